This design comes from an exercise in tuning for small area, a short achievable clock period and few clock cycles per item on the open sky130 flow, not from production work.
RTL that was checked went through simulation tests only; none was proved equivalent to the original.
Runs are listed by start time; runs that overlapped did not see each other's results, and the first one shown may already differ from the original design.
The series may have gaps, and a smaller design here may also do less where the tests do not look.
For runs 2 to 12, 14, 17 to 19, 22, 23, 25, 27, 31, 33, 36 and 37, only the layout was checked, not whether the RTL still works.
Power is estimated from default activity; no workload was simulated.

**design.v**
```verilog
`timescale 1ns / 1ps
module CLA_4bit(
    input  signed [3:0] A,
    input  signed [3:0] B,
    input        Cin,
    output signed [3:0] Sum,
    output       Cout
);
    wire [3:0] G, P;  
    wire [4:1] C;     
    assign G = A & B;
    assign P = A ^ B;
    assign C[1] = G[0] | (P[0] & Cin);
    assign C[2] = G[1] | (P[1] & G[0]) | (P[1] & P[0] & Cin);
    assign C[3] = G[2] | (P[2] & G[1]) | (P[2] & P[1] & G[0]) | (P[2] & P[1] & P[0] & Cin);
    assign Cout = G[3] | (P[3] & G[2]) | (P[3] & P[2] & G[1]) | (P[3] & P[2] & P[1] & G[0]) | (P[3] & P[2] & P[1] & P[0] & Cin);
    assign Sum = P ^ {C[3:1], Cin};
endmodule
module CLA_16bit(
    input  signed [15:0] A,
    input  signed [15:0] B,
    input         Cin,
    output  signed [15:0] Sum,
    output        Cout
);
    wire [3:0] C_block; 
    CLA_4bit CLA0 (.A(A[3:0]),   .B(B[3:0]),   .Cin(Cin),      .Sum(Sum[3:0]),   .Cout(C_block[0]));
    CLA_4bit CLA1 (.A(A[7:4]),   .B(B[7:4]),   .Cin(C_block[0]),.Sum(Sum[7:4]),   .Cout(C_block[1]));
    CLA_4bit CLA2 (.A(A[11:8]),  .B(B[11:8]),  .Cin(C_block[1]),.Sum(Sum[11:8]),  .Cout(C_block[2]));
    CLA_4bit CLA3 (.A(A[15:12]), .B(B[15:12]), .Cin(C_block[2]),.Sum(Sum[15:12]), .Cout(C_block[3]));
    assign Cout = C_block[3];
endmodule
`timescale 1ns / 1ps
module Adder_16bit (
    input  signed [15:0] A,
    input  signed [15:0] B,
    input         Cin,   
    output signed [15:0] Sum,
    output        Cout    
);
    CLA_16bit cla_add (
        .A(A),
        .B(B),
        .Cin(Cin),
        .Sum(Sum),
        .Cout(Cout)
    );
endmodule
`timescale 1ns / 1ps
module Subtractor_16bit (
    input  signed [15:0] A,
    input  signed [15:0] B,
    input         Bin,   
    output signed [15:0] Diff,
    output        Bout    
);
    wire signed [15:0] B_inverted;
    wire        Cout;     
    wire        Cin;  
    assign B_inverted = ~B;
    assign Cin = ~Bin;
    CLA_16bit cla_sub (
        .A   (A),
        .B   (B_inverted),
        .Cin (Cin),
        .Sum (Diff),
        .Cout(Cout)
    );
    assign Bout = ~Cout;
endmodule
module Comparator_16bit (
    input  signed [15:0] A,
    input  signed [15:0] B,
    output wire signed [1:0] comp_out   
);
    wire signed [15:0] Diff;
    wire        Bout;
    Subtractor_16bit sub (
        .A   (A),
        .B   (B),
        .Bin (1'b0),
        .Diff(Diff),
        .Bout(Bout)
    );
    wire sign     = Diff[15];
    wire zero     = (Diff == 16'sd0);
    wire overflow = (A[15] ^ B[15]) & (A[15] ^ Diff[15]);
    wire lt = (sign ^ overflow);
    wire gt = ~zero & ~lt;
    assign comp_out = (lt  == 1'b1) ? -2'sd1 :
							 (gt  == 1'b1) ?  2'sd1 : 2'sd0;
endmodule
`timescale 1ns / 1ps
module Shifter16_Left (
    input  wire [15:0] in,      
    input  wire [3:0]  ctrl,   
    output reg  [15:0] out     
);
    always @(*) begin
        case (ctrl)
            4'd0:  out = in;
            4'd1:  out = in << 1;
            4'd2:  out = in << 2;
            4'd3:  out = in << 3;
            4'd4:  out = in << 4;
            4'd5:  out = in << 5;
            4'd6:  out = in << 6;
            4'd7:  out = in << 7;
            4'd8:  out = in << 8;
            4'd9:  out = in << 9;
            4'd10: out = in << 10;
            4'd11: out = in << 11;
            4'd12: out = in << 12;
            4'd13: out = in << 13;
            4'd14: out = in << 14;
            4'd15: out = in << 15;
            default: out = {16{1'bx}};
        endcase
    end
endmodule
module Shifter16_Right (
    input  wire [15:0] in,     
    input  wire [3:0]  ctrl,   
    output reg  [15:0] out      
);
    always @(*) begin
        case (ctrl)
            4'd0:  out = in;
            4'd1:  out = in >> 1;
            4'd2:  out = in >> 2;
            4'd3:  out = in >> 3;
            4'd4:  out = in >> 4;
            4'd5:  out = in >> 5;
            4'd6:  out = in >> 6;
            4'd7:  out = in >> 7;
            4'd8:  out = in >> 8;
            4'd9:  out = in >> 9;
            4'd10: out = in >> 10;
            4'd11: out = in >> 11;
            4'd12: out = in >> 12;
            4'd13: out = in >> 13;
            4'd14: out = in >> 14;
            4'd15: out = in >> 15;
            default: out = {16{1'bx}};
        endcase
    end
endmodule
module Rotate16_Left (
    input  wire [15:0] in,
    input  wire [3:0]  ctrl,
    output reg  [15:0] out
);
    always @(*) begin
        case (ctrl)
            4'd0:  out = in;
            4'd1:  out = {in[14:0], in[15]};
            4'd2:  out = {in[13:0], in[15:14]};
            4'd3:  out = {in[12:0], in[15:13]};
            4'd4:  out = {in[11:0], in[15:12]};
            4'd5:  out = {in[10:0], in[15:11]};
            4'd6:  out = {in[9:0],  in[15:10]};
            4'd7:  out = {in[8:0],  in[15:9]};
            4'd8:  out = {in[7:0],  in[15:8]};
            4'd9:  out = {in[6:0],  in[15:7]};
            4'd10: out = {in[5:0],  in[15:6]};
            4'd11: out = {in[4:0],  in[15:5]};
            4'd12: out = {in[3:0],  in[15:4]};
            4'd13: out = {in[2:0],  in[15:3]};
            4'd14: out = {in[1:0],  in[15:2]};
            4'd15: out = {in[0],    in[15:1]};
            default: out = {16{1'bx}};
        endcase
    end
endmodule
module Rotate16_Right (
    input  wire [15:0] in,
    input  wire [3:0]  ctrl,
    output reg  [15:0] out
);
    always @(*) begin
        case (ctrl)
            4'd0:  out = in;
            4'd1:  out = {in[0],    in[15:1]};
            4'd2:  out = {in[1:0],  in[15:2]};
            4'd3:  out = {in[2:0],  in[15:3]};
            4'd4:  out = {in[3:0],  in[15:4]};
            4'd5:  out = {in[4:0],  in[15:5]};
            4'd6:  out = {in[5:0],  in[15:6]};
            4'd7:  out = {in[6:0],  in[15:7]};
            4'd8:  out = {in[7:0],  in[15:8]};
            4'd9:  out = {in[8:0],  in[15:9]};
            4'd10: out = {in[9:0],  in[15:10]};
            4'd11: out = {in[10:0], in[15:11]};
            4'd12: out = {in[11:0], in[15:12]};
            4'd13: out = {in[12:0], in[15:13]};
            4'd14: out = {in[13:0], in[15:14]};
            4'd15: out = {in[14:0], in[15]};
            default: out = {16{1'bx}};
        endcase
    end
endmodule
`timescale 1ns / 1ps
module Multiplier_16bit(
    input             clk,
    input             rst,
    input             start,
    input  signed [15:0] X,     
    input  signed [15:0] Y,     
    output reg signed [31:0] Z,  
    output reg        valid
);
    reg pres_state, next_state;
    reg [3:0] count, next_count;
    reg signed [34:0] P, next_P;    
    reg signed [34:0] P_temp;
    reg signed [31:0] next_Z;
    reg               next_valid;
    wire signed [34:0] M_ext = {{2{Y[15]}}, Y, 17'b0};
    wire [2:0] triple = {P[2], P[1], P[0]};
    parameter IDLE  = 1'b0,
              START = 1'b1;
    always @(posedge clk or negedge rst) begin
        if (!rst) begin
            P          <= 35'd0;
            count      <= 4'd0;
            pres_state <= IDLE;
            Z          <= 32'd0;
            valid      <= 1'b0;
        end else begin
            P          <= next_P;
            count      <= next_count;
            pres_state <= next_state;
            Z          <= next_Z;
            valid      <= next_valid;
        end
    end
    always @(*) begin
        next_state = pres_state;
        next_P     = P;
        next_count = count;
        next_Z     = Z;
        next_valid = 1'b0;
        case (pres_state)
            IDLE: begin
                if (start) begin
                    next_state = START;
                    next_P     = {19'd0, X, 1'b0};   
                    next_count = 4'd0;
                end else begin
                    next_Z = 32'd0;
                end
            end
            START: begin
                case (triple)
                    3'b001, 3'b010: P_temp = P + M_ext;          
                    3'b011:         P_temp = P + (M_ext <<< 1);  
                    3'b100:         P_temp = P - (M_ext <<< 1);  
                    3'b101, 3'b110: P_temp = P - M_ext;          
                    default:        P_temp = P;                  
                endcase
                next_P     = P_temp >>> 2;
                next_count = count + 4'd1;
                if (count == 4'd7) begin
                    next_state = IDLE;
                    next_Z     = next_P[32:1];
                    next_valid = 1'b1;
                end
            end
        endcase
    end
endmodule
`timescale 1ns / 1ps
module Divider_16bit (
    input  wire        clk,   
    input  wire        rst,   
    input  wire        start, 
    input  wire signed [15:0] A,       
    input  wire signed [15:0] B,       
    output wire signed [15:0] quot,    
    output wire signed [15:0] rem,     
    output reg               valid   
);
    reg [31:0] Z, next_Z;
    reg [31:0] Z_temp, Z_temp1;
    reg        pres_state, next_state;
    reg [3:0]  count, next_count;
    reg signed [15:0] quot_reg, rem_reg;
    assign quot = quot_reg;
    assign rem  = rem_reg;
    reg sign_A, sign_B, sign_q, sign_r;
    reg [15:0] A_abs, B_abs;
    localparam IDLE  = 1'b0;
    localparam START = 1'b1;
    always @(posedge clk or negedge rst) begin
        if (!rst) begin
            Z          <= 32'd0;
            pres_state <= IDLE;
            count      <= 4'd0;
            valid      <= 1'b0;
            quot_reg   <= 16'd0;
            rem_reg    <= 16'd0;
            sign_A     <= 1'b0;
            sign_B     <= 1'b0;
            sign_q     <= 1'b0;
            sign_r     <= 1'b0;
            A_abs      <= 16'd0;
            B_abs      <= 16'd0;
        end else begin
            if (pres_state == IDLE && start) begin
                sign_A <= A[15];
                sign_B <= B[15];
                sign_q <= A[15] ^ B[15];
                sign_r <= A[15];
                A_abs  <= A[15] ? -A : A;
                B_abs  <= B[15] ? -B : B;
            end
            Z          <= next_Z;
            pres_state <= next_state;
            count      <= next_count;
            valid      <= (pres_state == START) ? (&count) : 1'b0;
            if ((pres_state == START) && (&count)) begin
                if (sign_q)
                    quot_reg <= -$signed(next_Z[15:0]);
                else
                    quot_reg <=  $signed(next_Z[15:0]);
                if (sign_r)
                    rem_reg <= -$signed(next_Z[31:16]);
                else
                    rem_reg <=  $signed(next_Z[31:16]);
            end
        end
    end
    always @(*) begin
        next_Z     = Z;
        next_state = pres_state;
        next_count = count;
        case (pres_state)
            IDLE: begin
                if (start) begin
                    next_state = START;
                    next_count = 4'd0;
                    next_Z     = {16'd0, (A[15] ? -A : A)};   
                end
            end
            START: begin
                next_count = count + 1'b1;
                Z_temp  = Z << 1;
                Z_temp1 = {Z_temp[31:16] - B_abs, Z_temp[15:0]};
                if (Z_temp1[31]) begin
                    next_Z = { Z_temp[31:16], Z_temp[15:1], 1'b0 };
                end else begin
                    next_Z = { Z_temp1[31:16], Z_temp[15:1], 1'b1 };
                end
                if (&count)
                    next_state = IDLE;
            end
            default: next_state = IDLE;
        endcase
    end
endmodule
`timescale 1ns / 1ps
module ALU_16bit (
    input              clk,
    input              rst,
    input              start,
    input       [3:0]  op,         
    input  signed [15:0] A,
    input  signed [15:0] B,
    output reg signed [15:0] Z_low,
    output reg signed [15:0] Z_high,
    output reg         valid
);
    wire start_mul = (op == 4'b0010) && start;
    wire start_div = (op == 4'b0011) && start && (B != 16'sd0);   
    wire signed [15:0] sum;
    wire               cout;
    Adder_16bit adder (
        .A   (A),
        .B   (B),
        .Cin (1'b0),
        .Sum (sum),
        .Cout(cout)
    );
    wire signed [15:0] diff;
    wire               bout;
    Subtractor_16bit subtractor (
        .A   (A),
        .B   (B),
        .Bin (1'b0),
        .Diff(diff),
        .Bout(bout)
    );
    wire signed [31:0] mul_z;
    wire               mul_valid;
    Multiplier_16bit multiplier (
        .clk   (clk),
        .rst   (rst),
        .start (start_mul),
        .X     (A),
        .Y     (B),
        .Z     (mul_z),
        .valid (mul_valid)
    );
    wire signed [15:0] quot;
    wire signed [15:0] rem;
    wire               div_valid;
    Divider_16bit divider (
        .clk   (clk),
        .rst   (rst),
        .start (start_div),
        .A     (A),
        .B     (B),
        .quot  (quot),
        .rem   (rem),
        .valid (div_valid)
    );
    wire signed [1:0] comp_result;
    Comparator_16bit comparator (
        .A(A),
        .B(B),
        .comp_out(comp_result)
    );
    wire [15:0] shl_out;
    wire [15:0] shr_out;
    Shifter16_Left  shl (
        .in   (A),            
        .ctrl (B[3:0]),
        .out  (shl_out)
    );
    Shifter16_Right shr (
        .in   (A),            
        .ctrl (B[3:0]),
        .out  (shr_out)
    );
    wire [15:0] rol_out;
    wire [15:0] ror_out;
    Rotate16_Left  rol (
        .in   (A),           
        .ctrl (B[3:0]),
        .out  (rol_out)
    );
    Rotate16_Right ror (
        .in   (A),           
        .ctrl (B[3:0]),
        .out  (ror_out)
    );
    always @(posedge clk or negedge rst) begin
        if (!rst) begin
            Z_low  <= 16'sd0;
            Z_high <= 16'sd0;
            valid  <= 1'b0;
        end else begin
            case (op)
                4'b0000: begin  
                    Z_low  <= sum;
                    Z_high <= {{16{sum[15]}}};
                    valid  <= start;
                end
                4'b0001: begin  
                    Z_low  <= diff;
                    Z_high <= {{16{diff[15]}}};
                    valid  <= start;
                end
                4'b0010: begin  
                    if (mul_valid) begin
                        Z_low  <= mul_z[15:0];
                        Z_high <= mul_z[31:16];
                        valid  <= 1'b1;
                    end else begin
                        valid <= 1'b0;
                    end
                end
                4'b0011: begin  
                    if (start && B == 16'sd0) begin
                        Z_low  <= -16'sd1;
                        Z_high <= A;
                        valid  <= 1'b1;
                    end else if (div_valid) begin
                        Z_low  <= quot;
                        Z_high <= rem;
                        valid  <= 1'b1;
                    end else begin
                        valid <= 1'b0;
                    end
                end
                4'b0100: begin  
                    Z_low  <= {{14{comp_result[1]}}, comp_result};
                    Z_high <= 16'sd0;
                    valid  <= start;
                end
                4'b0101: begin  
                    Z_low  <= ~(A & B);
                    Z_high <= 16'sd0;
                    valid  <= start;
                end
                4'b0110: begin  
                    Z_low  <= A & B;
                    Z_high <= 16'sd0;
                    valid  <= start;
                end
                4'b0111: begin  
                    Z_low  <= ~(A | B);
                    Z_high <= 16'sd0;
                    valid  <= start;
                end
                4'b1000: begin  
                    Z_low  <= A | B;
                    Z_high <= 16'sd0;
                    valid  <= start;
                end
                4'b1001: begin  
                    Z_low  <= A ^ B;
                    Z_high <= 16'sd0;
                    valid  <= start;
                end
                4'b1010: begin  
                    Z_low  <= shl_out;
                    Z_high <= 16'sd0;
                    valid  <= start;
                end
                4'b1011: begin  
                    Z_low  <= shr_out;
                    Z_high <= 16'sd0;
                    valid  <= start;
                end
                4'b1100: begin  
                    Z_low  <= rol_out;
                    Z_high <= 16'sd0;
                    valid  <= start;
                end
                4'b1101: begin  
                    Z_low  <= ror_out;
                    Z_high <= 16'sd0;
                    valid  <= start;
                end
                default: begin
                    Z_low  <= 16'sd0;
                    Z_high <= 16'sd0;
                    valid  <= 1'b0;
                end
            endcase
        end
    end
endmodule
```
**run.sh**
```bash
#!/bin/bash
# synth_recipe.tcl (not shown) runs the flow's synth.tcl, then flattens the netlist and writes it again
# the make line also repeats each setting of config.mk as NAME=value (left out here)
make -C /OpenROAD-flow-scripts/flow DESIGN_CONFIG=/design/flow/config.mk WORK_HOME=/design/flow/orfs CLKGATE_MAP_FILE= SYNTH_SCRIPT=/design/flow/synth_recipe.tcl finish
```
**config.mk**
```make
export PLATFORM = sky130hd
export DESIGN_NAME = ALU_16bit
export DESIGN_NICKNAME = ALU_16bit
export VERILOG_FILES = /design/flow/design.v
export SDC_FILE = /design/flow/constraint.sdc
export NUM_CORES = 4
export LEC_CHECK = 0
export CAP_MARGIN = 20
export CORE_MARGIN = 2
export CORE_UTILIZATION = 40
export SLEW_MARGIN = 20
```
**constraint.sdc**
```tcl
create_clock -name core_clock -period 6.0 [get_ports {clk}]
set_input_delay 1.2000 -clock core_clock [delete_from_list [all_inputs] [get_ports {clk}]]
set_output_delay 1.2000 -clock core_clock [all_outputs]
set_load 0.01 [all_outputs]
```
==> results of run 1 <==
==> final timing paths <==
check / end / startpoint
min reg2reg: divider.quot_reg[1] / divider.quot_reg[1]
min: divider.quot_reg[1] / divider.quot_reg[1]
max: Z_low[7] / A[0]
min in group asynchronous: divider.Z[28] / rst
max in group asynchronous: multiplier.P[25] / rst
max reg2reg: divider.rem_reg[15] / divider.B_abs[6]
==> synthesized netlist by cell type (all sizes together), types with 29 or more instances <==
cell	n
a21oi	120
a22oi	51
a31oi	40
buf	29
clkbuf	155
dfrtp	192
ha	110
inv	97
mux2i	52
nand2	463
nand3	64
nand4	70
nor2	153
nor3	52
o21ai	216
xnor2	93
==> metal layers <==
| layer | track usage, % | wire length, um | vias up |
|---|---|---|---|
| li1 | - | - | 8636 |
| met5 | 0 | 0 | - |
| met3 | 5.60 | 6900 | 303 |
| met4 | 19.0 | 5030 | 0 |
| met2 | 52.9 | 35500 | 1213 |
| met1 | 42.2 | 31000 | 9336 |
==> worst register-to-register path, stage by stage (launching register included) <==
cell and delay, ps:
dfrtp_1 360, inv_1 130, ha_1 310, a2111oi_0 410, nor3_1 110, o21ai_1 150, o21a_1 440, mux2i_1 280
buf_4 260, a221oi_1 670, and3_1 360, nand4b_1 260, or3_1 440, nand3_1 70
==> final cells by class <==
type | instances | area share (%)
Multi-Input combinational cell | 1928 | 60.5
Clock buffer | 17 | 2.13
Tap cell | 592 | 3.70
Timing Repair Buffer | 157 | 6.91
Sequential cell | 192 | 24.0
Antenna cell | 2 | 0.0250
Inverter | 98 | 1.84
Clock inverter | 15 | 0.925
==> cells by family (layout without fill, tap and decap cells) <==
group           Yosys count  in the layout  synth area share [%]
compound gates          672            672                  24.4
xor+xnor                121            121                  5.90
fa+ha+maj               121            121                  8.89
buf+inv                 282            287                  6.07
flops                   192            192                  26.7
mux                      62             62                  3.52
other cells               0              2                     0
simple gates            952            952                  24.5
==> where the power goes <==
group | switching, mW | internal (mW)
combinational | 3.36 | 2.16
clock | 0.633 | 0.568
sequential | 0.461 | 1.81
total | 4.45 | 4.54
==> results.toml, run 1 <==
[global_routing]
grt_pass1_wl_um = 117000
antenna_found_initial = 1
grt-ovfl-total = 0
grt_usage_pct = 33.1
grt_pass1_vias = 18700
grt_max_degree = 153

[sta]
grt_setup_unrepaired = "no"
layout_min_cycle_time_ps = 5710
fin_ws_ps = 290
tns_ps = 0
slew_headroom_pct = 22.5
setup-violations-final = 0
hold_ws_ps = 483
min_period_over_period_pct = 95.2
fmax_mhz = 175
finClkSkew_ps = 17.5
hold_viol_final = 0
worst_pin_slew_ps = 1130
maxSlewViolCount = 0

[clocking]
htreeDepth = 4
clock_path_buffers = 2
post_cts_resize_count = 0
numCtsBuffers = 17
path_clk_slew_ps = 90
clock-root-buffer = "clkbuf_16"
ctsHoldBuffers = 0
tritoncts = "built"
post_cts_buffers = 0
clock_latency_ps = 470
numClockSinks = 192

[logic_synthesis]
yosysUniqueCellTypes = 77
synth.avg_cell_area_sq_um = 7.48
synth_edf_count = 0
async_flop_share_pct = 100
syn_area_sq_um = 18000
synth_seq_cells = 192
yosysWarnings = 7
seq_area_frac_synth_pct = 26.7
synth_top_area_share_pct = 26.7
synthCells = 2402
yosysTopAreaCell = "dfrtp_1"
ys.flop_type = "dfrtp_1"
syn_nets = 2562
synth_area_leaders = "dfrtp_1, nand2_1, ha_1"

[final_layout]
mostFrequentLayoutCells = "nand2_1, o21ai_0, dfrtp_1, nor2_1, a21oi_1"
top_regs = "multiplier.P x33, divider.Z x32, multiplier.Z x32"
postLayoutCoreUtil_pct = 45.2
regArea_sq_um = 4810
instances_no_fill = 3001
multi_input_area_sq_um = 12100
final_cell_area_sq_um = 20000
drive_gt1_share_pct = 6.65
n_fill_cell = 4530
nets = 2554
regMostFlops = "multiplier.P"
syn_to_final_growth_pct = 11.4
largest_reg_flops = 33
layout_commonest_cell = "nand2_1"

[route]
routed_wl_um = 78500
vias_per_cell = 6.49
drt_iter0_drc = 2773
routedWlPerCell_um = 26.2
first_pass_iters = 6
via_count = 19500
ant_nets = 0
drcViolationCount = 0

[critical_path]
crit_type = "in2reg"
r2r_slack_ps = 1680
max_stage_delay_ps = 980
arrival_ps = 6070
crit_path_end_kind = "flop"
crit_fanout = 8
crit_buf_inv = 3
required_ps = 6360
path_delay_family = "compound AO/OA/AOI/OAI gates"
startpoint_type = "primary input"
path_cells = "clkdlybuf4s50_1, inv_1, ha_1, nor2b_1, o21ai_0, a311oi_1, o31a_1, o21bai_1, a211o_1, a31oi_1, fa_1, nand2_1, nor3_1, buf_4, a2111oi_0, nand4_1, a22o_1"
reg2reg_depth = 13
path_depth = 17
cpMaxStageDelayCell = "a2111oi_0"

[die]
die_y_um = 216
initial_core_util_pct = 40.5
rows = 77
ios = 72
core_sq_um = 44300
die_w_um = 216
die_area_sq_um = 46600

[placed_design]
place.gp.congestion = 1.01
dpl.hpwl_um = 55900
dpl-instance-area_sq_um = 19400
dpl_worst_slack_ps = 52.6
numPlacedInstances = 2965
port_buffers = 71

[outcome]
status = "finished clean"

[power]
p_leak_nw = 8.86
power_density_nw_per_um2 = 449
irDropWorstVdd_uv = 344
power.total_mw = 8.99

[job]
max-cap-violations = 0

[hold_path]
hold_class = "reg2reg"
min_path_cells = 2
Testbench counts, summed over its fixed seeds: cycles 68,425, items 24,000.
==> inputs of run 2 (changes only) <==
==> design.v (replaced) <==
`timescale 1ns / 1ps
module ALU_16bit (
    input              clk,
    input              rst,
    input              start,
    input       [3:0]  op,
    input  signed [15:0] A,
    input  signed [15:0] B,
    output reg signed [15:0] Z_low,
    output reg signed [15:0] Z_high,
    output reg         valid
);
    reg        s_mul;      
    reg        s_norm;     
    reg        s_iter;     
    reg        s_fixq;     
    reg        s_fixr;     
    reg  [3:0] cnt;
    wire idle   = ~(s_mul | s_norm | s_iter | s_fixq | s_fixr);
    wire go     = start & idle;
    wire op_mul = (op == 4'b0010);
    wire op_div = (op == 4'b0011);
    wire sign_a = A[15];
    wire sign_b = B[15];
    wire sign_q = A[15] ^ B[15];
    function [4:0] clz16;
        input [15:0] x;
        integer i;
        reg found;
        begin
            clz16 = 5'd16;
            found = 1'b0;
            for (i = 15; i >= 0; i = i - 1)
                if (!found && x[i]) begin
                    clz16 = 15 - i;
                    found = 1'b1;
                end
        end
    endfunction
    wire [4:0] ca = clz16(A ^ {16{sign_a}});
    wire [4:0] cb = clz16(B ^ {16{sign_b}});
    wire signed [6:0] k_est = 7'sd15 - $signed({2'b00, cb}) + $signed({2'b00, ca}) - $signed({6'b0, sign_a});
    wire div_zero    = (B == 16'd0);
    wire div_trivial = (k_est > 7'sd15);           
    wire [3:0] k_ld  = k_est[6] ? 4'd0 : k_est[3:0];
    wire [16:0] a_ext = {A, 1'b0};
    wire [2:0]  trip  = s_mul ? a_ext[{cnt[2:0], 1'b0} +: 3] : {A[1:0], 1'b0};
    wire b_one  = (trip == 3'b001) | (trip == 3'b010) | (trip == 3'b101) | (trip == 3'b110);
    wire b_two  = (trip == 3'b011) | (trip == 3'b100);
    wire b_neg  = trip[2] & ~(trip == 3'b111);
    wire [17:0] b_ext  = {{2{B[15]}}, B};
    wire [17:0] b_ext2 = {B[15], B, 1'b0};
    reg  [17:0] ax;        
    reg  [17:0] by;        
    reg         inv_y;
    reg         cin;
    wire [15:0] r_sh = {Z_high[14:0], Z_low[15]};    
    always @(*) begin
        ax    = {{2{A[15]}}, A};
        by    = b_ext;
        inv_y = 1'b0;
        cin   = 1'b0;
        if (s_mul | (idle & op_mul)) begin
            ax    = s_mul ? {{2{Z_high[15]}}, Z_high} : 18'd0;
            by    = b_two ? b_ext2 : (b_one ? b_ext : 18'd0);
            inv_y = b_neg;
            cin   = b_neg;
        end else if (s_iter) begin
            ax    = {2'b00, r_sh};
            by    = b_ext;
            inv_y = ~sign_b;            
            cin   = ~sign_b;
        end else if (s_fixq) begin
            ax    = {2'b11, ~Z_low};
            by    = 18'd0;
            cin   = 1'b1;
        end else if (s_fixr) begin
            ax    = {2'b11, ~Z_high};
            by    = 18'd0;
            cin   = 1'b1;
        end else if (op_div) begin
            ax    = {{2{A[15]}}, A} ^ {18{sign_a}};    
            by    = 18'd0;
            cin   = sign_a;
        end else begin
            inv_y = op[0] | op[2];
            cin   = op[0] | op[2];
        end
    end
    wire [17:0] sum = ax + (by ^ {18{inv_y}}) + {17'd0, cin};
    wire [3:0]  s_amt  = B[3:0];
    wire        right  = op[0];            
    wire [3:0]  r_amt  = s_norm ? cnt : (right ? (4'd0 - s_amt) : s_amt);
    wire [15:0] r_in   = s_norm ? Z_low : A;
    wire [31:0] r_dbl  = {r_in, r_in} << r_amt;
    wire [15:0] rot    = r_dbl[31:16];
    wire [15:0] hmask  = 16'hFFFF << r_amt;           
    wire [15:0] shr_m  = 16'hFFFF >> s_amt;
    wire        lt  = sum[17];
    wire        eq  = (A == B);
    reg  [15:0] res;
    always @(*) begin
        case (op)
            4'b0000, 4'b0001: res = sum[15:0];
            4'b0100: res = lt ? 16'hFFFF : {15'd0, ~eq};
            4'b0101: res = ~(A & B);
            4'b0110: res = A & B;
            4'b0111: res = ~(A | B);
            4'b1000: res = A | B;
            4'b1001: res = A ^ B;
            4'b1010: res = rot & hmask;
            4'b1011: res = rot & shr_m;
            default: res = rot;           
        endcase
    end
    wire        take = ~sum[17];                           
    always @(posedge clk or negedge rst) begin
        if (!rst) begin
            valid  <= 1'b0;
            s_mul  <= 1'b0;
            s_norm <= 1'b0;
            s_iter <= 1'b0;
            s_fixq <= 1'b0;
            s_fixr <= 1'b0;
            cnt    <= 4'd0;
        end else begin
            valid  <= 1'b0;
            if (go) begin
                if (op_mul) begin
                    s_mul <= 1'b1;
                    cnt   <= 4'd1;
                end else if (op_div) begin
                    if (div_zero | div_trivial) begin
                        valid <= 1'b1;
                    end else begin
                        s_norm <= 1'b1;
                        cnt    <= k_ld;
                    end
                end else begin
                    valid <= 1'b1;
                end
            end
            if (s_mul) begin
                cnt <= cnt + 4'd1;
                if (cnt == 4'd7) begin
                    s_mul <= 1'b0;
                    valid <= 1'b1;
                end
            end
            if (s_norm) begin
                s_norm <= 1'b0;
                s_iter <= 1'b1;
                cnt    <= ~cnt;
            end
            if (s_iter) begin
                cnt <= cnt - 4'd1;
                if (cnt == 4'd0) begin
                    s_iter <= 1'b0;
                    if (sign_q)
                        s_fixq <= 1'b1;
                    else if (sign_a)
                        s_fixr <= 1'b1;
                    else
                        valid <= 1'b1;
                end
            end
            if (s_fixq) begin
                s_fixq <= 1'b0;
                if (sign_a)
                    s_fixr <= 1'b1;
                else
                    valid <= 1'b1;
            end
            if (s_fixr) begin
                s_fixr <= 1'b0;
                valid  <= 1'b1;
            end
        end
    end
    always @(posedge clk) begin
        if (s_mul | (go & op_mul)) begin
            Z_high <= sum[17:2];
            Z_low  <= {sum[1:0], Z_low[15:2]};
        end else if (s_norm) begin
            Z_high <= rot & ~hmask;
            Z_low  <= rot & hmask;
        end else if (s_iter) begin
            Z_high <= take ? sum[15:0] : r_sh;
            Z_low  <= {Z_low[14:0], take};
        end else if (s_fixq) begin
            Z_low  <= sum[15:0];
        end else if (s_fixr) begin
            Z_high <= sum[15:0];
        end else if (op_div) begin
            Z_high <= A;
            Z_low  <= div_zero ? 16'hFFFF : (div_trivial ? 16'd0 : sum[15:0]);
        end else begin
            Z_high <= (op[3:1] == 3'b000) ? {16{sum[15]}} : 16'd0;
            Z_low  <= res;
        end
    end
endmodule
==> run 2 against run 1 <==
Sequential share of layout area down 14 points. First-iteration DRC count down 36%. Maximum frequency down 3.2%. Critical path type unchanged. Highest routed layer unchanged.
==> results.toml, run 2 <==
[route]
routed_wl_um = 55200
drcViolationCount = 0
drt_iter0_drc = 1782
via_count = 12600
first_pass_iters = 6
ant_nets = 0
routedWlPerCell_um = 29.0
vias_per_cell = 6.62

[critical_path]
path_delay_family = "compound AO/OA/AOI/OAI gates"
crit_fanout = 10
path_depth = 23
max_stage_delay_ps = 470
path_cells = "clkdlybuf4s50_1, inv_1, mux4_2, nand2_2, a32oi_4, ha_4, mux2_4, and2_4, buf_12, a22oi_1, xor2_1, ha_2, o21a_1, o21a_1, o2111ai_2, buf_4, buf_4, nand3_1, xnor2_1, buf_4, a211o_1, o211ai_1, a31oi_1"
startpoint_type = "primary input"
arrival_ps = 5960
reg2reg_depth = 23
cpMostUsedCell = "buf_4"
crit_type = "in2reg"
crit_buf_inv = 6
cpMaxStageDelayCell = "clkdlybuf4s50_1"
crit_path_end_kind = "flop"
required_ps = 6060

[clocking]
clock_path_buffers = 2
numCtsBuffers = 5
clock-root-buffer = "clkbuf_16"
numClockSinks = 42
path_clk_slew_ps = 80
clock_latency_ps = 320
tritoncts = "built"
htreeDepth = 2

[logic_synthesis]
syn_area_sq_um = 9810
synthCells = 1371
synth.avg_cell_area_sq_um = 7.16
syn_nets = 1485
synth_top_cells_by_count = "nand2_1, a21oi_1, o21ai_0"
seq_area_frac_synth_pct = 12.3
yosysTopAreaCell = "edfxtp_1"
synth_seq_cells = 42
synth_top_area_share_pct = 9.79
synth_area_leaders = "edfxtp_1, ha_1, mux2i_1"
yosysUniqueCellTypes = 90
ys.flop_type = "edfxtp_1"
yosysWarnings = 1
yosysMostFrequentCell = "nand2_1"
synth_edf_count = 32
async_flop_share_pct = 23.8

[final_layout]
regArea_sq_um = 1210
top_regs = "Z_high x16, Z_low x16, cnt x4"
nets = 1694
postLayoutCoreUtil_pct = 52.7
multi_input_area_sq_um = 8040
drive_gt1_share_pct = 20.5
syn_to_final_growth_pct = 29.8
layout_commonest_cell = "buf_4"
n_fill_cell = 2395
mostFrequentLayoutCells = "buf_4, nand2_1, a21oi_1, nor2_1, o21ai_0"

[global_routing]
grt_pass1_vias = 11600
antenna_found_initial = 1
grt_pass1_wl_um = 78700
grt_max_degree = 59
grt-ovfl-total = 0
grt_usage_pct = 41.5

[sta]
setup-violations-final = 0
hold_viol_final = 0
fmax_mhz = 170
maxSlewViolCount = 0
tns_ps = 0
layout_min_cycle_time_ps = 5900
hold_ws_ps = 742
min_period_over_period_pct = 98.3
worst_pin_slew_ps = 1130
slew_headroom_pct = 23.9
finClkSkew_ps = 14.9

[die]
die_area_sq_um = 25800
initial_core_util_pct = 40.6
die_y_um = 161
core_sq_um = 24200
rows = 57
die_w_um = 161
ios = 72

[placed_design]
place.gp.congestion = 1.05
dpl.hpwl_um = 43300
port_buffers = 71

[outcome]
status = "finished clean"

[hold_path]
min_path_cells = 2
hold_class = "reg2reg"

[job]
max-cap-violations = 0
run 2: cell count changes after synthesis, sizes merged, moves of 32 or more:
cell	delta
nand2	-314
dfrtp	-182
o21ai	-100
clkbuf	-79
xnor2	-68
nand4	-64
nor2	-46
ha	-39
inv	-34
edfxtp	+32
run 2: kinds of logic (layout without fill, tap and decap cells):
kind of cell	Yosys count	count (layout)	synth area share (%)
AO/OA/AOI/OAI	503	503	34.2
AND/OR/NAND/NOR	429	429	20.6
buffers and inverters	174	384	7.56
multiplexers	99	99	11.1
adder cells (fa/ha/maj)	75	75	9.87
XOR/XNOR	49	49	4.37
flip-flops	42	42	12.3
other	0	1	0
run 2: final cells by class:
| cell class | instances | share of cell area (%) |
|---|---|---|
| diodes | 1 | 0.0196 |
| clock buffers | 5 | 0.982 |
| clock inverters | 3 | 0.383 |
| inverters | 65 | 1.92 |
| multi-input cells | 1155 | 63.1 |
| flip-flops and latches | 42 | 9.54 |
| well taps | 324 | 3.18 |
| repair buffers | 311 | 20.8 |
run 2: final timing paths:
check	from	end	slack (ps)
min in group asynchronous	rst	valid	1210
setup reg to reg	cnt[0]	Z_low[13]	550
max in group asynchronous	rst	s_fixr	4450
hold / removal	Z_low[4]	Z_low[2]	740
hold reg to reg	Z_low[4]	Z_low[2]	740
setup / recovery	A[8]	Z_low[13]	100
run 2: repair_timing:
item | in CTS | in global routing
gates resized for setup | 12 | 42
buffers inserted | 1 | 5
hold buffers | 0 | 0
pin swaps | 6 | 27
endpoints found under the setup margin | 26 | 33
cloned | 0 | 2
run 2: metal layers:
metal | vias up | share of wire, % | track usage, %
met3 | 203 | 11 | 9.01
li1 | 5578 | - | -
met4 | 0 | 6.7 | 22.7
met5 | - | 0 | 0
met2 | 905 | 43 | 64.1
met1 | 5929 | 39 | 54.0
run 2: worst reg2reg max path: stages, from the launching register on:
cell and delay (ps):
dfrtp_1 630, inv_1 270, mux4_2 290, nand2_2 80, a32oi_4 340, inv_1 90, ha_2 200, mux2_4 300
and2_4 180, buf_12 130, a22oi_1 160, xor2_1 240, ha_2 330, o21a_1 210, o21a_1 230, o2111ai_2 80
buf_4 160, buf_4 100, nand3_1 130, xnor2_1 150, buf_4 170, a211o_1 310, o211ai_1 290, a31oi_1 130
run 2: per-stage QoR:
stage                     std cells  setup WS, ps  area, sq um
after floorplan                1371          21.8         9830
after global placement         1889          -496        12300
after detailed placement       1889          -536        12300
after CTS                      1898          11.8        12500
after global routing           1905         -48.1        12700
final                          1906           104        12700
Power of run 2 is not shown: the default activity estimate is doubtful for this run.
==> inputs of run 3 (changes only) <==
==> design.v (replaced) <==
`timescale 1ns / 1ps
module ALU_16bit (
    input              clk,
    input              rst,
    input              start,
    input       [3:0]  op,
    input  signed [15:0] A,
    input  signed [15:0] B,
    output reg signed [15:0] Z_low,
    output reg signed [15:0] Z_high,
    output reg         valid
);
    reg        s_mul;      
    reg        s_norm;     
    reg        s_iter;     
    reg        s_fix;      
    reg  [3:0] cnt;
    reg        d_one, d_two, d_neg;    
    wire idle   = ~(s_mul | s_norm | s_iter | s_fix);
    wire go     = start & idle;
    wire op_mul = (op == 4'b0010);
    wire op_div = (op == 4'b0011);
    wire sign_a = A[15];
    wire sign_b = B[15];
    wire sign_q = A[15] ^ B[15];
    function [4:0] clz16;
        input [15:0] x;
        integer i;
        reg found;
        begin
            clz16 = 5'd16;
            found = 1'b0;
            for (i = 15; i >= 0; i = i - 1)
                if (!found && x[i]) begin
                    clz16 = 15 - i;
                    found = 1'b1;
                end
        end
    endfunction
    wire [4:0] ca = clz16(A ^ {16{sign_a}});
    wire [4:0] cb = clz16(B ^ {16{sign_b}});
    wire signed [6:0] k_est = 7'sd15 - $signed({2'b00, cb}) + $signed({2'b00, ca}) - $signed({6'b0, sign_a});
    wire div_zero    = (B == 16'd0);
    wire div_trivial = (k_est > 7'sd15);           
    wire [3:0] k_ld  = k_est[6] ? 4'd0 : k_est[3:0];
    wire [16:0] a_ext  = {A, 1'b0};
    wire [2:0]  nxt_i  = go ? 3'd1 : (cnt[2:0] + 3'd1);
    wire [2:0]  trip_n = a_ext[{nxt_i, 1'b0} +: 3];
    wire n_one = trip_n[1] ^ trip_n[0];
    wire n_two = (trip_n == 3'b011) | (trip_n == 3'b100);
    wire n_neg = trip_n[2] & ~(trip_n[1] & trip_n[0]);
    wire b_one = s_mul ? d_one : A[0];
    wire b_two = s_mul ? d_two : (A[1] & ~A[0]);
    wire b_neg = s_mul ? d_neg : A[1];
    wire [15:0] r_sh = {Z_high[14:0], Z_low[15]};        
    wire        fix_neg = s_fix & sign_a;
    wire [17:0] it_x = s_iter ? {2'b00, r_sh}
                     : s_mul  ? {{2{Z_high[15]}}, Z_high}
                     : s_fix  ? ({2'b00, Z_high} ^ {18{fix_neg}})
                     : 18'd0;
    wire        dv   = s_iter;
    wire [17:0] it_y0 = ({18{dv | b_one}} & {{2{B[15]}}, B})
                      | ({18{~dv & b_two}} & {B[15], B, 1'b0});
    wire        it_inv = dv ? ~sign_b : b_neg;
    wire        it_use = dv | s_mul | ~s_fix;
    wire [17:0] it_y = (it_y0 & {18{it_use}}) ^ {18{it_inv & it_use}};
    wire        it_c = (it_inv & it_use) | fix_neg;
    wire [18:0] it_s = {it_x, 1'b1} + {it_y, it_c};
    wire [17:0] it_sum = it_s[18:1];
    wire [15:0] negq = ~Z_low + 16'd1;
    wire        sub  = op[0] | op[2];              
    wire [17:0] ad_s = {A[15], A, 1'b1} + ({B[15], B, sub} ^ {{17{sub}}, 1'b0});
    wire [16:0] add  = ad_s[17:1];
    wire        right  = op[0];                    
    wire [15:0] abs_lo = sign_a ? negq : Z_low;
    wire [15:0] r_in   = s_norm ? abs_lo : (right ? {A[14:0], A[15]} : A);
    wire [3:0]  r_amt  = s_norm ? cnt : (B[3:0] ^ {4{right}});
    wire [31:0] r_dbl  = {r_in, r_in} << r_amt;
    wire [15:0] rot    = r_dbl[31:16];
    wire [15:0] hmask  = 16'hFFFF << r_amt;        
    wire [15:0] shr_m  = 16'hFFFF >> B[3:0];
    wire        lt  = add[16];
    wire        eq  = (A == B);
    reg  [15:0] res;
    always @(*) begin
        case (op)
            4'b0000, 4'b0001: res = add[15:0];
            4'b0100: res = lt ? 16'hFFFF : {15'd0, ~eq};
            4'b0101: res = ~(A & B);
            4'b0110: res = A & B;
            4'b0111: res = ~(A | B);
            4'b1000: res = A | B;
            4'b1001: res = A ^ B;
            4'b1010: res = rot & hmask;
            4'b1011: res = rot & shr_m;
            default: res = rot;           
        endcase
    end
    wire take = ~it_sum[17];              
    always @(posedge clk or negedge rst) begin
        if (!rst) begin
            valid  <= 1'b0;
            s_mul  <= 1'b0;
            s_norm <= 1'b0;
            s_iter <= 1'b0;
            s_fix  <= 1'b0;
            cnt    <= 4'd0;
            d_one  <= 1'b0;
            d_two  <= 1'b0;
            d_neg  <= 1'b0;
        end else begin
            valid <= 1'b0;
            d_one <= n_one;
            d_two <= n_two;
            d_neg <= n_neg;
            if (go) begin
                if (op_mul) begin
                    s_mul <= 1'b1;
                    cnt   <= 4'd1;
                end else if (op_div) begin
                    if (div_zero | div_trivial) begin
                        valid <= 1'b1;
                    end else begin
                        s_norm <= 1'b1;
                        cnt    <= k_ld;
                    end
                end else begin
                    valid <= 1'b1;
                end
            end
            if (s_mul) begin
                cnt <= cnt + 4'd1;
                if (cnt[2:0] == 3'd7) begin
                    s_mul <= 1'b0;
                    valid <= 1'b1;
                end
            end
            if (s_norm) begin
                s_norm <= 1'b0;
                s_iter <= 1'b1;
                cnt    <= ~cnt;
            end
            if (s_iter) begin
                cnt <= cnt - 4'd1;
                if (cnt == 4'd0) begin
                    s_iter <= 1'b0;
                    if (sign_q | sign_a)
                        s_fix <= 1'b1;
                    else
                        valid <= 1'b1;
                end
            end
            if (s_fix) begin
                s_fix <= 1'b0;
                valid <= 1'b1;
            end
        end
    end
    always @(posedge clk) begin
        if (s_mul | (idle & op_mul)) begin
            Z_high <= it_sum[17:2];
            Z_low  <= {it_sum[1:0], Z_low[15:2]};
        end else if (s_norm) begin
            Z_high <= rot & ~hmask;
            Z_low  <= rot & hmask;
        end else if (s_iter) begin
            Z_high <= take ? it_sum[15:0] : r_sh;
            Z_low  <= {Z_low[14:0], take};
        end else if (s_fix) begin
            Z_high <= it_sum[15:0];
            Z_low  <= sign_q ? negq : Z_low;
        end else if (op_div) begin
            Z_high <= A;
            Z_low  <= div_zero ? 16'hFFFF : (div_trivial ? 16'd0 : A);
        end else begin
            Z_high <= (op[3:1] == 3'b000) ? {16{add[15]}} : 16'd0;
            Z_low  <= res;
        end
    end
endmodule
--- a/config.mk
+++ b/config.mk
@@ -5,6 +5,7 @@
 export SDC_FILE = /design/flow/constraint.sdc
 export NUM_CORES = 4
 export LEC_CHECK = 0
+export ABC_AREA = 1
 export CAP_MARGIN = 20
 export CORE_MARGIN = 2
 export CORE_UTILIZATION = 40
==> run 3 against run 2 <==
Setup slack better by 330 ps. Count of clock-buffer cells in the layout is 1 higher. Critical path type unchanged. Sequential cell count is 2 higher. Die area is 11% higher.
==> results.toml, run 3 <==
[outcome]
status = "finished clean"

[clocking]
tritoncts = "built"
post_cts_buffers = 0
post_cts_resize_count = 0
ctsHoldBuffers = 0
clock-root-buffer = "clkbuf_16"
numClockSinks = 44
clock_path_buffers = 2
path_clk_slew_ps = 80
htreeDepth = 2
clock_latency_ps = 300
numCtsBuffers = 5

[global_routing]
antenna_found_initial = 0
grt_usage_pct = 33.5
grt_pass1_wl_um = 73100
grt-ovfl-total = 0
grt_max_degree = 38
grt_pass1_vias = 12300

[logic_synthesis]
synth_top_area_share_pct = 15.0
synth.avg_cell_area_sq_um = 5.98
synth_mux_area_share_pct = 0.103
synth_top_cells_by_count = "nand2_1, inv_1, nand3_1"
ys.flop_type = "edfxtp_1"
synth_area_leaders = "nand2_1, ha_1, nand3_1"
synth_edf_count = 16
synth-compound-area-share_pct = 23.8
synthSimpleGateAreaFrac_pct = 36.5
synthCells = 1822
synth_top_family_by_area = "simple AND/OR/NAND/NOR gates"
seq_area_frac_synth_pct = 10.1
syn_nets = 1950
synth_seq_cells = 44
synthAdderAreaFrac_pct = 10.4
async_flop_share_pct = 27.3
yosysUniqueCellTypes = 69
yosysMostFrequentCell = "nand2_1"
yosysTopAreaCell = "nand2_1"
syn_area_sq_um = 10900
synth_xor_area_share_pct = 6.89
yosysWarnings = 1

[final_layout]
multi_input_area_sq_um = 8490
nets = 1998
postLayoutCoreUtil_pct = 45.3
layout_commonest_cell = "nand2_1"
drive_gt1_share_pct = 9.19
diodes = 0
mostFrequentLayoutCells = "nand2_1, inv_1, nand3_1, nor2_1, a21oi_1"
top_regs = "Z_high x16, Z_low x16, cnt x4"
regArea_sq_um = 1100
final_cell_area_sq_um = 12200
syn_to_final_growth_pct = 11.7
n_fill_cell = 2903

[sta]
tns_ps = 0
finClkSkew_ps = 9.05
hold_ws_ps = 598
slew_headroom_pct = 46.4
setup-violations-final = 0
layout_min_cycle_time_ps = 5560
maxSlewViolCount = 0
min_period_over_period_pct = 92.7
hold_viol_final = 0
worst_pin_slew_ps = 803
grt_setup_unrepaired = "no"
fmax_mhz = 180

[die]
rows = 60
initial_core_util_pct = 40.5
die_area_sq_um = 28600
die_w_um = 169
die_y_um = 169
core_sq_um = 26900
ios = 72

[critical_path]
required_ps = 6050
crit_type = "in2reg"
crit_path_end_kind = "flop"
startpoint_type = "primary input"
crit_fanout = 15
cpMaxStageDelayCell = "clkdlybuf4s50_1"
max_stage_delay_ps = 460
arrival_ps = 5620
cpMostUsedCell = "nand2_1"

[route]
first_pass_iters = 5
drt_iter0_drc = 1869
routed_wl_um = 48900
via_count = 13400
drcViolationCount = 0
routedWlPerCell_um = 22.1
ant_nets = 0
vias_per_cell = 6.04

[power]
power_density_nw_per_um2 = 479
irDropWorstVdd_uv = 214
p_leak_nw = 5.98

[placed_design]
dpl-instance-area_sq_um = 12000
place.gp.congestion = 1.04
port_buffers = 71
dpl.hpwl_um = 38400

[job]
max-cap-violations = 0

[hold_path]
hold_class = "reg2reg"
[run 3: power breakdown]
| group | switching, mW | internal [mW] | leakage, nW |
|---|---|---|---|
| combinational | 3.16 | 1.63 | 5.44 |
| sequential | 0.207 | 0.501 | 0.462 |
| clock | 0.153 | 0.182 | 0.0786 |
[run 3: layout make-up]
type                       instances  share of cell area (%)
clock inverter                     2                   0.134
inverter                         232                    7.20
timing repair buffer             125                    9.13
multi-input combinational       1462                    69.8
sequential                        44                    9.05
clock buffer                       6                    1.23
tap                              341                    3.51
[run 3: worst paths after layout]
path / start / endpoint / slack, ps / cells past startpoint
max: A[14] / Z_low[4] / 440 / 30
min: cnt[1] / cnt[1] / 600 / 2
max reg2reg: s_mul / Z_high[12] / 1500 / 23
min reg2reg: cnt[1] / cnt[1] / 600 / 2
max in group asynchronous: rst / valid / 4400 / 1
min in group asynchronous: rst / s_iter / 1240 / 1
[run 3: per-stage QoR]
stage	worst slack (ps)	std cells	total power, mW
floorplan	741	1822	3.90
global placement	276	2203	5.36
detailed placement	112	2203	5.35
CTS	422	2211	5.70
global route	4.30	2212	6.33
finish	439	2212	5.83
[run 3: routing by layer]
metal / routed length, um / GRT usage, % / vias to the layer above
li1: - / - / 6308
met1: 20300 / 45.6 / 6077
met2: 20400 / 51.3 / 821
met3: 5320 / 5.40 / 152
met4: 2830 / 16.6 / 0
met5: 0 / 0 / -
[run 3: kinds of logic (layout without fill, tap and decap cells)]
logic type | count (synthesis) | count (layout)
xor+xnor | 84 | 84
simple gates | 875 | 875
flops | 44 | 44
buf+inv | 316 | 365
compound gates | 413 | 413
fa+ha+maj | 89 | 89
mux | 1 | 1
[run 3: critical path, delay by kind of cell]
kind	cells	cell delay (ps)
buf+inv	5	850
xor+xnor	1	210
compound gates	4	690
fa+ha+maj	3	870
simple gates	17	1790
==> inputs of run 4 (changes only) <==
==> design.v (replaced) <==
`timescale 1ns / 1ps
module Lzc16 (
    input  [15:0] x,
    output [3:0]  n
);
    wire       z3 = ~|x[15:8];
    wire [7:0] y8 = z3 ? x[7:0] : x[15:8];
    wire       z2 = ~|y8[7:4];
    wire [3:0] y4 = z2 ? y8[3:0] : y8[7:4];
    wire       z1 = ~|y4[3:2];
    wire [1:0] y2 = z1 ? y4[1:0] : y4[3:2];
    wire       z0 = ~y2[1];
    assign n = {z3, z2, z1, z0};
endmodule
`timescale 1ns / 1ps
module ALU_16bit (
    input              clk,
    input              rst,
    input              start,
    input       [3:0]  op,
    input  signed [15:0] A,
    input  signed [15:0] B,
    output reg signed [15:0] Z_low,
    output reg signed [15:0] Z_high,
    output reg         valid
);
    reg        s_mul;      
    reg        s_norm;     
    reg        s_iter;     
    reg        s_fix;      
    reg  [4:0] cnt;
    reg        d_one, d_two, d_neg;    
    reg        triv;       
    wire idle   = ~(s_mul | s_norm | s_iter | s_fix);
    wire go     = start & idle;
    wire op_mul = (op == 4'b0010);
    wire op_div = (op == 4'b0011);
    wire sign_a = A[15];
    wire sign_b = B[15];
    wire sign_q = A[15] ^ B[15];
    wire dz     = ~|B;
    wire [15:0] xa = {A[14:0] ^ {15{sign_a}}, 1'b1};
    wire [15:0] xb = {B[14:0] ^ {15{sign_b}}, 1'b1};
    wire [3:0]  ca1, cb1;
    Lzc16 lza (.x(xa), .n(ca1));
    Lzc16 lzb (.x(xb), .n(cb1));
    wire [4:0]  t_k   = {1'b0, ca1} + {1'b0, ~cb1} + {4'd0, ~sign_a};
    wire        trivial = t_k[4] & (|t_k[3:0]);        
    wire        t_zero = A[15] & ~A[14] & (&B);
    wire [4:0]  t_ld  = {t_k[4:1], t_k[0] | t_zero};
    wire [16:0] a_ext  = {A, 1'b0};
    wire [2:0]  nxt_i  = s_mul ? (cnt[2:0] + 3'd1) : 3'd1;
    wire [2:0]  trip_n = a_ext[{nxt_i, 1'b0} +: 3];
    wire n_one = trip_n[1] ^ trip_n[0];
    wire n_two = (trip_n == 3'b011) | (trip_n == 3'b100);
    wire n_neg = trip_n[2] & ~(trip_n[1] & trip_n[0]);
    wire        sub    = op[0] | op[2];           
    wire [15:0] r_sh   = {Z_high[14:0], Z_low[15]};
    wire        fix_neg = s_fix & sign_a;
    reg  [17:0] ax;
    reg         e1, e2, inv;
    always @(*) begin
        if (s_mul) begin
            ax = {{2{Z_high[15]}}, Z_high};
            e1 = d_one;  e2 = d_two;  inv = d_neg;
        end else if (s_iter) begin
            ax = {2'b00, r_sh};
            e1 = 1'b1;   e2 = 1'b0;   inv = ~sign_b;
        end else if (s_fix) begin
            ax = {2'b00, Z_high} ^ {18{fix_neg}};
            e1 = 1'b0;   e2 = 1'b0;   inv = 1'b0;
        end else if (op_mul) begin
            ax = 18'd0;
            e1 = A[0];   e2 = A[1] & ~A[0];   inv = A[1];
        end else begin
            ax = {{2{A[15]}}, A};
            e1 = ~op_div; e2 = 1'b0;  inv = sub & ~op_div;
        end
    end
    wire [17:0] by  = (({18{e1}} & {{2{B[15]}}, B}) | ({18{e2}} & {B[15], B, 1'b0})) ^ {18{inv}};
    wire [18:0] s19 = {ax, 1'b1} + {by, inv | fix_neg};
    wire [17:0] sum = s19[18:1];
    wire [15:0] negq = ~Z_low + 16'd1;
    wire        right  = op[0];                    
    wire [15:0] abs_lo = sign_a ? negq : Z_low;
    wire [15:0] r_in   = s_norm ? {abs_lo[0], abs_lo[15:1]} : (right ? {A[14:0], A[15]} : A);
    wire [3:0]  r_amt  = s_norm ? cnt[3:0] : (B[3:0] ^ {4{right}});
    wire [31:0] r_dbl  = {r_in, r_in} << r_amt;
    wire [15:0] rot    = r_dbl[31:16];
    wire [15:0] hmask  = 16'hFFFF << r_amt;        
    wire [15:0] nmask  = {1'b1, cnt[4] ? 15'd0 : hmask[15:1]};    
    wire [15:0] shr_m  = 16'hFFFF >> B[3:0];
    wire        lt  = sum[17];
    wire        eq  = (A == B);
    wire        op_cmp = (op == 4'b0100);
    wire        op_log = (op[3:2] == 2'b01 & op[1:0] != 2'b00) | (op[3:1] == 3'b100);   
    wire        op_shl = (op == 4'b1010);
    wire        op_shr = (op == 4'b1011);
    wire        op_rot = (op[3:1] == 3'b110);
    wire        op_sum = (op[3:2] == 2'b00);                                           
    wire        g_t11 = (op == 4'b0110) | (op == 4'b1000);                      
    wire        g_t01 = (op == 4'b0101) | (op == 4'b1000) | (op == 4'b1001);   
    wire        g_t00 = (op == 4'b0101) | (op == 4'b0111);                      
    wire [15:0] l_and = A & B;
    wire [15:0] l_or  = A | B;
    wire [15:0] logic_r = (l_and & {16{g_t11}}) | (l_or & ~l_and & {16{g_t01}}) | (~l_or & {16{g_t00}});
    wire [15:0] sh_m  = ({16{op_shl}} & hmask) | ({16{op_shr}} & shr_m) | {16{op_rot}};
    wire [15:0] res   = ({16{op_sum}} & sum[15:0])
                      | ({16{op_log}} & logic_r)
                      | (sh_m & rot)
                      | {{15{op_cmp & lt}}, op_cmp & (lt | ~eq)};
    wire take = ~sum[17];                 
    always @(posedge clk or negedge rst) begin
        if (!rst) begin
            valid  <= 1'b0;
            s_mul  <= 1'b0;
            s_norm <= 1'b0;
            s_iter <= 1'b0;
            s_fix  <= 1'b0;
            cnt    <= 5'd0;
        end else begin
            valid <= 1'b0;
            if (go) begin
                if (op_mul) begin
                    s_mul <= 1'b1;
                    cnt   <= 5'd1;
                end else if (op_div) begin
                    s_norm <= 1'b1;
                    cnt    <= t_ld;
                end else begin
                    valid <= 1'b1;
                end
            end
            if (s_mul) begin
                cnt <= cnt + 5'd1;
                if (cnt[2:0] == 3'd7) begin
                    s_mul <= 1'b0;
                    valid <= 1'b1;
                end
            end
            if (s_norm) begin
                s_norm <= 1'b0;
                cnt    <= 5'd16 - cnt;
                if (triv)
                    valid  <= 1'b1;
                else
                    s_iter <= 1'b1;
            end
            if (s_iter) begin
                cnt <= cnt - 5'd1;
                if (cnt[3:0] == 4'd0) begin
                    s_iter <= 1'b0;
                    if (sign_q | sign_a)
                        s_fix <= 1'b1;
                    else
                        valid <= 1'b1;
                end
            end
            if (s_fix) begin
                s_fix <= 1'b0;
                valid <= 1'b1;
            end
        end
    end
    always @(posedge clk) begin
        d_one <= n_one;
        d_two <= n_two;
        d_neg <= n_neg;
        triv  <= trivial | dz;
        if (s_mul | (idle & op_mul)) begin
            Z_high <= sum[17:2];
            Z_low  <= {sum[1:0], Z_low[15:2]};
        end else if (s_norm) begin
            Z_high <= triv ? A : (rot & ~nmask);
            Z_low  <= triv ? {16{dz}} : (rot & nmask);
        end else if (s_iter) begin
            Z_high <= take ? sum[15:0] : r_sh;
            Z_low  <= {Z_low[14:0], take};
        end else if (s_fix) begin
            Z_high <= sum[15:0];
            Z_low  <= sign_q ? negq : Z_low;
        end else begin
            Z_high <= op_div ? A : ((op[3:1] == 3'b000) ? {16{sum[15]}} : 16'd0);
            Z_low  <= res;
        end
    end
endmodule
==> run 4 against run 3 <==
Still clean. Sequential share of layout area is 1.4 points higher. Via count is 7.1% lower. Final cell count shrank 9.9%. Worst hold slack improved by 120 ps. Count of clock-buffer cells in the layout fell by 1. Design area down 11%. Register-to-register slack got worse by 40 ps. Clock power increased by 6.3%. First-iteration DRC count fell by 6.8%. Synthesized cell count shrank 11%. Largest cell class unchanged. Largest power group unchanged.
==> results.toml, run 4 <==
[sta]
hold_ws_ps = 713
tns_ps = 0
worst_pin_slew_ps = 1020
grt_setup_unrepaired = "no"
hold_viol_final = 0
slew_headroom_pct = 31.8
min_period_over_period_pct = 86.2
fmax_mhz = 193
finClkSkew_ps = 8.71
setup-violations-final = 0
layout_min_cycle_time_ps = 5170
maxSlewViolCount = 0

[logic_synthesis]
ys.flop_type = "dfxtp_1"
synth_edf_count = 16
yosysWarnings = 1
synth_top_area_share_pct = 12.3
yosysTopAreaCell = "nand2_1"
synth.avg_cell_area_sq_um = 5.86
yosysUniqueCellTypes = 58
yosysMostFrequentCell = "nand2_1"
async_flop_share_pct = 21.7
seq_area_frac_synth_pct = 11.9
synth_area_leaders = "nand2_1, nand3_1, ha_1"
syn_area_sq_um = 9520
synth_seq_cells = 46
syn_nets = 1727
synthCells = 1623
synth_top_cells_by_count = "nand2_1, nand3_1, inv_1"

[die]
die_area_sq_um = 25000
ios = 72
rows = 56
die_w_um = 158
die_y_um = 158
initial_core_util_pct = 40.7
core_sq_um = 23400

[clocking]
clock-root-buffer = "clkbuf_16"
htreeDepth = 2
path_clk_slew_ps = 80
ctsHoldBuffers = 0
numClockSinks = 46
clock_latency_ps = 310
tritoncts = "built"
numCtsBuffers = 5
clock_path_buffers = 2
post_cts_buffers = 0
post_cts_resize_count = 0

[global_routing]
grt_pass1_vias = 11200
grt_usage_pct = 40.1
grt-ovfl-total = 0
grt_max_degree = 43
grt_pass1_wl_um = 72900
antenna_found_initial = 0

[placed_design]
port_buffers = 71
numPlacedInstances = 1983
dpl.hpwl_um = 40700
place.gp.congestion = 1.08

[final_layout]
instances_no_fill = 1992
postLayoutCoreUtil_pct = 46.2
top_regs = "Z_high x16, Z_low x16, cnt x5"
diodes = 0
drive_gt1_share_pct = 6.28
syn_to_final_growth_pct = 13.7
mostFrequentLayoutCells = "nand2_1, nand3_1, inv_1, o21ai_0, nor2_1"
layout_commonest_cell = "nand2_1"
nets = 1776

[power]
p_switching_mw = 3.20
switching_share_pct = 61.6
seqPwrFrac_pct = 14.2
irDropWorstVdd_uv = 601
power_density_nw_per_um2 = 480
power.total_mw = 5.19
pwr-share-comb_pct = 79.0
p_leak_nw = 5.07
p_clk_share_pct = 6.9
internal_power_mw = 1.99

[outcome]
status = "finished clean"

[route]
first_pass_iters = 8
drt_iter0_drc = 1741
vias_per_cell = 6.23
routed_wl_um = 50800
ant_nets = 0
via_count = 12400
drcViolationCount = 0
routedWlPerCell_um = 25.5

[critical_path]
crit_fanout = 16
reg2reg_depth = 23
crit_path_end_kind = "flop"
arrival_ps = 5250
startpoint_type = "primary input"
crit_type = "in2reg"
required_ps = 6070

[hold_path]
hold_class = "reg2reg"
min_path_cells = 2

[job]
max-cap-violations = 0
==> run 4: layout make-up <==
type / count / area [sq um]
sequential: 46 / 1130
timing repair buffer: 121 / 1090
inverter: 212 / 796
multi-input combinational: 1286 / 7230
clock inverter: 3 / 48.8
clock buffer: 5 / 125
tap: 319 / 399
fill: 2629 / 12600
==> run 4: logic make-up (layout without fill, tap and decap cells) <==
logic type | Yosys count | after routing | synth area share [%]
xor+xnor | 73 | 73 | 6.80
buf+inv | 291 | 341 | 12.3
simple gates | 766 | 766 | 36.3
flops | 46 | 46 | 11.9
mux | 3 | 3 | 0.329
fa+ha+maj | 65 | 65 | 8.78
compound gates | 379 | 379 | 23.6
==> run 4: final timing paths <==
check / start / end / slack [ps]
hold reg to reg: cnt[1] / cnt[1] / 710
max in group asynchronous: rst / s_fix / 4470
setup reg to reg: s_fix / Z_low[13] / 1460
setup / recovery: op[0] / Z_low[13] / 830
hold / removal: cnt[1] / cnt[1] / 710
min in group asynchronous: rst / s_norm / 1210
==> run 4: power by group through the flow <==
stage	Combinational [mW]	Clock, mW	Sequential, mW
floorplan	2.56	0	0.659
global placement	3.95	0	0.726
CTS	3.97	0.355	0.718
finish	4.10	0.356	0.735
global route	4.44	0.364	0.738
detailed placement	3.96	0	0.724
==> run 4: critical path, stage by stage <==
cell	delay, ps
clkdlybuf4s50_1	570
nor2_4	70
nand3_1	160
nor4_1	90
a21oi_2	540
o22ai_1	170
xnor2_1	210
ha_1	390
nand2_1	120
o21ai_0	260
a31oi_1	150
nand2_1	80
nand2_1	120
nand2_1	110
nand2_2	110
nand2_2	100
inv_2	70
nor2_4	260
o211ai_1	180
nand2_1	110
nand3_1	60
o21ai_1	80
inv_1	60
==> run 4: metal layers <==
| metal | GRT usage, % | up-vias | wire length, um |
|---|---|---|---|
| li1 | - | 5663 | - |
| met1 | 51.6 | 5841 | 20200 |
| met2 | 63.8 | 747 | 22500 |
| met3 | 4.52 | 158 | 4340 |
| met4 | 25.6 | 0 | 3740 |
| met5 | 0 | - | 0 |
==> run 4: per-stage QoR <==
| step | worst slack (ps) | cell area (sq um) |
|---|---|---|
| global route | 391 | 10800 |
| finish | 827 | 10800 |
| detailed placement | 254 | 10600 |
| global placement | 229 | 10600 |
| CTS | 574 | 10800 |
| floorplan | 1460 | 9520 |
==> inputs of run 5 (changes only) <==
--- a/config.mk
+++ b/config.mk
@@ -9,4 +9,5 @@
 export CAP_MARGIN = 20
 export CORE_MARGIN = 2
 export CORE_UTILIZATION = 40
+export SETUP_SLACK_MARGIN = 2.0
 export SLEW_MARGIN = 20
==> run 5 against run 4 <==
Sequential power up 1%. Synthesized area unchanged. Synthesized cell count unchanged. Final cell count up 4.7%. Worst hold slack worse by 13 ps. Maximum frequency up 16%. Sequential share of layout area down 1.5 points. Critical path depth down 2. Clock skew up 5.0 ps.
==> results.toml, run 5 <==
[outcome]
status = "finished clean"

[global_routing]
grt_pass1_wl_um = 74900
grt_pass1_vias = 11800
antenna_found_initial = 0
grt-ovfl-total = 0
grt_usage_pct = 40.9
grt_max_degree = 44

[logic_synthesis]
synthCells = 1623
syn_nets = 1727
yosysMostFrequentCell = "nand2_1"
async_flop_share_pct = 21.7
synth_seq_cells = 46
yosysUniqueCellTypes = 58
syn_area_sq_um = 9520
ys.flop_type = "dfxtp_1"
yosysWarnings = 1
synth_top_area_share_pct = 12.3
seq_area_frac_synth_pct = 11.9
synth_top_cells_by_count = "nand2_1, nand3_1, inv_1"
synth.avg_cell_area_sq_um = 5.86
yosysTopAreaCell = "nand2_1"
synth_area_leaders = "nand2_1, nand3_1, ha_1"
synth_edf_count = 16

[final_layout]
drive_gt1_share_pct = 20.3
top_regs = "Z_high x16, Z_low x16, cnt x5"
layout_commonest_cell = "nand2_1"
syn_to_final_growth_pct = 32.7
instances_no_fill = 2085
mostFrequentLayoutCells = "nand2_1, nand3_1, inv_1, buf_4, nor2_1"
diodes = 0
nets = 1869
n_fill_cell = 2427
postLayoutCoreUtil_pct = 54.0

[power]
p_clk_share_pct = 6.1
power_density_nw_per_um2 = 483
p_switching_mw = 3.59
irDropWorstVdd_uv = 674
pwr-share-comb_pct = 81.7
p_leak_nw = 5.80
power.total_mw = 6.10
seqPwrFrac_pct = 12.2
internal_power_mw = 2.51
switching_share_pct = 58.8

[clocking]
path_clk_slew_ps = 90
ctsHoldBuffers = 0
clock_latency_ps = 320
clock-root-buffer = "clkbuf_16"
numCtsBuffers = 5
numClockSinks = 46
htreeDepth = 2
tritoncts = "built"
clock_path_buffers = 2

[die]
ios = 72
die_y_um = 158
rows = 56
core_sq_um = 23400
die_area_sq_um = 25000
die_w_um = 158
initial_core_util_pct = 40.7

[sta]
maxSlewViolCount = 0
worst_pin_slew_ps = 1040
min_period_over_period_pct = 74.4
finClkSkew_ps = 13.7
hold_viol_final = 0
fin_ws_ps = 1540
layout_min_cycle_time_ps = 4460
setup-violations-final = 0
fmax_mhz = 224
tns_ps = 0
grt_setup_unrepaired = "yes"
slew_headroom_pct = 30.1

[critical_path]
arrival_ps = 4710
crit_fanout = 18
startpoint_type = "flop"
crit_path_end_kind = "flop"
crit_type = "reg2reg"
required_ps = 6250

[placed_design]
numPlacedInstances = 1982
place.gp.congestion = 1.10
dpl_worst_slack_ps = 435
dpl.hpwl_um = 39500
port_buffers = 71

[route]
routed_wl_um = 52500
ant_nets = 0
first_pass_iters = 7
drt_iter0_drc = 1883
vias_per_cell = 6.24
via_count = 13000
drcViolationCount = 0
routedWlPerCell_um = 25.2

[job]
max-cap-violations = 0

[hold_path]
hold_class = "reg2reg"
==> run 5: cell counts after synthesis <==
Identical to the previous run, type by type.
==> run 5: final timing paths <==
kind	start	to	slack, ps	cells past startpoint
setup / recovery	s_iter	Z_high[15]	1540	21
hold / removal	cnt[1]	cnt[1]	700	2
setup reg to reg	s_iter	Z_high[15]	1540	21
hold reg to reg	cnt[1]	cnt[1]	700	2
max in group asynchronous	rst	s_mul	4460	1
min in group asynchronous	rst	cnt[1]	1220	1
==> run 5: kinds of logic (layout without fill, tap and decap cells) <==
logic type | after synthesis | after routing | share of synthesized area (%)
xor+xnor | 73 | 73 | 6.80
mux | 3 | 3 | 0.329
buf+inv | 291 | 431 | 12.3
simple gates | 766 | 766 | 36.3
compound gates | 379 | 382 | 23.6
fa+ha+maj | 65 | 65 | 8.78
flops | 46 | 46 | 11.9
==> run 5: per-stage QoR <==
| stage | hold WS, ps | cell area (sq um) |
|---|---|---|
| final | 700 | 12600 |
| after global routing | 749 | 12600 |
| after CTS | 695 | 11900 |
| after detailed placement | 685 | 10800 |
| after global placement | 666 | 10800 |
| after floorplan | 564 | 9780 |
==> run 5: cell type report <==
cell class	count	area [sq um]	share of cell area [%]
multi-input cells	1289	8120	64.3
clock buffers	5	125	0.991
flip-flops and latches	46	1130	8.96
clock inverters	3	48.8	0.386
well taps	319	399	3.16
inverters	212	843	6.68
repair buffers	210	1950	15.5
repair inverters	1	5.00	0.0396
==> run 5: layer usage <==
metal	share of wire, %	vias up	wire length (um)	GRT usage, %
met4	9.0	0	4710	29.5
met1	38	6009	19900	51.8
met5	0	-	0	0
met2	42	893	22300	62.0
li1	-	5862	-	-
met3	11	251	5630	7.72
==> run 5: power by group through the flow <==
stage                     Clock, mW  Sequential (mW)  Combinational (mW)
after detailed placement          0            0.725                4.02
after global routing          0.376            0.748                5.30
after floorplan                   0            0.662                2.66
final                         0.372            0.743                4.98
after CTS                     0.364            0.726                4.53
after global placement            0            0.728                4.02
==> run 5: critical path, stage by stage, from the launching register on <==
cell	delay [ps]
dfrtp_1	390
buf_4	190
nor2_1	810
nand2_1	180
nand2_2	160
nand2_8	150
xnor2_1	350
ha_4	230
inv_2	70
nor3_4	200
nand2_2	80
nand2_2	70
nand4_1	100
buf_4	150
nand3b_1	150
nand4_1	230
buf_4	230
o211ai_1	170
o211ai_1	170
nand2_1	90
nand2_1	70
a22oi_2	150
==> run 5: what timing repair did <==
item	CTS	global route
endpoints found under the setup margin	38	37
buffers inserted	54	31
pin swaps	61	60
gates cloned	6	4
gates resized for setup	181	103
==> inputs of run 6 (changes only) <==
==> flow/run.sh (new file) <==
#!/bin/bash
# The standard layout, except that the ports are buffered with buf_2 cells
# instead of the default delay-type buffer.  Each tool's output is in
# standard.log (make) and orfs/logs/.
export BUFFER_PORTS_ARGS="-buffer_cell sky130_fd_sc_hd__buf_2"
bash standard.sh > standard.log 2>&1
==> standard.sh (new file) <==
#!/bin/bash
# synth_recipe.tcl (not shown) runs the flow's synth.tcl, then flattens the netlist and writes it again
# the make line also repeats each setting of config.mk as NAME=value (left out here)
make -C /OpenROAD-flow-scripts/flow DESIGN_CONFIG=/design/flow/config.mk WORK_HOME=/design/flow/orfs CLKGATE_MAP_FILE= SYNTH_SCRIPT=/design/flow/synth_recipe.tcl "${@:-finish}"
--- a/config.mk
+++ b/config.mk
@@ -9,5 +9,4 @@
 export CAP_MARGIN = 20
 export CORE_MARGIN = 2
 export CORE_UTILIZATION = 40
-export SETUP_SLACK_MARGIN = 2.0
 export SLEW_MARGIN = 20
removed: run.sh
==> run 6 against run 5 <==
Sequential power fell by 1%. Die area did not move. Clock skew fell by 4.7 ps. Critical path depth rose by 1. Critical path type is now in2reg. Critical endpoint is now Z_high[11].
==> results.toml, run 6 <==
[logic_synthesis]
synth_area_leaders = "nand2_1, nand3_1, ha_1"
yosysTopAreaCell = "nand2_1"
syn_nets = 1727
synthCells = 1623
synth_edf_count = 16
yosysWarnings = 1
ys.flop_type = "dfxtp_1"
synth_top_area_share_pct = 12.3
synth.avg_cell_area_sq_um = 5.86
async_flop_share_pct = 21.7
synth_seq_cells = 46
seq_area_frac_synth_pct = 11.9
syn_area_sq_um = 9520
yosysUniqueCellTypes = 58
synth_top_cells_by_count = "nand2_1, nand3_1, inv_1"
yosysMostFrequentCell = "nand2_1"

[route]
first_pass_iters = 6
ant_nets = 0
vias_per_cell = 6.25
routedWlPerCell_um = 24.2
drcViolationCount = 0
drt_iter0_drc = 2117
via_count = 12300
routed_wl_um = 47700

[sta]
finClkSkew_ps = 8.95
slew_headroom_pct = 29.2
layout_min_cycle_time_ps = 5380
grt_setup_unrepaired = "no"
tns_ps = 0
hold_viol_final = 0
hold_ws_ps = 680
fmax_mhz = 186
fin_ws_ps = 618
setup-violations-final = 0
min_period_over_period_pct = 89.7
maxSlewViolCount = 0
worst_pin_slew_ps = 1060

[final_layout]
mostFrequentLayoutCells = "nand2_1, nand3_1, inv_1, o21ai_0, nor2_1"
syn_to_final_growth_pct = 7.81
drive_gt1_share_pct = 9.15
top_regs = "Z_high x16, Z_low x16, cnt x5"
n_fill_cell = 2677
diodes = 0
layout_commonest_cell = "nand2_1"
nets = 1753

[power]
p_leak_nw = 4.97
power_density_nw_per_um2 = 487
power.total_mw = 5.00
irDropWorstVdd_uv = 494

[global_routing]
grt_util_met2_pct = 58.3
grt_pass1_vias = 11100
busiest_layer = "met2"
grt_pass1_wl_um = 69500
antenna_found_initial = 1
grt_max_degree = 53
grt_usage_pct = 37.8
gr-usage-met1_pct = 50.2
grt-ovfl-total = 0
use_met3_pct = 4.79

[die]
die_y_um = 158
initial_core_util_pct = 40.7
core_sq_um = 23400
die_w_um = 158
ios = 72
rows = 56
die_area_sq_um = 25000

[critical_path]
arrival_ps = 5630
crit_path_end_kind = "flop"
required_ps = 6250
crit_type = "in2reg"
crit_fanout = 16
startpoint_type = "primary input"

[clocking]
numCtsBuffers = 5
htreeDepth = 2
tritoncts = "built"
clock_path_buffers = 2
ctsHoldBuffers = 0
post_cts_resize_count = 0
path_clk_slew_ps = 80
clock_latency_ps = 310
clock-root-buffer = "clkbuf_16"
numClockSinks = 46
post_cts_buffers = 0

[hold_path]
hold_class = "reg2reg"

[placed_design]
dpl.hpwl_um = 37400
dpl_worst_slack_ps = 464
port_buffers = 71
place.gp.congestion = 1.12

[job]
max-cap-violations = 0

[outcome]
status = "finished clean"
==> run 6: cell counts after synthesis <==
No cell type changed its count.
==> run 6: kinds of logic (layout without fill, tap and decap cells) <==
kind of cell | Yosys count | count (layout) | synth area share (%)
AOI/OAI and AO/OA | 379 | 379 | 23.6
xor gates and xnor gates | 73 | 73 | 6.80
adders and majority gates | 65 | 65 | 8.78
buffers and inverters | 291 | 318 | 12.3
DFF | 46 | 46 | 11.9
muxes | 3 | 3 | 0.329
and+or+nand+nor | 766 | 766 | 36.3
==> run 6: critical path, cell delays in order <==
cell	delay, ps
buf_2	130
nor2_4	380
nand2_2	90
a21oi_1	120
o21ai_0	130
o21ai_1	520
buf_4	280
o22ai_1	130
xnor2_1	190
ha_1	360
a21oi_1	200
o21ai_0	150
a31oi_1	210
nand2_1	80
nand2_1	170
nand4_1	380
buf_4	330
a31oi_1	130
o21ai_0	90
nand3_1	140
o21ai_0	130
inv_1	70
==> run 6: cell type report <==
class,count,area [sq um],share of cell area (%)
well taps,319,399,3.89
multi-input cells,1286,7230,70.5
flip-flops and latches,46,1130,11.0
clock inverters,2,13.8,0.134
clock buffers,6,129,1.26
repair buffers,98,558,5.44
inverters,212,796,7.76
==> run 6: power breakdown <==
part / switching [mW] / internal (mW)
Clock: 0.149 / 0.155
Combinational: 2.76 / 1.19
Sequential: 0.247 / 0.486
Total: 3.16 / 1.84
==> run 6: per-layer routing <==
layer	vias to the layer above	routed length, um	part of all wire [%]
met2	862	20400	43
met4	0	3200	6.7
li1	5613	-	-
met5	-	0	0
met3	175	5050	11
met1	5647	19000	40
==> run 6: final timing paths <==
path | to | cells after the start | start | slack (ps)
max in group asynchronous | s_norm | 1 | rst | 5070
min in group asynchronous | cnt[0] | 1 | rst | 730
worst min register to register | cnt[1] | 2 | cnt[1] | 680
worst max-delay path | Z_high[11] | 22 | op[2] | 620
worst max register to register | Z_high[11] | 19 | s_mul | 1260
worst min-delay path | cnt[1] | 2 | cnt[1] | 680
==> run 6: through the flow <==
stage / instance area, sq um / instances / util (%)
global placement: 10100 / 1961 / 43.2
floorplan: 9520 / 1623 / -
detailed placement: 10100 / 1961 / 43.2
finish: 10300 / 1969 / 43.8
global route: 10300 / 1969 / 43.8
CTS: 10300 / 1969 / 43.8
==> inputs of run 7 (changes only) <==
--- a/design.v
+++ b/design.v
@@ -11,6 +11,15 @@
     wire [1:0] y2 = z1 ? y4[1:0] : y4[3:2];
     wire       z0 = ~y2[1];
     assign n = {z3, z2, z1, z0};
+endmodule
+module PrefixOr16 (
+    input  [15:0] x,
+    output [15:0] y
+);
+    wire [15:0] l1 = x  | {x[14:0], 1'b0};
+    wire [15:0] l2 = l1 | {l1[13:0], 2'b0};
+    wire [15:0] l3 = l2 | {l2[11:0], 4'b0};
+    assign y       = l3 | {l3[7:0], 8'b0};
 endmodule
 `timescale 1ns / 1ps
 module ALU_16bit (
@@ -30,6 +39,7 @@
     reg        s_fix;      
     reg  [4:0] cnt;
     reg        d_one, d_two, d_neg;    
+    reg        f_one, f_two, f_neg;    
     reg        triv;       
     wire idle   = ~(s_mul | s_norm | s_iter | s_fix);
     wire go     = start & idle;
@@ -49,55 +59,71 @@
     wire        t_zero = A[15] & ~A[14] & (&B);
     wire [4:0]  t_ld  = {t_k[4:1], t_k[0] | t_zero};
     wire [16:0] a_ext  = {A, 1'b0};
-    wire [2:0]  nxt_i  = s_mul ? (cnt[2:0] + 3'd1) : 3'd1;
-    wire [2:0]  trip_n = a_ext[{nxt_i, 1'b0} +: 3];
-    wire n_one = trip_n[1] ^ trip_n[0];
-    wire n_two = (trip_n == 3'b011) | (trip_n == 3'b100);
-    wire n_neg = trip_n[2] & ~(trip_n[1] & trip_n[0]);
-    wire        sub    = op[0] | op[2];           
+    wire [1:0]  nxt_j  = s_mul ? (cnt[1:0] + 2'd1) : 2'd1;
+    wire [2:0]  trp_lo = a_ext[{nxt_j, 2'b00} +: 3];
+    wire [2:0]  trp_hi = a_ext[{nxt_j, 2'b10} +: 3];
+    wire n_one = trp_lo[1] ^ trp_lo[0];
+    wire n_two = (trp_lo == 3'b011) | (trp_lo == 3'b100);
+    wire n_neg = trp_lo[2] & ~(trp_lo[1] & trp_lo[0]);
+    wire m_one = trp_hi[1] ^ trp_hi[0];
+    wire m_two = (trp_hi == 3'b011) | (trp_hi == 3'b100);
+    wire m_neg = trp_hi[2] & ~(trp_hi[1] & trp_hi[0]);
     wire [15:0] r_sh   = {Z_high[14:0], Z_low[15]};
     wire        fix_neg = s_fix & sign_a;
-    reg  [17:0] ax;
+    reg  [19:0] ax;
     reg         e1, e2, inv;
+    reg         h1, h2, hinv;
     always @(*) begin
+        h1 = 1'b0;   h2 = 1'b0;   hinv = 1'b0;
         if (s_mul) begin
-            ax = {{2{Z_high[15]}}, Z_high};
+            ax = {{4{Z_high[15]}}, Z_high};
             e1 = d_one;  e2 = d_two;  inv = d_neg;
+            h1 = f_one;  h2 = f_two;  hinv = f_neg;
         end else if (s_iter) begin
-            ax = {2'b00, r_sh};
+            ax = {4'b0000, r_sh};
             e1 = 1'b1;   e2 = 1'b0;   inv = ~sign_b;
         end else if (s_fix) begin
-            ax = {2'b00, Z_high} ^ {18{fix_neg}};
+            ax = {4'b0000, Z_high} ^ {20{fix_neg}};
             e1 = 1'b0;   e2 = 1'b0;   inv = 1'b0;
-        end else if (op_mul) begin
-            ax = 18'd0;
-            e1 = A[0];   e2 = A[1] & ~A[0];   inv = A[1];
         end else begin
-            ax = {{2{A[15]}}, A};
-            e1 = ~op_div; e2 = 1'b0;  inv = sub & ~op_div;
+            ax = {20{A[1]}} & {{3{B[15]}}, B, 1'b0};
+            e1 = A[0];   e2 = 1'b0;   inv = 1'b0;
+            h1 = A[2];   h2 = A[3] & ~A[2];   hinv = A[3];
         end
     end
-    wire [17:0] by  = (({18{e1}} & {{2{B[15]}}, B}) | ({18{e2}} & {B[15], B, 1'b0})) ^ {18{inv}};
-    wire [18:0] s19 = {ax, 1'b1} + {by, inv | fix_neg};
-    wire [17:0] sum = s19[18:1];
-    wire [15:0] negq = ~Z_low + 16'd1;
+    wire        mul_any = s_mul | idle;
+    wire [17:0] by18 = (({18{e1}} & {{2{B[15]}}, B}) | ({18{e2}} & {B[15], B, 1'b0})) ^ {18{inv}};
+    wire [19:0] by  = {{2{by18[17]}}, by18};
+    wire [17:0] hy  = ((({18{h1}} & {{2{B[15]}}, B}) | ({18{h2}} & {B[15], B, 1'b0})) ^ {18{hinv}});
+    wire [19:0] ty  = mul_any ? {hy, hinv, inv} : 20'd0;
+    wire [19:0] cs_s = ax ^ by ^ ty;
+    wire [19:0] cs_c = {(ax[18:0] & by[18:0]) | (ax[18:0] & ty[18:0]) | (by[18:0] & ty[18:0]), mul_any & hinv};
+    wire        a_ci = mul_any ? hinv : (inv | fix_neg);
+    wire [20:0] s21 = {cs_s, 1'b1} + {cs_c, a_ci};
+    wire [19:0] sum = s21[20:1];
+    wire        sub  = op[0] | op[2];              
+    wire [17:0] ad_s = {A[15], A, 1'b1} + ({B[15], B, sub} ^ {{17{sub}}, 1'b0});
+    wire [16:0] add  = ad_s[17:1];
+    wire        cn_on = s_norm ? sign_a : sign_q;    
+    wire [15:0] zl_or;                                
+    PrefixOr16 zpo (.x(Z_low), .y(zl_or));
+    wire [15:0] zl_cn = Z_low ^ ({zl_or[14:0], 1'b0} & {16{cn_on}});
     wire        right  = op[0];                    
-    wire [15:0] abs_lo = sign_a ? negq : Z_low;
-    wire [15:0] r_in   = s_norm ? {abs_lo[0], abs_lo[15:1]} : (right ? {A[14:0], A[15]} : A);
+    wire [15:0] r_in   = s_norm ? {zl_cn[0], zl_cn[15:1]} : (right ? {A[14:0], A[15]} : A);
     wire [3:0]  r_amt  = s_norm ? cnt[3:0] : (B[3:0] ^ {4{right}});
     wire [31:0] r_dbl  = {r_in, r_in} << r_amt;
     wire [15:0] rot    = r_dbl[31:16];
     wire [15:0] hmask  = 16'hFFFF << r_amt;        
     wire [15:0] nmask  = {1'b1, cnt[4] ? 15'd0 : hmask[15:1]};    
     wire [15:0] shr_m  = 16'hFFFF >> B[3:0];
-    wire        lt  = sum[17];
+    wire        lt  = add[16];
     wire        eq  = (A == B);
     wire        op_cmp = (op == 4'b0100);
     wire        op_log = (op[3:2] == 2'b01 & op[1:0] != 2'b00) | (op[3:1] == 3'b100);   
     wire        op_shl = (op == 4'b1010);
     wire        op_shr = (op == 4'b1011);
     wire        op_rot = (op[3:1] == 3'b110);
-    wire        op_sum = (op[3:2] == 2'b00);                                           
+    wire        op_sum = (op[3:1] == 3'b000);                                          
     wire        g_t11 = (op == 4'b0110) | (op == 4'b1000);                      
     wire        g_t01 = (op == 4'b0101) | (op == 4'b1000) | (op == 4'b1001);   
     wire        g_t00 = (op == 4'b0101) | (op == 4'b0111);                      
@@ -105,11 +131,12 @@
     wire [15:0] l_or  = A | B;
     wire [15:0] logic_r = (l_and & {16{g_t11}}) | (l_or & ~l_and & {16{g_t01}}) | (~l_or & {16{g_t00}});
     wire [15:0] sh_m  = ({16{op_shl}} & hmask) | ({16{op_shr}} & shr_m) | {16{op_rot}};
-    wire [15:0] res   = ({16{op_sum}} & sum[15:0])
+    wire [15:0] res   = ({16{op_sum}} & add[15:0])
+                      | ({16{op_div}} & A)
                       | ({16{op_log}} & logic_r)
                       | (sh_m & rot)
                       | {{15{op_cmp & lt}}, op_cmp & (lt | ~eq)};
-    wire take = ~sum[17];                 
+    wire take = ~sum[19];                 
     always @(posedge clk or negedge rst) begin
         if (!rst) begin
             valid  <= 1'b0;
@@ -133,7 +160,7 @@
             end
             if (s_mul) begin
                 cnt <= cnt + 5'd1;
-                if (cnt[2:0] == 3'd7) begin
+                if (cnt[1:0] == 2'd3) begin
                     s_mul <= 1'b0;
                     valid <= 1'b1;
                 end
@@ -166,10 +193,13 @@
         d_one <= n_one;
         d_two <= n_two;
         d_neg <= n_neg;
+        f_one <= m_one;
+        f_two <= m_two;
+        f_neg <= m_neg;
         triv  <= trivial | dz;
         if (s_mul | (idle & op_mul)) begin
-            Z_high <= sum[17:2];
-            Z_low  <= {sum[1:0], Z_low[15:2]};
+            Z_high <= sum[19:4];
+            Z_low  <= {sum[3:0], Z_low[15:4]};
         end else if (s_norm) begin
             Z_high <= triv ? A : (rot & ~nmask);
             Z_low  <= triv ? {16{dz}} : (rot & nmask);
@@ -178,9 +208,9 @@
             Z_low  <= {Z_low[14:0], take};
         end else if (s_fix) begin
             Z_high <= sum[15:0];
-            Z_low  <= sign_q ? negq : Z_low;
+            Z_low  <= zl_cn;
         end else begin
-            Z_high <= op_div ? A : ((op[3:1] == 3'b000) ? {16{sum[15]}} : 16'd0);
+            Z_high <= op_div ? A : (op_sum ? {16{add[15]}} : 16'd0);
             Z_low  <= res;
         end
     end
==> run.sh (new file) <==
#!/bin/bash
# synth_recipe.tcl (not shown) runs the flow's synth.tcl, then flattens the netlist and writes it again
# the make line also repeats each setting of config.mk as NAME=value (left out here)
make -C /OpenROAD-flow-scripts/flow DESIGN_CONFIG=/design/flow/config.mk WORK_HOME=/design/flow/orfs CLKGATE_MAP_FILE= SYNTH_SCRIPT=/design/flow/synth_recipe.tcl finish
removed: flow/run.sh
removed: standard.sh
==> run 7 against run 6 <==
Still clean. Core utilization up 1.4 points. Routed wire length up 18%. Worst hold slack worse by 150 ps. Power up 29%. Synthesized cell count up 22%. Sequential power down 6.8%. First-iteration DRC count down 7.7%. Via count up 19%. Register-to-register slack worse by 400 ps. Critical path type unchanged. Largest power group unchanged.
==> results.toml, run 7 <==
[placed_design]
dpl.hpwl_um = 45500
port_buffers = 71
numPlacedInstances = 2420
place.gp.congestion = 1.04

[critical_path]
crit_type = "in2reg"
required_ps = 6200
r2r-end = "Z_high[0]"
r2r_slack_ps = 860
reg2reg_depth = 25
path_cells = "clkdlybuf4s50_1, inv_1, o21ai_0, o21ai_1, buf_4, o22ai_1, xor2_1, fa_1, inv_1, ha_1, a21oi_1, o21ai_0, a21oi_1, nand3_1, nand2_1, nand2_1, nand2_1, nand2_1, nand2_1, nand2_1, nand2_1, nand3_1, nand2_1, nand2_1"
cpMaxStageDelayCell = "clkdlybuf4s50_1"
startpoint_type = "primary input"
cpMostUsedCell = "nand2_1"
reg2reg_from = "s_mul"
max_stage_delay_ps = 540
crit_fanout = 15
crit_path_end_kind = "flop"
arrival_ps = 5850

[global_routing]
grt_max_degree = 45
use_met3_pct = 4.67
busiest_layer = "met2"
antenna_found_initial = 0
grt_usage_pct = 36.3
grt-ovfl-total = 0
grt_util_met2_pct = 58.5
gr-usage-met1_pct = 47.2
grt_pass1_wl_um = 83400
grt_pass1_vias = 13500

[logic_synthesis]
syn_area_sq_um = 11500
synth_seq_cells = 49
synth-compound-area-share_pct = 21.8
synth_mux_area_share_pct = 0.0981
yosysTopAreaCell = "nand2_1"
synth_top_area_share_pct = 15.3
synth.avg_cell_area_sq_um = 5.78
synth_edf_count = 1
synthCells = 1987
async_flop_share_pct = 20.4
seq_area_frac_synth_pct = 9.07
ys.flop_type = "dfxtp_1"
synth_top_cells_by_count = "nand2_1, nand3_1, inv_1"
synth_top_family_by_area = "simple AND/OR/NAND/NOR gates"
synth_area_leaders = "nand2_1, nand3_1, ha_1"
syn_nets = 2128
yosysMostFrequentCell = "nand2_1"
synthAdderAreaFrac_pct = 12.6
synth_xor_area_share_pct = 6.33
synthSimpleGateAreaFrac_pct = 38.1
yosysUniqueCellTypes = 58
yosysWarnings = 1

[final_layout]
syn_to_final_growth_pct = 12.3
regArea_sq_um = 1040
layout_commonest_cell = "nand2_1"
nets = 2184
drive_gt1_share_pct = 6.12
multi_input_area_sq_um = 9060
instances_no_fill = 2428
mostFrequentLayoutCells = "nand2_1, nand3_1, inv_1, nor2_1, a21oi_1"
diodes = 0
n_fill_cell = 3201
top_regs = "Z_high x16, Z_low x16, cnt x5"

[die]
ios = 72
core_sq_um = 28500
rows = 62
die_y_um = 173
die_w_um = 173
initial_core_util_pct = 40.3
die_area_sq_um = 30100

[clocking]
numCtsBuffers = 5
tritoncts = "built"
ctsHoldBuffers = 0
clock_path_buffers = 2
numClockSinks = 49
htreeDepth = 2
post_cts_buffers = 0
clock-root-buffer = "clkbuf_16"
clock_latency_ps = 310
path_clk_slew_ps = 70
post_cts_resize_count = 0

[sta]
tns_ps = 0
finClkSkew_ps = 8.16
hold_ws_ps = 534
min_period_over_period_pct = 94.3
hold_viol_final = 0
maxSlewViolCount = 0
grt_setup_unrepaired = "no"
fmax_mhz = 177
slew_headroom_pct = 29.6
setup-violations-final = 0
layout_min_cycle_time_ps = 5660
worst_pin_slew_ps = 1050

[hold_path]
min_path_cells = 2
hold_class = "reg2reg"
hold_path.startpoint = "Z_low[10]"
holdPathEnd = "Z_low[6]"

[power]
switching_share_pct = 61.3
power_density_nw_per_um2 = 500
p_clk_share_pct = 5.2
p_leak_nw = 6.27
pwr-share-comb_pct = 84.2
p_switching_mw = 3.95
seqPwrFrac_pct = 10.6
internal_power_mw = 2.50
irDropWorstVdd_uv = 377

[route]
via_count = 14600
ant_nets = 0
first_pass_iters = 6
routedWlPerCell_um = 23.1
vias_per_cell = 6.01
routed_wl_um = 56000
drt_iter0_drc = 1953
drcViolationCount = 0

[outcome]
status = "finished clean"

[job]
max-cap-violations = 0
==> run 7: power by group through the flow <==
stage | combinational [mW] | sequential (mW) | clock (mW)
6_report | 5.43 | 0.683 | 0.334
5_1_grt | 6.01 | 0.690 | 0.345
4_1_cts | 5.35 | 0.670 | 0.332
3_5_place_dp | 5.32 | 0.677 | 0
3_3_place_gp | 5.30 | 0.679 | 0
2_1_floorplan | 3.63 | 0.628 | 0
==> run 7: cell families after synthesis <==
kind of cell,count (synthesis)
buffers and inverters,341
AND/OR/NAND/NOR,992
AO/OA/AOI/OAI,419
XOR/XNOR,83
adder cells (fa/ha/maj),102
flip-flops,49
multiplexers,1
==> run 7: cell type report <==
| class | instances | area share [%] |
|---|---|---|
| Inverter | 258 | 7.53 |
| Timing Repair Buffer | 132 | 9.06 |
| Clock buffer | 8 | 1.30 |
| Tap cell | 384 | 3.73 |
| Sequential cell | 49 | 8.07 |
| Multi-Input combinational cell | 1597 | 70.3 |
==> run 7: metal layers <==
metal	up-vias	wire, um
li1	6797	-
met1	6806	22900
met5	-	0
met2	808	24600
met4	0	3810
met3	190	4750
==> run 7: worst max path at each step <==
stage	from	cells past startpoint	slack [ps]	to
4_1_cts	A[2]	24	440	Z_high[0]
2_1_floorplan	A[2]	26	1200	Z_high[4]
3_3_place_gp	A[3]	24	260	Z_high[0]
3_5_place_dp	A[3]	23	150	Z_high[0]
6_report	A[0]	24	340	Z_high[0]
5_1_grt	A[0]	24	10	Z_high[8]
==> run 7: worst max-delay path, delay by kind of cell <==
family | cells | cell delay [ps]
compound gates | 6 | 1420
simple gates | 11 | 1240
buf+inv | 4 | 950
fa+ha+maj | 2 | 890
xor+xnor | 1 | 130
==> run 7: metrics by stage <==
stage          total power, mW  cell area (sq um)  setup WS, ps  util, %
2_1_floorplan             4.26              11500          1200        -
3_3_place_gp              5.98              12700           260     44.7
3_5_place_dp              5.99              12700           145     44.7
4_1_cts                   6.35              12900           439     45.3
5_1_grt                   7.05              12900          12.1     45.3
6_report                  6.44              12900           342     45.3
==> inputs of run 8 (changes only) <==
==> flow/run.sh (new file) <==
#!/bin/bash
# The standard layout, except that the ports are buffered with buf_2 cells
# instead of the default delay-type buffer.  Each tool's output is in
# standard.log (make) and orfs/logs/.
export BUFFER_PORTS_ARGS="-buffer_cell sky130_fd_sc_hd__buf_2"
bash standard.sh > standard.log 2>&1
==> standard.sh (new file) <==
#!/bin/bash
# synth_recipe.tcl (not shown) runs the flow's synth.tcl, then flattens the netlist and writes it again
# the make line also repeats each setting of config.mk as NAME=value (left out here)
make -C /OpenROAD-flow-scripts/flow DESIGN_CONFIG=/design/flow/config.mk WORK_HOME=/design/flow/orfs CLKGATE_MAP_FILE= SYNTH_SCRIPT=/design/flow/synth_recipe.tcl "${@:-finish}"
--- a/config.mk
+++ b/config.mk
@@ -9,4 +9,5 @@
 export CAP_MARGIN = 20
 export CORE_MARGIN = 2
 export CORE_UTILIZATION = 40
+export SETUP_SLACK_MARGIN = 1.0
 export SLEW_MARGIN = 20
removed: run.sh
==> run 8 against run 7 <==
Synthesized cell count did not move. Core utilization fell by 0.61 points. Design area fell by 1.3%. Via count fell by 0.18%. Sequential cell count did not move. Clock skew fell by 3.1 ps. Power rose by 2.4%. Non-clock buffer count fell by 11. Largest cell class unchanged. Largest power group unchanged.
==> results.toml, run 8 <==
[critical_path]
crit_type = "in2reg"
startpoint_type = "primary input"
crit_fanout = 17
reg2reg_depth = 27
r2r_slack_ps = 1200
crit_path_end_kind = "flop"
r2r-end = "Z_high[8]"
arrival_ps = 5060
required_ps = 6200
reg2reg_from = "s_fix"

[route]
routed.top_layer = "met5"
first_pass_iters = 6
drcViolationCount = 0
vias_per_cell = 6.02
ant_nets = 0
drt_iter0_drc = 1985
via_count = 14600
routed_wl_um = 56000
wl_met3_um = 5780
dr_wl_met2_um = 24500
routedWlPerCell_um = 23.1
wl_met1_um = 22300

[hold_path]
holdPathEnd = "Z_low[8]"
min_path_cells = 2
hold_path.startpoint = "Z_low[12]"
hold_class = "reg2reg"

[logic_synthesis]
synth_seq_cells = 49
yosysUniqueCellTypes = 58
syn_nets = 2128
synthSimpleGateAreaFrac_pct = 38.1
yosysTopAreaCell = "nand2_1"
synth.avg_cell_area_sq_um = 5.78
synth_area_leaders = "nand2_1, nand3_1, ha_1"
synth_top_family_by_area = "simple AND/OR/NAND/NOR gates"
yosysMostFrequentCell = "nand2_1"
syn_area_sq_um = 11500
seq_area_frac_synth_pct = 9.07
synth-compound-area-share_pct = 21.8
synthCells = 1987
synth_edf_count = 1
synth_xor_area_share_pct = 6.33
synth_mux_area_share_pct = 0.0981
synthAdderAreaFrac_pct = 12.6
synth_top_cells_by_count = "nand2_1, nand3_1, inv_1"
synth_top_area_share_pct = 15.3
async_flop_share_pct = 20.4
ys.flop_type = "dfxtp_1"
yosysWarnings = 1

[sta]
grt_setup_unrepaired = "no"
setup-violations-final = 0
hold_viol_final = 0
tns_ps = 0
fin_ws_ps = 1140
worst_pin_slew_ps = 1100
fmax_mhz = 206
min_period_over_period_pct = 81.0
finClkSkew_ps = 5.05
layout_min_cycle_time_ps = 4860
slew_headroom_pct = 26.3
maxSlewViolCount = 0

[global_routing]
grt_max_degree = 45
grt-ovfl-total = 0
antenna_found_initial = 3
grt_pass1_wl_um = 82500
grt_pass1_vias = 13400
grt_usage_pct = 35.9

[die]
core_sq_um = 28500
die_area_sq_um = 30100
die_w_um = 173
initial_core_util_pct = 40.3
die_y_um = 173
rows = 62
ios = 72

[power]
p_leak_nw = 6.28
irDropWorstVdd_uv = 429
power_density_nw_per_um2 = 519

[placed_design]
port_buffers = 71
dpl.hpwl_um = 44300
dpl_worst_slack_ps = 256
place.gp.congestion = 1.05

[clocking]
htreeDepth = 2
tritoncts = "built"
numCtsBuffers = 5
clock-root-buffer = "clkbuf_16"
clock_path_buffers = 2
ctsHoldBuffers = 0
numClockSinks = 49
clock_latency_ps = 300
path_clk_slew_ps = 70

[final_layout]
mostFrequentLayoutCells = "nand2_1, nand3_1, inv_1, nor2_1, a21oi_1"
drive_gt1_share_pct = 11.3
top_regs = "Z_high x16, Z_low x16, cnt x5"
syn_to_final_growth_pct = 10.8
layout_commonest_cell = "nand2_1"
nets = 2175

[job]
max-cap-violations = 0

[outcome]
status = "finished clean"
## run 8: cell counts after synthesis
Identical to the previous run, type by type.
## run 8: logic make-up after synthesis
family,count (synthesis)
AOI/OAI and AO/OA,419
xor gates and xnor gates,83
adders and majority gates,102
buffers and inverters,341
DFF,49
muxes,1
and+or+nand+nor,992
## run 8: metal layers
metal	GRT usage (%)	up-vias
met3	7.11	186
met4	18.3	4
li1	-	6781
met5	0	-
met1	46.4	6780
met2	56.9	824
## run 8: cell type report
cell class	instances	area (sq um)
timing repair buffer	121	756
sequential	49	1040
inverter	258	1000
clock buffer	8	168
timing repair inverter	1	7.51
multi-input combinational	1598	9260
tap	384	480
fill	3188	15800
antenna	1	2.50
## run 8: metrics by stage
stage / hold slack (ps) / power [mW] / utilization (%) / instance area [sq um] / cells
after floorplan: 513 / 4.26 / - / 11500 / 1987
after global placement: 517 / 5.77 / 42.8 / 12200 / 2396
after detailed placement: 521 / 5.80 / 42.8 / 12200 / 2396
after CTS: 533 / 6.20 / 43.6 / 12400 / 2405
after global routing: 551 / 7.21 / 44.7 / 12700 / 2419
final: 533 / 6.60 / 44.7 / 12700 / 2420
## run 8: worst max-delay path by stage
| stage | end | startpoint |
|---|---|---|
| after floorplan | Z_high[4] | A[2] |
| after global placement | Z_high[12] | A[2] |
| after detailed placement | Z_high[13] | A[2] |
| after CTS | Z_high[13] | A[3] |
| after global routing | Z_high[8] | A[0] |
| final | Z_high[8] | A[0] |
## run 8: critical path: stages
cell	delay [ps]
buf_2	120
inv_1	180
o21ai_1	120
o21ai_1	130
buf_6	220
a21oi_1	100
xor2_1	180
buf_4	150
fa_1	490
inv_1	40
ha_1	340
a21o_1	220
nand3_1	90
nand2_1	80
a21oi_2	220
nand3_1	140
nand2_1	90
nand2_2	100
nand2_4	130
clkinvlp_4	210
a21oi_2	180
nand2_1	60
nand2_1	50
nand3_1	80
o21ai_1	80
inv_1	50
## run 8: repair_timing
action,4_1_cts,5_1_grt
gates cloned,1,1
pin swaps,1,8
resized for setup,14,51
setup endpoints to repair,17,19
buffers inserted,0,13
## run 8: where the power goes
part,leakage (nW),internal [mW],switching (mW)
sequential,0.452,0.464,0.201
combinational,5.74,1.86,3.74
clock,0.0823,0.192,0.143
total,6.28,2.52,4.09
==> inputs of run 9 (changes only) <==
--- a/config.mk
+++ b/config.mk
@@ -9,5 +9,5 @@
 export CAP_MARGIN = 20
 export CORE_MARGIN = 2
 export CORE_UTILIZATION = 40
-export SETUP_SLACK_MARGIN = 1.0
+export SETUP_SLACK_MARGIN = 2.0
 export SLEW_MARGIN = 20
==> run 9 against run 8 <==
Register-to-register slack improved by 430 ps. Combinational power increased by 39%. Sequential power increased by 2%. Sequential share of layout area decreased by 1.0 points. Power increased by 33%. Synthesized cell count unchanged. Core utilization increased by 6.5 points. Worst hold slack got worse by 4.2 ps. Global-route usage increased by 1.6 points.
==> results.toml, run 9 <==
[critical_path]
path_delay_family = "simple AND/OR/NAND/NOR gates"
cpMaxStageDelayCell = "fa_1"
crit_path_end_kind = "flop"
startpoint_type = "primary input"
path_depth = 23
arrival_ps = 4660
reg2reg_depth = 25
cpMostUsedCell = "nand2_1"
crit_type = "in2reg"
required_ps = 6200
crit_buf_inv = 6
crit_fanout = 11
path_cells = "buf_2, inv_2, o22ai_2, or2_2, nand3_2, fa_1, inv_1, ha_4, nand2_2, nor2_4, and2_4, buf_6, nand3_4, nand4_1, nand2_4, nand2_8, inv_12, a22oi_2, nand2_1, nand2_1, nand3_1, nand2_1, inv_1"
max_stage_delay_ps = 560

[logic_synthesis]
synth_edf_count = 1
synth_top_area_share_pct = 15.3
yosysWarnings = 1
seq_area_frac_synth_pct = 9.07
synth_seq_cells = 49
ys.flop_type = "dfxtp_1"
syn_area_sq_um = 11500
syn_nets = 2128
yosysUniqueCellTypes = 58
synth_top_cells_by_count = "nand2_1, nand3_1, inv_1"
synth_area_leaders = "nand2_1, nand3_1, ha_1"
synth.avg_cell_area_sq_um = 5.78
synthCells = 1987
yosysTopAreaCell = "nand2_1"
async_flop_share_pct = 20.4
yosysMostFrequentCell = "nand2_1"

[final_layout]
top_regs = "Z_high x16, Z_low x16, cnt x5"
syn_to_final_growth_pct = 26.9
nets = 2230
n_fill_cell = 2987
diodes = 0
drive_gt1_share_pct = 21.9
mostFrequentLayoutCells = "nand2_1, nand3_1, inv_1, nor2_1, a21oi_1"
layout_commonest_cell = "nand2_1"
regArea_sq_um = 1040
postLayoutCoreUtil_pct = 51.2
multi_input_area_sq_um = 10400

[sta]
min_period_over_period_pct = 74.3
hold_viol_final = 0
maxSlewViolCount = 0
worst_pin_slew_ps = 924
layout_min_cycle_time_ps = 4460
fmax_mhz = 224
slew_headroom_pct = 38.2
tns_ps = 0
fin_ws_ps = 1540
finClkSkew_ps = 5.42
grt_setup_unrepaired = "yes"
setup-violations-final = 0

[die]
die_y_um = 173
core_sq_um = 28500
die_area_sq_um = 30100
rows = 62
die_w_um = 173
initial_core_util_pct = 40.3
ios = 72

[global_routing]
grt_pass1_wl_um = 85700
busiest_layer = "met2"
gr-usage-met1_pct = 48.5
grt-ovfl-total = 0
use_met3_pct = 6.16
antenna_found_initial = 0
grt_max_degree = 45
grt_util_met2_pct = 60.7
grt_usage_pct = 37.5
grt_pass1_vias = 13700

[route]
vias_per_cell = 6.11
routed_wl_um = 59000
ant_nets = 0
drt_iter0_drc = 2180
routedWlPerCell_um = 23.9
via_count = 15100
first_pass_iters = 6
drcViolationCount = 0

[power]
p_leak_nw = 6.87
power_density_nw_per_um2 = 603
irDropWorstVdd_uv = 529
power.total_mw = 8.79

[hold_path]
min_path_cells = 2
hold_class = "reg2reg"

[placed_design]
dpl.hpwl_um = 44400
port_buffers = 71
place.gp.congestion = 1.05
dpl_worst_slack_ps = 550

[clocking]
clock-root-buffer = "clkbuf_16"
clock_path_buffers = 2
tritoncts = "built"
numClockSinks = 49
numCtsBuffers = 5
ctsHoldBuffers = 0
clock_latency_ps = 310
path_clk_slew_ps = 70
htreeDepth = 2

[job]
max-cap-violations = 0

[outcome]
status = "finished clean"
## run 9: layer usage
| metal | share of wire (%) | wire (um) |
|---|---|---|
| met2 | 45 | 26500 |
| met4 | 6.5 | 3860 |
| met3 | 9.3 | 5500 |
| met1 | 39 | 23200 |
| met5 | 0 | 0 |
## run 9: worst paths after layout
check                          start        end  slack [ps]
max                             B[0]  Z_high[4]        1540
max in group asynchronous        rst     s_iter        5040
min                        Z_low[10]   Z_low[6]         530
min reg2reg                Z_low[10]   Z_low[6]         530
min in group asynchronous        rst     s_norm         750
max reg2reg                   s_iter  Z_high[4]        1630
## run 9: through the flow
step,hold slack (ps),area [sq um],cells
2_1_floorplan,513,11900,1987
3_3_place_gp,517,12400,2386
3_5_place_dp,525,12400,2386
4_1_cts,537,13900,2440
5_1_grt,555,14600,2474
6_report,529,14600,2474
## run 9: power breakdown
group / internal (mW) / switching [mW] / total (mW)
Clock: 0.192 / 0.143 / 0.336
Sequential: 0.464 / 0.211 / 0.676
Combinational: 2.98 / 4.80 / 7.77
## run 9: logic make-up after synthesis
| group | after synthesis | synth area share (%) |
|---|---|---|
| AOI/OAI and AO/OA | 419 | 21.8 |
| and+or+nand+nor | 992 | 38.1 |
| xor gates and xnor gates | 83 | 6.33 |
| buffers and inverters | 341 | 12.1 |
| adders and majority gates | 102 | 12.6 |
| DFF | 49 | 9.07 |
| muxes | 1 | 0.0981 |
## run 9: what timing repair did
item / 4_1_cts / 5_1_grt
setup buffers: 38 / 34
resized for setup: 196 / 101
gates cloned: 8 / 0
setup endpoints to repair: 38 / 34
pin swaps: 69 / 56
## run 9: cell type report
class,count,share of cell area (%)
repair buffers,170,9.18
clock buffers,8,1.15
inverters,258,7.34
well taps,384,3.30
multi-input cells,1602,71.6
flip-flops and latches,49,7.16
repair inverters,3,0.232
## run 9: worst min-delay path, delay by kind of cell, from the launching register on
family,cells,cell delay (ps)
AND/OR/NAND/NOR,2,130
flip-flops,1,360
==> inputs of run 10 (changes only) <==
--- a/config.mk
+++ b/config.mk
@@ -9,5 +9,5 @@
 export CAP_MARGIN = 20
 export CORE_MARGIN = 2
 export CORE_UTILIZATION = 40
-export SETUP_SLACK_MARGIN = 2.0
+export SETUP_SLACK_MARGIN = 1.5
 export SLEW_MARGIN = 20
==> run 10 against run 9 <==
Die area did not move. First-iteration DRC count fell by 13%. Clock skew fell by 3.0 ps. Synthesized cell count did not move. Setup slack got worse by 220 ps. Highest routed layer unchanged. Largest power group unchanged. Critical endpoint is now Z_high[2].
==> results.toml, run 10 <==
[clocking]
tritoncts = "built"
clock_latency_ps = 300
clock_path_buffers = 2
clock-root-buffer = "clkbuf_16"
htreeDepth = 2
ctsHoldBuffers = 0
numCtsBuffers = 5
path_clk_slew_ps = 70
numClockSinks = 49

[route]
drcViolationCount = 0
routedWlPerCell_um = 23.4
first_pass_iters = 6
via_count = 15000
vias_per_cell = 6.04
routed_wl_um = 57900
ant_nets = 0
drt_iter0_drc = 1894

[logic_synthesis]
seq_area_frac_synth_pct = 9.07
yosysUniqueCellTypes = 58
synth_seq_cells = 49
yosysTopAreaCell = "nand2_1"
yosysMostFrequentCell = "nand2_1"
yosysWarnings = 1
ys.flop_type = "dfxtp_1"
syn_area_sq_um = 11500
synth_top_cells_by_count = "nand2_1, nand3_1, inv_1"
synth.avg_cell_area_sq_um = 5.78
synth_edf_count = 1
synthCells = 1987
synth_top_area_share_pct = 15.3
async_flop_share_pct = 20.4
synth_area_leaders = "nand2_1, nand3_1, ha_1"
syn_nets = 2128

[critical_path]
cpMaxStageDelayCell = "fa_1"
r2r-end = "Z_high[2]"
crit_fanout = 7
crit_type = "in2reg"
arrival_ps = 4930
reg2reg_depth = 28
crit_buf_inv = 7
startpoint_type = "primary input"
path_delay_family = "compound AO/OA/AOI/OAI gates"
cp-startpoint = "A[0]"
max_stage_delay_ps = 510
cp-endpoint = "Z_high[2]"
cpMostUsedCell = "nand2_1"
crit_path_end_kind = "flop"
r2r_slack_ps = 1360
path_depth = 26
required_ps = 6250
reg2reg_from = "s_mul"

[sta]
layout_min_cycle_time_ps = 4680
tns_ps = 0
hold_viol_final = 0
maxSlewViolCount = 0
min_period_over_period_pct = 78.0
grt_setup_unrepaired = "yes"
finClkSkew_ps = 2.41
hold_ws_ps = 533
slew_headroom_pct = 27.5
worst_pin_slew_ps = 1080
fmax_mhz = 214
setup-violations-final = 0

[global_routing]
grt-ovfl-total = 0
grt_pass1_wl_um = 84500
antenna_found_initial = 2
grt_max_degree = 45
grt_usage_pct = 36.8
grt_pass1_vias = 13800

[die]
ios = 72
die_area_sq_um = 30100
die_w_um = 173
core_sq_um = 28500
die_y_um = 173
initial_core_util_pct = 40.3
rows = 62

[final_layout]
layout_commonest_cell = "nand2_1"
final_cell_area_sq_um = 14000
postLayoutCoreUtil_pct = 49.2
nets = 2231
syn_to_final_growth_pct = 22.1
mostFrequentLayoutCells = "nand2_1, nand3_1, inv_1, nor2_1, a21oi_1"
top_regs = "Z_high x16, Z_low x16, cnt x5"
drive_gt1_share_pct = 18.7

[placed_design]
dpl-instance-area_sq_um = 12200
dpl.hpwl_um = 44400
place.gp.congestion = 1.04
port_buffers = 71

[power]
power_density_nw_per_um2 = 603
power.total_mw = 8.46
p_leak_nw = 6.75
irDropWorstVdd_uv = 521

[job]
max-cap-violations = 0

[hold_path]
min_path_cells = 2
hold_class = "reg2reg"

[outcome]
status = "finished clean"
-- run 10: cell counts after synthesis --
Identical to the previous run, type by type.
-- run 10: kinds of logic after synthesis --
kind of cell / Yosys count / share of synthesized area, %
AND/OR/NAND/NOR: 992 / 38.1
AO/OA/AOI/OAI: 419 / 21.8
buffers and inverters: 341 / 12.1
adder cells (fa/ha/maj): 102 / 12.6
XOR/XNOR: 83 / 6.33
flip-flops: 49 / 9.07
multiplexers: 1 / 0.0981
-- run 10: tightest hold or removal path, cell delays in order, from the launching register on --
cell and delay [ps]:
dfxtp_1 360, nand2_1 80, nand2_1 50
-- run 10: worst min path at each step --
stage	end	from	slack [ps]
floorplan	Z_low[8]	Z_low[12]	510
global placement	Z_low[8]	Z_low[12]	510
detailed placement	Z_low[8]	Z_low[12]	520
CTS	Z_low[8]	Z_low[12]	530
global route	Z_low[10]	Z_low[14]	570
finish	Z_low[6]	Z_low[10]	530
-- run 10: cell type report --
class	count	area, sq um
Fill cell	3036	14500
Sequential cell	49	1040
Clock buffer	8	168
Tap cell	384	480
Timing Repair inverter	2	13.8
Antenna cell	1	2.50
Multi-Input combinational cell	1600	9990
Inverter	258	1030
Timing Repair Buffer	174	1300
-- run 10: stage by stage --
| stage | setup WS, ps | std cells |
|---|---|---|
| floorplan | 1510 | 1987 |
| global placement | 539 | 2393 |
| detailed placement | 479 | 2393 |
| CTS | 1420 | 2442 |
| global route | 1210 | 2475 |
| finish | 1320 | 2476 |
-- run 10: layer usage --
metal | track usage (%) | wire [um]
met2 | 59.9 | 25800
met4 | 16.9 | 3500
met3 | 6.84 | 5730
met5 | 0 | 0
met1 | 47.3 | 22900
-- run 10: repair_timing --
action                                  4_1_cts  5_1_grt
pin swaps                                    59       40
gates cloned                                  7        0
setup buffers                                34       33
gates resized for setup                     135       90
endpoints found under the setup margin       22       33
hold endpoints to repair                      0        0
-- run 10: power breakdown --
group          switching (mW)  internal (mW)  leakage, nW
registers               0.212          0.464        0.452
clock network           0.137          0.192       0.0823
logic                    4.59           2.86         6.21
==> inputs of run 11 (changes only) <==
--- a/design.v
+++ b/design.v
@@ -1,3 +1,31 @@
+`timescale 1ns / 1ps
+module BkCarry #(parameter WIDTH = 17) (
+    input  [WIDTH-1:0] p,
+    input  [WIDTH-1:0] g,
+    input              ci,
+    output [WIDTH-1:0] co
+);
+    integer i, j;
+    reg [WIDTH-1:0] pp, gg;
+    always @* begin
+        pp = p;
+        gg = g;
+        gg[0] = g[0] | (p[0] & ci);
+        for (i = 1; i <= $clog2(WIDTH); i = i + 1) begin
+            for (j = 2**i - 1; j < WIDTH; j = j + 2**i) begin
+                gg[j] = gg[j] | (pp[j] & gg[j - 2**(i-1)]);
+                pp[j] = pp[j] & pp[j - 2**(i-1)];
+            end
+        end
+        for (i = $clog2(WIDTH); i > 0; i = i - 1) begin
+            for (j = 2**i + 2**(i-1) - 1; j < WIDTH; j = j + 2**i) begin
+                gg[j] = gg[j] | (pp[j] & gg[j - 2**(i-1)]);
+                pp[j] = pp[j] & pp[j - 2**(i-1)];
+            end
+        end
+    end
+    assign co = gg;
+endmodule
 `timescale 1ns / 1ps
 module Lzc16 (
     input  [15:0] x,
@@ -101,9 +129,14 @@
     wire        a_ci = mul_any ? hinv : (inv | fix_neg);
     wire [20:0] s21 = {cs_s, 1'b1} + {cs_c, a_ci};
     wire [19:0] sum = s21[20:1];
-    wire        sub  = op[0] | op[2];              
-    wire [17:0] ad_s = {A[15], A, 1'b1} + ({B[15], B, sub} ^ {{17{sub}}, 1'b0});
-    wire [16:0] add  = ad_s[17:1];
+    wire        sub  = (op == 4'b0001) | (op == 4'b0100);    
+    wire [16:0] ae   = {A[15], A};
+    wire [16:0] be   = {B[15], B} ^ {17{sub}};
+    wire [16:0] ap   = ae ^ be;
+    wire [16:0] ag   = ae & be;
+    wire [16:0] aco;
+    BkCarry #(.WIDTH(17)) acy (.p(ap), .g(ag), .ci(sub), .co(aco));
+    wire [16:0] add  = ap ^ {aco[15:0], sub};
     wire        cn_on = s_norm ? sign_a : sign_q;    
     wire [15:0] zl_or;                                
     PrefixOr16 zpo (.x(Z_low), .y(zl_or));
@@ -117,7 +150,7 @@
     wire [15:0] nmask  = {1'b1, cnt[4] ? 15'd0 : hmask[15:1]};    
     wire [15:0] shr_m  = 16'hFFFF >> B[3:0];
     wire        lt  = add[16];
-    wire        eq  = (A == B);
+    wire        eq  = &ap[15:0];
     wire        op_cmp = (op == 4'b0100);
     wire        op_log = (op[3:2] == 2'b01 & op[1:0] != 2'b00) | (op[3:1] == 3'b100);   
     wire        op_shl = (op == 4'b1010);
@@ -127,9 +160,7 @@
     wire        g_t11 = (op == 4'b0110) | (op == 4'b1000);                      
     wire        g_t01 = (op == 4'b0101) | (op == 4'b1000) | (op == 4'b1001);   
     wire        g_t00 = (op == 4'b0101) | (op == 4'b0111);                      
-    wire [15:0] l_and = A & B;
-    wire [15:0] l_or  = A | B;
-    wire [15:0] logic_r = (l_and & {16{g_t11}}) | (l_or & ~l_and & {16{g_t01}}) | (~l_or & {16{g_t00}});
+    wire [15:0] logic_r = (ag[15:0] & {16{g_t11}}) | (ap[15:0] & {16{g_t01}}) | (~(ap[15:0] | ag[15:0]) & {16{g_t00}});
     wire [15:0] sh_m  = ({16{op_shl}} & hmask) | ({16{op_shr}} & shr_m) | {16{op_rot}};
     wire [15:0] res   = ({16{op_sum}} & add[15:0])
                       | ({16{op_div}} & A)
--- a/config.mk
+++ b/config.mk
@@ -9,5 +9,5 @@
 export CAP_MARGIN = 20
 export CORE_MARGIN = 2
 export CORE_UTILIZATION = 40
-export SETUP_SLACK_MARGIN = 1.5
+export SETUP_SLACK_MARGIN = 1.0
 export SLEW_MARGIN = 20
==> run 11 against run 10 <==
Still clean on timing, DRC and antenna. Non-clock buffer count shrank 57. First-iteration DRC count shrank 14%. Die area shrank 4.8%. Sequential cell count is the same. Sequential share of layout area grew 0.94 points. Critical path type unchanged. Highest routed layer unchanged.
==> results.toml, run 11 <==
[logic_synthesis]
async_flop_share_pct = 20.4
synth_edf_count = 1
synthCells = 1850
syn_area_sq_um = 10900
syn_nets = 1983
seq_area_frac_synth_pct = 9.54
yosysTopAreaCell = "nand2_1"
synth_top_cells_by_count = "nand2_1, nand3_1, inv_1"
yosysUniqueCellTypes = 59
yosysMostFrequentCell = "nand2_1"
synth_top_area_share_pct = 12.8
yosysWarnings = 2
synth_seq_cells = 49
ys.flop_type = "dfxtp_1"
synth_area_leaders = "nand2_1, nand3_1, inv_1"
synth.avg_cell_area_sq_um = 5.90

[placed_design]
dpl-instance-area_sq_um = 11600
dpl.hpwl_um = 42300
dpl_worst_slack_ps = 124
place.gp.congestion = 1.08
port_buffers = 71

[critical_path]
crit_fanout = 7
startpoint_type = "primary input"
cpMaxStageDelayCell = "fa_1"
crit_path_end_kind = "flop"
r2r-end = "Z_high[2]"
cp-startpoint = "A[2]"
reg2reg_from = "s_iter"
crit_type = "in2reg"
path_cells = "buf_4, clkinvlp_4, o31ai_4, buf_6, buf_4, nand2_1, o21ai_0, o21ai_0, a21oi_2, fa_1, ha_4, nand4_1, nor3_2, nand3_2, nand4_1, nand2_1, nor2_1, nand2_1, nand4_1, nand2_1, nand3_1, o21ai_1, inv_1"
arrival_ps = 5130
required_ps = 6260
reg2reg_depth = 24
path_delay_family = "simple AND/OR/NAND/NOR gates"
r2r_slack_ps = 1210
crit_buf_inv = 5
max_stage_delay_ps = 500
cpMostUsedCell = "nand2_1"

[sta]
fin_ws_ps = 1120
hold_viol_final = 0
tns_ps = 0
finClkSkew_ps = 9.04
min_period_over_period_pct = 81.3
slew_headroom_pct = 35.4
fmax_mhz = 205
layout_min_cycle_time_ps = 4880
worst_pin_slew_ps = 965
maxSlewViolCount = 0
setup-violations-final = 0
grt_setup_unrepaired = "yes"
hold_ws_ps = 589

[global_routing]
grt-ovfl-total = 0
antenna_found_initial = 0
grt_pass1_vias = 12700
grt_max_degree = 46
grt_pass1_wl_um = 79400
grt_usage_pct = 36.7

[route]
ant_nets = 0
routed_wl_um = 54000
routedWlPerCell_um = 24.2
vias_per_cell = 6.19
first_pass_iters = 7
drcViolationCount = 0
drt_iter0_drc = 1624
via_count = 13800

[hold_path]
min_path_cells = 2
hold_path.startpoint = "Z_low[14]"
hold_class = "reg2reg"
holdPathEnd = "Z_low[10]"

[die]
initial_core_util_pct = 40.6
rows = 60
ios = 72
core_sq_um = 26900
die_w_um = 169
die_y_um = 169
die_area_sq_um = 28600

[outcome]
status = "finished clean"

[final_layout]
n_fill_cell = 2891
top_regs = "Z_high x16, Z_low x16, cnt x5"
syn_to_final_growth_pct = 14.1
mostFrequentLayoutCells = "nand2_1, nand3_1, inv_1, nor2_1, o21ai_0"
nets = 2025
drive_gt1_share_pct = 13.9
final_cell_area_sq_um = 12500
diodes = 0
layout_commonest_cell = "nand2_1"

[clocking]
tritoncts = "built"
clock_latency_ps = 310
numClockSinks = 49
clock_path_buffers = 2
path_clk_slew_ps = 80
htreeDepth = 2
ctsHoldBuffers = 0
numCtsBuffers = 5
clock-root-buffer = "clkbuf_16"

[job]
max-cap-violations = 0
run 11: cell count changes after synthesis, moves of 6 or more:
cell / change
a22oi_1: -11
ha_1: -16
a211oi_1: +8
clkbuf_1: -6
nand2_1: -96
nand3_1: -22
fa_1: +8
clkinv_1: -8
o21ai_0: +9
nor2_1: +9
xnor2_1: +10
a21oi_1: -18
run 11: repair_timing:
item | CTS | global route
gates resized for setup | 12 | 95
setup endpoints to repair | 18 | 21
setup buffers | 3 | 11
cloned | 0 | 4
pin swaps | 1 | 28
run 11: how the worst max path moves through the flow:
stage,to,cells past startpoint
after global placement,Z_high[8],24
after floorplan,Z_high[0],27
after CTS,Z_high[8],22
after detailed placement,Z_high[8],23
final,Z_high[2],23
after global routing,Z_high[5],24
run 11: cell type report:
class | count | area (sq um) | share of cell area (%)
Timing Repair inverter | 2 | 13.8 | 0.111
Multi-Input combinational cell | 1463 | 9040 | 72.6
Clock buffer | 5 | 125 | 1.00
Tap cell | 341 | 427 | 3.43
Clock inverter | 3 | 68.8 | 0.553
Timing Repair Buffer | 117 | 752 | 6.04
Sequential cell | 49 | 1040 | 8.38
Inverter | 254 | 978 | 7.86
run 11: logic make-up after synthesis:
group	count (synthesis)	share of synthesized area, %
flip-flops	49	9.54
buffers and inverters	339	12.6
multiplexers	1	0.103
adder cells (fa/ha/maj)	94	12.8
AO/OA/AOI/OAI	406	22.5
AND/OR/NAND/NOR	868	34.9
XOR/XNOR	93	7.53
run 11: worst min-delay path: cells and delay by family, from the launching register on:
kind | cells | cell delay [ps]
flops | 1 | 380
simple gates | 2 | 170
run 11: stage by stage:
step	util, %	cells
3_5_place_dp	43.0	2208
5_1_grt	46.3	2234
3_3_place_gp	43.0	2208
4_1_cts	44.1	2219
2_1_floorplan	-	1850
6_report	46.3	2234
run 11: per-layer routing:
metal  GRT usage, %  wire length [um]  vias to the layer above
met5              0                 0                        -
met4           18.7              3440                        0
met3           4.69              5020                      191
met2           57.9             23700                      824
met1           49.2             21800                     6498
li1               -                 -                     6310
Power of run 11 is not shown: the default activity estimate is doubtful for this run.
==> inputs of run 12 (changes only) <==
==> design.v: back to that of run 7 <==
--- a/config.mk
+++ b/config.mk
@@ -9,5 +9,4 @@
 export CAP_MARGIN = 20
 export CORE_MARGIN = 2
 export CORE_UTILIZATION = 40
-export SETUP_SLACK_MARGIN = 1.0
 export SLEW_MARGIN = 20
==> run 12 against run 11 <==
Register-to-register slack lost 640 ps. Design area shrank 0.73%. Core utilization shrank 2.9 points. First-iteration DRC count grew 34%. Via count grew 5.1%. Synthesized area grew 5.2%. Count of clock-buffer cells in the layout grew 3. Setup slack lost 790 ps. Still clean. Sequential cell count is the same. Critical path depth grew 2.
==> results.toml, run 12 <==
[sta]
maxSlewViolCount = 0
finClkSkew_ps = 5.98
setup-violations-final = 0
hold_viol_final = 0
min_period_over_period_pct = 94.4
slew_headroom_pct = 27.8
grt_setup_unrepaired = "no"
hold_ws_ps = 538
layout_min_cycle_time_ps = 5670
fmax_mhz = 176
worst_pin_slew_ps = 1080
tns_ps = 0

[die]
ios = 72
initial_core_util_pct = 40.3
die_w_um = 173
die_y_um = 173
die_area_sq_um = 30100
rows = 62
core_sq_um = 28500

[clocking]
clock-root-buffer = "clkbuf_16"
post_cts_resize_count = 0
htreeDepth = 2
path_clk_slew_ps = 70
clock_latency_ps = 300
clock_path_buffers = 2
tritoncts = "built"
post_cts_buffers = 0
numClockSinks = 49
ctsHoldBuffers = 0
numCtsBuffers = 5

[final_layout]
top_regs = "Z_high x16, Z_low x16, cnt x5"
postLayoutCoreUtil_pct = 43.4
instances_no_fill = 2406
nets = 2160
n_fill_cell = 3222
layout_commonest_cell = "nand2_1"
mostFrequentLayoutCells = "nand2_1, nand3_1, inv_1, nor2_1, a21oi_1"
syn_to_final_growth_pct = 7.67
drive_gt1_share_pct = 8.51

[power]
p_leak_nw = 6.19
seqPwrFrac_pct = 10.5
switching_share_pct = 62.7
pwr-share-comb_pct = 84.2
internal_power_mw = 2.34
power_density_nw_per_um2 = 507
power.total_mw = 6.27
irDropWorstVdd_uv = 407
p_switching_mw = 3.93
p_clk_share_pct = 5.3

[hold_path]
min_path_cells = 2
holdPathEnd = "Z_low[8]"
hold_path.startpoint = "Z_low[12]"
hold_class = "reg2reg"

[placed_design]
numPlacedInstances = 2396
port_buffers = 71
place.gp.congestion = 1.05
dpl.hpwl_um = 44300

[critical_path]
crit_type = "in2reg"
reg2reg_depth = 25
r2r_slack_ps = 570
crit_path_end_kind = "flop"
arrival_ps = 5910
required_ps = 6250
crit_fanout = 17
r2r-end = "Z_high[12]"
reg2reg_from = "s_iter"
startpoint_type = "primary input"

[global_routing]
busiest_layer = "met2"
grt_max_degree = 45
gr-usage-met1_pct = 46.9
use_met3_pct = 6.71
grt-ovfl-total = 0
grt_pass1_vias = 13400
antenna_found_initial = 2
grt_pass1_wl_um = 82500
grt_util_met2_pct = 56.9
grt_usage_pct = 35.9

[outcome]
status = "finished clean"

[route]
first_pass_iters = 6
vias_per_cell = 6.04
routed_wl_um = 55400
drcViolationCount = 0
ant_nets = 0
routedWlPerCell_um = 23.0
drt_iter0_drc = 2171
via_count = 14500

[logic_synthesis]
synthCells = 1987
synth_area_leaders = "nand2_1, nand3_1, ha_1"
seq_area_frac_synth_pct = 9.07
synth_top_cells_by_count = "nand2_1, nand3_1, inv_1"
yosysMostFrequentCell = "nand2_1"
synth_top_area_share_pct = 15.3
syn_area_sq_um = 11500
ys.flop_type = "dfxtp_1"
yosysTopAreaCell = "nand2_1"
yosysUniqueCellTypes = 58
yosysWarnings = 1
synth_edf_count = 1
synth.avg_cell_area_sq_um = 5.78
syn_nets = 2128
synth_seq_cells = 49
async_flop_share_pct = 20.4

[job]
max-cap-violations = 0
run 12: routing by layer:
layer	vias up	share of wire, %
li1	6752	-
met1	6746	40
met2	857	44
met3	172	10
met4	2	5.6
met5	-	0.023
run 12: cell type report:
type | count | area, sq um | area share, %
diodes | 2 | 5.00 | 0.0405
flip-flops and latches | 49 | 1040 | 8.42
well taps | 384 | 480 | 3.89
repair buffers | 108 | 633 | 5.12
multi-input cells | 1597 | 9060 | 73.3
clock buffers | 8 | 168 | 1.36
inverters | 258 | 971 | 7.85
run 12: metrics by stage:
step / instance area, sq um / setup slack (ps)
final: 12400 / 334
after global routing: 12400 / 95.6
after CTS: 12400 / 550
after detailed placement: 12200 / 256
after global placement: 12200 / 424
after floorplan: 11500 / 1200
run 12: critical path, stage by stage:
cell and delay [ps]:
buf_2 220, inv_1 170, o31ai_1 490, clkinv_1 130, buf_4 220, o22ai_1 210
or2_2 160, nand3_1 90, fa_1 550, inv_1 40, ha_1 380, nand2_1 130
nor3_1 390, nand3_1 190, nand3_1 150, nand2_1 60, nand2_1 140, nand2_1 140
inv_1 360, nand2_1 90, nand3_1 100, nand2_1 60, nand3_1 110, nand2_1 60
nand2_1 60
run 12: worst max-delay path by stage:
stage,from,endpoint,slack [ps]
2_1_floorplan,A[2],Z_high[4],1200
3_3_place_gp,A[2],Z_high[12],420
3_5_place_dp,A[2],Z_high[13],260
4_1_cts,A[2],Z_high[13],550
5_1_grt,A[2],Z_high[13],100
6_report,A[2],Z_high[12],330
run 12: logic make-up (layout without fill, tap and decap cells):
| group | count (synthesis) | count (layout) | share of synthesized area, % |
|---|---|---|---|
| muxes | 1 | 1 | 0.0981 |
| DFF | 49 | 49 | 9.07 |
| adders and majority gates | 102 | 102 | 12.6 |
| and+or+nand+nor | 992 | 992 | 38.1 |
| AOI/OAI and AO/OA | 419 | 419 | 21.8 |
| buffers and inverters | 341 | 374 | 12.1 |
| other | 0 | 2 | 0 |
| xor gates and xnor gates | 83 | 83 | 6.33 |
run 12: power by group through the flow:
| stage | Combinational, mW | Clock [mW] | Sequential, mW |
|---|---|---|---|
| 5_1_grt | 5.86 | 0.347 | 0.669 |
| 6_report | 5.28 | 0.335 | 0.657 |
| 2_1_floorplan | 3.63 | 0 | 0.628 |
| 3_5_place_dp | 5.14 | 0 | 0.654 |
| 3_3_place_gp | 5.12 | 0 | 0.652 |
| 4_1_cts | 5.17 | 0.333 | 0.648 |
==> inputs of run 13 (changes only) <==
--- a/design.v
+++ b/design.v
@@ -1,3 +1,31 @@
+`timescale 1ns / 1ps
+module BkCarry #(parameter WIDTH = 17, parameter LOGW = 5) (
+    input  [WIDTH-1:0] p,
+    input  [WIDTH-1:0] g,
+    input              ci,
+    output [WIDTH-1:0] co
+);
+    integer i, j;
+    reg [WIDTH-1:0] pp, gg;
+    always @* begin
+        pp = p;
+        gg = g;
+        gg[0] = g[0] | (p[0] & ci);
+        for (i = 1; i <= LOGW; i = i + 1) begin
+            for (j = 2**i - 1; j < WIDTH; j = j + 2**i) begin
+                gg[j] = gg[j] | (pp[j] & gg[j - 2**(i-1)]);
+                pp[j] = pp[j] & pp[j - 2**(i-1)];
+            end
+        end
+        for (i = LOGW; i > 0; i = i - 1) begin
+            for (j = 2**i + 2**(i-1) - 1; j < WIDTH; j = j + 2**i) begin
+                gg[j] = gg[j] | (pp[j] & gg[j - 2**(i-1)]);
+                pp[j] = pp[j] & pp[j - 2**(i-1)];
+            end
+        end
+    end
+    assign co = gg;
+endmodule
 `timescale 1ns / 1ps
 module Lzc16 (
     input  [15:0] x,
@@ -101,9 +129,14 @@
     wire        a_ci = mul_any ? hinv : (inv | fix_neg);
     wire [20:0] s21 = {cs_s, 1'b1} + {cs_c, a_ci};
     wire [19:0] sum = s21[20:1];
-    wire        sub  = op[0] | op[2];              
-    wire [17:0] ad_s = {A[15], A, 1'b1} + ({B[15], B, sub} ^ {{17{sub}}, 1'b0});
-    wire [16:0] add  = ad_s[17:1];
+    wire        sub  = (op == 4'b0001) | (op == 4'b0100);    
+    wire [16:0] ae   = {A[15], A};
+    wire [16:0] be   = {B[15], B} ^ {17{sub}};
+    wire [16:0] ap   = ae ^ be;
+    wire [16:0] ag   = ae & be;
+    wire [16:0] aco;
+    BkCarry #(.WIDTH(17), .LOGW(5)) acy (.p(ap), .g(ag), .ci(sub), .co(aco));
+    wire [16:0] add  = ap ^ {aco[15:0], sub};
     wire        cn_on = s_norm ? sign_a : sign_q;    
     wire [15:0] zl_or;                                
     PrefixOr16 zpo (.x(Z_low), .y(zl_or));
@@ -117,7 +150,7 @@
     wire [15:0] nmask  = {1'b1, cnt[4] ? 15'd0 : hmask[15:1]};    
     wire [15:0] shr_m  = 16'hFFFF >> B[3:0];
     wire        lt  = add[16];
-    wire        eq  = (A == B);
+    wire        eq  = &ap[15:0];
     wire        op_cmp = (op == 4'b0100);
     wire        op_log = (op[3:2] == 2'b01 & op[1:0] != 2'b00) | (op[3:1] == 3'b100);   
     wire        op_shl = (op == 4'b1010);
@@ -127,9 +160,7 @@
     wire        g_t11 = (op == 4'b0110) | (op == 4'b1000);                      
     wire        g_t01 = (op == 4'b0101) | (op == 4'b1000) | (op == 4'b1001);   
     wire        g_t00 = (op == 4'b0101) | (op == 4'b0111);                      
-    wire [15:0] l_and = A & B;
-    wire [15:0] l_or  = A | B;
-    wire [15:0] logic_r = (l_and & {16{g_t11}}) | (l_or & ~l_and & {16{g_t01}}) | (~l_or & {16{g_t00}});
+    wire [15:0] logic_r = (ag[15:0] & {16{g_t11}}) | (ap[15:0] & {16{g_t01}}) | (~(ap[15:0] | ag[15:0]) & {16{g_t00}});
     wire [15:0] sh_m  = ({16{op_shl}} & hmask) | ({16{op_shr}} & shr_m) | {16{op_rot}};
     wire [15:0] res   = ({16{op_sum}} & add[15:0])
                       | ({16{op_div}} & A)
--- a/config.mk
+++ b/config.mk
@@ -9,4 +9,5 @@
 export CAP_MARGIN = 20
 export CORE_MARGIN = 2
 export CORE_UTILIZATION = 40
+export SETUP_SLACK_MARGIN = 1.0
 export SLEW_MARGIN = 20
==> run 13 against run 12 <==
Still clean. Sequential share of layout area is essentially flat. Via count shrank 4.9%. Worst hold slack gained 51 ps. First-iteration DRC count shrank 25%. Critical path depth shrank 2. Final cell count shrank 7.1%. Core utilization grew 2.9 points.
==> results.toml, run 13 <==
[job]
max-cap-violations = 0

[route]
routedWlPerCell_um = 24.2
drt_iter0_drc = 1624
routed_wl_um = 54000
first_pass_iters = 7
via_count = 13800
drcViolationCount = 0
ant_nets = 0
vias_per_cell = 6.19

[sta]
tns_ps = 0
fmax_mhz = 205
finClkSkew_ps = 9.04
slew_headroom_pct = 35.4
hold_viol_final = 0
worst_pin_slew_ps = 965
grt_setup_unrepaired = "yes"
setup-violations-final = 0
layout_min_cycle_time_ps = 4880
maxSlewViolCount = 0
min_period_over_period_pct = 81.3

[placed_design]
port_buffers = 71
dpl.hpwl_um = 42300
place.gp.congestion = 1.08

[global_routing]
grt_pass1_vias = 12700
grt_usage_pct = 36.7
antenna_found_initial = 0
grt_pass1_wl_um = 79400
grt-ovfl-total = 0
grt_max_degree = 46

[logic_synthesis]
yosysUniqueCellTypes = 59
syn_nets = 1983
synth_seq_cells = 49
synth_top_cells_by_count = "nand2_1, nand3_1, inv_1"
synth.avg_cell_area_sq_um = 5.90
synth_edf_count = 1
synth_area_leaders = "nand2_1, nand3_1, inv_1"
syn_area_sq_um = 10900
synthCells = 1850
yosysMostFrequentCell = "nand2_1"
async_flop_share_pct = 20.4
ys.flop_type = "dfxtp_1"
yosysTopAreaCell = "nand2_1"
yosysWarnings = 2
seq_area_frac_synth_pct = 9.54
synth_top_area_share_pct = 12.8

[final_layout]
syn_to_final_growth_pct = 14.1
nets = 2025
mostFrequentLayoutCells = "nand2_1, nand3_1, inv_1, nor2_1, o21ai_0"
n_fill_cell = 2891
layout_commonest_cell = "nand2_1"
drive_gt1_share_pct = 13.9
top_regs = "Z_high x16, Z_low x16, cnt x5"
diodes = 0

[clocking]
htreeDepth = 2
clock_path_buffers = 2
numCtsBuffers = 5
clock_latency_ps = 310
ctsHoldBuffers = 0
numClockSinks = 49
tritoncts = "built"
path_clk_slew_ps = 80
clock-root-buffer = "clkbuf_16"

[critical_path]
crit_path_end_kind = "flop"
cpMostUsedCell = "nand2_1"
arrival_ps = 5130
path_delay_family = "simple AND/OR/NAND/NOR gates"
crit_buf_inv = 5
cpMaxStageDelayCell = "fa_1"
max_stage_delay_ps = 500
crit_fanout = 7
path_cells = "buf_4, clkinvlp_4, o31ai_4, buf_6, buf_4, nand2_1, o21ai_0, o21ai_0, a21oi_2, fa_1, ha_4, nand4_1, nor3_2, nand3_2, nand4_1, nand2_1, nor2_1, nand2_1, nand4_1, nand2_1, nand3_1, o21ai_1, inv_1"
crit_type = "in2reg"
startpoint_type = "primary input"
required_ps = 6260

[die]
initial_core_util_pct = 40.6
ios = 72
rows = 60
core_sq_um = 26900
die_w_um = 169
die_y_um = 169
die_area_sq_um = 28600

[hold_path]
hold_class = "reg2reg"

[outcome]
status = "finished clean"
[run 13: changes by cell type after synthesis, moves of 8 or more]
| cell | previous run | this run |
|---|---|---|
| nand3_1 | 269 | 247 |
| nand2_1 | 467 | 371 |
| fa_1 | 22 | 30 |
| xnor2_1 | 22 | 32 |
| a22oi_1 | 27 | 16 |
| clkinv_1 | 17 | 9 |
| a21oi_1 | 132 | 114 |
| ha_1 | 80 | 64 |
| nor2_1 | 152 | 161 |
| a211oi_1 | 6 | 14 |
| o21ai_0 | 107 | 116 |
[run 13: stage by stage]
step           instances  utilization (%)  hold WS, ps  area (sq um)  worst slack, ps
2_1_floorplan       1850                -          494         11000             1010
3_3_place_gp        2208             43.0          568         11600              249
3_5_place_dp        2208             43.0          565         11600              124
4_1_cts             2219             44.1          580         11800              935
5_1_grt             2234             46.3          601         12500              888
6_report            2234             46.3          589         12500             1120
[run 13: layout make-up]
cell class,count,area (sq um),share of cell area [%]
multi-input combinational,1463,9040,72.6
sequential,49,1040,8.38
inverter,254,978,7.86
timing repair buffer,117,752,6.04
tap,341,427,3.43
clock buffer,5,125,1.00
clock inverter,3,68.8,0.553
timing repair inverter,2,13.8,0.111
[run 13: kinds of logic (layout without fill, tap and decap cells)]
family | after synthesis | after routing | share of synthesized area (%)
and+or+nand+nor | 868 | 869 | 34.9
DFF | 49 | 49 | 9.54
AOI/OAI and AO/OA | 406 | 406 | 22.5
adders and majority gates | 94 | 94 | 12.8
xor gates and xnor gates | 93 | 93 | 7.53
muxes | 1 | 1 | 0.103
buffers and inverters | 339 | 381 | 12.6
[run 13: worst paths after layout]
| check | startpoint | to | slack (ps) | cells after the start |
|---|---|---|---|---|
| setup / recovery | A[2] | Z_high[2] | 1120 | 23 |
| hold / removal | Z_low[14] | Z_low[10] | 590 | 2 |
| setup reg to reg | s_iter | Z_high[2] | 1210 | 24 |
| hold reg to reg | Z_low[14] | Z_low[10] | 590 | 2 |
| max in group asynchronous | rst | s_fix | 5020 | 1 |
| min in group asynchronous | rst | s_mul | 750 | 1 |
[run 13: repair_timing]
action	4_1_cts	5_1_grt
pin swaps	1	28
setup endpoints to repair	18	21
gates resized for setup	12	95
cloned	0	4
buffers inserted	3	11
[run 13: routing by layer]
layer / track usage [%] / wire [um]
met5: 0 / 0
met4: 18.7 / 3440
met3: 4.69 / 5020
met2: 57.9 / 23700
met1: 49.2 / 21800
[run 13: worst register-to-register path: stages (launching register included)]
cell and delay (ps):
dfrtp_2 490, buf_4 240, inv_1 110, nand2_2 220
inv_1 210, o21ai_0 100, o21ai_1 80, buf_4 260
a21oi_2 110, xor2_2 190, buf_4 160, fa_1 550
ha_4 320, nand4_1 160, nor3_2 300, nand3_2 130
nand4_1 120, nand2_1 160, nor2_1 320, nand2_1 90
nand4_1 110, nand2_1 60, nand3_1 100, o21ai_1 70
inv_1 80
Testbench counts for the RTL of run 13, summed over its fixed seeds: cycles 37,038, items 24,000.
Power of run 13 is not shown: the default activity estimate is doubtful for this run.
==> inputs of run 14 (changes only) <==
--- a/design.v
+++ b/design.v
@@ -1,31 +1,3 @@
-`timescale 1ns / 1ps
-module BkCarry #(parameter WIDTH = 17, parameter LOGW = 5) (
-    input  [WIDTH-1:0] p,
-    input  [WIDTH-1:0] g,
-    input              ci,
-    output [WIDTH-1:0] co
-);
-    integer i, j;
-    reg [WIDTH-1:0] pp, gg;
-    always @* begin
-        pp = p;
-        gg = g;
-        gg[0] = g[0] | (p[0] & ci);
-        for (i = 1; i <= LOGW; i = i + 1) begin
-            for (j = 2**i - 1; j < WIDTH; j = j + 2**i) begin
-                gg[j] = gg[j] | (pp[j] & gg[j - 2**(i-1)]);
-                pp[j] = pp[j] & pp[j - 2**(i-1)];
-            end
-        end
-        for (i = LOGW; i > 0; i = i - 1) begin
-            for (j = 2**i + 2**(i-1) - 1; j < WIDTH; j = j + 2**i) begin
-                gg[j] = gg[j] | (pp[j] & gg[j - 2**(i-1)]);
-                pp[j] = pp[j] & pp[j - 2**(i-1)];
-            end
-        end
-    end
-    assign co = gg;
-endmodule
 `timescale 1ns / 1ps
 module Lzc16 (
     input  [15:0] x,
@@ -96,8 +68,10 @@
     wire m_one = trp_hi[1] ^ trp_hi[0];
     wire m_two = (trp_hi == 3'b011) | (trp_hi == 3'b100);
     wire m_neg = trp_hi[2] & ~(trp_hi[1] & trp_hi[0]);
+    wire        sub    = op[0] | op[2];           
     wire [15:0] r_sh   = {Z_high[14:0], Z_low[15]};
     wire        fix_neg = s_fix & sign_a;
+    wire        mul_any = s_mul | (idle & op_mul);
     reg  [19:0] ax;
     reg         e1, e2, inv;
     reg         h1, h2, hinv;
@@ -113,13 +87,17 @@
         end else if (s_fix) begin
             ax = {4'b0000, Z_high} ^ {20{fix_neg}};
             e1 = 1'b0;   e2 = 1'b0;   inv = 1'b0;
+        end else if (op_mul) begin
+            ax = 20'd0;
+            e1 = A[0];   e2 = A[1] & ~A[0];   inv = A[1];
+            h1 = A[2] ^ A[1];
+            h2 = (A[3:1] == 3'b011) | (A[3:1] == 3'b100);
+            hinv = A[3] & ~(A[2] & A[1]);
         end else begin
-            ax = {20{A[1]}} & {{3{B[15]}}, B, 1'b0};
-            e1 = A[0];   e2 = 1'b0;   inv = 1'b0;
-            h1 = A[2];   h2 = A[3] & ~A[2];   hinv = A[3];
+            ax = {{4{A[15]}}, A};
+            e1 = ~op_div; e2 = 1'b0;  inv = sub & ~op_div;
         end
     end
-    wire        mul_any = s_mul | idle;
     wire [17:0] by18 = (({18{e1}} & {{2{B[15]}}, B}) | ({18{e2}} & {B[15], B, 1'b0})) ^ {18{inv}};
     wire [19:0] by  = {{2{by18[17]}}, by18};
     wire [17:0] hy  = ((({18{h1}} & {{2{B[15]}}, B}) | ({18{h2}} & {B[15], B, 1'b0})) ^ {18{hinv}});
@@ -129,14 +107,6 @@
     wire        a_ci = mul_any ? hinv : (inv | fix_neg);
     wire [20:0] s21 = {cs_s, 1'b1} + {cs_c, a_ci};
     wire [19:0] sum = s21[20:1];
-    wire        sub  = (op == 4'b0001) | (op == 4'b0100);    
-    wire [16:0] ae   = {A[15], A};
-    wire [16:0] be   = {B[15], B} ^ {17{sub}};
-    wire [16:0] ap   = ae ^ be;
-    wire [16:0] ag   = ae & be;
-    wire [16:0] aco;
-    BkCarry #(.WIDTH(17), .LOGW(5)) acy (.p(ap), .g(ag), .ci(sub), .co(aco));
-    wire [16:0] add  = ap ^ {aco[15:0], sub};
     wire        cn_on = s_norm ? sign_a : sign_q;    
     wire [15:0] zl_or;                                
     PrefixOr16 zpo (.x(Z_low), .y(zl_or));
@@ -149,21 +119,22 @@
     wire [15:0] hmask  = 16'hFFFF << r_amt;        
     wire [15:0] nmask  = {1'b1, cnt[4] ? 15'd0 : hmask[15:1]};    
     wire [15:0] shr_m  = 16'hFFFF >> B[3:0];
-    wire        lt  = add[16];
-    wire        eq  = &ap[15:0];
+    wire        lt  = sum[19];
+    wire        eq  = (A == B);
     wire        op_cmp = (op == 4'b0100);
     wire        op_log = (op[3:2] == 2'b01 & op[1:0] != 2'b00) | (op[3:1] == 3'b100);   
     wire        op_shl = (op == 4'b1010);
     wire        op_shr = (op == 4'b1011);
     wire        op_rot = (op[3:1] == 3'b110);
-    wire        op_sum = (op[3:1] == 3'b000);                                          
+    wire        op_sum = (op[3:2] == 2'b00);                                           
     wire        g_t11 = (op == 4'b0110) | (op == 4'b1000);                      
     wire        g_t01 = (op == 4'b0101) | (op == 4'b1000) | (op == 4'b1001);   
     wire        g_t00 = (op == 4'b0101) | (op == 4'b0111);                      
-    wire [15:0] logic_r = (ag[15:0] & {16{g_t11}}) | (ap[15:0] & {16{g_t01}}) | (~(ap[15:0] | ag[15:0]) & {16{g_t00}});
+    wire [15:0] l_and = A & B;
+    wire [15:0] l_or  = A | B;
+    wire [15:0] logic_r = (l_and & {16{g_t11}}) | (l_or & ~l_and & {16{g_t01}}) | (~l_or & {16{g_t00}});
     wire [15:0] sh_m  = ({16{op_shl}} & hmask) | ({16{op_shr}} & shr_m) | {16{op_rot}};
-    wire [15:0] res   = ({16{op_sum}} & add[15:0])
-                      | ({16{op_div}} & A)
+    wire [15:0] res   = ({16{op_sum}} & sum[15:0])
                       | ({16{op_log}} & logic_r)
                       | (sh_m & rot)
                       | {{15{op_cmp & lt}}, op_cmp & (lt | ~eq)};
@@ -228,7 +199,7 @@
         f_two <= m_two;
         f_neg <= m_neg;
         triv  <= trivial | dz;
-        if (s_mul | (idle & op_mul)) begin
+        if (mul_any) begin
             Z_high <= sum[19:4];
             Z_low  <= {sum[3:0], Z_low[15:4]};
         end else if (s_norm) begin
@@ -241,7 +212,7 @@
             Z_high <= sum[15:0];
             Z_low  <= zl_cn;
         end else begin
-            Z_high <= op_div ? A : (op_sum ? {16{add[15]}} : 16'd0);
+            Z_high <= op_div ? A : ((op[3:1] == 3'b000) ? {16{sum[15]}} : 16'd0);
             Z_low  <= res;
         end
     end
==> run 14 against run 13 <==
Still clean on timing, DRC and antenna. Global-route usage increased by 2.9 points. Design area down 0.82%. Routed wire length decreased by 0.38%. Core utilization up 2.9 points. Count of clock-buffer cells in the layout did not move. Die area down 6.1%. Critical path depth is 3 higher. Largest cell class unchanged.
==> results.toml, run 14 <==
[sta]
maxSlewViolCount = 0
finClkSkew_ps = 8.07
min_period_over_period_pct = 85.8
fmax_mhz = 194
hold_viol_final = 0
fin_ws_ps = 850
grt_setup_unrepaired = "yes"
setup-violations-final = 0
worst_pin_slew_ps = 1070
layout_min_cycle_time_ps = 5150
slew_headroom_pct = 28.4
tns_ps = 0
hold_ws_ps = 585

[critical_path]
crit_buf_inv = 7
startpoint_type = "primary input"
crit_path_end_kind = "flop"
reg2reg_from = "s_mul"
arrival_ps = 5370
cp-endpoint = "Z_low[3]"
cpMostUsedCell = "inv_1"
required_ps = 6220
path_delay_family = "compound AO/OA/AOI/OAI gates"
reg2reg_depth = 26
r2r_slack_ps = 890
path_depth = 26
cpMaxStageDelayCell = "fa_1"
max_stage_delay_ps = 570
crit_fanout = 8
r2r-end = "Z_low[3]"
cp-startpoint = "A[3]"
crit_type = "in2reg"

[clocking]
tritoncts = "built"
htreeDepth = 2
numClockSinks = 49
numCtsBuffers = 5
path_clk_slew_ps = 80
clock-root-buffer = "clkbuf_16"
clock_path_buffers = 2
clock_latency_ps = 320

[final_layout]
syn_to_final_growth_pct = 20.7
nets = 1925
regArea_sq_um = 1040
multi_input_area_sq_um = 8670
layout_commonest_cell = "nand2_1"
top_regs = "Z_high x16, Z_low x16, cnt x5"
mostFrequentLayoutCells = "nand2_1, nand3_1, inv_1, a21oi_1, o21ai_0"
drive_gt1_share_pct = 18.7
n_fill_cell = 2694

[logic_synthesis]
syn_nets = 1836
synth_seq_cells = 49
yosysWarnings = 1
synth.avg_cell_area_sq_um = 5.99
yosysTopAreaCell = "nand3_1"
synth_top_area_share_pct = 11.9
ys.flop_type = "dfxtp_1"
syn_area_sq_um = 10200
yosysMostFrequentCell = "nand2_1"
synth_area_leaders = "nand3_1, nand2_1, ha_1"
async_flop_share_pct = 20.4
synth_edf_count = 1
synth_top_cells_by_count = "nand2_1, nand3_1, inv_1"
seq_area_frac_synth_pct = 10.2
yosysUniqueCellTypes = 60
synthCells = 1709

[global_routing]
grt_pass1_wl_um = 78400
grt_pass1_vias = 12400
grt_max_degree = 42
antenna_found_initial = 1
grt-ovfl-total = 0
grt_usage_pct = 39.6

[route]
first_pass_iters = 6
routed_wl_um = 53800
ant_nets = 0
routedWlPerCell_um = 25.2
vias_per_cell = 6.34
via_count = 13500
drcViolationCount = 0
drt_iter0_drc = 1935

[placed_design]
dpl_worst_slack_ps = 3.64
dpl.hpwl_um = 41200
port_buffers = 71
place.gp.congestion = 1.05

[die]
rows = 58
die_w_um = 164
die_y_um = 164
core_sq_um = 25100
ios = 72
die_area_sq_um = 26900
initial_core_util_pct = 40.7

[job]
max-cap-violations = 0

[outcome]
status = "finished clean"

[hold_path]
hold_class = "reg2reg"
[run 14: changes by cell type in the layout (fill, tap and decap cells not counted), moves of 16 or more]
cell | previous run | this run
buf_4 | 43 | 73
nand2_1 | 365 | 310
inv_1 | 232 | 192
o21ai_1 | 17 | 42
nor2_1 | 157 | 97
xor2_1 | 50 | 34
[run 14: timing repair]
item,in CTS,in global routing
endpoints found under the hold margin,0,0
pin swaps,21,48
setup buffers,26,16
endpoints found under the setup margin,32,36
cloned,2,1
hold buffers,0,0
resized for setup,107,107
[run 14: tightest hold or removal path: stages, from the launching register on]
cell and delay, ps:
dfxtp_1 380, nor2_1 120, a31oi_1 40
[run 14: how the worst min path moves through the flow]
stage / depth (start not counted) / start / end
final: 2 / Z_low[14] / Z_low[10]
after global routing: 2 / Z_low[14] / Z_low[10]
after CTS: 2 / Z_low[14] / Z_low[10]
after detailed placement: 2 / Z_low[14] / Z_low[10]
after global placement: 2 / Z_low[14] / Z_low[10]
after floorplan: 1 / triv / s_iter
[run 14: logic make-up (layout without fill, tap and decap cells)]
logic type | count (synthesis) | after routing | share of synthesized area (%)
fa+ha+maj | 88 | 88 | 12.4
flops | 49 | 49 | 10.2
buf+inv | 299 | 388 | 12.2
other cells | 0 | 1 | 0
simple gates | 752 | 752 | 33.1
mux | 2 | 2 | 0.208
compound gates | 452 | 453 | 26.0
xor+xnor | 67 | 67 | 5.88
[run 14: layout make-up]
class                           instances  area share (%)
Multi-Input combinational cell       1362            70.2
Timing Repair Buffer                  164            10.0
Sequential cell                        49            8.44
Inverter                              216            6.72
Tap cell                              330            3.34
Clock buffer                            5            1.01
Clock inverter                          3           0.203
Antenna cell                            1          0.0203
[run 14: layer usage]
layer	up-vias	track usage (%)	part of all wire [%]
met5	-	1.52	0.071
met4	2	25.3	8.2
met3	230	5.25	9.9
met2	918	63.1	44
met1	6301	50.2	38
li1	6054	-	-
[run 14: per-stage QoR]
stage | cell area (sq um) | instances | util, %
2_1_floorplan | 10200 | 1709 | -
3_3_place_gp | 10900 | 2076 | 43.6
3_5_place_dp | 10900 | 2076 | 43.6
4_1_cts | 11800 | 2112 | 47.1
5_1_grt | 12300 | 2129 | 49.2
6_report | 12400 | 2130 | 49.2
Power of run 14 is not shown: the default activity estimate is doubtful for this run.
==> inputs of run 15 (changes only) <==
==> design.v: back to that of run 13 <==
--- a/config.mk
+++ b/config.mk
@@ -9,5 +9,5 @@
 export CAP_MARGIN = 20
 export CORE_MARGIN = 2
 export CORE_UTILIZATION = 40
-export SETUP_SLACK_MARGIN = 1.0
+export SETUP_SLACK_MARGIN = 0.7
 export SLEW_MARGIN = 20
==> run 15 against run 14 <==
Still clean. Highest routed layer is now met4. Die area up 6.5%. Sequential share of layout area up 0.35 points. Critical endpoint is now Z_high[4]. Global-route usage down 3.8 points.
==> results.toml, run 15 <==
[outcome]
status = "finished clean"

[sta]
worst_pin_slew_ps = 957
min_period_over_period_pct = 84.0
maxSlewViolCount = 0
finClkSkew_ps = 6.52
slew_headroom_pct = 35.7
fmax_mhz = 198
hold_viol_final = 0
tns_ps = 0
setup-violations-final = 0
hold_ws_ps = 580
grt_setup_unrepaired = "no"
layout_min_cycle_time_ps = 5040

[die]
die_area_sq_um = 28600
die_y_um = 169
ios = 72
initial_core_util_pct = 40.6
core_sq_um = 26900
die_w_um = 169
rows = 60

[critical_path]
max_stage_delay_ps = 500
path_cells = "inv_1, nor2_1, inv_1, nor2_1, a31oi_1, a21oi_1, fa_1, ha_1, a21o_1, nand3_1, nand2_1, a21oi_1, nand3_1, nand2_1, nand2_1, nand2_2, nand2_4, nand2_1, o211ai_1, nand2_1, nand3_1, nand2_1, inv_1"
crit_fanout = 13
cpMaxStageDelayCell = "fa_1"
arrival_ps = 5250
cpMostUsedCell = "nand2_1"
crit_path_end_kind = "flop"
crit_type = "reg2reg"
startpoint_type = "flop"
required_ps = 6210

[final_layout]
drive_gt1_share_pct = 10.2
layout_commonest_cell = "nand2_1"
mostFrequentLayoutCells = "nand2_1, nand3_1, inv_1, nor2_1, o21ai_0"
instances_no_fill = 2224
syn_to_final_growth_pct = 8.60
top_regs = "Z_high x16, Z_low x16, cnt x5"
diodes = 0
nets = 2015

[logic_synthesis]
seq_area_frac_synth_pct = 9.54
yosysWarnings = 2
synth.avg_cell_area_sq_um = 5.90
yosysUniqueCellTypes = 59
synthCells = 1850
synth_top_cells_by_count = "nand2_1, nand3_1, inv_1"
yosysTopAreaCell = "nand2_1"
async_flop_share_pct = 20.4
synth_top_area_share_pct = 12.8
ys.flop_type = "dfxtp_1"
synth_edf_count = 1
synth_seq_cells = 49
syn_nets = 1983
synth_area_leaders = "nand2_1, nand3_1, inv_1"
yosysMostFrequentCell = "nand2_1"
syn_area_sq_um = 10900

[route]
routed_wl_um = 51800
ant_nets = 0
first_pass_iters = 6
drcViolationCount = 0
drt_iter0_drc = 1685
vias_per_cell = 6.13
routedWlPerCell_um = 23.3
via_count = 13600

[placed_design]
dpl.hpwl_um = 41400
numPlacedInstances = 2214
place.gp.congestion = 1.08
port_buffers = 71

[global_routing]
grt_pass1_vias = 12700
grt_usage_pct = 35.8
grt_pass1_wl_um = 77600
antenna_found_initial = 0
grt_max_degree = 46
grt-ovfl-total = 0

[clocking]
tritoncts = "built"
clock_latency_ps = 310
clock_path_buffers = 2
numCtsBuffers = 5
ctsHoldBuffers = 0
clock-root-buffer = "clkbuf_16"
htreeDepth = 2
path_clk_slew_ps = 80
numClockSinks = 49

[hold_path]
hold_class = "reg2reg"

[job]
max-cap-violations = 0
run 15: changes by cell type in the layout (fill, tap and decap cells not counted), moves of 15 or more:
| cell | change |
|---|---|
| nor2_1 | +63 |
| nand2_1 | +58 |
| inv_1 | +43 |
| buf_4 | -37 |
| o21ai_1 | -27 |
| xor2_1 | +24 |
| nand3_1 | +17 |
| ha_4 | -15 |
run 15: area by class of cell:
class	count	area, sq um
fillers	2999	15000
well taps	341	427
clock buffers	5	125
multi-input cells	1462	8590
clock inverters	3	23.8
flip-flops and latches	49	1040
inverters	254	971
repair buffers	110	671
run 15: worst paths after layout:
check	depth (start not counted)	end	start	slack (ps)
worst min register to register	2	Z_low[10]	Z_low[14]	580
worst max register to register	23	Z_high[4]	s_fix	960
min in group asynchronous	1	valid	rst	740
worst max-delay path	23	Z_high[4]	s_fix	960
worst min-delay path	2	Z_low[10]	Z_low[14]	580
max in group asynchronous	1	s_iter	rst	5030
run 15: cell families after synthesis:
family / after synthesis / share of synthesized area [%]
and+or+nand+nor: 868 / 34.9
DFF: 49 / 9.54
muxes: 1 / 0.103
xor gates and xnor gates: 93 / 7.53
adders and majority gates: 94 / 12.8
AOI/OAI and AO/OA: 406 / 22.5
buffers and inverters: 339 / 12.6
run 15: metal layers:
layer | part of all wire (%) | up-vias | global-route usage, % | wire length (um)
met3 | 10 | 166 | 7.00 | 5310
met2 | 44 | 777 | 56.8 | 22700
li1 | - | 6281 | - | -
met1 | 40 | 6415 | 46.4 | 20600
met4 | 6.1 | 0 | 18.1 | 3190
met5 | 0 | - | 0 | 0
run 15: timing repair:
action,CTS,global route
hold endpoints to repair,0,0
gates resized for setup,2,27
pin swaps,0,1
setup endpoints to repair,3,18
buffers inserted,0,2
run 15: critical path, delay by kind of cell (launching register included):
family          cells  cell delay (ps)
compound gates      5             1050
simple gates       13             1940
fa+ha+maj           2              860
flops               1              470
buf+inv             3              620
run 15: through the flow:
| stage | instance area [sq um] | utilization (%) | setup slack, ps |
|---|---|---|---|
| detailed placement | 11600 | 43.1 | 387 |
| global route | 11900 | 44.1 | 714 |
| floorplan | 10900 | - | 724 |
| CTS | 11700 | 43.7 | 712 |
| finish | 11900 | 44.1 | 961 |
| global placement | 11600 | 43.1 | 449 |
Testbench counts for the RTL of run 15, summed over its fixed seeds: cycles 37,038, items 24,000.
Power of run 15 is not shown: the default activity estimate is doubtful for this run.
==> inputs of run 16 (changes only) <==
--- a/config.mk
+++ b/config.mk
@@ -8,6 +8,7 @@
 export ABC_AREA = 1
 export CAP_MARGIN = 20
 export CORE_MARGIN = 2
-export CORE_UTILIZATION = 40
-export SETUP_SLACK_MARGIN = 0.7
+export CORE_UTILIZATION = 55
+export PLACE_DENSITY = 0.7
+export SETUP_SLACK_MARGIN = 1.0
 export SLEW_MARGIN = 20
==> run 16 against run 15 <==
Sequential cell count unchanged. Via count is 2.6% higher. Die area shrank 27%. Synthesized area unchanged. Worst hold slack got worse by 3.9 ps. Final cell count down 3.4%. Synthesized cell count unchanged. Global-route usage is 12 points higher. Sequential share of layout area decreased by 0.16 points. Count of clock-buffer cells in the layout is 1 higher. Maximum frequency rose by 1.8%. Critical endpoint is now Z_high[11].
==> results.toml, run 16 <==
[clocking]
htreeDepth = 2
numCtsBuffers = 5
tritoncts = "built"
numClockSinks = 49
clock_path_buffers = 2
clock-root-buffer = "clkbuf_16"
path_clk_slew_ps = 90
ctsHoldBuffers = 0
clock_latency_ps = 320

[die]
die_area_sq_um = 21000
core_sq_um = 19500
rows = 51
die_w_um = 145
ios = 72
initial_core_util_pct = 56.1
die_y_um = 145

[route]
routedWlPerCell_um = 23.6
ant_nets = 0
routed_wl_um = 50700
drcViolationCount = 0
drt_iter0_drc = 2062
first_pass_iters = 8
vias_per_cell = 6.51
via_count = 14000

[sta]
setup-violations-final = 0
fmax_mhz = 202
fin_ws_ps = 1050
finClkSkew_ps = 13.9
layout_min_cycle_time_ps = 4950
maxSlewViolCount = 0
hold_viol_final = 0
slew_headroom_pct = 30.0
min_period_over_period_pct = 82.5
tns_ps = 0
worst_pin_slew_ps = 1050
grt_setup_unrepaired = "yes"

[critical_path]
crit_fanout = 8
reg2reg_from = "s_fix"
crit_type = "in2reg"
cpMaxStageDelayCell = "fa_1"
cp-startpoint = "A[0]"
required_ps = 6260
crit_path_end_kind = "flop"
cp-endpoint = "Z_high[11]"
arrival_ps = 5210
path_cells = "buf_2, inv_1, o21ai_0, o21ai_2, a21oi_1, xor2_4, fa_1, ha_1, nand4_1, nor3_2, nand3_1, nand3_1, nand2_1, nand2_4, nand2_2, nand2_4, inv_2, nor2_1, o21ai_1, nand3_1, nand2_1, inv_1"
reg2reg_depth = 26
startpoint_type = "primary input"
max_stage_delay_ps = 490
r2r_slack_ps = 1090
cpMostUsedCell = "nand3_1"
r2r-end = "Z_high[11]"

[logic_synthesis]
synth_top_area_share_pct = 12.8
synth_top_cells_by_count = "nand2_1, nand3_1, inv_1"
synth_area_leaders = "nand2_1, nand3_1, inv_1"
ys.flop_type = "dfxtp_1"
synth.avg_cell_area_sq_um = 5.90
synth_edf_count = 1
synthCells = 1850
yosysTopAreaCell = "nand2_1"
synth_seq_cells = 49
syn_area_sq_um = 10900
yosysMostFrequentCell = "nand2_1"
seq_area_frac_synth_pct = 9.54
yosysWarnings = 2
syn_nets = 1983
async_flop_share_pct = 20.4
yosysUniqueCellTypes = 59

[final_layout]
drive_gt1_share_pct = 12.7
postLayoutCoreUtil_pct = 62.0
final_cell_area_sq_um = 12100
mostFrequentLayoutCells = "nand2_1, nand3_1, inv_1, nor2_1, o21ai_0"
layout_commonest_cell = "nand2_1"
nets = 2015
syn_to_final_growth_pct = 10.6
diodes = 0
top_regs = "Z_high x16, Z_low x16, cnt x5"

[placed_design]
dpl.hpwl_um = 39100
port_buffers = 71
dpl-instance-area_sq_um = 11400
dpl_worst_slack_ps = 312
place.gp.congestion = 1.09

[global_routing]
grt_max_degree = 46
grt_pass1_wl_um = 73900
grt-ovfl-total = 0
grt_pass1_vias = 12500
grt_usage_pct = 47.4
antenna_found_initial = 0

[job]
max-cap-violations = 0

[hold_path]
hold_class = "reg2reg"

[outcome]
status = "finished clean"
[run 16: cell counts after synthesis]
No cell type changed its count.
[run 16: cells by family (layout without fill, tap and decap cells)]
group,count (synthesis),after routing,synth area share (%)
flops,49,49,9.54
xor+xnor,93,93,7.53
mux,1,1,0.103
simple gates,868,869,34.9
fa+ha+maj,94,94,12.8
buf+inv,339,371,12.6
compound gates,406,406,22.5
[run 16: layer usage]
metal	vias to the layer above	track usage, %	wire length, um
met2	1126	72.3	21400
met3	297	13.2	7100
met5	-	1.25	0
met4	0	33.4	4680
li1	6290	-	-
met1	6279	57.3	17600
[run 16: worst min-delay path by stage]
stage / cells past startpoint / slack (ps) / endpoint / from
floorplan: 1 / 490 / s_iter / triv
global placement: 2 / 540 / Z_low[10] / Z_low[14]
detailed placement: 2 / 560 / Z_low[10] / Z_low[14]
CTS: 2 / 570 / Z_low[10] / Z_low[14]
global route: 2 / 610 / Z_low[10] / Z_low[14]
finish: 2 / 580 / Z_low[10] / Z_low[14]
[run 16: per-stage QoR]
| stage | instances | hold slack, ps |
|---|---|---|
| 6_report | 2148 | 576 |
| 5_1_grt | 2148 | 613 |
| 4_1_cts | 2138 | 571 |
| 3_5_place_dp | 2127 | 556 |
| 3_3_place_gp | 2127 | 540 |
| 2_1_floorplan | 1850 | 494 |
[run 16: critical path: cells and delay by family]
kind / cells / cell delay, ps
adders and majority gates: 2 / 880
AOI/OAI and AO/OA: 4 / 960
buffers and inverters: 4 / 400
and+or+nand+nor: 11 / 1500
xor gates and xnor gates: 1 / 260
[run 16: area by class of cell]
cell class | instances | area [sq um]
Clock inverter | 2 | 13.8
Timing Repair Buffer | 108 | 673
Fill cell | 1964 | 7390
Sequential cell | 49 | 1040
Clock buffer | 6 | 150
Tap cell | 265 | 332
Inverter | 254 | 980
Multi-Input combinational cell | 1463 | 8880
Timing Repair inverter | 1 | 7.51
[run 16: repair_timing]
item,in CTS,in global routing
gates cloned,0,2
pin swaps,0,7
endpoints found under the setup margin,18,21
buffers inserted,3,8
resized for setup,16,76
Power of run 16 is not shown: the default activity estimate is doubtful for this run.
==> inputs of run 17 (changes only) <==
--- a/design.v
+++ b/design.v
@@ -98,27 +98,16 @@
     wire m_neg = trp_hi[2] & ~(trp_hi[1] & trp_hi[0]);
     wire [15:0] r_sh   = {Z_high[14:0], Z_low[15]};
     wire        fix_neg = s_fix & sign_a;
-    reg  [19:0] ax;
-    reg         e1, e2, inv;
-    reg         h1, h2, hinv;
-    always @(*) begin
-        h1 = 1'b0;   h2 = 1'b0;   hinv = 1'b0;
-        if (s_mul) begin
-            ax = {{4{Z_high[15]}}, Z_high};
-            e1 = d_one;  e2 = d_two;  inv = d_neg;
-            h1 = f_one;  h2 = f_two;  hinv = f_neg;
-        end else if (s_iter) begin
-            ax = {4'b0000, r_sh};
-            e1 = 1'b1;   e2 = 1'b0;   inv = ~sign_b;
-        end else if (s_fix) begin
-            ax = {4'b0000, Z_high} ^ {20{fix_neg}};
-            e1 = 1'b0;   e2 = 1'b0;   inv = 1'b0;
-        end else begin
-            ax = {20{A[1]}} & {{3{B[15]}}, B, 1'b0};
-            e1 = A[0];   e2 = 1'b0;   inv = 1'b0;
-            h1 = A[2];   h2 = A[3] & ~A[2];   hinv = A[3];
-        end
-    end
+    wire [19:0] ax = ({20{s_mul}}  & {{4{Z_high[15]}}, Z_high})
+                   | ({20{s_iter}} & {4'b0000, r_sh})
+                   | ({20{s_fix}}  & ({4'b0000, Z_high} ^ {20{fix_neg}}))
+                   | ({20{idle & A[1]}} & {{3{B[15]}}, B, 1'b0});
+    wire e1   = (s_mul & d_one) | s_iter | (idle & A[0]);
+    wire e2   = s_mul & d_two;
+    wire inv  = (s_mul & d_neg) | (s_iter & ~sign_b);
+    wire h1   = (s_mul & f_one) | (idle & A[2]);
+    wire h2   = (s_mul & f_two) | (idle & A[3] & ~A[2]);
+    wire hinv = (s_mul & f_neg) | (idle & A[3]);
     wire        mul_any = s_mul | idle;
     wire [17:0] by18 = (({18{e1}} & {{2{B[15]}}, B}) | ({18{e2}} & {B[15], B, 1'b0})) ^ {18{inv}};
     wire [19:0] by  = {{2{by18[17]}}, by18};
@@ -129,7 +118,7 @@
     wire        a_ci = mul_any ? hinv : (inv | fix_neg);
     wire [20:0] s21 = {cs_s, 1'b1} + {cs_c, a_ci};
     wire [19:0] sum = s21[20:1];
-    wire        sub  = (op == 4'b0001) | (op == 4'b0100);    
+    wire        sub  = (op[0] ^ op[2]) & ~op[1] & ~op[3];     
     wire [16:0] ae   = {A[15], A};
     wire [16:0] be   = {B[15], B} ^ {17{sub}};
     wire [16:0] ap   = ae ^ be;
@@ -168,6 +157,11 @@
                       | (sh_m & rot)
                       | {{15{op_cmp & lt}}, op_cmp & (lt | ~eq)};
     wire take = ~sum[19];                 
+    wire sel_mul  = s_mul | (idle & op_mul);
+    wire sel_norm = s_norm;
+    wire sel_iter = s_iter;
+    wire sel_fix  = s_fix;
+    wire sel_idle = idle & ~op_mul;
     always @(posedge clk or negedge rst) begin
         if (!rst) begin
             valid  <= 1'b0;
@@ -228,21 +222,15 @@
         f_two <= m_two;
         f_neg <= m_neg;
         triv  <= trivial | dz;
-        if (s_mul | (idle & op_mul)) begin
-            Z_high <= sum[19:4];
-            Z_low  <= {sum[3:0], Z_low[15:4]};
-        end else if (s_norm) begin
-            Z_high <= triv ? A : (rot & ~nmask);
-            Z_low  <= triv ? {16{dz}} : (rot & nmask);
-        end else if (s_iter) begin
-            Z_high <= take ? sum[15:0] : r_sh;
-            Z_low  <= {Z_low[14:0], take};
-        end else if (s_fix) begin
-            Z_high <= sum[15:0];
-            Z_low  <= zl_cn;
-        end else begin
-            Z_high <= op_div ? A : (op_sum ? {16{add[15]}} : 16'd0);
-            Z_low  <= res;
-        end
+        Z_high <= ({16{sel_mul}}  & sum[19:4])
+                | ({16{sel_norm}} & (triv ? A : (rot & ~nmask)))
+                | ({16{sel_iter}} & ((take ? sum[15:0] : r_sh)))
+                | ({16{sel_fix}}  & sum[15:0])
+                | ({16{sel_idle}} & (op_div ? A : (op_sum ? {16{add[15]}} : 16'd0)));
+        Z_low  <= ({16{sel_mul}}  & {sum[3:0], Z_low[15:4]})
+                | ({16{sel_norm}} & (triv ? {16{dz}} : (rot & nmask)))
+                | ({16{sel_iter}} & {Z_low[14:0], take})
+                | ({16{sel_fix}}  & zl_cn)
+                | ({16{sel_idle}} & res);
     end
 endmodule
--- a/config.mk
+++ b/config.mk
@@ -8,7 +8,6 @@
 export ABC_AREA = 1
 export CAP_MARGIN = 20
 export CORE_MARGIN = 2
-export CORE_UTILIZATION = 55
-export PLACE_DENSITY = 0.7
+export CORE_UTILIZATION = 40
 export SETUP_SLACK_MARGIN = 1.0
 export SLEW_MARGIN = 20
==> run 17 against run 16 <==
Sequential share of layout area is 0.083 points higher. Maximum frequency is 2.5% higher. Setup slack gained 120 ps. Critical path depth down 2. Count of clock-buffer cells in the layout grew 1. Clock skew shrank 4.4 ps. Synthesized area shrank 4.4%. Final cell count shrank 1.7%. Worst hold slack improved by 41 ps. Core utilization is 16 points lower. First-iteration DRC count fell by 5.9%. Register-to-register slack better by 180 ps.
==> results.toml, run 17 <==
[outcome]
status = "finished clean"

[die]
die_w_um = 165
ios = 72
rows = 59
core_sq_um = 25800
die_y_um = 165
die_area_sq_um = 27400
initial_core_util_pct = 40.4

[critical_path]
path_delay_family = "simple AND/OR/NAND/NOR gates"
max_stage_delay_ps = 510
startpoint_type = "primary input"
r2r_slack_ps = 1270
arrival_ps = 5010
crit_fanout = 7
cp-endpoint = "Z_high[15]"
cp-startpoint = "A[1]"
reg2reg_from = "s_iter"
crit_path_end_kind = "flop"
cpMaxStageDelayCell = "fa_1"
cpMostUsedCell = "nand2_1"
reg2reg_depth = 16
r2r-end = "Z_high[15]"
required_ps = 6180
crit_buf_inv = 4
crit_type = "in2reg"
path_depth = 20
path_cells = "buf_2, inv_1, nor2_1, inv_1, nor2_1, a221oi_1, fa_1, inv_1, ha_1, a21oi_2, nand2_1, a21oi_1, o21ai_0, nand2_1, nand2_1, or2_2, nand2_1, nor2_1, a211oi_2, nand2_1"

[clocking]
tritoncts = "built"
htreeDepth = 2
clock-root-buffer = "clkbuf_16"
numCtsBuffers = 5
clock_path_buffers = 2
clock_latency_ps = 300
numClockSinks = 49
path_clk_slew_ps = 70

[final_layout]
postLayoutCoreUtil_pct = 45.8
mostFrequentLayoutCells = "nand2_1, nand3_1, inv_1, nor2_1, buf_2"
instances_no_fill = 2111
nets = 1908
top_regs = "Z_high x16, Z_low x16, cnt x5"
diodes = 0
layout_commonest_cell = "nand2_1"
regArea_sq_um = 1030
n_fill_cell = 2788
drive_gt1_share_pct = 14.2
final_cell_area_sq_um = 11800
syn_to_final_growth_pct = 13.4
multi_input_area_sq_um = 8550

[logic_synthesis]
async_flop_share_pct = 20.4
yosysTopAreaCell = "nand2_1"
yosysWarnings = 2
synth_seq_cells = 49
syn_nets = 1839
synthCells = 1706
seq_area_frac_synth_pct = 9.88
ys.flop_type = "dfxtp_1"
yosysUniqueCellTypes = 59
synth.avg_cell_area_sq_um = 6.11
syn_area_sq_um = 10400
yosysMostFrequentCell = "nand2_1"
synth_area_leaders = "nand2_1, nand3_1, inv_1"
synth_top_area_share_pct = 12.6
synth_edf_count = 0
synth_top_cells_by_count = "nand2_1, nand3_1, inv_1"

[route]
drt_iter0_drc = 1940
vias_per_cell = 6.16
drcViolationCount = 0
routedWlPerCell_um = 22.7
via_count = 13000
first_pass_iters = 6
ant_nets = 0
routed_wl_um = 48000

[power]
p_switching_mw = 3.60
power_density_nw_per_um2 = 496
switching_share_pct = 61.4
pwr-share-comb_pct = 83.1
power.total_mw = 5.87
seqPwrFrac_pct = 11.0
p_leak_nw = 5.71
p_clk_share_pct = 5.9
internal_power_mw = 2.26
irDropWorstVdd_uv = 372

[sta]
fmax_mhz = 207
worst_pin_slew_ps = 1050
setup-violations-final = 0
hold_viol_final = 0
layout_min_cycle_time_ps = 4830
min_period_over_period_pct = 80.5
slew_headroom_pct = 30.2
finClkSkew_ps = 9.47
hold_ws_ps = 617
tns_ps = 0
maxSlewViolCount = 0
fin_ws_ps = 1170
grt_setup_unrepaired = "no"

[placed_design]
dpl.hpwl_um = 38300
dpl-instance-area_sq_um = 11100
place.gp.congestion = 1.05
numPlacedInstances = 2080
port_buffers = 71
dpl_worst_slack_ps = 343

[global_routing]
grt_max_degree = 38
gr-usage-met1_pct = 49.1
grt-ovfl-total = 0
grt_pass1_vias = 11500
use_met3_pct = 7.72
antenna_found_initial = 0
grt_util_met2_pct = 51.3
grt_pass1_wl_um = 70800
grt_usage_pct = 34.6
busiest_layer = "met2"

[hold_path]
hold_class = "reg2reg"

[job]
max-cap-violations = 0
-- run 17: cell count changes after synthesis, moves of 15 or more --
cell,change
nor2_1,-38
nand2_1,-20
inv_1,-21
o22ai_1,+17
o21ai_0,-41
o221ai_1,+15
a21oi_1,-45
-- run 17: final cells by class --
cell class	count	area share, %
multi-input combinational	1361	72.3
sequential	49	8.71
inverter	237	7.68
timing repair buffer	120	6.26
tap	335	3.54
clock buffer	7	1.21
clock inverter	1	0.254
timing repair inverter	1	0.0423
-- run 17: metal layers --
metal | wire [um] | share of wire, %
met1 | 20200 | 42
met2 | 20000 | 42
met3 | 5890 | 12
met4 | 1950 | 4.1
met5 | 0 | 0
-- run 17: how the worst min path moves through the flow --
stage                    from   endpoint  slack [ps]  cells after the start
finish              Z_high[5]  Z_high[6]         620                      2
floorplan           Z_high[5]  Z_high[6]         570                      2
global placement    Z_high[5]  Z_high[6]         620                      2
detailed placement  Z_high[5]  Z_high[6]         600                      2
CTS                 Z_high[5]  Z_high[6]         610                      2
global route        Z_high[5]  Z_high[6]         640                      2
-- run 17: repair_timing --
action	in CTS	in global routing
gates cloned	0	2
resized for setup	13	77
pin swaps	4	15
setup buffers	10	11
hold buffers	0	0
setup endpoints to repair	17	20
hold endpoints to repair	0	0
-- run 17: power groups by stage --
stage | combinational, mW | sequential, mW | clock [mW]
floorplan | 3.19 | 0.604 | 0
global placement | 4.48 | 0.646 | 0
detailed placement | 4.51 | 0.645 | 0
CTS | 4.55 | 0.639 | 0.342
global route | 5.35 | 0.658 | 0.357
finish | 4.88 | 0.647 | 0.344
-- run 17: cells by family after synthesis --
| kind of cell | Yosys count | share of synthesized area [%] |
|---|---|---|
| AND/OR/NAND/NOR | 824 | 35.3 |
| AO/OA/AOI/OAI | 339 | 21.0 |
| buffers and inverters | 297 | 11.7 |
| XOR/XNOR | 102 | 8.57 |
| adder cells (fa/ha/maj) | 94 | 13.4 |
| flip-flops | 49 | 9.88 |
| multiplexers | 1 | 0.108 |
-- run 17: worst min-delay path, cell delays in order (launching register included) --
cell and delay, ps:
dfxtp_1 360, nand3_1 110, nand4_1 90
==> inputs of run 18 (changes only) <==
--- a/design.v
+++ b/design.v
@@ -58,9 +58,12 @@
     input  signed [15:0] A,
     input  signed [15:0] B,
     output reg signed [15:0] Z_low,
-    output reg signed [15:0] Z_high,
+    output     signed [15:0] Z_high,
     output reg         valid
 );
+    reg  [15:0] zh_r;
+    reg         zh_ext;
+    assign Z_high = zh_r | {16{zh_ext & Z_low[15]}};
     reg        s_mul;      
     reg        s_norm;     
     reg        s_iter;     
@@ -96,11 +99,11 @@
     wire m_one = trp_hi[1] ^ trp_hi[0];
     wire m_two = (trp_hi == 3'b011) | (trp_hi == 3'b100);
     wire m_neg = trp_hi[2] & ~(trp_hi[1] & trp_hi[0]);
-    wire [15:0] r_sh   = {Z_high[14:0], Z_low[15]};
+    wire [15:0] r_sh   = {zh_r[14:0], Z_low[15]};
     wire        fix_neg = s_fix & sign_a;
-    wire [19:0] ax = ({20{s_mul}}  & {{4{Z_high[15]}}, Z_high})
+    wire [19:0] ax = ({20{s_mul}}  & {{4{zh_r[15]}}, zh_r})
                    | ({20{s_iter}} & {4'b0000, r_sh})
-                   | ({20{s_fix}}  & ({4'b0000, Z_high} ^ {20{fix_neg}}))
+                   | ({20{s_fix}}  & ({4'b0000, zh_r} ^ {20{fix_neg}}))
                    | ({20{idle & A[1]}} & {{3{B[15]}}, B, 1'b0});
     wire e1   = (s_mul & d_one) | s_iter | (idle & A[0]);
     wire e2   = s_mul & d_two;
@@ -222,11 +225,12 @@
         f_two <= m_two;
         f_neg <= m_neg;
         triv  <= trivial | dz;
-        Z_high <= ({16{sel_mul}}  & sum[19:4])
+        zh_r   <= ({16{sel_mul}}  & sum[19:4])
                 | ({16{sel_norm}} & (triv ? A : (rot & ~nmask)))
                 | ({16{sel_iter}} & ((take ? sum[15:0] : r_sh)))
                 | ({16{sel_fix}}  & sum[15:0])
-                | ({16{sel_idle}} & (op_div ? A : (op_sum ? {16{add[15]}} : 16'd0)));
+                | ({16{sel_idle & op_div}} & A);
+        zh_ext <= sel_idle & op_sum;
         Z_low  <= ({16{sel_mul}}  & {sum[3:0], Z_low[15:4]})
                 | ({16{sel_norm}} & (triv ? {16{dz}} : (rot & nmask)))
                 | ({16{sel_iter}} & {Z_low[14:0], take})
==> run 18 against run 17 <==
Still clean. Clock power grew 4%. Global-route usage is 1.6 points lower. Register-to-register slack got worse by 30 ps. Final cell count is 0.33% higher. Sequential power down 2%. Count of clock-buffer cells in the layout shrank 2. Synthesized cell count is 1.9% higher. Sequential cell count rose by 1. Die area is 1.2% higher. Via count decreased by 1.9%. Combinational power down 4%. Non-clock buffer count fell by 17. Critical path type unchanged.
==> results.toml, run 18 <==
[sta]
slew_headroom_pct = 40.8
grt_setup_unrepaired = "no"
min_period_over_period_pct = 80.7
hold_viol_final = 0
fmax_mhz = 207
tns_ps = 0
maxSlewViolCount = 0
layout_min_cycle_time_ps = 4840
worst_pin_slew_ps = 887
hold_ws_ps = 672
finClkSkew_ps = 13.9
setup-violations-final = 0

[logic_synthesis]
synth_top_cells_by_count = "nand2_1, nand3_1, inv_1"
synth_area_leaders = "nand2_1, nand3_1, inv_1"
synth_seq_cells = 50
yosysMostFrequentCell = "nand2_1"
yosysTopAreaCell = "nand2_1"
synth_top_area_share_pct = 14.0
yosysWarnings = 2
ys.flop_type = "dfxtp_1"
synthCells = 1738
seq_area_frac_synth_pct = 9.95
syn_nets = 1871
synth_edf_count = 0
syn_area_sq_um = 10600
yosysUniqueCellTypes = 62
async_flop_share_pct = 20.0
synth.avg_cell_area_sq_um = 6.08

[route]
ant_nets = 0
drcViolationCount = 0
routedWlPerCell_um = 22.3
vias_per_cell = 6.02
via_count = 12800
first_pass_iters = 6
drt_iter0_drc = 1970
routed_wl_um = 47200

[clocking]
numCtsBuffers = 5
clock_latency_ps = 320
htreeDepth = 2
ctsHoldBuffers = 0
path_clk_slew_ps = 90
tritoncts = "built"
numClockSinks = 50
clock-root-buffer = "clkbuf_16"
clock_path_buffers = 2

[global_routing]
grt-ovfl-total = 0
antenna_found_initial = 0
grt_usage_pct = 33.0
grt_pass1_vias = 11600
grt_pass1_wl_um = 70900
grt_max_degree = 38

[final_layout]
diodes = 0
syn_to_final_growth_pct = 8.59
regArea_sq_um = 1050
multi_input_area_sq_um = 8260
nets = 1915
instances_no_fill = 2118
postLayoutCoreUtil_pct = 44.1
top_regs = "Z_low x16, zh_r x16, cnt x5"
layout_commonest_cell = "nand2_1"
drive_gt1_share_pct = 9.93
n_fill_cell = 2845
mostFrequentLayoutCells = "nand2_1, nand3_1, inv_1, nor2_1, xor2_1"

[critical_path]
crit_type = "in2reg"
crit_path_end_kind = "flop"
reg2reg_from = "s_mul"
crit_fanout = 12
cp-startpoint = "A[0]"
arrival_ps = 5040
startpoint_type = "primary input"
required_ps = 6200

[die]
die_area_sq_um = 27700
ios = 72
rows = 59
initial_core_util_pct = 40.6
die_y_um = 166
die_w_um = 166
core_sq_um = 26000

[hold_path]
hold_class = "reg2reg"
hold_path.startpoint = "zh_r[10]"

[placed_design]
numPlacedInstances = 2101
place.gp.congestion = 1.03
port_buffers = 71
dpl.hpwl_um = 38000

[outcome]
status = "finished clean"

[power]
power.total_mw = 5.68
irDropWorstVdd_uv = 321
power_density_nw_per_um2 = 495
p_leak_nw = 5.77

[job]
max-cap-violations = 0
-- run 18: cell types whose count changed in the layout (fill, tap and decap cells not counted), moves of 5 or more --
cell	delta
nand2_1	+47
xor2_1	+14
ha_1	+6
or2_2	-9
nand2_2	-7
nand3b_1	+5
xor2_4	-6
buf_4	-16
inv_2	-7
a21oi_1	+8
o21ai_1	-9
inv_1	+26
inv_4	-5
-- run 18: per-stage QoR --
step	instance area, sq um	setup WS [ps]
2_1_floorplan	10600	1270
3_3_place_gp	11100	519
3_5_place_dp	11100	555
4_1_cts	11300	1030
5_1_grt	11500	980
6_report	11500	1160
-- run 18: kinds of logic (layout without fill, tap and decap cells) --
group,count (synthesis),after routing,synth area share (%)
muxes,1,1,0.107
and+or+nand+nor,850,850,35.6
DFF,50,50,9.95
adders and majority gates,94,94,13.3
xor gates and xnor gates,103,103,8.61
buffers and inverters,318,363,12.6
AOI/OAI and AO/OA,322,322,19.9
-- run 18: what timing repair did --
action	CTS	global route
setup buffers	0	9
setup endpoints to repair	11	24
cloned	0	0
pin swaps	0	1
gates resized for setup	2	16
-- run 18: critical path: stages --
cell,delay [ps]
buf_2,180
clkinvlp_4,190
o221ai_2,230
inv_2,150
buf_4,170
o22ai_1,140
xor2_1,270
fa_1,500
ha_1,400
o21ai_1,320
o21ai_0,210
nand3_1,110
nand2_1,100
a21oi_1,240
xor2_2,280
o21ai_0,120
a21oi_1,130
o21ai_0,90
-- run 18: where the power goes --
part	switching [mW]	total, mW	leakage (nW)	internal [mW]
logic	3.16	4.69	5.22	1.53
clock network	0.158	0.357	0.0842	0.199
registers	0.182	0.632	0.460	0.450
total	3.50	5.68	5.77	2.18
-- run 18: final timing paths --
kind	end	slack (ps)	depth (start not counted)
worst max-delay path	zh_r[15]	1160	18
worst min-delay path	zh_r[11]	670	2
worst max register to register	zh_r[15]	1240	17
worst min register to register	zh_r[11]	670	2
max in group asynchronous	cnt[2]	4990	1
min in group asynchronous	valid	770	1
-- run 18: layout make-up --
class / count / area share, %
Tap cell: 335 / 3.66
Sequential cell: 50 / 9.17
Clock inverter: 3 / 0.382
Timing Repair Buffer: 103 / 5.30
Inverter: 252 / 8.41
Multi-Input combinational cell: 1370 / 72.0
Clock buffer: 5 / 1.09
-- run 18: layer usage --
layer	part of all wire, %	GRT usage [%]	vias up
li1	-	-	5933
met3	11	7.20	94
met4	3.7	10.8	0
met1	43	46.6	5985
met2	42	49.8	748
met5	0	0	-
==> inputs of run 19 (changes only) <==
--- a/config.mk
+++ b/config.mk
@@ -9,5 +9,5 @@
 export CAP_MARGIN = 20
 export CORE_MARGIN = 2
 export CORE_UTILIZATION = 40
-export SETUP_SLACK_MARGIN = 1.0
+export SETUP_SLACK_MARGIN = 1.5
 export SLEW_MARGIN = 20
==> run 19 against run 18 <==
Still clean. Maximum frequency is 9.2% higher. Sequential share of layout area is 0.58 points lower. Routed wire length is 2.1% higher. Global-route usage is 0.37 points lower.
==> results.toml, run 19 <==
[final_layout]
mostFrequentLayoutCells = "nand2_1, nand3_1, inv_1, nor2_1, xor2_1"
top_regs = "Z_low x16, zh_r x16, cnt x5"
drive_gt1_share_pct = 17.2
nets = 1957
n_fill_cell = 2807
syn_to_final_growth_pct = 17.1
layout_commonest_cell = "nand2_1"

[route]
vias_per_cell = 6.04
ant_nets = 0
first_pass_iters = 6
via_count = 13000
drt_iter0_drc = 1727
routedWlPerCell_um = 22.3
drcViolationCount = 0
routed_wl_um = 48100

[critical_path]
arrival_ps = 4630
crit_path_end_kind = "flop"
startpoint_type = "primary input"
crit_type = "in2reg"
required_ps = 6200
crit_fanout = 6

[die]
rows = 59
die_area_sq_um = 27700
core_sq_um = 26000
ios = 72
die_y_um = 166
initial_core_util_pct = 40.6
die_w_um = 166

[sta]
slew_headroom_pct = 32.2
fin_ws_ps = 1570
grt_setup_unrepaired = "yes"
fmax_mhz = 226
min_period_over_period_pct = 73.9
maxSlewViolCount = 0
tns_ps = 0
finClkSkew_ps = 6.70
layout_min_cycle_time_ps = 4430
worst_pin_slew_ps = 1020
setup-violations-final = 0
hold_viol_final = 0

[clocking]
numClockSinks = 50
clock_latency_ps = 310
clock_path_buffers = 2
numCtsBuffers = 5
clock-root-buffer = "clkbuf_16"
path_clk_slew_ps = 80
tritoncts = "built"
htreeDepth = 2

[global_routing]
antenna_found_initial = 1
grt_pass1_wl_um = 70400
grt-ovfl-total = 0
grt_max_degree = 38
grt_pass1_vias = 11600
grt_usage_pct = 32.6

[logic_synthesis]
synthAdderAreaFrac_pct = 13.3
async_flop_share_pct = 20.0
synth_seq_cells = 50
synth-compound-area-share_pct = 19.9
seq_area_frac_synth_pct = 9.95
synth_edf_count = 0
yosysTopAreaCell = "nand2_1"
synthSimpleGateAreaFrac_pct = 35.6
synth_area_leaders = "nand2_1, nand3_1, inv_1"
syn_nets = 1871
ys.flop_type = "dfxtp_1"
synth.avg_cell_area_sq_um = 6.08
synth_xor_area_share_pct = 8.61
yosysMostFrequentCell = "nand2_1"
synth_top_area_share_pct = 14.0
yosysUniqueCellTypes = 62
synth_top_cells_by_count = "nand2_1, nand3_1, inv_1"
synth_mux_area_share_pct = 0.107
syn_area_sq_um = 10600
synth_top_family_by_area = "simple AND/OR/NAND/NOR gates"
synthCells = 1738
yosysWarnings = 2

[outcome]
status = "finished clean"

[placed_design]
dpl_worst_slack_ps = 401
dpl.hpwl_um = 37300
place.gp.congestion = 1.03
port_buffers = 71

[power]
irDropWorstVdd_uv = 312
power_density_nw_per_um2 = 512
p_leak_nw = 6.02
power.total_mw = 6.32

[job]
max-cap-violations = 0

[hold_path]
hold_class = "reg2reg"
-- run 19: cell count changes in the layout (fill, tap and decap cells not counted), sizes merged --
cell | previous run | this run
clkbuf | 5 | 8
clkinv | 5 | 6
clkinvlp | 1 | 6
buf | 103 | 139
diode | 0 | 1
bufinv | 1 | 0
inv | 248 | 245
nor2 | 128 | 129
-- run 19: metrics by stage --
step	cell area, sq um	hold WS (ps)	utilization [%]	std cells
after floorplan	10600	530	-	1738
after global placement	11100	635	42.8	2097
after detailed placement	11100	636	42.8	2097
after CTS	11500	644	44.3	2120
after global routing	12400	564	47.6	2160
final	12400	547	47.6	2161
-- run 19: metal layers --
layer	share of wire, %	GRT usage [%]	wire length, um	vias up
met5	0	0	0	-
met1	41	46.3	19500	5976
met2	42	47.9	20000	922
met4	4.7	13.2	2270	0
li1	-	-	-	6028
met3	13	6.92	6360	121
-- run 19: worst max-delay path: stages --
cell,delay [ps]
buf_6,120
clkinvlp_4,140
o221ai_4,230
inv_2,130
nand2_1,80
nand2_1,120
xor2_2,180
inv_1,110
fa_1,520
ha_4,310
nand2_2,70
inv_1,80
nand3_1,110
nor3_2,230
nand4_1,150
nand3_2,100
or2_1,110
nand2_2,70
nand2_1,160
o221ai_1,230
inv_1,110
nand3_1,70
-- run 19: path summary, 6_finish.rpt --
kind,startpoint,end,slack [ps],cells after the start
max in group asynchronous,rst,s_mul,4970,1
worst min-delay path,s_fix,s_fix,550,1
worst max-delay path,A[0],Z_low[0],1570,22
worst min register to register,s_fix,s_fix,550,1
worst max register to register,s_norm,Z_low[0],1640,25
min in group asynchronous,rst,valid,770,1
-- run 19: power breakdown --
part	switching (mW)	internal [mW]	total [mW]
clock	0.147	0.166	0.313
combinational	3.46	1.91	5.37
sequential	0.189	0.452	0.640
total	3.79	2.53	6.32
-- run 19: layout make-up --
cell class | instances | area, sq um | area share [%]
diodes | 1 | 2.50 | 0.0202
clock buffers | 6 | 139 | 1.12
clock inverters | 2 | 11.3 | 0.0911
inverters | 252 | 1000 | 8.10
multi-input cells | 1371 | 8760 | 70.8
flip-flops and latches | 50 | 1060 | 8.58
well taps | 335 | 419 | 3.39
repair buffers | 141 | 951 | 7.69
repair inverters | 3 | 21.3 | 0.172
-- run 19: repair_timing --
| item | CTS | global route |
|---|---|---|
| endpoints found under the setup margin | 30 | 30 |
| buffers inserted | 15 | 34 |
| resized for setup | 32 | 144 |
| hold buffers | 0 | 0 |
| hold endpoints to repair | 0 | 0 |
| pin swaps | 5 | 37 |
| cloned | 0 | 6 |
-- run 19: cells by family (layout without fill, tap and decap cells) --
family          count (synthesis)  count (layout)
simple gates                  850             851
compound gates                322             322
buf+inv                       318             404
xor+xnor                      103             103
fa+ha+maj                      94              94
flops                          50              50
mux                             1               1
other cells                     0               1
==> inputs of run 20 (changes only) <==
--- a/design.v
+++ b/design.v
@@ -68,7 +68,7 @@
     reg        s_norm;     
     reg        s_iter;     
     reg        s_fix;      
-    reg  [4:0] cnt;
+    reg  [3:0] cnt;
     reg        d_one, d_two, d_neg;    
     reg        f_one, f_two, f_neg;    
     reg        triv;       
@@ -85,12 +85,12 @@
     wire [3:0]  ca1, cb1;
     Lzc16 lza (.x(xa), .n(ca1));
     Lzc16 lzb (.x(xb), .n(cb1));
-    wire [4:0]  t_k   = {1'b0, ca1} + {1'b0, ~cb1} + {4'd0, ~sign_a};
-    wire        trivial = t_k[4] & (|t_k[3:0]);        
+    wire [5:0]  u_k   = {2'b00, cb1} - {2'b00, ca1} + {5'd0, sign_a};    
+    wire        trivial = u_k[5];                      
     wire        t_zero = A[15] & ~A[14] & (&B);
-    wire [4:0]  t_ld  = {t_k[4:1], t_k[0] | t_zero};
+    wire [3:0]  u_ld  = u_k[3:0] | {4{t_zero}};        
     wire [16:0] a_ext  = {A, 1'b0};
-    wire [1:0]  nxt_j  = s_mul ? (cnt[1:0] + 2'd1) : 2'd1;
+    wire [1:0]  nxt_j  = s_mul ? {1'b1, ~cnt[1]} : 2'd1;
     wire [2:0]  trp_lo = a_ext[{nxt_j, 2'b00} +: 3];
     wire [2:0]  trp_hi = a_ext[{nxt_j, 2'b10} +: 3];
     wire n_one = trp_lo[1] ^ trp_lo[0];
@@ -134,12 +134,11 @@
     PrefixOr16 zpo (.x(Z_low), .y(zl_or));
     wire [15:0] zl_cn = Z_low ^ ({zl_or[14:0], 1'b0} & {16{cn_on}});
     wire        right  = op[0];                    
-    wire [15:0] r_in   = s_norm ? {zl_cn[0], zl_cn[15:1]} : (right ? {A[14:0], A[15]} : A);
-    wire [3:0]  r_amt  = s_norm ? cnt[3:0] : (B[3:0] ^ {4{right}});
+    wire [15:0] r_in   = s_norm ? zl_cn : (right ? {A[14:0], A[15]} : A);
+    wire [3:0]  r_amt  = (B[3:0] ^ {4{right}}) & {4{~s_norm}} | (~cnt & {4{s_norm}});
     wire [31:0] r_dbl  = {r_in, r_in} << r_amt;
     wire [15:0] rot    = r_dbl[31:16];
     wire [15:0] hmask  = 16'hFFFF << r_amt;        
-    wire [15:0] nmask  = {1'b1, cnt[4] ? 15'd0 : hmask[15:1]};    
     wire [15:0] shr_m  = 16'hFFFF >> B[3:0];
     wire        lt  = add[16];
     wire        eq  = &ap[15:0];
@@ -172,37 +171,36 @@
             s_norm <= 1'b0;
             s_iter <= 1'b0;
             s_fix  <= 1'b0;
-            cnt    <= 5'd0;
+            cnt    <= 4'd0;
         end else begin
             valid <= 1'b0;
             if (go) begin
                 if (op_mul) begin
                     s_mul <= 1'b1;
-                    cnt   <= 5'd1;
+                    cnt   <= 4'd2;
                 end else if (op_div) begin
                     s_norm <= 1'b1;
-                    cnt    <= t_ld;
+                    cnt    <= u_ld;
                 end else begin
                     valid <= 1'b1;
                 end
             end
             if (s_mul) begin
-                cnt <= cnt + 5'd1;
-                if (cnt[1:0] == 2'd3) begin
+                cnt <= cnt - 4'd1;
+                if (cnt[1:0] == 2'd0) begin
                     s_mul <= 1'b0;
                     valid <= 1'b1;
                 end
             end
             if (s_norm) begin
                 s_norm <= 1'b0;
-                cnt    <= 5'd16 - cnt;
                 if (triv)
                     valid  <= 1'b1;
                 else
                     s_iter <= 1'b1;
             end
             if (s_iter) begin
-                cnt <= cnt - 5'd1;
+                cnt <= cnt - 4'd1;
                 if (cnt[3:0] == 4'd0) begin
                     s_iter <= 1'b0;
                     if (sign_q | sign_a)
@@ -226,13 +224,13 @@
         f_neg <= m_neg;
         triv  <= trivial | dz;
         zh_r   <= ({16{sel_mul}}  & sum[19:4])
-                | ({16{sel_norm}} & (triv ? A : (rot & ~nmask)))
+                | ({16{sel_norm}} & (triv ? A : (rot & ~hmask)))
                 | ({16{sel_iter}} & ((take ? sum[15:0] : r_sh)))
                 | ({16{sel_fix}}  & sum[15:0])
                 | ({16{sel_idle & op_div}} & A);
         zh_ext <= sel_idle & op_sum;
         Z_low  <= ({16{sel_mul}}  & {sum[3:0], Z_low[15:4]})
-                | ({16{sel_norm}} & (triv ? {16{dz}} : (rot & nmask)))
+                | ({16{sel_norm}} & (triv ? {16{dz}} : (rot & hmask)))
                 | ({16{sel_iter}} & {Z_low[14:0], take})
                 | ({16{sel_fix}}  & zl_cn)
                 | ({16{sel_idle}} & res);
--- a/config.mk
+++ b/config.mk
@@ -9,5 +9,5 @@
 export CAP_MARGIN = 20
 export CORE_MARGIN = 2
 export CORE_UTILIZATION = 40
-export SETUP_SLACK_MARGIN = 1.5
+export SETUP_SLACK_MARGIN = 1.0
 export SLEW_MARGIN = 20
==> run 20 against run 19 <==
Final cell count decreased by 3.3%. Worst hold slack improved by 17 ps. Count of clock-buffer cells in the layout increased by 2. Design area decreased by 8.9%. Core utilization decreased by 2.8 points. Maximum frequency decreased by 7.4%. Critical path type unchanged.
==> results.toml, run 20 <==
[outcome]
status = "finished clean"

[global_routing]
grt-ovfl-total = 0
antenna_found_initial = 0
grt_pass1_vias = 11400
grt_usage_pct = 35.4
grt_max_degree = 37
grt_pass1_wl_um = 71300

[sta]
min_period_over_period_pct = 79.7
maxSlewViolCount = 0
fmax_mhz = 209
grt_setup_unrepaired = "no"
finClkSkew_ps = 4.36
worst_pin_slew_ps = 757
slew_headroom_pct = 49.5
tns_ps = 0
hold_viol_final = 0
layout_min_cycle_time_ps = 4780
setup-violations-final = 0

[final_layout]
multi_input_area_sq_um = 8040
top_regs = "Z_low x16, zh_r x16, cnt x4"
drive_gt1_share_pct = 9.72
syn_to_final_growth_pct = 10.0
diodes = 0
regArea_sq_um = 1030
postLayoutCoreUtil_pct = 44.7
final_cell_area_sq_um = 11300
mostFrequentLayoutCells = "nand2_1, inv_1, nand3_1, nor2_1, a21oi_1"
instances_no_fill = 2089
nets = 1892
n_fill_cell = 2757
layout_commonest_cell = "nand2_1"

[critical_path]
r2r-end = "zh_r[14]"
path_delay_family = "compound AO/OA/AOI/OAI gates"
reg2reg_depth = 23
crit_path_end_kind = "flop"
cpMaxStageDelayCell = "fa_1"
crit_type = "in2reg"
startpoint_type = "primary input"
cp-endpoint = "zh_r[13]"
required_ps = 6150
cp-startpoint = "A[0]"
path_depth = 18
max_stage_delay_ps = 510
arrival_ps = 4940
r2r_slack_ps = 1370
crit_buf_inv = 4
reg2reg_from = "s_fix"
path_cells = "buf_2, clkinvlp_4, o221ai_4, inv_2, buf_4, o22ai_1, xor2_1, fa_1, ha_1, a21oi_1, nand2_1, a21oi_1, o21ai_1, nand3_1, nand2_1, xnor2_1, o21bai_1, nand4_1"
crit_fanout = 10

[placed_design]
dpl.hpwl_um = 38500
port_buffers = 71
place.gp.congestion = 1.03
dpl-instance-area_sq_um = 10900
numPlacedInstances = 2071

[die]
initial_core_util_pct = 40.7
die_w_um = 164
die_y_um = 164
ios = 72
die_area_sq_um = 26900
rows = 58
core_sq_um = 25200

[logic_synthesis]
seq_area_frac_synth_pct = 10.0
yosysWarnings = 2
syn_nets = 1841
async_flop_share_pct = 18.4
yosysMostFrequentCell = "nand2_1"
synth_top_cells_by_count = "nand2_1, inv_1, nand3_1"
yosysTopAreaCell = "nand2_1"
synth_edf_count = 0
synth_area_leaders = "nand2_1, nand3_1, inv_1"
synth_top_area_share_pct = 14.5
ys.flop_type = "dfxtp_1"
synth.avg_cell_area_sq_um = 6.00
synth_seq_cells = 49
synthCells = 1707
yosysUniqueCellTypes = 57
syn_area_sq_um = 10200

[clocking]
clock_latency_ps = 300
htreeDepth = 2
tritoncts = "built"
ctsHoldBuffers = 0
clock-root-buffer = "clkbuf_16"
clock_path_buffers = 2
numClockSinks = 49
numCtsBuffers = 5
path_clk_slew_ps = 70

[route]
routedWlPerCell_um = 23.0
first_pass_iters = 6
ant_nets = 0
routed_wl_um = 48100
via_count = 12700
drcViolationCount = 0
vias_per_cell = 6.07
drt_iter0_drc = 2076

[hold_path]
hold_class = "reg2reg"
hold_path.startpoint = "zh_r[3]"

[job]
max-cap-violations = 0
==> run 20: cell types whose count changed in the layout (fill, tap and decap cells not counted), sizes merged, moves of 6 or more <==
cell	delta
o221ai	+6
nor2	-15
nand3	-29
xnor2	-6
nand4	+8
inv	+7
a21oi	+11
a221oi	-7
buf	-31
o21ai	+7
==> run 20: cell families after synthesis <==
kind of cell,Yosys count,synth area share [%]
and+or+nand+nor,808,34.5
AOI/OAI and AO/OA,334,20.6
buffers and inverters,321,12.5
xor gates and xnor gates,99,8.54
adders and majority gates,95,13.7
DFF,49,10.0
muxes,1,0.110
==> run 20: area by class of cell <==
class,count,area share (%)
timing repair buffer,108,5.88
inverter,257,8.64
multi-input combinational,1337,71.4
tap,330,3.67
clock buffer,8,1.30
sequential,49,9.16
==> run 20: how the worst min path moves through the flow <==
stage	slack, ps	depth (start not counted)	to
floorplan	480	2	zh_r[4]
global placement	530	2	zh_r[4]
detailed placement	530	2	zh_r[4]
CTS	560	2	zh_r[4]
global route	590	2	zh_r[4]
finish	560	2	zh_r[4]
==> run 20: through the flow <==
| stage | setup slack (ps) | hold WS, ps |
|---|---|---|
| CTS | 1040 | 555 |
| floorplan | 1120 | 482 |
| detailed placement | 331 | 529 |
| finish | 1220 | 564 |
| global placement | 509 | 534 |
| global route | 972 | 587 |
==> run 20: what timing repair did <==
| item | 4_1_cts | 5_1_grt |
|---|---|---|
| pin swaps | 0 | 2 |
| resized for setup | 6 | 24 |
| buffers inserted | 3 | 7 |
| endpoints found under the setup margin | 24 | 19 |
==> run 20: layer usage <==
layer  GRT usage (%)  part of all wire [%]
met5               0                     0
met4            13.7                   4.7
met3            4.90                    11
met2            52.6                    42
met1            51.4                    42
==> run 20: tightest hold or removal path: stages (launching register included) <==
cell and delay (ps):
dfxtp_1 370, a31oi_1 100, nand3_1 70
Testbench counts for the RTL of run 20, summed over its fixed seeds: cycles 37,038, items 24,000.
Power of run 20 is not shown: default switching activity piles up to over one toggle a cycle in this logic, so the estimate is an artifact.
==> inputs of run 21 (changes only) <==
--- a/config.mk
+++ b/config.mk
@@ -8,6 +8,7 @@
 export ABC_AREA = 1
 export CAP_MARGIN = 20
 export CORE_MARGIN = 2
-export CORE_UTILIZATION = 40
+export CORE_UTILIZATION = 65
+export PLACE_DENSITY = 0.75
 export SETUP_SLACK_MARGIN = 1.0
 export SLEW_MARGIN = 20
==> run 21 against run 20 <==
Still clean on timing, DRC and antenna. Maximum frequency about the same. Count of clock-buffer cells in the layout down 2. Via count is 4.7% higher. Critical endpoint is now Z_low[12].
==> results.toml, run 21 <==
[route]
drt_iter0_drc = 2536
first_pass_iters = 12
vias_per_cell = 6.74
ant_nets = 0
drcViolationCount = 0
routed_wl_um = 44300
via_count = 13300
routedWlPerCell_um = 22.5

[sta]
layout_min_cycle_time_ps = 4780
fin_ws_ps = 1220
worst_pin_slew_ps = 838
tns_ps = 0
setup-violations-final = 0
grt_setup_unrepaired = "no"
fmax_mhz = 209
min_period_over_period_pct = 79.7
maxSlewViolCount = 0
finClkSkew_ps = 12.6
hold_viol_final = 0
slew_headroom_pct = 43.7

[critical_path]
max_stage_delay_ps = 510
crit_path_end_kind = "flop"
r2r-end = "zh_r[11]"
cpMaxStageDelayCell = "fa_1"
arrival_ps = 5000
crit_type = "in2reg"
required_ps = 6210
cpMostUsedCell = "nand3_1"
startpoint_type = "primary input"
cp-startpoint = "op[0]"
reg2reg_from = "s_iter"
path_cells = "buf_2, buf_4, a21oi_2, buf_6, xor2_1, ha_1, nand3_1, nand3_1, inv_1, or2_1, o2111ai_1, inv_1, nor2_1, nor2_1, fa_1, o22ai_1, a211oi_1, nand3_1, nand2_1, nand2_1"
r2r_slack_ps = 1240
crit_fanout = 38
cp-endpoint = "Z_low[12]"
reg2reg_depth = 23

[job]
max-cap-violations = 0

[die]
core_sq_um = 15300
ios = 72
die_area_sq_um = 16800
die_w_um = 130
initial_core_util_pct = 66.9
rows = 45
die_y_um = 130

[clocking]
ctsHoldBuffers = 0
clock_path_buffers = 2
htreeDepth = 2
numCtsBuffers = 5
clock_latency_ps = 320
path_clk_slew_ps = 70
tritoncts = "built"
clock-root-buffer = "clkbuf_16"
numClockSinks = 49

[global_routing]
grt_pass1_wl_um = 65500
antenna_found_initial = 0
grt_pass1_vias = 11700
grt_usage_pct = 51.6
grt-ovfl-total = 0
grt_max_degree = 39

[logic_synthesis]
yosysTopAreaCell = "nand2_1"
yosysUniqueCellTypes = 57
syn_nets = 1841
seq_area_frac_synth_pct = 10.0
synth_top_cells_by_count = "nand2_1, inv_1, nand3_1"
synth_area_leaders = "nand2_1, nand3_1, inv_1"
synthCells = 1707
synth_top_area_share_pct = 14.5
ys.flop_type = "dfxtp_1"
async_flop_share_pct = 18.4
syn_area_sq_um = 10200
synth.avg_cell_area_sq_um = 6.00
yosysWarnings = 2
yosysMostFrequentCell = "nand2_1"
synth_edf_count = 0
synth_seq_cells = 49

[final_layout]
postLayoutCoreUtil_pct = 72.6
nets = 1888
syn_to_final_growth_pct = 8.58
instances_no_fill = 1969
mostFrequentLayoutCells = "nand2_1, inv_1, nand3_1, nor2_1, a21oi_1"
top_regs = "Z_low x16, zh_r x16, cnt x4"
drive_gt1_share_pct = 9.80
layout_commonest_cell = "nand2_1"

[outcome]
status = "finished clean"

[placed_design]
dpl.hpwl_um = 34400
port_buffers = 71
place.gp.congestion = 1.12
dpl_worst_slack_ps = 589
numPlacedInstances = 1947

[hold_path]
hold_path.startpoint = "zh_r[7]"
hold_class = "reg2reg"
run 21: cell counts after synthesis:
Identical to the previous run, type by type.
run 21: kinds of logic after synthesis:
kind of cell | synth area share (%)
simple gates | 34.5
compound gates | 20.6
buf+inv | 12.5
xor+xnor | 8.54
fa+ha+maj | 13.7
flops | 10.0
mux | 0.110
run 21: how the worst min path moves through the flow:
stage	endpoint	slack, ps	cells past startpoint
after floorplan	zh_r[4]	480	2
after global placement	zh_r[2]	540	2
after detailed placement	zh_r[2]	560	2
after CTS	zh_r[2]	560	2
after global routing	zh_r[2]	610	2
final	zh_r[8]	570	2
run 21: critical path, delay by kind of cell:
family | cells | cell delay [ps]
compound gates | 4 | 860
xor+xnor | 1 | 170
fa+ha+maj | 2 | 900
buf+inv | 5 | 960
simple gates | 8 | 890
run 21: per-layer routing:
metal | share of wire (%) | wire [um] | vias up | global-route usage (%)
met5 | 0.14 | 64 | - | 2.94
met4 | 8.3 | 3690 | 2 | 31.2
met3 | 18 | 7910 | 313 | 20.9
met2 | 39 | 17400 | 1206 | 73.0
met1 | 34 | 15300 | 5893 | 65.3
li1 | - | - | 5848 | -
run 21: layout make-up:
cell class	instances	area, sq um
repair buffers	104	616
well taps	211	264
inverters	257	971
clock inverters	2	38.8
diodes	3	7.51
multi-input cells	1337	8070
fillers	1349	4200
clock buffers	6	129
flip-flops and latches	49	1030
run 21: what timing repair did:
| action | in CTS | in global routing |
|---|---|---|
| buffers inserted | 0 | 10 |
| pin swaps | 0 | 2 |
| gates cloned | 0 | 1 |
| endpoints found under the setup margin | 8 | 29 |
| endpoints found under the hold margin | 0 | 0 |
| gates resized for setup | 1 | 33 |
run 21: metrics by stage:
stage,instance area (sq um),hold slack [ps]
final,11100,575
after global routing,11100,607
after CTS,10900,562
after detailed placement,10700,555
after global placement,10700,537
after floorplan,10200,482
Power of run 21 is left out for the same reason.
==> inputs of run 22 (changes only) <==
--- a/design.v
+++ b/design.v
@@ -121,7 +121,7 @@
     wire        a_ci = mul_any ? hinv : (inv | fix_neg);
     wire [20:0] s21 = {cs_s, 1'b1} + {cs_c, a_ci};
     wire [19:0] sum = s21[20:1];
-    wire        sub  = (op[0] ^ op[2]) & ~op[1] & ~op[3];     
+    wire        sub  = op[0] | op[2];              
     wire [16:0] ae   = {A[15], A};
     wire [16:0] be   = {B[15], B} ^ {17{sub}};
     wire [16:0] ap   = ae ^ be;
@@ -151,7 +151,11 @@
     wire        g_t11 = (op == 4'b0110) | (op == 4'b1000);                      
     wire        g_t01 = (op == 4'b0101) | (op == 4'b1000) | (op == 4'b1001);   
     wire        g_t00 = (op == 4'b0101) | (op == 4'b0111);                      
-    wire [15:0] logic_r = (ag[15:0] & {16{g_t11}}) | (ap[15:0] & {16{g_t01}}) | (~(ap[15:0] | ag[15:0]) & {16{g_t00}});
+    reg  [15:0] logic_r;
+    integer li;
+    always @(*)
+        for (li = 0; li < 16; li = li + 1)
+            logic_r[li] = A[li] ? (B[li] ? g_t11 : g_t01) : (B[li] ? g_t01 : g_t00);
     wire [15:0] sh_m  = ({16{op_shl}} & hmask) | ({16{op_shr}} & shr_m) | {16{op_rot}};
     wire [15:0] res   = ({16{op_sum}} & add[15:0])
                       | ({16{op_div}} & A)
--- a/config.mk
+++ b/config.mk
@@ -8,7 +8,6 @@
 export ABC_AREA = 1
 export CAP_MARGIN = 20
 export CORE_MARGIN = 2
-export CORE_UTILIZATION = 65
-export PLACE_DENSITY = 0.75
+export CORE_UTILIZATION = 40
 export SETUP_SLACK_MARGIN = 1.0
 export SLEW_MARGIN = 20
==> run 22 against run 21 <==
Still clean on timing, DRC and antenna. First-iteration DRC count fell by 35%. Final cell count rose by 4.1%. Synthesized area increased by 1.0%. Maximum frequency down 3.2%. Clock skew is 5.3 ps lower. Sequential share of layout area about the same. Non-clock buffer count shrank 9. Largest cell class unchanged.
==> results.toml, run 22 <==
[logic_synthesis]
syn_area_sq_um = 10300
synth.avg_cell_area_sq_um = 6.11
yosysWarnings = 2
synth_seq_cells = 49
synth_area_leaders = "nand2_1, nand3_1, dfxtp_1"
synthCells = 1692
seq_area_frac_synth_pct = 9.92
synth_top_cells_by_count = "nand2_1, inv_1, nand3_1"
synth_edf_count = 0
ys.flop_type = "dfxtp_1"
async_flop_share_pct = 18.4
yosysUniqueCellTypes = 58
synth_top_area_share_pct = 13.0
syn_nets = 1809
yosysTopAreaCell = "nand2_1"
yosysMostFrequentCell = "nand2_1"

[global_routing]
grt_pass1_wl_um = 73500
grt_usage_pct = 36.4
grt-ovfl-total = 0
grt_max_degree = 40
antenna_found_initial = 2
grt_pass1_vias = 11600

[sta]
tns_ps = 0
fin_ws_ps = 1060
fmax_mhz = 202
hold_viol_final = 0
grt_setup_unrepaired = "yes"
min_period_over_period_pct = 82.3
worst_pin_slew_ps = 1050
setup-violations-final = 0
maxSlewViolCount = 0
finClkSkew_ps = 7.29
slew_headroom_pct = 30.1
layout_min_cycle_time_ps = 4940

[die]
die_w_um = 165
ios = 72
die_y_um = 165
core_sq_um = 25300
rows = 58
initial_core_util_pct = 40.9
die_area_sq_um = 27200

[final_layout]
syn_to_final_growth_pct = 7.04
layout_commonest_cell = "nand2_1"
mostFrequentLayoutCells = "nand2_1, inv_1, nand3_1, a21oi_1, nor2_1"
nets = 1836
drive_gt1_share_pct = 12.3
regArea_sq_um = 1030
diodes = 0
top_regs = "Z_low x16, zh_r x16, cnt x4"
multi_input_area_sq_um = 8040
n_fill_cell = 2875
postLayoutCoreUtil_pct = 43.8

[clocking]
ctsHoldBuffers = 0
clock_latency_ps = 320
numClockSinks = 49
clock_path_buffers = 2
tritoncts = "built"
htreeDepth = 2
path_clk_slew_ps = 80
numCtsBuffers = 5
clock-root-buffer = "clkbuf_16"

[placed_design]
port_buffers = 71
dpl.hpwl_um = 39200
dpl_worst_slack_ps = 668
place.gp.congestion = 1.03

[outcome]
status = "finished clean"

[critical_path]
crit_fanout = 16
startpoint_type = "primary input"
crit_type = "in2reg"
required_ps = 6180
crit_path_end_kind = "flop"
arrival_ps = 5120

[job]
max-cap-violations = 0

[route]
routedWlPerCell_um = 24.1
ant_nets = 0
routed_wl_um = 49300
vias_per_cell = 6.19
drcViolationCount = 0
first_pass_iters = 6
drt_iter0_drc = 1646
via_count = 12700

[hold_path]
hold_class = "reg2reg"
[run 22: changes by cell type after synthesis, sizes merged, moves of 5 or more]
cell / previous run / this run
a21oi: 87 / 125
nand3: 223 / 229
buf: 32 / 44
nand4: 36 / 25
a211oi: 8 / 3
nand2: 400 / 372
o21ai: 83 / 112
ha: 66 / 49
o22ai: 59 / 65
o221ai: 20 / 15
nor3: 13 / 20
inv: 253 / 225
clkinv: 4 / 11
nor2: 114 / 106
[run 22: layer usage]
metal	routed length [um]	part of all wire, %	vias to the layer above	GRT usage, %
li1	-	-	5798	-
met1	20300	41	5906	49.5
met2	20900	42	816	55.2
met3	5970	12	156	9.17
met4	2160	4.4	4	14.3
met5	26	0.053	-	0
[run 22: cells by family (layout without fill, tap and decap cells)]
family	count (synthesis)	after routing	synth area share (%)
DFF	49	49	9.92
xor gates and xnor gates	98	98	8.37
adders and majority gates	78	78	11.5
muxes	1	1	0.109
buffers and inverters	311	339	12.7
AOI/OAI and AO/OA	386	386	22.7
and+or+nand+nor	769	769	34.7
[run 22: worst max-delay path, stage by stage]
cell and delay (ps):
buf_2 160, inv_1 220, nor3_1 100, a21oi_1 220, buf_4 280, o22ai_1 120, xor2_1 180, fa_1 560
inv_1 50, ha_1 360, a21oi_1 260, o21ai_0 160, a21oi_1 180, nand3_1 100, or2_1 220, nand2_2 210
o22ai_1 100, a21oi_1 270, nand4_1 150
[run 22: path summary, 6_finish.rpt]
| kind | from | endpoint | slack, ps | cells past startpoint |
|---|---|---|---|---|
| min in group asynchronous | rst | s_iter | 720 | 1 |
| setup / recovery | A[3] | zh_r[10] | 1060 | 19 |
| setup reg to reg | s_iter | zh_r[10] | 1660 | 19 |
| hold / removal | cnt[3] | cnt[3] | 580 | 2 |
| hold reg to reg | cnt[3] | cnt[3] | 580 | 2 |
| max in group asynchronous | rst | s_mul | 5100 | 1 |
[run 22: final cells by class]
| type | count | area share (%) |
|---|---|---|
| repair buffers | 95 | 4.88 |
| clock inverters | 3 | 0.226 |
| well taps | 330 | 3.73 |
| inverters | 236 | 8.14 |
| multi-input cells | 1332 | 72.6 |
| flip-flops and latches | 49 | 9.27 |
| clock buffers | 5 | 1.13 |
[run 22: what timing repair did]
item | CTS | global route
setup buffers | 0 | 2
gates resized for setup | 0 | 18
endpoints found under the setup margin | 0 | 18
[run 22: metrics by stage]
| step | hold slack, ps | area [sq um] | std cells |
|---|---|---|---|
| global placement | 567 | 10900 | 2040 |
| detailed placement | 557 | 10900 | 2040 |
| finish | 585 | 11100 | 2050 |
| CTS | 583 | 11000 | 2048 |
| global route | 619 | 11100 | 2050 |
| floorplan | 482 | 10300 | 1692 |
Power of run 22 is not shown: the default activity estimate is doubtful for this run.
==> inputs of run 23 (changes only) <==
--- a/design.v
+++ b/design.v
@@ -85,7 +85,8 @@
     wire [3:0]  ca1, cb1;
     Lzc16 lza (.x(xa), .n(ca1));
     Lzc16 lzb (.x(xb), .n(cb1));
-    wire [5:0]  u_k   = {2'b00, cb1} - {2'b00, ca1} + {5'd0, sign_a};    
+    wire        npw   = sign_a & ~|({A[14:0], 1'b0} & ~A);
+    wire [5:0]  u_k   = {2'b00, cb1} - {2'b00, ca1} + {5'd0, npw};       
     wire        trivial = u_k[5];                      
     wire        t_zero = A[15] & ~A[14] & (&B);
     wire [3:0]  u_ld  = u_k[3:0] | {4{t_zero}};        
==> run 23 against run 22 <==
Worst hold slack got worse by 8.3 ps. Setup slack better by 110 ps. Global-route usage down 0.78 points. Count of clock-buffer cells in the layout unchanged. Synthesized area is 0.63% lower. Maximum frequency increased by 2.3%. Synthesized cell count rose by 2.7%. Core utilization grew 0.44 points. Routed wire length shrank 2.3%. Final cell count up 2.3%. Sequential share of layout area fell by 0.066 points.
==> results.toml, run 23 <==
[logic_synthesis]
yosysWarnings = 2
synth_top_cells_by_count = "nand2_1, nand3_1, inv_1"
synth_top_area_share_pct = 14.6
synthCells = 1737
synth_seq_cells = 49
synth_area_leaders = "nand2_1, nand3_1, dfxtp_1"
async_flop_share_pct = 18.4
syn_nets = 1855
yosysUniqueCellTypes = 54
syn_area_sq_um = 10300
synth.avg_cell_area_sq_um = 5.92
synth_edf_count = 0
seq_area_frac_synth_pct = 9.98
ys.flop_type = "dfxtp_1"
yosysMostFrequentCell = "nand2_1"
yosysTopAreaCell = "nand2_1"

[sta]
maxSlewViolCount = 0
layout_min_cycle_time_ps = 4830
worst_pin_slew_ps = 1010
finClkSkew_ps = 7.09
slew_headroom_pct = 32.1
hold_viol_final = 0
min_period_over_period_pct = 80.5
grt_setup_unrepaired = "yes"
fmax_mhz = 207
tns_ps = 0
setup-violations-final = 0

[die]
ios = 72
die_area_sq_um = 27000
die_w_um = 164
initial_core_util_pct = 40.8
rows = 58
die_y_um = 164
core_sq_um = 25200

[critical_path]
crit_type = "in2reg"
arrival_ps = 5030
crit_path_end_kind = "flop"
crit_buf_inv = 4
path_cells = "buf_2, buf_6, inv_2, nand2_1, o21ai_0, or2_1, nor3_1, nand2_1, o21ai_0, xor2_1, o21bai_1, a21oi_1, ha_1, fa_1, inv_1, ha_1, xnor2_1, o21ai_0, o21ai_0, nand2_1, o21ai_0"
max_stage_delay_ps = 530
required_ps = 6200
cpMostUsedCell = "o21ai_0"
crit_fanout = 17
startpoint_type = "primary input"
cpMaxStageDelayCell = "fa_1"
path_delay_family = "compound AO/OA/AOI/OAI gates"

[route]
drcViolationCount = 0
via_count = 12900
routedWlPerCell_um = 23.0
vias_per_cell = 6.13
drt_iter0_drc = 1758
routed_wl_um = 48200
ant_nets = 0
first_pass_iters = 6

[final_layout]
layout_commonest_cell = "nand2_1"
n_fill_cell = 2821
syn_to_final_growth_pct = 8.49
diodes = 0
mostFrequentLayoutCells = "nand2_1, nand3_1, inv_1, nor2_1, a21oi_1"
drive_gt1_share_pct = 9.73
nets = 1885
top_regs = "Z_low x16, zh_r x16, cnt x4"

[clocking]
numClockSinks = 49
clock_path_buffers = 2
tritoncts = "built"
clock_latency_ps = 320
path_clk_slew_ps = 80
clock-root-buffer = "clkbuf_16"
htreeDepth = 2
numCtsBuffers = 5

[job]
max-cap-violations = 0

[placed_design]
port_buffers = 71
dpl.hpwl_um = 38700
place.gp.congestion = 1.02

[global_routing]
grt_pass1_wl_um = 71800
antenna_found_initial = 2
grt_max_degree = 40
grt_pass1_vias = 11600
grt_usage_pct = 35.6
grt-ovfl-total = 0

[outcome]
status = "finished clean"

[hold_path]
hold_class = "reg2reg"
run 23: changes by cell type after synthesis, sizes merged, moves of 6 or more:
| cell | before | now |
|---|---|---|
| nand4 | 25 | 33 |
| nand2 | 372 | 404 |
| a221oi | 9 | 15 |
| o22ai | 65 | 59 |
| a21oi | 125 | 109 |
| xnor2 | 16 | 26 |
| nor2 | 106 | 116 |
run 23: area by class of cell:
class                      count  area, sq um  area share [%]
clock buffer                   5          125            1.12
clock inverter                 3         25.0           0.224
inverter                     236          896            8.04
multi-input combinational   1374         8080            72.5
sequential                    49         1030            9.20
tap                          330          413            3.70
timing repair buffer         101          584            5.24
run 23: metrics by stage:
step	hold WS, ps	utilization [%]	area (sq um)	worst slack [ps]	instances
after global routing	608	44.3	11100	975	2098
after floorplan	476	-	10300	1300	1737
final	576	44.3	11100	1170	2098
after global placement	551	43.2	10900	506	2087
after detailed placement	546	43.2	10900	288	2087
after CTS	560	43.8	11000	1030	2095
run 23: path summary, 6_finish.rpt:
kind	from	endpoint	slack, ps	depth (start not counted)
min	zh_r[1]	zh_r[2]	580	2
max in group asynchronous	rst	s_iter	5090	1
max	A[15]	cnt[2]	1170	21
min reg2reg	zh_r[1]	zh_r[2]	580	2
max reg2reg	s_mul	zh_r[11]	1320	20
min in group asynchronous	rst	cnt[1]	720	1
run 23: worst register-to-register path: cells and delay by family, from the launching register on:
kind,cells,cell delay [ps]
flops,1,380
compound gates,5,1120
simple gates,9,1660
xor+xnor,1,120
fa+ha+maj,2,860
buf+inv,3,410
run 23: kinds of logic (layout without fill, tap and decap cells):
| kind of cell | count (synthesis) | after routing | synth area share, % |
|---|---|---|---|
| adders and majority gates | 79 | 79 | 11.7 |
| buffers and inverters | 314 | 345 | 12.3 |
| xor gates and xnor gates | 103 | 103 | 8.78 |
| and+or+nand+nor | 814 | 814 | 34.7 |
| muxes | 1 | 1 | 0.110 |
| AOI/OAI and AO/OA | 377 | 377 | 22.4 |
| DFF | 49 | 49 | 9.98 |
run 23: timing repair:
item                       CTS  global route
pin swaps                    0             0
setup endpoints to repair   17            21
resized for setup            6            21
buffers inserted             0             3
hold buffers                 0             0
gates cloned                 0             0
run 23: routing by layer:
metal  routed length, um  global-route usage (%)
met2               21000                    56.1
met1               19700                    47.6
met4                2740                    16.8
met3                4670                    5.56
met5                   0                       0
Power of run 23 is not shown: the default activity estimate is doubtful for this run.
==> inputs of run 24 (changes only) <==
--- a/design.v
+++ b/design.v
@@ -85,8 +85,7 @@
     wire [3:0]  ca1, cb1;
     Lzc16 lza (.x(xa), .n(ca1));
     Lzc16 lzb (.x(xb), .n(cb1));
-    wire        npw   = sign_a & ~|({A[14:0], 1'b0} & ~A);
-    wire [5:0]  u_k   = {2'b00, cb1} - {2'b00, ca1} + {5'd0, npw};       
+    wire [5:0]  u_k   = {2'b00, cb1} - {2'b00, ca1} + {5'd0, sign_a};    
     wire        trivial = u_k[5];                      
     wire        t_zero = A[15] & ~A[14] & (&B);
     wire [3:0]  u_ld  = u_k[3:0] | {4{t_zero}};        
@@ -122,7 +121,7 @@
     wire        a_ci = mul_any ? hinv : (inv | fix_neg);
     wire [20:0] s21 = {cs_s, 1'b1} + {cs_c, a_ci};
     wire [19:0] sum = s21[20:1];
-    wire        sub  = op[0] | op[2];              
+    wire        sub  = (op[0] ^ op[2]) & ~op[1] & ~op[3];     
     wire [16:0] ae   = {A[15], A};
     wire [16:0] be   = {B[15], B} ^ {17{sub}};
     wire [16:0] ap   = ae ^ be;
@@ -152,11 +151,7 @@
     wire        g_t11 = (op == 4'b0110) | (op == 4'b1000);                      
     wire        g_t01 = (op == 4'b0101) | (op == 4'b1000) | (op == 4'b1001);   
     wire        g_t00 = (op == 4'b0101) | (op == 4'b0111);                      
-    reg  [15:0] logic_r;
-    integer li;
-    always @(*)
-        for (li = 0; li < 16; li = li + 1)
-            logic_r[li] = A[li] ? (B[li] ? g_t11 : g_t01) : (B[li] ? g_t01 : g_t00);
+    wire [15:0] logic_r = (ag[15:0] & {16{g_t11}}) | (ap[15:0] & {16{g_t01}}) | (~(ap[15:0] | ag[15:0]) & {16{g_t00}});
     wire [15:0] sh_m  = ({16{op_shl}} & hmask) | ({16{op_shr}} & shr_m) | {16{op_rot}};
     wire [15:0] res   = ({16{op_sum}} & add[15:0])
                       | ({16{op_div}} & A)
--- a/config.mk
+++ b/config.mk
@@ -9,5 +9,5 @@
 export CAP_MARGIN = 20
 export CORE_MARGIN = 2
 export CORE_UTILIZATION = 40
-export SETUP_SLACK_MARGIN = 1.0
+export SETUP_SLACK_MARGIN = 1.3
 export SLEW_MARGIN = 20
==> run 24 against run 23 <==
Maximum frequency is 5.0% higher. Sequential share of layout area fell by 0.30 points. Synthesized area down 0.37%. Critical endpoint is now zh_r[12]. Largest cell class unchanged. Design area increased by 3.6%. Final cell count fell by 0.24%. Synthesized cell count shrank 1.7%. Still clean on timing, DRC and antenna.
==> results.toml, run 24 <==
[final_layout]
n_fill_cell = 2737
top_regs = "Z_low x16, zh_r x16, cnt x4"
multi_input_area_sq_um = 8250
syn_to_final_growth_pct = 12.8
regArea_sq_um = 1030
nets = 1895
drive_gt1_share_pct = 12.2
layout_commonest_cell = "nand2_1"
mostFrequentLayoutCells = "nand2_1, inv_1, nand3_1, nor2_1"

[sta]
layout_min_cycle_time_ps = 4600
slew_headroom_pct = 38.7
worst_pin_slew_ps = 914
fmax_mhz = 218
finClkSkew_ps = 7.13
maxSlewViolCount = 0
tns_ps = 0
hold_viol_final = 0
min_period_over_period_pct = 76.6
setup-violations-final = 0
grt_setup_unrepaired = "yes"

[clocking]
numClockSinks = 49
path_clk_slew_ps = 70
clock-root-buffer = "clkbuf_16"
clock_latency_ps = 300
htreeDepth = 2
tritoncts = "built"
ctsHoldBuffers = 0
numCtsBuffers = 5
clock_path_buffers = 2

[global_routing]
grt_pass1_wl_um = 72800
grt-ovfl-total = 0
antenna_found_initial = 1
grt_usage_pct = 36.1
grt_pass1_vias = 11600
grt_max_degree = 37

[placed_design]
port_buffers = 71
dpl.hpwl_um = 39200
place.gp.congestion = 1.01

[critical_path]
crit_path_end_kind = "flop"
reg2reg_depth = 22
required_ps = 6180
crit_type = "in2reg"
crit_fanout = 9
r2r_slack_ps = 1580
cp-endpoint = "zh_r[12]"
r2r-end = "zh_r[12]"
arrival_ps = 4780
cp-startpoint = "A[2]"
reg2reg_from = "s_iter"
startpoint_type = "primary input"

[logic_synthesis]
seq_area_frac_synth_pct = 10.0
yosysTopAreaCell = "nand2_1"
synth_edf_count = 0
synth_top_area_share_pct = 14.5
yosysMostFrequentCell = "nand2_1"
syn_nets = 1841
yosysWarnings = 2
synth.avg_cell_area_sq_um = 6.00
yosysUniqueCellTypes = 57
synth_top_cells_by_count = "nand2_1, inv_1, nand3_1"
syn_area_sq_um = 10200
synth_seq_cells = 49
synthCells = 1707
ys.flop_type = "dfxtp_1"
synth_area_leaders = "nand2_1, nand3_1, inv_1"
async_flop_share_pct = 18.4

[outcome]
status = "finished clean"

[route]
ant_nets = 0
routed_wl_um = 49100
vias_per_cell = 6.09
routedWlPerCell_um = 23.5
drcViolationCount = 0
via_count = 12700
first_pass_iters = 5
drt_iter0_drc = 1841

[die]
die_area_sq_um = 26900
core_sq_um = 25200
rows = 58
initial_core_util_pct = 40.7
die_y_um = 164
ios = 72
die_w_um = 164

[job]
max-cap-violations = 0

[hold_path]
hold_class = "reg2reg"
-- run 24: cell families (layout without fill, tap and decap cells) --
kind of cell / Yosys count / in the layout / share of synthesized area (%)
AOI/OAI and AO/OA: 334 / 334 / 20.6
buffers and inverters: 321 / 376 / 12.5
muxes: 1 / 1 / 0.110
and+or+nand+nor: 808 / 808 / 34.5
DFF: 49 / 49 / 10.0
other: 0 / 1 / 0
adders and majority gates: 95 / 95 / 13.7
xor gates and xnor gates: 99 / 99 / 8.54
-- run 24: timing repair --
| item | CTS | global route |
|---|---|---|
| setup buffers | 7 | 5 |
| hold endpoints to repair | 0 | 0 |
| cloned | 1 | 0 |
| pin swaps | 2 | 8 |
| resized for setup | 27 | 63 |
| setup endpoints to repair | 32 | 35 |
-- run 24: worst min path at each step --
stage / from / end / slack (ps) / cells after the start
final: zh_r[1] / zh_r[2] / 560 / 2
after global routing: zh_r[5] / zh_r[6] / 600 / 2
after CTS: zh_r[1] / zh_r[2] / 560 / 2
after detailed placement: zh_r[1] / zh_r[2] / 550 / 2
after global placement: zh_r[1] / zh_r[2] / 550 / 2
after floorplan: zh_r[3] / zh_r[4] / 480 / 2
-- run 24: per-stage QoR --
step	setup slack [ps]	cells	utilization [%]	hold WS, ps	instance area (sq um)
finish	1400	2093	45.9	562	11600
global route	1220	2092	45.9	600	11600
CTS	1280	2087	44.7	561	11300
detailed placement	420	2071	43.3	549	10900
global placement	536	2071	43.3	546	10900
floorplan	1360	1707	-	482	10200
-- run 24: layer usage --
layer	GRT usage [%]	wire length, um	vias up
met5	0	0	-
li1	-	-	5870
met2	54.6	20800	783
met4	15.9	2470	0
met1	50.8	20700	5975
met3	5.30	5180	120
-- run 24: area by class of cell --
cell class / instances / share of cell area, %
clock inverters: 1 / 0.0650
clock buffers: 7 / 1.42
well taps: 330 / 3.57
inverters: 257 / 8.48
diodes: 1 / 0.0217
repair buffers: 111 / 6.10
flip-flops and latches: 49 / 8.90
multi-input cells: 1337 / 71.4
-- run 24: critical path: stages --
cell and delay (ps):
buf_4 140, inv_1 100, buf_6 170, a32oi_4 250
buf_6 180, o22ai_1 90, xor2_1 170, fa_1 540
inv_1 50, ha_2 390, nand2_1 120, inv_1 120
nand3_2 120, nor2_2 120, nand4_1 110, nand4_1 140
nand2_4 120, buf_4 190, inv_1 110, o22ai_1 100
a21oi_2 140, nand4_1 90
Testbench counts for the RTL of run 24, summed over its fixed seeds: cycles 37,038, items 24,000.
Power of run 24 is not shown: default switching activity piles up to over one toggle a cycle in this logic, so the estimate is an artifact.
==> inputs of run 25 (changes only) <==
--- a/design.v
+++ b/design.v
@@ -85,7 +85,8 @@
     wire [3:0]  ca1, cb1;
     Lzc16 lza (.x(xa), .n(ca1));
     Lzc16 lzb (.x(xb), .n(cb1));
-    wire [5:0]  u_k   = {2'b00, cb1} - {2'b00, ca1} + {5'd0, sign_a};    
+    wire        npw   = sign_a & ~|({A[14:0], 1'b0} & ~A);
+    wire [5:0]  u_k   = {2'b00, cb1} - {2'b00, ca1} + {5'd0, npw};       
     wire        trivial = u_k[5];                      
     wire        t_zero = A[15] & ~A[14] & (&B);
     wire [3:0]  u_ld  = u_k[3:0] | {4{t_zero}};        
@@ -121,7 +122,7 @@
     wire        a_ci = mul_any ? hinv : (inv | fix_neg);
     wire [20:0] s21 = {cs_s, 1'b1} + {cs_c, a_ci};
     wire [19:0] sum = s21[20:1];
-    wire        sub  = (op[0] ^ op[2]) & ~op[1] & ~op[3];     
+    wire        sub  = op[0] | op[2];              
     wire [16:0] ae   = {A[15], A};
     wire [16:0] be   = {B[15], B} ^ {17{sub}};
     wire [16:0] ap   = ae ^ be;
@@ -134,8 +135,9 @@
     PrefixOr16 zpo (.x(Z_low), .y(zl_or));
     wire [15:0] zl_cn = Z_low ^ ({zl_or[14:0], 1'b0} & {16{cn_on}});
     wire        right  = op[0];                    
-    wire [15:0] r_in   = s_norm ? zl_cn : (right ? {A[14:0], A[15]} : A);
-    wire [3:0]  r_amt  = (B[3:0] ^ {4{right}}) & {4{~s_norm}} | (~cnt & {4{s_norm}});
+    wire [15:0] r_in   = s_norm ? zl_cn : A;
+    wire [3:0]  s_neg  = 4'd0 - B[3:0];
+    wire [3:0]  r_amt  = s_norm ? ~cnt : (right ? s_neg : B[3:0]);
     wire [31:0] r_dbl  = {r_in, r_in} << r_amt;
     wire [15:0] rot    = r_dbl[31:16];
     wire [15:0] hmask  = 16'hFFFF << r_amt;        
@@ -151,7 +153,11 @@
     wire        g_t11 = (op == 4'b0110) | (op == 4'b1000);                      
     wire        g_t01 = (op == 4'b0101) | (op == 4'b1000) | (op == 4'b1001);   
     wire        g_t00 = (op == 4'b0101) | (op == 4'b0111);                      
-    wire [15:0] logic_r = (ag[15:0] & {16{g_t11}}) | (ap[15:0] & {16{g_t01}}) | (~(ap[15:0] | ag[15:0]) & {16{g_t00}});
+    reg  [15:0] logic_r;
+    integer li;
+    always @(*)
+        for (li = 0; li < 16; li = li + 1)
+            logic_r[li] = A[li] ? (B[li] ? g_t11 : g_t01) : (B[li] ? g_t01 : g_t00);
     wire [15:0] sh_m  = ({16{op_shl}} & hmask) | ({16{op_shr}} & shr_m) | {16{op_rot}};
     wire [15:0] res   = ({16{op_sum}} & add[15:0])
                       | ({16{op_div}} & A)
--- a/config.mk
+++ b/config.mk
@@ -9,5 +9,5 @@
 export CAP_MARGIN = 20
 export CORE_MARGIN = 2
 export CORE_UTILIZATION = 40
-export SETUP_SLACK_MARGIN = 1.3
+export SETUP_SLACK_MARGIN = 1.0
 export SLEW_MARGIN = 20
==> run 25 against run 24 <==
Still clean on timing, DRC and antenna. Count of clock-buffer cells in the layout is 2 lower. Via count fell by 0.87%. Core utilization fell by 1.8 points. Non-clock buffer count decreased by 14. Design area is 3.7% lower. Sequential share of layout area is 0.32 points higher. First-iteration DRC count is 10% lower. Global-route usage down 0.84 points. Critical endpoint is now zh_r[5]. Largest cell class unchanged.
==> results.toml, run 25 <==
[sta]
fmax_mhz = 208
finClkSkew_ps = 11.9
slew_headroom_pct = 18.6
tns_ps = 0
layout_min_cycle_time_ps = 4810
hold_ws_ps = 567
setup-violations-final = 0
hold_viol_final = 0
worst_pin_slew_ps = 1220
min_period_over_period_pct = 80.1
maxSlewViolCount = 0
grt_setup_unrepaired = "no"

[logic_synthesis]
async_flop_share_pct = 18.4
synth_area_leaders = "nand2_1, nand3_1, dfxtp_1"
synth_top_area_share_pct = 15.3
synth_edf_count = 0
ys.flop_type = "dfxtp_1"
seq_area_frac_synth_pct = 9.96
yosysWarnings = 2
synthCells = 1738
synth_top_cells_by_count = "nand2_1, nand3_1, inv_1"
synth_seq_cells = 49
synth.avg_cell_area_sq_um = 5.93
yosysMostFrequentCell = "nand2_1"
syn_nets = 1861
yosysTopAreaCell = "nand2_1"
yosysUniqueCellTypes = 64
syn_area_sq_um = 10300

[critical_path]
arrival_ps = 5000
crit_type = "in2reg"
required_ps = 6190
max_stage_delay_ps = 530
cpMostUsedCell = "nand2_1"
crit_path_end_kind = "flop"
cpMaxStageDelayCell = "fa_1"
crit_fanout = 16
path_cells = "buf_2, clkinvlp_4, o221ai_2, inv_4, nand2_1, nand2_1, xor2_2, inv_1, fa_1, ha_1, inv_1, o21bai_1, nand3_1, nand2_1, a21oi_1, nand3_1, or2_1, nand2_4, clkinvlp_4, o22ai_1, nand4_1"
startpoint_type = "primary input"

[route]
via_count = 12600
vias_per_cell = 6.03
routedWlPerCell_um = 23.0
drt_iter0_drc = 1649
ant_nets = 0
drcViolationCount = 0
first_pass_iters = 6
routed_wl_um = 48300

[clocking]
clock-root-buffer = "clkbuf_16"
tritoncts = "built"
path_clk_slew_ps = 80
htreeDepth = 2
clock_latency_ps = 320
clock_path_buffers = 2
numClockSinks = 49
ctsHoldBuffers = 0
numCtsBuffers = 5

[die]
initial_core_util_pct = 40.8
die_y_um = 164
die_w_um = 164
die_area_sq_um = 27000
core_sq_um = 25300
rows = 58
ios = 72

[global_routing]
grt_usage_pct = 35.3
grt-ovfl-total = 0
grt_pass1_wl_um = 71100
grt_pass1_vias = 11400
grt_max_degree = 33
antenna_found_initial = 0

[final_layout]
mostFrequentLayoutCells = "nand2_1, nand3_1, inv_1, nor2_1, a21oi_1"
syn_to_final_growth_pct = 7.98
diodes = 0
top_regs = "Z_low x16, zh_r x16, cnt x4"
layout_commonest_cell = "nand2_1"
nets = 1887
drive_gt1_share_pct = 10.1

[placed_design]
port_buffers = 71
place.gp.congestion = 1.05
dpl.hpwl_um = 38300

[job]
max-cap-violations = 0

[outcome]
status = "finished clean"

[hold_path]
hold_class = "reg2reg"
==> run 25: path summary, 6_finish.rpt <==
kind | start | endpoint | slack [ps] | cells after the start
max | A[0] | zh_r[5] | 1190 | 21
min | cnt[3] | s_fix | 570 | 3
max reg2reg | s_norm | zh_r[5] | 1490 | 21
min reg2reg | cnt[3] | s_fix | 570 | 3
max in group asynchronous | rst | s_iter | 5100 | 1
min in group asynchronous | rst | cnt[3] | 720 | 1
==> run 25: critical path: cells and delay by family <==
kind | cells | cell delay [ps]
AO/OA/AOI/OAI | 4 | 700
XOR/XNOR | 1 | 220
adder cells (fa/ha/maj) | 2 | 890
buffers and inverters | 6 | 980
AND/OR/NAND/NOR | 8 | 980
==> run 25: timing repair <==
item | in CTS | in global routing
setup buffers | 1 | 0
gates cloned | 0 | 1
setup endpoints to repair | 17 | 21
gates resized for setup | 3 | 23
hold endpoints to repair | 0 | 0
==> run 25: area by class of cell <==
cell class	count	area, sq um
inverter	236	903
tap	330	413
multi-input combinational	1374	8070
clock buffer	5	125
fill	2820	14100
timing repair inverter	1	7.51
sequential	49	1030
timing repair buffer	97	553
clock inverter	3	25.0
==> run 25: cell families after synthesis <==
logic type	Yosys count	synth area share, %
xor+xnor	98	8.41
flops	49	9.96
compound gates	341	20.7
buf+inv	315	12.4
mux	1	0.109
fa+ha+maj	84	12.3
simple gates	850	36.1
==> run 25: layer usage <==
layer | part of all wire, % | global-route usage (%) | vias up
li1 | - | - | 5901
met1 | 42 | 49.5 | 5776
met2 | 43 | 53.5 | 837
met3 | 11 | 7.01 | 123
met4 | 4.2 | 12.5 | 0
met5 | 0 | 0 | -
==> run 25: stage by stage <==
stage	cells	setup slack, ps	util, %	cell area [sq um]
after CTS	2094	1070	43.7	11000
after global routing	2095	1000	44.0	11100
after floorplan	1738	1300	-	10300
after detailed placement	2085	426	43.0	10900
after global placement	2085	544	43.0	10900
final	2095	1190	44.0	11100
Power of run 25 is left out for the same reason.
==> inputs of run 26 (changes only) <==
--- a/design.v
+++ b/design.v
@@ -79,6 +79,7 @@
     wire sign_a = A[15];
     wire sign_b = B[15];
     wire sign_q = A[15] ^ B[15];
+    reg  sa_r, sb_r, sq_r;
     wire dz     = ~|B;
     wire [15:0] xa = {A[14:0] ^ {15{sign_a}}, 1'b1};
     wire [15:0] xb = {B[14:0] ^ {15{sign_b}}, 1'b1};
@@ -100,15 +101,15 @@
     wire m_one = trp_hi[1] ^ trp_hi[0];
     wire m_two = (trp_hi == 3'b011) | (trp_hi == 3'b100);
     wire m_neg = trp_hi[2] & ~(trp_hi[1] & trp_hi[0]);
-    wire [15:0] r_sh   = {zh_r[14:0], Z_low[15]};
-    wire        fix_neg = s_fix & sign_a;
+    wire        r_neg  = zh_r[15];                  
+    wire        fix_sb = r_neg & sq_r;
     wire [19:0] ax = ({20{s_mul}}  & {{4{zh_r[15]}}, zh_r})
-                   | ({20{s_iter}} & {4'b0000, r_sh})
-                   | ({20{s_fix}}  & ({4'b0000, zh_r} ^ {20{fix_neg}}))
+                   | ({20{s_iter}} & {{3{zh_r[15]}}, zh_r, Z_low[15]})
+                   | ({20{s_fix}}  & ({{4{zh_r[15]}}, zh_r} ^ {20{sa_r}}))
                    | ({20{idle & A[1]}} & {{3{B[15]}}, B, 1'b0});
-    wire e1   = (s_mul & d_one) | s_iter | (idle & A[0]);
+    wire e1   = (s_mul & d_one) | s_iter | (s_fix & r_neg) | (idle & A[0]);
     wire e2   = s_mul & d_two;
-    wire inv  = (s_mul & d_neg) | (s_iter & ~sign_b);
+    wire inv  = (s_mul & d_neg) | (s_iter & ~(sb_r ^ r_neg)) | (s_fix & fix_sb);
     wire h1   = (s_mul & f_one) | (idle & A[2]);
     wire h2   = (s_mul & f_two) | (idle & A[3] & ~A[2]);
     wire hinv = (s_mul & f_neg) | (idle & A[3]);
@@ -118,8 +119,9 @@
     wire [17:0] hy  = ((({18{h1}} & {{2{B[15]}}, B}) | ({18{h2}} & {B[15], B, 1'b0})) ^ {18{hinv}});
     wire [19:0] ty  = mul_any ? {hy, hinv, inv} : 20'd0;
     wire [19:0] cs_s = ax ^ by ^ ty;
-    wire [19:0] cs_c = {(ax[18:0] & by[18:0]) | (ax[18:0] & ty[18:0]) | (by[18:0] & ty[18:0]), mul_any & hinv};
-    wire        a_ci = mul_any ? hinv : (inv | fix_neg);
+    wire [19:0] cs_c = {(ax[18:0] & by[18:0]) | (ax[18:0] & ty[18:0]) | (by[18:0] & ty[18:0]),
+                        (mul_any & hinv) | (s_fix & fix_sb)};
+    wire        a_ci = mul_any ? hinv : (s_iter ? inv : sa_r);
     wire [20:0] s21 = {cs_s, 1'b1} + {cs_c, a_ci};
     wire [19:0] sum = s21[20:1];
     wire        sub  = op[0] | op[2];              
@@ -130,14 +132,13 @@
     wire [16:0] aco;
     BkCarry #(.WIDTH(17), .LOGW(5)) acy (.p(ap), .g(ag), .ci(sub), .co(aco));
     wire [16:0] add  = ap ^ {aco[15:0], sub};
-    wire        cn_on = s_norm ? sign_a : sign_q;    
+    wire        cn_on = s_norm ? sa_r : sq_r;        
     wire [15:0] zl_or;                                
     PrefixOr16 zpo (.x(Z_low), .y(zl_or));
     wire [15:0] zl_cn = Z_low ^ ({zl_or[14:0], 1'b0} & {16{cn_on}});
     wire        right  = op[0];                    
-    wire [15:0] r_in   = s_norm ? zl_cn : A;
-    wire [3:0]  s_neg  = 4'd0 - B[3:0];
-    wire [3:0]  r_amt  = s_norm ? ~cnt : (right ? s_neg : B[3:0]);
+    wire [15:0] r_in   = s_norm ? zl_cn : (right ? {A[14:0], A[15]} : A);
+    wire [3:0]  r_amt  = (B[3:0] ^ {4{right}}) & {4{~s_norm}} | (~cnt & {4{s_norm}});
     wire [31:0] r_dbl  = {r_in, r_in} << r_amt;
     wire [15:0] rot    = r_dbl[31:16];
     wire [15:0] hmask  = 16'hFFFF << r_amt;        
@@ -209,7 +210,7 @@
                 cnt <= cnt - 4'd1;
                 if (cnt[3:0] == 4'd0) begin
                     s_iter <= 1'b0;
-                    if (sign_q | sign_a)
+                    if (sq_r | sa_r | ~take)
                         s_fix <= 1'b1;
                     else
                         valid <= 1'b1;
@@ -229,10 +230,12 @@
         f_two <= m_two;
         f_neg <= m_neg;
         triv  <= trivial | dz;
+        sa_r  <= sign_a;
+        sb_r  <= sign_b;
+        sq_r  <= sign_q;
         zh_r   <= ({16{sel_mul}}  & sum[19:4])
                 | ({16{sel_norm}} & (triv ? A : (rot & ~hmask)))
-                | ({16{sel_iter}} & ((take ? sum[15:0] : r_sh)))
-                | ({16{sel_fix}}  & sum[15:0])
+                | ({16{sel_iter | sel_fix}} & sum[15:0])
                 | ({16{sel_idle & op_div}} & A);
         zh_ext <= sel_idle & op_sum;
         Z_low  <= ({16{sel_mul}}  & {sum[3:0], Z_low[15:4]})
--- a/config.mk
+++ b/config.mk
@@ -9,5 +9,5 @@
 export CAP_MARGIN = 20
 export CORE_MARGIN = 2
 export CORE_UTILIZATION = 40
-export SETUP_SLACK_MARGIN = 1.0
+export SETUP_SLACK_MARGIN = 1.3
 export SLEW_MARGIN = 20
==> run 26 against run 25 <==
Setup slack improved by 200 ps. Worst hold slack improved by 50 ps. Non-clock buffer count up 1. Clock skew up 2.2 ps. Largest cell class unchanged. Synthesized cell count decreased by 1.7%. Sequential share of layout area grew 0.45 points. Final cell count decreased by 1.5%. Count of clock-buffer cells in the layout stayed put. Core utilization shrank 0.67 points. Critical endpoint is now zh_r[11].
==> results.toml, run 26 <==
[outcome]
status = "finished clean"

[global_routing]
grt_pass1_vias = 11600
grt_max_degree = 40
grt_usage_pct = 33.7
grt_pass1_wl_um = 71800
antenna_found_initial = 0
grt-ovfl-total = 0

[placed_design]
dpl-instance-area_sq_um = 10900
port_buffers = 71
dpl.hpwl_um = 37900
place.gp.congestion = 0.992

[route]
vias_per_cell = 6.09
via_count = 12600
routed_wl_um = 47900
ant_nets = 0
drt_iter0_drc = 1744
drcViolationCount = 0
first_pass_iters = 9
routedWlPerCell_um = 23.2

[final_layout]
top_regs = "Z_low x16, zh_r x16, cnt x4"
drive_gt1_share_pct = 11.6
diodes = 0
syn_to_final_growth_pct = 7.06
final_cell_area_sq_um = 11200
mostFrequentLayoutCells = "nand2_1, inv_1, nand3_1, a21oi_1, o21ai_0"
nets = 1844
layout_commonest_cell = "nand2_1"

[logic_synthesis]
synth_top_cells_by_count = "nand2_1, inv_1, nand3_1"
yosysWarnings = 2
ys.flop_type = "dfxtp_1"
yosysMostFrequentCell = "nand2_1"
syn_nets = 1825
synth.avg_cell_area_sq_um = 6.15
synthCells = 1708
yosysTopAreaCell = "nand2_1"
synth_top_area_share_pct = 13.7
synth_seq_cells = 52
yosysUniqueCellTypes = 57
seq_area_frac_synth_pct = 10.3
synth_area_leaders = "nand2_1, nand3_1, dfxtp_1"
syn_area_sq_um = 10500
async_flop_share_pct = 17.3
synth_edf_count = 0

[critical_path]
crit_path_end_kind = "flop"
startpoint_type = "primary input"
crit_type = "in2reg"
max_stage_delay_ps = 490
required_ps = 6150
cpMaxStageDelayCell = "fa_1"
arrival_ps = 4760
crit_fanout = 16
path_cells = "buf_2, inv_1, o21ai_2, inv_4, o22ai_1, xor2_1, fa_1, ha_1, nand3_1, nand2_1, a21boi_2, buf_4, o21ai_1, a21boi_2, or2_2, nand3_1, o2111ai_1"

[clocking]
ctsHoldBuffers = 0
tritoncts = "built"
clock_path_buffers = 2
path_clk_slew_ps = 100
numClockSinks = 52
clock_latency_ps = 330
numCtsBuffers = 5
htreeDepth = 2
clock-root-buffer = "clkbuf_16"

[die]
initial_core_util_pct = 40.5
die_y_um = 166
ios = 72
core_sq_um = 25900
die_area_sq_um = 27600
die_w_um = 166
rows = 59

[sta]
tns_ps = 0
fmax_mhz = 217
layout_min_cycle_time_ps = 4610
maxSlewViolCount = 0
setup-violations-final = 0
grt_setup_unrepaired = "yes"
min_period_over_period_pct = 76.9
finClkSkew_ps = 14.1
worst_pin_slew_ps = 992
slew_headroom_pct = 33.9
hold_viol_final = 0

[job]
max-cap-violations = 0

[hold_path]
hold_class = "reg2reg"
run 26: cell types whose count changed after synthesis, moves of 21 or more:
| cell | delta |
|---|---|
| xnor2_1 | +26 |
| nand3_1 | -22 |
| nand2_1 | -36 |
| nor2_1 | -33 |
| nand3_2 | +23 |
| o21ai_0 | +21 |
run 26: cells by family after synthesis:
logic type,Yosys count,synth area share [%]
AOI/OAI and AO/OA,363,22.2
xor gates and xnor gates,105,8.83
adders and majority gates,78,11.4
buffers and inverters,321,12.9
DFF,52,10.3
muxes,1,0.107
and+or+nand+nor,788,34.2
run 26: cell type report:
cell class | instances | area [sq um]
repair buffers | 98 | 584
fillers | 2909 | 14700
multi-input cells | 1335 | 8110
clock inverters | 3 | 21.3
flip-flops and latches | 52 | 1090
well taps | 335 | 419
inverters | 235 | 891
clock buffers | 5 | 125
run 26: final timing paths:
path,startpoint,end,slack [ps],depth (start not counted)
min,cnt[2],cnt[2],620,2
min reg2reg,cnt[2],cnt[2],620,2
max reg2reg,s_fix,zh_r[11],1400,17
max,A[0],zh_r[11],1390,17
max in group asynchronous,rst,s_iter,5060,1
min in group asynchronous,rst,valid,730,1
run 26: stage by stage:
| step | utilization [%] | std cells | hold slack [ps] | setup WS (ps) |
|---|---|---|---|---|
| final | 43.4 | 2063 | 617 | 1390 |
| after global routing | 43.4 | 2063 | 658 | 1130 |
| after CTS | 42.8 | 2054 | 608 | 1280 |
| after detailed placement | 42.2 | 2046 | 591 | 668 |
| after global placement | 42.2 | 2046 | 577 | 634 |
| after floorplan | - | 1708 | 524 | 1380 |
run 26: repair_timing:
action,CTS,global route
pin swaps,0,6
endpoints found under the setup margin,13,17
setup buffers,0,9
endpoints found under the hold margin,0,0
resized for setup,8,17
run 26: metal layers:
| layer | part of all wire (%) | vias up | wire (um) | GRT usage, % |
|---|---|---|---|---|
| met5 | 0 | - | 0 | 0 |
| met4 | 5.5 | 0 | 2630 | 14.6 |
| met3 | 9.9 | 135 | 4730 | 6.36 |
| met2 | 43 | 743 | 20700 | 52.5 |
| met1 | 41 | 5854 | 19800 | 45.6 |
| li1 | - | 5837 | - | - |
run 26: critical path: cells and delay by family:
family	cells	cell delay, ps
compound gates	6	1070
fa+ha+maj	2	850
simple gates	4	640
buf+inv	4	620
xor+xnor	1	350
Testbench counts for the RTL of run 26, summed over its fixed seeds: cycles 36,454, items 24,000.
Power of run 26 is not shown: the default activity estimate is doubtful for this run.
==> inputs of run 27 (changes only) <==
--- a/design.v
+++ b/design.v
@@ -71,7 +71,8 @@
     reg  [3:0] cnt;
     reg        d_one, d_two, d_neg;    
     reg        f_one, f_two, f_neg;    
-    reg        triv;       
+    reg  [3:0] ca_r;       
+    reg        npw_r;      
     wire idle   = ~(s_mul | s_norm | s_iter | s_fix);
     wire go     = start & idle;
     wire op_mul = (op == 4'b0010);
@@ -87,8 +88,8 @@
     Lzc16 lza (.x(xa), .n(ca1));
     Lzc16 lzb (.x(xb), .n(cb1));
     wire        npw   = sign_a & ~|({A[14:0], 1'b0} & ~A);
-    wire [5:0]  u_k   = {2'b00, cb1} - {2'b00, ca1} + {5'd0, npw};       
-    wire        trivial = u_k[5];                      
+    wire [5:0]  u_k   = {2'b00, cnt} - {2'b00, ca_r} + {5'd0, npw_r};    
+    wire        triv  = u_k[5] | dz;                   
     wire        t_zero = A[15] & ~A[14] & (&B);
     wire [3:0]  u_ld  = u_k[3:0] | {4{t_zero}};        
     wire [16:0] a_ext  = {A, 1'b0};
@@ -137,8 +138,9 @@
     PrefixOr16 zpo (.x(Z_low), .y(zl_or));
     wire [15:0] zl_cn = Z_low ^ ({zl_or[14:0], 1'b0} & {16{cn_on}});
     wire        right  = op[0];                    
-    wire [15:0] r_in   = s_norm ? zl_cn : (right ? {A[14:0], A[15]} : A);
-    wire [3:0]  r_amt  = (B[3:0] ^ {4{right}}) & {4{~s_norm}} | (~cnt & {4{s_norm}});
+    wire [15:0] r_in   = s_norm ? zl_cn : A;
+    wire [3:0]  s_neg  = 4'd0 - B[3:0];
+    wire [3:0]  r_amt  = s_norm ? ~u_ld : (right ? s_neg : B[3:0]);
     wire [31:0] r_dbl  = {r_in, r_in} << r_amt;
     wire [15:0] rot    = r_dbl[31:16];
     wire [15:0] hmask  = 16'hFFFF << r_amt;        
@@ -187,7 +189,7 @@
                     cnt   <= 4'd2;
                 end else if (op_div) begin
                     s_norm <= 1'b1;
-                    cnt    <= u_ld;
+                    cnt    <= cb1;
                 end else begin
                     valid <= 1'b1;
                 end
@@ -201,6 +203,7 @@
             end
             if (s_norm) begin
                 s_norm <= 1'b0;
+                cnt    <= u_ld;
                 if (triv)
                     valid  <= 1'b1;
                 else
@@ -229,7 +232,8 @@
         f_one <= m_one;
         f_two <= m_two;
         f_neg <= m_neg;
-        triv  <= trivial | dz;
+        ca_r  <= ca1;
+        npw_r <= npw;
         sa_r  <= sign_a;
         sb_r  <= sign_b;
         sq_r  <= sign_q;
==> run 27 against run 26 <==
Via count hardly changed. Highest routed layer unchanged. Still clean. Core utilization increased by 0.084 points. Critical endpoint is now zh_r[13]. Design area grew 0.48%. Critical path type is now reg2reg. Critical path depth grew 2.
==> results.toml, run 27 <==
[logic_synthesis]
async_flop_share_pct = 16.1
syn_nets = 1849
synth_top_cells_by_count = "nand2_1, inv_1, nand3_1"
ys.flop_type = "dfxtp_1"
synthCells = 1727
syn_area_sq_um = 10500
yosysTopAreaCell = "nand2_1"
synth.avg_cell_area_sq_um = 6.10
seq_area_frac_synth_pct = 11.1
yosysUniqueCellTypes = 57
yosysMostFrequentCell = "nand2_1"
synth_area_leaders = "nand2_1, nand3_1, dfxtp_1"
synth_top_area_share_pct = 13.4
synth_edf_count = 0
yosysWarnings = 2
synth_seq_cells = 56

[global_routing]
grt_usage_pct = 33.0
grt_pass1_vias = 11900
grt_max_degree = 36
grt_pass1_wl_um = 70900
grt-ovfl-total = 0
antenna_found_initial = 0

[critical_path]
required_ps = 6210
reg2reg_depth = 19
crit_type = "reg2reg"
r2r_slack_ps = 1430
reg2reg_from = "zh_r[15]"
crit_path_end_kind = "flop"
arrival_ps = 4790
crit_fanout = 15
r2r-end = "zh_r[13]"
startpoint_type = "flop"

[die]
core_sq_um = 26000
die_w_um = 166
ios = 72
rows = 59
initial_core_util_pct = 40.6
die_y_um = 166
die_area_sq_um = 27700

[route]
vias_per_cell = 6.03
routedWlPerCell_um = 22.3
routed_wl_um = 46400
drt_iter0_drc = 1317
via_count = 12600
first_pass_iters = 6
ant_nets = 0
drcViolationCount = 0

[job]
max-cap-violations = 0

[clocking]
numCtsBuffers = 5
path_clk_slew_ps = 90
numClockSinks = 56
ctsHoldBuffers = 0
htreeDepth = 2
clock-root-buffer = "clkbuf_16"
clock_path_buffers = 2
clock_latency_ps = 330
tritoncts = "built"

[hold_path]
min_path_cells = 2
hold_class = "reg2reg"
holdPathEnd = "cnt[3]"
hold_path.startpoint = "cnt[3]"

[final_layout]
instances_no_fill = 2086
diodes = 0
postLayoutCoreUtil_pct = 43.5
layout_commonest_cell = "nand2_1"
drive_gt1_share_pct = 11.5
n_fill_cell = 2852
top_regs = "Z_low x16, zh_r x16"
nets = 1872
mostFrequentLayoutCells = "nand2_1, inv_1, nand3_1, a21oi_1, o21ai_0"
syn_to_final_growth_pct = 7.12

[outcome]
status = "finished clean"

[sta]
grt_setup_unrepaired = "yes"
layout_min_cycle_time_ps = 4570
tns_ps = 0
hold_viol_final = 0
slew_headroom_pct = 28.9
worst_pin_slew_ps = 1070
fmax_mhz = 219
setup-violations-final = 0
finClkSkew_ps = 15.0
maxSlewViolCount = 0
min_period_over_period_pct = 76.2

[power]
power.total_mw = 6.55
power_density_nw_per_um2 = 580
irDropWorstVdd_uv = 416
p_leak_nw = 5.61

[placed_design]
place.gp.congestion = 0.996
port_buffers = 71
dpl.hpwl_um = 37300
numPlacedInstances = 2077
==> run 27: cell count changes in the layout (fill, tap and decap cells not counted), moves of 16 or more <==
| cell | previous run | this run |
|---|---|---|
| nor2_1 | 83 | 99 |
| xor2_1 | 60 | 81 |
| xnor2_1 | 43 | 17 |
| o211ai_1 | 35 | 7 |
| a21oi_1 | 86 | 115 |
| o21ai_0 | 84 | 104 |
==> run 27: through the flow <==
stage	worst slack [ps]	hold slack [ps]	instance area, sq um
floorplan	1510	547	10500
global placement	881	599	11000
detailed placement	741	597	11000
CTS	1310	609	11200
global route	1250	633	11300
finish	1430	614	11300
==> run 27: critical path, cell delays in order, from the launching register on <==
cell and delay, ps:
dfxtp_1 400, inv_1 130, or2_1 220, nand3_1 80, nand3_1 420, inv_4 400
xor2_1 260, fa_1 500, fa_1 420, nand3_1 100, nand3_1 190, nand3_1 130
nand2_1 100, nand3_1 90, nand2_1 110, a31oi_2 250, o21bai_1 130, or2_2 280
nand3_1 130, nand3_1 100
==> run 27: cell families after synthesis <==
group / after synthesis / synth area share (%)
AO/OA/AOI/OAI: 377 / 21.2
XOR/XNOR: 99 / 8.23
adder cells (fa/ha/maj): 83 / 11.9
buffers and inverters: 317 / 12.6
flip-flops: 56 / 11.1
multiplexers: 1 / 0.107
AND/OR/NAND/NOR: 794 / 34.8
==> run 27: final cells by class <==
cell class	count	area [sq um]	share of cell area [%]
Clock inverter	3	23.8	0.211
Clock buffer	5	125	1.11
Inverter	239	911	8.07
Sequential cell	56	1170	10.3
Timing Repair Buffer	94	531	4.70
Tap cell	335	419	3.71
Multi-Input combinational cell	1354	8110	71.9
==> run 27: worst max path at each step <==
stage              from       end  slack (ps)  depth (start not counted)
3_3_place_gp       A[2]     s_fix         880                         17
2_1_floorplan      A[2]  zh_r[13]        1510                         19
4_1_cts            A[1]  zh_r[13]        1310                         17
6_report       zh_r[15]  zh_r[13]        1430                         19
3_5_place_dp       A[2]     valid         740                         18
5_1_grt        zh_r[15]  zh_r[13]        1250                         19
==> run 27: where the power goes <==
part	switching [mW]	leakage, nW	total (mW)	internal, mW
clock network	0.182	0.0751	0.342	0.160
logic	3.74	5.03	5.54	1.80
registers	0.148	0.505	0.667	0.520
total	4.07	5.61	6.55	2.48
==> run 27: timing repair <==
item                                    in CTS  in global routing
pin swaps                                    0                  1
endpoints found under the setup margin       7                 21
cloned                                       0                  0
resized for setup                            6                 14
buffers inserted                             0                  1
==> run 27: layer usage <==
metal	wire length, um	part of all wire (%)	GRT usage [%]	vias up
li1	-	-	-	5855
met1	18700	40	42.9	5848
met2	20900	45	53.3	726
met3	4380	9.4	5.27	143
met4	2510	5.4	16.3	0
met5	0	0	0	-
==> inputs of run 28 (changes only) <==
--- a/design.v
+++ b/design.v
@@ -71,8 +71,7 @@
     reg  [3:0] cnt;
     reg        d_one, d_two, d_neg;    
     reg        f_one, f_two, f_neg;    
-    reg  [3:0] ca_r;       
-    reg        npw_r;      
+    reg        triv;       
     wire idle   = ~(s_mul | s_norm | s_iter | s_fix);
     wire go     = start & idle;
     wire op_mul = (op == 4'b0010);
@@ -88,8 +87,8 @@
     Lzc16 lza (.x(xa), .n(ca1));
     Lzc16 lzb (.x(xb), .n(cb1));
     wire        npw   = sign_a & ~|({A[14:0], 1'b0} & ~A);
-    wire [5:0]  u_k   = {2'b00, cnt} - {2'b00, ca_r} + {5'd0, npw_r};    
-    wire        triv  = u_k[5] | dz;                   
+    wire [5:0]  u_k   = {2'b00, cb1} - {2'b00, ca1} + {5'd0, npw};       
+    wire        trivial = u_k[5];                      
     wire        t_zero = A[15] & ~A[14] & (&B);
     wire [3:0]  u_ld  = u_k[3:0] | {4{t_zero}};        
     wire [16:0] a_ext  = {A, 1'b0};
@@ -140,7 +139,7 @@
     wire        right  = op[0];                    
     wire [15:0] r_in   = s_norm ? zl_cn : A;
     wire [3:0]  s_neg  = 4'd0 - B[3:0];
-    wire [3:0]  r_amt  = s_norm ? ~u_ld : (right ? s_neg : B[3:0]);
+    wire [3:0]  r_amt  = s_norm ? ~cnt : (right ? s_neg : B[3:0]);
     wire [31:0] r_dbl  = {r_in, r_in} << r_amt;
     wire [15:0] rot    = r_dbl[31:16];
     wire [15:0] hmask  = 16'hFFFF << r_amt;        
@@ -189,7 +188,7 @@
                     cnt   <= 4'd2;
                 end else if (op_div) begin
                     s_norm <= 1'b1;
-                    cnt    <= cb1;
+                    cnt    <= u_ld;
                 end else begin
                     valid <= 1'b1;
                 end
@@ -203,7 +202,6 @@
             end
             if (s_norm) begin
                 s_norm <= 1'b0;
-                cnt    <= u_ld;
                 if (triv)
                     valid  <= 1'b1;
                 else
@@ -232,8 +230,7 @@
         f_one <= m_one;
         f_two <= m_two;
         f_neg <= m_neg;
-        ca_r  <= ca1;
-        npw_r <= npw;
+        triv  <= trivial | dz;
         sa_r  <= sign_a;
         sb_r  <= sign_b;
         sq_r  <= sign_q;
==> run 28 against run 27 <==
Largest power group unchanged. Clock power down 3%. Critical path type is now in2reg. Count of clock-buffer cells in the layout up 1. Combinational power down 9.0%. Sequential power down 3%. Sequential share of layout area down 0.44 points.
==> results.toml, run 28 <==
[outcome]
status = "finished clean"

[sta]
fmax_mhz = 219
slew_headroom_pct = 31.6
hold_viol_final = 0
maxSlewViolCount = 0
min_period_over_period_pct = 76.0
worst_pin_slew_ps = 1020
layout_min_cycle_time_ps = 4560
hold_ws_ps = 646
tns_ps = 0
grt_setup_unrepaired = "yes"
finClkSkew_ps = 7.08
setup-violations-final = 0

[power]
irDropWorstVdd_uv = 363
internal_power_mw = 2.33
p_switching_mw = 3.69
seqPwrFrac_pct = 10.8
p_clk_share_pct = 5.5
p_leak_nw = 5.29
power_density_nw_per_um2 = 549
power.total_mw = 6.02
switching_share_pct = 61.3
pwr-share-comb_pct = 83.7

[critical_path]
required_ps = 6270
startpoint_type = "primary input"
crit_type = "in2reg"
r2r-end = "Z_low[0]"
reg2reg_depth = 23
r2r_slack_ps = 1550
crit_path_end_kind = "flop"
cp-endpoint = "Z_low[0]"
crit_fanout = 16
reg2reg_from = "s_mul"
arrival_ps = 4830
cp-startpoint = "A[0]"

[clocking]
path_clk_slew_ps = 80
tritoncts = "built"
clock_path_buffers = 2
ctsHoldBuffers = 0
htreeDepth = 2
clock_latency_ps = 330
numCtsBuffers = 5
clock-root-buffer = "clkbuf_16"
numClockSinks = 52

[logic_synthesis]
synth_seq_cells = 52
ys.flop_type = "dfxtp_1"
synth_edf_count = 0
synth_top_cells_by_count = "nand2_1, nand3_1, inv_1"
async_flop_share_pct = 17.3
yosysUniqueCellTypes = 57
yosysMostFrequentCell = "nand2_1"
yosysTopAreaCell = "nand2_1"
synth_top_area_share_pct = 12.8
synth.avg_cell_area_sq_um = 6.06
syn_nets = 1798
synthCells = 1676
seq_area_frac_synth_pct = 10.7
synth_area_leaders = "nand2_1, nand3_1, dfxtp_1"
syn_area_sq_um = 10200
yosysWarnings = 2

[route]
drt_iter0_drc = 1838
routedWlPerCell_um = 23.5
first_pass_iters = 6
vias_per_cell = 6.11
routed_wl_um = 47800
via_count = 12400
ant_nets = 0
drcViolationCount = 0

[die]
die_y_um = 163
die_w_um = 163
core_sq_um = 25000
die_area_sq_um = 26700
rows = 58
ios = 72
initial_core_util_pct = 40.6

[final_layout]
top_regs = "Z_low x16, zh_r x16, cnt x4"
n_fill_cell = 2770
mostFrequentLayoutCells = "nand2_1, nand3_1, inv_1, a21oi_1, o21ai_0"
diodes = 0
postLayoutCoreUtil_pct = 43.8
instances_no_fill = 2030
layout_commonest_cell = "nand2_1"
nets = 1821
drive_gt1_share_pct = 10.8
syn_to_final_growth_pct = 8.01

[global_routing]
grt_pass1_wl_um = 71200
grt-ovfl-total = 0
grt_max_degree = 33
grt_usage_pct = 35.7
antenna_found_initial = 1
grt_pass1_vias = 11400

[hold_path]
hold_class = "reg2reg"

[placed_design]
numPlacedInstances = 2021
port_buffers = 71
place.gp.congestion = 1.02
dpl.hpwl_um = 37800

[job]
max-cap-violations = 0
## run 28: changes by cell type after synthesis, sizes merged, moves of 5 or more
cell / delta
o211ai: +8
nand2: -39
nand3: -10
xnor2: +16
inv: -9
nor4: +5
xor2: -18
a21oi: -5
clkbuf: -5
## run 28: critical path, stage by stage
cell and delay (ps):
buf_2 250, clkinvlp_4 270, o21ai_4 240, inv_2 170, nand2_1 90, nand2_1 100, xor2_2 180, inv_1 110
fa_1 480, ha_2 410, nand2_1 90, inv_1 80, nand3_1 120, nor3_2 180, nand4_1 120, nand3_1 140
xor2_2 240, nand2_1 100, o221ai_1 90, inv_1 70, nand3_1 80
## run 28: how the worst min path moves through the flow
stage	from	to	slack, ps	depth (start not counted)
floorplan	cnt[3]	s_iter	520	2
global route	cnt[2]	cnt[2]	680	2
CTS	cnt[2]	cnt[2]	650	2
global placement	cnt[2]	cnt[2]	620	2
detailed placement	cnt[3]	s_iter	640	2
finish	cnt[2]	cnt[2]	650	2
## run 28: routing by layer
metal | vias up | wire length [um] | global-route usage (%)
met5 | - | 0 | 0
met4 | 0 | 2500 | 17.3
met1 | 5758 | 20000 | 48.7
li1 | 5750 | - | -
met3 | 141 | 5030 | 6.93
met2 | 752 | 20300 | 53.8
## run 28: power groups by stage
stage	clock network [mW]	registers (mW)	logic (mW)
2_1_floorplan	0	0.610	3.45
3_3_place_gp	0	0.646	4.83
3_5_place_dp	0	0.650	4.79
4_1_cts	0.328	0.642	4.84
5_1_grt	0.343	0.659	5.54
6_report	0.333	0.649	5.04
## run 28: metrics by stage
step | setup slack, ps | cell area (sq um)
detailed placement | 710 | 10700
CTS | 1290 | 10900
floorplan | 1640 | 10200
global route | 1240 | 11000
finish | 1440 | 11000
global placement | 744 | 10700
## run 28: logic make-up after synthesis
logic type,share of synthesized area [%]
buffers and inverters,12.4
AO/OA/AOI/OAI,23.3
adder cells (fa/ha/maj),12.4
flip-flops,10.7
AND/OR/NAND/NOR,32.8
XOR/XNOR,8.36
multiplexers,0.111
## run 28: cell type report
cell class              instances  area, sq um  area share [%]
clock buffers                   6          129            1.17
clock inverters                 2         13.8           0.125
inverters                     230          886            8.07
multi-input cells            1318         7920            72.2
flip-flops and latches         52         1090            9.90
well taps                     330          413            3.76
repair buffers                 92          526            4.79
## run 28: timing repair
item	CTS	global route
resized for setup	6	31
endpoints found under the setup margin	10	18
setup buffers	1	0
Testbench counts for the RTL of run 28, summed over its fixed seeds: cycles 36,454, items 24,000.
==> inputs of run 29 (changes only) <==
--- a/config.mk
+++ b/config.mk
@@ -9,5 +9,5 @@
 export CAP_MARGIN = 20
 export CORE_MARGIN = 2
 export CORE_UTILIZATION = 40
-export SETUP_SLACK_MARGIN = 1.3
+export SETUP_SLACK_MARGIN = 1.9
 export SLEW_MARGIN = 20
==> run 29 against run 28 <==
Synthesized cell count is the same. Worst hold slack lost 23 ps. Combinational power grew about 40%. Setup slack gained 430 ps. Still clean on timing, DRC and antenna. Register-to-register slack gained 370 ps.
==> results.toml, run 29 <==
[final_layout]
drive_gt1_share_pct = 23.0
instances_no_fill = 2097
layout_commonest_cell = "nand2_1"
syn_to_final_growth_pct = 24.5
top_regs = "Z_low x16, zh_r x16, cnt x4"
nets = 1887
mostFrequentLayoutCells = "nand2_1, nand3_1, inv_1, a21oi_1, nor2_1"

[global_routing]
grt_usage_pct = 37.2
grt_max_degree = 33
grt-ovfl-total = 0
grt_pass1_vias = 11700
grt_pass1_wl_um = 73800
antenna_found_initial = 1

[sta]
hold_viol_final = 0
fmax_mhz = 242
worst_pin_slew_ps = 1040
min_period_over_period_pct = 68.9
layout_min_cycle_time_ps = 4130
maxSlewViolCount = 0
tns_ps = 0
fin_ws_ps = 1870
hold_ws_ps = 623
finClkSkew_ps = 19.1
grt_setup_unrepaired = "yes"
setup-violations-final = 0
slew_headroom_pct = 29.7

[critical_path]
arrival_ps = 4330
crit_path_end_kind = "flop"
r2r-end = "zh_r[15]"
path_delay_family = "compound AO/OA/AOI/OAI gates"
max_stage_delay_ps = 490
path_cells = "buf_4, inv_4, o22ai_4, buf_12, inv_4, o22ai_2, xor2_2, fa_1, inv_2, ha_4, a21oi_4, a21boi_4, o21ai_2, a21oi_2, o21ai_2, nand2_1, nand3b_1, nand3_1, o211ai_1"
crit_fanout = 8
reg2reg_depth = 20
startpoint_type = "primary input"
required_ps = 6200
cpMaxStageDelayCell = "fa_1"
r2r_slack_ps = 1920
reg2reg_from = "s_fix"
crit_type = "in2reg"
crit_buf_inv = 5

[clocking]
clock_path_buffers = 2
clock-root-buffer = "clkbuf_16"
htreeDepth = 2
numClockSinks = 52
tritoncts = "built"
clock_latency_ps = 330
path_clk_slew_ps = 100
numCtsBuffers = 5
ctsHoldBuffers = 0

[die]
die_y_um = 163
initial_core_util_pct = 40.6
rows = 58
die_area_sq_um = 26700
core_sq_um = 25000
die_w_um = 163
ios = 72

[hold_path]
min_path_cells = 2
hold_path.startpoint = "cnt[2]"
hold_class = "reg2reg"
holdPathEnd = "cnt[2]"

[route]
drt_iter0_drc = 2122
via_count = 13000
routed_wl_um = 52100
ant_nets = 0
routedWlPerCell_um = 24.9
first_pass_iters = 6
drcViolationCount = 0
vias_per_cell = 6.22

[logic_synthesis]
synthCells = 1676
yosysUniqueCellTypes = 57
ys.flop_type = "dfxtp_1"
synth_seq_cells = 52
seq_area_frac_synth_pct = 10.7
synth.avg_cell_area_sq_um = 6.06
syn_area_sq_um = 10200
yosysTopAreaCell = "nand2_1"
synth_top_cells_by_count = "nand2_1, nand3_1, inv_1"
yosysMostFrequentCell = "nand2_1"
synth_area_leaders = "nand2_1, nand3_1, dfxtp_1"
synth_edf_count = 0
syn_nets = 1798
async_flop_share_pct = 17.3
synth_top_area_share_pct = 12.8
yosysWarnings = 2

[power]
irDropWorstVdd_uv = 457
p_switching_mw = 4.60
p_clk_share_pct = 4.1
p_leak_nw = 5.83
seqPwrFrac_pct = 8.4
internal_power_mw = 3.45
pwr-share-comb_pct = 87.5
switching_share_pct = 57.1
power_density_nw_per_um2 = 637
power.total_mw = 8.05

[placed_design]
numPlacedInstances = 2015
dpl.hpwl_um = 39200
dpl_worst_slack_ps = 861
port_buffers = 71
place.gp.congestion = 1.02

[outcome]
status = "finished clean"

[job]
max-cap-violations = 0
-- run 29: cell counts after synthesis --
Identical to the previous run, type by type.
-- run 29: how the worst max path moves through the flow --
stage | from | end | slack (ps) | cells past startpoint
after floorplan | A[2] | Z_low[0] | 1900 | 21
after global placement | A[0] | zh_r[15] | 910 | 18
after detailed placement | A[0] | zh_r[11] | 860 | 17
after CTS | A[3] | Z_low[0] | 1850 | 18
after global routing | A[3] | Z_low[0] | 1770 | 20
final | A[2] | zh_r[15] | 1870 | 19
-- run 29: cell families (layout without fill, tap and decap cells) --
logic type,Yosys count,after routing,share of synthesized area (%)
AOI/OAI and AO/OA,388,389,23.3
xor gates and xnor gates,97,97,8.36
adders and majority gates,83,83,12.4
buffers and inverters,306,394,12.4
DFF,52,52,10.7
muxes,1,1,0.111
other,0,1,0
and+or+nand+nor,749,750,32.8
-- run 29: stage by stage --
| step | cell area (sq um) | util [%] |
|---|---|---|
| after floorplan | 10200 | - |
| after global placement | 10700 | 42.7 |
| after detailed placement | 10700 | 42.8 |
| after CTS | 11400 | 45.5 |
| after global routing | 12600 | 50.5 |
| final | 12600 | 50.5 |
-- run 29: worst register-to-register path: cells and delay by family, from the launching register on --
| family | cells | cell delay (ps) |
|---|---|---|
| buffers and inverters | 5 | 780 |
| DFF | 1 | 540 |
| and+or+nand+nor | 5 | 620 |
| xor gates and xnor gates | 1 | 190 |
| adders and majority gates | 2 | 810 |
| AOI/OAI and AO/OA | 7 | 1020 |
-- run 29: layout make-up --
| type | count | area (sq um) |
|---|---|---|
| Timing Repair inverter | 2 | 15.0 |
| Fill cell | 2600 | 12400 |
| Antenna cell | 1 | 2.50 |
| Multi-Input combinational cell | 1320 | 8860 |
| Clock buffer | 5 | 125 |
| Timing Repair Buffer | 154 | 1190 |
| Clock inverter | 3 | 21.3 |
| Tap cell | 330 | 413 |
| Sequential cell | 52 | 1090 |
| Inverter | 230 | 933 |
-- run 29: metal layers --
layer  GRT usage, %  share of wire [%]  vias to the layer above
met1           53.3                 41                     6012
li1               -                  -                     5875
met2           54.9                 41                      972
met3           6.58                 12                      174
met4           14.4                5.2                        0
met5              0                  0                        -
-- run 29: power by group through the flow --
stage	Clock [mW]	Combinational [mW]	Sequential [mW]
6_report	0.331	7.04	0.675
5_1_grt	0.337	7.51	0.680
4_1_cts	0.326	5.48	0.662
3_5_place_dp	0	4.94	0.669
3_3_place_gp	0	4.98	0.667
2_1_floorplan	0	3.51	0.610
-- run 29: timing repair --
action,in CTS,in global routing
gates resized for setup,86,194
endpoints found under the hold margin,0,0
pin swaps,15,77
buffers inserted,21,46
gates cloned,1,5
setup endpoints to repair,33,28
==> inputs of run 30 (changes only) <==
--- a/config.mk
+++ b/config.mk
@@ -6,8 +6,8 @@
 export NUM_CORES = 4
 export LEC_CHECK = 0
 export ABC_AREA = 1
-export CAP_MARGIN = 20
+export CAP_MARGIN = 10
 export CORE_MARGIN = 2
 export CORE_UTILIZATION = 40
-export SETUP_SLACK_MARGIN = 1.9
-export SLEW_MARGIN = 20
+export SETUP_SLACK_MARGIN = 1.3
+export SLEW_MARGIN = 10
==> run 30 against run 29 <==
Count of clock-buffer cells in the layout is 1 higher. Sequential power is 3.9% lower. Routed wire length is 8.4% lower. Clock power hardly changed. Synthesized area stayed put. Clock skew is 12 ps lower. Synthesized cell count stayed put. Combinational power is 28% lower. Setup slack worse by 430 ps.
==> results.toml, run 30 <==
[route]
vias_per_cell = 6.11
drcViolationCount = 0
routed_wl_um = 47800
routedWlPerCell_um = 23.5
first_pass_iters = 6
via_count = 12400
drt_iter0_drc = 1838
ant_nets = 0

[logic_synthesis]
synth_edf_count = 0
syn_nets = 1798
yosysWarnings = 2
syn_area_sq_um = 10200
async_flop_share_pct = 17.3
synth_top_area_share_pct = 12.8
yosysUniqueCellTypes = 57
seq_area_frac_synth_pct = 10.7
synth_top_cells_by_count = "nand2_1, nand3_1, inv_1"
yosysTopAreaCell = "nand2_1"
synth.avg_cell_area_sq_um = 6.06
ys.flop_type = "dfxtp_1"
synth_seq_cells = 52
synthCells = 1676
yosysMostFrequentCell = "nand2_1"
synth_area_leaders = "nand2_1, nand3_1, dfxtp_1"

[hold_path]
hold_class = "reg2reg"
hold_path.startpoint = "cnt[2]"
min_path_cells = 2

[die]
die_area_sq_um = 26700
rows = 58
die_w_um = 163
initial_core_util_pct = 40.6
die_y_um = 163
ios = 72
core_sq_um = 25000

[placed_design]
dpl.hpwl_um = 37800
place.gp.congestion = 1.02
numPlacedInstances = 2021
dpl-instance-area_sq_um = 10700
port_buffers = 71

[sta]
maxSlewViolCount = 0
layout_min_cycle_time_ps = 4560
worst_pin_slew_ps = 1020
slew_headroom_pct = 31.6
hold_viol_final = 0
min_period_over_period_pct = 76.0
fmax_mhz = 219
setup-violations-final = 0
finClkSkew_ps = 7.08
tns_ps = 0
grt_setup_unrepaired = "yes"

[clocking]
numClockSinks = 52
tritoncts = "built"
clock_latency_ps = 330
clock-root-buffer = "clkbuf_16"
clock_path_buffers = 2
numCtsBuffers = 5
path_clk_slew_ps = 80
htreeDepth = 2

[critical_path]
crit_fanout = 16
arrival_ps = 4830
crit_path_end_kind = "flop"
crit_type = "in2reg"
cp-startpoint = "A[0]"
required_ps = 6270
startpoint_type = "primary input"
reg2reg_depth = 23
reg2reg_from = "s_mul"

[global_routing]
grt_usage_pct = 35.7
grt-ovfl-total = 0
grt_max_degree = 33
grt_pass1_wl_um = 71200
antenna_found_initial = 1
grt_pass1_vias = 11400

[final_layout]
final_cell_area_sq_um = 11000
mostFrequentLayoutCells = "nand2_1, nand3_1, inv_1, a21oi_1, o21ai_0"
n_fill_cell = 2770
instances_no_fill = 2030
top_regs = "Z_low x16, zh_r x16, cnt x4"
syn_to_final_growth_pct = 8.01
nets = 1821
postLayoutCoreUtil_pct = 43.8
layout_commonest_cell = "nand2_1"
drive_gt1_share_pct = 10.8
diodes = 0

[power]
irDropWorstVdd_uv = 363
power.total_mw = 6.02
p_leak_nw = 5.29
power_density_nw_per_um2 = 549

[job]
max-cap-violations = 0

[outcome]
status = "finished clean"
==> run 30: cell counts after synthesis <==
No cell type changed its count.
==> run 30: path summary, 6_finish.rpt <==
path	endpoint	slack, ps
worst max-delay path	Z_low[0]	1440
worst min-delay path	cnt[2]	650
worst max register to register	Z_low[0]	1550
worst min register to register	cnt[2]	650
max in group asynchronous	s_norm	5020
min in group asynchronous	cnt[2]	750
==> run 30: cell families (layout without fill, tap and decap cells) <==
logic type	Yosys count	after routing	share of synthesized area, %
adders and majority gates	83	83	12.4
DFF	52	52	10.7
xor gates and xnor gates	97	97	8.36
and+or+nand+nor	749	749	32.8
muxes	1	1	0.111
buffers and inverters	306	330	12.4
AOI/OAI and AO/OA	388	388	23.3
==> run 30: layer usage <==
metal	wire, um	share of wire [%]	GRT usage [%]	vias up
met3	5030	11	6.93	141
met5	0	0	0	-
met4	2500	5.2	17.3	0
met1	20000	42	48.7	5758
met2	20300	42	53.8	752
li1	-	-	-	5750
==> run 30: area by class of cell <==
type | count | area (sq um) | area share [%]
repair buffers | 92 | 526 | 4.79
clock buffers | 6 | 129 | 1.17
multi-input cells | 1318 | 7920 | 72.2
inverters | 230 | 886 | 8.07
flip-flops and latches | 52 | 1090 | 9.90
clock inverters | 2 | 13.8 | 0.125
well taps | 330 | 413 | 3.76
==> run 30: repair_timing <==
item                       4_1_cts  5_1_grt
gates cloned                     0        0
pin swaps                        0        0
setup endpoints to repair       10       18
hold buffers                     0        0
resized for setup                6       31
buffers inserted                 1        0
==> run 30: report_power, final <==
group | switching (mW) | leakage [nW] | internal, mW
clock network | 0.176 | 0.0712 | 0.158
registers | 0.159 | 0.475 | 0.489
logic | 3.35 | 4.74 | 1.68
==> run 30: stage by stage <==
stage               hold slack (ps)  setup WS, ps
floorplan                       520          1640
global placement                618           744
detailed placement              637           710
CTS                             650          1290
global route                    675          1240
finish                          646          1440
==> run 30: worst max-delay path, stage by stage <==
cell        delay, ps
buf_2             250
clkinvlp_4        270
o21ai_4           240
inv_2             170
nand2_1            90
nand2_1           100
xor2_2            180
inv_1             110
fa_1              480
ha_2              410
nand2_1            90
inv_1              80
nand3_1           120
nor3_2            180
nand4_1           120
nand3_1           140
xor2_2            240
nand2_1           100
o221ai_1           90
inv_1              70
nand3_1            80
==> inputs of run 31 (changes only) <==
--- a/design.v
+++ b/design.v
@@ -118,12 +118,9 @@
     wire [19:0] by  = {{2{by18[17]}}, by18};
     wire [17:0] hy  = ((({18{h1}} & {{2{B[15]}}, B}) | ({18{h2}} & {B[15], B, 1'b0})) ^ {18{hinv}});
     wire [19:0] ty  = mul_any ? {hy, hinv, inv} : 20'd0;
-    wire [19:0] cs_s = ax ^ by ^ ty;
-    wire [19:0] cs_c = {(ax[18:0] & by[18:0]) | (ax[18:0] & ty[18:0]) | (by[18:0] & ty[18:0]),
-                        (mul_any & hinv) | (s_fix & fix_sb)};
     wire        a_ci = mul_any ? hinv : (s_iter ? inv : sa_r);
-    wire [20:0] s21 = {cs_s, 1'b1} + {cs_c, a_ci};
-    wire [19:0] sum = s21[20:1];
+    wire [19:0] c0  = {19'd0, (mul_any & hinv) | (s_fix & fix_sb)};
+    wire [19:0] sum = ax + by + ty + c0 + {19'd0, a_ci};
     wire        sub  = op[0] | op[2];              
     wire [16:0] ae   = {A[15], A};
     wire [16:0] be   = {B[15], B} ^ {17{sub}};
--- a/config.mk
+++ b/config.mk
@@ -6,8 +6,8 @@
 export NUM_CORES = 4
 export LEC_CHECK = 0
 export ABC_AREA = 1
-export CAP_MARGIN = 10
+export CAP_MARGIN = 20
 export CORE_MARGIN = 2
 export CORE_UTILIZATION = 40
 export SETUP_SLACK_MARGIN = 1.3
-export SLEW_MARGIN = 10
+export SLEW_MARGIN = 20
==> run 31 against run 30 <==
Clock power down 3%. First-iteration DRC count down 14%. Final cell count down 0.74%. Sequential power up 1%. Power up 9.2%. Worst hold slack worse by 12 ps. Synthesized cell count down 2.6%. Global-route usage down 0.56 points. Core utilization up 1.8 points. Routed wire length down 1.9%. Non-clock buffer count up 29. Via count down 0.96%. Critical path type unchanged. Highest routed layer unchanged.
==> results.toml, run 31 <==
[outcome]
status = "finished clean"

[power]
switching_share_pct = 60.1
power_density_nw_per_um2 = 592
power.total_mw = 6.57
pwr-share-comb_pct = 85.1
seqPwrFrac_pct = 10.0
p_leak_nw = 5.31
p_clk_share_pct = 4.9
irDropWorstVdd_uv = 349
p_switching_mw = 3.95
internal_power_mw = 2.62

[logic_synthesis]
synth_top_area_share_pct = 12.7
synth_top_cells_by_count = "nand2_1, nand3_1, inv_1"
synth_edf_count = 0
synth.avg_cell_area_sq_um = 6.08
synth_seq_cells = 52
yosysWarnings = 2
yosysMostFrequentCell = "nand2_1"
seq_area_frac_synth_pct = 10.9
synth_area_leaders = "nand2_1, nand3_1, dfxtp_1"
async_flop_share_pct = 17.3
ys.flop_type = "dfxtp_1"
syn_area_sq_um = 9930
yosysUniqueCellTypes = 57
syn_nets = 1754
synthCells = 1632
yosysTopAreaCell = "nand2_1"

[placed_design]
dpl_worst_slack_ps = 414
place.gp.congestion = 1.04
dpl.hpwl_um = 37100
dpl-instance-area_sq_um = 10500
port_buffers = 71

[final_layout]
top_regs = "Z_low x16, zh_r x16, cnt x4"
layout_commonest_cell = "nand2_1"
nets = 1811
postLayoutCoreUtil_pct = 45.6
drive_gt1_share_pct = 13.2
final_cell_area_sq_um = 11100
syn_to_final_growth_pct = 11.8
mostFrequentLayoutCells = "nand2_1, nand3_1, inv_1, a21oi_1, nor2_1"

[critical_path]
path_cells = "clkbuf_4, clkinvlp_4, o21ai_4, buf_4, nand2_1, o21ai_0, xor2_1, buf_4, fa_1, ha_2, nand2_1, nor4_4, nand4_1, nand3_1, xor2_2, nand2_1, o211ai_1, a21oi_1, nand2_1"
crit_buf_inv = 4
cp-startpoint = "A[0]"
crit_path_end_kind = "flop"
startpoint_type = "primary input"
cpMostUsedCell = "nand2_1"
crit_type = "in2reg"
reg2reg_from = "s_iter"
required_ps = 6260
cpMaxStageDelayCell = "fa_1"
path_delay_family = "simple AND/OR/NAND/NOR gates"
arrival_ps = 4890
max_stage_delay_ps = 470
crit_fanout = 5

[global_routing]
antenna_found_initial = 0
grt_usage_pct = 35.1
grt_pass1_vias = 11100
grt_util_met2_pct = 53.7
grt-ovfl-total = 0
gr-usage-met1_pct = 49.0
busiest_layer = "met2"
grt_pass1_wl_um = 69500
grt_max_degree = 33
use_met3_pct = 4.98

[clocking]
clock_path_buffers = 2
tritoncts = "built"
clock_latency_ps = 320
htreeDepth = 2
clock-root-buffer = "clkbuf_16"
path_clk_slew_ps = 80
numCtsBuffers = 5
numClockSinks = 52

[route]
drcViolationCount = 0
routed_wl_um = 46900
drt_iter0_drc = 1584
first_pass_iters = 5
via_count = 12300
vias_per_cell = 6.10
ant_nets = 0
routedWlPerCell_um = 23.3

[hold_path]
hold_class = "reg2reg"
hold_path.startpoint = "sq_r"

[sta]
setup-violations-final = 0
grt_setup_unrepaired = "yes"
worst_pin_slew_ps = 996
fin_ws_ps = 1370
maxSlewViolCount = 0
finClkSkew_ps = 8.41
fmax_mhz = 216
slew_headroom_pct = 33.6
tns_ps = 0
layout_min_cycle_time_ps = 4630
hold_viol_final = 0
min_period_over_period_pct = 77.1

[job]
max-cap-violations = 0

[die]
die_area_sq_um = 26100
die_w_um = 162
ios = 72
core_sq_um = 24300
rows = 57
initial_core_util_pct = 40.8
die_y_um = 162
==> run 31: changes by cell type after synthesis, moves of 5 or more <==
cell	before	now
inv_1	203	184
nand2_1	347	335
xor2_1	64	73
a21oi_1	111	119
xnor2_1	33	25
nand3_2	9	2
a211oi_1	18	12
clkinv_1	7	12
or2_2	1	6
==> run 31: metrics by stage <==
stage                     std cells  hold slack, ps
after floorplan                1632             520
after global placement         1974             620
after detailed placement       1974             628
after CTS                      1994             647
after global routing           2014             671
final                          2015             633
==> run 31: worst paths after layout <==
kind	cells after the start	endpoint	slack, ps
max in group asynchronous	1	s_mul	5020
min	3	valid	630
max reg2reg	21	Z_low[0]	1460
max	19	Z_low[0]	1370
min in group asynchronous	1	cnt[3]	740
min reg2reg	3	valid	630
==> run 31: power groups by stage <==
stage	clock, mW	combinational (mW)	sequential [mW]
2_1_floorplan	0	3.43	0.620
3_3_place_gp	0	5.01	0.655
3_5_place_dp	0	5.01	0.655
4_1_cts	0.324	5.18	0.646
5_1_grt	0.331	6.08	0.667
6_report	0.323	5.59	0.657
==> run 31: repair_timing <==
action                                 4_1_cts  5_1_grt
cloned                                       0        1
setup endpoints to repair                   12       22
setup buffers                               12       18
endpoints found under the hold margin        0        0
pin swaps                                    2       12
gates resized for setup                     15       49
hold buffers                                 0        0
==> run 31: kinds of logic (layout without fill, tap and decap cells) <==
kind of cell / after synthesis / after routing / synth area share [%]
XOR/XNOR: 99 / 99 / 8.81
flip-flops: 52 / 52 / 10.9
multiplexers: 1 / 1 / 0.113
AO/OA/AOI/OAI: 388 / 388 / 23.7
adder cells (fa/ha/maj): 83 / 83 / 12.7
AND/OR/NAND/NOR: 723 / 724 / 32.1
buffers and inverters: 286 / 343 / 11.6
other: 0 / 1 / 0
==> run 31: area by class of cell <==
type | count | area [sq um]
well taps | 324 | 405
multi-input cells | 1295 | 7870
diodes | 1 | 2.50
fillers | 2632 | 13200
clock inverters | 3 | 27.5
inverters | 214 | 840
clock buffers | 5 | 125
repair buffers | 121 | 739
flip-flops and latches | 52 | 1090
==> run 31: routing by layer <==
| layer | vias to the layer above | routed length, um |
|---|---|---|
| met2 | 731 | 20100 |
| met1 | 5760 | 19800 |
| met3 | 121 | 4570 |
| met5 | - | 0 |
| li1 | 5670 | - |
| met4 | 0 | 2370 |
==> run 31: worst register-to-register path, cell delays in order, from the launching register on <==
cell	delay, ps
dfrtp_1	420
nor2_4	190
inv_4	120
nor3_4	220
inv_2	150
o21ai_4	240
buf_4	150
nand2_1	80
o21ai_0	130
xor2_1	250
buf_4	170
fa_1	470
ha_2	420
nand2_1	120
nor4_4	330
nand4_1	130
nand3_1	180
xor2_2	290
nand2_1	120
o211ai_1	140
a21oi_1	70
nand2_1	90
==> inputs of run 32 (changes only) <==
--- a/design.v
+++ b/design.v
@@ -117,7 +117,7 @@
     wire [17:0] by18 = (({18{e1}} & {{2{B[15]}}, B}) | ({18{e2}} & {B[15], B, 1'b0})) ^ {18{inv}};
     wire [19:0] by  = {{2{by18[17]}}, by18};
     wire [17:0] hy  = ((({18{h1}} & {{2{B[15]}}, B}) | ({18{h2}} & {B[15], B, 1'b0})) ^ {18{hinv}});
-    wire [19:0] ty  = mul_any ? {hy, hinv, inv} : 20'd0;
+    wire [19:0] ty  = {hy, hinv, mul_any & inv};
     wire        a_ci = mul_any ? hinv : (s_iter ? inv : sa_r);
     wire [19:0] c0  = {19'd0, (mul_any & hinv) | (s_fix & fix_sb)};
     wire [19:0] sum = ax + by + ty + c0 + {19'd0, a_ci};
==> run 32 against run 31 <==
Worst hold slack lost 1.5 ps. Non-clock buffer count fell by 15. Highest routed layer unchanged. Count of clock-buffer cells in the layout unchanged. Final cell count down 1.0%. Still clean on timing, DRC and antenna. Critical path type unchanged. Synthesized area is 0.54% higher. Synthesized cell count is essentially flat.
==> results.toml, run 32 <==
[outcome]
status = "finished clean"

[clocking]
path_clk_slew_ps = 80
clock-root-buffer = "clkbuf_16"
numCtsBuffers = 5
htreeDepth = 2
numClockSinks = 52
tritoncts = "built"
clock_latency_ps = 310
ctsHoldBuffers = 0
clock_path_buffers = 2

[placed_design]
port_buffers = 71
numPlacedInstances = 1976
dpl-instance-area_sq_um = 10600
dpl.hpwl_um = 37300
place.gp.congestion = 1.03

[critical_path]
crit_path_end_kind = "flop"
startpoint_type = "primary input"
r2r-end = "zh_r[14]"
cp-startpoint = "B[0]"
required_ps = 6200
crit_fanout = 23
r2r_slack_ps = 1500
reg2reg_depth = 21
cp-endpoint = "Z_low[12]"
arrival_ps = 4790
reg2reg_from = "s_fix"
crit_type = "in2reg"

[global_routing]
grt_pass1_vias = 11000
grt_max_degree = 33
antenna_found_initial = 0
grt_util_met2_pct = 53.4
grt_pass1_wl_um = 69500
grt-ovfl-total = 0
use_met3_pct = 6.33
busiest_layer = "met2"
gr-usage-met1_pct = 48.3
grt_usage_pct = 35.1

[power]
power_density_nw_per_um2 = 557
p_leak_nw = 5.23
irDropWorstVdd_uv = 319

[sta]
worst_pin_slew_ps = 1010
layout_min_cycle_time_ps = 4590
min_period_over_period_pct = 76.5
slew_headroom_pct = 32.6
setup-violations-final = 0
maxSlewViolCount = 0
hold_ws_ps = 632
hold_viol_final = 0
finClkSkew_ps = 7.23
fmax_mhz = 218
grt_setup_unrepaired = "yes"
tns_ps = 0

[die]
ios = 72
die_area_sq_um = 26200
core_sq_um = 24400
initial_core_util_pct = 40.9
rows = 57
die_y_um = 162
die_w_um = 162

[final_layout]
mostFrequentLayoutCells = "nand2_1, nand3_1, inv_1, a21oi_1, nor2_1"
top_regs = "Z_low x16, zh_r x16, cnt x4"
diodes = 0
final_cell_area_sq_um = 10900
instances_no_fill = 1994
syn_to_final_growth_pct = 9.50
drive_gt1_share_pct = 11.2
n_fill_cell = 2676
layout_commonest_cell = "nand2_1"
nets = 1791
postLayoutCoreUtil_pct = 44.8

[route]
ant_nets = 0
vias_per_cell = 6.09
first_pass_iters = 6
routed_wl_um = 47300
drt_iter0_drc = 1859
routedWlPerCell_um = 23.7
via_count = 12200
drcViolationCount = 0

[logic_synthesis]
yosysMostFrequentCell = "nand2_1"
syn_nets = 1755
yosysTopAreaCell = "nand2_1"
synth_seq_cells = 52
seq_area_frac_synth_pct = 10.9
synth.avg_cell_area_sq_um = 6.11
synth_top_cells_by_count = "nand2_1, nand3_1, inv_1"
async_flop_share_pct = 17.3
synth_area_leaders = "nand2_1, nand3_1, dfxtp_1"
yosysUniqueCellTypes = 59
syn_area_sq_um = 9980
synth_edf_count = 0
synthCells = 1633
synth_top_area_share_pct = 11.9
yosysWarnings = 2
ys.flop_type = "dfxtp_1"

[job]
max-cap-violations = 0

[hold_path]
hold_class = "reg2reg"
## run 32: cell types whose count changed in the layout (fill, tap and decap cells not counted), sizes merged, moves of 4 or more
| cell | before | now |
|---|---|---|
| a211oi | 13 | 19 |
| a21oi | 120 | 111 |
| nor2 | 104 | 96 |
| inv | 198 | 218 |
| o22ai | 61 | 66 |
| clkinvlp | 10 | 4 |
| or2 | 7 | 2 |
| buf | 119 | 105 |
| xor2 | 73 | 77 |
| nand2 | 339 | 316 |
## run 32: cells by family after synthesis
kind of cell	share of synthesized area (%)
and+or+nand+nor	30.8
AOI/OAI and AO/OA	23.9
buffers and inverters	12.5
xor gates and xnor gates	9.13
adders and majority gates	12.7
DFF	10.9
muxes	0.113
## run 32: power by group
part	total, mW	internal (mW)	leakage (nW)	switching [mW]
registers	0.669	0.497	0.472	0.173
clock network	0.310	0.155	0.0736	0.155
logic	5.11	1.77	4.69	3.34
total	6.09	2.42	5.23	3.67
## run 32: what timing repair did
item / 4_1_cts / 5_1_grt
resized for setup: 6 / 37
pin swaps: 0 / 4
endpoints found under the hold margin: 0 / 0
buffers inserted: 0 / 10
setup endpoints to repair: 14 / 17
gates cloned: 0 / 0
## run 32: through the flow
stage	setup slack, ps	power [mW]
floorplan	1330	4.11
global placement	811	5.46
detailed placement	771	5.48
CTS	1300	5.81
global route	1280	6.61
finish	1410	6.09
## run 32: per-layer routing
| layer | share of wire (%) | wire length [um] |
|---|---|---|
| met1 | 42 | 19800 |
| met2 | 43 | 20200 |
| met3 | 9.8 | 4640 |
| met4 | 5.6 | 2640 |
| met5 | 0 | 0 |
## run 32: worst max-delay path: stages
cell      delay, ps
buf_2            90
clkinv_1        370
ha_1            490
ha_1            330
o211ai_2         90
o21ai_2         410
inv_2           460
nor2_1          480
nand2_1         150
inv_1           140
o211ai_1        130
nand3_1         160
nand2_1          60
nand2_1         100
nand3_1          90
## run 32: final cells by class
| cell class | instances | area, sq um | share of cell area [%] |
|---|---|---|---|
| multi-input combinational | 1273 | 7750 | 71.0 |
| sequential | 52 | 1090 | 9.95 |
| inverter | 231 | 888 | 8.13 |
| timing repair buffer | 106 | 649 | 5.94 |
| tap | 324 | 405 | 3.71 |
| clock buffer | 5 | 125 | 1.14 |
| clock inverter | 3 | 18.8 | 0.172 |
## run 32: worst min-delay path by stage
stage / slack [ps] / end / from / cells after the start
4_1_cts: 610 / s_fix / cnt[3] / 3
3_5_place_dp: 590 / s_iter / cnt[3] / 2
2_1_floorplan: 520 / s_iter / cnt[3] / 2
5_1_grt: 650 / s_fix / cnt[3] / 3
3_3_place_gp: 600 / s_iter / cnt[3] / 2
6_report: 630 / s_iter / cnt[3] / 2
Testbench counts for the RTL of run 32, summed over its fixed seeds: cycles 36,454, items 24,000.
==> inputs of run 33 (changes only) <==
--- a/design.v
+++ b/design.v
@@ -118,9 +118,12 @@
     wire [19:0] by  = {{2{by18[17]}}, by18};
     wire [17:0] hy  = ((({18{h1}} & {{2{B[15]}}, B}) | ({18{h2}} & {B[15], B, 1'b0})) ^ {18{hinv}});
     wire [19:0] ty  = {hy, hinv, mul_any & inv};
+    wire [19:0] cs_s = ax ^ by ^ ty;
+    wire [19:0] cs_c = {(ax[18:0] & by[18:0]) | (ax[18:0] & ty[18:0]) | (by[18:0] & ty[18:0]),
+                        (mul_any & hinv) | (s_fix & fix_sb)};
     wire        a_ci = mul_any ? hinv : (s_iter ? inv : sa_r);
-    wire [19:0] c0  = {19'd0, (mul_any & hinv) | (s_fix & fix_sb)};
-    wire [19:0] sum = ax + by + ty + c0 + {19'd0, a_ci};
+    wire [20:0] s21 = {cs_s, 1'b1} + {cs_c, a_ci};
+    wire [19:0] sum = s21[20:1];
     wire        sub  = op[0] | op[2];              
     wire [16:0] ae   = {A[15], A};
     wire [16:0] be   = {B[15], B} ^ {17{sub}};
==> run 33 against run 32 <==
Still clean on timing, DRC and antenna. Clock skew is 2.3 ps higher. Synthesized area is 3.2% higher. Sequential power is 3% lower. Global-route usage is 0.37 points lower. Power is 1.8% higher. Via count is 2.4% higher. Register-to-register slack better by 170 ps. Non-clock buffer count is 7 lower. First-iteration DRC count is 8.4% lower. Largest cell class unchanged. Largest power group unchanged. Highest routed layer unchanged.
==> results.toml, run 33 <==
[outcome]
status = "finished clean"

[die]
initial_core_util_pct = 40.8
die_w_um = 164
die_area_sq_um = 27000
core_sq_um = 25300
die_y_um = 164
ios = 72
rows = 58

[sta]
hold_ws_ps = 586
min_period_over_period_pct = 75.9
worst_pin_slew_ps = 969
maxSlewViolCount = 0
slew_headroom_pct = 35.4
fmax_mhz = 220
hold_viol_final = 0
layout_min_cycle_time_ps = 4550
setup-violations-final = 0
grt_setup_unrepaired = "no"
finClkSkew_ps = 9.49
tns_ps = 0

[critical_path]
crit_fanout = 9
reg2reg_from = "s_fix"
startpoint_type = "primary input"
path_depth = 21
cp-endpoint = "Z_low[15]"
r2r-end = "zh_r[15]"
arrival_ps = 4760
crit_buf_inv = 4
max_stage_delay_ps = 400
crit_type = "in2reg"
reg2reg_depth = 21
path_delay_family = "buffers and inverters"
cp-startpoint = "B[3]"
r2r_slack_ps = 1670
required_ps = 6210
cpMostUsedCell = "nand2_1"
path_cells = "buf_2, clkinv_1, xor2_1, ha_1, nand2_1, inv_1, nand2_1, nand2_1, nand2_1, o2111ai_1, inv_1, nor2_1, nor2_1, o21a_1, fa_1, xor2_1, o22ai_1, a21oi_2, nand3_1, nand2_1, nand2_1"
crit_path_end_kind = "flop"
cpMaxStageDelayCell = "fa_1"

[logic_synthesis]
yosysMostFrequentCell = "nand2_1"
yosysUniqueCellTypes = 55
syn_nets = 1805
synth_edf_count = 0
synth_top_area_share_pct = 12.1
seq_area_frac_synth_pct = 10.5
synth.avg_cell_area_sq_um = 6.12
synthCells = 1683
synth_xor_area_share_pct = 8.32
synth_mux_area_share_pct = 0.109
synth_top_family_by_area = "simple AND/OR/NAND/NOR gates"
synthSimpleGateAreaFrac_pct = 33.5
synthAdderAreaFrac_pct = 12.2
async_flop_share_pct = 17.3
ys.flop_type = "dfxtp_1"
synth_top_cells_by_count = "nand2_1, inv_1, nand3_1"
yosysWarnings = 2
yosysTopAreaCell = "nand2_1"
synth_area_leaders = "nand2_1, nand3_1, dfxtp_1"
synth_seq_cells = 52
synth-compound-area-share_pct = 22.7
syn_area_sq_um = 10300

[route]
routed_wl_um = 47400
vias_per_cell = 6.08
via_count = 12400
ant_nets = 0
routedWlPerCell_um = 23.2
drcViolationCount = 0
first_pass_iters = 8
drt_iter0_drc = 1702

[clocking]
path_clk_slew_ps = 80
numCtsBuffers = 5
clock-root-buffer = "clkbuf_16"
htreeDepth = 2
numClockSinks = 52
clock_path_buffers = 2
tritoncts = "built"
ctsHoldBuffers = 0
clock_latency_ps = 320

[global_routing]
grt-ovfl-total = 0
grt_pass1_vias = 11400
grt_max_degree = 33
grt_pass1_wl_um = 70300
antenna_found_initial = 0
grt_usage_pct = 34.8

[final_layout]
n_fill_cell = 2824
diodes = 0
nets = 1837
regArea_sq_um = 1090
multi_input_area_sq_um = 7990
syn_to_final_growth_pct = 8.46
mostFrequentLayoutCells = "nand2_1, inv_1, nand3_1, a21oi_1, nor2_1"
layout_commonest_cell = "nand2_1"
drive_gt1_share_pct = 11.5
top_regs = "Z_low x16, zh_r x16, cnt x4"

[placed_design]
dpl.hpwl_um = 38100
port_buffers = 71
place.gp.congestion = 1.04

[hold_path]
hold_path.startpoint = "cnt[3]"
hold_class = "reg2reg"

[power]
power_density_nw_per_um2 = 555
p_leak_nw = 5.40
irDropWorstVdd_uv = 300

[job]
max-cap-violations = 0
## run 33: changes by cell type in the layout (fill, tap and decap cells not counted), sizes merged, moves of 4 or more
cell and change:
nor2 +11, inv +15, xnor2 -7, nand3 +4, a22oi -4, o221ai +5, nor3 +11, nand2 +21
buf -7, clkinv -4
## run 33: worst min path at each step
stage	end	slack (ps)	cells past startpoint
floorplan	cnt[3]	540	2
global placement	cnt[3]	580	2
detailed placement	cnt[3]	580	2
CTS	cnt[3]	590	2
global route	cnt[3]	600	2
finish	cnt[3]	590	2
## run 33: cell families after synthesis
logic type	Yosys count
multiplexers	1
buffers and inverters	318
flip-flops	52
XOR/XNOR	97
adder cells (fa/ha/maj)	83
AO/OA/AOI/OAI	383
AND/OR/NAND/NOR	749
## run 33: worst reg2reg max path: cells and delay by family, from the launching register on
kind | cells | cell delay [ps]
DFF | 1 | 380
xor gates and xnor gates | 1 | 140
buffers and inverters | 5 | 750
and+or+nand+nor | 5 | 600
adders and majority gates | 2 | 900
AOI/OAI and AO/OA | 8 | 1420
## run 33: cell type report
cell class	count	area share [%]
Multi-Input combinational cell	1313	71.6
Tap cell	330	3.70
Sequential cell	52	9.75
Timing Repair Buffer	99	5.09
Clock buffer	7	1.38
Inverter	243	8.40
Clock inverter	1	0.0784
Timing Repair inverter	1	0.0448
## run 33: stage by stage
step | worst slack (ps) | area (sq um) | instances | power (mW) | utilization, %
2_1_floorplan | 1540 | 10300 | 1683 | 4.09 | -
3_3_place_gp | 823 | 10900 | 2032 | 5.59 | 43.0
3_5_place_dp | 764 | 10900 | 2032 | 5.59 | 43.0
4_1_cts | 1280 | 11000 | 2040 | 5.98 | 43.7
5_1_grt | 1300 | 11200 | 2046 | 6.74 | 44.2
6_report | 1450 | 11200 | 2046 | 6.20 | 44.2
## run 33: repair_timing
item                                    4_1_cts  5_1_grt
hold endpoints to repair                      0        0
setup buffers                                 0        5
resized for setup                             8       27
pin swaps                                     0        1
cloned                                        0        1
endpoints found under the setup margin        9       13
## run 33: per-layer routing
| metal | global-route usage [%] | vias to the layer above | part of all wire (%) |
|---|---|---|---|
| met2 | 51.4 | 793 | 41 |
| met1 | 48.5 | 5727 | 42 |
| met5 | 0 | - | 0 |
| met3 | 6.25 | 140 | 11 |
| li1 | - | 5788 | - |
| met4 | 17.1 | 0 | 6.1 |
## run 33: power breakdown
part	switching (mW)	internal (mW)
combinational	3.48	1.72
clock	0.161	0.183
sequential	0.161	0.491
==> inputs of run 34 (changes only) <==
--- a/design.v
+++ b/design.v
@@ -117,7 +117,7 @@
     wire [17:0] by18 = (({18{e1}} & {{2{B[15]}}, B}) | ({18{e2}} & {B[15], B, 1'b0})) ^ {18{inv}};
     wire [19:0] by  = {{2{by18[17]}}, by18};
     wire [17:0] hy  = ((({18{h1}} & {{2{B[15]}}, B}) | ({18{h2}} & {B[15], B, 1'b0})) ^ {18{hinv}});
-    wire [19:0] ty  = {hy, hinv, mul_any & inv};
+    wire [19:0] ty  = mul_any ? {hy, hinv, inv} : 20'd0;
     wire [19:0] cs_s = ax ^ by ^ ty;
     wire [19:0] cs_c = {(ax[18:0] & by[18:0]) | (ax[18:0] & ty[18:0]) | (by[18:0] & ty[18:0]),
                         (mul_any & hinv) | (s_fix & fix_sb)};
--- a/config.mk
+++ b/config.mk
@@ -5,7 +5,7 @@
 export SDC_FILE = /design/flow/constraint.sdc
 export NUM_CORES = 4
 export LEC_CHECK = 0
-export ABC_AREA = 1
+export ABC_AREA = 0
 export CAP_MARGIN = 20
 export CORE_MARGIN = 2
 export CORE_UTILIZATION = 40
==> run 34 against run 33 <==
Design area up 8.6%. Still clean. Final cell count shrank 7.0%. Worst hold slack better by 83 ps. Non-clock buffer count grew 43. Sequential share of layout area decreased by 0.78 points. Largest cell class unchanged. Synthesized area increased by 4.4%. Count of clock-buffer cells in the layout fell by 1. Critical path depth shrank 3. Setup slack worse by 24 ps. Critical path type unchanged. Core utilization rose by 1.3 points. Die area increased by 4.3%.
==> results.toml, run 34 <==
[die]
initial_core_util_pct = 40.3
core_sq_um = 26700
die_y_um = 168
ios = 72
die_w_um = 168
rows = 60
die_area_sq_um = 28200

[placed_design]
dpl.hpwl_um = 36600
place.gp.congestion = 1.03
dpl-instance-area_sq_um = 11300
port_buffers = 71
numPlacedInstances = 1867

[final_layout]
top_regs = "Z_low x16, zh_r x16, cnt x4"
final_cell_area_sq_um = 12100
nets = 1682
syn_to_final_growth_pct = 12.8
postLayoutCoreUtil_pct = 45.5
drive_gt1_share_pct = 15.8
mostFrequentLayoutCells = "nand2_1, a21oi_1, nor2_1, o21ai_0"
instances_no_fill = 1902
diodes = 0
layout_commonest_cell = "nand2_1"

[sta]
layout_min_cycle_time_ps = 4580
hold_viol_final = 0
setup-violations-final = 0
maxSlewViolCount = 0
tns_ps = 0
slew_headroom_pct = 29.9
finClkSkew_ps = 15.2
grt_setup_unrepaired = "no"
worst_pin_slew_ps = 1050
min_period_over_period_pct = 76.3
fmax_mhz = 219

[route]
routed_wl_um = 49500
drt_iter0_drc = 1774
via_count = 12800
ant_nets = 0
first_pass_iters = 9
drcViolationCount = 0
vias_per_cell = 6.75
routedWlPerCell_um = 26.0

[global_routing]
grt_usage_pct = 33.6
grt_pass1_vias = 11500
grt_max_degree = 45
grt-ovfl-total = 0
grt_pass1_wl_um = 73100
antenna_found_initial = 0

[clocking]
path_clk_slew_ps = 90
htreeDepth = 2
clock_path_buffers = 2
numClockSinks = 52
tritoncts = "built"
clock-root-buffer = "clkbuf_16"
clock_latency_ps = 320
numCtsBuffers = 5
ctsHoldBuffers = 0

[critical_path]
reg2reg_from = "s_mul"
cp-startpoint = "A[2]"
startpoint_type = "primary input"
r2r-end = "zh_r[12]"
path_cells = "buf_2, clkinvlp_4, a32o_2, buf_6, a22oi_2, xnor2_2, fa_1, inv_1, ha_2, a21oi_2, nor2b_1, o21ai_1, nand2_1, a221o_1, a21oi_2, xnor2_2, a222oi_1, o211ai_1"
max_stage_delay_ps = 540
r2r_slack_ps = 1490
required_ps = 6170
crit_path_end_kind = "flop"
reg2reg_depth = 19
arrival_ps = 4740
cp-endpoint = "zh_r[12]"
crit_fanout = 13
cpMaxStageDelayCell = "fa_1"
crit_type = "in2reg"

[logic_synthesis]
ys.flop_type = "dfxtp_1"
yosysUniqueCellTypes = 86
yosysTopAreaCell = "dfxtp_1"
synth_top_area_share_pct = 8.01
synth_seq_cells = 52
synth.avg_cell_area_sq_um = 6.89
synthCells = 1560
syn_nets = 1682
syn_area_sq_um = 10800
seq_area_frac_synth_pct = 10.1
async_flop_share_pct = 17.3
synth_top_cells_by_count = "nand2_1, a21oi_1, nor2_1"
yosysWarnings = 2
yosysMostFrequentCell = "nand2_1"
synth_area_leaders = "dfxtp_1, xnor2_1, a21oi_1"
synth_edf_count = 0

[job]
max-cap-violations = 0

[outcome]
status = "finished clean"

[hold_path]
hold_class = "reg2reg"
run 34: logic make-up (layout without fill, tap and decap cells):
family | after synthesis | after routing | synth area share (%)
flops | 52 | 52 | 10.1
simple gates | 488 | 488 | 21.9
xor+xnor | 108 | 108 | 8.80
mux | 42 | 42 | 4.04
buf+inv | 234 | 235 | 8.61
compound gates | 553 | 553 | 34.9
fa+ha+maj | 83 | 83 | 11.7
run 34: critical path, delay by kind of cell:
| kind | cells | cell delay [ps] |
|---|---|---|
| AND/OR/NAND/NOR | 2 | 140 |
| buffers and inverters | 4 | 510 |
| AO/OA/AOI/OAI | 8 | 1810 |
| adder cells (fa/ha/maj) | 2 | 850 |
| XOR/XNOR | 2 | 210 |
run 34: area by class of cell:
cell class | count | area, sq um
inverters | 85 | 337
clock buffers | 6 | 129
multi-input cells | 1274 | 9170
flip-flops and latches | 52 | 1090
fillers | 2777 | 14500
repair buffers | 142 | 960
clock inverters | 2 | 16.3
well taps | 341 | 427
run 34: timing repair:
action / in CTS / in global routing
setup buffers: 4 / 22
cloned: 0 / 1
gates resized for setup: 19 / 95
pin swaps: 5 / 26
endpoints found under the setup margin: 16 / 20
run 34: how the worst min path moves through the flow:
stage | start | endpoint | slack [ps] | cells past startpoint
final | cnt[2] | cnt[2] | 670 | 2
after CTS | cnt[2] | cnt[2] | 650 | 2
after global routing | sa_r | s_fix | 730 | 2
after global placement | cnt[2] | cnt[2] | 640 | 2
after floorplan | sq_r | s_fix | 520 | 2
after detailed placement | cnt[2] | cnt[2] | 630 | 2
run 34: per-stage QoR:
step           hold WS [ps]  setup WS, ps
3_5_place_dp            630           578
6_report                668          1420
4_1_cts                 653          1270
2_1_floorplan           516          1180
5_1_grt                 725          1280
3_3_place_gp            644           673
run 34: layer usage:
| metal | GRT usage, % | part of all wire, % | wire, um | up-vias |
|---|---|---|---|---|
| met3 | 8.25 | 12 | 5950 | 154 |
| met2 | 50.5 | 42 | 20700 | 890 |
| met4 | 13.2 | 4.6 | 2260 | 0 |
| met5 | 0 | 0 | 0 | - |
| li1 | - | - | - | 5741 |
| met1 | 46.2 | 42 | 20600 | 6059 |
Testbench counts for the RTL of run 34, summed over its fixed seeds: cycles 36,454, items 24,000.
Power of run 34 is not shown: the default activity estimate is doubtful for this run.
==> inputs of run 35 (changes only) <==
--- a/config.mk
+++ b/config.mk
@@ -5,9 +5,10 @@
 export SDC_FILE = /design/flow/constraint.sdc
 export NUM_CORES = 4
 export LEC_CHECK = 0
-export ABC_AREA = 0
+export ABC_AREA = 1
 export CAP_MARGIN = 20
 export CORE_MARGIN = 2
 export CORE_UTILIZATION = 40
-export SETUP_SLACK_MARGIN = 1.3
+export PLACE_DENSITY = 0.75
+export SETUP_SLACK_MARGIN = 1.5
 export SLEW_MARGIN = 20
==> run 35 against run 34 <==
Worst hold slack got worse by 27 ps. Final cell count increased by 7.6%. Routed wire length decreased by 3.0%. Still clean on timing, DRC and antenna. Die area decreased by 5.4%. Synthesized cell count increased by 7.4%. Critical path type unchanged. Count of clock-buffer cells in the layout increased by 1. Sequential share of layout area increased by 0.57 points. Core utilization increased by 0.070 points. Register-to-register slack improved by 180 ps.
==> results.toml, run 35 <==
[logic_synthesis]
synth_top_cells_by_count = "nand2_1, nand3_1, inv_1"
synth_top_area_share_pct = 12.8
synth_area_leaders = "nand2_1, nand3_1, dfxtp_1"
yosysMostFrequentCell = "nand2_1"
yosysTopAreaCell = "nand2_1"
yosysUniqueCellTypes = 57
syn_area_sq_um = 10200
async_flop_share_pct = 17.3
synthCells = 1676
ys.flop_type = "dfxtp_1"
seq_area_frac_synth_pct = 10.7
synth.avg_cell_area_sq_um = 6.06
synth_edf_count = 0
synth_seq_cells = 52
syn_nets = 1798
yosysWarnings = 2

[final_layout]
drive_gt1_share_pct = 13.7
diodes = 0
mostFrequentLayoutCells = "nand2_1, nand3_1, inv_1, a21oi_1"
layout_commonest_cell = "nand2_1"
nets = 1838
top_regs = "Z_low x16, zh_r x16, cnt x4"
instances_no_fill = 2047
n_fill_cell = 2668
final_cell_area_sq_um = 11400
syn_to_final_growth_pct = 12.3

[sta]
hold_viol_final = 0
setup-violations-final = 0
tns_ps = 0
slew_headroom_pct = 35.9
worst_pin_slew_ps = 952
fin_ws_ps = 1600
grt_setup_unrepaired = "yes"
layout_min_cycle_time_ps = 4400
hold_ws_ps = 642
maxSlewViolCount = 0
min_period_over_period_pct = 73.3
fmax_mhz = 228
finClkSkew_ps = 16.2

[critical_path]
crit_path_end_kind = "flop"
cp-endpoint = "s_fix"
crit_type = "in2reg"
required_ps = 6210
reg2reg_from = "sa_r"
r2r_slack_ps = 1670
cp-startpoint = "A[3]"
crit_fanout = 7
startpoint_type = "primary input"
reg2reg_depth = 18
arrival_ps = 4600
r2r-end = "Z_low[0]"

[placed_design]
dpl-instance-area_sq_um = 10700
dpl_worst_slack_ps = 645
port_buffers = 71
dpl.hpwl_um = 37200
numPlacedInstances = 2017
place.gp.congestion = 1.04

[power]
p_leak_nw = 5.40
seqPwrFrac_pct = 10.5
p_clk_share_pct = 5.6
internal_power_mw = 2.62
switching_share_pct = 59.1
irDropWorstVdd_uv = 464
power_density_nw_per_um2 = 560
p_switching_mw = 3.78
pwr-share-comb_pct = 83.9

[global_routing]
grt_usage_pct = 34.7
grt_max_degree = 33
grt_pass1_vias = 11200
grt_pass1_wl_um = 69800
grt-ovfl-total = 0
antenna_found_initial = 0

[clocking]
clock_path_buffers = 2
clock-root-buffer = "clkbuf_16"
tritoncts = "built"
path_clk_slew_ps = 80
numCtsBuffers = 5
htreeDepth = 2
numClockSinks = 52
clock_latency_ps = 310
ctsHoldBuffers = 0

[hold_path]
hold_class = "reg2reg"

[route]
via_count = 12700
ant_nets = 0
drt_iter0_drc = 2051
routed_wl_um = 48000
vias_per_cell = 6.23
routedWlPerCell_um = 23.5
first_pass_iters = 10
drcViolationCount = 0

[die]
initial_core_util_pct = 40.6
die_area_sq_um = 26700
core_sq_um = 25000
die_w_um = 163
rows = 58
die_y_um = 163
ios = 72

[job]
max-cap-violations = 0

[outcome]
status = "finished clean"
==> run 35: cell types whose count changed in the layout (fill, tap and decap cells not counted), sizes merged, moves of 26 or more <==
| cell | before | now |
|---|---|---|
| nand2 | 156 | 353 |
| nand3 | 45 | 228 |
| inv | 80 | 218 |
| o22ai | 12 | 63 |
| xnor2 | 83 | 33 |
| a22oi | 47 | 4 |
| xor2 | 25 | 64 |
| nor3 | 46 | 12 |
| buf | 136 | 104 |
| mux2i | 31 | 0 |
| nand2b | 30 | 0 |
| a31oi | 31 | 5 |
==> run 35: how the worst min path moves through the flow <==
| stage | start | end | slack [ps] | cells past startpoint |
|---|---|---|---|---|
| after floorplan | cnt[3] | s_iter | 520 | 2 |
| after global placement | cnt[3] | s_iter | 620 | 2 |
| after detailed placement | cnt[2] | cnt[2] | 630 | 2 |
| after CTS | cnt[2] | cnt[2] | 640 | 2 |
| after global routing | cnt[2] | cnt[2] | 660 | 2 |
| final | cnt[2] | cnt[2] | 640 | 2 |
==> run 35: kinds of logic (layout without fill, tap and decap cells) <==
group,count (synthesis),in the layout,synth area share (%)
adders and majority gates,83,83,12.4
DFF,52,52,10.7
AOI/OAI and AO/OA,388,389,23.3
muxes,1,1,0.111
xor gates and xnor gates,97,97,8.36
and+or+nand+nor,749,749,32.8
buffers and inverters,306,346,12.4
==> run 35: repair_timing <==
item,4_1_cts,5_1_grt
gates resized for setup,23,73
gates cloned,0,1
buffers inserted,4,17
pin swaps,2,12
setup endpoints to repair,25,26
==> run 35: routing by layer <==
| metal | routed length [um] | GRT usage (%) | vias up |
|---|---|---|---|
| met4 | 3030 | 16.7 | 0 |
| met3 | 6000 | 4.80 | 184 |
| met5 | 0 | 0 | - |
| met1 | 18600 | 48.2 | 5849 |
| li1 | - | - | 5794 |
| met2 | 20400 | 52.8 | 922 |
==> run 35: power by group through the flow <==
stage	clock network (mW)	registers (mW)	logic, mW
CTS	0.349	0.658	4.76
global placement	0	0.664	4.63
floorplan	0	0.610	3.45
global route	0.361	0.680	5.85
finish	0.356	0.672	5.37
detailed placement	0	0.664	4.67
==> run 35: through the flow <==
step / util (%) / total power [mW]
after floorplan: - / 4.06
after global placement: 42.6 / 5.29
after detailed placement: 42.6 / 5.33
after CTS: 43.8 / 5.77
after global routing: 45.6 / 6.89
final: 45.6 / 6.39
==> run 35: area by class of cell <==
cell class | count | area (sq um) | area share, %
Inverter | 230 | 905 | 7.93
Sequential cell | 52 | 1090 | 9.54
Tap cell | 330 | 413 | 3.62
Clock inverter | 1 | 30.0 | 0.263
Timing Repair Buffer | 108 | 701 | 6.14
Clock buffer | 7 | 133 | 1.16
Multi-Input combinational cell | 1319 | 8140 | 71.3
==> run 35: critical path: stages <==
cell,delay [ps]
buf_2,230
nand4_1,190
nor2_2,260
a21oi_4,110
buf_4,180
o22ai_1,140
xor2_1,120
fa_1,550
inv_1,40
ha_1,380
nand3_1,150
nor3_2,220
nand4_1,140
nand3_2,120
xor2_2,250
nand3_1,140
nand3_1,120
inv_1,50
==> inputs of run 36 (changes only) <==
--- a/design.v
+++ b/design.v
@@ -22,6 +22,34 @@
                 gg[j] = gg[j] | (pp[j] & gg[j - 2**(i-1)]);
                 pp[j] = pp[j] & pp[j - 2**(i-1)];
             end
+        end
+    end
+    assign co = gg;
+endmodule
+module SkCarry #(parameter WIDTH = 21, parameter LOGW = 5) (
+    input  [WIDTH-1:0] p,
+    input  [WIDTH-1:0] g,
+    input              ci,
+    output [WIDTH-1:0] co
+);
+    integer i, l, j;
+    reg [WIDTH-1:0] pp, gg, pn, gn;
+    always @* begin
+        pp = p;
+        gg = g;
+        gg[0] = g[0] | (p[0] & ci);
+        for (l = 0; l < LOGW; l = l + 1) begin
+            pn = pp;
+            gn = gg;
+            for (i = 0; i < WIDTH; i = i + 1) begin
+                if ((i >> l) & 1) begin
+                    j = ((i >> l) << l) - 1;
+                    gn[i] = gg[i] | (pp[i] & gg[j]);
+                    pn[i] = pp[i] & pp[j];
+                end
+            end
+            pp = pn;
+            gg = gn;
         end
     end
     assign co = gg;
@@ -122,8 +150,11 @@
     wire [19:0] cs_c = {(ax[18:0] & by[18:0]) | (ax[18:0] & ty[18:0]) | (by[18:0] & ty[18:0]),
                         (mul_any & hinv) | (s_fix & fix_sb)};
     wire        a_ci = mul_any ? hinv : (s_iter ? inv : sa_r);
-    wire [20:0] s21 = {cs_s, 1'b1} + {cs_c, a_ci};
-    wire [19:0] sum = s21[20:1];
+    wire [19:0] ip  = cs_s ^ cs_c;
+    wire [19:0] ig  = cs_s & cs_c;
+    wire [19:0] ico;
+    SkCarry #(.WIDTH(20), .LOGW(5)) icy (.p(ip), .g(ig), .ci(a_ci), .co(ico));
+    wire [19:0] sum = ip ^ {ico[18:0], a_ci};
     wire        sub  = op[0] | op[2];              
     wire [16:0] ae   = {A[15], A};
     wire [16:0] be   = {B[15], B} ^ {17{sub}};
--- a/config.mk
+++ b/config.mk
@@ -9,6 +9,5 @@
 export CAP_MARGIN = 20
 export CORE_MARGIN = 2
 export CORE_UTILIZATION = 40
-export PLACE_DENSITY = 0.75
-export SETUP_SLACK_MARGIN = 1.5
+export SETUP_SLACK_MARGIN = 1.3
 export SLEW_MARGIN = 20
==> run 36 against run 35 <==
Global-route usage shrank 0.41 points. Setup slack lost 230 ps. Design area decreased by 3.6%. Core utilization fell by 0.093 points. Non-clock buffer count is 11 higher. Synthesized cell count down 3.2%. Final cell count is 2.3% lower.
==> results.toml, run 36 <==
[sta]
fmax_mhz = 216
finClkSkew_ps = 9.65
slew_headroom_pct = 41.2
grt_setup_unrepaired = "yes"
maxSlewViolCount = 0
hold_viol_final = 0
tns_ps = 0
setup-violations-final = 0
worst_pin_slew_ps = 882
min_period_over_period_pct = 77.2
fin_ws_ps = 1370
layout_min_cycle_time_ps = 4630

[critical_path]
cpMaxStageDelayCell = "fa_1"
max_stage_delay_ps = 540
startpoint_type = "primary input"
crit_path_end_kind = "flop"
arrival_ps = 4830
crit_type = "in2reg"
required_ps = 6200
crit_fanout = 8
crit_buf_inv = 4
path_delay_family = "adder cells"
path_cells = "buf_2, clkinv_1, o22ai_1, xor2_1, fa_1, inv_1, ha_1, a21o_1, a21oi_1, o21bai_1, a31oi_1, nand2_2, inv_2, fa_1, o22ai_1, nand3b_1"

[outcome]
status = "finished clean"

[die]
core_sq_um = 24200
initial_core_util_pct = 40.5
die_w_um = 160
ios = 72
die_y_um = 160
rows = 57
die_area_sq_um = 25700

[logic_synthesis]
synth_seq_cells = 52
syn_area_sq_um = 9790
synth_top_area_share_pct = 13.1
synth_area_leaders = "nand2_1, nand3_1, dfxtp_1"
synthCells = 1622
synth.avg_cell_area_sq_um = 6.04
seq_area_frac_synth_pct = 11.1
syn_nets = 1747
yosysTopAreaCell = "nand2_1"
async_flop_share_pct = 17.3
yosysMostFrequentCell = "nand2_1"
synth_top_cells_by_count = "nand2_1, nand3_1, inv_1"
yosysUniqueCellTypes = 54
synth_edf_count = 0
ys.flop_type = "dfxtp_1"
yosysWarnings = 3

[placed_design]
numPlacedInstances = 1966
dpl_worst_slack_ps = 640
port_buffers = 71
place.gp.congestion = 1.03
dpl.hpwl_um = 36500

[final_layout]
layout_commonest_cell = "nand2_1"
syn_to_final_growth_pct = 12.3
postLayoutCoreUtil_pct = 45.5
drive_gt1_share_pct = 12.6
nets = 1797
mostFrequentLayoutCells = "nand2_1, nand3_1, inv_1, a21oi_1, nor2_1"
top_regs = "Z_low x16, zh_r x16, cnt x4"
instances_no_fill = 2000

[route]
ant_nets = 0
via_count = 11900
drcViolationCount = 0
drt_iter0_drc = 1504
first_pass_iters = 6
routed_wl_um = 45800
routedWlPerCell_um = 22.9
vias_per_cell = 5.96

[clocking]
path_clk_slew_ps = 80
clock-root-buffer = "clkbuf_16"
ctsHoldBuffers = 0
clock_path_buffers = 2
tritoncts = "built"
clock_latency_ps = 310
numClockSinks = 52
numCtsBuffers = 5
htreeDepth = 2

[global_routing]
antenna_found_initial = 2
grt_usage_pct = 34.3
grt-ovfl-total = 0
grt_pass1_vias = 10900
grt_max_degree = 34
grt_pass1_wl_um = 67100

[job]
max-cap-violations = 0

[power]
irDropWorstVdd_uv = 287
p_leak_nw = 5.33
power_density_nw_per_um2 = 545

[hold_path]
hold_class = "reg2reg"
[run 36: cell count changes in the layout (fill, tap and decap cells not counted), sizes merged, moves of 5 or more]
cell   before  now
nand4      30   18
inv       218  212
buf       104  119
o21ai     123  103
xnor2      33   22
nand2     353  344
fa         29   34
xor2       64   70
[run 36: layout make-up]
class	instances	area (sq um)
inverter	225	878
timing repair buffer	119	739
fill	2653	13200
clock inverter	1	30.0
clock buffer	7	154
tap	324	405
antenna	3	7.51
sequential	52	1090
multi-input combinational	1269	7690
[run 36: metal layers]
layer | GRT usage (%) | routed length (um) | vias up
met3 | 5.71 | 4240 | 113
met5 | 0 | 0 | -
met1 | 45.3 | 18900 | 5520
met4 | 19.2 | 2720 | 0
met2 | 53.4 | 19900 | 706
li1 | - | - | 5580
[run 36: cells by family (layout without fill, tap and decap cells)]
kind of cell	after synthesis	count (layout)	synth area share, %
and+or+nand+nor	728	728	32.5
AOI/OAI and AO/OA	362	362	22.0
buffers and inverters	301	352	12.5
xor gates and xnor gates	92	92	8.23
adders and majority gates	86	86	13.6
DFF	52	52	11.1
muxes	1	1	0.115
other	0	3	0
[run 36: tightest hold or removal path, stage by stage, from the launching register on]
cell and delay, ps:
dfrtp_2 430, nor4_1 70, o21ai_0 80
[run 36: path summary, 6_finish.rpt]
kind	from	slack [ps]	to	cells past startpoint
max	B[7]	1370	zh_r[12]	16
min	s_fix	630	valid	2
max reg2reg	s_iter	1390	zh_r[12]	22
min reg2reg	s_fix	630	valid	2
max in group asynchronous	rst	5010	s_mul	1
min in group asynchronous	rst	750	cnt[2]	1
[run 36: power breakdown]
part           total (mW)  switching, mW  internal (mW)
Clock               0.381          0.158          0.224
Combinational        4.97           3.17           1.80
Sequential          0.644          0.148          0.496
Total                5.99           3.47           2.52
[run 36: repair_timing]
| action | CTS | global route |
|---|---|---|
| setup buffers | 7 | 16 |
| pin swaps | 7 | 15 |
| gates resized for setup | 22 | 42 |
| setup endpoints to repair | 20 | 17 |
| hold endpoints to repair | 0 | 0 |
[run 36: through the flow]
stage | total power [mW] | hold slack, ps | area, sq um
CTS | 5.65 | 618 | 10700
global placement | 5.17 | 587 | 10400
detailed placement | 5.18 | 606 | 10400
finish | 5.99 | 626 | 11000
global route | 6.49 | 635 | 11000
floorplan | 3.87 | 520 | 9820
==> inputs of run 37 (changes only) <==
--- a/design.v
+++ b/design.v
@@ -26,13 +26,13 @@
     end
     assign co = gg;
 endmodule
-module SkCarry #(parameter WIDTH = 21, parameter LOGW = 5) (
+module KsCarry #(parameter WIDTH = 20, parameter LOGW = 5) (
     input  [WIDTH-1:0] p,
     input  [WIDTH-1:0] g,
     input              ci,
     output [WIDTH-1:0] co
 );
-    integer i, l, j;
+    integer i, l;
     reg [WIDTH-1:0] pp, gg, pn, gn;
     always @* begin
         pp = p;
@@ -42,10 +42,9 @@
             pn = pp;
             gn = gg;
             for (i = 0; i < WIDTH; i = i + 1) begin
-                if ((i >> l) & 1) begin
-                    j = ((i >> l) << l) - 1;
-                    gn[i] = gg[i] | (pp[i] & gg[j]);
-                    pn[i] = pp[i] & pp[j];
+                if (i >= (1 << l)) begin
+                    gn[i] = gg[i] | (pp[i] & gg[i - (1 << l)]);
+                    pn[i] = pp[i] & pp[i - (1 << l)];
                 end
             end
             pp = pn;
@@ -153,7 +152,7 @@
     wire [19:0] ip  = cs_s ^ cs_c;
     wire [19:0] ig  = cs_s & cs_c;
     wire [19:0] ico;
-    SkCarry #(.WIDTH(20), .LOGW(5)) icy (.p(ip), .g(ig), .ci(a_ci), .co(ico));
+    KsCarry #(.WIDTH(20), .LOGW(5)) icy (.p(ip), .g(ig), .ci(a_ci), .co(ico));
     wire [19:0] sum = ip ^ {ico[18:0], a_ci};
     wire        sub  = op[0] | op[2];              
     wire [16:0] ae   = {A[15], A};
==> run 37 against run 36 <==
Still clean on timing, DRC and antenna. Sequential share of layout area decreased by 0.24 points. Largest power group unchanged. Global-route usage increased by 0.80 points. Highest routed layer unchanged. Core utilization decreased by 0.86 points. Design area increased by 2.5%.
==> results.toml, run 37 <==
[critical_path]
crit_type = "in2reg"
max_stage_delay_ps = 400
r2r_slack_ps = 1480
required_ps = 6160
path_cells = "buf_2, inv_1, o21ai_1, inv_2, buf_4, nand2_1, nand2_1, xor2_2, inv_1, fa_1, ha_1, nand2_1, nor2_1, inv_1, a21oi_1, a2111oi_0, nand3_1, o21ai_0, nand4_1"
r2r-end = "zh_r[14]"
crit_path_end_kind = "flop"
path_delay_family = "compound AO/OA/AOI/OAI gates"
arrival_ps = 4670
reg2reg_from = "s_fix"
reg2reg_depth = 21
crit_buf_inv = 6
cpMaxStageDelayCell = "fa_1"
startpoint_type = "primary input"
crit_fanout = 10

[sta]
setup-violations-final = 0
finClkSkew_ps = 5.09
hold_viol_final = 0
min_period_over_period_pct = 75.3
tns_ps = 0
worst_pin_slew_ps = 1040
slew_headroom_pct = 30.3
grt_setup_unrepaired = "yes"
layout_min_cycle_time_ps = 4520
maxSlewViolCount = 0
fmax_mhz = 221

[final_layout]
diodes = 0
top_regs = "Z_low x16, zh_r x16, cnt x4"
final_cell_area_sq_um = 11300
syn_to_final_growth_pct = 9.51
drive_gt1_share_pct = 12.1
instances_no_fill = 2071
n_fill_cell = 2788
nets = 1862
layout_commonest_cell = "nand2_1"
mostFrequentLayoutCells = "nand2_1, nand3_1, inv_1, nor2_1, a21oi_1"
postLayoutCoreUtil_pct = 44.6

[logic_synthesis]
yosysTopAreaCell = "nand2_1"
synth.avg_cell_area_sq_um = 6.05
synth_area_leaders = "nand2_1, nand3_1, dfxtp_1"
syn_nets = 1822
yosysWarnings = 3
synth_top_cells_by_count = "nand2_1, nand3_1, inv_1"
syn_area_sq_um = 10300
async_flop_share_pct = 17.3
synth_top_area_share_pct = 14.6
synth_seq_cells = 52
synth_edf_count = 0
yosysMostFrequentCell = "nand2_1"
yosysUniqueCellTypes = 62
seq_area_frac_synth_pct = 10.6
synthCells = 1700
ys.flop_type = "dfxtp_1"

[route]
routedWlPerCell_um = 23.2
first_pass_iters = 5
via_count = 12500
routed_wl_um = 48100
drcViolationCount = 0
ant_nets = 0
vias_per_cell = 6.02
drt_iter0_drc = 1556

[global_routing]
grt_usage_pct = 35.1
grt_max_degree = 34
grt_pass1_wl_um = 70900
antenna_found_initial = 0
grt-ovfl-total = 0
grt_pass1_vias = 11100

[hold_path]
hold_class = "reg2reg"
min_path_cells = 2
hold_path.startpoint = "cnt[3]"
holdPathEnd = "s_iter"

[clocking]
tritoncts = "built"
numClockSinks = 52
path_clk_slew_ps = 80
clock_path_buffers = 2
numCtsBuffers = 5
ctsHoldBuffers = 0
clock-root-buffer = "clkbuf_16"
htreeDepth = 2
clock_latency_ps = 300

[power]
power.total_mw = 6.17
p_leak_nw = 5.57
irDropWorstVdd_uv = 360
power_density_nw_per_um2 = 547

[placed_design]
dpl.hpwl_um = 38200
place.gp.congestion = 1.02
port_buffers = 71
numPlacedInstances = 2043
dpl-instance-area_sq_um = 10800

[die]
ios = 72
core_sq_um = 25300
die_w_um = 164
rows = 58
die_y_um = 164
die_area_sq_um = 27000
initial_core_util_pct = 40.8

[job]
max-cap-violations = 0

[outcome]
status = "finished clean"
run 37: repair_timing:
| item | in CTS | in global routing |
|---|---|---|
| pin swaps | 0 | 4 |
| setup endpoints to repair | 12 | 17 |
| gates resized for setup | 11 | 31 |
| gates cloned | 1 | 0 |
| buffers inserted | 0 | 19 |
run 37: worst max-delay path by stage:
stage               startpoint        to  slack (ps)  depth (start not counted)
floorplan                 A[2]     s_fix        1530                         20
global placement          A[2]  zh_r[12]         780                         20
detailed placement        A[2]  zh_r[12]         700                         20
CTS                       A[3]     s_fix        1310                         21
global route             s_fix     valid        1270                         24
finish                    A[0]  zh_r[14]        1480                         19
run 37: routing by layer:
| metal | part of all wire (%) | routed length (um) | GRT usage, % |
|---|---|---|---|
| met2 | 43 | 20600 | 54.0 |
| met4 | 4.7 | 2250 | 12.2 |
| met5 | 0 | 0 | 0 |
| met1 | 44 | 21000 | 50.3 |
| met3 | 8.8 | 4250 | 4.70 |
run 37: cells by family (layout without fill, tap and decap cells):
logic type | after synthesis | in the layout | share of synthesized area (%)
fa+ha+maj | 83 | 83 | 12.3
simple gates | 814 | 814 | 35.1
flops | 52 | 52 | 10.6
compound gates | 334 | 334 | 20.7
mux | 1 | 1 | 0.109
buf+inv | 313 | 354 | 12.5
xor+xnor | 103 | 103 | 8.77
run 37: layout make-up:
cell class	instances	area, sq um	area share [%]
Clock buffer	6	129	1.14
Clock inverter	2	35.0	0.311
Timing Repair inverter	1	5.00	0.0444
Multi-Input combinational cell	1335	8000	71.0
Timing Repair Buffer	109	682	6.05
Sequential cell	52	1090	9.69
Tap cell	330	413	3.66
Inverter	236	913	8.10
run 37: through the flow:
stage,hold WS (ps),setup slack (ps)
finish,605,1480
global route,638,1270
floorplan,520,1530
detailed placement,580,698
CTS,596,1310
global placement,576,778
run 37: report_power, final:
group / switching, mW / internal, mW
combinational: 3.42 / 1.75
sequential: 0.168 / 0.490
clock: 0.141 / 0.197
run 37: tightest hold or removal path, stage by stage, from the launching register on:
cell and delay, ps:
dfrtp_1 340, nor3_1 100, a21oi_1 130
==> inputs of run 38 (changes only) <==
--- a/design.v
+++ b/design.v
@@ -22,33 +22,6 @@
                 gg[j] = gg[j] | (pp[j] & gg[j - 2**(i-1)]);
                 pp[j] = pp[j] & pp[j - 2**(i-1)];
             end
-        end
-    end
-    assign co = gg;
-endmodule
-module KsCarry #(parameter WIDTH = 20, parameter LOGW = 5) (
-    input  [WIDTH-1:0] p,
-    input  [WIDTH-1:0] g,
-    input              ci,
-    output [WIDTH-1:0] co
-);
-    integer i, l;
-    reg [WIDTH-1:0] pp, gg, pn, gn;
-    always @* begin
-        pp = p;
-        gg = g;
-        gg[0] = g[0] | (p[0] & ci);
-        for (l = 0; l < LOGW; l = l + 1) begin
-            pn = pp;
-            gn = gg;
-            for (i = 0; i < WIDTH; i = i + 1) begin
-                if (i >= (1 << l)) begin
-                    gn[i] = gg[i] | (pp[i] & gg[i - (1 << l)]);
-                    pn[i] = pp[i] & pp[i - (1 << l)];
-                end
-            end
-            pp = pn;
-            gg = gn;
         end
     end
     assign co = gg;
@@ -144,16 +117,10 @@
     wire [17:0] by18 = (({18{e1}} & {{2{B[15]}}, B}) | ({18{e2}} & {B[15], B, 1'b0})) ^ {18{inv}};
     wire [19:0] by  = {{2{by18[17]}}, by18};
     wire [17:0] hy  = ((({18{h1}} & {{2{B[15]}}, B}) | ({18{h2}} & {B[15], B, 1'b0})) ^ {18{hinv}});
-    wire [19:0] ty  = mul_any ? {hy, hinv, inv} : 20'd0;
-    wire [19:0] cs_s = ax ^ by ^ ty;
-    wire [19:0] cs_c = {(ax[18:0] & by[18:0]) | (ax[18:0] & ty[18:0]) | (by[18:0] & ty[18:0]),
-                        (mul_any & hinv) | (s_fix & fix_sb)};
+    wire [19:0] ty  = {hy, hinv, mul_any & inv};
     wire        a_ci = mul_any ? hinv : (s_iter ? inv : sa_r);
-    wire [19:0] ip  = cs_s ^ cs_c;
-    wire [19:0] ig  = cs_s & cs_c;
-    wire [19:0] ico;
-    KsCarry #(.WIDTH(20), .LOGW(5)) icy (.p(ip), .g(ig), .ci(a_ci), .co(ico));
-    wire [19:0] sum = ip ^ {ico[18:0], a_ci};
+    wire [19:0] c0  = {19'd0, (mul_any & hinv) | (s_fix & fix_sb)};
+    wire [19:0] sum = ax + by + ty + c0 + {19'd0, a_ci};
     wire        sub  = op[0] | op[2];              
     wire [16:0] ae   = {A[15], A};
     wire [16:0] be   = {B[15], B} ^ {17{sub}};
--- a/config.mk
+++ b/config.mk
@@ -9,5 +9,5 @@
 export CAP_MARGIN = 20
 export CORE_MARGIN = 2
 export CORE_UTILIZATION = 40
-export SETUP_SLACK_MARGIN = 1.3
+export SETUP_SLACK_MARGIN = 1.6
 export SLEW_MARGIN = 20
==> run 38 against run 37 <==
Still clean on timing, DRC and antenna. First-iteration DRC count up 5.1%. Core utilization grew 2.9 points. Global-route usage decreased by 0.46 points. Worst hold slack better by 33 ps. Power grew 15%. Critical path type is now reg2reg. Critical endpoint is now zh_r[13].
==> results.toml, run 38 <==
[final_layout]
layout_commonest_cell = "nand2_1"
top_regs = "Z_low x16, zh_r x16, cnt x4"
syn_to_final_growth_pct = 16.2
diodes = 0
postLayoutCoreUtil_pct = 47.6
nets = 1810
mostFrequentLayoutCells = "nand2_1, nand3_1, inv_1, a21oi_1, nor2_1"
drive_gt1_share_pct = 15.9

[critical_path]
crit_buf_inv = 5
cp-startpoint = "s_fix"
r2r_slack_ps = 1680
max_stage_delay_ps = 540
required_ps = 6170
cpMaxStageDelayCell = "fa_1"
reg2reg_from = "s_fix"
cp-endpoint = "zh_r[13]"
crit_path_end_kind = "flop"
r2r-end = "zh_r[13]"
arrival_ps = 4490
path_delay_family = "compound AO/OA/AOI/OAI gates"
reg2reg_depth = 18
crit_fanout = 15
startpoint_type = "flop"
crit_type = "reg2reg"
path_cells = "nor2_4, inv_6, nor3_4, buf_4, nand2_2, o21ai_4, inv_8, buf_4, xor2_1, fa_1, inv_1, ha_2, a21oi_2, o21ai_0, a21oi_1, o21ai_0, xnor2_1, o2111ai_2"
path_depth = 18

[hold_path]
hold_class = "reg2reg"

[sta]
slew_headroom_pct = 32.7
tns_ps = 0
worst_pin_slew_ps = 995
setup-violations-final = 0
min_period_over_period_pct = 71.9
hold_viol_final = 0
maxSlewViolCount = 0
hold_ws_ps = 638
fmax_mhz = 232
layout_min_cycle_time_ps = 4320
grt_setup_unrepaired = "yes"
finClkSkew_ps = 15.1

[route]
ant_nets = 0
wl_met1_um = 19100
routed_wl_um = 46800
drt_iter0_drc = 1636
via_count = 12300
dr_wl_met2_um = 20100
wl_met3_um = 4800
vias_per_cell = 6.11
drcViolationCount = 0
routedWlPerCell_um = 23.3
routed.top_layer = "met4"
first_pass_iters = 6

[die]
die_area_sq_um = 26200
rows = 57
die_y_um = 162
die_w_um = 162
core_sq_um = 24400
ios = 72
initial_core_util_pct = 40.9

[logic_synthesis]
synth_edf_count = 0
synth_area_leaders = "nand2_1, nand3_1, dfxtp_1"
synth-compound-area-share_pct = 23.9
synthAdderAreaFrac_pct = 12.7
synth_mux_area_share_pct = 0.113
synthCells = 1633
synth_top_family_by_area = "simple AND/OR/NAND/NOR gates"
yosysTopAreaCell = "nand2_1"
ys.flop_type = "dfxtp_1"
yosysMostFrequentCell = "nand2_1"
yosysUniqueCellTypes = 59
synth.avg_cell_area_sq_um = 6.11
synth_top_area_share_pct = 11.9
seq_area_frac_synth_pct = 10.9
synth_top_cells_by_count = "nand2_1, nand3_1, inv_1"
synth_xor_area_share_pct = 9.13
synthSimpleGateAreaFrac_pct = 30.8
syn_area_sq_um = 9980
yosysWarnings = 2
async_flop_share_pct = 17.3
synth_seq_cells = 52
syn_nets = 1755

[power]
switching_share_pct = 58.5
p_leak_nw = 5.39
p_switching_mw = 4.14
p_clk_share_pct = 5.3
pwr-share-comb_pct = 85.3
internal_power_mw = 2.94
seqPwrFrac_pct = 9.4
irDropWorstVdd_uv = 397
power_density_nw_per_um2 = 610

[clocking]
numCtsBuffers = 5
tritoncts = "built"
clock_latency_ps = 320
clock_path_buffers = 2
htreeDepth = 2
clock-root-buffer = "clkbuf_16"
path_clk_slew_ps = 90
numClockSinks = 52

[job]
max-cap-violations = 0

[global_routing]
grt_usage_pct = 34.7
antenna_found_initial = 0
grt_pass1_vias = 11300
grt_max_degree = 33
grt_pass1_wl_um = 69000
grt-ovfl-total = 0

[placed_design]
place.gp.congestion = 1.07
port_buffers = 71
dpl.hpwl_um = 35700

[outcome]
status = "finished clean"
-- run 38: area by class of cell --
class / count / area (sq um)
multi-input combinational: 1273 / 8160
sequential: 52 / 1090
fill: 2620 / 12800
clock buffer: 5 / 125
clock inverter: 3 / 46.3
tap: 324 / 405
timing repair buffer: 125 / 845
inverter: 231 / 928
-- run 38: worst min-delay path: cells and delay by family (launching register included) --
kind | cells | cell delay [ps]
flip-flops | 1 | 330
AO/OA/AOI/OAI | 1 | 70
buffers and inverters | 1 | 100
AND/OR/NAND/NOR | 1 | 110
-- run 38: logic make-up after synthesis --
logic type / count (synthesis)
AOI/OAI and AO/OA: 390
xor gates and xnor gates: 104
adders and majority gates: 83
buffers and inverters: 308
DFF: 52
muxes: 1
and+or+nand+nor: 695
-- run 38: metal layers --
layer	GRT usage, %	up-vias
met5	0	-
met4	16.5	0
li1	-	5681
met2	53.6	708
met3	7.05	147
met1	46.2	5759
-- run 38: what timing repair did --
item | CTS | global route
setup endpoints to repair | 27 | 22
pin swaps | 2 | 26
buffers inserted | 8 | 26
gates cloned | 0 | 0
gates resized for setup | 34 | 117
hold buffers | 0 | 0
-- run 38: power by group through the flow --
| stage | Combinational, mW | Sequential [mW] | Clock [mW] |
|---|---|---|---|
| after floorplan | 3.50 | 0.626 | 0 |
| after global placement | 4.88 | 0.663 | 0 |
| after detailed placement | 4.88 | 0.665 | 0 |
| after CTS | 4.99 | 0.657 | 0.368 |
| after global routing | 6.56 | 0.675 | 0.375 |
| final | 6.03 | 0.666 | 0.371 |
-- run 38: worst min-delay path by stage --
stage | from | end | cells past startpoint
final | sq_r | valid | 3
after global placement | cnt[3] | s_iter | 2
after CTS | cnt[3] | s_fix | 3
after global routing | sq_r | valid | 3
after detailed placement | cnt[3] | s_iter | 2
after floorplan | cnt[3] | s_iter | 2
-- run 38: per-stage QoR --
step	total power, mW	area (sq um)	instances	setup WS (ps)
after floorplan	4.13	10000	1633	1600
final	7.07	11600	2013	1680
after global routing	7.61	11600	2013	1510
after detailed placement	5.54	10500	1971	660
after CTS	6.02	10900	1987	1560
after global placement	5.55	10500	1971	765
Testbench counts for the RTL of run 38, summed over its fixed seeds: cycles 36,454, items 24,000.
==> inputs of run 39 (changes only) <==
--- a/design.v
+++ b/design.v
@@ -117,10 +117,13 @@
     wire [17:0] by18 = (({18{e1}} & {{2{B[15]}}, B}) | ({18{e2}} & {B[15], B, 1'b0})) ^ {18{inv}};
     wire [19:0] by  = {{2{by18[17]}}, by18};
     wire [17:0] hy  = ((({18{h1}} & {{2{B[15]}}, B}) | ({18{h2}} & {B[15], B, 1'b0})) ^ {18{hinv}});
-    wire [19:0] ty  = {hy, hinv, mul_any & inv};
+    wire [19:0] ty  = mul_any ? {hy, hinv, inv} : 20'd0;
+    wire [19:0] cs_s = ax ^ by ^ ty;
+    wire [19:0] cs_c = {(ax[18:0] & by[18:0]) | (ax[18:0] & ty[18:0]) | (by[18:0] & ty[18:0]),
+                        (mul_any & hinv) | (s_fix & fix_sb)};
     wire        a_ci = mul_any ? hinv : (s_iter ? inv : sa_r);
-    wire [19:0] c0  = {19'd0, (mul_any & hinv) | (s_fix & fix_sb)};
-    wire [19:0] sum = ax + by + ty + c0 + {19'd0, a_ci};
+    wire [20:0] s21 = {cs_s, 1'b1} + {cs_c, a_ci};
+    wire [19:0] sum = s21[20:1];
     wire        sub  = op[0] | op[2];              
     wire [16:0] ae   = {A[15], A};
     wire [16:0] be   = {B[15], B} ^ {17{sub}};
==> run 39 against run 38 <==
Still clean. Via count up 2.5%. Power is 4.2% lower. Synthesized cell count increased by 2.6%. First-iteration DRC count grew 6.9%. Core utilization is 1.6 points lower. Register-to-register slack better by 140 ps. Setup slack worse by 37 ps. Count of clock-buffer cells in the layout grew 1. Worst hold slack got worse by 15 ps. Clock power is about 10% lower. Highest routed layer unchanged.
==> results.toml, run 39 <==
[clocking]
path_clk_slew_ps = 90
tritoncts = "built"
numCtsBuffers = 5
clock-root-buffer = "clkbuf_16"
clock_latency_ps = 320
clock_path_buffers = 2
numClockSinks = 52
htreeDepth = 2

[critical_path]
cpMaxStageDelayCell = "fa_1"
crit_type = "in2reg"
required_ps = 6260
path_cells = "buf_4, nand4_1, nor2_1, a21oi_2, buf_6, o22ai_1, xor2_1, fa_1, inv_1, ha_2, nand2_2, nor4_1, nand2_1, nand2_2, nand2_2, nand2_1, xor2_2, nand2_1, nand4_1"
crit_fanout = 8
crit_buf_inv = 3
startpoint_type = "primary input"
path_delay_family = "simple AND/OR/NAND/NOR gates"
arrival_ps = 4620
max_stage_delay_ps = 550
crit_path_end_kind = "flop"

[route]
vias_per_cell = 6.15
routedWlPerCell_um = 23.7
first_pass_iters = 6
ant_nets = 0
via_count = 12600
routed_wl_um = 48600
drt_iter0_drc = 1749
drcViolationCount = 0

[die]
die_y_um = 163
die_w_um = 163
ios = 72
rows = 58
die_area_sq_um = 26700
initial_core_util_pct = 40.6
core_sq_um = 25000

[power]
power_density_nw_per_um2 = 588
irDropWorstVdd_uv = 350
p_leak_nw = 5.44

[sta]
hold_ws_ps = 624
setup-violations-final = 0
layout_min_cycle_time_ps = 4350
tns_ps = 0
slew_headroom_pct = 25.8
min_period_over_period_pct = 72.6
worst_pin_slew_ps = 1100
hold_viol_final = 0
fmax_mhz = 230
grt_setup_unrepaired = "yes"
maxSlewViolCount = 0
finClkSkew_ps = 9.06

[global_routing]
grt_pass1_wl_um = 71300
grt_pass1_vias = 11400
antenna_found_initial = 1
grt-ovfl-total = 0
grt_usage_pct = 35.8
grt_max_degree = 33

[logic_synthesis]
synth_top_family_by_area = "simple AND/OR/NAND/NOR gates"
async_flop_share_pct = 17.3
synth_area_leaders = "nand2_1, nand3_1, dfxtp_1"
synthSimpleGateAreaFrac_pct = 32.8
yosysWarnings = 2
synth_top_cells_by_count = "nand2_1, nand3_1, inv_1"
synth-compound-area-share_pct = 23.3
synth_seq_cells = 52
yosysTopAreaCell = "nand2_1"
yosysMostFrequentCell = "nand2_1"
syn_nets = 1798
yosysUniqueCellTypes = 57
synth.avg_cell_area_sq_um = 6.06
seq_area_frac_synth_pct = 10.7
syn_area_sq_um = 10200
synthCells = 1676
synth_xor_area_share_pct = 8.36
synthAdderAreaFrac_pct = 12.4
synth_mux_area_share_pct = 0.111
synth_top_area_share_pct = 12.8
synth_edf_count = 0
ys.flop_type = "dfxtp_1"

[final_layout]
diodes = 0
final_cell_area_sq_um = 11500
syn_to_final_growth_pct = 13.3
top_regs = "Z_low x16, zh_r x16, cnt x4"
nets = 1840
drive_gt1_share_pct = 15.0
mostFrequentLayoutCells = "nand2_1, nand3_1, inv_1, a21oi_1, nor2_1"
instances_no_fill = 2049
layout_commonest_cell = "nand2_1"

[placed_design]
place.gp.congestion = 1.02
dpl.hpwl_um = 37800
port_buffers = 71
numPlacedInstances = 2021
dpl-instance-area_sq_um = 10700

[hold_path]
hold_class = "reg2reg"

[job]
max-cap-violations = 0

[outcome]
status = "finished clean"
==> run 39: what timing repair did <==
action | 4_1_cts | 5_1_grt
hold buffers | 0 | 0
endpoints found under the setup margin | 22 | 35
gates cloned | 0 | 2
setup buffers | 2 | 16
gates resized for setup | 29 | 108
pin swaps | 1 | 23
==> run 39: power by group <==
part | switching, mW | internal (mW)
Clock | 0.176 | 0.158
Combinational | 3.66 | 2.12
Sequential | 0.163 | 0.490
Total | 4.00 | 2.77
==> run 39: final cells by class <==
type / count / area [sq um]
fill: 2722 / 13500
clock inverter: 2 / 13.8
inverter: 230 / 912
tap: 330 / 413
multi-input combinational: 1318 / 8230
sequential: 52 / 1090
timing repair buffer: 111 / 724
clock buffer: 6 / 129
==> run 39: through the flow <==
step	setup slack (ps)	util [%]	power, mW
floorplan	1640	-	4.06
global placement	744	42.7	5.47
detailed placement	710	42.7	5.45
CTS	1590	43.8	5.91
global route	1510	46.0	7.29
finish	1650	46.0	6.77
==> run 39: per-layer routing <==
metal	track usage, %	up-vias	wire length, um
li1	-	5790	-
met1	48.8	5844	19600
met2	54.0	815	20600
met3	6.86	153	5730
met4	17.1	0	2740
met5	0	-	0
==> run 39: worst paths after layout <==
path | from | to | slack (ps) | depth (start not counted)
max reg2reg | s_fix | zh_r[12] | 1820 | 20
max | A[3] | zh_r[12] | 1650 | 19
max in group asynchronous | rst | s_norm | 5030 | 1
min in group asynchronous | rst | cnt[2] | 750 | 1
min | cnt[2] | cnt[2] | 620 | 2
min reg2reg | cnt[2] | cnt[2] | 620 | 2
==> run 39: kinds of logic after synthesis <==
group                      after synthesis
DFF                                     52
xor gates and xnor gates                97
adders and majority gates               83
and+or+nand+nor                        749
muxes                                    1
AOI/OAI and AO/OA                      388
buffers and inverters                  306
==> run 39: worst register-to-register path, cell delays in order (launching register included) <==
cell and delay (ps):
dfrtp_1 390, buf_4 250, nor2_1 280, nand4_1 250
nor2_1 190, a21oi_2 90, buf_6 180, o22ai_1 150
xor2_1 120, fa_1 550, inv_1 50, ha_2 390
nand2_2 100, nor4_1 290, nand2_1 100, nand2_2 100
nand2_2 90, nand2_1 110, xor2_2 240, nand2_1 100
nand4_1 110
Testbench counts for the RTL of run 39, summed over its fixed seeds: cycles 36,454, items 24,000.

## what the ideal ports hide
Ports are ideal in the flow. The routed layouts listed here were re-timed in OpenROAD. Step 1 assumes that a clkbuf_16 drives the clock port and a buf_2 every other input. Step 2 moves the port delays by t, midway between the first and last clock arrival at a register: inputs arrive t later, outputs are due t later. That takes back most of the time a late clock gives input paths. a / b / c = no drivers / after step 1 / after step 2; a / b = the first two.
run	t, ns	setup slack, ns	hold slack, ns
run 1	0.514	0.290 / 0.301 / -0.213	0.483 / 0.483 / 0.483
run 2	0.354	0.104 / 0.125 / -0.230	0.742 / 0.742 / 0.742
run 3	0.347	0.439 / 0.465 / 0.119	0.598 / 0.598 / 0.598
run 4	0.353	0.827 / 0.848 / 0.495	0.713 / 0.713 / 0.713
run 5	0.357	1.537 / 1.537 / 1.183	0.700 / 0.700 / 0.700
run 6	0.356	0.618 / 0.646 / 0.289	0.680 / 0.680 / 0.680
run 7	0.345	0.342 / 0.355 / 0.010	0.534 / 0.534 / 0.534
run 8	0.346	1.137 / 1.164 / 0.819	0.533 / 0.533 / 0.533
run 9	0.348	1.541 / 1.554 / 1.205	0.529 / 0.529 / 0.529
run 10	0.347	1.321 / 1.308 / 0.961	0.533 / 0.533 / 0.533
run 11	0.348	1.122 / 1.135 / 0.787	0.589 / 0.589 / 0.589
run 12	0.346	0.334 / 0.358 / 0.012	0.538 / 0.538 / 0.538
run 13	0.348	1.122 / 1.135 / 0.787	0.589 / 0.589 / 0.589
run 14	0.364	0.850 / 0.873 / 0.509	0.585 / 0.585 / 0.585
run 15	0.353	0.961 / 0.961 / 0.704	0.580 / 0.580 / 0.580
run 16	0.359	1.051 / 1.075 / 0.716	0.576 / 0.576 / 0.576
run 17	0.351	1.170 / 1.200 / 0.849	0.617 / 0.617 / 0.617
run 18	0.359	1.161 / 1.186 / 0.827	0.672 / 0.672 / 0.672
run 19	0.348	1.568 / 1.576 / 1.227	0.547 / 0.547 / 0.547
run 20	0.341	1.215 / 1.238 / 0.898	0.564 / 0.564 / 0.564
run 21	0.352	1.216 / 1.234 / 0.882	0.575 / 0.575 / 0.575
run 22	0.361	1.059 / 1.088 / 0.726	0.585 / 0.585 / 0.585
run 23	0.358	1.170 / 1.194 / 0.835	0.576 / 0.576 / 0.576
run 24	0.343	1.402 / 1.418 / 1.076	0.562 / 0.562 / 0.562
run 25	0.361	1.192 / 1.206 / 0.845	0.567 / 0.567 / 0.567
run 26	0.367	1.387 / 1.399 / 1.046	0.617 / 0.617 / 0.617
run 27	0.371	1.426 / 1.426 / 1.102	0.614 / 0.614 / 0.614
run 28	0.370	1.443 / 1.459 / 1.088	0.646 / 0.646 / 0.646
run 29	0.368	1.869 / 1.866 / 1.497	0.623 / 0.623 / 0.623
run 30	0.370	1.443 / 1.459 / 1.088	0.646 / 0.646 / 0.646
run 31	0.358	1.372 / 1.391 / 1.033	0.633 / 0.633 / 0.633
run 32	0.363	1.407 / 1.441 / 1.077	0.632 / 0.632 / 0.632
run 33	0.359	1.448 / 1.474 / 1.115	0.586 / 0.586 / 0.586
run 34	0.360	1.424 / 1.455 / 1.095	0.668 / 0.668 / 0.668
run 35	0.359	1.605 / 1.621 / 1.262	0.642 / 0.642 / 0.642
run 36	0.354	1.371 / 1.390 / 1.036	0.626 / 0.626 / 0.626
run 37	0.340	1.483 / 1.485 / 1.155	0.605 / 0.605 / 0.605
run 38	0.364	1.683 / 1.683 / 1.350	0.638 / 0.638 / 0.638
run 39	0.362	1.646 / 1.668 / 1.305	0.624 / 0.624 / 0.624
With both steps, setup timing fails in run 1 and run 2, where it was met with ideal ports. For run 1, which loses most, drivers alone change the setup slack by +0.011 ns; drivers and shift together by -0.503 ns.
